What follows belongs to an exercise in optimizing a design on an open flow for small area; a production flow would make more cautious choices. Function was checked by simulation only, so behaviour that the tests miss may differ from the original. Order is by start time. A run may have started before the one above it ended, and the first run may already hold edits. Not every run is shown, and edits may drop behaviour that the tests do not exercise. Power and IR drop assume default switching activity.

$ cat flow/config.mk
export PLATFORM = sky130hd
export DESIGN_NAME = sd_dac_top
export DESIGN_NICKNAME = sd_dac_top
export VERILOG_FILES = /design/flow/design.v
export SDC_FILE = /design/flow/constraint.sdc
export NUM_CORES = 8
export LEC_CHECK = 0
export CAP_MARGIN = 30
export CORE_MARGIN = 2
export CORE_UTILIZATION = 40
export SLEW_MARGIN = 30
$ cat flow/constraint.sdc
create_clock -name core_clock -period 15.0 [get_ports {clk}]
set_input_delay 3.0000 -clock core_clock [delete_from_list [all_inputs] [get_ports {clk}]]
set_output_delay 3.0000 -clock core_clock [all_outputs]
set_load 0.01 [all_outputs]
$ cat flow/design.v
module quarterwave_table #(
    parameter QLUT_DEPTH = 8,
    parameter DATA_WIDTH = 16
)(
    input  wire        [QLUT_DEPTH-3:0] address,  
    output reg signed [DATA_WIDTH-1:0] value     
);
    always @* begin
         case(address)
            6'd0: value = 16'h192;
            6'd1: value = 16'h4B6;
            6'd2: value = 16'h7D9;
            6'd3: value = 16'hAFB;
            6'd4: value = 16'hE1B;
            6'd5: value = 16'h1139;
            6'd6: value = 16'h1455;
            6'd7: value = 16'h176D;
            6'd8: value = 16'h1A82;
            6'd9: value = 16'h1D93;
            6'd10: value = 16'h209F;
            6'd11: value = 16'h23A6;
            6'd12: value = 16'h26A7;
            6'd13: value = 16'h29A3;
            6'd14: value = 16'h2C98;
            6'd15: value = 16'h2F86;
            6'd16: value = 16'h326D;
            6'd17: value = 16'h354D;
            6'd18: value = 16'h3824;
            6'd19: value = 16'h3AF2;
            6'd20: value = 16'h3DB7;
            6'd21: value = 16'h4073;
            6'd22: value = 16'h4325;
            6'd23: value = 16'h45CC;
            6'd24: value = 16'h4869;
            6'd25: value = 16'h4AFA;
            6'd26: value = 16'h4D80;
            6'd27: value = 16'h4FFA;
            6'd28: value = 16'h5268;
            6'd29: value = 16'h54C9;
            6'd30: value = 16'h571D;
            6'd31: value = 16'h5963;
            6'd32: value = 16'h5B9C;
            6'd33: value = 16'h5DC6;
            6'd34: value = 16'h5FE2;
            6'd35: value = 16'h61F0;
            6'd36: value = 16'h63EE;
            6'd37: value = 16'h65DD;
            6'd38: value = 16'h67BC;
            6'd39: value = 16'h698B;
            6'd40: value = 16'h6B4A;
            6'd41: value = 16'h6CF8;
            6'd42: value = 16'h6E95;
            6'd43: value = 16'h7022;
            6'd44: value = 16'h719D;
            6'd45: value = 16'h7306;
            6'd46: value = 16'h745E;
            6'd47: value = 16'h75A4;
            6'd48: value = 16'h76D8;
            6'd49: value = 16'h77F9;
            6'd50: value = 16'h7908;
            6'd51: value = 16'h7A04;
            6'd52: value = 16'h7AEE;
            6'd53: value = 16'h7BC4;
            6'd54: value = 16'h7C88;
            6'd55: value = 16'h7D38;
            6'd56: value = 16'h7DD5;
            6'd57: value = 16'h7E5E;
            6'd58: value = 16'h7ED4;
            6'd59: value = 16'h7F37;
            6'd60: value = 16'h7F86;
            6'd61: value = 16'h7FC1;
            6'd62: value = 16'h7FE8;
            6'd63: value = 16'h7FFC;
            default: value = 16'd0;
        endcase
    end
endmodule
module quarterwave_generator #(
    parameter DATA_WIDTH  = 16,
              QLUT_DEPTH  = 8,
              PHASE_WIDTH = 32
) (
    input  wire                            clk,
    input  wire                            arst,
    input  wire                            sample_clk_ce,
    input  wire        [PHASE_WIDTH-1:0]   phase_increment,
    output reg  signed [DATA_WIDTH -1:0]   sinewave,
    output reg  signed [DATA_WIDTH -1:0]   cosinewave
);
  reg         [           1:0] sine_negate;
  reg         [QLUT_DEPTH-3:0] sine_index;
  wire signed [DATA_WIDTH-1:0] sine_table_value;
  reg         [           1:0] cosine_negate;
  reg         [QLUT_DEPTH-3:0] cosine_index;
  wire signed [DATA_WIDTH-1:0] cosine_table_value;
  reg         [PHASE_WIDTH-1:0] phase_accumulator;
  quarterwave_table #( .QLUT_DEPTH(QLUT_DEPTH), .DATA_WIDTH(DATA_WIDTH) ) sinewave_inst (
      .address(sine_index),
      .value(sine_table_value)
  );
  quarterwave_table #( .QLUT_DEPTH(QLUT_DEPTH), .DATA_WIDTH(DATA_WIDTH) ) cosinewave_inst (
      .address(cosine_index),
      .value(cosine_table_value)
  );
  always @(posedge clk or negedge arst) begin
    if      (arst == 1'b0)          phase_accumulator <= '0;
    else if (sample_clk_ce == 1'b1) phase_accumulator <= PHASE_WIDTH'(phase_accumulator + phase_increment);
  end
  always @(posedge clk or negedge arst) begin
    if (arst == 1'b0) begin
      sine_negate        <= 2'b00;
      sine_index         <= '0;
      sinewave           <= '0;
      cosine_negate      <= 2'b00;
      cosine_index       <= '0;
      cosinewave         <= '0;
    end else if (sample_clk_ce == 1'b1) begin
      sine_negate[0]     <= phase_accumulator[PHASE_WIDTH-1];
      cosine_negate [0]  <= phase_accumulator[PHASE_WIDTH-1] ^ phase_accumulator[PHASE_WIDTH-2];
      if (phase_accumulator[(PHASE_WIDTH-2)]) begin
         sine_index      <= ~phase_accumulator[PHASE_WIDTH-3:(PHASE_WIDTH-QLUT_DEPTH)];
         cosine_index    <=  phase_accumulator[PHASE_WIDTH-3:(PHASE_WIDTH-QLUT_DEPTH)];
      end else begin
         sine_index      <=  phase_accumulator[PHASE_WIDTH-3:(PHASE_WIDTH-QLUT_DEPTH)];
         cosine_index    <= ~phase_accumulator[PHASE_WIDTH-3:(PHASE_WIDTH-QLUT_DEPTH)];
      end
      sine_negate  [1]   <= sine_negate  [0];
      cosine_negate[1]   <= cosine_negate[0];
      sinewave           <= sine_negate  [1] ? -sine_table_value   : sine_table_value;
      cosinewave         <= cosine_negate[1] ? -cosine_table_value : cosine_table_value;
    end
  end
endmodule
module halfBandFirst (
    input wire clk,
    input wire clk_enable,
    input wire reset,
    input wire signed [15:0] filter_in,
    output signed [20:0] filter_out,
    output ce_out
);
   reg signed [21:0] coeffs [0:32];  
	initial begin
		 coeffs[0]  = 22'b0000000000000000010110;  
		 coeffs[1]  = 22'b1111111111111111011010;  
		 coeffs[2]  = 22'b0000000000000001000101;  
		 coeffs[3]  = 22'b1111111111111110001101;  
		 coeffs[4]  = 22'b0000000000000010110111;  
		 coeffs[5]  = 22'b1111111111111011101010;  
		 coeffs[6]  = 22'b0000000000000110011000;  
		 coeffs[7]  = 22'b1111111111110110111011;  
		 coeffs[8]  = 22'b0000000000001100101000;  
		 coeffs[9]  = 22'b1111111111101110110100;  
		 coeffs[10] = 22'b0000000000010110111110;  
		 coeffs[11] = 22'b1111111111100001110010;  
		 coeffs[12] = 22'b0000000000100111001011;  
		 coeffs[13] = 22'b1111111111001101111000;  
		 coeffs[14] = 22'b0000000000111111011010;  
		 coeffs[15] = 22'b1111111110110000100111;  
		 coeffs[16] = 22'b0000000001100010100000;  
		 coeffs[17] = 22'b1111111110000110110010;  
		 coeffs[18] = 22'b0000000010010100001001;  
		 coeffs[19] = 22'b1111111101001100000011;  
		 coeffs[20] = 22'b0000000011011001100101;  
		 coeffs[21] = 22'b1111111011111001110111;  
		 coeffs[22] = 22'b0000000100111011001101;  
		 coeffs[23] = 22'b1111111010000101000011;  
		 coeffs[24] = 22'b0000000111001000100011;  
		 coeffs[25] = 22'b1111110111010111001001;  
		 coeffs[26] = 22'b0000001010100011101110;  
		 coeffs[27] = 22'b1111110010111001001111;  
		 coeffs[28] = 22'b0000010000101011110000;  
		 coeffs[29] = 22'b1111101001110101111001;  
		 coeffs[30] = 22'b0000011111110010001000;  
		 coeffs[31] = 22'b1111001010001010100111;  
		 coeffs[32] = 22'b0010100010110011111000;  
	end
    reg signed [15:0] delay_pipeline [0:65];  
    wire signed [16:0] tapsum [0:32];
    wire signed [15:0] add_signext;  
    wire signed [15:0] add_signext_1;  
    wire signed [15:0] add_signext_2;  
    wire signed [15:0] add_signext_3;  
    wire signed [15:0] add_signext_4;  
    wire signed [15:0] add_signext_5;  
    wire signed [15:0] add_signext_6;  
    wire signed [15:0] add_signext_7;  
    wire signed [15:0] add_signext_8;  
    wire signed [15:0] add_signext_9;  
    wire signed [15:0] add_signext_10;  
    wire signed [15:0] add_signext_11;  
    wire signed [15:0] add_signext_12;  
    wire signed [15:0] add_signext_13;  
    wire signed [15:0] add_signext_14;  
    wire signed [15:0] add_signext_15;  
    wire signed [15:0] add_signext_16;  
    wire signed [15:0] add_signext_17;  
    wire signed [15:0] add_signext_18;  
    wire signed [15:0] add_signext_19;  
    wire signed [15:0] add_signext_20;  
    wire signed [15:0] add_signext_21;  
    wire signed [15:0] add_signext_22;  
    wire signed [15:0] add_signext_23;  
    wire signed [15:0] add_signext_24;  
    wire signed [15:0] add_signext_25;  
    wire signed [15:0] add_signext_26;  
    wire signed [15:0] add_signext_27;  
    wire signed [15:0] add_signext_28;  
    wire signed [15:0] add_signext_29;  
    wire signed [15:0] add_signext_30;  
    wire signed [15:0] add_signext_31;  
    wire signed [15:0] add_signext_32;  
    wire signed [15:0] add_signext_33;  
    wire signed [15:0] add_signext_34;  
    wire signed [15:0] add_signext_35;  
    wire signed [15:0] add_signext_36;  
    wire signed [15:0] add_signext_37;  
    wire signed [15:0] add_signext_38;  
    wire signed [15:0] add_signext_39;  
    wire signed [15:0] add_signext_40;  
    wire signed [15:0] add_signext_41;  
    wire signed [15:0] add_signext_42;  
    wire signed [15:0] add_signext_43;  
    wire signed [15:0] add_signext_44;  
    wire signed [15:0] add_signext_45;  
    wire signed [15:0] add_signext_46;  
    wire signed [15:0] add_signext_47;  
    wire signed [15:0] add_signext_48;  
    wire signed [15:0] add_signext_49;  
    wire signed [15:0] add_signext_50;  
    wire signed [15:0] add_signext_51;  
    wire signed [15:0] add_signext_52;  
    wire signed [15:0] add_signext_53;  
    wire signed [15:0] add_signext_54;  
    wire signed [15:0] add_signext_55;  
    wire signed [15:0] add_signext_56;  
    wire signed [15:0] add_signext_57;  
    wire signed [15:0] add_signext_58;  
    wire signed [15:0] add_signext_59;  
    wire signed [15:0] add_signext_60;  
    wire signed [15:0] add_signext_61;  
    wire signed [15:0] add_signext_62;  
    wire signed [15:0] add_signext_63;  
    wire signed [15:0] add_signext_64;  
    wire signed [15:0] add_signext_65;  
    reg  [1:0] cur_count;  
    wire phase_1;  
    always @ (posedge clk or posedge reset)
    begin: ce_output
      if (reset == 1'b1) begin
        cur_count <= 2'b00;
      end
      else begin
        if (clk_enable == 1'b1) begin
          if (cur_count >= 2'b01) begin
            cur_count <= 2'b00;
          end
          else begin
            cur_count <= cur_count + 2'b01;
          end
        end
	  end
    end  
    assign  phase_1 = (cur_count == 2'b01 && clk_enable == 1'b1) ? 1'b1 : 1'b0;
    always @(posedge clk or posedge reset) begin
        if (reset) begin
            delay_pipeline[0] <= 0;
            delay_pipeline[1] <= 0;
            delay_pipeline[2] <= 0;
            delay_pipeline[3] <= 0;
            delay_pipeline[4] <= 0;
            delay_pipeline[5] <= 0;
            delay_pipeline[6] <= 0;
            delay_pipeline[7] <= 0;
            delay_pipeline[8] <= 0;
            delay_pipeline[9] <= 0;
            delay_pipeline[10] <= 0;
            delay_pipeline[11] <= 0;
            delay_pipeline[12] <= 0;
            delay_pipeline[13] <= 0;
            delay_pipeline[14] <= 0;
            delay_pipeline[15] <= 0;
            delay_pipeline[16] <= 0;
            delay_pipeline[17] <= 0;
            delay_pipeline[18] <= 0;
            delay_pipeline[19] <= 0;
            delay_pipeline[20] <= 0;
            delay_pipeline[21] <= 0;
            delay_pipeline[22] <= 0;
            delay_pipeline[23] <= 0;
            delay_pipeline[24] <= 0;
            delay_pipeline[25] <= 0;
            delay_pipeline[26] <= 0;
            delay_pipeline[27] <= 0;
            delay_pipeline[28] <= 0;
            delay_pipeline[29] <= 0;
            delay_pipeline[30] <= 0;
            delay_pipeline[31] <= 0;
            delay_pipeline[32] <= 0;
            delay_pipeline[33] <= 0;
            delay_pipeline[34] <= 0;
            delay_pipeline[35] <= 0;
            delay_pipeline[36] <= 0;
            delay_pipeline[37] <= 0;
            delay_pipeline[38] <= 0;
            delay_pipeline[39] <= 0;
            delay_pipeline[40] <= 0;
            delay_pipeline[41] <= 0;
            delay_pipeline[42] <= 0;
            delay_pipeline[43] <= 0;
            delay_pipeline[44] <= 0;
            delay_pipeline[45] <= 0;
            delay_pipeline[46] <= 0;
            delay_pipeline[47] <= 0;
            delay_pipeline[48] <= 0;
            delay_pipeline[49] <= 0;
            delay_pipeline[50] <= 0;
            delay_pipeline[51] <= 0;
            delay_pipeline[52] <= 0;
            delay_pipeline[53] <= 0;
            delay_pipeline[54] <= 0;
            delay_pipeline[55] <= 0;
            delay_pipeline[56] <= 0;
            delay_pipeline[57] <= 0;
            delay_pipeline[58] <= 0;
            delay_pipeline[59] <= 0;
            delay_pipeline[60] <= 0;
            delay_pipeline[61] <= 0;
            delay_pipeline[62] <= 0;
            delay_pipeline[63] <= 0;
            delay_pipeline[64] <= 0;
            delay_pipeline[65] <= 0;
        end else if (phase_1 == 1'b1) begin
            delay_pipeline[0] <= filter_in;
            delay_pipeline[1] <= delay_pipeline[0];
            delay_pipeline[2] <= delay_pipeline[1];
            delay_pipeline[3] <= delay_pipeline[2];
            delay_pipeline[4] <= delay_pipeline[3];
            delay_pipeline[5] <= delay_pipeline[4];
            delay_pipeline[6] <= delay_pipeline[5];
            delay_pipeline[7] <= delay_pipeline[6];
            delay_pipeline[8] <= delay_pipeline[7];
            delay_pipeline[9] <= delay_pipeline[8];
            delay_pipeline[10] <= delay_pipeline[9];
            delay_pipeline[11] <= delay_pipeline[10];
            delay_pipeline[12] <= delay_pipeline[11];
            delay_pipeline[13] <= delay_pipeline[12];
            delay_pipeline[14] <= delay_pipeline[13];
            delay_pipeline[15] <= delay_pipeline[14];
            delay_pipeline[16] <= delay_pipeline[15];
            delay_pipeline[17] <= delay_pipeline[16];
            delay_pipeline[18] <= delay_pipeline[17];
            delay_pipeline[19] <= delay_pipeline[18];
            delay_pipeline[20] <= delay_pipeline[19];
            delay_pipeline[21] <= delay_pipeline[20];
            delay_pipeline[22] <= delay_pipeline[21];
            delay_pipeline[23] <= delay_pipeline[22];
            delay_pipeline[24] <= delay_pipeline[23];
            delay_pipeline[25] <= delay_pipeline[24];
            delay_pipeline[26] <= delay_pipeline[25];
            delay_pipeline[27] <= delay_pipeline[26];
            delay_pipeline[28] <= delay_pipeline[27];
            delay_pipeline[29] <= delay_pipeline[28];
            delay_pipeline[30] <= delay_pipeline[29];
            delay_pipeline[31] <= delay_pipeline[30];
            delay_pipeline[32] <= delay_pipeline[31];
            delay_pipeline[33] <= delay_pipeline[32];
            delay_pipeline[34] <= delay_pipeline[33];
            delay_pipeline[35] <= delay_pipeline[34];
            delay_pipeline[36] <= delay_pipeline[35];
            delay_pipeline[37] <= delay_pipeline[36];
            delay_pipeline[38] <= delay_pipeline[37];
            delay_pipeline[39] <= delay_pipeline[38];
            delay_pipeline[40] <= delay_pipeline[39];
            delay_pipeline[41] <= delay_pipeline[40];
            delay_pipeline[42] <= delay_pipeline[41];
            delay_pipeline[43] <= delay_pipeline[42];
            delay_pipeline[44] <= delay_pipeline[43];
            delay_pipeline[45] <= delay_pipeline[44];
            delay_pipeline[46] <= delay_pipeline[45];
            delay_pipeline[47] <= delay_pipeline[46];
            delay_pipeline[48] <= delay_pipeline[47];
            delay_pipeline[49] <= delay_pipeline[48];
            delay_pipeline[50] <= delay_pipeline[49];
            delay_pipeline[51] <= delay_pipeline[50];
            delay_pipeline[52] <= delay_pipeline[51];
            delay_pipeline[53] <= delay_pipeline[52];
            delay_pipeline[54] <= delay_pipeline[53];
            delay_pipeline[55] <= delay_pipeline[54];
            delay_pipeline[56] <= delay_pipeline[55];
            delay_pipeline[57] <= delay_pipeline[56];
            delay_pipeline[58] <= delay_pipeline[57];
            delay_pipeline[59] <= delay_pipeline[58];
            delay_pipeline[60] <= delay_pipeline[59];
            delay_pipeline[61] <= delay_pipeline[60];
            delay_pipeline[62] <= delay_pipeline[61];
            delay_pipeline[63] <= delay_pipeline[62];
            delay_pipeline[64] <= delay_pipeline[63];
            delay_pipeline[65] <= delay_pipeline[64];
        end
    end
    assign add_signext = delay_pipeline[0];
    assign add_signext_1 = delay_pipeline[65];
    assign tapsum[0] = add_signext + add_signext_1;
    assign add_signext_2 = delay_pipeline[1];
    assign add_signext_3 = delay_pipeline[64];
    assign tapsum[1] = add_signext_2 + add_signext_3;
    assign add_signext_4 = delay_pipeline[2];
    assign add_signext_5 = delay_pipeline[63];
    assign tapsum[2] = add_signext_4 + add_signext_5;
    assign add_signext_6 = delay_pipeline[3];
    assign add_signext_7 = delay_pipeline[62];
    assign tapsum[3] = add_signext_6 + add_signext_7;
    assign add_signext_8 = delay_pipeline[4];
    assign add_signext_9 = delay_pipeline[61];
    assign tapsum[4] = add_signext_8 + add_signext_9;
    assign add_signext_10 = delay_pipeline[5];
    assign add_signext_11 = delay_pipeline[60];
    assign tapsum[5] = add_signext_10 + add_signext_11;
    assign add_signext_12 = delay_pipeline[6];
    assign add_signext_13 = delay_pipeline[59];
    assign tapsum[6] = add_signext_12 + add_signext_13;
    assign add_signext_14 = delay_pipeline[7];
    assign add_signext_15 = delay_pipeline[58];
    assign tapsum[7] = add_signext_14 + add_signext_15;
    assign add_signext_16 = delay_pipeline[8];
    assign add_signext_17 = delay_pipeline[57];
    assign tapsum[8] = add_signext_16 + add_signext_17;
    assign add_signext_18 = delay_pipeline[9];
    assign add_signext_19 = delay_pipeline[56];
    assign tapsum[9] = add_signext_18 + add_signext_19;
    assign add_signext_20 = delay_pipeline[10];
    assign add_signext_21 = delay_pipeline[55];
    assign tapsum[10] = add_signext_20 + add_signext_21;
    assign add_signext_22 = delay_pipeline[11];
    assign add_signext_23 = delay_pipeline[54];
    assign tapsum[11] = add_signext_22 + add_signext_23;
    assign add_signext_24 = delay_pipeline[12];
    assign add_signext_25 = delay_pipeline[53];
    assign tapsum[12] = add_signext_24 + add_signext_25;
    assign add_signext_26 = delay_pipeline[13];
    assign add_signext_27 = delay_pipeline[52];
    assign tapsum[13] = add_signext_26 + add_signext_27;
    assign add_signext_28 = delay_pipeline[14];
    assign add_signext_29 = delay_pipeline[51];
    assign tapsum[14] = add_signext_28 + add_signext_29;
    assign add_signext_30 = delay_pipeline[15];
    assign add_signext_31 = delay_pipeline[50];
    assign tapsum[15] = add_signext_30 + add_signext_31;
    assign add_signext_32 = delay_pipeline[16];
    assign add_signext_33 = delay_pipeline[49];
    assign tapsum[16] = add_signext_32 + add_signext_33;
    assign add_signext_34 = delay_pipeline[17];
    assign add_signext_35 = delay_pipeline[48];
    assign tapsum[17] = add_signext_34 + add_signext_35;
    assign add_signext_36 = delay_pipeline[18];
    assign add_signext_37 = delay_pipeline[47];
    assign tapsum[18] = add_signext_36 + add_signext_37;
    assign add_signext_38 = delay_pipeline[19];
    assign add_signext_39 = delay_pipeline[46];
    assign tapsum[19] = add_signext_38 + add_signext_39;
    assign add_signext_40 = delay_pipeline[20];
    assign add_signext_41 = delay_pipeline[45];
    assign tapsum[20] = add_signext_40 + add_signext_41;
    assign add_signext_42 = delay_pipeline[21];
    assign add_signext_43 = delay_pipeline[44];
    assign tapsum[21] = add_signext_42 + add_signext_43;
    assign add_signext_44 = delay_pipeline[22];
    assign add_signext_45 = delay_pipeline[43];
    assign tapsum[22] = add_signext_44 + add_signext_45;
    assign add_signext_46 = delay_pipeline[23];
    assign add_signext_47 = delay_pipeline[42];
    assign tapsum[23] = add_signext_46 + add_signext_47;
    assign add_signext_48 = delay_pipeline[24];
    assign add_signext_49 = delay_pipeline[41];
    assign tapsum[24] = add_signext_48 + add_signext_49;
    assign add_signext_50 = delay_pipeline[25];
    assign add_signext_51 = delay_pipeline[40];
    assign tapsum[25] = add_signext_50 + add_signext_51;
    assign add_signext_52 = delay_pipeline[26];
    assign add_signext_53 = delay_pipeline[39];
    assign tapsum[26] = add_signext_52 + add_signext_53;
    assign add_signext_54 = delay_pipeline[27];
    assign add_signext_55 = delay_pipeline[38];
    assign tapsum[27] = add_signext_54 + add_signext_55;
    assign add_signext_56 = delay_pipeline[28];
    assign add_signext_57 = delay_pipeline[37];
    assign tapsum[28] = add_signext_56 + add_signext_57;
    assign add_signext_58 = delay_pipeline[29];
    assign add_signext_59 = delay_pipeline[36];
    assign tapsum[29] = add_signext_58 + add_signext_59;
    assign add_signext_60 = delay_pipeline[30];
    assign add_signext_61 = delay_pipeline[35];
    assign tapsum[30] = add_signext_60 + add_signext_61;
    assign add_signext_62 = delay_pipeline[31];
    assign add_signext_63 = delay_pipeline[34];
    assign tapsum[31] = add_signext_62 + add_signext_63;
    assign add_signext_64 = delay_pipeline[32];
    assign add_signext_65 = delay_pipeline[33];
    assign tapsum[32] = add_signext_64 + add_signext_65;
	 localparam[1:0] INIT          = 2'd0,
					     MAC           = 2'd1,
					     OUTPUT_PHASE  = 2'd2;
	 reg[1:0] state_reg, state_nxt;
    reg signed [38:0] product_nxt;
	 reg signed [44:0] product_cast_nxt;
    reg signed [44:0] acc_reg , acc_nxt;
    reg  [6:0] counter_reg, counter_nxt;
    reg signed [20:0] output_typeconvert_reg, output_typeconvert_nxt;
	 always @(posedge clk or posedge reset) begin
			 if(reset) begin
				  state_reg <= INIT;
				  acc_reg <= 0;
				  counter_reg <= 0;
				  output_typeconvert_reg <= 0;
			 end
			 else begin
				  state_reg <= state_nxt;
				  acc_reg <= acc_nxt;
				  counter_reg <= counter_nxt;
				  output_typeconvert_reg <= output_typeconvert_nxt;
			 end
		end
		always @(*) begin
			 state_nxt = state_reg;
			 acc_nxt = acc_reg;
			 product_nxt = 0;
			 product_cast_nxt = 0;
			 counter_nxt = counter_reg;   
			 output_typeconvert_nxt = output_typeconvert_reg;
			 case(state_reg)
				  INIT: begin
						acc_nxt = 0;
						state_nxt = MAC;
						counter_nxt = 7'b0000_001;   
				  end
				  MAC: begin
						counter_nxt = counter_reg + 7'b0000_001;
						if (counter_reg == 7'd33) begin
							 state_nxt = OUTPUT_PHASE;
						end
						product_nxt = coeffs[counter_reg - 1] * tapsum[counter_reg - 1];
						product_cast_nxt = $signed({{6{product_nxt[38]}}, product_nxt});
						acc_nxt = acc_reg + product_cast_nxt;
				  end
				  OUTPUT_PHASE: begin
						if (counter_reg == 7'd127) begin
							 counter_nxt = 7'd0;
							 state_nxt = INIT;
							 output_typeconvert_nxt = $signed({{5{delay_pipeline[32][15]}}, delay_pipeline[32]});
						end
						else if (counter_reg > 7'd63) begin
							 output_typeconvert_nxt = (acc_reg[40:0] + {acc_reg[20], {19{~acc_reg[20]}}}) >>> 20;
							 counter_nxt = counter_reg + 7'b0000_001;
						end
						else begin
							 counter_nxt = counter_reg + 7'b0000_001;
						end
				  end
				  default: state_nxt = INIT;
			 endcase
		end
    assign filter_out = output_typeconvert_reg;
    assign ce_out = phase_1;
endmodule
module halfBandSecond (
    input wire clk,
    input wire clk_enable,
    input wire reset,
    input wire signed [20:0] filter_in,
    output signed [19:0] filter_out,
    output ce_out
);
	reg signed [19:0] coeffs [0:5];  
	initial begin
		 coeffs[0]  = 20'b11111111111101001001;  
		 coeffs[1]  = 20'b00000000010100101001;  
		 coeffs[2]  = 20'b11111110101100101010;  
		 coeffs[3]  = 20'b00000011111010011110;  
		 coeffs[4]  = 20'b11110101100000001111;  
		 coeffs[5]  = 20'b00100111100110110101;  
	end
    reg signed  [20:0] delay_pipeline [0:11];  
    wire signed [21:0] tapsum [0:5];
    wire signed [20:0] add_signext;  
    wire signed [20:0] add_signext_1;  
    wire signed [20:0] add_signext_2;  
    wire signed [20:0] add_signext_3;  
    wire signed [20:0] add_signext_4;  
    wire signed [20:0] add_signext_5;  
    wire signed [20:0] add_signext_6;  
    wire signed [20:0] add_signext_7;  
    wire signed [20:0] add_signext_8;  
    wire signed [20:0] add_signext_9;  
    wire signed [20:0] add_signext_10;  
    wire signed [20:0] add_signext_11;  
    reg  [1:0] cur_count;  
    wire phase_1;  
    always @ (posedge clk or posedge reset)
    begin: ce_output
      if (reset == 1'b1) begin
        cur_count <= 2'b00;
      end
      else begin
        if (clk_enable == 1'b1) begin
          if (cur_count >= 2'b01) begin
            cur_count <= 2'b00;
          end
          else begin
            cur_count <= cur_count + 2'b01;
          end
        end
	  end
    end  
    assign  phase_1 = (cur_count == 2'b01 && clk_enable == 1'b1) ? 1'b1 : 1'b0;
    always @(posedge clk or posedge reset) begin
        if (reset) begin
            delay_pipeline[0] <= 0;
            delay_pipeline[1] <= 0;
            delay_pipeline[2] <= 0;
            delay_pipeline[3] <= 0;
            delay_pipeline[4] <= 0;
            delay_pipeline[5] <= 0;
            delay_pipeline[6] <= 0;
            delay_pipeline[7] <= 0;
            delay_pipeline[8] <= 0;
            delay_pipeline[9] <= 0;
            delay_pipeline[10] <= 0;
            delay_pipeline[11] <= 0;
        end else if (phase_1 == 1'b1) begin
            delay_pipeline[0] <= filter_in;
            delay_pipeline[1] <= delay_pipeline[0];
            delay_pipeline[2] <= delay_pipeline[1];
            delay_pipeline[3] <= delay_pipeline[2];
            delay_pipeline[4] <= delay_pipeline[3];
            delay_pipeline[5] <= delay_pipeline[4];
            delay_pipeline[6] <= delay_pipeline[5];
            delay_pipeline[7] <= delay_pipeline[6];
            delay_pipeline[8] <= delay_pipeline[7];
            delay_pipeline[9] <= delay_pipeline[8];
            delay_pipeline[10] <= delay_pipeline[9];
            delay_pipeline[11] <= delay_pipeline[10];
        end
    end
    assign add_signext = delay_pipeline[0];
    assign add_signext_1 = delay_pipeline[11];
    assign tapsum[0] = add_signext + add_signext_1;
    assign add_signext_2 = delay_pipeline[1];
    assign add_signext_3 = delay_pipeline[10];
    assign tapsum[1] = add_signext_2 + add_signext_3;
    assign add_signext_4 = delay_pipeline[2];
    assign add_signext_5 = delay_pipeline[9];
    assign tapsum[2] = add_signext_4 + add_signext_5;
    assign add_signext_6 = delay_pipeline[3];
    assign add_signext_7 = delay_pipeline[8];
    assign tapsum[3] = add_signext_6 + add_signext_7;
    assign add_signext_8 = delay_pipeline[4];
    assign add_signext_9 = delay_pipeline[7];
    assign tapsum[4] = add_signext_8 + add_signext_9;
    assign add_signext_10 = delay_pipeline[5];
    assign add_signext_11 = delay_pipeline[6];
    assign tapsum[5] = add_signext_10 + add_signext_11;
	 localparam [1:0] INIT          = 2'd0,
					      MAC           = 2'd1,
					      OUTPUT_PHASE  = 2'd2;
	 reg[1:0] state_reg, state_nxt;
    reg signed [41:0] product_nxt ;
	 reg signed [44:0] product_cast_nxt;
    reg signed [44:0] acc_reg , acc_nxt;          
    reg  [5:0] counter_reg, counter_nxt;
    reg signed [19:0] output_typeconvert_reg, output_typeconvert_nxt;
	 always @(posedge clk or posedge reset) begin
			 if(reset) begin
				  state_reg <= INIT;
				  acc_reg <= 0;
				  counter_reg <= 0;
				  output_typeconvert_reg <= 0;
			 end
			 else begin
				  state_reg <= state_nxt;
				  acc_reg <= acc_nxt;
				  counter_reg <= counter_nxt;
				  output_typeconvert_reg <= output_typeconvert_nxt;
			 end
		end
		always @(*) begin
			 state_nxt = state_reg;
			 acc_nxt = acc_reg;
			 product_nxt = 0;
			 product_cast_nxt = 0;
			 counter_nxt = counter_reg;   
			 output_typeconvert_nxt = output_typeconvert_reg;
			 case(state_reg)
				  INIT: begin
						acc_nxt = 0;
						state_nxt = MAC;
						counter_nxt = 6'b000_001;   
				  end
				  MAC: begin
						counter_nxt = counter_reg + 6'b000_001;
						if (counter_reg == 6'd6) begin
							 state_nxt = OUTPUT_PHASE;
						end
						product_nxt = coeffs[counter_reg - 1] * tapsum[counter_reg - 1];
						product_cast_nxt = $signed({{3{product_nxt[41]}}, product_nxt});
						acc_nxt = acc_reg + product_cast_nxt;
				  end
				  OUTPUT_PHASE: begin
						if (counter_reg == 6'd63) begin
							 counter_nxt = 6'd0;
							 state_nxt = INIT;
							 output_typeconvert_nxt = delay_pipeline[5];
						end
						else if (counter_reg > 6'd31) begin
							 output_typeconvert_nxt = (acc_reg[37:0] + {acc_reg[18], {17{~acc_reg[18]}}}) >>> 18;
							 counter_nxt = counter_reg + 6'b000_001;
						end
						else begin
							 counter_nxt = counter_reg + 6'b000_001;
						end
				  end
				  default: state_nxt = INIT;
			 endcase
		end
    assign filter_out = output_typeconvert_reg;
    assign ce_out = phase_1;
endmodule
module inverseSinc (
    input wire clk,
    input wire clk_enable,
    input wire reset,
    input wire signed [19:0] filter_in,
    output signed [17:0] filter_out,
    output ce_out
);
	reg signed [15:0] coeffs [0:5];  
	initial begin
		 coeffs[0]  = 16'b0000000100011001;  
		 coeffs[1]  = 16'b1111100000000111;  
		 coeffs[2]  = 16'b0010001001000000;  
		 coeffs[3]  = 16'b0111000011011011;  
		 coeffs[4]  = 16'b1111000111101101;  
		 coeffs[5]  = 16'b0000000111011001;  
	end
    reg signed [19:0] delay_pipeline [0:5];  
    reg  [1:0] cur_count;  
    wire phase_1;  
    always @ (posedge clk or posedge reset)
    begin: ce_output
      if (reset == 1'b1) begin
        cur_count <= 2'b00;
      end
      else begin
        if (clk_enable == 1'b1) begin
          if (cur_count >= 2'b01) begin
            cur_count <= 2'b00;
          end
          else begin
            cur_count <= cur_count + 2'b01;
          end
        end
	  end
    end  
    assign  phase_1 = (cur_count == 2'b01 && clk_enable == 1'b1) ? 1'b1 : 1'b0;
    always @( posedge clk or posedge reset)
    begin: Delay_Pipeline_process
      if (reset == 1'b1) begin
        delay_pipeline[0] <= 0;
        delay_pipeline[1] <= 0;
        delay_pipeline[2] <= 0;
        delay_pipeline[3] <= 0;
        delay_pipeline[4] <= 0;
        delay_pipeline[5] <= 0;
      end
      else begin
        if (phase_1 == 1'b1) begin
          delay_pipeline[0] <= filter_in;
          delay_pipeline[1] <= delay_pipeline[0];
          delay_pipeline[2] <= delay_pipeline[1];
          delay_pipeline[3] <= delay_pipeline[2];
          delay_pipeline[4] <= delay_pipeline[3];
          delay_pipeline[5] <= delay_pipeline[4];
        end
      end
    end  
	 localparam [1:0] INIT          = 2'd0,
					      MAC   = 2'd1,
					      OUTPUT_PHASE  = 2'd2;
    reg[1:0] state_reg, state_nxt;
    reg signed [35:0] product_nxt ;
	 reg signed [38:0] product_cast_nxt;
    reg signed [38:0] acc_reg1 , acc_nxt1, acc_reg2 , acc_nxt2;
    reg  [5:0] counter_reg, counter_nxt;
    reg signed [19:0] output_typeconvert_reg, output_typeconvert_nxt;
	 always @(posedge clk or posedge reset) begin
			 if(reset) begin
				  state_reg <= INIT;
				  acc_reg1 <= 0;
				  acc_reg2 <= 0;
				  counter_reg <= 0;
				  output_typeconvert_reg <= 0;
   		 end
			 else begin
				  state_reg <= state_nxt;
				  acc_reg1 <= acc_nxt1;
				  acc_reg2 <= acc_nxt2;
				  counter_reg <= counter_nxt;
				  output_typeconvert_reg <= output_typeconvert_nxt;
			 end
		end
		always @(*) begin
			 state_nxt = state_reg;
			 acc_nxt1 = acc_reg1;
			 product_nxt = 0;
			 product_cast_nxt = 0;
			 acc_nxt2 = acc_reg2;
			 counter_nxt = counter_reg;   
			 output_typeconvert_nxt = output_typeconvert_reg;
			 case(state_reg)
				  INIT: begin
						acc_nxt1 = 39'd0;
						acc_nxt2 = 39'd0;
						state_nxt = MAC;
						counter_nxt = 6'b000_001;
				  end
				  MAC: begin
						counter_nxt = counter_reg + 6'b000_001;
						if (counter_reg > 0 && counter_reg < 6'd7) begin
							 product_nxt = coeffs[counter_reg - 1] * delay_pipeline[counter_reg - 1];
							 product_cast_nxt = $signed({{3{product_nxt[35]}}, product_nxt});
							 acc_nxt1 = acc_reg1 + product_cast_nxt;
						end
						else if (counter_reg == 6'd16) begin
							 output_typeconvert_nxt = (acc_reg1[32:0] + {acc_reg1[15], {14{~acc_reg1[15]}}}) >>> 15;
						end
						else if (counter_reg > 6'd16 && counter_reg < 6'd23) begin
							 product_nxt = coeffs[22 - counter_reg] * delay_pipeline[counter_reg - 17];
							 product_cast_nxt = $signed({{3{product_nxt[35]}}, product_nxt});
							 acc_nxt2 = acc_reg2 + product_cast_nxt;
						end
						else if (counter_reg > 6'd23) begin
							 state_nxt = OUTPUT_PHASE;
						end
				  end
				  OUTPUT_PHASE: begin
						if (counter_reg == 6'd31) begin
							 state_nxt = INIT;
							 output_typeconvert_nxt = (acc_reg2[32:0] + {acc_reg2[15], {14{~acc_reg2[15]}}}) >>> 15;
						end
						else begin
							 counter_nxt = counter_reg + 6'b000_001;
						end
				  end
				  default: state_nxt = INIT;
			 endcase
		end
		assign filter_out = output_typeconvert_reg;
		assign ce_out = phase_1;
endmodule
`timescale 1 ns / 1 ns
module cic1
               (
                clk,
                clk_enable,
                reset,
                filter_in,
                filter_out,
                ce_out
                );
  input   clk; 
  input   clk_enable; 
  input   reset; 
  input   signed [17:0] filter_in;  
  output  signed [18:0] filter_out;  
  output  ce_out; 
  parameter signed [17:0] zeroconst = 18'b000000000000000000;  
  reg  [1:0] cur_count;  
  wire phase_0;  
  reg  signed [17:0] input_register;  
  wire signed [17:0] section_in1;  
  wire signed [17:0] section_cast1;  
  reg  signed [17:0] diff1;  
  wire signed [17:0] section_out1;  
  wire signed [17:0] sub_cast;  
  wire signed [17:0] sub_cast_1;  
  wire signed [18:0] sub_temp;  
  reg  signed [17:0] cic_pipeline1;  
  wire signed [17:0] section_in2;  
  reg  signed [17:0] diff2;  
  wire signed [17:0] section_out2;  
  wire signed [17:0] sub_cast_2;  
  wire signed [17:0] sub_cast_3;  
  wire signed [18:0] sub_temp_1;  
  reg  signed [17:0] cic_pipeline2;  
  wire signed [17:0] section_in3;  
  reg  signed [17:0] diff3;  
  wire signed [17:0] section_out3;  
  wire signed [17:0] sub_cast_4;  
  wire signed [17:0] sub_cast_5;  
  wire signed [18:0] sub_temp_2;  
  reg  signed [17:0] cic_pipeline3;  
  wire signed [17:0] upsampling;  
  wire signed [17:0] section_in4;  
  wire signed [17:0] sum1;  
  reg  signed [17:0] section_out4;  
  wire signed [17:0] add_cast;  
  wire signed [17:0] add_cast_1;  
  wire signed [18:0] add_temp;  
  wire signed [17:0] section_in5;  
  wire signed [17:0] sum2;  
  reg  signed [17:0] section_out5;  
  wire signed [17:0] add_cast_2;  
  wire signed [17:0] add_cast_3;  
  wire signed [18:0] add_temp_1;  
  wire signed [17:0] section_in6;  
  wire signed [17:0] sum3;  
  reg  signed [17:0] section_out6;  
  wire signed [17:0] add_cast_4;  
  wire signed [17:0] add_cast_5;  
  wire signed [18:0] add_temp_2;  
  wire signed [18:0] output_typeconvert;  
  reg  signed [18:0] output_register;  
  always @ (posedge clk or posedge reset)
    begin: ce_output
      if (reset == 1'b1) begin
        cur_count <= 2'b00;
      end
      else begin
        if (clk_enable == 1'b1) begin
          if (cur_count >= 2'b01) begin
            cur_count <= 2'b00;
          end
          else begin
            cur_count <= cur_count + 2'b01;
          end
        end
      end
    end  
  assign  phase_0 = (cur_count == 2'b01 && clk_enable == 1'b1) ? 1'b1 : 1'b0;
  always @ (posedge clk or posedge reset)
    begin: input_reg_process
      if (reset == 1'b1) begin
        input_register <= 0;
      end
      else begin
        if (phase_0 == 1'b1) begin
          input_register <= filter_in;
        end
      end
    end  
  assign section_in1 = input_register;
  assign section_cast1 = $signed({{1{section_in1[17]}}, section_in1[17:1]});
  assign sub_cast = section_cast1;
  assign sub_cast_1 = diff1;
  assign sub_temp = sub_cast - sub_cast_1;
  assign section_out1 = sub_temp[17:0];
  always @ (posedge clk or posedge reset)
    begin: comb_delay_section1
      if (reset == 1'b1) begin
        diff1 <= 0;
      end
      else begin
        if (phase_0 == 1'b1) begin
          diff1 <= section_cast1;
        end
      end
    end  
  always @ (posedge clk or posedge reset)
    begin: cic_pipeline_process_section1
      if (reset == 1'b1) begin
        cic_pipeline1 <= 0;
      end
      else begin
        if (phase_0 == 1'b1) begin
          cic_pipeline1 <= section_out1;
        end
      end
    end  
  assign section_in2 = cic_pipeline1;
  assign sub_cast_2 = section_in2;
  assign sub_cast_3 = diff2;
  assign sub_temp_1 = sub_cast_2 - sub_cast_3;
  assign section_out2 = sub_temp_1[17:0];
  always @ (posedge clk or posedge reset)
    begin: comb_delay_section2
      if (reset == 1'b1) begin
        diff2 <= 0;
      end
      else begin
        if (phase_0 == 1'b1) begin
          diff2 <= section_in2;
        end
      end
    end  
  always @ (posedge clk or posedge reset)
    begin: cic_pipeline_process_section2
      if (reset == 1'b1) begin
        cic_pipeline2 <= 0;
      end
      else begin
        if (phase_0 == 1'b1) begin
          cic_pipeline2 <= section_out2;
        end
      end
    end  
  assign section_in3 = cic_pipeline2;
  assign sub_cast_4 = section_in3;
  assign sub_cast_5 = diff3;
  assign sub_temp_2 = sub_cast_4 - sub_cast_5;
  assign section_out3 = sub_temp_2[17:0];
  always @ (posedge clk or posedge reset)
    begin: comb_delay_section3
      if (reset == 1'b1) begin
        diff3 <= 0;
      end
      else begin
        if (phase_0 == 1'b1) begin
          diff3 <= section_in3;
        end
      end
    end  
  always @ (posedge clk or posedge reset)
    begin: cic_pipeline_process_section3
      if (reset == 1'b1) begin
        cic_pipeline3 <= 0;
      end
      else begin
        if (phase_0 == 1'b1) begin
          cic_pipeline3 <= section_out3;
        end
      end
    end  
  assign upsampling = (phase_0 == 1'b1) ? cic_pipeline3 :
                zeroconst;
  assign section_in4 = upsampling;
  assign add_cast = section_in4;
  assign add_cast_1 = section_out4;
  assign add_temp = add_cast + add_cast_1;
  assign sum1 = add_temp[17:0];
  always @ (posedge clk or posedge reset)
    begin: integrator_delay_section4
      if (reset == 1'b1) begin
        section_out4 <= 0;
      end
      else begin
        if (clk_enable == 1'b1) begin
          section_out4 <= sum1;
        end
      end
    end  
  assign section_in5 = section_out4;
  assign add_cast_2 = section_in5;
  assign add_cast_3 = section_out5;
  assign add_temp_1 = add_cast_2 + add_cast_3;
  assign sum2 = add_temp_1[17:0];
  always @ (posedge clk or posedge reset)
    begin: integrator_delay_section5
      if (reset == 1'b1) begin
        section_out5 <= 0;
      end
      else begin
        if (clk_enable == 1'b1) begin
          section_out5 <= sum2;
        end
      end
    end  
  assign section_in6 = section_out5;
  assign add_cast_4 = section_in6;
  assign add_cast_5 = section_out6;
  assign add_temp_2 = add_cast_4 + add_cast_5;
  assign sum3 = add_temp_2[17:0];
  always @ (posedge clk or posedge reset)
    begin: integrator_delay_section6
      if (reset == 1'b1) begin
        section_out6 <= 0;
      end
      else begin
        if (clk_enable == 1'b1) begin
          section_out6 <= sum3;
        end
      end
    end  
  assign output_typeconvert = $signed({section_out6[16:0], 2'b00});
  always @ (posedge clk or posedge reset)
    begin: output_reg_process
      if (reset == 1'b1) begin
        output_register <= 0;
      end
      else begin
        if (clk_enable == 1'b1) begin
          output_register <= output_typeconvert;
        end
      end
    end  
  assign ce_out = phase_0;
  assign filter_out = output_register;
endmodule   
`timescale 1 ns / 1 ns
module cic2
               (
                clk,
                clk_enable,
                reset,
                filter_in,
                filter_out,
                ce_out
                );
  input   clk; 
  input   clk_enable; 
  input   reset; 
  input   signed [18:0] filter_in;  
  output  signed [17:0] filter_out;  
  output  ce_out; 
  parameter signed [17:0] zeroconst = 18'b000000000000000000;  
  reg  [1:0] cur_count;  
  wire phase_0;  
  reg  signed [18:0] input_register;  
  wire signed [18:0] section_in1;  
  wire signed [17:0] section_cast1;  
  reg  signed [17:0] diff1;  
  wire signed [17:0] section_out1;  
  wire signed [17:0] sub_cast;  
  wire signed [17:0] sub_cast_1;  
  wire signed [18:0] sub_temp;  
  reg  signed [17:0] cic_pipeline1;  
  wire signed [17:0] section_in2;  
  reg  signed [17:0] diff2;  
  wire signed [17:0] section_out2;  
  wire signed [17:0] sub_cast_2;  
  wire signed [17:0] sub_cast_3;  
  wire signed [18:0] sub_temp_1;  
  reg  signed [17:0] cic_pipeline2;  
  wire signed [17:0] upsampling;  
  wire signed [17:0] section_in3;  
  wire signed [17:0] sum1;  
  reg  signed [17:0] section_out3;  
  wire signed [17:0] add_cast;  
  wire signed [17:0] add_cast_1;  
  wire signed [18:0] add_temp;  
  wire signed [17:0] section_in4;  
  wire signed [17:0] sum2;  
  reg  signed [17:0] section_out4;  
  wire signed [17:0] add_cast_2;  
  wire signed [17:0] add_cast_3;  
  wire signed [18:0] add_temp_1;  
  wire signed [17:0] output_typeconvert;  
  reg  signed [17:0] output_register;  
  always @ (posedge clk or posedge reset)
    begin: ce_output
      if (reset == 1'b1) begin
        cur_count <= 2'b00;
      end
      else begin
        if (clk_enable == 1'b1) begin
          if (cur_count >= 2'b01) begin
            cur_count <= 2'b00;
          end
          else begin
            cur_count <= cur_count + 2'b01;
          end
        end
      end
    end  
  assign  phase_0 = (cur_count == 2'b01 && clk_enable == 1'b1) ? 1'b1 : 1'b0;
  always @ (posedge clk or posedge reset)
    begin: input_reg_process
      if (reset == 1'b1) begin
        input_register <= 0;
      end
      else begin
        if (phase_0 == 1'b1) begin
          input_register <= filter_in;
        end
      end
    end  
  assign section_in1 = input_register;
  assign section_cast1 = $signed({{1{section_in1[18]}}, section_in1[18:2]});
  assign sub_cast = section_cast1;
  assign sub_cast_1 = diff1;
  assign sub_temp = sub_cast - sub_cast_1;
  assign section_out1 = sub_temp[17:0];
  always @ (posedge clk or posedge reset)
    begin: comb_delay_section1
      if (reset == 1'b1) begin
        diff1 <= 0;
      end
      else begin
        if (phase_0 == 1'b1) begin
          diff1 <= section_cast1;
        end
      end
    end  
  always @ (posedge clk or posedge reset)
    begin: cic_pipeline_process_section1
      if (reset == 1'b1) begin
        cic_pipeline1 <= 0;
      end
      else begin
        if (phase_0 == 1'b1) begin
          cic_pipeline1 <= section_out1;
        end
      end
    end  
  assign section_in2 = cic_pipeline1;
  assign sub_cast_2 = section_in2;
  assign sub_cast_3 = diff2;
  assign sub_temp_1 = sub_cast_2 - sub_cast_3;
  assign section_out2 = sub_temp_1[17:0];
  always @ (posedge clk or posedge reset)
    begin: comb_delay_section2
      if (reset == 1'b1) begin
        diff2 <= 0;
      end
      else begin
        if (phase_0 == 1'b1) begin
          diff2 <= section_in2;
        end
      end
    end  
  always @ (posedge clk or posedge reset)
    begin: cic_pipeline_process_section2
      if (reset == 1'b1) begin
        cic_pipeline2 <= 0;
      end
      else begin
        if (phase_0 == 1'b1) begin
          cic_pipeline2 <= section_out2;
        end
      end
    end  
  assign upsampling = (phase_0 == 1'b1) ? cic_pipeline2 :
                zeroconst;
  assign section_in3 = upsampling;
  assign add_cast = section_in3;
  assign add_cast_1 = section_out3;
  assign add_temp = add_cast + add_cast_1;
  assign sum1 = add_temp[17:0];
  always @ (posedge clk or posedge reset)
    begin: integrator_delay_section3
      if (reset == 1'b1) begin
        section_out3 <= 0;
      end
      else begin
        if (clk_enable == 1'b1) begin
          section_out3 <= sum1;
        end
      end
    end  
  assign section_in4 = section_out3;
  assign add_cast_2 = section_in4;
  assign add_cast_3 = section_out4;
  assign add_temp_1 = add_cast_2 + add_cast_3;
  assign sum2 = add_temp_1[17:0];
  always @ (posedge clk or posedge reset)
    begin: integrator_delay_section4
      if (reset == 1'b1) begin
        section_out4 <= 0;
      end
      else begin
        if (clk_enable == 1'b1) begin
          section_out4 <= sum2;
        end
      end
    end  
  assign output_typeconvert = $signed({section_out4[16:0], 1'b0});
  always @ (posedge clk or posedge reset)
    begin: output_reg_process
      if (reset == 1'b1) begin
        output_register <= 0;
      end
      else begin
        if (clk_enable == 1'b1) begin
          output_register <= output_typeconvert;
        end
      end
    end  
  assign ce_out = phase_0;
  assign filter_out = output_register;
endmodule   
`timescale 1 ns / 1 ns
module cic3
               (
                clk,
                clk_enable,
                reset,
                filter_in,
                filter_out,
                ce_out
                );
  input   clk; 
  input   clk_enable; 
  input   reset; 
  input   signed [17:0] filter_in;  
  output  signed [16:0] filter_out;  
  output  ce_out; 
  parameter signed [17:0] zeroconst = 18'b000000000000000000;  
  reg  [1:0] cur_count;  
  wire phase_0;  
  reg  signed [17:0] input_register;  
  wire signed [17:0] section_in1;  
  wire signed [17:0] section_cast1;  
  reg  signed [17:0] diff1;  
  wire signed [17:0] section_out1;  
  wire signed [17:0] sub_cast;  
  wire signed [17:0] sub_cast_1;  
  wire signed [18:0] sub_temp;  
  reg  signed [17:0] cic_pipeline1;  
  wire signed [17:0] upsampling;  
  wire signed [17:0] section_in2;  
  wire signed [17:0] sum1;  
  reg  signed [17:0] section_out2;  
  wire signed [17:0] add_cast;  
  wire signed [17:0] add_cast_1;  
  wire signed [18:0] add_temp;  
  wire signed [16:0] output_typeconvert;  
  reg  signed [16:0] output_register;  
  always @ (posedge clk or posedge reset)
    begin: ce_output
      if (reset == 1'b1) begin
        cur_count <= 2'b00;
      end
      else begin
        if (clk_enable == 1'b1) begin
          if (cur_count >= 2'b01) begin
            cur_count <= 2'b00;
          end
          else begin
            cur_count <= cur_count + 2'b01;
          end
        end
      end
    end  
  assign  phase_0 = (cur_count == 2'b01 && clk_enable == 1'b1) ? 1'b1 : 1'b0;
  always @ (posedge clk or posedge reset)
    begin: input_reg_process
      if (reset == 1'b1) begin
        input_register <= 0;
      end
      else begin
        if (phase_0 == 1'b1) begin
          input_register <= filter_in;
        end
      end
    end  
  assign section_in1 = input_register;
  assign section_cast1 = $signed({{1{section_in1[17]}}, section_in1[17:1]});
  assign sub_cast = section_cast1;
  assign sub_cast_1 = diff1;
  assign sub_temp = sub_cast - sub_cast_1;
  assign section_out1 = sub_temp[17:0];
  always @ (posedge clk or posedge reset)
    begin: comb_delay_section1
      if (reset == 1'b1) begin
        diff1 <= 0;
      end
      else begin
        if (phase_0 == 1'b1) begin
          diff1 <= section_cast1;
        end
      end
    end  
  always @ (posedge clk or posedge reset)
    begin: cic_pipeline_process_section1
      if (reset == 1'b1) begin
        cic_pipeline1 <= 0;
      end
      else begin
        if (phase_0 == 1'b1) begin
          cic_pipeline1 <= section_out1;
        end
      end
    end  
  assign upsampling = (phase_0 == 1'b1) ? cic_pipeline1 :
                zeroconst;
  assign section_in2 = upsampling;
  assign add_cast = section_in2;
  assign add_cast_1 = section_out2;
  assign add_temp = add_cast + add_cast_1;
  assign sum1 = add_temp[17:0];
  always @ (posedge clk or posedge reset)
    begin: integrator_delay_section2
      if (reset == 1'b1) begin
        section_out2 <= 0;
      end
      else begin
        if (clk_enable == 1'b1) begin
          section_out2 <= sum1;
        end
      end
    end  
  assign output_typeconvert = section_out2[16:0];
  always @ (posedge clk or posedge reset)
    begin: output_reg_process
      if (reset == 1'b1) begin
        output_register <= 0;
      end
      else begin
        if (clk_enable == 1'b1) begin
          output_register <= output_typeconvert;
        end
      end
    end  
  assign ce_out = phase_0;
  assign filter_out = output_register;
endmodule   
`timescale 1 ns / 1 ns
module cic4
               (
                clk,
                clk_enable,
                reset,
                filter_in,
                filter_out,
                ce_out
                );
  input   clk; 
  input   clk_enable; 
  input   reset; 
  input   signed [16:0] filter_in;  
  output  signed [15:0] filter_out;  
  output  ce_out; 
  parameter signed [17:0] zeroconst = 18'b000000000000000000;  
  reg  [1:0] cur_count;  
  wire phase_0;  
  reg  signed [16:0] input_register;  
  wire signed [16:0] section_in1;  
  wire signed [17:0] section_cast1;  
  reg  signed [17:0] diff1;  
  wire signed [17:0] section_out1;  
  wire signed [17:0] sub_cast;  
  wire signed [17:0] sub_cast_1;  
  wire signed [18:0] sub_temp;  
  reg  signed [17:0] cic_pipeline1;  
  wire signed [17:0] upsampling;  
  wire signed [17:0] section_in2;  
  wire signed [17:0] sum1;  
  reg  signed [17:0] section_out2;  
  wire signed [17:0] add_cast;  
  wire signed [17:0] add_cast_1;  
  wire signed [18:0] add_temp;  
  wire signed [15:0] output_typeconvert;  
  reg  signed [15:0] output_register;  
  always @ (posedge clk or posedge reset)
    begin: ce_output
      if (reset == 1'b1) begin
        cur_count <= 2'b00;
      end
      else begin
        if (clk_enable == 1'b1) begin
          if (cur_count >= 2'b01) begin
            cur_count <= 2'b00;
          end
          else begin
            cur_count <= cur_count + 2'b01;
          end
        end
      end
    end  
  assign  phase_0 = (cur_count == 2'b01 && clk_enable == 1'b1) ? 1'b1 : 1'b0;
  always @ (posedge clk or posedge reset)
    begin: input_reg_process
      if (reset == 1'b1) begin
        input_register <= 0;
      end
      else begin
        if (phase_0 == 1'b1) begin
          input_register <= filter_in;
        end
      end
    end  
  assign section_in1 = input_register;
  assign section_cast1 = $signed({{1{section_in1[16]}}, section_in1});
  assign sub_cast = section_cast1;
  assign sub_cast_1 = diff1;
  assign sub_temp = sub_cast - sub_cast_1;
  assign section_out1 = sub_temp[17:0];
  always @ (posedge clk or posedge reset)
    begin: comb_delay_section1
      if (reset == 1'b1) begin
        diff1 <= 0;
      end
      else begin
        if (phase_0 == 1'b1) begin
          diff1 <= section_cast1;
        end
      end
    end  
  always @ (posedge clk or posedge reset)
    begin: cic_pipeline_process_section1
      if (reset == 1'b1) begin
        cic_pipeline1 <= 0;
      end
      else begin
        if (phase_0 == 1'b1) begin
          cic_pipeline1 <= section_out1;
        end
      end
    end  
  assign upsampling = (phase_0 == 1'b1) ? cic_pipeline1 :
                zeroconst;
  assign section_in2 = upsampling;
  assign add_cast = section_in2;
  assign add_cast_1 = section_out2;
  assign add_temp = add_cast + add_cast_1;
  assign sum1 = add_temp[17:0];
  always @ (posedge clk or posedge reset)
    begin: integrator_delay_section2
      if (reset == 1'b1) begin
        section_out2 <= 0;
      end
      else begin
        if (clk_enable == 1'b1) begin
          section_out2 <= sum1;
        end
      end
    end  
  assign output_typeconvert = section_out2[15:0];
  always @ (posedge clk or posedge reset)
    begin: output_reg_process
      if (reset == 1'b1) begin
        output_register <= 0;
      end
      else begin
        if (clk_enable == 1'b1) begin
          output_register <= output_typeconvert;
        end
      end
    end  
  assign ce_out = phase_0;
  assign filter_out = output_register;
endmodule   
module interpolatingFilter (
    input         clk,
    input         clk_enable,
    input         reset,
    input  signed [15:0] input_data,
    output signed [15:0] output_data,
    output        ce_out
);
    wire signed [15:0] filter_in_stage1;
    wire signed [20:0] filter_out_stage1;
    wire ce_out_stage1, clk_enable_stage1;
    wire signed [20:0] filter_in_stage2;
    wire signed [19:0] filter_out_stage2;
    wire ce_out_stage2, clk_enable_stage2;
    wire signed [19:0] filter_in_stage3;
    wire signed [17:0] filter_out_stage3;
    wire ce_out_stage3, clk_enable_stage3;
    wire signed [17:0] filter_in_stage4;
    wire signed [18:0] filter_out_stage4;
    wire ce_out_stage4, clk_enable_stage4;
    wire signed [18:0] filter_in_stage5;
    wire signed [17:0] filter_out_stage5;
    wire ce_out_stage5, clk_enable_stage5;
    wire signed [17:0] filter_in_stage6;
    wire signed [16:0] filter_out_stage6;
    wire ce_out_stage6, clk_enable_stage6;
    wire signed [16:0] filter_in_stage7;
    wire signed [15:0] filter_out_stage7;
    wire ce_out_stage7, clk_enable_stage7;
    halfBandFirst stage1 (
        .clk(clk),
        .clk_enable(clk_enable_stage1),
        .reset(reset),
        .filter_in(filter_in_stage1),
        .filter_out(filter_out_stage1),
        .ce_out(ce_out_stage1)
    );
    halfBandSecond stage2 (
        .clk(clk),
        .clk_enable(clk_enable_stage2),
        .reset(reset),
        .filter_in(filter_in_stage2),
        .filter_out(filter_out_stage2),
        .ce_out(ce_out_stage2)
    );
    inverseSinc stage3 (
        .clk(clk),
        .clk_enable(clk_enable_stage3),
        .reset(reset),
        .filter_in(filter_in_stage3),
        .filter_out(filter_out_stage3),
        .ce_out(ce_out_stage3)
    );
    cic1 stage4 (
        .clk(clk),
        .clk_enable(clk_enable_stage4),
        .reset(reset),
        .filter_in(filter_in_stage4),
        .filter_out(filter_out_stage4),
        .ce_out(ce_out_stage4)
    );
    cic2 stage5 (
        .clk(clk),
        .clk_enable(clk_enable_stage5),
        .reset(reset),
        .filter_in(filter_in_stage5),
        .filter_out(filter_out_stage5),
        .ce_out(ce_out_stage5)
    );
    cic3 stage6 (
        .clk(clk),
        .clk_enable(clk_enable_stage6),
        .reset(reset),
        .filter_in(filter_in_stage6),
        .filter_out(filter_out_stage6),
        .ce_out(ce_out_stage6)
    );
    cic4 stage7 (
        .clk(clk),
        .clk_enable(clk_enable_stage7),
        .reset(reset),
        .filter_in(filter_in_stage7),
        .filter_out(filter_out_stage7),
        .ce_out(ce_out_stage7)
    );
    assign filter_in_stage1 = input_data;
    assign filter_in_stage2 = filter_out_stage1;
    assign filter_in_stage3 = filter_out_stage2;
    assign filter_in_stage4 = filter_out_stage3;
    assign filter_in_stage5 = filter_out_stage4;
    assign filter_in_stage6 = filter_out_stage5;
    assign filter_in_stage7 = filter_out_stage6;
    assign output_data = filter_out_stage7;
    assign clk_enable_stage7 = clk_enable;
    assign clk_enable_stage6 = ce_out_stage7;
    assign clk_enable_stage5 = ce_out_stage6;
    assign clk_enable_stage4 = ce_out_stage5;
    assign clk_enable_stage3 = ce_out_stage4;
    assign clk_enable_stage2 = ce_out_stage3;
    assign clk_enable_stage1 = ce_out_stage2;
    assign ce_out = ce_out_stage1;
endmodule
module sigma_delta_modulator (
    input wire clk,               
    input wire rst_n,             
    input wire signed [15:0] in,  
    output reg out                
);
    wire [20:0] sd_in;
    reg signed [20:0] s1, w1, y1;
    reg signed [20:0] r, s, v, w, y;
    localparam FULLSC = 19'd49152;  
    assign sd_in = {{5{in[15]}}, in};
    always @* begin
        r = sd_in - y1;
        s = r + s1;
        v = s - y1;
        w = v + w1;
        y = (w[20] == 1'b0) ? FULLSC : - FULLSC;
    end
    always @(posedge clk or negedge rst_n) begin
        if (rst_n == 1'b0) begin
            s1 <= 0;
            w1 <= 0;
            y1  <= 0;
            out <= 0;
        end else begin
            s1 <= s;
            w1 <= w;
            y1 <= y;
            out <= ~w[20];  
        end
    end
endmodule
module sd_dac_top(
    input clk,                        
    input rst_n,                      
    input tone_en,                    
    input [31:0] phase_increment,     
    input signed [15:0] sample_in,    
    output sample_strobe,             
    output output_pdm_p,
    output output_pdm_n
);
    wire ce_out;
    wire clk_enable = 1'b1;
    localparam PHASE_WIDTH=32;
  wire signed [15:0]               lo_cosinewave;
  wire signed [15:0]               lo_sinewave, lo_sinewave_int;
  wire signed [15:0]               filter_in;
    wire nco_ce;
    quarterwave_generator #(
      .DATA_WIDTH (16),
      .QLUT_DEPTH (8),
      .PHASE_WIDTH(PHASE_WIDTH)
  ) nco_inst (
      .clk            (clk),
      .arst           (rst_n),
      .sample_clk_ce  (nco_ce),
      .phase_increment(phase_increment),
      .sinewave         (lo_sinewave),
      .cosinewave     (lo_cosinewave)
  );
    assign filter_in = tone_en ? lo_sinewave : sample_in;
    interpolatingFilter u_interpolatingFilter (
        .clk(clk),           
        .clk_enable(clk_enable),
        .reset(!rst_n),
        .input_data(filter_in),
        .output_data(lo_sinewave_int),
        .ce_out(ce_out)
    );
     sigma_delta_modulator u_sigma_delta_modulator(
        .clk(clk),
        .rst_n(rst_n),
        .in(lo_sinewave_int),
        .out(output_pdm_p)
    );
	reg [6:0] counter44;
    reg clk44;
    always @(posedge clk or negedge rst_n) begin
        if (!rst_n) begin
            counter44 <= 7'd0;
            clk44 <= 1'b0;
        end else begin
            if (counter44 == 7'd63) begin
                counter44 <= 7'd0;
                clk44 <= ~clk44;
            end else begin
                counter44 <= counter44 + 7'd1;
            end
        end
    end
    assign nco_ce = (counter44 == 7'd63) && !clk44;
    assign output_pdm_n = ~ output_pdm_p;
    assign sample_strobe = ce_out;
endmodule
$ cat flow/run.sh
#!/bin/bash
# synth_recipe.tcl (not shown) runs the flow's synth.tcl, then flattens the netlist and writes it again
# the make line also repeats each setting of config.mk as NAME=value (left out here)
make -C /OpenROAD-flow-scripts/flow DESIGN_CONFIG=/design/flow/config.mk WORK_HOME=/design/flow/orfs CLKGATE_MAP_FILE= SYNTH_SCRIPT=/design/flow/synth_recipe.tcl finish
==> metrics.yaml, run 1 <==
run_status:
  status: "complete, no violations"
grt:
  grt_max_degree: 204
  grt_first_pass_wirelength_mm: 974
  track_usage: 0.271
  antenna_found_initial: 38
  overflow: 0
  grt_pass1_vias: 150000
die:
  ios: 54
  initial_core_util: 0.402
  rows: 251
  die_area_mm2: 0.476
  die_w_um: 690
  core_area_mm2: 0.468
  dieHeight_um: 690
layout:
  reg_top3: "u_interpolatingFilter.stage1.delay_pipeline: 1056 flops, u_interpolatingFilter.stage2.delay_pipeline: 252 flops, u_interpolatingFilter.stage3.delay_pipeline: 120 flops"
  largest_reg_flops: 1056
  regMostFlops: "u_interpolatingFilter.stage1.delay_pipeline"
  area_growth_pct: 9.63
  final_nets: 24300
  nFillCells: 45700
  multi_input_area_mm2: 0.120
  ff_latch_area_mm2: 0.0560
  layout-drive-gt1-share: 0.0665
synthesis:
  syn_inst: 21300
  synth-edff-count: 0
  yosysTopAreaCell: "dfrtp_1"
  synth_area_leaders: "dfrtp_1 30%, fa_1 16%, ha_1 10%"
  avgSynthCellArea_um2: 8.83
  yosys_warnings: 14
  synth_fp_nets: 24400
  synth-async-reset-ratio: 1.00
  synth-seq-area-share: 0.298
  ys.flop_type: "dfrtp_1"
  synth_top_area_share: 0.298
  synth_cell_types: 102
  netlist_top_cells_count: "5124 x nand2_1, 2529 x inv_1, 2239 x dfrtp_1"
  synthesis.area_mm2: 0.188
  synth-seq-cells: 2239
  yosysMostFrequentCell: "nand2_1"
sta:
  worst_slack_ns: 1.69
  worst_slew_pin_slew_ns: 1.29
  max_slew_margin: 0.131
  finalSetupTns_ns: 0
  fmax_mhz: 75.1
  finalCritPeriodShare: 0.887
  hold_viol: 0
  min_period_ns: 13.31
  slew_violations: 0
  finClkSkew_ns: 0.0469
  grt_setup_unrepaired: "false"
  setup_violations: 0
hold_path:
  min_path_cells: 0
  hold_path_end: "u_interpolatingFilter.stage7.output_register[9]$_DFF_PN0_"
  min_from: "u_interpolatingFilter.stage7.section_out2[9]$_DFF_PN0_"
  hp-class: "register to register"
placement:
  dp_slack_ns: 2.02
  gp_congestion: 1.03
  dp_hpwl_mm: 503
  portBuffers: 53
worst_setup_path:
  cp_data_required_time_ns: 15.86
  cp_slowest_cell: "a2111oi_1"
  end_kind: "register"
  worstReg2RegEnd: "u_interpolatingFilter.stage1.acc_reg[39]$_DFFE_PN0P_"
  crit_type: "register to register"
  start_kind: "register"
  crit_fanout: 21
  worst_path_most_repeated_cell: "fa_1"
  slowest_delay_ns: 0.96
  worstPathArrival_ns: 14.17
  r2r_slack_ns: 1.69
  reg2reg_depth: 42
  reg2reg_from: "u_interpolatingFilter.stage1.counter_reg[1]$_DFFE_PN0P_"
drt:
  drc_errors: 0
  wl_met2_mm: 284
  first_pass_iters: 8
  m1WireLength_mm: 289
  ant_nets: 0
  met3_length_mm: 43.4
  viasPerCell: 5.47
  dr_total_vias: 151000
  top_layer_used: "met5"
  wl_per_cell_um: 23.4
  wl_mm: 646
  drt-initial-drc-count: 13900
clock_network:
  cts_tree: "built"
  clock_sinks: 2239
  cts-buffers-inserted: 280
  insertion_delay_ns: 0.98
  cts_root_buf: "clkbuf_16"
  cts_buffer_depth: 4
  post_cts_buffers: 0
  cts_resized: 0
  clk_pin_slew_worst_paths_ns: 0.06
  cts_hold_buf: 0
  htreeDepth: 5
run:
  cap_violations: 0
power_and_ir_drop:
  powerDensity_mw_per_mm2: 69.6
  vdd_ir_drop_max_v: 0.000269
  p_leak_uw: 0.106
cells by family after synthesis:
kind of cell / Yosys count / synth area share
other cells: 1 / 0.0000199
xor+xnor: 866 / 0.0405
flops: 2239 / 0.298
mux: 541 / 0.0319
simple gates: 7719 / 0.176
fa+ha+maj: 3100 / 0.268
compound gates: 3488 / 0.119
buf+inv: 3341 / 0.0669
through the flow:
| stage | utilization | hold slack, ns | power [µW] | cells | cell area [µm²] |
|---|---|---|---|---|---|
| 4_1_cts | 0.440 | 0.353 | 14500 | 27500 | 206000 |
| 2_1_floorplan | - | 0.360 | 6910 | 21300 | 188000 |
| 3_3_place_gp | 0.419 | 0.368 | 7210 | 27000 | 196000 |
| 6_report | 0.441 | 0.380 | 14300 | 27600 | 206000 |
| 5_1_grt | 0.441 | 0.372 | 14900 | 27500 | 206000 |
| 3_5_place_dp | 0.420 | 0.373 | 7230 | 27000 | 196000 |
worst max path at each step:
| stage | slack (ns) | depth (start not counted) | from | end |
|---|---|---|---|---|
| 3_3_place_gp | 1.91 | 42 | u_interpolatingFilter.stage1.counter_reg[1]$_DFFE_PN0P_ | u_interpolatingFilter.stage1.acc_reg[39]$_DFFE_PN0P_ |
| 3_5_place_dp | 2.02 | 42 | u_interpolatingFilter.stage1.counter_reg[1]$_DFFE_PN0P_ | u_interpolatingFilter.stage1.acc_reg[39]$_DFFE_PN0P_ |
| 5_1_grt | 1.16 | 42 | u_interpolatingFilter.stage1.counter_reg[1]$_DFFE_PN0P_ | u_interpolatingFilter.stage1.acc_reg[39]$_DFFE_PN0P_ |
| 2_1_floorplan | 4.74 | 42 | u_interpolatingFilter.stage1.counter_reg[0]$_DFFE_PN0P_ | u_interpolatingFilter.stage1.acc_reg[39]$_DFFE_PN0P_ |
| 4_1_cts | 1.95 | 42 | u_interpolatingFilter.stage1.counter_reg[1]$_DFFE_PN0P_ | u_interpolatingFilter.stage1.acc_reg[39]$_DFFE_PN0P_ |
| 6_report | 1.69 | 42 | u_interpolatingFilter.stage1.counter_reg[1]$_DFFE_PN0P_ | u_interpolatingFilter.stage1.acc_reg[39]$_DFFE_PN0P_ |
power breakdown:
group          total, µW  leakage [µW]  switching (µW)  internal, µW
clock               7230       0.00470            2950          4280
combinational       1010        0.0703             583           430
sequential          6100        0.0307            14.1          6090
total              14300         0.106            3540         10800
cell type report:
cell class,count,area share
multi-input combinational,15700,0.582
sequential,2239,0.272
inverter,2536,0.0462
clock buffer,387,0.0388
tap,6198,0.0376
timing repair buffer,353,0.0152
clock inverter,110,0.00804
antenna,13,0.000158
cell usage in the layout, fill, tap and decap left out, types with 200 or more instances in the layout:
cell       instances
mux2_2           448
nor3_1           206
o21ai_0          989
inv_1           2529
fa_1            1540
nand2_1         5115
buf_4            268
xor2_1           318
nand3_1          248
a21o_1           251
dfrtp_1         2237
nor2_1           881
nor2b_1          200
clkbuf_16        285
ha_1            1557
nand2b_1         222
xnor2_1          540
a21oi_1          761
critical path, delay by kind of cell (launching register included):
family / cells / cell delay (ns)
AO/OA/AOI/OAI: 16 / 4.66
flip-flops: 1 / 0.57
XOR/XNOR: 1 / 0.11
AND/OR/NAND/NOR: 9 / 2.46
adder cells (fa/ha/maj): 8 / 3.85
buffers and inverters: 8 / 1.49
metal layers:
| metal | up-vias | track usage |
|---|---|---|
| met2 | 4836 | 0.420 |
| met1 | 75200 | 0.383 |
| li1 | 69400 | - |
| met3 | 1070 | 0.0393 |
| met4 | 22 | 0.105 |
| met5 | - | 0 |
==> run 2: changes to the inputs <==
==> flow/design.v (replaced) <==
module quarterwave_table #(
    parameter QLUT_DEPTH = 8,
    parameter DATA_WIDTH = 16
)(
    input  wire        [QLUT_DEPTH-3:0] address,  
    output reg signed [DATA_WIDTH-1:0] value     
);
    always @* begin
         case(address)
            6'd0: value = 16'h192;
            6'd1: value = 16'h4B6;
            6'd2: value = 16'h7D9;
            6'd3: value = 16'hAFB;
            6'd4: value = 16'hE1B;
            6'd5: value = 16'h1139;
            6'd6: value = 16'h1455;
            6'd7: value = 16'h176D;
            6'd8: value = 16'h1A82;
            6'd9: value = 16'h1D93;
            6'd10: value = 16'h209F;
            6'd11: value = 16'h23A6;
            6'd12: value = 16'h26A7;
            6'd13: value = 16'h29A3;
            6'd14: value = 16'h2C98;
            6'd15: value = 16'h2F86;
            6'd16: value = 16'h326D;
            6'd17: value = 16'h354D;
            6'd18: value = 16'h3824;
            6'd19: value = 16'h3AF2;
            6'd20: value = 16'h3DB7;
            6'd21: value = 16'h4073;
            6'd22: value = 16'h4325;
            6'd23: value = 16'h45CC;
            6'd24: value = 16'h4869;
            6'd25: value = 16'h4AFA;
            6'd26: value = 16'h4D80;
            6'd27: value = 16'h4FFA;
            6'd28: value = 16'h5268;
            6'd29: value = 16'h54C9;
            6'd30: value = 16'h571D;
            6'd31: value = 16'h5963;
            6'd32: value = 16'h5B9C;
            6'd33: value = 16'h5DC6;
            6'd34: value = 16'h5FE2;
            6'd35: value = 16'h61F0;
            6'd36: value = 16'h63EE;
            6'd37: value = 16'h65DD;
            6'd38: value = 16'h67BC;
            6'd39: value = 16'h698B;
            6'd40: value = 16'h6B4A;
            6'd41: value = 16'h6CF8;
            6'd42: value = 16'h6E95;
            6'd43: value = 16'h7022;
            6'd44: value = 16'h719D;
            6'd45: value = 16'h7306;
            6'd46: value = 16'h745E;
            6'd47: value = 16'h75A4;
            6'd48: value = 16'h76D8;
            6'd49: value = 16'h77F9;
            6'd50: value = 16'h7908;
            6'd51: value = 16'h7A04;
            6'd52: value = 16'h7AEE;
            6'd53: value = 16'h7BC4;
            6'd54: value = 16'h7C88;
            6'd55: value = 16'h7D38;
            6'd56: value = 16'h7DD5;
            6'd57: value = 16'h7E5E;
            6'd58: value = 16'h7ED4;
            6'd59: value = 16'h7F37;
            6'd60: value = 16'h7F86;
            6'd61: value = 16'h7FC1;
            6'd62: value = 16'h7FE8;
            6'd63: value = 16'h7FFC;
            default: value = 16'd0;
        endcase
    end
endmodule
module quarterwave_generator (
    input  wire        clk,
    input  wire        arst,
    input  wire        ce,
    input  wire [31:0] phase_increment,
    output wire [15:0] sinewave
);
  reg [31:0] phase_accumulator;
  reg [5:0]  sine_index;
  reg [1:0]  sine_negate;
  reg [5:0]  out_index;
  reg        out_negate;
  always @(posedge clk or negedge arst) begin
    if (!arst) begin
      phase_accumulator <= 32'd0;
      sine_index        <= 6'd0;
      sine_negate       <= 2'b00;
    end else if (ce) begin
      phase_accumulator <= phase_accumulator + phase_increment;
      sine_negate[0]    <= phase_accumulator[31];
      sine_negate[1]    <= sine_negate[0];
      sine_index        <= phase_accumulator[30] ? ~phase_accumulator[29:24] : phase_accumulator[29:24];
    end
  end
  always @(posedge clk) begin
    if (ce) begin
      out_index  <= sine_index;
      out_negate <= sine_negate[1];
    end
  end
  wire [15:0] table_value;
  quarterwave_table sine_table (.address(out_index), .value(table_value));
  assign sinewave = out_negate ? -table_value : table_value;
endmodule
module sigma_delta_modulator (
    input  wire        clk,
    input  wire        rst_n,
    input  wire [15:0] in,
    output wire        out
);
    reg [20:0] s1, w1;
    reg        fb_valid, fb_neg;
    wire [20:0] sd_in = {{5{in[15]}}, in};
    wire [20:0] y1 = fb_valid ? (fb_neg ? 21'h1F4000 : 21'h00C000) : 21'd0;
    wire [20:0] s = sd_in - y1 + s1;
    wire [20:0] w = s - y1 + w1;
    always @(posedge clk or negedge rst_n) begin
        if (!rst_n) begin
            s1 <= 21'd0; w1 <= 21'd0; fb_valid <= 1'b0; fb_neg <= 1'b0;
        end else begin
            s1 <= s; w1 <= w; fb_valid <= 1'b1; fb_neg <= w[20];
        end
    end
    assign out = fb_valid & ~fb_neg;
endmodule
module sd_dac_top(
    input clk, input rst_n, input tone_en, input [31:0] phase_increment,
    input signed [15:0] sample_in, output sample_strobe, output output_pdm_p, output output_pdm_n);
    reg [6:0] N;
    reg clr;    
    always @(posedge clk or negedge rst_n) begin
        if (!rst_n) begin N <= 7'd0; clr <= 1'b1; end
        else begin N <= N + 7'd1; if (N == 7'd127) clr <= 1'b0; end
    end
    assign sample_strobe = (N == 7'd127);
    wire [15:0] sine;
    quarterwave_generator nco (.clk(clk), .arst(rst_n), .ce(N == 7'd63), .phase_increment(phase_increment), .sinewave(sine));
    wire [15:0] xin = tone_en ? sine : sample_in;
    wire isH, isS, first, mf, mt, m2s;
    wire [20:0] coef;
    wire [7:0] xs;
    wire [1:0] ms;
    wire [127:0] onehot = 128'd1 << N;
    assign isH = |(onehot & 128'hab22844ecd6a1feccf6a00cd6d605feb);
    assign isS = |(onehot & 128'h54dd7bb13295e0133095ff32929ba010);
    assign first = |(onehot & 128'h00402020008020000080202000802001);
    assign mf = |(onehot & 128'h00001ba00000000000001f2000000000);
    assign mt = |(onehot & 128'h14084001009400100000800200020000);
    assign m2s = |(onehot & 128'h00d500102200e0031014201010918010);
    assign coef[0] = |(onehot & 128'h29028046c8081f0c400a000928404be0);
    assign coef[1] = |(onehot & 128'h0b028406cd20190ccd6800080460062a);
    assign coef[2] = |(onehot & 128'h8b0017c6c928100404000729040059c0);
    assign coef[3] = |(onehot & 128'h23000e6c046206e88e2a190169600383);
    assign coef[4] = |(onehot & 128'h820002aa852214e00b6a154c04201608);
    assign coef[5] = |(onehot & 128'h9ef9ff3bf8f6f4a7f5dbfbfe8399be5a);
    assign coef[6] = |(onehot & 128'h018064ae148a7eab8c22d447a0714cfa);
    assign coef[7] = |(onehot & 128'h9ab05cc0aca642c98ff84cede0f81383);
    assign coef[8] = |(onehot & 128'hb65b21593474af6a3bfba2122be9b330);
    assign coef[9] = |(onehot & 128'h8d4ba0ff1c50b122f821b4570321b9d2);
    assign coef[10] = |(onehot & 128'h331019c66426168488ba0e2168a80bc3);
    assign coef[11] = |(onehot & 128'hd17c2d677607b49e9cbf9ac752eb979b);
    assign coef[12] = |(onehot & 128'h907ab16b3404b722d0bb92a262899f5b);
    assign coef[13] = |(onehot & 128'hbd598fff6c169aa4f5f93f106a88bf6b);
    assign coef[14] = |(onehot & 128'hc00683e846010334c16c17017002178b);
    assign coef[15] = |(onehot & 128'h88020dea4c001d24856a1e004000172b);
    assign coef[16] = |(onehot & 128'h81824bce44805b2581684f44e010172b);
    assign coef[17] = |(onehot & 128'h9192694e74867fa781faca02a099173a);
    assign coef[18] = |(onehot & 128'hd9966b4e7e857f3781fecb02b09b173a);
    assign coef[19] = |(onehot & 128'h99926bce7c867fa781facf02a099173a);
    assign coef[20] = |(onehot & 128'h99924b4e6c845f2581fa4b00a098172a);
    assign xs[0] = |(onehot & 128'h00000800000000800000008428000000);
    assign xs[1] = |(onehot & 128'h20000640040210084000100001400080);
    assign xs[2] = |(onehot & 128'h00202088090000000901040040000421);
    assign xs[3] = |(onehot & 128'h01000020002001200400410000001800);
    assign xs[4] = |(onehot & 128'h000080020000064420c2080100000200);
    assign xs[5] = |(onehot & 128'h40021000004000008208020004004102);
    assign xs[6] = |(onehot & 128'h82000000000100000000000000082000);
    assign xs[7] = |(onehot & 128'h08000104d00808000020006882200048);
    assign ms[0] = |(onehot & 128'h14084aa10080000000000a2000020000);
    assign ms[1] = |(onehot & 128'h00001100001400100000950200000000);
    reg [67*16-1:0] r1;
    always @(posedge clk) r1 <= {r1[66*16-1:0], (N == 7'd127) ? xin : (clr ? 16'd0 : r1[67*16-1:66*16])};
    wire [20:0] rnd;
    reg [7*21-1:0] rm;
    always @(posedge clk) rm <= {rm[6*21-1:0], clr ? 21'd0 : (N == 7'd127) ? rnd : rm[7*21-1:6*21]};
    reg [3*20-1:0] rm2;
    always @(posedge clk) rm2 <= {rm2[2*20-1:0], clr ? 20'd0 : (N == 7'd44 || N == 7'd108) ? rnd[19:0] : rm2[3*20-1:2*20]};
    wire [15:0] xr = ({16{xs[0]}} & r1[7*16 +: 16]) | ({16{xs[1]}} & r1[11*16 +: 16]) | ({16{xs[2]}} & r1[15*16 +: 16]) | ({16{xs[3]}} & r1[19*16 +: 16]) | ({16{xs[4]}} & r1[28*16 +: 16]) | ({16{xs[5]}} & r1[32*16 +: 16]) | ({16{xs[6]}} & r1[53*16 +: 16]) | ({16{xs[7]}} & r1[65*16 +: 16]);
    wire [20:0] mr = ({21{ms[0]}} & rm[4*21 +: 21]) | ({21{ms[1]}} & rm[6*21 +: 21]);
    wire [19:0] m2r = rm2[0*20 +: 20];
    wire [21:0] opx = {{6{xr[15]}}, xr};
    wire [21:0] opy = mf ? {mr[20], mr} : mt ? {{2{mr[19]}}, mr[19:0]} : m2s ? {{2{m2r[19]}}, m2r} : 22'd0;
    wire [21:0] dat = opx + opy;
    reg [40:0] accH, accS;
    wire [40:0] acc_in = first ? 41'd0 : isH ? accH : accS;
    wire [21:0] cb = {coef[20], coef};   
    reg [40:0] pp [0:10];
    reg [40:0] negs, K;
    reg [23:0] m, q;
    reg one, two, neg;
    integer i;
    always @* begin
        negs = 0; K = 0;
        for (i = 0; i < 11; i = i + 1) begin
            neg = cb[2*i+1];
            if (i == 0) begin
                one = cb[0];
                two = cb[1] & ~cb[0];
            end else begin
                one = cb[2*i] ^ cb[2*i-1];
                two = (cb[2*i+1] & ~cb[2*i] & ~cb[2*i-1]) | (~cb[2*i+1] & cb[2*i] & cb[2*i-1]);
            end
            m = one ? {{2{dat[21]}}, dat} : two ? {dat[21], dat, 1'b0} : 24'd0;
            q = m ^ {24{neg}};
            q[23] = ~q[23];
            pp[i] = {17'd0, q} << (2*i);
            negs[2*i] = neg;
            K = K + (41'd1 << (23+2*i));
        end
    end
    wire [40:0] sum = acc_in + pp[0] + pp[1] + pp[2] + pp[3] + pp[4] + pp[5] + pp[6] + pp[7] + pp[8] + pp[9] + pp[10] + negs - K;
    always @(posedge clk) begin
        if (isH) accH <= sum;
        if (isS) accS <= sum;
    end
    wire [40:0] rsum = sum + {21'd0, sum[20], {19{~sum[20]}}};
    assign rnd = rsum[40:20];
    reg [15:0] v0, v1, v2;
    always @(posedge clk or negedge rst_n) begin
        if (!rst_n) begin v0 <= 0; v1 <= 0; v2 <= 0; end
        else if (N[3:0] == 4'd4) begin v0 <= clr ? 16'd0 : rnd[16:1]; v1 <= v0; v2 <= v1; end
    end
    wire [3:0] b = N[3:0] - 4'd5;
    reg [15:0] cic;
    always @* begin
        case (b[3:2])
            2'd0: cic = v0 + 6*v1 + v2;
            2'd1: cic = 2*v0 + 6*v1;
            2'd2: cic = 4*v0 + 4*v1;
            default: cic = 6*v0 + 2*v1;
        endcase
    end
    sigma_delta_modulator sdm (.clk(clk), .rst_n(rst_n), .in(cic), .out(output_pdm_p));
    assign output_pdm_n = ~output_pdm_p;
endmodule
==> metrics.yaml, run 2 <==
sta:
  fmax_mhz: 69.4  # was 75.1 MHz
  max_slew_margin: 0.292  # was 0.131
  setup_violations: 0  # unchanged
  finalCritPeriodShare: 0.961  # was 0.887
  finClkSkew_ns: 0.0505  # was 0.0469 ns
  slew_violations: 0  # unchanged
  finalSetupTns_ns: 0  # unchanged
  grt_setup_unrepaired: "false"  # unchanged
  worst_slew_pin_slew_ns: 1.05  # was 1.29 ns
  hold_viol: 0  # unchanged
  worst_slack_ns: 0.589  # was 1.69 ns
  min_period_ns: 14.41  # was 13.31 ns
synthesis:
  synth-seq-cells: 1522  # was 2239
  yosys_warnings: 5  # was 14
  ys.flop_type: "dfxtp_1"  # was dfrtp_1
  synthesis.area_mm2: 0.0686  # was 0.188 mm²
  synth_area_leaders: "dfxtp_1 38%, fa_1 7.7%, ha_1 6.2%"  # was dfrtp_1 30%, fa_1 16%, ha_1 10%
  yosysMostFrequentCell: "dfxtp_1"  # was nand2_1
  synth_top_area_share: 0.378  # was 0.298
  avgSynthCellArea_um2: 9.93  # was 8.83 µm²
  syn_inst: 6908  # was 21.3k
  synth-edff-count: 89  # was 0
  synth_fp_nets: 7563  # was 24.4k
  synth-async-reset-ratio: 0.0913  # was 1.00
  yosysTopAreaCell: "dfxtp_1"  # was dfrtp_1
  synth_cell_types: 112  # was 102
  synth-seq-area-share: 0.468  # was 0.298
  netlist_top_cells_count: "1294 x dfxtp_1, 533 x inv_1, 512 x o21ai_0"  # was 5124 x nand2_1, 2529 x inv_1, 2239 x dfrtp_1
drt:
  drc_errors: 0  # unchanged
  viasPerCell: 5.80  # was 5.47
  wl_per_cell_um: 25.1  # was 23.4 µm
  ant_nets: 0  # unchanged
  wl_mm: 233  # was 646 mm
  drt-initial-drc-count: 6023  # was 13.9k
  first_pass_iters: 8  # unchanged
  dr_total_vias: 53800  # was 151k
run_status:
  status: "complete, no violations"  # unchanged
clock_network:
  cts_hold_buf: 0  # unchanged
  cts_root_buf: "clkbuf_16"  # unchanged
  htreeDepth: 4  # was 5
  cts_tree: "built"  # unchanged
  cts_resized: 0  # unchanged
  cts_buffer_depth: 3  # was 4
  cts-buffers-inserted: 148  # was 280
  post_cts_buffers: 0  # unchanged
  insertion_delay_ns: 0.79  # was 0.98 ns
  clock_sinks: 1522  # was 2239
  clk_pin_slew_worst_paths_ns: 0.06  # about the same
power_and_ir_drop:
  power.net_switching_uw: 2030  # was 3540 µW
  switching_share: 0.232  # was 0.247
  p_seq_frac: 0.471  # was 0.425
  powerDensity_mw_per_mm2: 113  # was 69.6 mW/mm²
  internal_power_uw: 6740  # was 10800 µW
  clkPwrFrac: 0.438  # was 0.504
  vdd_ir_drop_max_v: 0.000405  # was 0.000269 V
  p_comb_frac: 0.091  # was 0.071
  p_leak_uw: 0.0327  # was 0.106 µW
  total_power_uw: 8770  # was 14300 µW
worst_setup_path:
  end_kind: "register"  # unchanged
  start_kind: "register"  # unchanged
  crit_fanout: 16  # was 21
  reg2reg_from: "N[0]$_DFF_PN0_"  # was u_interpolatingFilter.stage1.counter_reg[1]$_DFFE_PN0P_
  cp_slowest_cell: "nand3_1"  # was a2111oi_1
  crit_type: "register to register"  # unchanged
  critPathLaunch: "N[0]$_DFF_PN0_"  # was u_interpolatingFilter.stage1.counter_reg[1]$_DFFE_PN0P_
  slowest_delay_ns: 0.70  # was 0.96 ns
  cp_data_required_time_ns: 15.66  # was 15.86 ns
  worstPathArrival_ns: 15.07  # was 14.17 ns
placement:
  dp_slack_ns: 1.23  # was 2.02 ns
  portBuffers: 53  # unchanged
  dp.cells: 9001  # was 27.0k
  dp_hpwl_mm: 170  # was 503 mm
  gp_congestion: 1.04  # was 1.03
layout:
  nFillCells: 15800  # was 45.7k
  final_cells: 9274  # was 27.6k
  reg_top3: "r1: 1072 flops, rm: 147 flops, rm2: 60 flops"  # was u_interpolatingFilter.stage1.delay_pipeline: 1056 flops, u_interpolatingFilter.stage2.delay_pipeline: 252 flops, u_interpolatingFilter.stage3.delay_pipeline: 120 flops
  utilization: 0.458  # was 0.441
  final_nets: 7588  # was 24.3k
  layout-drive-gt1-share: 0.0966  # was 0.0665
  final_cell_mix: "1294 x dfxtp_1, 533 x inv_1, 512 x o21ai_0"  # was 5115 x nand2_1, 2529 x inv_1, 2237 x dfrtp_1
  area_growth_pct: 13.6  # was 9.63%
  regMostFlops: "r1"  # was u_interpolatingFilter.stage1.delay_pipeline
  largest_reg_flops: 1072  # was 1056
  final_common_cell: "dfxtp_1"  # was nand2_1
hold_path:
  hp-class: "register to register"  # unchanged
  min_from: "r1[497]$_DFF_P_"  # was u_interpolatingFilter.stage7.section_out2[9]$_DFF_PN0_
die:
  initial_core_util: 0.404  # was 0.402
  rows: 151  # was 251
  core_area_mm2: 0.170  # was 0.468 mm²
  die_area_mm2: 0.175  # was 0.476 mm²
  die_w_um: 418  # was 690 µm
  dieHeight_um: 418  # was 690 µm
  ios: 54  # unchanged
run:
  cap_violations: 0  # unchanged
grt:
  grt_max_degree: 75  # was 204
  overflow: 0  # unchanged
  grt_pass1_vias: 51900  # was 150k
  antenna_found_initial: 13  # was 38
  grt_first_pass_wirelength_mm: 345  # was 974 mm
  track_usage: 0.263  # was 0.271
[run 2: power groups by stage]
stage / Combinational [µW] / Sequential (µW) / Clock, µW
CTS: 806 / 4130 / 3930
global placement: 773 / 4220 / 0
detailed placement: 800 / 4220 / 0
finish: 800 / 4130 / 3840
floorplan: 634 / 4220 / 0
global route: 896 / 4130 / 4100
[run 2: per-stage QoR]
step / area [µm²] / hold WS [ns]
2_1_floorplan: 68600 / 0.310
3_3_place_gp: 72600 / 0.310
3_5_place_dp: 72600 / 0.312
4_1_cts: 77800 / 0.286
5_1_grt: 77900 / 0.297
6_report: 77900 / 0.294
[run 2: final timing paths]
kind | to | slack (ns) | cells after the start
min in group asynchronous | nco.phase_accumulator[23]$_DFFE_PN0P_ | 2.22 | 1
max in group asynchronous | v1[2]$_DFFE_PN0N_ | 11.54 | 2
worst min register to register | r1[513]$_DFF_P_ | 0.29 | 0
worst max register to register | rm2[19]$_SDFF_PP0_ | 0.59 | 44
worst min-delay path | r1[513]$_DFF_P_ | 0.29 | 0
worst max-delay path | rm2[19]$_SDFF_PP0_ | 0.59 | 44
[run 2: cell type report]
class | instances | area (µm²) | area share
sequential | 1522 | 32100 | 0.412
tap | 2218 | 2780 | 0.0356
multi-input combinational | 4392 | 33100 | 0.425
inverter | 542 | 2030 | 0.0261
clock inverter | 69 | 1070 | 0.0138
timing repair buffer | 327 | 2650 | 0.0341
clock buffer | 201 | 4140 | 0.0531
antenna | 3 | 7.51 | 0.0000964
[run 2: routing by layer]
layer,GRT usage,up-vias,wire length [µm]
met5,0,-,61
met4,0.122,10,12100
met3,0.0604,606,21000
met2,0.388,2648,98600
met1,0.364,26100,101000
li1,-,24400,-
[run 2: worst max-delay path, delay by kind of cell, from the launching register on]
kind,cells,cell delay (ns)
AOI/OAI and AO/OA,13,3.80
xor gates and xnor gates,2,0.69
adders and majority gates,8,3.93
buffers and inverters,9,1.66
DFF,1,0.40
and+or+nand+nor,12,3.78
[run 2: kinds of logic after synthesis]
| family | count (synthesis) | share of synthesized area |
|---|---|---|
| AOI/OAI and AO/OA | 1974 | 0.185 |
| DFF | 1522 | 0.468 |
| and+or+nand+nor | 1435 | 0.100 |
| buffers and inverters | 994 | 0.0561 |
| adders and majority gates | 617 | 0.141 |
| xor gates and xnor gates | 288 | 0.0372 |
| muxes | 77 | 0.0126 |
| other | 1 | 0.0000547 |
==> run 3: changes to the inputs <==
==> flow/design.v (replaced) <==
module quarterwave_table #(
    parameter QLUT_DEPTH = 8,
    parameter DATA_WIDTH = 16
)(
    input  wire        [QLUT_DEPTH-3:0] address,  
    output reg signed [DATA_WIDTH-1:0] value     
);
    always @* begin
         case(address)
            6'd0: value = 16'h192;
            6'd1: value = 16'h4B6;
            6'd2: value = 16'h7D9;
            6'd3: value = 16'hAFB;
            6'd4: value = 16'hE1B;
            6'd5: value = 16'h1139;
            6'd6: value = 16'h1455;
            6'd7: value = 16'h176D;
            6'd8: value = 16'h1A82;
            6'd9: value = 16'h1D93;
            6'd10: value = 16'h209F;
            6'd11: value = 16'h23A6;
            6'd12: value = 16'h26A7;
            6'd13: value = 16'h29A3;
            6'd14: value = 16'h2C98;
            6'd15: value = 16'h2F86;
            6'd16: value = 16'h326D;
            6'd17: value = 16'h354D;
            6'd18: value = 16'h3824;
            6'd19: value = 16'h3AF2;
            6'd20: value = 16'h3DB7;
            6'd21: value = 16'h4073;
            6'd22: value = 16'h4325;
            6'd23: value = 16'h45CC;
            6'd24: value = 16'h4869;
            6'd25: value = 16'h4AFA;
            6'd26: value = 16'h4D80;
            6'd27: value = 16'h4FFA;
            6'd28: value = 16'h5268;
            6'd29: value = 16'h54C9;
            6'd30: value = 16'h571D;
            6'd31: value = 16'h5963;
            6'd32: value = 16'h5B9C;
            6'd33: value = 16'h5DC6;
            6'd34: value = 16'h5FE2;
            6'd35: value = 16'h61F0;
            6'd36: value = 16'h63EE;
            6'd37: value = 16'h65DD;
            6'd38: value = 16'h67BC;
            6'd39: value = 16'h698B;
            6'd40: value = 16'h6B4A;
            6'd41: value = 16'h6CF8;
            6'd42: value = 16'h6E95;
            6'd43: value = 16'h7022;
            6'd44: value = 16'h719D;
            6'd45: value = 16'h7306;
            6'd46: value = 16'h745E;
            6'd47: value = 16'h75A4;
            6'd48: value = 16'h76D8;
            6'd49: value = 16'h77F9;
            6'd50: value = 16'h7908;
            6'd51: value = 16'h7A04;
            6'd52: value = 16'h7AEE;
            6'd53: value = 16'h7BC4;
            6'd54: value = 16'h7C88;
            6'd55: value = 16'h7D38;
            6'd56: value = 16'h7DD5;
            6'd57: value = 16'h7E5E;
            6'd58: value = 16'h7ED4;
            6'd59: value = 16'h7F37;
            6'd60: value = 16'h7F86;
            6'd61: value = 16'h7FC1;
            6'd62: value = 16'h7FE8;
            6'd63: value = 16'h7FFC;
            default: value = 16'd0;
        endcase
    end
endmodule
module quarterwave_generator (
    input  wire        clk,
    input  wire        arst,
    input  wire        ce,
    input  wire [31:0] phase_increment,
    output wire [15:0] sinewave
);
  reg [31:0] phase_accumulator;
  reg [5:0]  sine_index;
  reg [1:0]  sine_negate;
  reg [5:0]  out_index;
  reg        out_negate;
  wire [15:0] sum_lo, sum_hi0, sum_hi1;
  wire        c16, c_unused0, c_unused1;
  rca #(16) add_lo  (.a(phase_accumulator[15:0]),  .b(phase_increment[15:0]),  .ci(1'b0), .s(sum_lo),  .co(c16));
  rca #(16) add_hi0 (.a(phase_accumulator[31:16]), .b(phase_increment[31:16]), .ci(1'b0), .s(sum_hi0), .co(c_unused0));
  rca #(16) add_hi1 (.a(phase_accumulator[31:16]), .b(phase_increment[31:16]), .ci(1'b1), .s(sum_hi1), .co(c_unused1));
  wire [31:0] next_phase = {c16 ? sum_hi1 : sum_hi0, sum_lo};
  always @(posedge clk or negedge arst) begin
    if (!arst) begin
      phase_accumulator <= 32'd0;
      sine_index        <= 6'd0;
      sine_negate       <= 2'b00;
    end else if (ce) begin
      phase_accumulator <= next_phase;
      sine_negate[0]    <= phase_accumulator[31];
      sine_negate[1]    <= sine_negate[0];
      sine_index        <= phase_accumulator[29:24] ^ {6{phase_accumulator[30]}};
    end
  end
  always @(posedge clk) begin
    if (ce) begin
      out_index  <= sine_index;
      out_negate <= sine_negate[1];
    end
  end
  wire [15:0] table_value;
  quarterwave_table sine_table (.address(out_index), .value(table_value));
  wire [15:0] neg_value;
  wire        c_unused2;
  rca #(16) negate (.a(table_value ^ {16{out_negate}}), .b(16'd0), .ci(out_negate), .s(neg_value), .co(c_unused2));
  assign sinewave = neg_value;
endmodule
module rca #(parameter W = 16) (
    input  wire [W-1:0] a,
    input  wire [W-1:0] b,
    input  wire         ci,
    output wire [W-1:0] s,
    output wire         co
);
    wire [W:0] c;
    assign c[0] = ci;
    genvar i;
    generate
        for (i = 0; i < W; i = i + 1) begin : bit_
            assign s[i]   = a[i] ^ b[i] ^ c[i];
            assign c[i+1] = (a[i] & b[i]) | (c[i] & (a[i] ^ b[i]));
        end
    endgenerate
    assign co = c[W];
endmodule
module csa3 #(parameter W = 16) (
    input  wire [W-1:0] a,
    input  wire [W-1:0] b,
    input  wire [W-1:0] c,
    input  wire         ci,
    output wire [W-1:0] s
);
    wire [W-1:0] ps = a ^ b ^ c;
    wire [W-1:0] pc = (a & b) | (c & (a ^ b));
    wire co;
    rca #(W) add (.a(ps), .b({pc[W-2:0], 1'b0}), .ci(ci), .s(s), .co(co));
endmodule
module sigma_delta_modulator (
    input  wire        clk,
    input  wire        rst_n,
    input  wire [15:0] in,
    output wire        out
);
    reg [20:0] s1, w1;
    reg        fb_valid, fb_neg;
    wire [20:0] sd_in = {{5{in[15]}}, in};
    wire [20:0] my1  = fb_valid ? (fb_neg ? 21'h00C000 : 21'h1F4000) : 21'd0;
    wire [20:0] my2  = fb_valid ? (fb_neg ? 21'h018000 : 21'h1E8000) : 21'd0;
    wire [20:0] s, w, t;
    csa3 #(21) add_s (.a(s1), .b(sd_in), .c(my1), .ci(1'b0), .s(s));
    wire [20:0] ps1 = w1 ^ s1 ^ sd_in;
    wire [20:0] pc1 = (w1 & s1) | (sd_in & (w1 ^ s1));
    csa3 #(21) add_w (.a(ps1), .b({pc1[19:0], 1'b0}), .c(my2), .ci(1'b0), .s(w));
    always @(posedge clk or negedge rst_n) begin
        if (!rst_n) begin
            s1 <= 21'd0; w1 <= 21'd0; fb_valid <= 1'b0; fb_neg <= 1'b0;
        end else begin
            s1 <= s; w1 <= w; fb_valid <= 1'b1; fb_neg <= w[20];
        end
    end
    assign out = fb_valid & ~fb_neg;
endmodule
module sched_rom (
    input  wire [6:0]  N,
    output wire [7:0]  xs,      
    output wire        x8,      
    output wire [1:0]  ms,      
    output wire        mf,      
    output wire        mt,      
    output wire        m2s,     
    output wire        isH,     
    output wire        isS,     
    output wire        first,   
    output wire [18:0] coef     
);
    wire [127:0] onehot = 128'd1 << N;
    assign xs[0] = |(onehot & 128'h20020410c00001000200008308000000);
    assign xs[1] = |(onehot & 128'h0c180104000000000020002000000400);
    assign xs[2] = |(onehot & 128'h00000040208880610008080880000012);
    assign xs[3] = |(onehot & 128'h00008200006010880004000040000000);
    assign xs[4] = |(onehot & 128'h00000088000000000081060010000080);
    assign xs[5] = |(onehot & 128'h00c00020000002004500010000000000);
    assign xs[6] = |(onehot & 128'h10004000000004000040001000008000);
    assign xs[7] = |(onehot & 128'h80200000100040123002000005d22b68);
    assign x8 = |(onehot & 128'h00000002080000000000000000000000);
    assign ms[0] = |(onehot & 128'h42050540000000008000050000000000);
    assign ms[1] = |(onehot & 128'h000002a100102800000080b800081000);
    assign mf = |(onehot & 128'h000007e000000000000005b800000000);
    assign mt = |(onehot & 128'h42050001001028008000800000081000);
    assign m2s = |(onehot & 128'h01003800070700040810700420254005);
    assign isH = |(onehot & 128'h78f48035f1d12ff6e7541403aba14ff5);
    assign isS = |(onehot & 128'h870b7fca0e2ed00918abeb7c505eb00a);
    assign first = |(onehot & 128'h01001040002010000020201000101001);
    assign coef[0] = |(onehot & 128'hee2fdcfe5abf7c0efdffcd3450ded3fa);
    assign coef[1] = |(onehot & 128'h6ad983bf31c606c6f7270a4501b3c912);
    assign coef[2] = |(onehot & 128'h644815a758d53040a1f688546184ca26);
    assign coef[3] = |(onehot & 128'h96775bfd1b6b5d3a1b99cf61d97f16f9);
    assign coef[4] = |(onehot & 128'ha2d7450cb3ea46f8980d40513a5b1c5c);
    assign coef[5] = |(onehot & 128'h6cc49641a8d037b0a2849312e3a44054);
    assign coef[6] = |(onehot & 128'h07373839cdbbb2bb57cda029533f20e8);
    assign coef[7] = |(onehot & 128'h76f3151db96b140ab29990537b3f06bd);
    assign coef[8] = |(onehot & 128'h84f65e543b685d3e4c98c731f84d17dc);
    assign coef[9] = |(onehot & 128'h4910ab208591a13523142269a2212324);
    assign coef[10] = |(onehot & 128'h1074096411d12c000314056100a142f1);
    assign coef[11] = |(onehot & 128'h101c0fb38185068203361a7723a1c277);
    assign coef[12] = |(onehot & 128'h1e2d9d8a099636b412b79876603783d7);
    assign coef[13] = |(onehot & 128'h5fa9bf2b2d96beb177b7a67c61b7e297);
    assign coef[14] = |(onehot & 128'h1ea99e8e390716b412b38a3460b7c3b7);
    assign coef[15] = |(onehot & 128'h548c1a03298416b466b6822461a5c357);
    assign coef[16] = |(onehot & 128'h14a81aa6b98416b447b68a2462a5c397);
    assign coef[17] = |(onehot & 128'h04ac1ea2298416b447b68a3460a5c3d6);
    assign coef[18] = |(onehot & 128'h44ac1aa2298416b467b68a2460a5c3d6);
endmodule
module mac_unit (
    input  wire        clk,
    input  wire        isH,
    input  wire        isS,
    input  wire        first,
    input  wire [18:0] coef,
    input  wire [21:0] dat,
    output reg  [40:0] accH,
    output reg         cpH,
    output reg  [37:0] accS,
    output reg         cpS
);
    wire [40:0] acc_in = first ? 41'd0 : isH ? accH : {3'd0, accS};
    wire        cp_in  = first ? 1'b0 : isH ? cpH : cpS;
    wire [20:0] cb = {coef[18], coef, 1'b0};    
    wire [23:0] d  = {{2{dat[21]}}, dat};
    wire [9:0] neg, one, two;
    genvar i;
    generate
        for (i = 0; i < 10; i = i + 1) begin : digit
            assign neg[i] = cb[2*i+2] & ~(cb[2*i+1] & cb[2*i]);
            assign one[i] = cb[2*i+1] ^ cb[2*i];
            assign two[i] = (cb[2*i+2] & ~cb[2*i+1] & ~cb[2*i]) | (~cb[2*i+2] & cb[2*i+1] & cb[2*i]);
        end
    endgenerate
    wire pp0_0 = (((one[0] & d[0]) | (two[0] & 1'b0)) ^ neg[0]);
    wire pp0_1 = (((one[0] & d[1]) | (two[0] & d[0])) ^ neg[0]);
    wire pp0_2 = (((one[0] & d[2]) | (two[0] & d[1])) ^ neg[0]);
    wire pp0_3 = (((one[0] & d[3]) | (two[0] & d[2])) ^ neg[0]);
    wire pp0_4 = (((one[0] & d[4]) | (two[0] & d[3])) ^ neg[0]);
    wire pp0_5 = (((one[0] & d[5]) | (two[0] & d[4])) ^ neg[0]);
    wire pp0_6 = (((one[0] & d[6]) | (two[0] & d[5])) ^ neg[0]);
    wire pp0_7 = (((one[0] & d[7]) | (two[0] & d[6])) ^ neg[0]);
    wire pp0_8 = (((one[0] & d[8]) | (two[0] & d[7])) ^ neg[0]);
    wire pp0_9 = (((one[0] & d[9]) | (two[0] & d[8])) ^ neg[0]);
    wire pp0_10 = (((one[0] & d[10]) | (two[0] & d[9])) ^ neg[0]);
    wire pp0_11 = (((one[0] & d[11]) | (two[0] & d[10])) ^ neg[0]);
    wire pp0_12 = (((one[0] & d[12]) | (two[0] & d[11])) ^ neg[0]);
    wire pp0_13 = (((one[0] & d[13]) | (two[0] & d[12])) ^ neg[0]);
    wire pp0_14 = (((one[0] & d[14]) | (two[0] & d[13])) ^ neg[0]);
    wire pp0_15 = (((one[0] & d[15]) | (two[0] & d[14])) ^ neg[0]);
    wire pp0_16 = (((one[0] & d[16]) | (two[0] & d[15])) ^ neg[0]);
    wire pp0_17 = (((one[0] & d[17]) | (two[0] & d[16])) ^ neg[0]);
    wire pp0_18 = (((one[0] & d[18]) | (two[0] & d[17])) ^ neg[0]);
    wire pp0_19 = (((one[0] & d[19]) | (two[0] & d[18])) ^ neg[0]);
    wire pp0_20 = (((one[0] & d[20]) | (two[0] & d[19])) ^ neg[0]);
    wire pp0_21 = (((one[0] & d[21]) | (two[0] & d[20])) ^ neg[0]);
    wire pp0_22 = (((one[0] & d[22]) | (two[0] & d[21])) ^ neg[0]);
    wire pp0_23 = ~(((one[0] & d[23]) | (two[0] & d[22])) ^ neg[0]);
    wire pp1_0 = (((one[1] & d[0]) | (two[1] & 1'b0)) ^ neg[1]);
    wire pp1_1 = (((one[1] & d[1]) | (two[1] & d[0])) ^ neg[1]);
    wire pp1_2 = (((one[1] & d[2]) | (two[1] & d[1])) ^ neg[1]);
    wire pp1_3 = (((one[1] & d[3]) | (two[1] & d[2])) ^ neg[1]);
    wire pp1_4 = (((one[1] & d[4]) | (two[1] & d[3])) ^ neg[1]);
    wire pp1_5 = (((one[1] & d[5]) | (two[1] & d[4])) ^ neg[1]);
    wire pp1_6 = (((one[1] & d[6]) | (two[1] & d[5])) ^ neg[1]);
    wire pp1_7 = (((one[1] & d[7]) | (two[1] & d[6])) ^ neg[1]);
    wire pp1_8 = (((one[1] & d[8]) | (two[1] & d[7])) ^ neg[1]);
    wire pp1_9 = (((one[1] & d[9]) | (two[1] & d[8])) ^ neg[1]);
    wire pp1_10 = (((one[1] & d[10]) | (two[1] & d[9])) ^ neg[1]);
    wire pp1_11 = (((one[1] & d[11]) | (two[1] & d[10])) ^ neg[1]);
    wire pp1_12 = (((one[1] & d[12]) | (two[1] & d[11])) ^ neg[1]);
    wire pp1_13 = (((one[1] & d[13]) | (two[1] & d[12])) ^ neg[1]);
    wire pp1_14 = (((one[1] & d[14]) | (two[1] & d[13])) ^ neg[1]);
    wire pp1_15 = (((one[1] & d[15]) | (two[1] & d[14])) ^ neg[1]);
    wire pp1_16 = (((one[1] & d[16]) | (two[1] & d[15])) ^ neg[1]);
    wire pp1_17 = (((one[1] & d[17]) | (two[1] & d[16])) ^ neg[1]);
    wire pp1_18 = (((one[1] & d[18]) | (two[1] & d[17])) ^ neg[1]);
    wire pp1_19 = (((one[1] & d[19]) | (two[1] & d[18])) ^ neg[1]);
    wire pp1_20 = (((one[1] & d[20]) | (two[1] & d[19])) ^ neg[1]);
    wire pp1_21 = (((one[1] & d[21]) | (two[1] & d[20])) ^ neg[1]);
    wire pp1_22 = (((one[1] & d[22]) | (two[1] & d[21])) ^ neg[1]);
    wire pp1_23 = ~(((one[1] & d[23]) | (two[1] & d[22])) ^ neg[1]);
    wire pp2_0 = (((one[2] & d[0]) | (two[2] & 1'b0)) ^ neg[2]);
    wire pp2_1 = (((one[2] & d[1]) | (two[2] & d[0])) ^ neg[2]);
    wire pp2_2 = (((one[2] & d[2]) | (two[2] & d[1])) ^ neg[2]);
    wire pp2_3 = (((one[2] & d[3]) | (two[2] & d[2])) ^ neg[2]);
    wire pp2_4 = (((one[2] & d[4]) | (two[2] & d[3])) ^ neg[2]);
    wire pp2_5 = (((one[2] & d[5]) | (two[2] & d[4])) ^ neg[2]);
    wire pp2_6 = (((one[2] & d[6]) | (two[2] & d[5])) ^ neg[2]);
    wire pp2_7 = (((one[2] & d[7]) | (two[2] & d[6])) ^ neg[2]);
    wire pp2_8 = (((one[2] & d[8]) | (two[2] & d[7])) ^ neg[2]);
    wire pp2_9 = (((one[2] & d[9]) | (two[2] & d[8])) ^ neg[2]);
    wire pp2_10 = (((one[2] & d[10]) | (two[2] & d[9])) ^ neg[2]);
    wire pp2_11 = (((one[2] & d[11]) | (two[2] & d[10])) ^ neg[2]);
    wire pp2_12 = (((one[2] & d[12]) | (two[2] & d[11])) ^ neg[2]);
    wire pp2_13 = (((one[2] & d[13]) | (two[2] & d[12])) ^ neg[2]);
    wire pp2_14 = (((one[2] & d[14]) | (two[2] & d[13])) ^ neg[2]);
    wire pp2_15 = (((one[2] & d[15]) | (two[2] & d[14])) ^ neg[2]);
    wire pp2_16 = (((one[2] & d[16]) | (two[2] & d[15])) ^ neg[2]);
    wire pp2_17 = (((one[2] & d[17]) | (two[2] & d[16])) ^ neg[2]);
    wire pp2_18 = (((one[2] & d[18]) | (two[2] & d[17])) ^ neg[2]);
    wire pp2_19 = (((one[2] & d[19]) | (two[2] & d[18])) ^ neg[2]);
    wire pp2_20 = (((one[2] & d[20]) | (two[2] & d[19])) ^ neg[2]);
    wire pp2_21 = (((one[2] & d[21]) | (two[2] & d[20])) ^ neg[2]);
    wire pp2_22 = (((one[2] & d[22]) | (two[2] & d[21])) ^ neg[2]);
    wire pp2_23 = ~(((one[2] & d[23]) | (two[2] & d[22])) ^ neg[2]);
    wire pp3_0 = (((one[3] & d[0]) | (two[3] & 1'b0)) ^ neg[3]);
    wire pp3_1 = (((one[3] & d[1]) | (two[3] & d[0])) ^ neg[3]);
    wire pp3_2 = (((one[3] & d[2]) | (two[3] & d[1])) ^ neg[3]);
    wire pp3_3 = (((one[3] & d[3]) | (two[3] & d[2])) ^ neg[3]);
    wire pp3_4 = (((one[3] & d[4]) | (two[3] & d[3])) ^ neg[3]);
    wire pp3_5 = (((one[3] & d[5]) | (two[3] & d[4])) ^ neg[3]);
    wire pp3_6 = (((one[3] & d[6]) | (two[3] & d[5])) ^ neg[3]);
    wire pp3_7 = (((one[3] & d[7]) | (two[3] & d[6])) ^ neg[3]);
    wire pp3_8 = (((one[3] & d[8]) | (two[3] & d[7])) ^ neg[3]);
    wire pp3_9 = (((one[3] & d[9]) | (two[3] & d[8])) ^ neg[3]);
    wire pp3_10 = (((one[3] & d[10]) | (two[3] & d[9])) ^ neg[3]);
    wire pp3_11 = (((one[3] & d[11]) | (two[3] & d[10])) ^ neg[3]);
    wire pp3_12 = (((one[3] & d[12]) | (two[3] & d[11])) ^ neg[3]);
    wire pp3_13 = (((one[3] & d[13]) | (two[3] & d[12])) ^ neg[3]);
    wire pp3_14 = (((one[3] & d[14]) | (two[3] & d[13])) ^ neg[3]);
    wire pp3_15 = (((one[3] & d[15]) | (two[3] & d[14])) ^ neg[3]);
    wire pp3_16 = (((one[3] & d[16]) | (two[3] & d[15])) ^ neg[3]);
    wire pp3_17 = (((one[3] & d[17]) | (two[3] & d[16])) ^ neg[3]);
    wire pp3_18 = (((one[3] & d[18]) | (two[3] & d[17])) ^ neg[3]);
    wire pp3_19 = (((one[3] & d[19]) | (two[3] & d[18])) ^ neg[3]);
    wire pp3_20 = (((one[3] & d[20]) | (two[3] & d[19])) ^ neg[3]);
    wire pp3_21 = (((one[3] & d[21]) | (two[3] & d[20])) ^ neg[3]);
    wire pp3_22 = (((one[3] & d[22]) | (two[3] & d[21])) ^ neg[3]);
    wire pp3_23 = ~(((one[3] & d[23]) | (two[3] & d[22])) ^ neg[3]);
    wire pp4_0 = (((one[4] & d[0]) | (two[4] & 1'b0)) ^ neg[4]);
    wire pp4_1 = (((one[4] & d[1]) | (two[4] & d[0])) ^ neg[4]);
    wire pp4_2 = (((one[4] & d[2]) | (two[4] & d[1])) ^ neg[4]);
    wire pp4_3 = (((one[4] & d[3]) | (two[4] & d[2])) ^ neg[4]);
    wire pp4_4 = (((one[4] & d[4]) | (two[4] & d[3])) ^ neg[4]);
    wire pp4_5 = (((one[4] & d[5]) | (two[4] & d[4])) ^ neg[4]);
    wire pp4_6 = (((one[4] & d[6]) | (two[4] & d[5])) ^ neg[4]);
    wire pp4_7 = (((one[4] & d[7]) | (two[4] & d[6])) ^ neg[4]);
    wire pp4_8 = (((one[4] & d[8]) | (two[4] & d[7])) ^ neg[4]);
    wire pp4_9 = (((one[4] & d[9]) | (two[4] & d[8])) ^ neg[4]);
    wire pp4_10 = (((one[4] & d[10]) | (two[4] & d[9])) ^ neg[4]);
    wire pp4_11 = (((one[4] & d[11]) | (two[4] & d[10])) ^ neg[4]);
    wire pp4_12 = (((one[4] & d[12]) | (two[4] & d[11])) ^ neg[4]);
    wire pp4_13 = (((one[4] & d[13]) | (two[4] & d[12])) ^ neg[4]);
    wire pp4_14 = (((one[4] & d[14]) | (two[4] & d[13])) ^ neg[4]);
    wire pp4_15 = (((one[4] & d[15]) | (two[4] & d[14])) ^ neg[4]);
    wire pp4_16 = (((one[4] & d[16]) | (two[4] & d[15])) ^ neg[4]);
    wire pp4_17 = (((one[4] & d[17]) | (two[4] & d[16])) ^ neg[4]);
    wire pp4_18 = (((one[4] & d[18]) | (two[4] & d[17])) ^ neg[4]);
    wire pp4_19 = (((one[4] & d[19]) | (two[4] & d[18])) ^ neg[4]);
    wire pp4_20 = (((one[4] & d[20]) | (two[4] & d[19])) ^ neg[4]);
    wire pp4_21 = (((one[4] & d[21]) | (two[4] & d[20])) ^ neg[4]);
    wire pp4_22 = (((one[4] & d[22]) | (two[4] & d[21])) ^ neg[4]);
    wire pp4_23 = ~(((one[4] & d[23]) | (two[4] & d[22])) ^ neg[4]);
    wire pp5_0 = (((one[5] & d[0]) | (two[5] & 1'b0)) ^ neg[5]);
    wire pp5_1 = (((one[5] & d[1]) | (two[5] & d[0])) ^ neg[5]);
    wire pp5_2 = (((one[5] & d[2]) | (two[5] & d[1])) ^ neg[5]);
    wire pp5_3 = (((one[5] & d[3]) | (two[5] & d[2])) ^ neg[5]);
    wire pp5_4 = (((one[5] & d[4]) | (two[5] & d[3])) ^ neg[5]);
    wire pp5_5 = (((one[5] & d[5]) | (two[5] & d[4])) ^ neg[5]);
    wire pp5_6 = (((one[5] & d[6]) | (two[5] & d[5])) ^ neg[5]);
    wire pp5_7 = (((one[5] & d[7]) | (two[5] & d[6])) ^ neg[5]);
    wire pp5_8 = (((one[5] & d[8]) | (two[5] & d[7])) ^ neg[5]);
    wire pp5_9 = (((one[5] & d[9]) | (two[5] & d[8])) ^ neg[5]);
    wire pp5_10 = (((one[5] & d[10]) | (two[5] & d[9])) ^ neg[5]);
    wire pp5_11 = (((one[5] & d[11]) | (two[5] & d[10])) ^ neg[5]);
    wire pp5_12 = (((one[5] & d[12]) | (two[5] & d[11])) ^ neg[5]);
    wire pp5_13 = (((one[5] & d[13]) | (two[5] & d[12])) ^ neg[5]);
    wire pp5_14 = (((one[5] & d[14]) | (two[5] & d[13])) ^ neg[5]);
    wire pp5_15 = (((one[5] & d[15]) | (two[5] & d[14])) ^ neg[5]);
    wire pp5_16 = (((one[5] & d[16]) | (two[5] & d[15])) ^ neg[5]);
    wire pp5_17 = (((one[5] & d[17]) | (two[5] & d[16])) ^ neg[5]);
    wire pp5_18 = (((one[5] & d[18]) | (two[5] & d[17])) ^ neg[5]);
    wire pp5_19 = (((one[5] & d[19]) | (two[5] & d[18])) ^ neg[5]);
    wire pp5_20 = (((one[5] & d[20]) | (two[5] & d[19])) ^ neg[5]);
    wire pp5_21 = (((one[5] & d[21]) | (two[5] & d[20])) ^ neg[5]);
    wire pp5_22 = (((one[5] & d[22]) | (two[5] & d[21])) ^ neg[5]);
    wire pp5_23 = ~(((one[5] & d[23]) | (two[5] & d[22])) ^ neg[5]);
    wire pp6_0 = (((one[6] & d[0]) | (two[6] & 1'b0)) ^ neg[6]);
    wire pp6_1 = (((one[6] & d[1]) | (two[6] & d[0])) ^ neg[6]);
    wire pp6_2 = (((one[6] & d[2]) | (two[6] & d[1])) ^ neg[6]);
    wire pp6_3 = (((one[6] & d[3]) | (two[6] & d[2])) ^ neg[6]);
    wire pp6_4 = (((one[6] & d[4]) | (two[6] & d[3])) ^ neg[6]);
    wire pp6_5 = (((one[6] & d[5]) | (two[6] & d[4])) ^ neg[6]);
    wire pp6_6 = (((one[6] & d[6]) | (two[6] & d[5])) ^ neg[6]);
    wire pp6_7 = (((one[6] & d[7]) | (two[6] & d[6])) ^ neg[6]);
    wire pp6_8 = (((one[6] & d[8]) | (two[6] & d[7])) ^ neg[6]);
    wire pp6_9 = (((one[6] & d[9]) | (two[6] & d[8])) ^ neg[6]);
    wire pp6_10 = (((one[6] & d[10]) | (two[6] & d[9])) ^ neg[6]);
    wire pp6_11 = (((one[6] & d[11]) | (two[6] & d[10])) ^ neg[6]);
    wire pp6_12 = (((one[6] & d[12]) | (two[6] & d[11])) ^ neg[6]);
    wire pp6_13 = (((one[6] & d[13]) | (two[6] & d[12])) ^ neg[6]);
    wire pp6_14 = (((one[6] & d[14]) | (two[6] & d[13])) ^ neg[6]);
    wire pp6_15 = (((one[6] & d[15]) | (two[6] & d[14])) ^ neg[6]);
    wire pp6_16 = (((one[6] & d[16]) | (two[6] & d[15])) ^ neg[6]);
    wire pp6_17 = (((one[6] & d[17]) | (two[6] & d[16])) ^ neg[6]);
    wire pp6_18 = (((one[6] & d[18]) | (two[6] & d[17])) ^ neg[6]);
    wire pp6_19 = (((one[6] & d[19]) | (two[6] & d[18])) ^ neg[6]);
    wire pp6_20 = (((one[6] & d[20]) | (two[6] & d[19])) ^ neg[6]);
    wire pp6_21 = (((one[6] & d[21]) | (two[6] & d[20])) ^ neg[6]);
    wire pp6_22 = (((one[6] & d[22]) | (two[6] & d[21])) ^ neg[6]);
    wire pp6_23 = ~(((one[6] & d[23]) | (two[6] & d[22])) ^ neg[6]);
    wire pp7_0 = (((one[7] & d[0]) | (two[7] & 1'b0)) ^ neg[7]);
    wire pp7_1 = (((one[7] & d[1]) | (two[7] & d[0])) ^ neg[7]);
    wire pp7_2 = (((one[7] & d[2]) | (two[7] & d[1])) ^ neg[7]);
    wire pp7_3 = (((one[7] & d[3]) | (two[7] & d[2])) ^ neg[7]);
    wire pp7_4 = (((one[7] & d[4]) | (two[7] & d[3])) ^ neg[7]);
    wire pp7_5 = (((one[7] & d[5]) | (two[7] & d[4])) ^ neg[7]);
    wire pp7_6 = (((one[7] & d[6]) | (two[7] & d[5])) ^ neg[7]);
    wire pp7_7 = (((one[7] & d[7]) | (two[7] & d[6])) ^ neg[7]);
    wire pp7_8 = (((one[7] & d[8]) | (two[7] & d[7])) ^ neg[7]);
    wire pp7_9 = (((one[7] & d[9]) | (two[7] & d[8])) ^ neg[7]);
    wire pp7_10 = (((one[7] & d[10]) | (two[7] & d[9])) ^ neg[7]);
    wire pp7_11 = (((one[7] & d[11]) | (two[7] & d[10])) ^ neg[7]);
    wire pp7_12 = (((one[7] & d[12]) | (two[7] & d[11])) ^ neg[7]);
    wire pp7_13 = (((one[7] & d[13]) | (two[7] & d[12])) ^ neg[7]);
    wire pp7_14 = (((one[7] & d[14]) | (two[7] & d[13])) ^ neg[7]);
    wire pp7_15 = (((one[7] & d[15]) | (two[7] & d[14])) ^ neg[7]);
    wire pp7_16 = (((one[7] & d[16]) | (two[7] & d[15])) ^ neg[7]);
    wire pp7_17 = (((one[7] & d[17]) | (two[7] & d[16])) ^ neg[7]);
    wire pp7_18 = (((one[7] & d[18]) | (two[7] & d[17])) ^ neg[7]);
    wire pp7_19 = (((one[7] & d[19]) | (two[7] & d[18])) ^ neg[7]);
    wire pp7_20 = (((one[7] & d[20]) | (two[7] & d[19])) ^ neg[7]);
    wire pp7_21 = (((one[7] & d[21]) | (two[7] & d[20])) ^ neg[7]);
    wire pp7_22 = (((one[7] & d[22]) | (two[7] & d[21])) ^ neg[7]);
    wire pp7_23 = ~(((one[7] & d[23]) | (two[7] & d[22])) ^ neg[7]);
    wire pp8_0 = (((one[8] & d[0]) | (two[8] & 1'b0)) ^ neg[8]);
    wire pp8_1 = (((one[8] & d[1]) | (two[8] & d[0])) ^ neg[8]);
    wire pp8_2 = (((one[8] & d[2]) | (two[8] & d[1])) ^ neg[8]);
    wire pp8_3 = (((one[8] & d[3]) | (two[8] & d[2])) ^ neg[8]);
    wire pp8_4 = (((one[8] & d[4]) | (two[8] & d[3])) ^ neg[8]);
    wire pp8_5 = (((one[8] & d[5]) | (two[8] & d[4])) ^ neg[8]);
    wire pp8_6 = (((one[8] & d[6]) | (two[8] & d[5])) ^ neg[8]);
    wire pp8_7 = (((one[8] & d[7]) | (two[8] & d[6])) ^ neg[8]);
    wire pp8_8 = (((one[8] & d[8]) | (two[8] & d[7])) ^ neg[8]);
    wire pp8_9 = (((one[8] & d[9]) | (two[8] & d[8])) ^ neg[8]);
    wire pp8_10 = (((one[8] & d[10]) | (two[8] & d[9])) ^ neg[8]);
    wire pp8_11 = (((one[8] & d[11]) | (two[8] & d[10])) ^ neg[8]);
    wire pp8_12 = (((one[8] & d[12]) | (two[8] & d[11])) ^ neg[8]);
    wire pp8_13 = (((one[8] & d[13]) | (two[8] & d[12])) ^ neg[8]);
    wire pp8_14 = (((one[8] & d[14]) | (two[8] & d[13])) ^ neg[8]);
    wire pp8_15 = (((one[8] & d[15]) | (two[8] & d[14])) ^ neg[8]);
    wire pp8_16 = (((one[8] & d[16]) | (two[8] & d[15])) ^ neg[8]);
    wire pp8_17 = (((one[8] & d[17]) | (two[8] & d[16])) ^ neg[8]);
    wire pp8_18 = (((one[8] & d[18]) | (two[8] & d[17])) ^ neg[8]);
    wire pp8_19 = (((one[8] & d[19]) | (two[8] & d[18])) ^ neg[8]);
    wire pp8_20 = (((one[8] & d[20]) | (two[8] & d[19])) ^ neg[8]);
    wire pp8_21 = (((one[8] & d[21]) | (two[8] & d[20])) ^ neg[8]);
    wire pp8_22 = (((one[8] & d[22]) | (two[8] & d[21])) ^ neg[8]);
    wire pp8_23 = ~(((one[8] & d[23]) | (two[8] & d[22])) ^ neg[8]);
    wire pp9_0 = (((one[9] & d[0]) | (two[9] & 1'b0)) ^ neg[9]);
    wire pp9_1 = (((one[9] & d[1]) | (two[9] & d[0])) ^ neg[9]);
    wire pp9_2 = (((one[9] & d[2]) | (two[9] & d[1])) ^ neg[9]);
    wire pp9_3 = (((one[9] & d[3]) | (two[9] & d[2])) ^ neg[9]);
    wire pp9_4 = (((one[9] & d[4]) | (two[9] & d[3])) ^ neg[9]);
    wire pp9_5 = (((one[9] & d[5]) | (two[9] & d[4])) ^ neg[9]);
    wire pp9_6 = (((one[9] & d[6]) | (two[9] & d[5])) ^ neg[9]);
    wire pp9_7 = (((one[9] & d[7]) | (two[9] & d[6])) ^ neg[9]);
    wire pp9_8 = (((one[9] & d[8]) | (two[9] & d[7])) ^ neg[9]);
    wire pp9_9 = (((one[9] & d[9]) | (two[9] & d[8])) ^ neg[9]);
    wire pp9_10 = (((one[9] & d[10]) | (two[9] & d[9])) ^ neg[9]);
    wire pp9_11 = (((one[9] & d[11]) | (two[9] & d[10])) ^ neg[9]);
    wire pp9_12 = (((one[9] & d[12]) | (two[9] & d[11])) ^ neg[9]);
    wire pp9_13 = (((one[9] & d[13]) | (two[9] & d[12])) ^ neg[9]);
    wire pp9_14 = (((one[9] & d[14]) | (two[9] & d[13])) ^ neg[9]);
    wire pp9_15 = (((one[9] & d[15]) | (two[9] & d[14])) ^ neg[9]);
    wire pp9_16 = (((one[9] & d[16]) | (two[9] & d[15])) ^ neg[9]);
    wire pp9_17 = (((one[9] & d[17]) | (two[9] & d[16])) ^ neg[9]);
    wire pp9_18 = (((one[9] & d[18]) | (two[9] & d[17])) ^ neg[9]);
    wire pp9_19 = (((one[9] & d[19]) | (two[9] & d[18])) ^ neg[9]);
    wire pp9_20 = (((one[9] & d[20]) | (two[9] & d[19])) ^ neg[9]);
    wire pp9_21 = (((one[9] & d[21]) | (two[9] & d[20])) ^ neg[9]);
    wire pp9_22 = (((one[9] & d[22]) | (two[9] & d[21])) ^ neg[9]);
    wire t1, t2, t3, t4, t5, t6, t7, t8, t9, t10, t11, t12, t13, t14, t15, t16, t17, t18, t19, t20, t21, t22, t23, t24, t25, t26, t27, t28, t29, t30, t31, t32, t33, t34, t35, t36, t37, t38, t39, t40, t41, t42, t43, t44, t45, t46, t47, t48, t49, t50, t51, t52, t53, t54, t55, t56, t57, t58, t59, t60, t61, t62, t63, t64, t65, t66, t67, t68, t69, t70, t71, t72, t73, t74, t75, t76, t77, t78, t79, t80, t81, t82, t83, t84, t85, t86, t87, t88, t89, t90, t91, t92, t93, t94, t95, t96, t97, t98, t99, t100, t101, t102, t103, t104, t105, t106, t107, t108, t109, t110, t111, t112, t113, t114, t115, t116, t117, t118, t119, t120, t121, t122, t123, t124, t125, t126, t127, t128, t129, t130, t131, t132, t133, t134, t135, t136, t137, t138, t139, t140, t141, t142, t143, t144, t145, t146, t147, t148, t149, t150, t151, t152, t153, t154, t155, t156, t157, t158, t159, t160, t161, t162, t163, t164, t165, t166, t167, t168, t169, t170, t171, t172, t173, t174, t175, t176, t177, t178, t179, t180, t181, t182, t183, t184, t185, t186, t187, t188, t189, t190, t191, t192, t193, t194, t195, t196, t197, t198, t199, t200, t201, t202, t203, t204, t205, t206, t207, t208, t209, t210, t211, t212, t213, t214, t215, t216, t217, t218, t219, t220, t221, t222, t223, t224, t225, t226, t227, t228, t229, t230, t231, t232, t233, t234, t235, t236, t237, t238, t239, t240, t241, t242, t243, t244, t245, t246, t247, t248, t249, t250, t251, t252, t253, t254, t255, t256, t257, t258, t259, t260, t261, t262, t263, t264, t265, t266, t267, t268, t269, t270, t271, t272, t273, t274, t275, t276, t277, t278, t279, t280, t281, t282, t283, t284, t285, t286, t287, t288, t289, t290, t291, t292, t293, t294, t295, t296, t297, t298, t299, t300, t301, t302, t303, t304, t305, t306, t307, t308, t309, t310, t311, t312, t313, t314, t315, t316, t317, t318, t319, t320, t321, t322, t323, t324, t325, t326, t327, t328, t329, t330, t331, t332, t333, t334, t335, t336, t337, t338, t339, t340, t341, t342, t343, t344, t345, t346, t347, t348, t349, t350, t351, t352, t353, t354, t355, t356, t357, t358, t359, t360, t361, t362, t363, t364, t365, t366, t367, t368, t369, t370, t371, t372, t373, t374, t375, t376, t377, t378, t379, t380, t381, t382, t383, t384, t385, t386, t387, t388, t389, t390, t391, t392, t393, t394, t395, t396, t397, t398, t399, t400, t401, t402, t403, t404, t405, t406, t407, t408, t409, t410, t411, t412, t413, t414, t415, t416, t417, t418, t419, t420, t421, t422, t423, t424, t425, t426, t427, t428, t429, t430, t431, t432, t433, t434, t435, t436, t437, t438, t439, t440, t441, t442, t443, t444, t445, t446, t447, t448, t449, t450, t451, t452, t453, t454, t455, t456, t457, t458, t459, t460, t461, t462, t463, t464, t465, t466, t467, t468, t469, t470, t471, t472, t473, t474, t475, t476, t477, t478, t479, t480, t481, t482, t483, t484, t485, t486, t487, t488, t489, t490, t491, t492, t493, t494, t495, t496;
    assign t1 = acc_in[14] ^ pp0_14;
    assign t2 = acc_in[14] & pp0_14;
    assign t3 = acc_in[15] ^ pp0_15;
    assign t4 = acc_in[15] & pp0_15;
    assign t5 = acc_in[16] ^ pp0_16 ^ pp1_14;
    assign t6 = (acc_in[16] & pp0_16) | (pp1_14 & (acc_in[16] ^ pp0_16));
    assign t7 = pp2_12 ^ pp3_10;
    assign t8 = pp2_12 & pp3_10;
    assign t9 = acc_in[17] ^ pp0_17 ^ pp1_15;
    assign t10 = (acc_in[17] & pp0_17) | (pp1_15 & (acc_in[17] ^ pp0_17));
    assign t11 = pp2_13 ^ pp3_11;
    assign t12 = pp2_13 & pp3_11;
    assign t13 = acc_in[18] ^ pp0_18 ^ pp1_16;
    assign t14 = (acc_in[18] & pp0_18) | (pp1_16 & (acc_in[18] ^ pp0_18));
    assign t15 = pp2_14 ^ pp3_12 ^ pp4_10;
    assign t16 = (pp2_14 & pp3_12) | (pp4_10 & (pp2_14 ^ pp3_12));
    assign t17 = pp5_8 ^ pp6_6;
    assign t18 = pp5_8 & pp6_6;
    assign t19 = acc_in[19] ^ pp0_19 ^ pp1_17;
    assign t20 = (acc_in[19] & pp0_19) | (pp1_17 & (acc_in[19] ^ pp0_19));
    assign t21 = pp2_15 ^ pp3_13 ^ pp4_11;
    assign t22 = (pp2_15 & pp3_13) | (pp4_11 & (pp2_15 ^ pp3_13));
    assign t23 = pp5_9 ^ pp6_7;
    assign t24 = pp5_9 & pp6_7;
    assign t25 = acc_in[20] ^ pp0_20 ^ pp1_18;
    assign t26 = (acc_in[20] & pp0_20) | (pp1_18 & (acc_in[20] ^ pp0_20));
    assign t27 = pp2_16 ^ pp3_14 ^ pp4_12;
    assign t28 = (pp2_16 & pp3_14) | (pp4_12 & (pp2_16 ^ pp3_14));
    assign t29 = pp5_10 ^ pp6_8;
    assign t30 = pp5_10 & pp6_8;
    assign t31 = acc_in[21] ^ pp0_21 ^ pp1_19;
    assign t32 = (acc_in[21] & pp0_21) | (pp1_19 & (acc_in[21] ^ pp0_21));
    assign t33 = pp2_17 ^ pp3_15 ^ pp4_13;
    assign t34 = (pp2_17 & pp3_15) | (pp4_13 & (pp2_17 ^ pp3_15));
    assign t35 = pp5_11 ^ pp6_9;
    assign t36 = pp5_11 & pp6_9;
    assign t37 = acc_in[22] ^ pp0_22 ^ pp1_20;
    assign t38 = (acc_in[22] & pp0_22) | (pp1_20 & (acc_in[22] ^ pp0_22));
    assign t39 = pp2_18 ^ pp3_16 ^ pp4_14;
    assign t40 = (pp2_18 & pp3_16) | (pp4_14 & (pp2_18 ^ pp3_16));
    assign t41 = pp5_12 ^ pp6_10;
    assign t42 = pp5_12 & pp6_10;
    assign t43 = acc_in[23] ^ pp0_23 ^ pp1_21;
    assign t44 = (acc_in[23] & pp0_23) | (pp1_21 & (acc_in[23] ^ pp0_23));
    assign t45 = pp2_19 ^ pp3_17 ^ pp4_15;
    assign t46 = (pp2_19 & pp3_17) | (pp4_15 & (pp2_19 ^ pp3_17));
    assign t47 = pp5_13 ^ pp6_11 ^ pp7_9;
    assign t48 = (pp5_13 & pp6_11) | (pp7_9 & (pp5_13 ^ pp6_11));
    assign t49 = acc_in[24] ^ pp1_22 ^ pp2_20;
    assign t50 = (acc_in[24] & pp1_22) | (pp2_20 & (acc_in[24] ^ pp1_22));
    assign t51 = pp3_18 ^ pp4_16 ^ pp5_14;
    assign t52 = (pp3_18 & pp4_16) | (pp5_14 & (pp3_18 ^ pp4_16));
    assign t53 = pp6_12 ^ pp7_10;
    assign t54 = pp6_12 & pp7_10;
    assign t55 = acc_in[25] ^ pp1_23 ^ pp2_21;
    assign t56 = (acc_in[25] & pp1_23) | (pp2_21 & (acc_in[25] ^ pp1_23));
    assign t57 = pp3_19 ^ pp4_17 ^ pp5_15;
    assign t58 = (pp3_19 & pp4_17) | (pp5_15 & (pp3_19 ^ pp4_17));
    assign t59 = acc_in[26] ^ pp2_22 ^ pp3_20;
    assign t60 = (acc_in[26] & pp2_22) | (pp3_20 & (acc_in[26] ^ pp2_22));
    assign t61 = pp4_18 ^ pp5_16;
    assign t62 = pp4_18 & pp5_16;
    assign t63 = acc_in[27] ^ pp2_23 ^ pp3_21;
    assign t64 = (acc_in[27] & pp2_23) | (pp3_21 & (acc_in[27] ^ pp2_23));
    assign t65 = acc_in[28] ^ pp3_22;
    assign t66 = acc_in[28] & pp3_22;
    assign t67 = acc_in[8] ^ pp0_8;
    assign t68 = acc_in[8] & pp0_8;
    assign t69 = acc_in[9] ^ pp0_9;
    assign t70 = acc_in[9] & pp0_9;
    assign t71 = acc_in[10] ^ pp0_10 ^ pp1_8;
    assign t72 = (acc_in[10] & pp0_10) | (pp1_8 & (acc_in[10] ^ pp0_10));
    assign t73 = pp2_6 ^ pp3_4;
    assign t74 = pp2_6 & pp3_4;
    assign t75 = acc_in[11] ^ pp0_11 ^ pp1_9;
    assign t76 = (acc_in[11] & pp0_11) | (pp1_9 & (acc_in[11] ^ pp0_11));
    assign t77 = pp2_7 ^ pp3_5;
    assign t78 = pp2_7 & pp3_5;
    assign t79 = acc_in[12] ^ pp0_12 ^ pp1_10;
    assign t80 = (acc_in[12] & pp0_12) | (pp1_10 & (acc_in[12] ^ pp0_12));
    assign t81 = pp2_8 ^ pp3_6 ^ pp4_4;
    assign t82 = (pp2_8 & pp3_6) | (pp4_4 & (pp2_8 ^ pp3_6));
    assign t83 = pp5_2 ^ pp6_0;
    assign t84 = pp5_2 & pp6_0;
    assign t85 = acc_in[13] ^ pp0_13 ^ pp1_11;
    assign t86 = (acc_in[13] & pp0_13) | (pp1_11 & (acc_in[13] ^ pp0_13));
    assign t87 = pp2_9 ^ pp3_7 ^ pp4_5;
    assign t88 = (pp2_9 & pp3_7) | (pp4_5 & (pp2_9 ^ pp3_7));
    assign t89 = pp5_3 ^ pp6_1;
    assign t90 = pp5_3 & pp6_1;
    assign t91 = t1 ^ pp1_12 ^ pp2_10;
    assign t92 = (t1 & pp1_12) | (pp2_10 & (t1 ^ pp1_12));
    assign t93 = pp3_8 ^ pp4_6 ^ pp5_4;
    assign t94 = (pp3_8 & pp4_6) | (pp5_4 & (pp3_8 ^ pp4_6));
    assign t95 = pp6_2 ^ pp7_0 ^ neg[7];
    assign t96 = (pp6_2 & pp7_0) | (neg[7] & (pp6_2 ^ pp7_0));
    assign t97 = t3 ^ pp1_13 ^ pp2_11;
    assign t98 = (t3 & pp1_13) | (pp2_11 & (t3 ^ pp1_13));
    assign t99 = pp3_9 ^ pp4_7 ^ pp5_5;
    assign t100 = (pp3_9 & pp4_7) | (pp5_5 & (pp3_9 ^ pp4_7));
    assign t101 = pp6_3 ^ pp7_1 ^ t2;
    assign t102 = (pp6_3 & pp7_1) | (t2 & (pp6_3 ^ pp7_1));
    assign t103 = t5 ^ t7 ^ pp4_8;
    assign t104 = (t5 & t7) | (pp4_8 & (t5 ^ t7));
    assign t105 = pp5_6 ^ pp6_4 ^ pp7_2;
    assign t106 = (pp5_6 & pp6_4) | (pp7_2 & (pp5_6 ^ pp6_4));
    assign t107 = pp8_0 ^ neg[8] ^ t4;
    assign t108 = (pp8_0 & neg[8]) | (t4 & (pp8_0 ^ neg[8]));
    assign t109 = t9 ^ t11 ^ pp4_9;
    assign t110 = (t9 & t11) | (pp4_9 & (t9 ^ t11));
    assign t111 = pp5_7 ^ pp6_5 ^ pp7_3;
    assign t112 = (pp5_7 & pp6_5) | (pp7_3 & (pp5_7 ^ pp6_5));
    assign t113 = pp8_1 ^ t6 ^ t8;
    assign t114 = (pp8_1 & t6) | (t8 & (pp8_1 ^ t6));
    assign t115 = t13 ^ t15 ^ t17;
    assign t116 = (t13 & t15) | (t17 & (t13 ^ t15));
    assign t117 = pp7_4 ^ pp8_2 ^ pp9_0;
    assign t118 = (pp7_4 & pp8_2) | (pp9_0 & (pp7_4 ^ pp8_2));
    assign t119 = neg[9] ^ t10 ^ t12;
    assign t120 = (neg[9] & t10) | (t12 & (neg[9] ^ t10));
    assign t121 = t19 ^ t21 ^ t23;
    assign t122 = (t19 & t21) | (t23 & (t19 ^ t21));
    assign t123 = pp7_5 ^ pp8_3 ^ pp9_1;
    assign t124 = (pp7_5 & pp8_3) | (pp9_1 & (pp7_5 ^ pp8_3));
    assign t125 = t14 ^ t16 ^ t18;
    assign t126 = (t14 & t16) | (t18 & (t14 ^ t16));
    assign t127 = t25 ^ t27 ^ t29;
    assign t128 = (t25 & t27) | (t29 & (t25 ^ t27));
    assign t129 = pp7_6 ^ pp8_4 ^ pp9_2;
    assign t130 = (pp7_6 & pp8_4) | (pp9_2 & (pp7_6 ^ pp8_4));
    assign t131 = t20 ^ t22 ^ t24;
    assign t132 = (t20 & t22) | (t24 & (t20 ^ t22));
    assign t133 = t31 ^ t33 ^ t35;
    assign t134 = (t31 & t33) | (t35 & (t31 ^ t33));
    assign t135 = pp7_7 ^ pp8_5 ^ pp9_3;
    assign t136 = (pp7_7 & pp8_5) | (pp9_3 & (pp7_7 ^ pp8_5));
    assign t137 = t26 ^ t28 ^ t30;
    assign t138 = (t26 & t28) | (t30 & (t26 ^ t28));
    assign t139 = t37 ^ t39 ^ t41;
    assign t140 = (t37 & t39) | (t41 & (t37 ^ t39));
    assign t141 = pp7_8 ^ pp8_6 ^ pp9_4;
    assign t142 = (pp7_8 & pp8_6) | (pp9_4 & (pp7_8 ^ pp8_6));
    assign t143 = t32 ^ t34 ^ t36;
    assign t144 = (t32 & t34) | (t36 & (t32 ^ t34));
    assign t145 = t43 ^ t45 ^ t47;
    assign t146 = (t43 & t45) | (t47 & (t43 ^ t45));
    assign t147 = pp8_7 ^ pp9_5 ^ 1'b1;
    assign t148 = (pp8_7 & pp9_5) | (1'b1 & (pp8_7 ^ pp9_5));
    assign t149 = t38 ^ t40 ^ t42;
    assign t150 = (t38 & t40) | (t42 & (t38 ^ t40));
    assign t151 = t49 ^ t51 ^ t53;
    assign t152 = (t49 & t51) | (t53 & (t49 ^ t51));
    assign t153 = pp8_8 ^ pp9_6 ^ 1'b1;
    assign t154 = (pp8_8 & pp9_6) | (1'b1 & (pp8_8 ^ pp9_6));
    assign t155 = t44 ^ t46 ^ t48;
    assign t156 = (t44 & t46) | (t48 & (t44 ^ t46));
    assign t157 = t55 ^ t57 ^ pp6_13;
    assign t158 = (t55 & t57) | (pp6_13 & (t55 ^ t57));
    assign t159 = pp7_11 ^ pp8_9 ^ pp9_7;
    assign t160 = (pp7_11 & pp8_9) | (pp9_7 & (pp7_11 ^ pp8_9));
    assign t161 = t50 ^ t52 ^ t54;
    assign t162 = (t50 & t52) | (t54 & (t50 ^ t52));
    assign t163 = t59 ^ t61 ^ pp6_14;
    assign t164 = (t59 & t61) | (pp6_14 & (t59 ^ t61));
    assign t165 = pp7_12 ^ pp8_10 ^ pp9_8;
    assign t166 = (pp7_12 & pp8_10) | (pp9_8 & (pp7_12 ^ pp8_10));
    assign t167 = 1'b1 ^ t56 ^ t58;
    assign t168 = (1'b1 & t56) | (t58 & (1'b1 ^ t56));
    assign t169 = t63 ^ pp4_19 ^ pp5_17;
    assign t170 = (t63 & pp4_19) | (pp5_17 & (t63 ^ pp4_19));
    assign t171 = pp6_15 ^ pp7_13 ^ pp8_11;
    assign t172 = (pp6_15 & pp7_13) | (pp8_11 & (pp6_15 ^ pp7_13));
    assign t173 = pp9_9 ^ t60 ^ t62;
    assign t174 = (pp9_9 & t60) | (t62 & (pp9_9 ^ t60));
    assign t175 = t65 ^ pp4_20 ^ pp5_18;
    assign t176 = (t65 & pp4_20) | (pp5_18 & (t65 ^ pp4_20));
    assign t177 = pp6_16 ^ pp7_14 ^ pp8_12;
    assign t178 = (pp6_16 & pp7_14) | (pp8_12 & (pp6_16 ^ pp7_14));
    assign t179 = pp9_10 ^ 1'b1 ^ t64;
    assign t180 = (pp9_10 & 1'b1) | (t64 & (pp9_10 ^ 1'b1));
    assign t181 = acc_in[29] ^ pp3_23 ^ pp4_21;
    assign t182 = (acc_in[29] & pp3_23) | (pp4_21 & (acc_in[29] ^ pp3_23));
    assign t183 = pp5_19 ^ pp6_17 ^ pp7_15;
    assign t184 = (pp5_19 & pp6_17) | (pp7_15 & (pp5_19 ^ pp6_17));
    assign t185 = pp8_13 ^ pp9_11 ^ t66;
    assign t186 = (pp8_13 & pp9_11) | (t66 & (pp8_13 ^ pp9_11));
    assign t187 = acc_in[30] ^ pp4_22 ^ pp5_20;
    assign t188 = (acc_in[30] & pp4_22) | (pp5_20 & (acc_in[30] ^ pp4_22));
    assign t189 = pp6_18 ^ pp7_16 ^ pp8_14;
    assign t190 = (pp6_18 & pp7_16) | (pp8_14 & (pp6_18 ^ pp7_16));
    assign t191 = pp9_12 ^ 1'b1;
    assign t192 = pp9_12 & 1'b1;
    assign t193 = acc_in[31] ^ pp4_23 ^ pp5_21;
    assign t194 = (acc_in[31] & pp4_23) | (pp5_21 & (acc_in[31] ^ pp4_23));
    assign t195 = pp6_19 ^ pp7_17 ^ pp8_15;
    assign t196 = (pp6_19 & pp7_17) | (pp8_15 & (pp6_19 ^ pp7_17));
    assign t197 = acc_in[32] ^ pp5_22 ^ pp6_20;
    assign t198 = (acc_in[32] & pp5_22) | (pp6_20 & (acc_in[32] ^ pp5_22));
    assign t199 = pp7_18 ^ pp8_16;
    assign t200 = pp7_18 & pp8_16;
    assign t201 = acc_in[33] ^ pp5_23 ^ pp6_21;
    assign t202 = (acc_in[33] & pp5_23) | (pp6_21 & (acc_in[33] ^ pp5_23));
    assign t203 = acc_in[34] ^ pp6_22;
    assign t204 = acc_in[34] & pp6_22;
    assign t205 = acc_in[4] ^ pp0_4;
    assign t206 = acc_in[4] & pp0_4;
    assign t207 = acc_in[5] ^ pp0_5;
    assign t208 = acc_in[5] & pp0_5;
    assign t209 = acc_in[6] ^ pp0_6 ^ pp1_4;
    assign t210 = (acc_in[6] & pp0_6) | (pp1_4 & (acc_in[6] ^ pp0_6));
    assign t211 = pp2_2 ^ pp3_0;
    assign t212 = pp2_2 & pp3_0;
    assign t213 = acc_in[7] ^ pp0_7 ^ pp1_5;
    assign t214 = (acc_in[7] & pp0_7) | (pp1_5 & (acc_in[7] ^ pp0_7));
    assign t215 = pp2_3 ^ pp3_1;
    assign t216 = pp2_3 & pp3_1;
    assign t217 = t67 ^ pp1_6 ^ pp2_4;
    assign t218 = (t67 & pp1_6) | (pp2_4 & (t67 ^ pp1_6));
    assign t219 = pp3_2 ^ pp4_0 ^ neg[4];
    assign t220 = (pp3_2 & pp4_0) | (neg[4] & (pp3_2 ^ pp4_0));
    assign t221 = t69 ^ pp1_7 ^ pp2_5;
    assign t222 = (t69 & pp1_7) | (pp2_5 & (t69 ^ pp1_7));
    assign t223 = pp3_3 ^ pp4_1 ^ t68;
    assign t224 = (pp3_3 & pp4_1) | (t68 & (pp3_3 ^ pp4_1));
    assign t225 = t71 ^ t73 ^ pp4_2;
    assign t226 = (t71 & t73) | (pp4_2 & (t71 ^ t73));
    assign t227 = pp5_0 ^ neg[5] ^ t70;
    assign t228 = (pp5_0 & neg[5]) | (t70 & (pp5_0 ^ neg[5]));
    assign t229 = t75 ^ t77 ^ pp4_3;
    assign t230 = (t75 & t77) | (pp4_3 & (t75 ^ t77));
    assign t231 = pp5_1 ^ t72 ^ t74;
    assign t232 = (pp5_1 & t72) | (t74 & (pp5_1 ^ t72));
    assign t233 = t79 ^ t81 ^ t83;
    assign t234 = (t79 & t81) | (t83 & (t79 ^ t81));
    assign t235 = neg[6] ^ t76 ^ t78;
    assign t236 = (neg[6] & t76) | (t78 & (neg[6] ^ t76));
    assign t237 = t85 ^ t87 ^ t89;
    assign t238 = (t85 & t87) | (t89 & (t85 ^ t87));
    assign t239 = t80 ^ t82 ^ t84;
    assign t240 = (t80 & t82) | (t84 & (t80 ^ t82));
    assign t241 = t91 ^ t93 ^ t95;
    assign t242 = (t91 & t93) | (t95 & (t91 ^ t93));
    assign t243 = t86 ^ t88 ^ t90;
    assign t244 = (t86 & t88) | (t90 & (t86 ^ t88));
    assign t245 = t97 ^ t99 ^ t101;
    assign t246 = (t97 & t99) | (t101 & (t97 ^ t99));
    assign t247 = t92 ^ t94 ^ t96;
    assign t248 = (t92 & t94) | (t96 & (t92 ^ t94));
    assign t249 = t103 ^ t105 ^ t107;
    assign t250 = (t103 & t105) | (t107 & (t103 ^ t105));
    assign t251 = t98 ^ t100 ^ t102;
    assign t252 = (t98 & t100) | (t102 & (t98 ^ t100));
    assign t253 = t109 ^ t111 ^ t113;
    assign t254 = (t109 & t111) | (t113 & (t109 ^ t111));
    assign t255 = t104 ^ t106 ^ t108;
    assign t256 = (t104 & t106) | (t108 & (t104 ^ t106));
    assign t257 = t115 ^ t117 ^ t119;
    assign t258 = (t115 & t117) | (t119 & (t115 ^ t117));
    assign t259 = t110 ^ t112 ^ t114;
    assign t260 = (t110 & t112) | (t114 & (t110 ^ t112));
    assign t261 = t121 ^ t123 ^ t125;
    assign t262 = (t121 & t123) | (t125 & (t121 ^ t123));
    assign t263 = t116 ^ t118 ^ t120;
    assign t264 = (t116 & t118) | (t120 & (t116 ^ t118));
    assign t265 = t127 ^ t129 ^ t131;
    assign t266 = (t127 & t129) | (t131 & (t127 ^ t129));
    assign t267 = t122 ^ t124 ^ t126;
    assign t268 = (t122 & t124) | (t126 & (t122 ^ t124));
    assign t269 = t133 ^ t135 ^ t137;
    assign t270 = (t133 & t135) | (t137 & (t133 ^ t135));
    assign t271 = t128 ^ t130 ^ t132;
    assign t272 = (t128 & t130) | (t132 & (t128 ^ t130));
    assign t273 = t139 ^ t141 ^ t143;
    assign t274 = (t139 & t141) | (t143 & (t139 ^ t141));
    assign t275 = t134 ^ t136 ^ t138;
    assign t276 = (t134 & t136) | (t138 & (t134 ^ t136));
    assign t277 = t145 ^ t147 ^ t149;
    assign t278 = (t145 & t147) | (t149 & (t145 ^ t147));
    assign t279 = t140 ^ t142 ^ t144;
    assign t280 = (t140 & t142) | (t144 & (t140 ^ t142));
    assign t281 = t151 ^ t153 ^ t155;
    assign t282 = (t151 & t153) | (t155 & (t151 ^ t153));
    assign t283 = t146 ^ t148 ^ t150;
    assign t284 = (t146 & t148) | (t150 & (t146 ^ t148));
    assign t285 = t157 ^ t159 ^ t161;
    assign t286 = (t157 & t159) | (t161 & (t157 ^ t159));
    assign t287 = t152 ^ t154 ^ t156;
    assign t288 = (t152 & t154) | (t156 & (t152 ^ t154));
    assign t289 = t163 ^ t165 ^ t167;
    assign t290 = (t163 & t165) | (t167 & (t163 ^ t165));
    assign t291 = t158 ^ t160 ^ t162;
    assign t292 = (t158 & t160) | (t162 & (t158 ^ t160));
    assign t293 = t169 ^ t171 ^ t173;
    assign t294 = (t169 & t171) | (t173 & (t169 ^ t171));
    assign t295 = t164 ^ t166 ^ t168;
    assign t296 = (t164 & t166) | (t168 & (t164 ^ t166));
    assign t297 = t175 ^ t177 ^ t179;
    assign t298 = (t175 & t177) | (t179 & (t175 ^ t177));
    assign t299 = t170 ^ t172 ^ t174;
    assign t300 = (t170 & t172) | (t174 & (t170 ^ t172));
    assign t301 = t181 ^ t183 ^ t185;
    assign t302 = (t181 & t183) | (t185 & (t181 ^ t183));
    assign t303 = t176 ^ t178 ^ t180;
    assign t304 = (t176 & t178) | (t180 & (t176 ^ t178));
    assign t305 = t187 ^ t189 ^ t191;
    assign t306 = (t187 & t189) | (t191 & (t187 ^ t189));
    assign t307 = t182 ^ t184 ^ t186;
    assign t308 = (t182 & t184) | (t186 & (t182 ^ t184));
    assign t309 = t193 ^ t195 ^ pp9_13;
    assign t310 = (t193 & t195) | (pp9_13 & (t193 ^ t195));
    assign t311 = t188 ^ t190 ^ t192;
    assign t312 = (t188 & t190) | (t192 & (t188 ^ t190));
    assign t313 = t197 ^ t199 ^ pp9_14;
    assign t314 = (t197 & t199) | (pp9_14 & (t197 ^ t199));
    assign t315 = 1'b1 ^ t194 ^ t196;
    assign t316 = (1'b1 & t194) | (t196 & (1'b1 ^ t194));
    assign t317 = t201 ^ pp7_19 ^ pp8_17;
    assign t318 = (t201 & pp7_19) | (pp8_17 & (t201 ^ pp7_19));
    assign t319 = pp9_15 ^ t198 ^ t200;
    assign t320 = (pp9_15 & t198) | (t200 & (pp9_15 ^ t198));
    assign t321 = t203 ^ pp7_20 ^ pp8_18;
    assign t322 = (t203 & pp7_20) | (pp8_18 & (t203 ^ pp7_20));
    assign t323 = pp9_16 ^ 1'b1 ^ t202;
    assign t324 = (pp9_16 & 1'b1) | (t202 & (pp9_16 ^ 1'b1));
    assign t325 = acc_in[35] ^ pp6_23 ^ pp7_21;
    assign t326 = (acc_in[35] & pp6_23) | (pp7_21 & (acc_in[35] ^ pp6_23));
    assign t327 = pp8_19 ^ pp9_17 ^ t204;
    assign t328 = (pp8_19 & pp9_17) | (t204 & (pp8_19 ^ pp9_17));
    assign t329 = acc_in[36] ^ pp7_22 ^ pp8_20;
    assign t330 = (acc_in[36] & pp7_22) | (pp8_20 & (acc_in[36] ^ pp7_22));
    assign t331 = pp9_18 ^ 1'b1;
    assign t332 = pp9_18 & 1'b1;
    assign t333 = acc_in[37] ^ pp7_23 ^ pp8_21;
    assign t334 = (acc_in[37] & pp7_23) | (pp8_21 & (acc_in[37] ^ pp7_23));
    assign t335 = acc_in[38] ^ pp8_22;
    assign t336 = acc_in[38] & pp8_22;
    assign t337 = acc_in[2] ^ pp0_2;
    assign t338 = acc_in[2] & pp0_2;
    assign t339 = acc_in[3] ^ pp0_3;
    assign t340 = acc_in[3] & pp0_3;
    assign t341 = t205 ^ pp1_2 ^ pp2_0;
    assign t342 = (t205 & pp1_2) | (pp2_0 & (t205 ^ pp1_2));
    assign t343 = t207 ^ pp1_3 ^ pp2_1;
    assign t344 = (t207 & pp1_3) | (pp2_1 & (t207 ^ pp1_3));
    assign t345 = t209 ^ t211 ^ neg[3];
    assign t346 = (t209 & t211) | (neg[3] & (t209 ^ t211));
    assign t347 = t213 ^ t215 ^ t210;
    assign t348 = (t213 & t215) | (t210 & (t213 ^ t215));
    assign t349 = t217 ^ t219 ^ t214;
    assign t350 = (t217 & t219) | (t214 & (t217 ^ t219));
    assign t351 = t221 ^ t223 ^ t218;
    assign t352 = (t221 & t223) | (t218 & (t221 ^ t223));
    assign t353 = t225 ^ t227 ^ t222;
    assign t354 = (t225 & t227) | (t222 & (t225 ^ t227));
    assign t355 = t229 ^ t231 ^ t226;
    assign t356 = (t229 & t231) | (t226 & (t229 ^ t231));
    assign t357 = t233 ^ t235 ^ t230;
    assign t358 = (t233 & t235) | (t230 & (t233 ^ t235));
    assign t359 = t237 ^ t239 ^ t234;
    assign t360 = (t237 & t239) | (t234 & (t237 ^ t239));
    assign t361 = t241 ^ t243 ^ t238;
    assign t362 = (t241 & t243) | (t238 & (t241 ^ t243));
    assign t363 = t245 ^ t247 ^ t242;
    assign t364 = (t245 & t247) | (t242 & (t245 ^ t247));
    assign t365 = t249 ^ t251 ^ t246;
    assign t366 = (t249 & t251) | (t246 & (t249 ^ t251));
    assign t367 = t253 ^ t255 ^ t250;
    assign t368 = (t253 & t255) | (t250 & (t253 ^ t255));
    assign t369 = t257 ^ t259 ^ t254;
    assign t370 = (t257 & t259) | (t254 & (t257 ^ t259));
    assign t371 = t261 ^ t263 ^ t258;
    assign t372 = (t261 & t263) | (t258 & (t261 ^ t263));
    assign t373 = t265 ^ t267 ^ t262;
    assign t374 = (t265 & t267) | (t262 & (t265 ^ t267));
    assign t375 = t269 ^ t271 ^ t266;
    assign t376 = (t269 & t271) | (t266 & (t269 ^ t271));
    assign t377 = t273 ^ t275 ^ t270;
    assign t378 = (t273 & t275) | (t270 & (t273 ^ t275));
    assign t379 = t277 ^ t279 ^ t274;
    assign t380 = (t277 & t279) | (t274 & (t277 ^ t279));
    assign t381 = t281 ^ t283 ^ t278;
    assign t382 = (t281 & t283) | (t278 & (t281 ^ t283));
    assign t383 = t285 ^ t287 ^ t282;
    assign t384 = (t285 & t287) | (t282 & (t285 ^ t287));
    assign t385 = t289 ^ t291 ^ t286;
    assign t386 = (t289 & t291) | (t286 & (t289 ^ t291));
    assign t387 = t293 ^ t295 ^ t290;
    assign t388 = (t293 & t295) | (t290 & (t293 ^ t295));
    assign t389 = t297 ^ t299 ^ t294;
    assign t390 = (t297 & t299) | (t294 & (t297 ^ t299));
    assign t391 = t301 ^ t303 ^ t298;
    assign t392 = (t301 & t303) | (t298 & (t301 ^ t303));
    assign t393 = t305 ^ t307 ^ t302;
    assign t394 = (t305 & t307) | (t302 & (t305 ^ t307));
    assign t395 = t309 ^ t311 ^ t306;
    assign t396 = (t309 & t311) | (t306 & (t309 ^ t311));
    assign t397 = t313 ^ t315 ^ t310;
    assign t398 = (t313 & t315) | (t310 & (t313 ^ t315));
    assign t399 = t317 ^ t319 ^ t314;
    assign t400 = (t317 & t319) | (t314 & (t317 ^ t319));
    assign t401 = t321 ^ t323 ^ t318;
    assign t402 = (t321 & t323) | (t318 & (t321 ^ t323));
    assign t403 = t325 ^ t327 ^ t322;
    assign t404 = (t325 & t327) | (t322 & (t325 ^ t327));
    assign t405 = t329 ^ t331 ^ t326;
    assign t406 = (t329 & t331) | (t326 & (t329 ^ t331));
    assign t407 = t333 ^ pp9_19 ^ t330;
    assign t408 = (t333 & pp9_19) | (t330 & (t333 ^ pp9_19));
    assign t409 = t335 ^ pp9_20 ^ 1'b1;
    assign t410 = (t335 & pp9_20) | (1'b1 & (t335 ^ pp9_20));
    assign t411 = acc_in[39] ^ pp8_23 ^ pp9_21;
    assign t412 = (acc_in[39] & pp8_23) | (pp9_21 & (acc_in[39] ^ pp8_23));
    assign t413 = acc_in[40] ^ pp9_22;
    assign t414 = acc_in[40] & pp9_22;
    assign t415 = acc_in[0] ^ pp0_0;
    assign t416 = acc_in[0] & pp0_0;
    assign t417 = acc_in[1] ^ pp0_1;
    assign t418 = acc_in[1] & pp0_1;
    assign t419 = t337 ^ pp1_0 ^ neg[1];
    assign t420 = (t337 & pp1_0) | (neg[1] & (t337 ^ pp1_0));
    assign t421 = t339 ^ pp1_1 ^ t338;
    assign t422 = (t339 & pp1_1) | (t338 & (t339 ^ pp1_1));
    assign t423 = t341 ^ neg[2] ^ t340;
    assign t424 = (t341 & neg[2]) | (t340 & (t341 ^ neg[2]));
    assign t425 = t343 ^ t206 ^ t342;
    assign t426 = (t343 & t206) | (t342 & (t343 ^ t206));
    assign t427 = t345 ^ t208 ^ t344;
    assign t428 = (t345 & t208) | (t344 & (t345 ^ t208));
    assign t429 = t347 ^ t212 ^ t346;
    assign t430 = (t347 & t212) | (t346 & (t347 ^ t212));
    assign t431 = t349 ^ t216 ^ t348;
    assign t432 = (t349 & t216) | (t348 & (t349 ^ t216));
    assign t433 = t351 ^ t220 ^ t350;
    assign t434 = (t351 & t220) | (t350 & (t351 ^ t220));
    assign t435 = t353 ^ t224 ^ t352;
    assign t436 = (t353 & t224) | (t352 & (t353 ^ t224));
    assign t437 = t355 ^ t228 ^ t354;
    assign t438 = (t355 & t228) | (t354 & (t355 ^ t228));
    assign t439 = t357 ^ t232 ^ t356;
    assign t440 = (t357 & t232) | (t356 & (t357 ^ t232));
    assign t441 = t359 ^ t236 ^ t358;
    assign t442 = (t359 & t236) | (t358 & (t359 ^ t236));
    assign t443 = t361 ^ t240 ^ t360;
    assign t444 = (t361 & t240) | (t360 & (t361 ^ t240));
    assign t445 = t363 ^ t244 ^ t362;
    assign t446 = (t363 & t244) | (t362 & (t363 ^ t244));
    assign t447 = t365 ^ t248 ^ t364;
    assign t448 = (t365 & t248) | (t364 & (t365 ^ t248));
    assign t449 = t367 ^ t252 ^ t366;
    assign t450 = (t367 & t252) | (t366 & (t367 ^ t252));
    assign t451 = t369 ^ t256 ^ t368;
    assign t452 = (t369 & t256) | (t368 & (t369 ^ t256));
    assign t453 = t371 ^ t260 ^ t370;
    assign t454 = (t371 & t260) | (t370 & (t371 ^ t260));
    assign t455 = t373 ^ t264 ^ t372;
    assign t456 = (t373 & t264) | (t372 & (t373 ^ t264));
    assign t457 = t375 ^ t268 ^ t374;
    assign t458 = (t375 & t268) | (t374 & (t375 ^ t268));
    assign t459 = t377 ^ t272 ^ t376;
    assign t460 = (t377 & t272) | (t376 & (t377 ^ t272));
    assign t461 = t379 ^ t276 ^ t378;
    assign t462 = (t379 & t276) | (t378 & (t379 ^ t276));
    assign t463 = t381 ^ t280 ^ t380;
    assign t464 = (t381 & t280) | (t380 & (t381 ^ t280));
    assign t465 = t383 ^ t284 ^ t382;
    assign t466 = (t383 & t284) | (t382 & (t383 ^ t284));
    assign t467 = t385 ^ t288 ^ t384;
    assign t468 = (t385 & t288) | (t384 & (t385 ^ t288));
    assign t469 = t387 ^ t292 ^ t386;
    assign t470 = (t387 & t292) | (t386 & (t387 ^ t292));
    assign t471 = t389 ^ t296 ^ t388;
    assign t472 = (t389 & t296) | (t388 & (t389 ^ t296));
    assign t473 = t391 ^ t300 ^ t390;
    assign t474 = (t391 & t300) | (t390 & (t391 ^ t300));
    assign t475 = t393 ^ t304 ^ t392;
    assign t476 = (t393 & t304) | (t392 & (t393 ^ t304));
    assign t477 = t395 ^ t308 ^ t394;
    assign t478 = (t395 & t308) | (t394 & (t395 ^ t308));
    assign t479 = t397 ^ t312 ^ t396;
    assign t480 = (t397 & t312) | (t396 & (t397 ^ t312));
    assign t481 = t399 ^ t316 ^ t398;
    assign t482 = (t399 & t316) | (t398 & (t399 ^ t316));
    assign t483 = t401 ^ t320 ^ t400;
    assign t484 = (t401 & t320) | (t400 & (t401 ^ t320));
    assign t485 = t403 ^ t324 ^ t402;
    assign t486 = (t403 & t324) | (t402 & (t403 ^ t324));
    assign t487 = t405 ^ t328 ^ t404;
    assign t488 = (t405 & t328) | (t404 & (t405 ^ t328));
    assign t489 = t407 ^ t332 ^ t406;
    assign t490 = (t407 & t332) | (t406 & (t407 ^ t332));
    assign t491 = t409 ^ t334 ^ t408;
    assign t492 = (t409 & t334) | (t408 & (t409 ^ t334));
    assign t493 = t411 ^ t336 ^ t410;
    assign t494 = (t411 & t336) | (t410 & (t411 ^ t336));
    assign t495 = t413 ^ 1'b1 ^ t412;
    assign t496 = (t413 & 1'b1) | (t412 & (t413 ^ 1'b1));
    wire [40:0] ra = {t495, t493, t491, t489, t487, t485, t483, t481, t479, t477, t475, t473, t471, t469, t467, t465, t463, t461, t459, t457, t455, t453, t451, t449, t447, t445, t443, t441, t439, t437, t435, t433, t431, t429, t427, t425, t423, t421, t419, t417, t415};
    wire [40:0] rb = {t494, t492, t490, t488, t486, t484, t482, t480, t478, t476, t474, t472, t470, t468, t466, t464, t462, t460, t458, t456, t454, t452, t450, t448, t446, t444, t442, t440, t438, t436, t434, t432, t430, t428, t426, t424, t422, t420, t418, t416, neg[0]};
    wire [19:0] lo;
    wire [20:0] hi;
    wire        c20, c_unused;
    rca #(20) add_lo (.a(ra[19:0]),  .b(rb[19:0]),  .ci(1'b0),  .s(lo), .co(c20));
    rca #(21) add_hi (.a(ra[40:20]), .b(rb[40:20]), .ci(cp_in), .s(hi), .co(c_unused));
    always @(posedge clk) begin
        if (isH) begin accH <= {hi, lo}; cpH <= c20; end
        if (isS) begin accS <= {hi[17:0], lo}; cpS <= c20; end
    end
endmodule
module sd_dac_top (
    input               clk,
    input               rst_n,
    input               tone_en,
    input        [31:0] phase_increment,
    input signed [15:0] sample_in,
    output              sample_strobe,
    output              output_pdm_p,
    output              output_pdm_n
);
    reg [6:0] N;
    reg clr;    
    wire [6:0] N_next;
    wire c_unused0;
    rca #(7) count (.a(N), .b(7'd0), .ci(1'b1), .s(N_next), .co(c_unused0));
    always @(posedge clk or negedge rst_n) begin
        if (!rst_n) begin N <= 7'd0; clr <= 1'b1; end
        else begin N <= N_next; if (N == 7'd127) clr <= 1'b0; end
    end
    assign sample_strobe = (N == 7'd127);
    wire [15:0] sine;
    quarterwave_generator nco (.clk(clk), .arst(rst_n), .ce(N == 7'd63), .phase_increment(phase_increment), .sinewave(sine));
    wire [15:0] xin = tone_en ? sine : sample_in;
    wire [7:0] xs;
    wire [1:0] ms;
    wire x8, mf, mt, m2s, isH, isS, first;
    wire [18:0] coef;
    sched_rom ctl (.N(N), .xs(xs), .x8(x8), .ms(ms), .mf(mf), .mt(mt), .m2s(m2s),
                   .isH(isH), .isS(isS), .first(first), .coef(coef));
    wire [20:0] rndH;     
    wire [19:0] rndM2;    
    wire [15:0] rndV;     
    reg [67*16-1:0] r1;
    always @(posedge clk) r1 <= {r1[66*16-1:0], (N == 7'd127) ? xin : (clr ? 16'd0 : r1[67*16-1:66*16])};
    reg [7*21-1:0] rm;
    always @(posedge clk) rm <= {rm[6*21-1:0], clr ? 21'd0 : (N == 7'd127) ? rndH : rm[7*21-1:6*21]};
    reg [3*20-1:0] rm2;
    always @(posedge clk) rm2 <= {rm2[2*20-1:0], clr ? 20'd0 : (N == 7'd44 || N == 7'd108) ? rndM2 : rm2[3*20-1:2*20]};
    wire [15:0] xr = ({16{xs[0]}} & r1[0*16 +: 16]) | ({16{xs[1]}} & r1[4*16 +: 16]) | ({16{xs[2]}} & r1[8*16 +: 16]) | ({16{xs[3]}} & r1[17*16 +: 16]) | ({16{xs[4]}} & r1[21*16 +: 16]) | ({16{xs[5]}} & r1[25*16 +: 16]) | ({16{xs[6]}} & r1[27*16 +: 16]) | ({16{xs[7]}} & r1[51*16 +: 16]);
    wire [15:0] xr8 = {16{x8}} & r1[27*16 +: 16];
    wire [20:0] mr = ({21{ms[0]}} & rm[1*21 +: 21]) | ({21{ms[1]}} & rm[6*21 +: 21]);
    wire [19:0] m2r = rm2[0*20 +: 20];
    wire [21:0] opx = {{6{xr[15]}}, xr} | {{3{xr8[15]}}, xr8, 3'b000};
    wire [21:0] opy = ({22{mf}} & {mr[20], mr}) | ({22{mt}} & {{2{mr[19]}}, mr[19:0]}) | ({22{m2s}} & {{2{m2r[19]}}, m2r});
    wire [21:0] dsum;
    wire c_unused1;
    rca #(22) preadd (.a(opx), .b(opy), .ci(1'b0), .s(dsum), .co(c_unused1));
    reg [21:0] dat;
    always @(posedge clk) dat <= dsum;
    wire [40:0] accH;
    wire [37:0] accS;
    wire cpH, cpS;
    mac_unit mac (.clk(clk), .isH(isH), .isS(isS), .first(first), .coef(coef), .dat(dat),
                  .accH(accH), .cpH(cpH), .accS(accS), .cpS(cpS));
    wire rcH = accH[19] & ((accH[20] ^ cpH) | (|accH[18:0]));
    wire c_unused2, c_unused3, c_unused4;
    rca #(21) roundH (.a(accH[40:20]), .b({20'd0, cpH}), .ci(rcH), .s(rndH), .co(c_unused2));
    wire rcS2 = accS[17] & (accS[18] | (|accS[16:0]));
    rca #(20) roundM2 (.a(accS[37:18]), .b({17'd0, cpS, 2'b00}), .ci(rcS2), .s(rndM2), .co(c_unused3));
    wire rcS1 = accS[14] & (accS[15] | (|accS[13:0]));
    wire [16:0] rv;
    rca #(17) roundV (.a(accS[31:15]), .b({11'd0, cpS, 5'd0}), .ci(rcS1), .s(rv), .co(c_unused4));
    assign rndV = rv[16:1];
    reg [15:0] v0, v1, v2;
    always @(posedge clk or negedge rst_n) begin
        if (!rst_n) begin v0 <= 16'd0; v1 <= 16'd0; v2 <= 16'd0; end
        else if (N[3:0] == 4'd4) begin v0 <= clr ? 16'd0 : rndV; v1 <= v0; v2 <= v1; end
    end
    reg [15:0] cic;
    wire g_new = (N[3:0] == 4'd4);
    wire g_01  = (N[3:0] == 4'd8);
    wire g_dbl = (N[1:0] == 2'd0) & ~g_new & ~g_01;
    wire [15:0] dp = g_new ? (clr ? 16'd0 : rndV) : g_dbl ? {v0[14:0], 1'b0} : v0;
    wire [15:0] dq = g_new ? v1 : g_dbl ? {v1[14:0], 1'b0} : v2;
    wire [15:0] cic_next;
    csa3 #(16) cic_add (.a(cic), .b(dp), .c(~dq), .ci(1'b1), .s(cic_next));
    always @(posedge clk or negedge rst_n) begin
        if (!rst_n) cic <= 16'd0;
        else if (N[1:0] == 2'd0) cic <= cic_next;
    end
    sigma_delta_modulator sdm (.clk(clk), .rst_n(rst_n), .in(cic), .out(output_pdm_p));
    assign output_pdm_n = ~output_pdm_p;
endmodule
==> metrics.yaml, run 3 <==
layout:
  regMostFlops: "r1"  # unchanged
  final_cell_mix: "1316 x dfxtp_1, 615 x buf_4, 351 x fa_1"  # was 1294 x dfxtp_1, 533 x inv_1, 512 x o21ai_0
  fin_area_mm2: 0.0717  # was 0.0779 mm²
  utilization: 0.487  # was 0.458
  largest_reg_flops: 1072  # unchanged
  area_growth_pct: 21.1  # was 13.6%
  reg_top3: "r1: 1072 flops, rm: 147 flops, rm2: 60 flops"  # unchanged
  final_nets: 5947  # was 7588
  layout-drive-gt1-share: 0.206  # was 0.0966
  final_cells: 7396  # was 9274
  final_common_cell: "dfxtp_1"  # unchanged
sta:
  slew_violations: 0  # unchanged
  hold_viol: 0  # unchanged
  worst_slew_pin_slew_ns: 0.892  # was 1.05 ns
  worst_slack_ns: 0.446  # was 0.589 ns
  finalCritPeriodShare: 0.970  # was 0.961
  max_slew_margin: 0.404  # was 0.292
  fmax_mhz: 68.7  # was 69.4 MHz
  min_period_ns: 14.55  # was 14.41 ns
  finClkSkew_ns: 0.0737  # was 0.0505 ns
  grt_setup_unrepaired: "false"  # unchanged
  setup_violations: 0  # unchanged
clock_network:
  htreeDepth: 4  # unchanged
  insertion_delay_ns: 0.80  # was 0.79 ns
  cts_hold_buf: 0  # unchanged
  clk_pin_slew_worst_paths_ns: 0.08  # was 0.06 ns
  cts_buffer_depth: 3  # unchanged
  cts_tree: "built"  # unchanged
  cts-buffers-inserted: 150  # was 148
  clock_sinks: 1559  # was 1522
  cts_root_buf: "clkbuf_16"  # unchanged
synthesis:
  synth_fp_nets: 5402  # was 7563
  synth_cell_types: 101  # was 112
  synth-seq-area-share: 0.555  # was 0.468
  synth_compound_area_frac: 0.0956  # was 0.185
  yosys_warnings: 5  # unchanged
  ys.flop_type: "dfxtp_1"  # unchanged
  synth_area_leaders: "dfxtp_1 45%, fa_1 13%, dfrtp_1 6.5%"  # was dfxtp_1 38%, fa_1 7.7%, ha_1 6.2%
  synthSimpleGateAreaFrac: 0.0728  # was 0.100
  synth_mux_area_frac: 0.0274  # was 0.0126
  synth-seq-cells: 1559  # was 1522
  synth-adder-area-share: 0.168  # was 0.141
  yosysTopAreaCell: "dfxtp_1"  # unchanged
  avgSynthCellArea_um2: 12.4  # was 9.93 µm²
  netlist_top_cells_count: "1316 x dfxtp_1, 389 x fa_1, 343 x nand2_1"  # was 1294 x dfxtp_1, 533 x inv_1, 512 x o21ai_0
  yosysMostFrequentCell: "dfxtp_1"  # unchanged
  synthesis.area_mm2: 0.0592  # was 0.0686 mm²
  synth-edff-count: 88  # was 89
  syn_inst: 4791  # was 6908
  synth_top_family_by_area: "adder cells"  # was compound AO/OA/AOI/OAI gates
  synth_xor_area_frac: 0.0379  # was 0.0372
  synth_top_area_share: 0.445  # was 0.378
  synth-async-reset-ratio: 0.0994  # was 0.0913
drt:
  drt-initial-drc-count: 3391  # was 6023
  wl_mm: 176  # was 233 mm
  first_pass_iters: 9  # was 8
  ant_nets: 0  # unchanged
  wl_per_cell_um: 23.9  # was 25.1 µm
  dr_total_vias: 38100  # was 53.8k
  drc_errors: 0  # unchanged
  viasPerCell: 5.16  # was 5.80
worst_setup_path:
  r2r_slack_ns: 0.45  # was 0.59 ns
  start_kind: "register"  # unchanged
  critPathLaunch: "N[0]$_DFF_PN0_"  # unchanged
  reg2reg_from: "N[0]$_DFF_PN0_"  # unchanged
  crit_fanout: 5  # was 16
  worstPathArrival_ns: 15.12  # was 15.07 ns
  worst_path_most_repeated_cell: "fa_2"
  crit_end: "mac.accH[40]$_DFFE_PN_"  # was rm2[19]$_SDFF_PP0_
  worstReg2RegEnd: "mac.accH[40]$_DFFE_PN_"  # was rm2[19]$_SDFF_PP0_
  cp_data_required_time_ns: 15.56  # was 15.66 ns
  cp_slowest_cell: "fa_1"  # was nand3_1
  slowest_delay_ns: 0.56  # was 0.70 ns
  end_kind: "register"  # unchanged
  reg2reg_depth: 49  # was 44
  crit_type: "register to register"  # unchanged
grt:
  grt_first_pass_wirelength_mm: 263  # was 345 mm
  antenna_found_initial: 13  # unchanged
  grt_max_degree: 60  # was 75
  grt_pass1_vias: 39500  # was 51.9k
  overflow: 0  # unchanged
  use_met2: 0.365  # was 0.388
  grt_util_met3: 0.0340  # was 0.0604
  busiest_layer: "met2"  # unchanged
  track_usage: 0.235  # was 0.263
  grt_use_met1: 0.328  # was 0.364
power_and_ir_drop:
  p_leak_uw: 0.0299  # was 0.0327 µW
  vdd_ir_drop_max_v: 0.0000878  # was 0.000405 V
  total_power_uw: 8390  # was 8770 µW
  powerDensity_mw_per_mm2: 117  # was 113 mW/mm²
run_status:
  status: "complete, no violations"  # unchanged
placement:
  portBuffers: 53  # unchanged
  dpl-instance-area_mm2: 0.0660  # was 0.0726 mm²
  dp.cells: 7107  # was 9001
  dp_slack_ns: -0.819  # was 1.23 ns
  dp_hpwl_mm: 133  # was 170 mm
  gp_congestion: 1.02  # was 1.04
die:
  initial_core_util: 0.402  # was 0.404
  dieHeight_um: 389  # was 418 µm
  ios: 54  # unchanged
  core_area_mm2: 0.147  # was 0.170 mm²
  die_w_um: 389  # was 418 µm
  rows: 141  # was 151
  die_area_mm2: 0.151  # was 0.175 mm²
run:
  cap_violations: 0  # unchanged
hold_path:
  hp-class: "register to register"  # unchanged
==> run 3: cell types whose count changed after synthesis, moves of 126 or more <==
cell	delta
a21oi_1	-307
nor2_1	-222
clkbuf_1	-187
o21ai_0	-405
inv_1	-221
fa_1	+126
ha_1	-170
==> run 3: final cells by class <==
type	count	area, µm²
Sequential cell	1559	32900
Multi-Input combinational cell	2615	24200
Clock inverter	73	1040
Clock buffer	206	4330
Timing Repair Buffer	695	5670
Inverter	315	1180
Tap cell	1930	2410
Antenna cell	3	7.51
Fill cell	13100	75600
==> run 3: critical path: cells and delay by family, from the launching register on <==
| family | cells | cell delay (ns) |
|---|---|---|
| simple gates | 5 | 1.78 |
| compound gates | 2 | 0.16 |
| buf+inv | 6 | 0.48 |
| mux | 1 | 0.12 |
| fa+ha+maj | 30 | 10.63 |
| xor+xnor | 5 | 0.75 |
| flops | 1 | 0.39 |
==> run 3: layer usage <==
layer / vias to the layer above / wire length [µm]
li1: 17400 / -
met1: 19100 / 79600
met2: 1264 / 79100
met3: 330 / 9990
met4: 2 / 7780
met5: - / 13
==> run 3: power by group <==
| group | internal, µW | switching [µW] |
|---|---|---|
| registers | 4210 | 14.0 |
| clock network | 2260 | 1660 |
| logic | 126 | 128 |
==> run 3: cells by family (layout without fill, tap and decap cells) <==
logic type | after synthesis | after routing
AOI/OAI and AO/OA | 796 | 796
xor gates and xnor gates | 256 | 256
adders and majority gates | 560 | 560
buffers and inverters | 617 | 1289
DFF | 1559 | 1559
muxes | 149 | 149
other | 1 | 4
and+or+nand+nor | 853 | 853
==> run 3: worst min-delay path by stage <==
stage,start,end,cells after the start
after global placement,r1[423]$_DFF_P_,r1[439]$_DFF_P_,0
after detailed placement,r1[268]$_DFF_P_,r1[284]$_DFF_P_,0
final,r1[605]$_DFF_P_,r1[621]$_DFF_P_,0
after floorplan,r1[984]$_DFF_P_,r1[1000]$_DFF_P_,0
after global routing,r1[183]$_DFF_P_,r1[199]$_DFF_P_,0
after CTS,r1[670]$_DFF_P_,r1[686]$_DFF_P_,0
==> run 3: through the flow <==
stage                     TNS, ns  hold WS (ns)
after floorplan                 0         0.310
after global placement      -2.35         0.310
after detailed placement    -2.65         0.312
after CTS                       0         0.296
after global routing            0         0.309
final                           0         0.297
==> run 3: repair_timing <==
| action | in CTS | in global routing |
|---|---|---|
| hold endpoints to repair | 0 | 0 |
| pin swaps | 13 | 17 |
| setup endpoints to repair | 3 | 3 |
| setup buffers | 6 | 1 |
| resized for setup | 32 | 29 |
==> run 4: changes to the inputs <==
--- a/flow/config.mk
+++ b/flow/config.mk
@@ -9,3 +9,5 @@
 export CORE_MARGIN = 2
 export CORE_UTILIZATION = 40
+export CTS_BUF_LIST = sky130_fd_sc_hd__clkbuf_16
+export CTS_CLUSTER_SIZE = 20
 export SLEW_MARGIN = 30
==> metrics.yaml, run 4 <==
placement:
  dp_slack_ns: -0.819  # unchanged
  gp_congestion: 1.02  # unchanged
  dp_hpwl_mm: 133  # unchanged
  dp.cells: 7107  # unchanged
  portBuffers: 53  # unchanged
layout:
  ff_latch_area_mm2: 0.0329  # unchanged
  final_cell_mix: "1316 x dfxtp_1, 615 x buf_4, 351 x fa_1"  # unchanged
  final_common_cell: "dfxtp_1"  # unchanged
  area_growth_pct: 20.5  # was 21.1%
  largest_reg_flops: 1072  # unchanged
  utilization: 0.484  # was 0.487
  layout-drive-gt1-share: 0.200  # was 0.206
  final_cells: 7397  # was 7396
  final_nets: 5947  # unchanged
  nFillCells: 13100  # about the same
  multi_input_area_mm2: 0.0242  # unchanged
  reg_top3: "r1: 1072 flops, rm: 147 flops, rm2: 60 flops"  # unchanged
  regMostFlops: "r1"  # unchanged
synthesis:
  synth_top_area_share: 0.445  # unchanged
  avgSynthCellArea_um2: 12.4  # unchanged
  synth-async-reset-ratio: 0.0994  # unchanged
  synthesis.area_mm2: 0.0592  # unchanged
  ys.flop_type: "dfxtp_1"  # unchanged
  synth-edff-count: 88  # unchanged
  synth-seq-cells: 1559  # unchanged
  syn_inst: 4791  # unchanged
  synth_cell_types: 101  # unchanged
  yosys_warnings: 5  # unchanged
  netlist_top_cells_count: "1316 x dfxtp_1, 389 x fa_1, 343 x nand2_1"  # unchanged
  synth_area_leaders: "dfxtp_1 45%, fa_1 13%, dfrtp_1 6.5%"  # unchanged
  yosysTopAreaCell: "dfxtp_1"  # unchanged
  yosysMostFrequentCell: "dfxtp_1"  # unchanged
  synth_fp_nets: 5402  # unchanged
  synth-seq-area-share: 0.555  # unchanged
clock_network:
  clk_pin_slew_worst_paths_ns: 0.08  # about the same
  htreeDepth: 4  # unchanged
  cts_root_buf: "clkbuf_16"  # unchanged
  cts_buffer_depth: 3  # unchanged
  cts-buffers-inserted: 150  # unchanged
  cts_hold_buf: 0  # unchanged
  cts_tree: "built"  # unchanged
  clock_sinks: 1559  # unchanged
  insertion_delay_ns: 0.80  # about the same
grt:
  overflow: 0  # unchanged
  grt_first_pass_wirelength_mm: 263  # about the same
  grt_max_degree: 60  # unchanged
  antenna_found_initial: 13  # unchanged
  track_usage: 0.235  # about the same
  grt_pass1_vias: 39600  # was 39.5k
power_and_ir_drop:
  powerDensity_mw_per_mm2: 115  # was 117 mW/mm²
  total_power_uw: 8190  # was 8390 µW
  p_leak_uw: 0.0298  # was 0.0299 µW
  vdd_ir_drop_max_v: 0.0000876  # was 0.0000878 V
die:
  dieHeight_um: 389  # unchanged
  ios: 54  # unchanged
  die_w_um: 389  # unchanged
  rows: 141  # unchanged
  initial_core_util: 0.402  # unchanged
  die_area_mm2: 0.151  # unchanged
  core_area_mm2: 0.147  # unchanged
drt:
  drt-initial-drc-count: 3376  # was 3391
  dr_total_vias: 38300  # was 38.1k
  drc_errors: 0  # unchanged
  wl_mm: 176  # about the same
  viasPerCell: 5.18  # was 5.16
  ant_nets: 0  # unchanged
  first_pass_iters: 8  # was 9
  wl_per_cell_um: 23.8  # was 23.9 µm
run:
  cap_violations: 0  # unchanged
sta:
  setup_violations: 0  # unchanged
  grt_setup_unrepaired: "false"  # unchanged
  worst_slack_ns: 0.445  # was 0.446 ns
  finalCritPeriodShare: 0.970  # about the same
  finClkSkew_ns: 0.0781  # was 0.0737 ns
  max_slew_margin: 0.382  # was 0.404
  fmax_mhz: 68.7  # about the same
  slew_violations: 0  # unchanged
  min_period_ns: 14.55  # about the same
  hold_viol: 0  # unchanged
  worst_slew_pin_slew_ns: 0.918  # was 0.892 ns
worst_setup_path:
  reg2reg_depth: 49  # unchanged
  cp_data_required_time_ns: 15.56  # about the same
  cp_slowest_cell: "fa_1"  # unchanged
  r2r_slack_ns: 0.45  # about the same
  crit_type: "register to register"  # unchanged
  worst_path_most_repeated_cell: "fa_2"  # unchanged
  end_kind: "register"  # unchanged
  crit_fanout: 5  # unchanged
  worstPathArrival_ns: 15.12  # about the same
  start_kind: "register"  # unchanged
  slowest_delay_ns: 0.56  # about the same
run_status:
  status: "complete, no violations"  # unchanged
hold_path:
  min_path_cells: 0  # unchanged
  hp-class: "register to register"  # unchanged
## run 4: changes by cell type in the layout (fill, tap and decap cells not counted)
cell      change
clkbuf_1     -21
clkbuf_8     -34
clkinv_1     +34
diode_2       +1
inv_1        +21
## run 4: kinds of logic (layout without fill, tap and decap cells)
logic type                 after synthesis  in the layout  synth area share
DFF                                   1559           1559             0.555
and+or+nand+nor                        853            853            0.0728
AOI/OAI and AO/OA                      796            796            0.0956
buffers and inverters                  617           1289            0.0433
adders and majority gates              560            560             0.168
xor gates and xnor gates               256            256            0.0379
muxes                                  149            149            0.0274
other                                    1              5         0.0000634
## run 4: worst max-delay path, delay by kind of cell (launching register included)
family | cells | cell delay, ns
AO/OA/AOI/OAI | 2 | 0.16
XOR/XNOR | 5 | 0.75
adder cells (fa/ha/maj) | 30 | 10.63
buffers and inverters | 6 | 0.48
flip-flops | 1 | 0.39
multiplexers | 1 | 0.12
AND/OR/NAND/NOR | 5 | 1.78
## run 4: power breakdown
group	internal, µW	total, µW	switching [µW]
Sequential	4210	4220	14.0
Clock	2070	3720	1650
Combinational	126	254	128
Total	6410	8190	1790
## run 4: what timing repair did
item / 4_1_cts / 5_1_grt
resized for setup: 32 / 29
pin swaps: 13 / 17
setup buffers: 6 / 1
setup endpoints to repair: 3 / 3
## run 4: per-stage QoR
| stage | TNS (ns) | hold WS [ns] | area, µm² |
|---|---|---|---|
| final | 0 | 0.298 | 71300 |
| after detailed placement | -2.65 | 0.312 | 66000 |
| after global routing | 0 | 0.309 | 71300 |
| after floorplan | 0 | 0.310 | 59200 |
| after global placement | -2.35 | 0.310 | 66000 |
| after CTS | 0 | 0.297 | 71200 |
## run 4: routing by layer
layer  GRT usage  vias to the layer above  wire length, µm
met5           0                        -               29
met4       0.100                        4             7920
met3      0.0345                      345            10100
met2       0.365                     1344            78900
met1       0.327                    19200            79400
li1            -                    17400                -
## run 4: cell type report
class	count	area share
Clock inverter	128	0.0174
Inverter	315	0.0166
Antenna cell	4	0.000140
Timing Repair Buffer	695	0.0795
Sequential cell	1559	0.461
Tap cell	1930	0.0339
Clock buffer	151	0.0530
Multi-Input combinational cell	2615	0.339
## run 4: path summary, 6_finish.rpt
path                                           to       startpoint
setup / recovery           mac.accH[40]$_DFFE_PN_   N[0]$_DFF_PN0_
hold / removal                    r1[621]$_DFF_P_  r1[605]$_DFF_P_
hold reg to reg                   r1[621]$_DFF_P_  r1[605]$_DFF_P_
max in group asynchronous          N[6]$_DFF_PN0_            rst_n
min in group asynchronous    sdm.w1[20]$_DFF_PN0_            rst_n
setup reg to reg           mac.accH[40]$_DFFE_PN_   N[0]$_DFF_PN0_
==> run 5: changes to the inputs <==
--- a/flow/config.mk
+++ b/flow/config.mk
@@ -9,5 +9,4 @@
 export CORE_MARGIN = 2
 export CORE_UTILIZATION = 40
-export CTS_BUF_LIST = sky130_fd_sc_hd__clkbuf_16
-export CTS_CLUSTER_SIZE = 20
+export GPL_TIMING_DRIVEN = 0
 export SLEW_MARGIN = 30
==> metrics.yaml, run 5 <==
run_status:
  status: "complete, no violations"  # unchanged
layout:
  final_cell_mix: "1316 x dfxtp_1, 351 x fa_1, 338 x nand2_1"  # was 1316 x dfxtp_1, 615 x buf_4, 351 x fa_1
  fin_area_mm2: 0.0699  # was 0.0713 mm²
  layout-drive-gt1-share: 0.164  # was 0.200
  area_growth_pct: 18.1  # was 20.5%
  regMostFlops: "r1"  # unchanged
  final_cells: 7130  # was 7397
  largest_reg_flops: 1072  # unchanged
  reg_top3: "r1: 1072 flops, rm: 147 flops, rm2: 60 flops"  # unchanged
  final_nets: 5689  # was 5947
  final_common_cell: "dfxtp_1"  # unchanged
synthesis:
  synth-seq-area-share: 0.555  # unchanged
  synth_fp_nets: 5402  # unchanged
  syn_inst: 4791  # unchanged
  yosysMostFrequentCell: "dfxtp_1"  # unchanged
  synth_cell_types: 101  # unchanged
  synth_top_area_share: 0.445  # unchanged
  synth_area_leaders: "dfxtp_1 45%, fa_1 13%, dfrtp_1 6.5%"  # unchanged
  synth-edff-count: 88  # unchanged
  ys.flop_type: "dfxtp_1"  # unchanged
  avgSynthCellArea_um2: 12.4  # unchanged
  synth-seq-cells: 1559  # unchanged
  synthesis.area_mm2: 0.0592  # unchanged
  yosysTopAreaCell: "dfxtp_1"  # unchanged
  yosys_warnings: 5  # unchanged
  synth-async-reset-ratio: 0.0994  # unchanged
  netlist_top_cells_count: "1316 x dfxtp_1, 389 x fa_1, 343 x nand2_1"  # unchanged
power_and_ir_drop:
  internal_power_uw: 6530  # was 6410 µW
  powerDensity_mw_per_mm2: 118  # was 115 mW/mm²
  vdd_ir_drop_max_v: 0.000101  # was 0.0000876 V
  power.net_switching_uw: 1730  # was 1790 µW
  p_seq_frac: 0.511  # was 0.515
  p_leak_uw: 0.0282  # was 0.0298 µW
  p_comb_frac: 0.031  # about the same
  clkPwrFrac: 0.458  # was 0.454
  switching_share: 0.209  # was 0.218
run:
  cap_violations: 0  # unchanged
sta:
  slew_violations: 0  # unchanged
  worst_slew_pin_slew_ns: 1.15  # was 0.918 ns
  finClkSkew_ns: 0.0611  # was 0.0781 ns
  holdWs_ns: 0.289  # was 0.298 ns
  min_period_ns: 14.71  # was 14.55 ns
  finalSetupTns_ns: 0  # unchanged
  hold_viol: 0  # unchanged
  fmax_mhz: 68.0  # was 68.7 MHz
  setup_violations: 0  # unchanged
  finalCritPeriodShare: 0.981  # was 0.970
  grt_setup_unrepaired: "true"  # was false
  max_slew_margin: 0.232  # was 0.382
drt:
  wl_per_cell_um: 27.4  # was 23.8 µm
  wl_mm: 196  # was 176 mm
  viasPerCell: 5.43  # was 5.18
  drc_errors: 0  # unchanged
  dr_total_vias: 38700  # was 38.3k
  ant_nets: 0  # unchanged
  drt-initial-drc-count: 3705  # was 3376
  first_pass_iters: 8  # unchanged
worst_setup_path:
  slowest_delay_ns: 0.65  # was 0.56 ns
  start_kind: "register"  # unchanged
  reg2reg_depth: 42  # was 49
  cp_slowest_cell: "or4_1"  # was fa_1
  cp_data_required_time_ns: 15.52  # was 15.56 ns
  crit_type: "register to register"  # unchanged
  worstPathArrival_ns: 15.24  # was 15.12 ns
  worst_path_most_repeated_cell: "fa_2"  # unchanged
  r2r_slack_ns: 0.29  # was 0.45 ns
  worstReg2RegEnd: "mac.accH[40]$_DFFE_PN_"  # unchanged
  reg2reg_from: "N[3]$_DFF_PN0_"  # was N[0]$_DFF_PN0_
  crit_fanout: 10  # was 5
  end_kind: "register"  # unchanged
placement:
  portBuffers: 52  # was 53
  gp_congestion: 1.04  # was 1.02
  dp_hpwl_mm: 145  # was 133 mm
  dp.cells: 6788  # was 7107
  dpl-instance-area_mm2: 0.0626  # was 0.0660 mm²
clock_network:
  cts_root_buf: "clkbuf_16"  # unchanged
  insertion_delay_ns: 0.78  # was 0.80 ns
  htreeDepth: 4  # unchanged
  cts_buffer_depth: 3  # unchanged
  clk_pin_slew_worst_paths_ns: 0.06  # was 0.08 ns
  clock_sinks: 1559  # unchanged
  cts-buffers-inserted: 148  # was 150
  cts_tree: "built"  # unchanged
  cts_hold_buf: 0  # unchanged
die:
  core_area_mm2: 0.147  # unchanged
  die_area_mm2: 0.151  # unchanged
  ios: 54  # unchanged
  dieHeight_um: 389  # unchanged
  rows: 141  # unchanged
  die_w_um: 389  # unchanged
  initial_core_util: 0.402  # unchanged
grt:
  grt_pass1_vias: 39500  # was 39.6k
  track_usage: 0.259  # was 0.235
  grt_first_pass_wirelength_mm: 282  # was 263 mm
  antenna_found_initial: 10  # was 13
  overflow: 0  # unchanged
  grt_max_degree: 57  # was 60
hold_path:
  hp-class: "register to register"  # unchanged
  min_path_cells: 0  # unchanged
  hold_path_end: "rm[25]$_DFF_P_"  # was r1[621]$_DFF_P_
  min_from: "rm[4]$_SDFF_PP0_"  # was r1[605]$_DFF_P_
## run 5: cell counts after synthesis
No cell type changed its count.
## run 5: kinds of logic after synthesis
kind of cell / count (synthesis) / synth area share
AND/OR/NAND/NOR: 853 / 0.0728
AO/OA/AOI/OAI: 796 / 0.0956
adder cells (fa/ha/maj): 560 / 0.168
multiplexers: 149 / 0.0274
buffers and inverters: 617 / 0.0433
XOR/XNOR: 256 / 0.0379
other: 1 / 0.0000634
flip-flops: 1559 / 0.555
## run 5: how the worst max path moves through the flow
| stage | slack, ns | from | depth (start not counted) | to |
|---|---|---|---|---|
| after floorplan | 0.01 | phase_increment[0] | 37 | nco.phase_accumulator[31]$_DFFE_PN0P_ |
| after global placement | -3.70 | N[3]$_DFF_PN0_ | 46 | mac.accH[40]$_DFFE_PN_ |
| after detailed placement | -3.09 | N[2]$_DFF_PN0_ | 47 | mac.accH[40]$_DFFE_PN_ |
| after CTS | 0.0006 | N[3]$_DFF_PN0_ | 46 | mac.accH[40]$_DFFE_PN_ |
| after global routing | -0.11 | N[1]$_DFF_PN0_ | 49 | mac.accH[40]$_DFFE_PN_ |
| final | 0.29 | N[3]$_DFF_PN0_ | 42 | mac.accH[40]$_DFFE_PN_ |
## run 5: what timing repair did
item,CTS,global route
resized for setup,309,93
gates cloned,1,0
endpoints found under the setup margin,14,4
buffers inserted,65,15
pin swaps,42,36
## run 5: layout make-up
cell class	instances	area [µm²]
well taps	1930	2410
multi-input cells	2615	25100
clock inverters	61	821
plain buffers	290	1780
clock buffers	209	4280
inverters	315	1200
flip-flops and latches	1559	32900
fillers	13200	77400
repair buffers	149	1370
diodes	2	5.00
## run 5: layer usage
metal  share of wire  GRT usage  vias up
met5         0.00033          0        -
met4           0.058      0.134       10
met3           0.067     0.0465      513
met2            0.45      0.401     1684
met1            0.43      0.348    19600
li1                -          -    16900
## run 5: power groups by stage
stage | registers, µW | clock network (µW) | logic, µW
floorplan | 4310 | 0 | 184
global placement | 4310 | 0 | 245
detailed placement | 4310 | 0 | 264
CTS | 4220 | 3880 | 266
global route | 4220 | 4050 | 308
finish | 4220 | 3780 | 256
## run 5: per-stage QoR
step                power (µW)  worst slack [ns]  utilization
finish                    8260             0.288        0.474
detailed placement        4580             -3.09        0.425
global route              8580            -0.115        0.474
floorplan                 4490            0.0146            -
CTS                       8370          0.000599        0.472
global placement          4560             -3.70        0.422
## run 5: worst max-delay path: cells and delay by family, from the launching register on
family	cells	cell delay, ns
simple gates	3	1.69
flops	1	0.40
compound gates	3	0.87
xor+xnor	5	0.82
fa+ha+maj	26	9.94
buf+inv	5	0.72
==> run 6: changes to the inputs <==
--- a/flow/config.mk
+++ b/flow/config.mk
@@ -9,4 +9,6 @@
 export CORE_MARGIN = 2
 export CORE_UTILIZATION = 40
-export GPL_TIMING_DRIVEN = 0
+export CTS_BUF_LIST = sky130_fd_sc_hd__clkbuf_16
+export CTS_CLUSTER_DIAMETER = 100
+export CTS_CLUSTER_SIZE = 30
 export SLEW_MARGIN = 30
==> metrics.yaml, run 6 <==
run_status:
  status: "complete, no violations"  # unchanged
sta:
  setup_violations: 0  # unchanged
  grt_setup_unrepaired: "false"  # was true
  min_period_ns: 14.58  # was 14.71 ns
  hold_viol: 0  # unchanged
  worst_slack_ns: 0.418  # was 0.288 ns
  finClkSkew_ns: 0.0526  # was 0.0611 ns
  max_slew_margin: 0.415  # was 0.232
  fmax_mhz: 68.6  # was 68.0 MHz
  finalCritPeriodShare: 0.972  # was 0.981
  slew_violations: 0  # unchanged
  worst_slew_pin_slew_ns: 0.872  # was 1.15 ns
synthesis:
  synth_area_leaders: "dfxtp_1 45%, fa_1 13%, dfrtp_1 6.5%"  # unchanged
  yosys_warnings: 5  # unchanged
  syn_inst: 4791  # unchanged
  synth-seq-cells: 1559  # unchanged
  synth-async-reset-ratio: 0.0994  # unchanged
  synth-seq-area-share: 0.555  # unchanged
  yosysTopAreaCell: "dfxtp_1"  # unchanged
  synthesis.area_mm2: 0.0592  # unchanged
  netlist_top_cells_count: "1316 x dfxtp_1, 389 x fa_1, 343 x nand2_1"  # unchanged
  synth-edff-count: 88  # unchanged
  avgSynthCellArea_um2: 12.4  # unchanged
  synth_top_area_share: 0.445  # unchanged
  yosysMostFrequentCell: "dfxtp_1"  # unchanged
  synth_fp_nets: 5402  # unchanged
  ys.flop_type: "dfxtp_1"  # unchanged
  synth_cell_types: 101  # unchanged
layout:
  final_nets: 5863  # was 5689
  multi_input_area_mm2: 0.0242  # was 0.0251 mm²
  ff_latch_area_mm2: 0.0329  # about the same
  reg_top3: "r1: 1072 flops, rm: 147 flops, rm2: 60 flops"  # unchanged
  regMostFlops: "r1"  # unchanged
  layout-drive-gt1-share: 0.181  # was 0.164
  largest_reg_flops: 1072  # unchanged
  final_cell_mix: "1316 x dfxtp_1, 615 x buf_4, 349 x fa_1"  # was 1316 x dfxtp_1, 351 x fa_1, 338 x nand2_1
  area_growth_pct: 15.4  # was 18.1%
  nFillCells: 13400  # was 13.2k
  final_common_cell: "dfxtp_1"  # unchanged
drt:
  wl_mm: 173  # was 196 mm
  drc_errors: 0  # unchanged
  viasPerCell: 5.21  # was 5.43
  wl_per_cell_um: 24.0  # was 27.4 µm
  dr_total_vias: 37600  # was 38.7k
  first_pass_iters: 10  # was 8
  ant_nets: 0  # unchanged
  drt-initial-drc-count: 3517  # was 3705
worst_setup_path:
  reg2reg_depth: 49  # was 42
  r2r_slack_ns: 0.42  # was 0.29 ns
  crit_type: "register to register"  # unchanged
  critPathLaunch: "N[0]$_DFF_PN0_"  # was N[3]$_DFF_PN0_
  slowest_delay_ns: 0.57  # was 0.65 ns
  cp_data_required_time_ns: 15.41  # was 15.52 ns
  reg2reg_from: "N[0]$_DFF_PN0_"  # was N[3]$_DFF_PN0_
  cp_slowest_cell: "fa_1"  # was or4_1
  cpLargestDelayFamily: "adder cells"  # unchanged
  worstReg2RegEnd: "mac.accH[40]$_DFFE_PN_"  # unchanged
  start_kind: "register"  # unchanged
  end_kind: "register"  # unchanged
  crit_fanout: 5  # was 10
  cp_num_buf_inv: 6  # was 5
  worst_path_most_repeated_cell: "fa_2"  # unchanged
  worstPathArrival_ns: 14.99  # was 15.24 ns
run:
  cap_violations: 0  # unchanged
clock_network:
  clk_pin_slew_worst_paths_ns: 0.11  # was 0.06 ns
  cts-buffers-inserted: 66  # was 148
  cts_buffer_depth: 3  # unchanged
  insertion_delay_ns: 0.70  # was 0.78 ns
  htreeDepth: 3  # was 4
  clock_sinks: 1559  # unchanged
  cts_tree: "built"  # unchanged
  cts_root_buf: "clkbuf_16"  # unchanged
placement:
  gp_congestion: 1.02  # was 1.04
  portBuffers: 53  # was 52
  dp_hpwl_mm: 133  # was 145 mm
  dp_slack_ns: -0.819  # was -3.09 ns
power_and_ir_drop:
  powerDensity_mw_per_mm2: 96.6  # was 118 mW/mm²
  vdd_ir_drop_max_v: 0.0000976  # was 0.000101 V
  p_leak_uw: 0.0283  # was 0.0282 µW
  total_power_uw: 6600  # was 8260 µW
die:
  initial_core_util: 0.402  # unchanged
  core_area_mm2: 0.147  # unchanged
  ios: 54  # unchanged
  die_w_um: 389  # unchanged
  die_area_mm2: 0.151  # unchanged
  dieHeight_um: 389  # unchanged
  rows: 141  # unchanged
hold_path:
  hold_path_end: "rm[104]$_DFF_P_"  # was rm[25]$_DFF_P_
  min_path_cells: 0  # unchanged
  min_from: "rm[83]$_DFF_P_"  # was rm[4]$_SDFF_PP0_
  hp-class: "register to register"  # unchanged
grt:
  grt_max_degree: 60  # was 57
  grt_pass1_vias: 38400  # was 39.5k
  antenna_found_initial: 11  # was 10
  track_usage: 0.230  # was 0.259
  grt_first_pass_wirelength_mm: 258  # was 282 mm
  overflow: 0  # unchanged
run 6: report_power, final:
group	total (µW)	internal (µW)	switching (µW)	leakage (µW)
clock network	2130	871	1260	0.00101
logic	253	126	127	0.0137
registers	4220	4200	13.9	0.0135
total	6600	5200	1400	0.0283
run 6: how the worst max path moves through the flow:
| stage | slack (ns) | cells past startpoint | to |
|---|---|---|---|
| global placement | -0.83 | 38 | nco.phase_accumulator[31]$_DFFE_PN0P_ |
| floorplan | 0.01 | 37 | nco.phase_accumulator[31]$_DFFE_PN0P_ |
| global route | 0.03 | 49 | mac.accH[40]$_DFFE_PN_ |
| detailed placement | -0.82 | 38 | nco.phase_accumulator[31]$_DFFE_PN0P_ |
| finish | 0.42 | 49 | mac.accH[40]$_DFFE_PN_ |
| CTS | 0.02 | 48 | mac.accH[40]$_DFFE_PN_ |
run 6: cell type report:
type	instances	area share
inverters	315	0.0173
repair buffers	695	0.0830
clock inverters	24	0.00408
clock buffers	69	0.0253
diodes	4	0.000147
flip-flops and latches	1559	0.481
multi-input cells	2615	0.354
well taps	1930	0.0353
run 6: timing repair:
action	CTS	global route
hold endpoints to repair	0	0
hold buffers	0	0
pin swaps	14	17
endpoints found under the setup margin	4	3
setup buffers	6	1
resized for setup	34	29
run 6: per-layer routing:
metal  share of wire  GRT usage  up-vias
met4           0.042     0.0903        4
met5         0.00016          0        -
met1            0.46      0.326    18900
met2            0.45      0.358     1257
li1                -          -    17100
met3           0.055     0.0288      297
run 6: through the flow:
step | utilization | std cells | area [µm²] | setup TNS (ns) | hold slack, ns
detailed placement | 0.448 | 7107 | 66000 | -2.65 | 0.312
global route | 0.464 | 7207 | 68300 | 0 | 0.327
CTS | 0.463 | 7206 | 68200 | 0 | 0.326
global placement | 0.448 | 7107 | 66000 | -2.35 | 0.310
finish | 0.464 | 7211 | 68300 | 0 | 0.320
floorplan | - | 4791 | 59200 | 0 | 0.310
run 6: cell families after synthesis:
kind of cell             after synthesis  share of synthesized area
AO/OA/AOI/OAI                        796                     0.0956
XOR/XNOR                             256                     0.0379
adder cells (fa/ha/maj)              560                      0.168
buffers and inverters                617                     0.0433
flip-flops                          1559                      0.555
multiplexers                         149                     0.0274
other                                  1                  0.0000634
AND/OR/NAND/NOR                      853                     0.0728
==> run 7: changes to the inputs <==
--- a/flow/design.v
+++ b/flow/design.v
@@ -202,26 +202,26 @@
     assign mt = |(onehot & 128'h42050001001028008000800000081000);
     assign m2s = |(onehot & 128'h01003800070700040810700420254005);
-    assign isH = |(onehot & 128'h78f48035f1d12ff6e7541403aba14ff5);
-    assign isS = |(onehot & 128'h870b7fca0e2ed00918abeb7c505eb00a);
-    assign first = |(onehot & 128'h01001040002010000020201000101001);
-    assign coef[0] = |(onehot & 128'hee2fdcfe5abf7c0efdffcd3450ded3fa);
-    assign coef[1] = |(onehot & 128'h6ad983bf31c606c6f7270a4501b3c912);
-    assign coef[2] = |(onehot & 128'h644815a758d53040a1f688546184ca26);
-    assign coef[3] = |(onehot & 128'h96775bfd1b6b5d3a1b99cf61d97f16f9);
-    assign coef[4] = |(onehot & 128'ha2d7450cb3ea46f8980d40513a5b1c5c);
-    assign coef[5] = |(onehot & 128'h6cc49641a8d037b0a2849312e3a44054);
-    assign coef[6] = |(onehot & 128'h07373839cdbbb2bb57cda029533f20e8);
-    assign coef[7] = |(onehot & 128'h76f3151db96b140ab29990537b3f06bd);
-    assign coef[8] = |(onehot & 128'h84f65e543b685d3e4c98c731f84d17dc);
-    assign coef[9] = |(onehot & 128'h4910ab208591a13523142269a2212324);
-    assign coef[10] = |(onehot & 128'h1074096411d12c000314056100a142f1);
-    assign coef[11] = |(onehot & 128'h101c0fb38185068203361a7723a1c277);
-    assign coef[12] = |(onehot & 128'h1e2d9d8a099636b412b79876603783d7);
-    assign coef[13] = |(onehot & 128'h5fa9bf2b2d96beb177b7a67c61b7e297);
-    assign coef[14] = |(onehot & 128'h1ea99e8e390716b412b38a3460b7c3b7);
-    assign coef[15] = |(onehot & 128'h548c1a03298416b466b6822461a5c357);
-    assign coef[16] = |(onehot & 128'h14a81aa6b98416b447b68a2462a5c397);
-    assign coef[17] = |(onehot & 128'h04ac1ea2298416b447b68a3460a5c3d6);
-    assign coef[18] = |(onehot & 128'h44ac1aa2298416b467b68a2460a5c3d6);
+    assign isH = |(onehot & 128'hbc7a401af8e897fb73aa0a01d5d0a7fa);
+    assign isS = |(onehot & 128'h4385bfe5071768048c55f5be282f5805);
+    assign first = |(onehot & 128'h80800820001008000010100800080800);
+    assign coef[0] = |(onehot & 128'h7717ee7f2d5fbe077effe69a286f69fd);
+    assign coef[1] = |(onehot & 128'h356cc1df98e303637b93852280d9e489);
+    assign coef[2] = |(onehot & 128'h32240ad3ac6a982050fb442a30c26513);
+    assign coef[3] = |(onehot & 128'hcb3badfe8db5ae9d0dcce7b0ecbf8b7c);
+    assign coef[4] = |(onehot & 128'h516ba28659f5237c4c06a0289d2d8e2e);
+    assign coef[5] = |(onehot & 128'h36624b20d4681bd85142498971d2202a);
+    assign coef[6] = |(onehot & 128'h039b9c1ce6ddd95dabe6d014a99f9074);
+    assign coef[7] = |(onehot & 128'hbb798a8edcb58a05594cc829bd9f835e);
+    assign coef[8] = |(onehot & 128'h427b2f2a1db42e9f264c6398fc268bee);
+    assign coef[9] = |(onehot & 128'h2488559042c8d09a918a1134d1109192);
+    assign coef[10] = |(onehot & 128'h883a04b208e89600018a02b08050a178);
+    assign coef[11] = |(onehot & 128'h880e07d9c0c28341019b0d3b91d0e13b);
+    assign coef[12] = |(onehot & 128'h8f16cec504cb1b5a095bcc3b301bc1eb);
+    assign coef[13] = |(onehot & 128'hafd4df9596cb5f58bbdbd33e30dbf14b);
+    assign coef[14] = |(onehot & 128'h8f54cf471c838b5a0959c51a305be1db);
+    assign coef[15] = |(onehot & 128'haa460d0194c20b5a335b411230d2e1ab);
+    assign coef[16] = |(onehot & 128'h8a540d535cc20b5a23db45123152e1cb);
+    assign coef[17] = |(onehot & 128'h02560f5114c20b5a23db451a3052e1eb);
+    assign coef[18] = |(onehot & 128'h22560d5114c20b5a33db45123052e1eb);
 endmodule
 module mac_unit (
@@ -1025,6 +1025,12 @@
     wire x8, mf, mt, m2s, isH, isS, first;
     wire [18:0] coef;
+    wire isH_a, isS_a, first_a;
+    wire [18:0] coef_a;
     sched_rom ctl (.N(N), .xs(xs), .x8(x8), .ms(ms), .mf(mf), .mt(mt), .m2s(m2s),
-                   .isH(isH), .isS(isS), .first(first), .coef(coef));
+                   .isH(isH_a), .isS(isS_a), .first(first_a), .coef(coef_a));
+    reg isH_r, isS_r, first_r;
+    reg [18:0] coef_r;
+    always @(posedge clk) begin isH_r <= isH_a; isS_r <= isS_a; first_r <= first_a; coef_r <= coef_a; end
+    assign isH = isH_r; assign isS = isS_r; assign first = first_r; assign coef = coef_r;
     wire [20:0] rndH;     
     wire [19:0] rndM2;    
@@ -1062,7 +1068,6 @@
     assign rndV = rv[16:1];
     reg [15:0] v0, v1, v2;
-    always @(posedge clk or negedge rst_n) begin
-        if (!rst_n) begin v0 <= 16'd0; v1 <= 16'd0; v2 <= 16'd0; end
-        else if (N[3:0] == 4'd4) begin v0 <= clr ? 16'd0 : rndV; v1 <= v0; v2 <= v1; end
+    always @(posedge clk) begin
+        if (N[3:0] == 4'd4) begin v0 <= clr ? 16'd0 : rndV; v1 <= v0; v2 <= v1; end
     end
     reg [15:0] cic;
@@ -1070,5 +1075,5 @@
     wire g_01  = (N[3:0] == 4'd8);
     wire g_dbl = (N[1:0] == 2'd0) & ~g_new & ~g_01;
-    wire [15:0] dp = g_new ? (clr ? 16'd0 : rndV) : g_dbl ? {v0[14:0], 1'b0} : v0;
+    wire [15:0] dp = g_new ? rndV : g_dbl ? {v0[14:0], 1'b0} : v0;
     wire [15:0] dq = g_new ? v1 : g_dbl ? {v1[14:0], 1'b0} : v2;
     wire [15:0] cic_next;
@@ -1076,5 +1081,5 @@
     always @(posedge clk or negedge rst_n) begin
         if (!rst_n) cic <= 16'd0;
-        else if (N[1:0] == 2'd0) cic <= cic_next;
+        else if (N[1:0] == 2'd0 && !clr) cic <= cic_next;
     end
     sigma_delta_modulator sdm (.clk(clk), .rst_n(rst_n), .in(cic), .out(output_pdm_p));
--- a/flow/config.mk
+++ b/flow/config.mk
@@ -11,4 +11,5 @@
 export CTS_BUF_LIST = sky130_fd_sc_hd__clkbuf_16
 export CTS_CLUSTER_DIAMETER = 100
-export CTS_CLUSTER_SIZE = 30
+export CTS_CLUSTER_SIZE = 25
+export GPL_TIMING_DRIVEN = 0
 export SLEW_MARGIN = 30
==> metrics.yaml, run 7 <==
run_status:
  status: "complete, no violations"  # unchanged
synthesis:
  yosys_warnings: 5  # unchanged
  synth_area_leaders: "dfxtp_1 45%, fa_1 13%, edfxtp_1 6.8%"  # was dfxtp_1 45%, fa_1 13%, dfrtp_1 6.5%
  syn_inst: 4938  # was 4791
  synthesis.area_mm2: 0.0602  # was 0.0592 mm²
  netlist_top_cells_count: "1338 x dfxtp_1, 389 x fa_1, 379 x nand2_1"  # was 1316 x dfxtp_1, 389 x fa_1, 343 x nand2_1
  yosysMostFrequentCell: "dfxtp_1"  # unchanged
  synth_fp_nets: 5549  # was 5402
  yosysTopAreaCell: "dfxtp_1"  # unchanged
  synth_top_area_share: 0.445  # about the same
  synth-seq-cells: 1581  # was 1559
  synth-edff-count: 136  # was 88
  synth_cell_types: 93  # was 101
  synth-async-reset-ratio: 0.0677  # was 0.0994
  ys.flop_type: "dfxtp_1"  # unchanged
  avgSynthCellArea_um2: 12.2  # was 12.4 µm²
  synth-seq-area-share: 0.558  # was 0.555
clock_network:
  cts_tree: "built"  # unchanged
  cts_hold_buf: 0  # unchanged
  cts_root_buf: "clkbuf_16"  # unchanged
  post_cts_buffers: 0  # was 6
  clock_sinks: 1581  # was 1559
  clk_pin_slew_worst_paths_ns: 0.10  # was 0.11 ns
  htreeDepth: 3  # unchanged
  insertion_delay_ns: 0.73  # was 0.70 ns
  cts_buffer_depth: 3  # unchanged
  cts-buffers-inserted: 78  # was 66
die:
  core_area_mm2: 0.150  # was 0.147 mm²
  dieHeight_um: 392  # was 389 µm
  die_area_mm2: 0.154  # was 0.151 mm²
  die_w_um: 392  # was 389 µm
  rows: 142  # was 141
  ios: 54  # unchanged
  initial_core_util: 0.402  # about the same
sta:
  finalCritPeriodShare: 0.975  # was 0.972
  setup_violations: 0  # unchanged
  fmax_mhz: 68.4  # was 68.6 MHz
  finClkSkew_ns: 0.0322  # was 0.0526 ns
  hold_viol: 0  # unchanged
  finalSetupTns_ns: 0  # unchanged
  holdWs_ns: 0.313  # was 0.320 ns
  min_period_ns: 14.63  # was 14.58 ns
  slew_violations: 0  # unchanged
  worst_slew_pin_slew_ns: 1.09  # was 0.872 ns
  max_slew_margin: 0.271  # was 0.415
grt:
  grt_pass1_vias: 39400  # was 38.4k
  busiest_layer: "met2"  # unchanged
  grt_max_degree: 60  # unchanged
  antenna_found_initial: 7  # was 11
  overflow: 0  # unchanged
  grt_use_met1: 0.357  # was 0.326
  grt_first_pass_wirelength_mm: 284  # was 258 mm
  grt_util_met3: 0.0477  # was 0.0288
  track_usage: 0.257  # was 0.230
  use_met2: 0.392  # was 0.358
layout:
  largest_reg_flops: 1072  # unchanged
  ff_latch_area_mm2: 0.0336  # was 0.0329 mm²
  final_common_cell: "dfxtp_1"  # unchanged
  multi_input_area_mm2: 0.0243  # was 0.0242 mm²
  reg_top3: "r1: 1072 flops, rm: 147 flops, rm2: 60 flops"  # unchanged
  layout-drive-gt1-share: 0.0632  # was 0.181
  final_nets: 5693  # was 5863
  final_cell_mix: "1336 x dfxtp_1, 379 x nand2_1, 364 x fa_1"  # was 1316 x dfxtp_1, 615 x buf_4, 349 x fa_1
  area_growth_pct: 9.63  # was 15.4%
  fin_area_mm2: 0.0660  # was 0.0683 mm²
  regMostFlops: "r1"  # unchanged
  final_cells: 7129  # was 7211
  nFillCells: 14000  # was 13.4k
worst_setup_path:
  reg2reg_depth: 35  # was 49
  slowest_delay_ns: 0.45  # was 0.57 ns
  worstPathArrival_ns: 15.24  # was 14.99 ns
  cp_data_required_time_ns: 15.61  # was 15.41 ns
  crit_fanout: 3  # was 5
  end_kind: "register"  # unchanged
  worst_path_most_repeated_cell: "fa_2"  # unchanged
  start_kind: "primary input"  # was register
  cp_slowest_cell: "fa_2"  # was fa_1
  crit_type: "primary input to register"  # was register to register
power_and_ir_drop:
  total_power_uw: 6960  # was 6600 µW
  p_seq_frac: 0.617  # was 0.639
  clkPwrFrac: 0.340  # was 0.323
  internal_power_uw: 5450  # was 5200 µW
  p_leak_uw: 0.0258  # was 0.0283 µW
  switching_share: 0.216  # was 0.212
  p_comb_frac: 0.043  # was 0.038
  power.net_switching_uw: 1500  # was 1400 µW
  vdd_ir_drop_max_v: 0.000128  # was 0.0000976 V
  powerDensity_mw_per_mm2: 105  # was 96.6 mW/mm²
drt:
  dr_total_vias: 38700  # was 37.6k
  first_pass_iters: 6  # was 10
  wl_mm: 196  # was 173 mm
  wl_per_cell_um: 27.5  # was 24.0 µm
  viasPerCell: 5.43  # was 5.21
  drc_errors: 0  # unchanged
  ant_nets: 0  # unchanged
  drt-initial-drc-count: 3720  # was 3517
placement:
  portBuffers: 52  # was 53
  gp_congestion: 1.07  # was 1.02
  dp_hpwl_mm: 148  # was 133 mm
  dp.cells: 7017  # was 7107
  dpl-instance-area_mm2: 0.0635  # was 0.0660 mm²
run:
  cap_violations: 0  # unchanged
hold_path:
  min_path_cells: 0  # unchanged
  hp-class: "register to register"  # unchanged
[run 7: cell count changes in the layout (fill, tap and decap cells not counted), sizes merged, moves of 34 or more]
cell    before  now
nand2      343  381
clkbuf      69  263
edfxtp      88  136
mux2        72   21
a222oi      58    2
dfrtp      154  106
nand3       50   88
o21ai      119  153
buf        643  139
[run 7: kinds of logic after synthesis]
kind of cell,count (synthesis),synth area share
AOI/OAI and AO/OA,851,0.0973
xor gates and xnor gates,278,0.0406
adders and majority gates,560,0.165
buffers and inverters,593,0.0406
DFF,1581,0.558
muxes,111,0.0189
other,1,0.0000623
and+or+nand+nor,963,0.0800
[run 7: repair_timing]
action,in CTS,in global routing
resized for setup,4,7
endpoints found under the setup margin,2,2
pin swaps,1,2
[run 7: per-stage QoR]
stage | setup WS [ns] | utilization
3_3_place_gp | -0.925 | 0.423
5_1_grt | -0.0272 | 0.441
4_1_cts | 0.0265 | 0.441
2_1_floorplan | 0.00440 | -
6_report | 0.373 | 0.441
3_5_place_dp | -1.06 | 0.425
[run 7: routing by layer]
metal  up-vias  wire length [µm]
met5         -                18
met4         4             10400
met3       485             14700
met2      1706             84700
met1     19500             86200
li1      17000                 -
[run 7: power groups by stage]
stage                     logic, µW  clock network [µW]  registers (µW)
after global routing            356                2590            4300
after global placement          287                   0            4390
after detailed placement        309                   0            4390
final                           297                2370            4290
after CTS                       309                2450            4290
after floorplan                 225                   0            4390
[run 7: path summary, 6_finish.rpt]
kind	startpoint	end	slack (ns)
setup / recovery	phase_increment[0]	nco.phase_accumulator[31]$_DFFE_PN0P_	0.37
hold / removal	rm[90]$_DFF_P_	rm[111]$_DFF_P_	0.31
setup reg to reg	isH_r$_DFF_P_	mac.accH[40]$_DFFE_PP_	0.99
hold reg to reg	rm[90]$_DFF_P_	rm[111]$_DFF_P_	0.31
max in group asynchronous	rst_n	cic[0]$_DFFE_PN0P_	12.18
min in group asynchronous	rst_n	nco.phase_accumulator[3]$_DFFE_PN0P_	2.19
[run 7: cell type report]
cell class / count / share of cell area
multi-input cells: 2764 / 0.369
diodes: 2 / 0.0000759
well taps: 2016 / 0.0382
clock buffers: 80 / 0.0304
plain buffers: 309 / 0.0211
flip-flops and latches: 1581 / 0.509
inverters: 284 / 0.0162
clock inverters: 29 / 0.00615
repair buffers: 64 / 0.0102
[run 7: critical path, delay by kind of cell]
family / cells / cell delay [ns]
AOI/OAI and AO/OA: 1 / 0.10
xor gates and xnor gates: 2 / 0.28
adders and majority gates: 30 / 11.25
buffers and inverters: 2 / 0.48
and+or+nand+nor: 1 / 0.09
==> run 8: changes to the inputs <==
--- a/flow/config.mk
+++ b/flow/config.mk
@@ -11,5 +11,5 @@
 export CTS_BUF_LIST = sky130_fd_sc_hd__clkbuf_16
 export CTS_CLUSTER_DIAMETER = 100
-export CTS_CLUSTER_SIZE = 25
+export CTS_CLUSTER_SIZE = 35
 export GPL_TIMING_DRIVEN = 0
 export SLEW_MARGIN = 30
==> metrics.yaml, run 8 <==
synthesis:
  synth-edff-count: 136  # unchanged
  synthSimpleGateAreaFrac: 0.0800  # unchanged
  synth-seq-cells: 1581  # unchanged
  synthesis.area_mm2: 0.0602  # unchanged
  synth_mux_area_frac: 0.0189  # unchanged
  synth_top_family_by_area: "adder cells"  # unchanged
  synth-seq-area-share: 0.558  # unchanged
  yosysTopAreaCell: "dfxtp_1"  # unchanged
  synth_compound_area_frac: 0.0973  # unchanged
  ys.flop_type: "dfxtp_1"  # unchanged
  synth_area_leaders: "dfxtp_1 45%, fa_1 13%, edfxtp_1 6.8%"  # unchanged
  synth_fp_nets: 5549  # unchanged
  yosysMostFrequentCell: "dfxtp_1"  # unchanged
  syn_inst: 4938  # unchanged
  yosys_warnings: 5  # unchanged
  synth-adder-area-share: 0.165  # unchanged
  avgSynthCellArea_um2: 12.2  # unchanged
  synth_xor_area_frac: 0.0406  # unchanged
  netlist_top_cells_count: "1338 x dfxtp_1, 389 x fa_1, 379 x nand2_1"  # unchanged
  synth_top_area_share: 0.445  # unchanged
  synth-async-reset-ratio: 0.0677  # unchanged
  synth_cell_types: 93  # unchanged
power_and_ir_drop:
  clkPwrFrac: 0.311  # was 0.340
  power.net_switching_uw: 1460  # was 1500 µW
  vdd_ir_drop_max_v: 0.000124  # was 0.000128 V
  internal_power_uw: 5210  # was 5450 µW
  switching_share: 0.219  # was 0.216
  p_comb_frac: 0.045  # was 0.043
  p_leak_uw: 0.0256  # was 0.0258 µW
  powerDensity_mw_per_mm2: 102  # was 105 mW/mm²
  p_seq_frac: 0.644  # was 0.617
  total_power_uw: 6670  # was 6960 µW
hold_path:
  hp-class: "register to register"  # unchanged
worst_setup_path:
  start_kind: "primary input"  # unchanged
  cpLargestDelayFamily: "adder cells"  # unchanged
  cp_slowest_cell: "fa_2"  # unchanged
  worst_path_most_repeated_cell: "fa_2"  # unchanged
  cp_data_required_time_ns: 15.63  # was 15.61 ns
  crit_type: "primary input to register"  # unchanged
  end_kind: "register"  # unchanged
  slowest_delay_ns: 0.45  # about the same
  worstPathArrival_ns: 15.25  # was 15.24 ns
  cp_num_buf_inv: 2  # unchanged
  crit_fanout: 3  # unchanged
clock_network:
  clk_pin_slew_worst_paths_ns: 0.12  # was 0.10 ns
  cts_hold_buf: 0  # unchanged
  cts_root_buf: "clkbuf_16"  # unchanged
  insertion_delay_ns: 0.73  # about the same
  cts_tree: "built"  # unchanged
  clock_sinks: 1581  # unchanged
  cts_buffer_depth: 3  # unchanged
  cts-buffers-inserted: 58  # was 78
  htreeDepth: 2  # was 3
layout:
  layout-drive-gt1-share: 0.0597  # was 0.0632
  largest_reg_flops: 1072  # unchanged
  fin_area_mm2: 0.0655  # was 0.0660 mm²
  reg_top3: "r1: 1072 flops, rm: 147 flops, rm2: 60 flops"  # unchanged
  nFillCells: 14100  # was 14.0k
  final_cell_mix: "1336 x dfxtp_1, 379 x nand2_1, 364 x fa_1"  # unchanged
  final_common_cell: "dfxtp_1"  # unchanged
  final_nets: 5674  # was 5693
  regMostFlops: "r1"  # unchanged
  area_growth_pct: 8.80  # was 9.63%
die:
  ios: 54  # unchanged
  die_w_um: 392  # unchanged
  core_area_mm2: 0.150  # unchanged
  initial_core_util: 0.402  # unchanged
  rows: 142  # unchanged
  die_area_mm2: 0.154  # unchanged
  dieHeight_um: 392  # unchanged
grt:
  overflow: 0  # unchanged
  grt_first_pass_wirelength_mm: 282  # was 284 mm
  track_usage: 0.255  # was 0.257
  grt_max_degree: 60  # unchanged
  antenna_found_initial: 6  # was 7
  grt_pass1_vias: 39100  # was 39.4k
placement:
  dp_hpwl_mm: 148  # unchanged
  gp_congestion: 1.07  # unchanged
  portBuffers: 52  # unchanged
  dp_slack_ns: -1.06  # unchanged
  dpl-instance-area_mm2: 0.0635  # unchanged
drt:
  wl_per_cell_um: 27.5  # about the same
  drc_errors: 0  # unchanged
  drt-initial-drc-count: 3674  # was 3720
  ant_nets: 0  # unchanged
  wl_mm: 195  # was 196 mm
  dr_total_vias: 38600  # was 38.7k
  first_pass_iters: 10  # was 6
  viasPerCell: 5.42  # was 5.43
sta:
  min_period_ns: 14.62  # was 14.63 ns
  setup_violations: 0  # unchanged
  worst_slack_ns: 0.380  # was 0.373 ns
  max_slew_margin: 0.234  # was 0.271
  slew_violations: 0  # unchanged
  finClkSkew_ns: 0.0495  # was 0.0322 ns
  hold_viol: 0  # unchanged
  fmax_mhz: 68.4  # about the same
  finalCritPeriodShare: 0.975  # about the same
  worst_slew_pin_slew_ns: 1.15  # was 1.09 ns
run:
  cap_violations: 0  # unchanged
run_status:
  status: "complete, no violations"  # unchanged
==> run 8: worst register-to-register path: cells and delay by family, from the launching register on <==
family	cells	cell delay [ns]
xor+xnor	3	0.44
fa+ha+maj	24	10.71
buf+inv	6	1.79
flops	1	0.38
mux	1	0.29
simple gates	1	0.12
==> run 8: final timing paths <==
| check | endpoint | slack (ns) | cells after the start | startpoint |
|---|---|---|---|---|
| setup / recovery | nco.phase_accumulator[31]$_DFFE_PN0P_ | 0.38 | 36 | phase_increment[0] |
| hold / removal | rm[90]$_DFF_P_ | 0.28 | 0 | rm[69]$_DFF_P_ |
| setup reg to reg | mac.accH[40]$_DFFE_PP_ | 1.00 | 35 | isH_r$_DFF_P_ |
| hold reg to reg | rm[90]$_DFF_P_ | 0.28 | 0 | rm[69]$_DFF_P_ |
| max in group asynchronous | cic[0]$_DFFE_PN0P_ | 12.20 | 2 | rst_n |
| min in group asynchronous | nco.phase_accumulator[5]$_DFFE_PN0P_ | 2.18 | 1 | rst_n |
==> run 8: repair_timing <==
action | in CTS | in global routing
setup buffers | 0 | 1
pin swaps | 1 | 3
setup endpoints to repair | 2 | 2
gates resized for setup | 4 | 7
endpoints found under the hold margin | 0 | 0
==> run 8: power groups by stage <==
stage	clock network (µW)	logic [µW]	registers (µW)
global route	2290	356	4300
CTS	2140	309	4300
floorplan	0	225	4390
detailed placement	0	309	4390
global placement	0	287	4390
finish	2070	297	4300
==> run 8: routing by layer <==
layer | global-route usage | vias up | wire [µm]
met5 | 0 | - | 23
met4 | 0.104 | 4 | 9870
met3 | 0.0476 | 454 | 14600
met2 | 0.390 | 1671 | 84600
met1 | 0.356 | 19500 | 86300
li1 | - | 16900 | -
==> run 8: area by class of cell <==
cell class / instances / area (µm²) / share of cell area
Timing Repair Buffer: 65 / 682 / 0.0104
Clock buffer: 58 / 1450 / 0.0222
Inverter: 284 / 1070 / 0.0163
Clock inverter: 27 / 449 / 0.00686
Buffer: 309 / 1390 / 0.0212
Tap cell: 2016 / 2520 / 0.0385
Multi-Input combinational cell: 2764 / 24300 / 0.372
Antenna cell: 3 / 7.51 / 0.000115
Sequential cell: 1581 / 33600 / 0.513
==> run 8: metrics by stage <==
step           setup TNS [ns]  utilization  hold slack, ns  cells
3_5_place_dp            -2.50        0.425           0.312   7017
6_report                    0        0.438           0.279   7107
2_1_floorplan               0            -           0.310   4938
5_1_grt               -0.0284        0.438           0.281   7104
3_3_place_gp            -3.23        0.423           0.310   7006
4_1_cts                     0        0.437           0.284   7102
==> run 8: cell families (layout without fill, tap and decap cells) <==
| group | after synthesis | in the layout |
|---|---|---|
| other | 1 | 4 |
| AOI/OAI and AO/OA | 851 | 851 |
| DFF | 1581 | 1581 |
| xor gates and xnor gates | 278 | 278 |
| buffers and inverters | 593 | 743 |
| adders and majority gates | 560 | 560 |
| and+or+nand+nor | 963 | 963 |
| muxes | 111 | 111 |
==> run 9: changes to the inputs <==
--- a/flow/design.v
+++ b/flow/design.v
@@ -185,5 +185,5 @@
     output wire        isS,     
     output wire        first,   
-    output wire [18:0] coef     
+    output wire [5:0]  cidx     
 );
     wire [127:0] onehot = 128'd1 << N;
@@ -205,23 +205,62 @@
     assign isS = |(onehot & 128'h4385bfe5071768048c55f5be282f5805);
     assign first = |(onehot & 128'h80800820001008000010100800080800);
-    assign coef[0] = |(onehot & 128'h7717ee7f2d5fbe077effe69a286f69fd);
-    assign coef[1] = |(onehot & 128'h356cc1df98e303637b93852280d9e489);
-    assign coef[2] = |(onehot & 128'h32240ad3ac6a982050fb442a30c26513);
-    assign coef[3] = |(onehot & 128'hcb3badfe8db5ae9d0dcce7b0ecbf8b7c);
-    assign coef[4] = |(onehot & 128'h516ba28659f5237c4c06a0289d2d8e2e);
-    assign coef[5] = |(onehot & 128'h36624b20d4681bd85142498971d2202a);
-    assign coef[6] = |(onehot & 128'h039b9c1ce6ddd95dabe6d014a99f9074);
-    assign coef[7] = |(onehot & 128'hbb798a8edcb58a05594cc829bd9f835e);
-    assign coef[8] = |(onehot & 128'h427b2f2a1db42e9f264c6398fc268bee);
-    assign coef[9] = |(onehot & 128'h2488559042c8d09a918a1134d1109192);
-    assign coef[10] = |(onehot & 128'h883a04b208e89600018a02b08050a178);
-    assign coef[11] = |(onehot & 128'h880e07d9c0c28341019b0d3b91d0e13b);
-    assign coef[12] = |(onehot & 128'h8f16cec504cb1b5a095bcc3b301bc1eb);
-    assign coef[13] = |(onehot & 128'hafd4df9596cb5f58bbdbd33e30dbf14b);
-    assign coef[14] = |(onehot & 128'h8f54cf471c838b5a0959c51a305be1db);
-    assign coef[15] = |(onehot & 128'haa460d0194c20b5a335b411230d2e1ab);
-    assign coef[16] = |(onehot & 128'h8a540d535cc20b5a23db45123152e1cb);
-    assign coef[17] = |(onehot & 128'h02560f5114c20b5a23db451a3052e1eb);
-    assign coef[18] = |(onehot & 128'h22560d5114c20b5a33db45123052e1eb);
+    assign cidx[0] = |(onehot & 128'hac6c4553386a163833b307129410460b);
+    assign cidx[1] = |(onehot & 128'h9da3d1bca2f5461dc9a693a408ddb02c);
+    assign cidx[2] = |(onehot & 128'h32380ff08468188251ca45b8f0d221c2);
+    assign cidx[3] = |(onehot & 128'he8e332a25b7c768694063aad5d241aae);
+    assign cidx[4] = |(onehot & 128'h02cc1989164a5d5b80535b27a0427081);
+    assign cidx[5] = |(onehot & 128'had12c256c80180003a80840801890070);
+endmodule
+module coef_rom (input wire [5:0] cidx, output reg [18:0] coef);
+    always @* begin
+        case (cidx)
+            6'd1: coef = 19'sd22;
+            6'd2: coef = -19'sd38;
+            6'd3: coef = 19'sd69;
+            6'd4: coef = -19'sd115;
+            6'd5: coef = -19'sd183;
+            6'd6: coef = 19'sd183;
+            6'd7: coef = -19'sd278;
+            6'd8: coef = 19'sd281;
+            6'd9: coef = 19'sd408;
+            6'd10: coef = 19'sd473;
+            6'd11: coef = -19'sd581;
+            6'd12: coef = 19'sd808;
+            6'd13: coef = -19'sd1100;
+            6'd14: coef = 19'sd1321;
+            6'd15: coef = 19'sd1470;
+            6'd16: coef = -19'sd1934;
+            6'd17: coef = -19'sd2041;
+            6'd18: coef = 19'sd2507;
+            6'd19: coef = -19'sd3208;
+            6'd20: coef = -19'sd3603;
+            6'd21: coef = 19'sd4058;
+            6'd22: coef = -19'sd5081;
+            6'd23: coef = -19'sd5334;
+            6'd24: coef = 19'sd6304;
+            6'd25: coef = -19'sd7758;
+            6'd26: coef = 19'sd8768;
+            6'd27: coef = 19'sd9481;
+            6'd28: coef = -19'sd11517;
+            6'd29: coef = 19'sd13925;
+            6'd30: coef = 19'sd16030;
+            6'd31: coef = -19'sd16777;
+            6'd32: coef = 19'sd20173;
+            6'd33: coef = -19'sd24253;
+            6'd34: coef = 19'sd28891;
+            6'd35: coef = 19'sd29219;
+            6'd36: coef = -19'sd35383;
+            6'd37: coef = -19'sd42993;
+            6'd38: coef = 19'sd43246;
+            6'd39: coef = -19'sd53681;
+            6'd40: coef = 19'sd68336;
+            6'd41: coef = 19'sd83359;
+            6'd42: coef = -19'sd90759;
+            6'd43: coef = 19'sd130184;
+            6'd44: coef = 19'sd162229;
+            6'd45: coef = -19'sd220505;
+            default: coef = 19'd0;
+        endcase
+    end
 endmodule
 module mac_unit (
@@ -233,10 +272,10 @@
     input  wire [21:0] dat,
     output reg  [40:0] accH,
-    output reg         cpH,
+    output reg  [1:0]  cpH,
     output reg  [37:0] accS,
-    output reg         cpS
+    output reg  [1:0]  cpS
 );
     wire [40:0] acc_in = first ? 41'd0 : isH ? accH : {3'd0, accS};
-    wire        cp_in  = first ? 1'b0 : isH ? cpH : cpS;
+    wire [1:0]  cp_in  = first ? 2'd0 : isH ? cpH : cpS;
     wire [20:0] cb = {coef[18], coef, 1'b0};    
     wire [23:0] d  = {{2{dat[21]}}, dat};
@@ -989,11 +1028,13 @@
     wire [40:0] rb = {t494, t492, t490, t488, t486, t484, t482, t480, t478, t476, t474, t472, t470, t468, t466, t464, t462, t460, t458, t456, t454, t452, t450, t448, t446, t444, t442, t440, t438, t436, t434, t432, t430, t428, t426, t424, t422, t420, t418, t416, neg[0]};
     wire [19:0] lo;
-    wire [20:0] hi;
-    wire        c20, c_unused;
-    rca #(20) add_lo (.a(ra[19:0]),  .b(rb[19:0]),  .ci(1'b0),  .s(lo), .co(c20));
-    rca #(21) add_hi (.a(ra[40:20]), .b(rb[40:20]), .ci(cp_in), .s(hi), .co(c_unused));
+    wire [9:0]  mid;
+    wire [10:0] hi;
+    wire        c20, c30, c_unused;
+    rca #(20) add_lo  (.a(ra[19:0]),  .b(rb[19:0]),  .ci(1'b0),     .s(lo),  .co(c20));
+    rca #(10) add_mid (.a(ra[29:20]), .b(rb[29:20]), .ci(cp_in[0]), .s(mid), .co(c30));
+    rca #(11) add_hi  (.a(ra[40:30]), .b(rb[40:30]), .ci(cp_in[1]), .s(hi),  .co(c_unused));
     always @(posedge clk) begin
-        if (isH) begin accH <= {hi, lo}; cpH <= c20; end
-        if (isS) begin accS <= {hi[17:0], lo}; cpS <= c20; end
+        if (isH) begin accH <= {hi, mid, lo}; cpH <= {c30, c20}; end
+        if (isS) begin accS <= {hi[7:0], mid, lo}; cpS <= {c30, c20}; end
     end
 endmodule
@@ -1026,11 +1067,12 @@
     wire [18:0] coef;
     wire isH_a, isS_a, first_a;
-    wire [18:0] coef_a;
+    wire [5:0] cidx_a;
     sched_rom ctl (.N(N), .xs(xs), .x8(x8), .ms(ms), .mf(mf), .mt(mt), .m2s(m2s),
-                   .isH(isH_a), .isS(isS_a), .first(first_a), .coef(coef_a));
+                   .isH(isH_a), .isS(isS_a), .first(first_a), .cidx(cidx_a));
     reg isH_r, isS_r, first_r;
-    reg [18:0] coef_r;
-    always @(posedge clk) begin isH_r <= isH_a; isS_r <= isS_a; first_r <= first_a; coef_r <= coef_a; end
-    assign isH = isH_r; assign isS = isS_r; assign first = first_r; assign coef = coef_r;
+    reg [5:0] cidx_r;
+    always @(posedge clk) begin isH_r <= isH_a; isS_r <= isS_a; first_r <= first_a; cidx_r <= cidx_a; end
+    assign isH = isH_r; assign isS = isS_r; assign first = first_r;
+    coef_rom crom (.cidx(cidx_r), .coef(coef));
     wire [20:0] rndH;     
     wire [19:0] rndM2;    
@@ -1055,28 +1097,30 @@
     wire [40:0] accH;
     wire [37:0] accS;
-    wire cpH, cpS;
+    wire [1:0] cpH, cpS;
     mac_unit mac (.clk(clk), .isH(isH), .isS(isS), .first(first), .coef(coef), .dat(dat),
                   .accH(accH), .cpH(cpH), .accS(accS), .cpS(cpS));
-    wire rcH = accH[19] & ((accH[20] ^ cpH) | (|accH[18:0]));
+    wire rcH = accH[19] & ((accH[20] ^ cpH[0]) | (|accH[18:0]));
     wire c_unused2, c_unused3, c_unused4;
-    rca #(21) roundH (.a(accH[40:20]), .b({20'd0, cpH}), .ci(rcH), .s(rndH), .co(c_unused2));
+    rca #(21) roundH (.a(accH[40:20]), .b({10'd0, cpH[1], 9'd0, cpH[0]}), .ci(rcH), .s(rndH), .co(c_unused2));
     wire rcS2 = accS[17] & (accS[18] | (|accS[16:0]));
-    rca #(20) roundM2 (.a(accS[37:18]), .b({17'd0, cpS, 2'b00}), .ci(rcS2), .s(rndM2), .co(c_unused3));
+    rca #(20) roundM2 (.a(accS[37:18]), .b({7'd0, cpS[1], 9'd0, cpS[0], 2'b00}), .ci(rcS2), .s(rndM2), .co(c_unused3));
     wire rcS1 = accS[14] & (accS[15] | (|accS[13:0]));
     wire [16:0] rv;
-    rca #(17) roundV (.a(accS[31:15]), .b({11'd0, cpS, 5'd0}), .ci(rcS1), .s(rv), .co(c_unused4));
+    rca #(17) roundV (.a(accS[31:15]), .b({1'b0, cpS[1], 9'd0, cpS[0], 5'd0}), .ci(rcS1), .s(rv), .co(c_unused4));
     assign rndV = rv[16:1];
-    reg [15:0] v0, v1, v2;
+    reg [15:0] va, vb;
     always @(posedge clk) begin
-        if (N[3:0] == 4'd4) begin v0 <= clr ? 16'd0 : rndV; v1 <= v0; v2 <= v1; end
+        if (N[3:0] == 4'd4) begin va <= clr ? 16'd0 : rndV; vb <= va; end
     end
     reg [15:0] cic;
-    wire g_new = (N[3:0] == 4'd4);
-    wire g_01  = (N[3:0] == 4'd8);
-    wire g_dbl = (N[1:0] == 2'd0) & ~g_new & ~g_01;
-    wire [15:0] dp = g_new ? rndV : g_dbl ? {v0[14:0], 1'b0} : v0;
-    wire [15:0] dq = g_new ? v1 : g_dbl ? {v1[14:0], 1'b0} : v2;
+    wire g_new = (N[3:0] == 4'd4);      
+    wire g_abs = (N[3:0] == 4'd8);      
+    wire [15:0] va2 = {va[14:0], 1'b0};
+    wire [15:0] vb2 = {vb[14:0], 1'b0};
+    wire [15:0] opa = g_abs ? va2 : cic;
+    wire [15:0] opb = g_new ? rndV : g_abs ? {vb[13:0], 2'b00} : va2;
+    wire [15:0] opc = g_new ? ~vb : g_abs ? vb2 : ~vb2;
     wire [15:0] cic_next;
-    csa3 #(16) cic_add (.a(cic), .b(dp), .c(~dq), .ci(1'b1), .s(cic_next));
+    csa3 #(16) cic_add (.a(opa), .b(opb), .c(opc), .ci(~g_abs), .s(cic_next));
     always @(posedge clk or negedge rst_n) begin
         if (!rst_n) cic <= 16'd0;
--- a/flow/config.mk
+++ b/flow/config.mk
@@ -11,5 +11,5 @@
 export CTS_BUF_LIST = sky130_fd_sc_hd__clkbuf_16
 export CTS_CLUSTER_DIAMETER = 100
-export CTS_CLUSTER_SIZE = 35
+export CTS_CLUSTER_SIZE = 25
 export GPL_TIMING_DRIVEN = 0
 export SLEW_MARGIN = 30
==> metrics.yaml, run 9 <==
layout:
  final_cells: 6760  # was 7107
  final_cell_mix: "1336 x dfxtp_1, 367 x fa_1, 316 x inv_1"  # was 1336 x dfxtp_1, 379 x nand2_1, 364 x fa_1
  area_growth_pct: 9.59  # was 8.80%
  largest_reg_flops: 1072  # unchanged
  final_nets: 5438  # was 5674
  layout-drive-gt1-share: 0.0669  # was 0.0597
  nFillCells: 13400  # was 14.1k
  final_common_cell: "dfxtp_1"  # unchanged
  n_antenna_cell: 0  # was 3
  regMostFlops: "r1"  # unchanged
  reg_top3: "r1: 1072 flops, rm: 147 flops, rm2: 60 flops"  # unchanged
worst_setup_path:
  cp_data_required_time_ns: 15.63  # about the same
  worst_path_most_repeated_cell: "fa_2"  # unchanged
  worstPathArrival_ns: 15.13  # was 15.25 ns
  slowest_delay_ns: 0.43  # was 0.45 ns
  crit_fanout: 2  # was 3
  start_kind: "primary input"  # unchanged
  crit_type: "primary input to register"  # unchanged
  cp_slowest_cell: "fa_1"  # was fa_2
  end_kind: "register"  # unchanged
die:
  core_area_mm2: 0.146  # was 0.150 mm²
  initial_core_util: 0.403  # was 0.402
  rows: 140  # was 142
  die_area_mm2: 0.150  # was 0.154 mm²
  ios: 54  # unchanged
  die_w_um: 387  # was 392 µm
  dieHeight_um: 387  # was 392 µm
placement:
  dp_slack_ns: -0.876  # was -1.06 ns
  portBuffers: 52  # unchanged
  dp_hpwl_mm: 117  # was 148 mm
  dp.cells: 6646  # was 7017
  gp_congestion: 0.961  # was 1.07
grt:
  grt_max_degree: 61  # was 60
  grt_first_pass_wirelength_mm: 236  # was 282 mm
  overflow: 0  # unchanged
  grt_pass1_vias: 35600  # was 39.1k
  track_usage: 0.210  # was 0.255
  antenna_found_initial: 2  # was 6
clock_network:
  insertion_delay_ns: 0.74  # was 0.73 ns
  cts_root_buf: "clkbuf_16"  # unchanged
  cts_hold_buf: 0  # unchanged
  cts_tree: "built"  # unchanged
  post_cts_buffers: 0  # unchanged
  clock_sinks: 1567  # was 1581
  htreeDepth: 3  # was 2
  cts-buffers-inserted: 79  # was 58
  cts_buffer_depth: 3  # unchanged
  clk_pin_slew_worst_paths_ns: 0.10  # was 0.12 ns
drt:
  first_pass_iters: 9  # was 10
  viasPerCell: 5.20  # was 5.42
  drt-initial-drc-count: 3274  # was 3674
  ant_nets: 0  # unchanged
  wl_mm: 158  # was 195 mm
  wl_per_cell_um: 23.4  # was 27.5 µm
  dr_total_vias: 35200  # was 38.6k
  drc_errors: 0  # unchanged
run:
  cap_violations: 0  # unchanged
sta:
  min_period_ns: 14.50  # was 14.62 ns
  worst_slew_pin_slew_ns: 1.06  # was 1.15 ns
  slew_violations: 0  # unchanged
  max_slew_margin: 0.290  # was 0.234
  hold_viol: 0  # unchanged
  worst_slack_ns: 0.499  # was 0.380 ns
  setup_violations: 0  # unchanged
  finalCritPeriodShare: 0.967  # was 0.975
  fmax_mhz: 69.0  # was 68.4 MHz
  finClkSkew_ns: 0.0599  # was 0.0495 ns
  grt_setup_unrepaired: "false"
synthesis:
  synth-seq-area-share: 0.565  # was 0.558
  synth_top_area_share: 0.457  # was 0.445
  synth_area_leaders: "dfxtp_1 46%, fa_1 13%, edfxtp_1 6.2%"  # was dfxtp_1 45%, fa_1 13%, edfxtp_1 6.8%
  yosysTopAreaCell: "dfxtp_1"  # unchanged
  yosys_warnings: 6  # was 5
  yosysMostFrequentCell: "dfxtp_1"  # unchanged
  synth_fp_nets: 5295  # was 5549
  synth-edff-count: 122  # was 136
  syn_inst: 4669  # was 4938
  synth-seq-cells: 1567  # was 1581
  synth_cell_types: 95  # was 93
  ys.flop_type: "dfxtp_1"  # unchanged
  synthesis.area_mm2: 0.0586  # was 0.0602 mm²
  avgSynthCellArea_um2: 12.6  # was 12.2 µm²
  netlist_top_cells_count: "1338 x dfxtp_1, 392 x fa_1, 305 x inv_1"  # was 1338 x dfxtp_1, 389 x fa_1, 379 x nand2_1
  synth-async-reset-ratio: 0.0683  # was 0.0677
hold_path:
  hp-class: "register to register"  # unchanged
run_status:
  status: "complete, no violations"  # unchanged
power_and_ir_drop:
  powerDensity_mw_per_mm2: 108  # was 102 mW/mm²
  vdd_ir_drop_max_v: 0.000119  # was 0.000124 V
  p_leak_uw: 0.0252  # was 0.0256 µW
==> run 9: cell type report <==
cell class / instances / area [µm²] / area share
flip-flops and latches: 1567 / 33100 / 0.516
plain buffers: 283 / 1240 / 0.0193
clock buffers: 80 / 2000 / 0.0311
well taps: 1917 / 2400 / 0.0373
clock inverters: 32 / 429 / 0.00668
inverters: 315 / 1180 / 0.0184
repair buffers: 62 / 659 / 0.0103
multi-input cells: 2504 / 23200 / 0.361
==> run 9: critical path, delay by kind of cell <==
family | cells | cell delay (ns)
mux | 1 | 0.11
simple gates | 1 | 0.08
fa+ha+maj | 30 | 11.14
xor+xnor | 2 | 0.32
buf+inv | 2 | 0.50
==> run 9: per-layer routing <==
layer,vias to the layer above,part of all wire,track usage
li1,15900,-,-
met1,17700,0.44,0.290
met2,1335,0.45,0.328
met3,312,0.071,0.0409
met4,0,0.037,0.0738
met5,-,0,0
==> run 9: where the power goes <==
group / internal [µW] / switching, µW
Clock: 1020 / 1350
Combinational: 155 / 151
Sequential: 4240 / 14.7
Total: 5410 / 1520
==> run 9: cell families after synthesis <==
kind of cell | share of synthesized area
DFF | 0.565
xor gates and xnor gates | 0.0441
adders and majority gates | 0.173
muxes | 0.0281
AOI/OAI and AO/OA | 0.0886
buffers and inverters | 0.0412
other | 0.0000639
and+or+nand+nor | 0.0603
==> run 9: final timing paths <==
path | start | to | slack [ns] | cells past startpoint
max | phase_increment[0] | nco.phase_accumulator[31]$_DFFE_PN0P_ | 0.50 | 36
min | r1[855]$_DFF_P_ | r1[871]$_DFF_P_ | 0.30 | 0
max reg2reg | N[2]$_DFF_PN0_ | dat[20]$_DFF_P_ | 1.77 | 33
min reg2reg | r1[855]$_DFF_P_ | r1[871]$_DFF_P_ | 0.30 | 0
max in group asynchronous | rst_n | clr$_DFFE_PN1P_ | 12.15 | 2
min in group asynchronous | rst_n | sdm.s1[17]$_DFF_PN0_ | 2.17 | 1
==> run 9: metrics by stage <==
stage | total power [µW] | hold slack, ns | util | area, µm² | TNS [ns]
finish | 6920 | 0.295 | 0.442 | 64300 | 0
floorplan | 4570 | 0.310 | - | 58700 | 0
global placement | 4650 | 0.310 | 0.423 | 61600 | -1.82
detailed placement | 4670 | 0.312 | 0.425 | 61800 | -2.00
global route | 7220 | 0.305 | 0.442 | 64300 | 0
CTS | 7020 | 0.300 | 0.441 | 64200 | 0
==> run 9: repair_timing <==
action | in CTS | in global routing
resized for setup | 2 | 7
setup endpoints to repair | 2 | 2
pin swaps | 0 | 2
==> run 10: changes to the inputs <==
==> flow/flow/run.sh (new file) <==
#!/bin/bash
# The standard layout, with one change: synthesis maps the logic with an area-oriented ABC
# script (flow/abc_area.script, selected by ABC_AREA=1 in config.mk) instead of ORFS's.
set -euo pipefail
W=$(pwd)
rm -rf "$W/scripts"
cp -r "$FLOW_HOME/scripts" "$W/scripts"
cp "$W/flow/abc_area.script" "$W/scripts/abc_area.script"
bash "$W/standard.sh" SCRIPTS_DIR="$W/scripts" finish > "$W/standard_flow.log" 2>&1
==> flow/flow/abc_area.script (new file) <==
strash
dch -f
map -a
mfs2
strash
dch -f
map -a
topo
==> flow/standard.sh (new file) <==
#!/bin/bash
# synth_recipe.tcl (not shown) runs the flow's synth.tcl, then flattens the netlist and writes it again
# the make line also repeats each setting of config.mk as NAME=value (left out here)
make -C /OpenROAD-flow-scripts/flow DESIGN_CONFIG=/design/flow/config.mk WORK_HOME=/design/flow/orfs CLKGATE_MAP_FILE= SYNTH_SCRIPT=/design/flow/synth_recipe.tcl "${@:-finish}"
--- a/flow/config.mk
+++ b/flow/config.mk
@@ -6,4 +6,5 @@
 export NUM_CORES = 8
 export LEC_CHECK = 0
+export ABC_AREA = 1
 export CAP_MARGIN = 30
 export CORE_MARGIN = 2
removed: flow/run.sh
==> metrics.yaml, run 10 <==
grt:
  grt_pass1_vias: 34800  # was 35.6k
  grt_max_degree: 78  # was 61
  track_usage: 0.194  # was 0.210
  overflow: 0  # unchanged
  grt_first_pass_wirelength_mm: 213  # was 236 mm
  antenna_found_initial: 1  # was 2
clock_network:
  htreeDepth: 3  # unchanged
  cts_root_buf: "clkbuf_16"  # unchanged
  clock_sinks: 1567  # unchanged
  insertion_delay_ns: 0.72  # was 0.74 ns
  cts_tree: "built"  # unchanged
  cts_buffer_depth: 3  # unchanged
  cts-buffers-inserted: 78  # was 79
  clk_pin_slew_worst_paths_ns: 0.10  # about the same
sta:
  max_slew_margin: 0.342  # was 0.290
  finalCritPeriodShare: 0.973  # was 0.967
  worst_slack_ns: 0.398  # was 0.499 ns
  finalSetupTns_ns: 0  # unchanged
  setup_violations: 0  # unchanged
  fmax_mhz: 68.5  # was 69.0 MHz
  hold_viol: 0  # unchanged
  worst_slew_pin_slew_ns: 0.981  # was 1.06 ns
  finClkSkew_ns: 0.0570  # was 0.0599 ns
  min_period_ns: 14.60  # was 14.50 ns
  slew_violations: 0  # unchanged
synthesis:
  synth_cell_types: 42  # was 95
  avgSynthCellArea_um2: 11.9  # was 12.6 µm²
  synth_fp_nets: 5347  # was 5295
  synth_top_area_share: 0.476  # was 0.457
  synthesis.area_mm2: 0.0563  # was 0.0586 mm²
  synth-seq-cells: 1567  # unchanged
  synth-async-reset-ratio: 0.0683  # unchanged
  synth-edff-count: 122  # unchanged
  synth-seq-area-share: 0.588  # was 0.565
  synth_area_leaders: "dfxtp_1 48%, fa_1 14%, edfxtp_1 6.5%"  # was dfxtp_1 46%, fa_1 13%, edfxtp_1 6.2%
  ys.flop_type: "dfxtp_1"  # unchanged
  yosysTopAreaCell: "dfxtp_1"  # unchanged
  yosysMostFrequentCell: "dfxtp_1"  # unchanged
  yosys_warnings: 6  # unchanged
  netlist_top_cells_count: "1338 x dfxtp_1, 569 x clkinv_1, 410 x nand2_1"  # was 1338 x dfxtp_1, 392 x fa_1, 305 x inv_1
  syn_inst: 4721  # was 4669
layout:
  area_growth_pct: 11.5  # was 9.59%
  final_cells: 6809  # was 6760
  final_cell_mix: "1334 x dfxtp_1, 562 x clkinv_1, 409 x nand2_1"  # was 1336 x dfxtp_1, 367 x fa_1, 316 x inv_1
  final_nets: 5530  # was 5438
  reg_top3: "r1: 1072 flops, rm: 147 flops, rm2: 60 flops"  # unchanged
  regMostFlops: "r1"  # unchanged
  largest_reg_flops: 1072  # unchanged
  nFillCells: 13000  # was 13.4k
  layout-drive-gt1-share: 0.0487  # was 0.0669
  final_common_cell: "dfxtp_1"  # unchanged
  utilization: 0.450  # was 0.442
worst_setup_path:
  start_kind: "primary input"  # unchanged
  r2r_slack_ns: 2.01  # was 1.77 ns
  cp_slowest_cell: "fa_1"  # unchanged
  worstReg2RegEnd: "dat[20]$_DFF_P_"  # unchanged
  slowest_delay_ns: 0.43  # about the same
  worst_path_most_repeated_cell: "fa_2"  # unchanged
  cp_num_buf_inv: 2  # unchanged
  crit_type: "primary input to register"  # unchanged
  reg2reg_depth: 36  # was 33
  crit_end: "nco.phase_accumulator[31]$_DFFE_PN0P_"  # unchanged
  critPathLaunch: "phase_increment[0]"  # unchanged
  reg2reg_from: "N[0]$_DFF_PN0_"  # was N[2]$_DFF_PN0_
  end_kind: "register"  # unchanged
  cp_data_required_time_ns: 15.58  # was 15.63 ns
  worstPathArrival_ns: 15.18  # was 15.13 ns
  crit_fanout: 3  # was 2
  cpLargestDelayFamily: "adder cells"  # unchanged
  path_depth: 36  # unchanged
drt:
  first_pass_iters: 6  # was 9
  wl_per_cell_um: 20.2  # was 23.4 µm
  viasPerCell: 5.04  # was 5.20
  wl_mm: 137  # was 158 mm
  dr_total_vias: 34300  # was 35.2k
  drc_errors: 0  # unchanged
  ant_nets: 0  # unchanged
  drt-initial-drc-count: 2794  # was 3274
placement:
  portBuffers: 53  # was 52
  dp_slack_ns: -0.841  # was -0.876 ns
  dp_hpwl_mm: 99.2  # was 117 mm
  gp_congestion: 0.958  # was 0.961
  dp.cells: 6698  # was 6646
die:
  core_area_mm2: 0.140  # was 0.146 mm²
  rows: 137  # was 140
  ios: 54  # unchanged
  die_area_mm2: 0.144  # was 0.150 mm²
  die_w_um: 379  # was 387 µm
  initial_core_util: 0.403  # about the same
  dieHeight_um: 379  # was 387 µm
power_and_ir_drop:
  p_leak_uw: 0.0247  # was 0.0252 µW
  total_power_uw: 6840  # was 6920 µW
  powerDensity_mw_per_mm2: 109  # was 108 mW/mm²
  vdd_ir_drop_max_v: 0.000125  # was 0.000119 V
run_status:
  status: "complete, no violations"  # unchanged
run:
  cap_violations: 0  # unchanged
hold_path:
  hp-class: "register to register"  # unchanged
[run 10: changes by cell type after synthesis, moves of 53 or more]
cell,previous run,this run
a22oi_1,200,57
clkbuf_1,175,0
clkinv_1,3,569
inv_1,305,0
mux2_2,53,0
mux2i_1,105,1
nand2_1,259,410
nor2_1,153,370
o21ai_0,129,230
o22ai_1,14,232
xnor2_1,136,30
xor2_1,159,222
[run 10: layout make-up]
| type | instances | area (µm²) | area share |
|---|---|---|---|
| antenna | 2 | 5.00 | 0.0000797 |
| clock buffer | 80 | 2000 | 0.0319 |
| clock inverter | 27 | 363 | 0.00578 |
| inverter | 569 | 2140 | 0.0342 |
| multi-input combinational | 2585 | 21400 | 0.341 |
| sequential | 1567 | 33100 | 0.528 |
| tap | 1876 | 2350 | 0.0374 |
| timing repair buffer | 103 | 1390 | 0.0221 |
[run 10: power breakdown]
part	leakage [µW]	internal (µW)	switching, µW
clock network	0.00117	1000	1320
registers	0.0132	4240	16.9
logic	0.0104	131	134
total	0.0247	5370	1470
[run 10: per-stage QoR]
stage               hold slack, ns  area [µm²]
floorplan                    0.310       56300
global placement             0.310       59200
detailed placement           0.312       60400
CTS                          0.313       62700
global route                 0.311       62800
finish                       0.301       62800
[run 10: worst reg2reg max path: cells and delay by family (launching register included)]
family	cells	cell delay, ns
adder cells (fa/ha/maj)	21	8.51
AO/OA/AOI/OAI	3	1.07
flip-flops	1	0.40
buffers and inverters	5	1.69
AND/OR/NAND/NOR	7	1.16
[run 10: metal layers]
layer	global-route usage	vias up	wire, µm	share of wire
met2	0.305	1086	62100	0.45
met4	0.0681	0	4800	0.035
met1	0.272	17100	62500	0.46
met3	0.0318	279	7990	0.058
li1	-	15900	-	-
met5	0	-	0	0
[run 10: kinds of logic (layout without fill, tap and decap cells)]
group | after synthesis | after routing | synth area share
AO/OA/AOI/OAI | 818 | 818 | 0.0860
other | 1 | 3 | 0.0000666
multiplexers | 1 | 1 | 0.000178
adder cells (fa/ha/maj) | 575 | 575 | 0.180
buffers and inverters | 569 | 779 | 0.0379
flip-flops | 1567 | 1567 | 0.588
XOR/XNOR | 252 | 252 | 0.0392
AND/OR/NAND/NOR | 938 | 938 | 0.0681
[run 10: worst min path at each step]
stage                          startpoint          endpoint  slack [ns]  depth (start not counted)
after global routing       rm[90]$_DFF_P_   rm[111]$_DFF_P_        0.31                          0
final                     rm2[33]$_DFF_P_   rm2[53]$_DFF_P_        0.30                          0
after floorplan           r1[984]$_DFF_P_  r1[1000]$_DFF_P_        0.31                          0
after detailed placement  r1[269]$_DFF_P_   r1[285]$_DFF_P_        0.31                          0
after global placement    r1[769]$_DFF_P_   r1[785]$_DFF_P_        0.31                          0
after CTS                 rm2[32]$_DFF_P_   rm2[52]$_DFF_P_        0.31                          0
[run 10: what timing repair did]
item,4_1_cts,5_1_grt
hold buffers,0,0
setup endpoints to repair,1,2
setup buffers,0,2
gates resized for setup,3,5
hold endpoints to repair,0,0
pin swaps,1,1
==> run 11: changes to the inputs <==
--- a/flow/design.v
+++ b/flow/design.v
@@ -182,6 +182,5 @@
     output wire        mt,      
     output wire        m2s,     
-    output wire        isH,     
-    output wire        isS,     
+    output wire        swap,    
     output wire        first,   
     output wire [5:0]  cidx     
@@ -202,6 +201,5 @@
     assign mt = |(onehot & 128'h42050001001028008000800000081000);
     assign m2s = |(onehot & 128'h01003800070700040810700420254005);
-    assign isH = |(onehot & 128'hbc7a401af8e897fb73aa0a01d5d0a7fa);
-    assign isS = |(onehot & 128'h4385bfe5071768048c55f5be282f5805);
+    assign swap = |(onehot & 128'hc48ec02f0939b80d94fe1e027871e80f);
     assign first = |(onehot & 128'h80800820001008000010100800080800);
     assign cidx[0] = |(onehot & 128'hac6c4553386a163833b307129410460b);
@@ -266,16 +264,15 @@
 module mac_unit (
     input  wire        clk,
-    input  wire        isH,
-    input  wire        isS,
+    input  wire        swap,
     input  wire        first,
     input  wire [18:0] coef,
     input  wire [21:0] dat,
-    output reg  [40:0] accH,
-    output reg  [1:0]  cpH,
-    output reg  [37:0] accS,
-    output reg  [1:0]  cpS
+    output reg  [40:0] acc,
+    output reg  [1:0]  cp
 );
-    wire [40:0] acc_in = first ? 41'd0 : isH ? accH : {3'd0, accS};
-    wire [1:0]  cp_in  = first ? 2'd0 : isH ? cpH : cpS;
+    reg  [40:0] sh;
+    reg  [1:0]  shcp;
+    wire [40:0] acc_in = first ? 41'd0 : swap ? sh : acc;
+    wire [1:0]  cp_in  = first ? 2'd0 : swap ? shcp : cp;
     wire [20:0] cb = {coef[18], coef, 1'b0};    
     wire [23:0] d  = {{2{dat[21]}}, dat};
@@ -1035,6 +1032,7 @@
     rca #(11) add_hi  (.a(ra[40:30]), .b(rb[40:30]), .ci(cp_in[1]), .s(hi),  .co(c_unused));
     always @(posedge clk) begin
-        if (isH) begin accH <= {hi, mid, lo}; cpH <= {c30, c20}; end
-        if (isS) begin accS <= {hi[7:0], mid, lo}; cpS <= {c30, c20}; end
+        acc <= {hi, mid, lo};
+        cp  <= {c30, c20};
+        if (swap) begin sh <= acc; shcp <= cp; end
     end
 endmodule
@@ -1064,14 +1062,14 @@
     wire [7:0] xs;
     wire [1:0] ms;
-    wire x8, mf, mt, m2s, isH, isS, first;
+    wire x8, mf, mt, m2s, swap, first;
     wire [18:0] coef;
-    wire isH_a, isS_a, first_a;
+    wire swap_a, first_a;
     wire [5:0] cidx_a;
     sched_rom ctl (.N(N), .xs(xs), .x8(x8), .ms(ms), .mf(mf), .mt(mt), .m2s(m2s),
-                   .isH(isH_a), .isS(isS_a), .first(first_a), .cidx(cidx_a));
-    reg isH_r, isS_r, first_r;
+                   .swap(swap_a), .first(first_a), .cidx(cidx_a));
+    reg swap_r, first_r;
     reg [5:0] cidx_r;
-    always @(posedge clk) begin isH_r <= isH_a; isS_r <= isS_a; first_r <= first_a; cidx_r <= cidx_a; end
-    assign isH = isH_r; assign isS = isS_r; assign first = first_r;
+    always @(posedge clk) begin swap_r <= swap_a; first_r <= first_a; cidx_r <= cidx_a; end
+    assign swap = swap_r; assign first = first_r;
     coef_rom crom (.cidx(cidx_r), .coef(coef));
     wire [20:0] rndH;     
@@ -1095,9 +1093,9 @@
     reg [21:0] dat;
     always @(posedge clk) dat <= dsum;
-    wire [40:0] accH;
-    wire [37:0] accS;
-    wire [1:0] cpH, cpS;
-    mac_unit mac (.clk(clk), .isH(isH), .isS(isS), .first(first), .coef(coef), .dat(dat),
-                  .accH(accH), .cpH(cpH), .accS(accS), .cpS(cpS));
+    wire [40:0] acc;
+    wire [1:0] cp;
+    mac_unit mac (.clk(clk), .swap(swap), .first(first), .coef(coef), .dat(dat), .acc(acc), .cp(cp));
+    wire [40:0] accH = acc, accS = acc;
+    wire [1:0] cpH = cp, cpS = cp;
     wire rcH = accH[19] & ((accH[20] ^ cpH[0]) | (|accH[18:0]));
     wire c_unused2, c_unused3, c_unused4;
==> flow/run.sh (new file) <==
#!/bin/bash
# synth_recipe.tcl (not shown) runs the flow's synth.tcl, then flattens the netlist and writes it again
# the make line also repeats each setting of config.mk as NAME=value (left out here)
make -C /OpenROAD-flow-scripts/flow DESIGN_CONFIG=/design/flow/config.mk WORK_HOME=/design/flow/orfs CLKGATE_MAP_FILE= SYNTH_SCRIPT=/design/flow/synth_recipe.tcl finish
--- a/flow/config.mk
+++ b/flow/config.mk
@@ -6,11 +6,10 @@
 export NUM_CORES = 8
 export LEC_CHECK = 0
-export ABC_AREA = 1
 export CAP_MARGIN = 30
 export CORE_MARGIN = 2
 export CORE_UTILIZATION = 40
 export CTS_BUF_LIST = sky130_fd_sc_hd__clkbuf_16
-export CTS_CLUSTER_DIAMETER = 100
-export CTS_CLUSTER_SIZE = 25
+export CTS_CLUSTER_DIAMETER = 60
+export CTS_CLUSTER_SIZE = 30
 export GPL_TIMING_DRIVEN = 0
 export SLEW_MARGIN = 30
removed: flow/flow/run.sh
removed: flow/flow/abc_area.script
removed: flow/standard.sh
==> metrics.yaml, run 11 <==
worst_setup_path:
  cp_slowest_cell: "fa_1"  # unchanged
  worst_path_most_repeated_cell: "fa_2"  # unchanged
  slowest_delay_ns: 0.42  # was 0.43 ns
  cp_data_required_time_ns: 15.63  # was 15.58 ns
  end_kind: "register"  # unchanged
  crit_fanout: 2  # was 3
  crit_type: "primary input to register"  # unchanged
  worstPathArrival_ns: 15.17  # was 15.18 ns
  start_kind: "primary input"  # unchanged
  r2r_slack_ns: 1.79  # was 2.01 ns
drt:
  wl_mm: 157  # was 137 mm
  wl_per_cell_um: 23.1  # was 20.2 µm
  drt-initial-drc-count: 2944  # was 2794
  viasPerCell: 5.16  # was 5.04
  ant_nets: 0  # unchanged
  drc_errors: 0  # unchanged
  first_pass_iters: 6  # unchanged
  dr_total_vias: 35100  # was 34.3k
grt:
  overflow: 0  # unchanged
  grt_max_degree: 69  # was 78
  grt_pass1_vias: 35600  # was 34.8k
  track_usage: 0.211  # was 0.194
  antenna_found_initial: 7  # was 1
  grt_first_pass_wirelength_mm: 233  # was 213 mm
synthesis:
  syn_inst: 4668  # was 4721
  yosysMostFrequentCell: "dfxtp_1"  # unchanged
  synth-async-reset-ratio: 0.0682  # was 0.0683
  yosys_warnings: 6  # unchanged
  netlist_top_cells_count: "1380 x dfxtp_1, 391 x fa_1, 310 x inv_1"  # was 1338 x dfxtp_1, 569 x clkinv_1, 410 x nand2_1
  yosysTopAreaCell: "dfxtp_1"  # unchanged
  synth_fp_nets: 5293  # was 5347
  synth-seq-area-share: 0.562  # was 0.588
  avgSynthCellArea_um2: 12.5  # was 11.9 µm²
  synth_top_area_share: 0.474  # was 0.476
  synth_cell_types: 98  # was 42
  synthesis.area_mm2: 0.0583  # was 0.0563 mm²
  ys.flop_type: "dfxtp_1"  # unchanged
  synth-edff-count: 82  # was 122
  synth_area_leaders: "dfxtp_1 47%, fa_1 13%, dfrtp_1 4.5%"  # was dfxtp_1 48%, fa_1 14%, edfxtp_1 6.5%
  synth-seq-cells: 1569  # was 1567
layout:
  final_nets: 5442  # was 5530
  regMostFlops: "r1"  # unchanged
  area_growth_pct: 10.8  # was 11.5%
  final_common_cell: "dfxtp_1"  # unchanged
  layout-drive-gt1-share: 0.0693  # was 0.0487
  reg_top3: "r1: 1072 flops, rm: 147 flops, rm2: 60 flops"  # unchanged
  nFillCells: 13300  # was 13.0k
  fin_area_mm2: 0.0646  # was 0.0628 mm²
  final_cell_mix: "1379 x dfxtp_1, 366 x fa_1, 316 x inv_1"  # was 1334 x dfxtp_1, 562 x clkinv_1, 409 x nand2_1
  largest_reg_flops: 1072  # unchanged
sta:
  finalSetupTns_ns: 0  # unchanged
  fmax_mhz: 68.8  # was 68.5 MHz
  min_period_ns: 14.54  # was 14.60 ns
  slew_violations: 0  # unchanged
  hold_viol: 0  # unchanged
  finClkSkew_ns: 0.0662  # was 0.0570 ns
  grt_setup_unrepaired: "false"
  worst_slew_pin_slew_ns: 1.10  # was 0.981 ns
  holdWs_ns: 0.299  # was 0.301 ns
  worst_slack_ns: 0.459  # was 0.398 ns
  setup_violations: 0  # unchanged
  max_slew_margin: 0.264  # was 0.342
  finalCritPeriodShare: 0.969  # was 0.973
placement:
  portBuffers: 52  # was 53
  dp_hpwl_mm: 116  # was 99.2 mm
  gp_congestion: 0.967  # was 0.958
  dpl-instance-area_mm2: 0.0614  # was 0.0604 mm²
  dp_slack_ns: -0.971  # was -0.841 ns
clock_network:
  cts_buffer_depth: 3  # unchanged
  clk_pin_slew_worst_paths_ns: 0.10  # about the same
  cts_hold_buf: 0  # unchanged
  cts-buffers-inserted: 90  # was 78
  insertion_delay_ns: 0.74  # was 0.72 ns
  clock_sinks: 1569  # was 1567
  post_cts_buffers: 0  # unchanged
  htreeDepth: 3  # unchanged
  cts_tree: "built"  # unchanged
  cts_root_buf: "clkbuf_16"  # unchanged
power_and_ir_drop:
  switching_share: 0.227  # was 0.215
  powerDensity_mw_per_mm2: 112  # was 109 mW/mm²
  p_comb_frac: 0.038  # was 0.039
  clkPwrFrac: 0.376  # was 0.340
  internal_power_uw: 5590  # was 5370 µW
  vdd_ir_drop_max_v: 0.000115  # was 0.000125 V
  p_leak_uw: 0.0252  # was 0.0247 µW
  power.net_switching_uw: 1650  # was 1470 µW
  p_seq_frac: 0.586  # was 0.622
  total_power_uw: 7240  # was 6840 µW
run:
  cap_violations: 0  # unchanged
run_status:
  status: "complete, no violations"  # unchanged
die:
  ios: 54  # unchanged
  rows: 140  # was 137
  die_area_mm2: 0.149  # was 0.144 mm²
  initial_core_util: 0.402  # was 0.403
  dieHeight_um: 386  # was 379 µm
  die_w_um: 386  # was 379 µm
  core_area_mm2: 0.145  # was 0.140 mm²
hold_path:
  hp-class: "register to register"  # unchanged
## run 11: area by class of cell
| type | instances | area [µm²] | area share |
|---|---|---|---|
| Timing Repair Buffer | 57 | 626 | 0.00968 |
| Clock buffer | 91 | 2280 | 0.0352 |
| Clock inverter | 58 | 840 | 0.0130 |
| Tap cell | 1917 | 2400 | 0.0371 |
| Antenna cell | 2 | 5.00 | 0.0000775 |
| Buffer | 294 | 1300 | 0.0201 |
| Inverter | 316 | 1190 | 0.0184 |
| Multi-Input combinational cell | 2489 | 23200 | 0.359 |
| Sequential cell | 1569 | 32800 | 0.507 |
## run 11: cell families (layout without fill, tap and decap cells)
logic type | count (synthesis) | count (layout) | synth area share
buf+inv | 610 | 816 | 0.0425
simple gates | 713 | 713 | 0.0615
mux | 162 | 162 | 0.0290
flops | 1569 | 1569 | 0.562
fa+ha+maj | 574 | 574 | 0.173
compound gates | 747 | 747 | 0.0879
other cells | 1 | 3 | 0.0000643
xor+xnor | 292 | 292 | 0.0438
## run 11: power by group through the flow
stage	combinational, µW	sequential (µW)	clock, µW
after detailed placement	290	4340	0
after floorplan	204	4330	0
after global routing	324	4250	2960
after global placement	270	4340	0
after CTS	289	4240	2810
final	277	4240	2720
## run 11: timing repair
action,4_1_cts,5_1_grt
gates cloned,0,0
setup endpoints to repair,2,2
gates resized for setup,3,7
pin swaps,1,1
## run 11: path summary, 6_finish.rpt
check                      cells after the start                from                                    end
max in group asynchronous                      2               rst_n   nco.phase_accumulator[1]$_DFFE_PN0P_
min                                            0     r1[620]$_DFF_P_                        r1[636]$_DFF_P_
min in group asynchronous                      1               rst_n                   sdm.s1[20]$_DFF_PN0_
max                                           36  phase_increment[0]  nco.phase_accumulator[31]$_DFFE_PN0P_
max reg2reg                                   33      N[2]$_DFF_PN0_                        dat[20]$_DFF_P_
min reg2reg                                    0     r1[620]$_DFF_P_                        r1[636]$_DFF_P_
## run 11: critical path, delay by kind of cell
kind | cells | cell delay [ns]
mux | 1 | 0.13
buf+inv | 2 | 0.50
xor+xnor | 2 | 0.30
fa+ha+maj | 30 | 11.13
simple gates | 1 | 0.08
## run 11: stage by stage
step           cells  utilization
2_1_floorplan   4668            -
3_3_place_gp    6637        0.422
3_5_place_dp    6640        0.423
4_1_cts         6789        0.445
5_1_grt         6791        0.445
6_report        6793        0.445
## run 11: per-layer routing
layer,track usage,vias up,wire (µm)
met5,0,-,23
met4,0.0790,4,6260
met3,0.0335,296,9640
met2,0.328,1214,70500
met1,0.297,17600,70800
li1,-,15900,-
==> run 12: changes to the inputs <==
==> flow/flow/run.sh (new file) <==
#!/bin/bash
# The standard layout, with one change: synthesis maps the logic with an area-oriented ABC
# script (flow/abc_area.script, selected by ABC_AREA=1 in config.mk) instead of ORFS's.
set -euo pipefail
W=$(pwd)
rm -rf "$W/scripts"
cp -r "$FLOW_HOME/scripts" "$W/scripts"
cp "$W/flow/abc_area.script" "$W/scripts/abc_area.script"
bash "$W/standard.sh" SCRIPTS_DIR="$W/scripts" finish > "$W/standard_flow.log" 2>&1
==> flow/flow/abc_area.script (new file) <==
strash
dch -f
map -a
mfs2
strash
dch -f
map -a
topo
==> flow/standard.sh (new file) <==
#!/bin/bash
# synth_recipe.tcl (not shown) runs the flow's synth.tcl, then flattens the netlist and writes it again
# the make line also repeats each setting of config.mk as NAME=value (left out here)
make -C /OpenROAD-flow-scripts/flow DESIGN_CONFIG=/design/flow/config.mk WORK_HOME=/design/flow/orfs CLKGATE_MAP_FILE= SYNTH_SCRIPT=/design/flow/synth_recipe.tcl "${@:-finish}"
--- a/flow/config.mk
+++ b/flow/config.mk
@@ -6,10 +6,11 @@
 export NUM_CORES = 8
 export LEC_CHECK = 0
+export ABC_AREA = 1
 export CAP_MARGIN = 30
 export CORE_MARGIN = 2
 export CORE_UTILIZATION = 40
 export CTS_BUF_LIST = sky130_fd_sc_hd__clkbuf_16
-export CTS_CLUSTER_DIAMETER = 60
-export CTS_CLUSTER_SIZE = 30
+export CTS_CLUSTER_DIAMETER = 100
+export CTS_CLUSTER_SIZE = 25
 export GPL_TIMING_DRIVEN = 0
 export SLEW_MARGIN = 30
removed: flow/run.sh
==> metrics.yaml, run 12 <==
run_status:
  status: "complete, no violations"  # unchanged
layout:
  largest_reg_flops: 1072  # unchanged
  final_common_cell: "dfxtp_1"  # unchanged
  multi_input_area_mm2: 0.0211  # was 0.0232 mm²
  reg_top3: "r1: 1072 flops, rm: 147 flops, rm2: 60 flops"  # unchanged
  area_growth_pct: 11.1  # was 10.8%
  ff_latch_area_mm2: 0.0328  # about the same
  nFillCells: 12600  # was 13.3k
  final_cell_mix: "1377 x dfxtp_1, 519 x clkinv_1, 399 x nand2_1"  # was 1379 x dfxtp_1, 366 x fa_1, 316 x inv_1
  regMostFlops: "r1"  # unchanged
  utilization: 0.449  # was 0.445
  final_nets: 5411  # was 5442
  layout-drive-gt1-share: 0.0457  # was 0.0693
synthesis:
  synthesis.area_mm2: 0.0556  # was 0.0583 mm²
  synth_area_leaders: "dfxtp_1 50%, fa_1 14%, dfrtp_1 4.8%"  # was dfxtp_1 47%, fa_1 13%, dfrtp_1 4.5%
  synth_fp_nets: 5240  # was 5293
  avgSynthCellArea_um2: 12.0  # was 12.5 µm²
  yosysTopAreaCell: "dfxtp_1"  # unchanged
  yosys_warnings: 6  # unchanged
  syn_inst: 4615  # was 4668
  ys.flop_type: "dfxtp_1"  # unchanged
  synth-seq-area-share: 0.590  # was 0.562
  synth_cell_types: 46  # was 98
  synth-async-reset-ratio: 0.0682  # unchanged
  synth-edff-count: 82  # unchanged
  synth_top_area_share: 0.497  # was 0.474
  yosysMostFrequentCell: "dfxtp_1"  # unchanged
  synth-seq-cells: 1569  # unchanged
  netlist_top_cells_count: "1380 x dfxtp_1, 526 x clkinv_1, 400 x nand2_1"  # was 1380 x dfxtp_1, 391 x fa_1, 310 x inv_1
placement:
  portBuffers: 53  # was 52
  dp_slack_ns: -0.799  # was -0.971 ns
  gp_congestion: 0.944  # was 0.967
  dp_hpwl_mm: 93.1  # was 116 mm
worst_setup_path:
  end_kind: "register"  # unchanged
  start_kind: "primary input"  # unchanged
  worstPathArrival_ns: 15.19  # was 15.17 ns
  cp_slowest_cell: "clkdlybuf4s50_1"  # was fa_1
  worst_path_most_repeated_cell: "fa_2"  # unchanged
  slowest_delay_ns: 0.44  # was 0.42 ns
  crit_type: "primary input to register"  # unchanged
  cp_data_required_time_ns: 15.61  # was 15.63 ns
  crit_fanout: 3  # was 2
sta:
  grt_setup_unrepaired: "false"  # unchanged
  min_period_ns: 14.58  # was 14.54 ns
  finalSetupTns_ns: 0  # unchanged
  holdWs_ns: 0.298  # was 0.299 ns
  fmax_mhz: 68.6  # was 68.8 MHz
  worst_slack_ns: 0.419  # was 0.459 ns
  hold_viol: 0  # unchanged
  worst_slew_pin_slew_ns: 0.973  # was 1.10 ns
  setup_violations: 0  # unchanged
  finClkSkew_ns: 0.0514  # was 0.0662 ns
  finalCritPeriodShare: 0.972  # was 0.969
  slew_violations: 0  # unchanged
  max_slew_margin: 0.349  # was 0.264
clock_network:
  insertion_delay_ns: 0.72  # was 0.74 ns
  clk_pin_slew_worst_paths_ns: 0.10  # about the same
  clock_sinks: 1569  # unchanged
  cts-buffers-inserted: 79  # was 90
  cts_hold_buf: 0  # unchanged
  cts_root_buf: "clkbuf_16"  # unchanged
  cts_buffer_depth: 3  # unchanged
  cts_tree: "built"  # unchanged
  htreeDepth: 3  # unchanged
  post_cts_buffers: 0  # unchanged
drt:
  wl_mm: 130  # was 157 mm
  wl_per_cell_um: 19.7  # was 23.1 µm
  drc_errors: 0  # unchanged
  dr_total_vias: 33000  # was 35.1k
  drt-initial-drc-count: 2555  # was 2944
  viasPerCell: 5.00  # was 5.16
  first_pass_iters: 6  # unchanged
  ant_nets: 0  # unchanged
die:
  core_area_mm2: 0.138  # was 0.145 mm²
  dieHeight_um: 377  # was 386 µm
  initial_core_util: 0.404  # was 0.402
  die_w_um: 377  # was 386 µm
  ios: 54  # unchanged
  rows: 136  # was 140
  die_area_mm2: 0.142  # was 0.149 mm²
power_and_ir_drop:
  vdd_ir_drop_max_v: 0.000128  # was 0.000115 V
  powerDensity_mw_per_mm2: 111  # was 112 mW/mm²
  p_leak_uw: 0.0244  # was 0.0252 µW
hold_path:
  hp-class: "register to register"  # unchanged
run:
  cap_violations: 0  # unchanged
grt:
  antenna_found_initial: 2  # was 7
  track_usage: 0.186  # was 0.211
  overflow: 0  # unchanged
  grt_pass1_vias: 33900  # was 35.6k
  grt_max_degree: 71  # was 69
  grt_first_pass_wirelength_mm: 203  # was 233 mm
[run 12: changes by cell type after synthesis, moves of 48 or more]
cell	previous run	this run
nand2_1	251	400
xnor2_1	135	30
inv_1	310	0
nor2_1	141	322
a222oi_1	48	0
mux2_2	53	0
buf_1	52	0
o22ai_1	25	205
mux2i_1	107	1
clkinv_1	3	526
a22oi_1	189	67
o21ai_0	125	236
xor2_1	157	223
clkbuf_1	186	0
[run 12: stage by stage]
stage          std cells  instance area (µm²)  power, µW
2_1_floorplan       4615                55600       4550
3_3_place_gp        6462                58400       4610
3_5_place_dp        6498                59300       4640
4_1_cts             6604                61700       6970
5_1_grt             6605                61800       7160
6_report            6606                61800       6880
[run 12: cell families after synthesis]
family	count (synthesis)	share of synthesized area
DFF	1569	0.590
and+or+nand+nor	862	0.0632
AOI/OAI and AO/OA	829	0.0893
adders and majority gates	574	0.182
buffers and inverters	526	0.0355
xor gates and xnor gates	253	0.0399
other	1	0.0000675
muxes	1	0.000180
[run 12: worst paths after layout]
path / slack, ns / cells after the start / start / end
worst min register to register: 0.30 / 0 / rm[121]$_DFF_P_ / rm[142]$_DFF_P_
min in group asynchronous: 2.15 / 1 / rst_n / nco.phase_accumulator[8]$_DFFE_PN0P_
worst min-delay path: 0.30 / 0 / rm[121]$_DFF_P_ / rm[142]$_DFF_P_
max in group asynchronous: 12.18 / 2 / rst_n / cic[9]$_DFFE_PN0P_
worst max register to register: 1.47 / 33 / N[0]$_DFF_PN0_ / dat[20]$_DFF_P_
worst max-delay path: 0.42 / 36 / phase_increment[0] / nco.phase_accumulator[31]$_DFFE_PN0P_
[run 12: final cells by class]
cell class | count | share of cell area
sequential | 1569 | 0.531
multi-input combinational | 2520 | 0.342
antenna | 1 | 0.0000405
clock buffer | 81 | 0.0328
tap | 1794 | 0.0363
timing repair buffer | 90 | 0.0201
clock inverter | 25 | 0.00559
inverter | 526 | 0.0321
[run 12: timing repair]
| item | in CTS | in global routing |
|---|---|---|
| cloned | 0 | 0 |
| endpoints found under the setup margin | 1 | 2 |
| gates resized for setup | 1 | 6 |
[run 12: worst max-delay path: cells and delay by family]
family / cells / cell delay, ns
xor gates and xnor gates: 2 / 0.31
buffers and inverters: 2 / 0.52
adders and majority gates: 30 / 11.15
AOI/OAI and AO/OA: 1 / 0.10
and+or+nand+nor: 1 / 0.10
[run 12: layer usage]
metal,track usage,share of wire
met1,0.259,0.46
met2,0.294,0.45
met3,0.0291,0.053
met4,0.0618,0.035
met5,0,0
[run 12: power by group]
part	leakage, µW	switching, µW	internal (µW)
Sequential	0.0131	15.8	4230
Clock	0.00117	1330	1010
Combinational	0.0102	149	145
==> run 13: changes to the inputs <==
==> flow/flow/run.sh (replaced) <==
#!/bin/bash
# The standard layout, with a different synthesis of the same RTL:
#  - the standard synthesis is run first, for the names and cell types of its registers;
#  - then the whole flow runs with flow/synth.tcl as the synthesis script (Yosys's quick ABC pass
#    skipped, registers renamed to the standard names) and with flow/abc_area.script, an
#    area-oriented ABC script, in a copy of ORFS's scripts (ABC_AREA=1 in config.mk selects it).
set -euo pipefail
W=$(pwd)
RES="$W/orfs/results/$FLOW_PLATFORM/sd_dac_top/base"

bash "$W/standard.sh" synth > "$W/standard_synth.log" 2>&1
python3 "$W/flow/regs.py" "$RES/1_2_yosys.v" > "$W/standard_regs.txt"
cp "$RES/1_2_yosys.v" "$W/standard_synth.v"
rm -rf "$W/orfs"

rm -rf "$W/scripts"
cp -r "$FLOW_HOME/scripts" "$W/scripts"
cp "$W/flow/abc_area.script" "$W/scripts/abc_area.script"
REF_REGS="$W/standard_regs.txt" bash "$W/standard.sh" SCRIPTS_DIR="$W/scripts" \
  SYNTH_SCRIPT="$W/flow/synth.tcl" finish > "$W/flow.log" 2>&1
==> flow/flow/regs.py (new file) <==
# Lists the flip-flops of a mapped netlist: "base type name" per line (name without the leading
# backslash; base is the name without Yosys's cell-type suffix).
import re, sys
net = open(sys.argv[1]).read()
for typ, name in re.findall(r'^\s*(sky130_fd_sc_hd__\w*df\w*)\s+(\S+)\s*\(', net, re.M):
    if name.startswith('\\'):
        name = name[1:]
    base = re.sub(r'\$_[A-Z0-9_]+_$', '', name)
    print('{%s} %s {%s}' % (base, typ, name))
==> flow/flow/synth.tcl (new file) <==
# synth_recipe.tcl with two changes: Yosys's synth skips its quick ABC pass (-noabc), so that the
# adders are extracted from the logic as written, and the registers are then given the names the
# standard synthesis gives them (the enable polarity Yosys puts in a register's name can differ).
proc synth {args} { yosys synth -nofsm -noshare -noabc {*}$args }
source $::env(SCRIPTS_DIR)/synth.tcl
# left out here: clear keep_hierarchy, flatten, clean up, hide names made inside functions

# reference registers: lines "base type name" from the standard synthesis
set ref [dict create]
set f [open $::env(REF_REGS) r]
while {[gets $f line] >= 0} {
  if {[llength $line] != 3} { continue }
  lassign $line base type name
  dict set ref $base [list $type $name]
}
close $f
set top $::env(DESIGN_NAME)
set types [lsort -unique [lmap v [dict values $ref] {lindex $v 0}]]
set seen 0
set renames {}
foreach type $types {
  set l [yosys tee -q -s result.string select -list t:$type]
  foreach c [split [string trim $l] "\n"] {
    if {$c eq ""} { continue }
    set name [string range $c [expr {[string length $top] + 1}] end]
    regsub {\$_[A-Z0-9_]+_$} $name {} base
    if {![dict exists $ref $base]} { error "register $name has no counterpart in the standard synthesis" }
    lassign [dict get $ref $base] rtype rname
    if {$rtype ne $type} { error "register $name is a $type, the standard synthesis has a $rtype" }
    incr seen
    if {$name ne $rname} { lappend renames $name $rname }
  }
}
# every flip-flop cell must be one of the reference registers
set all [yosys tee -q -s result.string select -list t:sky130_fd_sc_hd__*df*]
set nall [llength [lsearch -all -inline -not [split [string trim $all] "\n"] ""]]
if {$seen != [dict size $ref] || $nall != $seen} { error "register count differs: $seen of [dict size $ref], $nall flip-flops" }
yosys cd $top
foreach {old new} $renames { yosys rename $old $new }
yosys cd
puts "registers renamed: [expr {[llength $renames] / 2}] of $seen"
# left out here: write 1_2_yosys.v
==> metrics.yaml, run 13 <==
run_status:
  status: "complete, no violations"  # unchanged
synthesis:
  synth_top_area_share: 0.507  # was 0.497
  synth-seq-cells: 1569  # unchanged
  yosysTopAreaCell: "dfxtp_1"  # unchanged
  synthesis.area_mm2: 0.0545  # was 0.0556 mm²
  yosysMostFrequentCell: "dfxtp_1"  # unchanged
  avgSynthCellArea_um2: 12.3  # was 12.0 µm²
  synth_fp_nets: 5023  # was 5240
  synth-async-reset-ratio: 0.0682  # unchanged
  synth-seq-area-share: 0.602  # was 0.590
  netlist_top_cells_count: "1380 x dfxtp_1, 491 x nand2_1, 402 x nor2_1"  # was 1380 x dfxtp_1, 526 x clkinv_1, 400 x nand2_1
  synth-edff-count: 82  # unchanged
  yosys_warnings: 6  # unchanged
  synth_cell_types: 47  # was 46
  ys.flop_type: "dfxtp_1"  # unchanged
  synth_area_leaders: "dfxtp_1 51%, fa_1 15%, dfrtp_1 4.9%"  # was dfxtp_1 50%, fa_1 14%, dfrtp_1 4.8%
  syn_inst: 4420  # was 4615
worst_setup_path:
  end_kind: "register"  # unchanged
  start_kind: "primary input"  # unchanged
  worstPathArrival_ns: 15.24  # was 15.19 ns
  crit_fanout: 4  # was 3
  cp_slowest_cell: "fa_2"  # was clkdlybuf4s50_1
  crit_type: "primary input to register"  # unchanged
  worst_path_most_repeated_cell: "fa_2"  # unchanged
  r2r_slack_ns: 2.22  # was 1.47 ns
  slowest_delay_ns: 0.41  # was 0.44 ns
  cp_data_required_time_ns: 15.59  # was 15.61 ns
clock_network:
  cts_buffer_depth: 3  # unchanged
  post_cts_buffers: 0  # unchanged
  cts-buffers-inserted: 77  # was 79
  cts_root_buf: "clkbuf_16"  # unchanged
  htreeDepth: 3  # unchanged
  cts_tree: "built"  # unchanged
  insertion_delay_ns: 0.72  # about the same
  clk_pin_slew_worst_paths_ns: 0.10  # about the same
  clock_sinks: 1569  # unchanged
sta:
  fmax_mhz: 68.3  # was 68.6 MHz
  setup_violations: 0  # unchanged
  slew_violations: 0  # unchanged
  hold_viol: 0  # unchanged
  max_slew_margin: 0.352  # was 0.349
  min_period_ns: 14.64  # was 14.58 ns
  finalCritPeriodShare: 0.976  # was 0.972
  grt_setup_unrepaired: "false"  # unchanged
  worst_slew_pin_slew_ns: 0.970  # was 0.973 ns
  finClkSkew_ns: 0.0469  # was 0.0514 ns
layout:
  area_growth_pct: 11.2  # was 11.1%
  final_common_cell: "dfxtp_1"  # unchanged
  largest_reg_flops: 1072  # unchanged
  regMostFlops: "r1"  # unchanged
  layout-drive-gt1-share: 0.0474  # was 0.0457
  final_cell_mix: "1377 x dfxtp_1, 491 x nand2_1, 383 x nor2_1"  # was 1377 x dfxtp_1, 519 x clkinv_1, 399 x nand2_1
  utilization: 0.448  # was 0.449
  reg_top3: "r1: 1072 flops, rm: 147 flops, rm2: 60 flops"  # unchanged
  final_nets: 5197  # was 5411
  final_cells: 6403  # was 6606
power_and_ir_drop:
  power.net_switching_uw: 1460  # was 1490 µW
  clkPwrFrac: 0.336  # was 0.340
  p_leak_uw: 0.0243  # was 0.0244 µW
  switching_share: 0.215  # was 0.217
  vdd_ir_drop_max_v: 0.000135  # was 0.000128 V
  p_comb_frac: 0.040  # was 0.043
  powerDensity_mw_per_mm2: 112  # was 111 mW/mm²
  p_seq_frac: 0.625  # was 0.617
  internal_power_uw: 5330  # was 5390 µW
run:
  cap_violations: 0  # unchanged
grt:
  grt_pass1_vias: 33100  # was 33.9k
  track_usage: 0.184  # was 0.186
  grt_max_degree: 74  # was 71
  overflow: 0  # unchanged
  antenna_found_initial: 1  # was 2
  grt_first_pass_wirelength_mm: 199  # was 203 mm
placement:
  dp.cells: 6295  # was 6498
  dp_hpwl_mm: 91.1  # was 93.1 mm
  portBuffers: 53  # unchanged
  gp_congestion: 0.928  # was 0.944
drt:
  ant_nets: 0  # unchanged
  dr_total_vias: 32100  # was 33.0k
  met3_length_mm: 5.75  # was 6.91 mm
  wl_per_cell_um: 19.7  # about the same
  m1WireLength_mm: 58.9  # was 59.8 mm
  wl_mm: 126  # was 130 mm
  wl_met2_mm: 58.1  # was 58.7 mm
  top_layer_used: "met5"  # was met4
  drt-initial-drc-count: 2763  # was 2555
  viasPerCell: 5.01  # was 5.00
  first_pass_iters: 8  # was 6
  drc_errors: 0  # unchanged
die:
  ios: 54  # unchanged
  core_area_mm2: 0.135  # was 0.138 mm²
  initial_core_util: 0.402  # was 0.404
  die_area_mm2: 0.139  # was 0.142 mm²
  die_w_um: 373  # was 377 µm
  dieHeight_um: 373  # was 377 µm
  rows: 135  # was 136
hold_path:
  hp-class: "register to register"  # unchanged
-- run 13: cell types whose count changed in the layout (fill, tap and decap cells not counted), sizes merged, moves of 7 or more --
cell,change
nor3,+27
clkinv,-221
nand2,+91
nor2,+80
nand4,+7
ha,-28
nand3,-10
o21a,-14
a31oi,+26
o21ai,-88
a22oi,-13
a21oi,-41
-- run 13: worst paths after layout --
path	startpoint	endpoint	cells past startpoint
max	phase_increment[0]	nco.phase_accumulator[31]$_DFFE_PN0P_	36
min	rm2[28]$_DFF_P_	rm2[48]$_DFF_P_	0
max reg2reg	N[3]$_DFF_PN0_	dat[20]$_DFF_P_	33
min reg2reg	rm2[28]$_DFF_P_	rm2[48]$_DFF_P_	0
max in group asynchronous	rst_n	cic[3]$_DFFE_PN0P_	2
min in group asynchronous	rst_n	nco.phase_accumulator[5]$_DFFE_PN0P_	1
-- run 13: logic make-up (layout without fill, tap and decap cells) --
| group | count (synthesis) | after routing | share of synthesized area |
|---|---|---|---|
| buf+inv | 301 | 500 | 0.0207 |
| compound gates | 699 | 699 | 0.0781 |
| other cells | 1 | 4 | 0.0000689 |
| fa+ha+maj | 552 | 552 | 0.182 |
| xor+xnor | 244 | 244 | 0.0392 |
| flops | 1569 | 1569 | 0.602 |
| simple gates | 1052 | 1052 | 0.0782 |
| mux | 2 | 2 | 0.000368 |
-- run 13: final cells by class --
cell class | count | area [µm²]
Multi-Input combinational cell | 2550 | 20900
Clock inverter | 27 | 343
Antenna cell | 3 | 7.51
Fill cell | 12400 | 74700
Inverter | 300 | 1130
Buffer | 1 | 3.75
Clock buffer | 77 | 1930
Sequential cell | 1569 | 32800
Timing Repair Buffer | 95 | 1270
Tap cell | 1781 | 2230
-- run 13: power by group through the flow --
stage / clock [µW] / combinational (µW) / sequential, µW
floorplan: 0 / 201 / 4340
global placement: 0 / 256 / 4340
detailed placement: 0 / 283 / 4340
CTS: 2360 / 282 / 4240
global route: 2510 / 332 / 4250
finish: 2280 / 270 / 4240
-- run 13: through the flow --
step | setup TNS (ns) | power [µW] | setup slack [ns] | hold slack [ns] | instance area, µm²
after floorplan | 0 | 4540 | 0.0315 | 0.310 | 54500
after global placement | -4.29 | 4600 | -0.871 | 0.309 | 57300
after detailed placement | -1.26 | 4620 | -0.731 | 0.312 | 58200
after CTS | 0 | 6890 | 0.0462 | 0.292 | 60500
after global routing | 0 | 7090 | 0.0237 | 0.298 | 60600
final | 0 | 6790 | 0.357 | 0.290 | 60600
-- run 13: repair_timing --
item,in CTS,in global routing
hold buffers,0,0
gates resized for setup,0,7
endpoints found under the setup margin,0,2
-- run 13: critical path: cells and delay by family --
family / cells / cell delay (ns)
adder cells (fa/ha/maj): 30 / 11.23
buffers and inverters: 1 / 0.40
XOR/XNOR: 2 / 0.31
AND/OR/NAND/NOR: 2 / 0.19
AO/OA/AOI/OAI: 1 / 0.06
-- run 13: metal layers --
| layer | up-vias | GRT usage |
|---|---|---|
| met5 | - | 0 |
| met4 | 2 | 0.0539 |
| met3 | 203 | 0.0223 |
| met2 | 851 | 0.294 |
| met1 | 15900 | 0.264 |
| li1 | 15100 | - |
==> run 14: changes to the inputs <==
--- a/flow/config.mk
+++ b/flow/config.mk
@@ -12,5 +12,5 @@
 export CTS_BUF_LIST = sky130_fd_sc_hd__clkbuf_16
 export CTS_CLUSTER_DIAMETER = 100
-export CTS_CLUSTER_SIZE = 25
+export CTS_CLUSTER_SIZE = 30
 export GPL_TIMING_DRIVEN = 0
 export SLEW_MARGIN = 30
==> metrics.yaml, run 14 <==
synthesis:
  synth-edff-count: 82  # unchanged
  synth_fp_nets: 5023  # unchanged
  synth_top_area_share: 0.507  # unchanged
  synthesis.area_mm2: 0.0545  # unchanged
  netlist_top_cells_count: "1380 x dfxtp_1, 491 x nand2_1, 402 x nor2_1"  # unchanged
  synth_area_leaders: "dfxtp_1 51%, fa_1 15%, dfrtp_1 4.9%"  # unchanged
  yosys_warnings: 6  # unchanged
  yosysTopAreaCell: "dfxtp_1"  # unchanged
  avgSynthCellArea_um2: 12.3  # unchanged
  syn_inst: 4420  # unchanged
  synth-seq-cells: 1569  # unchanged
  synth-async-reset-ratio: 0.0682  # unchanged
  synth_cell_types: 47  # unchanged
  yosysMostFrequentCell: "dfxtp_1"  # unchanged
  synth-seq-area-share: 0.602  # unchanged
  ys.flop_type: "dfxtp_1"  # unchanged
clock_network:
  insertion_delay_ns: 0.72  # about the same
  post_cts_buffers: 0  # unchanged
  clock_sinks: 1569  # unchanged
  cts-buffers-inserted: 68  # was 77
  cts_buffer_depth: 3  # unchanged
  htreeDepth: 3  # unchanged
  cts_root_buf: "clkbuf_16"  # unchanged
  clk_pin_slew_worst_paths_ns: 0.11  # was 0.10 ns
  cts_tree: "built"  # unchanged
die:
  initial_core_util: 0.402  # unchanged
  ios: 54  # unchanged
  core_area_mm2: 0.135  # unchanged
  dieHeight_um: 373  # unchanged
  rows: 135  # unchanged
  die_area_mm2: 0.139  # unchanged
  die_w_um: 373  # unchanged
drt:
  wl_mm: 126  # about the same
  first_pass_iters: 5  # was 8
  ant_nets: 0  # unchanged
  wl_per_cell_um: 19.7  # about the same
  dr_total_vias: 31800  # was 32.1k
  drt-initial-drc-count: 2669  # was 2763
  drc_errors: 0  # unchanged
  viasPerCell: 4.98  # was 5.01
layout:
  area_growth_pct: 10.9  # was 11.2%
  reg_top3: "r1: 1072 flops, rm: 147 flops, rm2: 60 flops"  # unchanged
  final_cells: 6393  # was 6403
  layout-drive-gt1-share: 0.0453  # was 0.0474
  final_common_cell: "dfxtp_1"  # unchanged
  regMostFlops: "r1"  # unchanged
  final_cell_mix: "1377 x dfxtp_1, 491 x nand2_1, 383 x nor2_1"  # unchanged
  final_nets: 5188  # was 5197
  largest_reg_flops: 1072  # unchanged
  nFillCells: 12400  # about the same
worst_setup_path:
  start_kind: "primary input"  # unchanged
  crit_type: "primary input to register"  # unchanged
  crit_fanout: 4  # unchanged
  r2r_slack_ns: 2.30  # was 2.22 ns
  cp_slowest_cell: "fa_2"  # unchanged
  cp_data_required_time_ns: 15.61  # was 15.59 ns
  end_kind: "register"  # unchanged
  cpLargestDelayFamily: "adder cells"  # unchanged
  cp_num_buf_inv: 1  # unchanged
  slowest_delay_ns: 0.41  # about the same
  worstPathArrival_ns: 15.25  # was 15.24 ns
  worst_path_most_repeated_cell: "fa_2"  # unchanged
run:
  cap_violations: 0  # unchanged
grt:
  overflow: 0  # unchanged
  grt_max_degree: 74  # unchanged
  track_usage: 0.184  # about the same
  grt_first_pass_wirelength_mm: 199  # about the same
  grt_pass1_vias: 32900  # was 33.1k
  antenna_found_initial: 2  # was 1
sta:
  holdWs_ns: 0.298  # was 0.290 ns
  min_period_ns: 14.64  # about the same
  worst_slack_ns: 0.355  # was 0.357 ns
  fmax_mhz: 68.3  # about the same
  max_slew_margin: 0.352  # about the same
  finalCritPeriodShare: 0.976  # about the same
  hold_viol: 0  # unchanged
  finClkSkew_ns: 0.0434  # was 0.0469 ns
  slew_violations: 0  # unchanged
  grt_setup_unrepaired: "false"  # unchanged
  finalSetupTns_ns: 0  # unchanged
  worst_slew_pin_slew_ns: 0.970  # about the same
  setup_violations: 0  # unchanged
power_and_ir_drop:
  powerDensity_mw_per_mm2: 111  # was 112 mW/mm²
  vdd_ir_drop_max_v: 0.000111  # was 0.000135 V
  p_leak_uw: 0.0242  # was 0.0243 µW
run_status:
  status: "complete, no violations"  # unchanged
hold_path:
  hp-class: "register to register"  # unchanged
placement:
  dp_hpwl_mm: 91.1  # unchanged
  dp.cells: 6295  # unchanged
  portBuffers: 53  # unchanged
  gp_congestion: 0.928  # unchanged
  dp_slack_ns: -0.731  # unchanged
## run 14: cell counts after synthesis
Identical to the previous run, type by type.
## run 14: through the flow
stage	instance area (µm²)	utilization	power [µW]
CTS	60300	0.446	6800
finish	60400	0.446	6710
detailed placement	58200	0.430	4620
global placement	57300	0.423	4600
floorplan	54500	-	4540
global route	60400	0.446	7000
## run 14: routing by layer
metal  share of wire  global-route usage
met1            0.47               0.263
met2            0.46               0.293
met3           0.043              0.0248
met4           0.026              0.0505
met5         0.00011                   0
## run 14: path summary, 6_finish.rpt
| path | start | endpoint | cells after the start |
|---|---|---|---|
| max reg2reg | N[3]$_DFF_PN0_ | dat[20]$_DFF_P_ | 33 |
| min | rm[15]$_SDFF_PP0_ | rm[36]$_DFF_P_ | 0 |
| min reg2reg | rm[15]$_SDFF_PP0_ | rm[36]$_DFF_P_ | 0 |
| max | phase_increment[0] | nco.phase_accumulator[31]$_DFFE_PN0P_ | 36 |
| min in group asynchronous | rst_n | nco.phase_accumulator[4]$_DFFE_PN0P_ | 1 |
| max in group asynchronous | rst_n | clr$_DFFE_PN1P_ | 2 |
## run 14: report_power, final
part / leakage [µW] / internal [µW] / switching (µW) / total (µW)
Clock: 0.00103 / 893 / 1300 / 2190
Combinational: 0.0101 / 137 / 132 / 269
Sequential: 0.0131 / 4230 / 16.1 / 4240
## run 14: cells by family (layout without fill, tap and decap cells)
family	Yosys count	in the layout	synth area share
AO/OA/AOI/OAI	699	699	0.0781
other	1	4	0.0000689
AND/OR/NAND/NOR	1052	1052	0.0782
XOR/XNOR	244	244	0.0392
multiplexers	2	2	0.000368
buffers and inverters	301	490	0.0207
adder cells (fa/ha/maj)	552	552	0.182
flip-flops	1569	1569	0.602
## run 14: worst register-to-register path: cells and delay by family, from the launching register on
family                     cells  cell delay, ns
adders and majority gates     21            8.48
and+or+nand+nor                6            1.69
buffers and inverters          4            1.03
DFF                            1            0.53
AOI/OAI and AO/OA              2            0.95
## run 14: what timing repair did
action	in CTS	in global routing
resized for setup	0	6
setup endpoints to repair	0	2
hold buffers	0	0
## run 14: cell type report
type / count / area [µm²] / area share
clock inverters: 24 / 347 / 0.00574
diodes: 3 / 7.51 / 0.000124
multi-input cells: 2550 / 20900 / 0.346
clock buffers: 70 / 1750 / 0.0290
inverters: 300 / 1130 / 0.0187
plain buffers: 1 / 3.75 / 0.0000622
well taps: 1781 / 2230 / 0.0369
repair buffers: 95 / 1270 / 0.0211
flip-flops and latches: 1569 / 32800 / 0.543
==> run 15: changes to the inputs <==
--- a/flow/config.mk
+++ b/flow/config.mk
@@ -10,7 +10,7 @@
 export CORE_MARGIN = 2
 export CORE_UTILIZATION = 40
-export CTS_BUF_LIST = sky130_fd_sc_hd__clkbuf_16
+export CTS_BUF_LIST = sky130_fd_sc_hd__clkbuf_8
 export CTS_CLUSTER_DIAMETER = 100
-export CTS_CLUSTER_SIZE = 30
+export CTS_CLUSTER_SIZE = 16
 export GPL_TIMING_DRIVEN = 0
 export SLEW_MARGIN = 30
==> metrics.yaml, run 15 <==
layout:
  area_growth_pct: 10.2  # was 10.9%
  largest_reg_flops: 1072  # unchanged
  reg_top3: "r1: 1072 flops, rm: 147 flops, rm2: 60 flops"  # unchanged
  ff_latch_area_mm2: 0.0328  # unchanged
  final_cell_mix: "1377 x dfxtp_1, 491 x nand2_1, 384 x nor2_1"  # was 1377 x dfxtp_1, 491 x nand2_1, 383 x nor2_1
  multi_input_area_mm2: 0.0209  # about the same
  utilization: 0.444  # was 0.446
  layout-drive-gt1-share: 0.0524  # was 0.0453
  regMostFlops: "r1"  # unchanged
  final_nets: 5230  # was 5188
  final_common_cell: "dfxtp_1"  # unchanged
  nFillCells: 12500  # was 12.4k
sta:
  worst_slew_pin_slew_ns: 1.01  # was 0.970 ns
  worst_slack_ns: 0.396  # was 0.355 ns
  finalCritPeriodShare: 0.974  # was 0.976
  slew_violations: 0  # unchanged
  max_slew_margin: 0.326  # was 0.352
  grt_setup_unrepaired: "false"  # unchanged
  holdWs_ns: 0.295  # was 0.298 ns
  finClkSkew_ns: 0.0623  # was 0.0434 ns
  hold_viol: 0  # unchanged
  min_period_ns: 14.60  # was 14.64 ns
  setup_violations: 0  # unchanged
  fmax_mhz: 68.5  # was 68.3 MHz
grt:
  grt_pass1_vias: 33400  # was 32.9k
  overflow: 0  # unchanged
  grt_first_pass_wirelength_mm: 200  # was 199 mm
  antenna_found_initial: 3  # was 2
  grt_max_degree: 74  # unchanged
  track_usage: 0.185  # was 0.184
hold_path:
  min_from: "rm[12]$_SDFF_PP0_"  # was rm[15]$_SDFF_PP0_
  hp-class: "register to register"  # unchanged
worst_setup_path:
  start_kind: "primary input"  # unchanged
  end_kind: "register"  # unchanged
  r2r_slack_ns: 2.26  # was 2.30 ns
  reg2reg_from: "N[3]$_DFF_PN0_"  # unchanged
  slowest_delay_ns: 0.41  # about the same
  worstPathArrival_ns: 15.34  # was 15.25 ns
  crit_type: "primary input to register"  # unchanged
  critPathLaunch: "phase_increment[0]"  # unchanged
  worst_path_most_repeated_cell: "fa_2"  # unchanged
  crit_fanout: 4  # unchanged
  cp_data_required_time_ns: 15.74  # was 15.61 ns
  cp_slowest_cell: "fa_2"  # unchanged
drt:
  ant_nets: 0  # unchanged
  dr_total_vias: 32100  # was 31.8k
  first_pass_iters: 5  # unchanged
  viasPerCell: 4.99  # was 4.98
  drc_errors: 0  # unchanged
  wl_mm: 126  # about the same
  drt-initial-drc-count: 2530  # was 2669
  wl_per_cell_um: 19.6  # was 19.7 µm
synthesis:
  netlist_top_cells_count: "1380 x dfxtp_1, 491 x nand2_1, 402 x nor2_1"  # unchanged
  yosysMostFrequentCell: "dfxtp_1"  # unchanged
  synth_fp_nets: 5023  # unchanged
  synth-seq-area-share: 0.602  # unchanged
  syn_inst: 4420  # unchanged
  yosys_warnings: 6  # unchanged
  synth_cell_types: 47  # unchanged
  avgSynthCellArea_um2: 12.3  # unchanged
  ys.flop_type: "dfxtp_1"  # unchanged
  synth-seq-cells: 1569  # unchanged
  synth_area_leaders: "dfxtp_1 51%, fa_1 15%, dfrtp_1 4.9%"  # unchanged
  yosysTopAreaCell: "dfxtp_1"  # unchanged
  synthesis.area_mm2: 0.0545  # unchanged
  synth_top_area_share: 0.507  # unchanged
  synth-edff-count: 82  # unchanged
  synth-async-reset-ratio: 0.0682  # unchanged
clock_network:
  htreeDepth: 3  # unchanged
  clock_sinks: 1569  # unchanged
  insertion_delay_ns: 0.86  # was 0.72 ns
  cts-buffers-inserted: 111  # was 68
  cts_resized: 0  # unchanged
  cts_root_buf: "clkbuf_8"  # was clkbuf_16
  cts_tree: "built"  # unchanged
  clk_pin_slew_worst_paths_ns: 0.11  # about the same
  cts_hold_buf: 0  # unchanged
  cts_buffer_depth: 3  # unchanged
  post_cts_buffers: 0  # unchanged
run_status:
  status: "complete, no violations"  # unchanged
power_and_ir_drop:
  vdd_ir_drop_max_v: 0.0000996  # was 0.000111 V
  power.net_switching_uw: 1400  # was 1450 µW
  p_seq_frac: 0.656  # was 0.633
  internal_power_uw: 5060  # was 5260 µW
  clkPwrFrac: 0.302  # was 0.327
  switching_share: 0.217  # was 0.216
  p_leak_uw: 0.0242  # about the same
  p_comb_frac: 0.042  # was 0.040
  powerDensity_mw_per_mm2: 108  # was 111 mW/mm²
  total_power_uw: 6460  # was 6710 µW
die:
  ios: 54  # unchanged
  core_area_mm2: 0.135  # unchanged
  dieHeight_um: 373  # unchanged
  initial_core_util: 0.402  # unchanged
  rows: 135  # unchanged
  die_w_um: 373  # unchanged
  die_area_mm2: 0.139  # unchanged
placement:
  dp_slack_ns: -0.731  # unchanged
  gp_congestion: 0.928  # unchanged
  portBuffers: 53  # unchanged
  dp_hpwl_mm: 91.1  # unchanged
run:
  cap_violations: 0  # unchanged
==> run 15: cell counts after synthesis <==
No cell type changed its count.
==> run 15: final timing paths <==
| path | endpoint | cells past startpoint |
|---|---|---|
| max | nco.phase_accumulator[31]$_DFFE_PN0P_ | 36 |
| min | rm[33]$_DFF_P_ | 0 |
| max reg2reg | dat[20]$_DFF_P_ | 33 |
| min reg2reg | rm[33]$_DFF_P_ | 0 |
| max in group asynchronous | sdm.w1[1]$_DFF_PN0_ | 2 |
| min in group asynchronous | nco.phase_accumulator[5]$_DFFE_PN0P_ | 1 |
==> run 15: critical path: cells and delay by family <==
family	cells	cell delay, ns
adder cells (fa/ha/maj)	30	11.32
buffers and inverters	1	0.40
XOR/XNOR	2	0.31
AND/OR/NAND/NOR	2	0.20
AO/OA/AOI/OAI	1	0.07
==> run 15: final cells by class <==
type                            instances  area share
Multi-Input combinational cell       2550       0.348
Antenna cell                            4    0.000167
Clock buffer                          113      0.0259
Tap cell                             1781      0.0371
Clock inverter                         32     0.00363
Sequential cell                      1569       0.546
Timing Repair Buffer                   94      0.0207
Buffer                                  1   0.0000625
Inverter                              300      0.0189
==> run 15: logic make-up after synthesis <==
family          synth area share
compound gates            0.0781
xor+xnor                  0.0392
fa+ha+maj                  0.182
buf+inv                   0.0207
flops                      0.602
mux                     0.000368
other cells            0.0000689
simple gates              0.0782
==> run 15: power groups by stage <==
stage | Clock, µW | Sequential [µW] | Combinational [µW]
after floorplan | 0 | 4340 | 201
after global placement | 0 | 4340 | 256
after detailed placement | 0 | 4340 | 283
after CTS | 2030 | 4240 | 282
after global routing | 2190 | 4250 | 332
final | 1950 | 4240 | 270
==> run 15: layer usage <==
| metal | global-route usage | up-vias | routed length, µm |
|---|---|---|---|
| met4 | 0.0552 | 2 | 3250 |
| met2 | 0.293 | 833 | 58200 |
| met3 | 0.0243 | 201 | 5370 |
| met1 | 0.263 | 15900 | 59400 |
| li1 | - | 15200 | - |
| met5 | 0 | - | 14 |
==> run 15: metrics by stage <==
step | TNS [ns] | cell area (µm²) | cells
global route | 0 | 60000 | 6442
global placement | -4.29 | 57300 | 6254
detailed placement | -1.26 | 58200 | 6295
finish | 0 | 60000 | 6444
floorplan | 0 | 54500 | 4420
CTS | 0 | 60000 | 6440
==> run 16: changes to the inputs <==
--- a/flow/config.mk
+++ b/flow/config.mk
@@ -7,10 +7,10 @@
 export LEC_CHECK = 0
 export ABC_AREA = 1
-export CAP_MARGIN = 30
+export CAP_MARGIN = 10
 export CORE_MARGIN = 2
 export CORE_UTILIZATION = 40
-export CTS_BUF_LIST = sky130_fd_sc_hd__clkbuf_8
+export CTS_BUF_LIST = sky130_fd_sc_hd__clkbuf_16
 export CTS_CLUSTER_DIAMETER = 100
-export CTS_CLUSTER_SIZE = 16
+export CTS_CLUSTER_SIZE = 25
 export GPL_TIMING_DRIVEN = 0
-export SLEW_MARGIN = 30
+export SLEW_MARGIN = 10
==> metrics.yaml, run 16 <==
run_status:
  status: "complete, no violations"  # unchanged
grt:
  grt_first_pass_wirelength_mm: 198  # was 200 mm
  antenna_found_initial: 4  # was 3
  grt_pass1_vias: 32800  # was 33.4k
  overflow: 0  # unchanged
  track_usage: 0.184  # was 0.185
  grt_max_degree: 74  # unchanged
die:
  rows: 135  # unchanged
  die_area_mm2: 0.139  # unchanged
  core_area_mm2: 0.135  # unchanged
  die_w_um: 373  # unchanged
  ios: 54  # unchanged
  initial_core_util: 0.402  # unchanged
  dieHeight_um: 373  # unchanged
sta:
  min_period_ns: 14.65  # was 14.60 ns
  finalCritPeriodShare: 0.977  # was 0.974
  worst_slew_pin_slew_ns: 1.24  # was 1.01 ns
  finalSetupTns_ns: 0  # unchanged
  hold_viol: 0  # unchanged
  slew_violations: 0  # unchanged
  grt_setup_unrepaired: "false"  # unchanged
  finClkSkew_ns: 0.0267  # was 0.0623 ns
  fmax_mhz: 68.3  # was 68.5 MHz
  max_slew_margin: 0.166  # was 0.326
  setup_violations: 0  # unchanged
layout:
  reg_top3: "r1: 1072 flops, rm: 147 flops, rm2: 60 flops"  # unchanged
  utilization: 0.447  # was 0.444
  nFillCells: 12400  # was 12.5k
  regMostFlops: "r1"  # unchanged
  final_cell_mix: "1377 x dfxtp_1, 491 x nand2_1, 385 x nor2_1"  # was 1377 x dfxtp_1, 491 x nand2_1, 384 x nor2_1
  fin_area_mm2: 0.0605  # was 0.0600 mm²
  area_growth_pct: 11.0  # was 10.2%
  layout-drive-gt1-share: 0.0453  # was 0.0524
  n_antenna_cell: 0  # was 4
  largest_reg_flops: 1072  # unchanged
  final_nets: 5194  # was 5230
  final_cells: 6397  # was 6444
  final_common_cell: "dfxtp_1"  # unchanged
worst_setup_path:
  cpLargestDelayFamily: "adder cells"  # unchanged
  worstReg2RegEnd: "dat[20]$_DFF_P_"  # unchanged
  r2r_slack_ns: 2.01  # was 2.26 ns
  critPathLaunch: "phase_increment[0]"  # unchanged
  worst_path_most_repeated_cell: "fa_2"  # unchanged
  end_kind: "register"  # unchanged
  cp_num_buf_inv: 1  # unchanged
  worstPathArrival_ns: 15.23  # was 15.34 ns
  cp_slowest_cell: "fa_1"  # was fa_2
  reg2reg_depth: 37  # was 33
  crit_type: "primary input to register"  # unchanged
  crit_fanout: 4  # unchanged
  reg2reg_from: "N[4]$_DFF_PN0_"  # was N[3]$_DFF_PN0_
  cp_data_required_time_ns: 15.58  # was 15.74 ns
  slowest_delay_ns: 0.43  # was 0.41 ns
  start_kind: "primary input"  # unchanged
placement:
  dp_hpwl_mm: 90.8  # was 91.1 mm
  portBuffers: 53  # unchanged
  gp_congestion: 0.928  # unchanged
  dp.cells: 6292  # was 6295
  dpl-instance-area_mm2: 0.0581  # was 0.0582 mm²
synthesis:
  synth-seq-area-share: 0.602  # unchanged
  netlist_top_cells_count: "1380 x dfxtp_1, 491 x nand2_1, 402 x nor2_1"  # unchanged
  synth-async-reset-ratio: 0.0682  # unchanged
  synth_cell_types: 47  # unchanged
  syn_inst: 4420  # unchanged
  synthesis.area_mm2: 0.0545  # unchanged
  synth_area_leaders: "dfxtp_1 51%, fa_1 15%, dfrtp_1 4.9%"  # unchanged
  synth-seq-cells: 1569  # unchanged
  synth-edff-count: 82  # unchanged
  yosysTopAreaCell: "dfxtp_1"  # unchanged
  ys.flop_type: "dfxtp_1"  # unchanged
  synth_fp_nets: 5023  # unchanged
  avgSynthCellArea_um2: 12.3  # unchanged
  yosysMostFrequentCell: "dfxtp_1"  # unchanged
  synth_top_area_share: 0.507  # unchanged
  yosys_warnings: 6  # unchanged
clock_network:
  cts-buffers-inserted: 77  # was 111
  cts_buffer_depth: 3  # unchanged
  cts_hold_buf: 0  # unchanged
  clk_pin_slew_worst_paths_ns: 0.10  # was 0.11 ns
  htreeDepth: 3  # unchanged
  clock_sinks: 1569  # unchanged
  cts_tree: "built"  # unchanged
  cts_root_buf: "clkbuf_16"  # was clkbuf_8
  insertion_delay_ns: 0.69  # was 0.86 ns
hold_path:
  min_path_cells: 0  # unchanged
  hold_path_end: "r1[823]$_DFF_P_"  # was rm[33]$_DFF_P_
  hp-class: "register to register"  # unchanged
  min_from: "r1[807]$_DFF_P_"  # was rm[12]$_SDFF_PP0_
drt:
  ant_nets: 0  # unchanged
  viasPerCell: 4.98  # was 4.99
  wl_per_cell_um: 19.7  # was 19.6 µm
  dr_total_vias: 31900  # was 32.1k
  first_pass_iters: 5  # unchanged
  drc_errors: 0  # unchanged
  wl_mm: 126  # about the same
  drt-initial-drc-count: 2631  # was 2530
power_and_ir_drop:
  powerDensity_mw_per_mm2: 113  # was 108 mW/mm²
  p_leak_uw: 0.0243  # was 0.0242 µW
  vdd_ir_drop_max_v: 0.000110  # was 0.0000996 V
run:
  cap_violations: 0  # unchanged
[run 16: area by class of cell]
| type | count | area [µm²] | area share |
|---|---|---|---|
| multi-input combinational | 2550 | 20800 | 0.344 |
| sequential | 1569 | 32800 | 0.542 |
| inverter | 300 | 1130 | 0.0187 |
| buffer | 1 | 3.75 | 0.0000621 |
| timing repair buffer | 92 | 1240 | 0.0206 |
| clock buffer | 80 | 2000 | 0.0331 |
| clock inverter | 24 | 283 | 0.00468 |
| tap | 1781 | 2230 | 0.0369 |
[run 16: cell families (layout without fill, tap and decap cells)]
kind of cell | after synthesis | in the layout | synth area share
fa+ha+maj | 552 | 552 | 0.182
compound gates | 699 | 699 | 0.0781
flops | 1569 | 1569 | 0.602
simple gates | 1052 | 1052 | 0.0782
xor+xnor | 244 | 244 | 0.0392
other cells | 1 | 1 | 0.0000689
mux | 2 | 2 | 0.000368
buf+inv | 301 | 497 | 0.0207
[run 16: per-layer routing]
| metal | share of wire | wire, µm | global-route usage |
|---|---|---|---|
| met1 | 0.47 | 58900 | 0.262 |
| met2 | 0.46 | 57500 | 0.290 |
| met3 | 0.047 | 5900 | 0.0260 |
| met4 | 0.029 | 3710 | 0.0538 |
| met5 | 0 | 0 | 0 |
[run 16: worst max-delay path by stage]
stage | cells past startpoint | endpoint | slack, ns
floorplan | 35 | nco.phase_accumulator[31]$_DFFE_PN0P_ | 0.03
global placement | 24 | mac.acc[19]$_DFF_P_ | -0.87
detailed placement | 36 | nco.phase_accumulator[31]$_DFFE_PN0P_ | -0.78
CTS | 36 | nco.phase_accumulator[31]$_DFFE_PN0P_ | 0.02
global route | 36 | nco.phase_accumulator[31]$_DFFE_PN0P_ | 0.02
finish | 36 | nco.phase_accumulator[31]$_DFFE_PN0P_ | 0.35
[run 16: worst register-to-register path, delay by kind of cell (launching register included)]
| kind | cells | cell delay (ns) |
|---|---|---|
| buffers and inverters | 7 | 1.69 |
| adder cells (fa/ha/maj) | 21 | 8.47 |
| flip-flops | 1 | 0.44 |
| AND/OR/NAND/NOR | 9 | 2.34 |
[run 16: report_power, final]
part           internal, µW  switching, µW
logic                   137            133
registers              4230           16.0
clock network           995           1310
[run 16: repair_timing]
| item | CTS | global route |
|---|---|---|
| buffers inserted | 0 | 0 |
| gates resized for setup | 1 | 4 |
| setup endpoints to repair | 1 | 2 |
| pin swaps | 1 | 6 |
| hold endpoints to repair | 0 | 0 |
[run 16: through the flow]
| stage | hold WS (ns) | worst slack, ns | total power, µW |
|---|---|---|---|
| 3_3_place_gp | 0.309 | -0.871 | 4600 |
| 2_1_floorplan | 0.310 | 0.0315 | 4540 |
| 6_report | 0.312 | 0.349 | 6820 |
| 4_1_cts | 0.311 | 0.0172 | 6910 |
| 3_5_place_dp | 0.312 | -0.777 | 4620 |
| 5_1_grt | 0.317 | 0.0191 | 7110 |
==> run 17: changes to the inputs <==
--- a/flow/config.mk
+++ b/flow/config.mk
@@ -10,7 +10,7 @@
 export CORE_MARGIN = 2
 export CORE_UTILIZATION = 40
-export CTS_BUF_LIST = sky130_fd_sc_hd__clkbuf_16
+export CTS_BUF_LIST = sky130_fd_sc_hd__clkbuf_8
 export CTS_CLUSTER_DIAMETER = 100
-export CTS_CLUSTER_SIZE = 25
+export CTS_CLUSTER_SIZE = 16
 export GPL_TIMING_DRIVEN = 0
 export SLEW_MARGIN = 10
==> metrics.yaml, run 17 <==
drt:
  wl_mm: 127  # was 126 mm
  first_pass_iters: 7  # was 5
  dr_total_vias: 32100  # was 31.9k
  viasPerCell: 4.99  # was 4.98
  wl_per_cell_um: 19.7  # about the same
  drt-initial-drc-count: 2430  # was 2631
  drc_errors: 0  # unchanged
  ant_nets: 0  # unchanged
worst_setup_path:
  crit_type: "primary input to register"  # unchanged
  worstPathArrival_ns: 15.41  # was 15.23 ns
  worst_path_most_repeated_cell: "fa_2"  # unchanged
  reg2reg_depth: 37  # unchanged
  crit_end: "nco.phase_accumulator[31]$_DFFE_PN0P_"  # unchanged
  start_kind: "primary input"  # unchanged
  worstReg2RegEnd: "dat[20]$_DFF_P_"  # unchanged
  slowest_delay_ns: 0.43  # about the same
  cp_data_required_time_ns: 15.75  # was 15.58 ns
  reg2reg_from: "N[4]$_DFF_PN0_"  # unchanged
  critPathLaunch: "phase_increment[0]"  # unchanged
  cp_slowest_cell: "fa_1"  # unchanged
  r2r_slack_ns: 1.87  # was 2.01 ns
  crit_fanout: 4  # unchanged
  end_kind: "register"  # unchanged
grt:
  grt_max_degree: 74  # unchanged
  grt_first_pass_wirelength_mm: 199  # was 198 mm
  track_usage: 0.185  # was 0.184
  antenna_found_initial: 7  # was 4
  overflow: 0  # unchanged
  grt_pass1_vias: 33000  # was 32.8k
sta:
  finalCritPeriodShare: 0.977  # about the same
  slew_violations: 0  # unchanged
  setup_violations: 0  # unchanged
  max_slew_margin: 0.204  # was 0.166
  holdWs_ns: 0.290  # was 0.312 ns
  finClkSkew_ns: 0.0723  # was 0.0267 ns
  worst_slew_pin_slew_ns: 1.18  # was 1.24 ns
  hold_viol: 0  # unchanged
  fmax_mhz: 68.2  # was 68.3 MHz
  finalSetupTns_ns: 0  # unchanged
  min_period_ns: 14.66  # was 14.65 ns
  worst_slack_ns: 0.339  # was 0.349 ns
  grt_setup_unrepaired: "false"  # unchanged
layout:
  layout-drive-gt1-share: 0.0511  # was 0.0453
  nFillCells: 12500  # was 12.4k
  area_growth_pct: 10.1  # was 11.0%
  final_nets: 5228  # was 5194
  ff_latch_area_mm2: 0.0328  # unchanged
  final_cells: 6443  # was 6397
  largest_reg_flops: 1072  # unchanged
  final_common_cell: "dfxtp_1"  # unchanged
  fin_area_mm2: 0.0600  # was 0.0605 mm²
  final_cell_mix: "1377 x dfxtp_1, 491 x nand2_1, 386 x nor2_1"  # was 1377 x dfxtp_1, 491 x nand2_1, 385 x nor2_1
  reg_top3: "r1: 1072 flops, rm: 147 flops, rm2: 60 flops"  # unchanged
  regMostFlops: "r1"  # unchanged
  multi_input_area_mm2: 0.0208  # about the same
die:
  ios: 54  # unchanged
  die_area_mm2: 0.139  # unchanged
  initial_core_util: 0.402  # unchanged
  die_w_um: 373  # unchanged
  dieHeight_um: 373  # unchanged
  core_area_mm2: 0.135  # unchanged
  rows: 135  # unchanged
hold_path:
  hp-class: "register to register"  # unchanged
  min_from: "r1[307]$_DFF_P_"  # was r1[807]$_DFF_P_
clock_network:
  post_cts_buffers: 0  # unchanged
  cts_buffer_depth: 3  # unchanged
  clk_pin_slew_worst_paths_ns: 0.11  # was 0.10 ns
  cts_tree: "built"  # unchanged
  cts-buffers-inserted: 111  # was 77
  cts_root_buf: "clkbuf_8"  # was clkbuf_16
  clock_sinks: 1569  # unchanged
  htreeDepth: 3  # unchanged
  insertion_delay_ns: 0.86  # was 0.69 ns
  cts_hold_buf: 0  # unchanged
synthesis:
  syn_inst: 4420  # unchanged
  synth-edff-count: 82  # unchanged
  yosysMostFrequentCell: "dfxtp_1"  # unchanged
  synth-async-reset-ratio: 0.0682  # unchanged
  yosys_warnings: 6  # unchanged
  yosysTopAreaCell: "dfxtp_1"  # unchanged
  synth_fp_nets: 5023  # unchanged
  synth_top_area_share: 0.507  # unchanged
  synthesis.area_mm2: 0.0545  # unchanged
  synth-seq-area-share: 0.602  # unchanged
  ys.flop_type: "dfxtp_1"  # unchanged
  netlist_top_cells_count: "1380 x dfxtp_1, 491 x nand2_1, 402 x nor2_1"  # unchanged
  synth_cell_types: 47  # unchanged
  synth_area_leaders: "dfxtp_1 51%, fa_1 15%, dfrtp_1 4.9%"  # unchanged
  synth-seq-cells: 1569  # unchanged
  avgSynthCellArea_um2: 12.3  # unchanged
placement:
  dp_hpwl_mm: 90.8  # unchanged
  portBuffers: 53  # unchanged
  dp_slack_ns: -0.777  # unchanged
  dp.cells: 6292  # unchanged
  dpl-instance-area_mm2: 0.0581  # unchanged
  gp_congestion: 0.928  # unchanged
power_and_ir_drop:
  powerDensity_mw_per_mm2: 108  # was 113 mW/mm²
  p_leak_uw: 0.0242  # was 0.0243 µW
  vdd_ir_drop_max_v: 0.000126  # was 0.000110 V
run:
  cap_violations: 0  # unchanged
run_status:
  status: "complete, no violations"  # unchanged
[run 17: changes by cell type in the layout (fill, tap and decap cells not counted), moves of 2 or more]
| cell | before | now |
|---|---|---|
| inv_1 | 8 | 20 |
| fa_1 | 371 | 373 |
| inv_6 | 2 | 4 |
| diode_2 | 0 | 2 |
| clkinv_8 | 2 | 0 |
| clkinv_16 | 3 | 0 |
| inv_4 | 3 | 0 |
| fa_2 | 26 | 24 |
| clkbuf_16 | 80 | 0 |
| clkbuf_8 | 0 | 113 |
| clkinvlp_4 | 0 | 2 |
| inv_8 | 0 | 2 |
[run 17: cells by family after synthesis]
kind of cell | Yosys count | synth area share
simple gates | 1052 | 0.0782
mux | 2 | 0.000368
flops | 1569 | 0.602
fa+ha+maj | 552 | 0.182
compound gates | 699 | 0.0781
xor+xnor | 244 | 0.0392
other cells | 1 | 0.0000689
buf+inv | 301 | 0.0207
[run 17: routing by layer]
layer  part of all wire  GRT usage
met4              0.029     0.0598
met5            0.00010          0
met2               0.46      0.291
met1               0.47      0.263
met3              0.044     0.0248
[run 17: area by class of cell]
class / count / area share
clock buffer: 113 / 0.0259
sequential: 1569 / 0.547
antenna: 2 / 0.0000835
multi-input combinational: 2550 / 0.347
timing repair buffer: 92 / 0.0208
inverter: 300 / 0.0188
buffer: 1 / 0.0000626
tap: 1781 / 0.0372
clock inverter: 35 / 0.00399
[run 17: worst min-delay path by stage]
stage | to | slack (ns) | cells after the start
floorplan | r1[1000]$_DFF_P_ | 0.31 | 0
global placement | r1[1064]$_DFF_P_ | 0.31 | 0
detailed placement | r1[1014]$_DFF_P_ | 0.31 | 0
CTS | r1[383]$_DFF_P_ | 0.29 | 0
global route | r1[979]$_DFF_P_ | 0.30 | 0
finish | r1[323]$_DFF_P_ | 0.29 | 0
[run 17: repair_timing]
| item | 4_1_cts | 5_1_grt |
|---|---|---|
| hold endpoints to repair | 0 | 0 |
| setup endpoints to repair | 0 | 1 |
| gates resized for setup | 0 | 2 |
[run 17: critical path, delay by kind of cell]
| kind | cells | cell delay (ns) |
|---|---|---|
| AO/OA/AOI/OAI | 1 | 0.07 |
| XOR/XNOR | 2 | 0.37 |
| adder cells (fa/ha/maj) | 30 | 11.34 |
| buffers and inverters | 1 | 0.40 |
| AND/OR/NAND/NOR | 2 | 0.21 |
[run 17: metrics by stage]
stage | utilization | power, µW
3_5_place_dp | 0.430 | 4620
6_report | 0.443 | 6490
3_3_place_gp | 0.423 | 4600
4_1_cts | 0.443 | 6590
5_1_grt | 0.443 | 6790
2_1_floorplan | - | 4540
[run 17: report_power, final]
part | leakage, µW | switching [µW] | internal (µW)
Combinational | 0.0101 | 133 | 138
Clock | 0.000996 | 1270 | 704
Sequential | 0.0131 | 16.1 | 4230
Total | 0.0242 | 1420 | 5070
==> run 18: changes to the inputs <==
--- a/flow/flow/run.sh
+++ b/flow/flow/run.sh
@@ -18,3 +18,3 @@
 cp "$W/flow/abc_area.script" "$W/scripts/abc_area.script"
 REF_REGS="$W/standard_regs.txt" bash "$W/standard.sh" SCRIPTS_DIR="$W/scripts" \
-  SYNTH_SCRIPT="$W/flow/synth.tcl" finish > "$W/flow.log" 2>&1
+  SYNTH_SCRIPT="$W/flow/synth.tcl" BUFFER_PORTS_ARGS="-buffer_cell sky130_fd_sc_hd__buf_1" finish > "$W/flow.log" 2>&1
==> metrics.yaml, run 18 <==
clock_network:
  post_cts_buffers: 0  # unchanged
  clk_pin_slew_worst_paths_ns: 0.11  # about the same
  cts_tree: "built"  # unchanged
  cts_root_buf: "clkbuf_8"  # unchanged
  cts_resized: 0  # unchanged
  insertion_delay_ns: 0.86  # about the same
  htreeDepth: 3  # unchanged
  cts_hold_buf: 0  # unchanged
  cts-buffers-inserted: 111  # unchanged
  clock_sinks: 1569  # unchanged
  cts_buffer_depth: 3  # unchanged
layout:
  ff_latch_area_mm2: 0.0328  # unchanged
  utilization: 0.441  # was 0.443
  largest_reg_flops: 1072  # unchanged
  multi_input_area_mm2: 0.0208  # about the same
  final_cell_mix: "1377 x dfxtp_1, 491 x nand2_1, 387 x nor2_1"  # was 1377 x dfxtp_1, 491 x nand2_1, 386 x nor2_1
  nFillCells: 12500  # unchanged
  regMostFlops: "r1"  # unchanged
  reg_top3: "r1: 1072 flops, rm: 147 flops, rm2: 60 flops"  # unchanged
  layout-drive-gt1-share: 0.0504  # was 0.0511
  final_common_cell: "dfxtp_1"  # unchanged
  final_nets: 5231  # was 5228
  area_growth_pct: 9.56  # was 10.1%
  fin_area_mm2: 0.0597  # was 0.0600 mm²
power_and_ir_drop:
  powerDensity_mw_per_mm2: 109  # was 108 mW/mm²
  clkPwrFrac: 0.307  # was 0.305
  p_comb_frac: 0.041  # was 0.042
  power.net_switching_uw: 1420  # about the same
  p_leak_uw: 0.0240  # was 0.0242 µW
  vdd_ir_drop_max_v: 0.000120  # was 0.000126 V
  p_seq_frac: 0.652  # was 0.654
  internal_power_uw: 5090  # was 5070 µW
  total_power_uw: 6510  # was 6490 µW
  switching_share: 0.218  # was 0.219
placement:
  dpl-instance-area_mm2: 0.0578  # was 0.0581 mm²
  gp_congestion: 0.937  # was 0.928
  portBuffers: 53  # unchanged
  dp_slack_ns: -0.486  # was -0.777 ns
  dp_hpwl_mm: 90.6  # was 90.8 mm
worst_setup_path:
  cp_slowest_cell: "fa_1"  # unchanged
  worstPathArrival_ns: 15.27  # was 15.41 ns
  worstReg2RegEnd: "dat[20]$_DFF_P_"  # unchanged
  slowest_delay_ns: 0.44  # was 0.43 ns
  crit_fanout: 4  # unchanged
  reg2reg_from: "N[6]$_DFF_PN0_"  # was N[4]$_DFF_PN0_
  worst_path_most_repeated_cell: "fa_2"  # unchanged
  crit_type: "primary input to register"  # unchanged
  cp_data_required_time_ns: 15.76  # was 15.75 ns
  start_kind: "primary input"  # unchanged
  end_kind: "register"  # unchanged
  r2r_slack_ns: 2.34  # was 1.87 ns
  reg2reg_depth: 34  # was 37
drt:
  wl_per_cell_um: 19.4  # was 19.7 µm
  wl_met2_mm: 57.6  # was 57.9 mm
  first_pass_iters: 6  # was 7
  top_layer_used: "met4"  # was met5
  drt-initial-drc-count: 2554  # was 2430
  wl_mm: 125  # was 127 mm
  met3_length_mm: 5.39  # was 5.61 mm
  m1WireLength_mm: 58.4  # was 59.5 mm
  ant_nets: 0  # unchanged
  dr_total_vias: 32100  # about the same
  viasPerCell: 4.98  # was 4.99
  drc_errors: 0  # unchanged
sta:
  slew_violations: 0  # unchanged
  finalSetupTns_ns: 0  # unchanged
  fmax_mhz: 68.9  # was 68.2 MHz
  grt_setup_unrepaired: "false"  # unchanged
  worst_slack_ns: 0.487  # was 0.339 ns
  finalCritPeriodShare: 0.968  # was 0.977
  worst_slew_pin_slew_ns: 1.20  # was 1.18 ns
  finClkSkew_ns: 0.0555  # was 0.0723 ns
  max_slew_margin: 0.191  # was 0.204
  min_period_ns: 14.51  # was 14.66 ns
  hold_viol: 0  # unchanged
  setup_violations: 0  # unchanged
die:
  die_w_um: 373  # unchanged
  initial_core_util: 0.402  # unchanged
  ios: 54  # unchanged
  dieHeight_um: 373  # unchanged
  rows: 135  # unchanged
  die_area_mm2: 0.139  # unchanged
  core_area_mm2: 0.135  # unchanged
synthesis:
  yosys_warnings: 6  # unchanged
  synth_cell_types: 47  # unchanged
  synth-edff-count: 82  # unchanged
  netlist_top_cells_count: "1380 x dfxtp_1, 491 x nand2_1, 402 x nor2_1"  # unchanged
  yosysMostFrequentCell: "dfxtp_1"  # unchanged
  synth_area_leaders: "dfxtp_1 51%, fa_1 15%, dfrtp_1 4.9%"  # unchanged
  avgSynthCellArea_um2: 12.3  # unchanged
  synthesis.area_mm2: 0.0545  # unchanged
  synth_fp_nets: 5023  # unchanged
  synth_top_area_share: 0.507  # unchanged
  synth-seq-area-share: 0.602  # unchanged
  syn_inst: 4420  # unchanged
  ys.flop_type: "dfxtp_1"  # unchanged
  yosysTopAreaCell: "dfxtp_1"  # unchanged
  synth-async-reset-ratio: 0.0682  # unchanged
  synth-seq-cells: 1569  # unchanged
grt:
  overflow: 0  # unchanged
  grt_pass1_vias: 33400  # was 33.0k
  grt_first_pass_wirelength_mm: 198  # was 199 mm
  antenna_found_initial: 4  # was 7
  track_usage: 0.183  # was 0.185
  grt_max_degree: 47  # was 74
hold_path:
  hp-class: "register to register"  # unchanged
  hold_path_end: "r1[276]$_DFF_P_"  # was r1[323]$_DFF_P_
  min_path_cells: 0  # unchanged
  min_from: "r1[260]$_DFF_P_"  # was r1[307]$_DFF_P_
run_status:
  status: "complete, no violations"  # unchanged
run:
  cap_violations: 0  # unchanged
[run 18: cell counts after synthesis]
No cell type changed its count.
[run 18: stage by stage]
stage | hold WS (ns) | instances
final | 0.290 | 6447
after CTS | 0.280 | 6439
after global placement | 0.309 | 6254
after detailed placement | 0.312 | 6294
after floorplan | 0.310 | 4420
after global routing | 0.281 | 6443
[run 18: cell families (layout without fill, tap and decap cells)]
kind of cell	after synthesis	in the layout	synth area share
other cells	1	7	0.0000689
flops	1569	1569	0.602
compound gates	699	699	0.0781
fa+ha+maj	552	552	0.182
xor+xnor	244	244	0.0392
mux	2	2	0.000368
buf+inv	301	541	0.0207
simple gates	1052	1052	0.0782
[run 18: worst max path at each step]
| stage | startpoint | end |
|---|---|---|
| 2_1_floorplan | phase_increment[0] | nco.phase_accumulator[31]$_DFFE_PN0P_ |
| 3_3_place_gp | swap_r$_DFF_P_ | mac.acc[19]$_DFF_P_ |
| 3_5_place_dp | phase_increment[0] | nco.phase_accumulator[31]$_DFFE_PN0P_ |
| 4_1_cts | phase_increment[0] | nco.phase_accumulator[31]$_DFFE_PN0P_ |
| 5_1_grt | phase_increment[0] | nco.phase_accumulator[31]$_DFFE_PN0P_ |
| 6_report | phase_increment[0] | nco.phase_accumulator[31]$_DFFE_PN0P_ |
[run 18: power groups by stage]
stage / clock, µW / sequential, µW / combinational, µW
2_1_floorplan: 0 / 4340 / 201
3_3_place_gp: 0 / 4340 / 244
3_5_place_dp: 0 / 4340 / 275
4_1_cts: 2080 / 4240 / 281
5_1_grt: 2240 / 4250 / 326
6_report: 2000 / 4240 / 268
[run 18: per-layer routing]
layer	GRT usage	vias to the layer above
met1	0.256	15900
met4	0.0583	0
li1	-	15200
met2	0.292	787
met3	0.0268	234
met5	0	-
[run 18: worst max-delay path, delay by kind of cell]
kind                     cells  cell delay (ns)
adder cells (fa/ha/maj)     30            11.53
XOR/XNOR                     2             0.35
AND/OR/NAND/NOR              2             0.22
buffers and inverters        1             0.08
AO/OA/AOI/OAI                1             0.07
[run 18: final cells by class]
| class | count | share of cell area |
|---|---|---|
| timing repair buffer | 95 | 0.0155 |
| multi-input combinational | 2550 | 0.348 |
| buffer | 1 | 0.0000629 |
| sequential | 1569 | 0.549 |
| clock inverter | 33 | 0.00480 |
| antenna | 6 | 0.000252 |
| inverter | 300 | 0.0189 |
| tap | 1781 | 0.0373 |
| clock buffer | 112 | 0.0258 |
==> run 19: changes to the inputs <==
--- a/flow/config.mk
+++ b/flow/config.mk
@@ -12,5 +12,5 @@
 export CTS_BUF_LIST = sky130_fd_sc_hd__clkbuf_8
 export CTS_CLUSTER_DIAMETER = 100
-export CTS_CLUSTER_SIZE = 16
+export CTS_CLUSTER_SIZE = 14
 export GPL_TIMING_DRIVEN = 0
 export SLEW_MARGIN = 10
==> metrics.yaml, run 19 <==
clock_network:
  cts_hold_buf: 0  # unchanged
  clk_pin_slew_worst_paths_ns: 0.10  # was 0.11 ns
  htreeDepth: 4  # was 3
  cts_resized: 0  # unchanged
  cts_root_buf: "clkbuf_8"  # unchanged
  insertion_delay_ns: 0.85  # was 0.86 ns
  clock_sinks: 1569  # unchanged
  post_cts_buffers: 0  # unchanged
  cts_buffer_depth: 3  # unchanged
  cts_tree: "built"  # unchanged
  cts-buffers-inserted: 134  # was 111
sta:
  fmax_mhz: 68.7  # was 68.9 MHz
  worst_slew_pin_slew_ns: 1.17  # was 1.20 ns
  max_slew_margin: 0.213  # was 0.191
  grt_setup_unrepaired: "false"  # unchanged
  finalCritPeriodShare: 0.970  # was 0.968
  hold_viol: 0  # unchanged
  min_period_ns: 14.55  # was 14.51 ns
  slew_violations: 0  # unchanged
  setup_violations: 0  # unchanged
  finClkSkew_ns: 0.0652  # was 0.0555 ns
  holdWs_ns: 0.295  # was 0.290 ns
run:
  cap_violations: 0  # unchanged
synthesis:
  synth-seq-area-share: 0.602  # unchanged
  synth_area_leaders: "dfxtp_1 51%, fa_1 15%, dfrtp_1 4.9%"  # unchanged
  yosysMostFrequentCell: "dfxtp_1"  # unchanged
  yosys_warnings: 6  # unchanged
  netlist_top_cells_count: "1380 x dfxtp_1, 491 x nand2_1, 402 x nor2_1"  # unchanged
  synth_cell_types: 47  # unchanged
  synth-async-reset-ratio: 0.0682  # unchanged
  ys.flop_type: "dfxtp_1"  # unchanged
  yosysTopAreaCell: "dfxtp_1"  # unchanged
  avgSynthCellArea_um2: 12.3  # unchanged
  synthesis.area_mm2: 0.0545  # unchanged
  synth_fp_nets: 5023  # unchanged
  syn_inst: 4420  # unchanged
  synth_top_area_share: 0.507  # unchanged
  synth-edff-count: 82  # unchanged
  synth-seq-cells: 1569  # unchanged
worst_setup_path:
  cpLargestDelayFamily: "adder cells"  # unchanged
  crit_type: "primary input to register"  # unchanged
  end_kind: "register"  # unchanged
  worst_path_most_repeated_cell: "fa_2"  # unchanged
  worstPathArrival_ns: 15.26  # was 15.27 ns
  crit_fanout: 4  # unchanged
  cp_num_buf_inv: 1  # unchanged
  slowest_delay_ns: 0.44  # about the same
  cp_slowest_cell: "fa_1"  # unchanged
  cp_data_required_time_ns: 15.71  # was 15.76 ns
  start_kind: "primary input"  # unchanged
  reg2reg_from: "N[6]$_DFF_PN0_"  # unchanged
  critPathLaunch: "phase_increment[0]"  # unchanged
die:
  ios: 54  # unchanged
  die_area_mm2: 0.139  # unchanged
  core_area_mm2: 0.135  # unchanged
  rows: 135  # unchanged
  initial_core_util: 0.402  # unchanged
  die_w_um: 373  # unchanged
  dieHeight_um: 373  # unchanged
grt:
  grt_max_degree: 47  # unchanged
  antenna_found_initial: 4  # unchanged
  overflow: 0  # unchanged
  track_usage: 0.184  # was 0.183
  grt_first_pass_wirelength_mm: 199  # was 198 mm
  grt_pass1_vias: 33600  # was 33.4k
power_and_ir_drop:
  clkPwrFrac: 0.328  # was 0.307
  p_leak_uw: 0.0242  # was 0.0240 µW
  powerDensity_mw_per_mm2: 112  # was 109 mW/mm²
  p_seq_frac: 0.632  # was 0.652
  switching_share: 0.219  # was 0.218
  power.net_switching_uw: 1470  # was 1420 µW
  total_power_uw: 6710  # was 6510 µW
  p_comb_frac: 0.040  # was 0.041
  internal_power_uw: 5230  # was 5090 µW
  vdd_ir_drop_max_v: 0.000106  # was 0.000120 V
layout:
  multi_input_area_mm2: 0.0208  # unchanged
  reg_top3: "r1: 1072 flops, rm: 147 flops, rm2: 60 flops"  # unchanged
  layout-drive-gt1-share: 0.0569  # was 0.0504
  final_common_cell: "dfxtp_1"  # unchanged
  nFillCells: 12400  # was 12.5k
  final_nets: 5254  # was 5231
  largest_reg_flops: 1072  # unchanged
  regMostFlops: "r1"  # unchanged
  final_cell_mix: "1377 x dfxtp_1, 491 x nand2_1, 387 x nor2_1"  # unchanged
  area_growth_pct: 10.3  # was 9.56%
  ff_latch_area_mm2: 0.0328  # unchanged
drt:
  ant_nets: 0  # unchanged
  wl_mm: 126  # was 125 mm
  viasPerCell: 4.97  # was 4.98
  drt-initial-drc-count: 2497  # was 2554
  first_pass_iters: 6  # unchanged
  drc_errors: 0  # unchanged
  wl_per_cell_um: 19.4  # about the same
  dr_total_vias: 32200  # was 32.1k
run_status:
  status: "complete, no violations"  # unchanged
placement:
  dp_hpwl_mm: 90.6  # unchanged
  gp_congestion: 0.937  # unchanged
  portBuffers: 53  # unchanged
hold_path:
  hp-class: "register to register"  # unchanged
  min_from: "r1[271]$_DFF_P_"  # was r1[260]$_DFF_P_
[run 19: path summary, 6_finish.rpt]
path / end / slack [ns] / cells after the start
max in group asynchronous: sdm.w1[0]$_DFF_PN0_ / 12.19 / 2
worst min-delay path: r1[287]$_DFF_P_ / 0.29 / 0
worst max register to register: dat[20]$_DFF_P_ / 2.30 / 34
worst max-delay path: nco.phase_accumulator[31]$_DFFE_PN0P_ / 0.45 / 36
worst min register to register: r1[287]$_DFF_P_ / 0.29 / 0
min in group asynchronous: sdm.w1[19]$_DFF_PN0_ / 2.18 / 1
[run 19: cell type report]
type	instances	share of cell area
Sequential cell	1569	0.546
Multi-Input combinational cell	2550	0.346
Tap cell	1781	0.0371
Clock buffer	137	0.0314
Inverter	300	0.0188
Timing Repair Buffer	95	0.0154
Clock inverter	40	0.00565
Antenna cell	5	0.000208
Buffer	1	0.0000625
[run 19: through the flow]
step                 util  cell area [µm²]  TNS, ns  worst slack, ns  cells
finish              0.444            60100        0            0.445   6478
global route        0.444            60100        0            0.122   6475
CTS                 0.444            60000        0            0.447   6471
detailed placement  0.427            57800   -0.717           -0.486   6294
global placement    0.421            56900    -2.54           -0.727   6254
floorplan               -            54500        0           0.0315   4420
[run 19: power groups by stage]
stage	Sequential [µW]	Combinational, µW	Clock (µW)
finish	4240	268	2200
global route	4250	326	2460
CTS	4240	281	2290
detailed placement	4340	275	0
global placement	4340	244	0
floorplan	4340	201	0
[run 19: cell families after synthesis]
| logic type | synth area share |
|---|---|
| other | 0.0000689 |
| flip-flops | 0.602 |
| multiplexers | 0.000368 |
| buffers and inverters | 0.0207 |
| adder cells (fa/ha/maj) | 0.182 |
| AO/OA/AOI/OAI | 0.0781 |
| AND/OR/NAND/NOR | 0.0782 |
| XOR/XNOR | 0.0392 |
[run 19: metal layers]
| metal | track usage | vias up | wire [µm] | share of wire |
|---|---|---|---|---|
| li1 | - | 15200 | - | - |
| met1 | 0.257 | 15900 | 58700 | 0.47 |
| met2 | 0.291 | 869 | 58000 | 0.46 |
| met3 | 0.0268 | 188 | 5430 | 0.043 |
| met4 | 0.0665 | 0 | 3430 | 0.027 |
| met5 | 0 | - | 0 | 0 |
==> run 20: changes to the inputs <==
--- a/flow/config.mk
+++ b/flow/config.mk
@@ -12,5 +12,5 @@
 export CTS_BUF_LIST = sky130_fd_sc_hd__clkbuf_8
 export CTS_CLUSTER_DIAMETER = 100
-export CTS_CLUSTER_SIZE = 14
+export CTS_CLUSTER_SIZE = 15
 export GPL_TIMING_DRIVEN = 0
 export SLEW_MARGIN = 10
==> metrics.yaml, run 20 <==
layout:
  area_growth_pct: 9.69  # was 10.3%
  regMostFlops: "r1"  # unchanged
  final_cell_mix: "1377 x dfxtp_1, 491 x nand2_1, 387 x nor2_1"  # unchanged
  fin_area_mm2: 0.0597  # was 0.0601 mm²
  reg_top3: "r1: 1072 flops, rm: 147 flops, rm2: 60 flops"  # unchanged
  final_nets: 5237  # was 5254
  final_common_cell: "dfxtp_1"  # unchanged
  layout-drive-gt1-share: 0.0514  # was 0.0569
  largest_reg_flops: 1072  # unchanged
worst_setup_path:
  cp_slowest_cell: "fa_1"  # unchanged
  r2r_slack_ns: 2.33  # was 2.30 ns
  reg2reg_depth: 35  # was 34
  reg2reg_from: "nco.phase_accumulator[0]$_DFFE_PN0P_"  # was N[6]$_DFF_PN0_
  crit_type: "primary input to register"  # unchanged
  cp_data_required_time_ns: 15.74  # was 15.71 ns
  start_kind: "primary input"  # unchanged
  crit_fanout: 4  # unchanged
  end_kind: "register"  # unchanged
  slowest_delay_ns: 0.44  # about the same
  worst_path_most_repeated_cell: "fa_2"  # unchanged
  worstReg2RegEnd: "nco.phase_accumulator[31]$_DFFE_PN0P_"  # was dat[20]$_DFF_P_
  worstPathArrival_ns: 15.28  # was 15.26 ns
synthesis:
  yosys_warnings: 6  # unchanged
  yosysMostFrequentCell: "dfxtp_1"  # unchanged
  synthesis.area_mm2: 0.0545  # unchanged
  synth_cell_types: 47  # unchanged
  syn_inst: 4420  # unchanged
  avgSynthCellArea_um2: 12.3  # unchanged
  synth-async-reset-ratio: 0.0682  # unchanged
  yosysTopAreaCell: "dfxtp_1"  # unchanged
  synth-edff-count: 82  # unchanged
  synth-seq-area-share: 0.602  # unchanged
  ys.flop_type: "dfxtp_1"  # unchanged
  netlist_top_cells_count: "1380 x dfxtp_1, 491 x nand2_1, 402 x nor2_1"  # unchanged
  synth-seq-cells: 1569  # unchanged
  synth_area_leaders: "dfxtp_1 51%, fa_1 15%, dfrtp_1 4.9%"  # unchanged
  synth_top_area_share: 0.507  # unchanged
  synth_fp_nets: 5023  # unchanged
clock_network:
  cts_root_buf: "clkbuf_8"  # unchanged
  cts_hold_buf: 0  # unchanged
  cts-buffers-inserted: 117  # was 134
  post_cts_buffers: 0  # unchanged
  htreeDepth: 3  # was 4
  clock_sinks: 1569  # unchanged
  cts_tree: "built"  # unchanged
  cts_resized: 0  # unchanged
  clk_pin_slew_worst_paths_ns: 0.11  # was 0.10 ns
  cts_buffer_depth: 3  # unchanged
  insertion_delay_ns: 0.87  # was 0.85 ns
sta:
  max_slew_margin: 0.191  # was 0.213
  hold_viol: 0  # unchanged
  slew_violations: 0  # unchanged
  finalCritPeriodShare: 0.969  # was 0.970
  worst_slack_ns: 0.463  # was 0.445 ns
  grt_setup_unrepaired: "false"  # unchanged
  min_period_ns: 14.54  # was 14.55 ns
  finClkSkew_ns: 0.0674  # was 0.0652 ns
  worst_slew_pin_slew_ns: 1.20  # was 1.17 ns
  fmax_mhz: 68.8  # was 68.7 MHz
  setup_violations: 0  # unchanged
die:
  die_area_mm2: 0.139  # unchanged
  initial_core_util: 0.402  # unchanged
  ios: 54  # unchanged
  die_w_um: 373  # unchanged
  rows: 135  # unchanged
  dieHeight_um: 373  # unchanged
  core_area_mm2: 0.135  # unchanged
drt:
  viasPerCell: 4.97  # about the same
  wl_mm: 125  # was 126 mm
  dr_total_vias: 32100  # was 32.2k
  drc_errors: 0  # unchanged
  ant_nets: 0  # unchanged
  first_pass_iters: 5  # was 6
  drt-initial-drc-count: 2501  # was 2497
  wl_per_cell_um: 19.4  # about the same
placement:
  portBuffers: 53  # unchanged
  dp_hpwl_mm: 90.6  # unchanged
  dp_slack_ns: -0.486  # unchanged
  gp_congestion: 0.937  # unchanged
  dpl-instance-area_mm2: 0.0578  # unchanged
grt:
  grt_first_pass_wirelength_mm: 198  # was 199 mm
  track_usage: 0.183  # was 0.184
  grt_max_degree: 47  # unchanged
  overflow: 0  # unchanged
  antenna_found_initial: 3  # was 4
  grt_pass1_vias: 33400  # was 33.6k
power_and_ir_drop:
  vdd_ir_drop_max_v: 0.000108  # was 0.000106 V
  total_power_uw: 6530  # was 6710 µW
  p_leak_uw: 0.0241  # was 0.0242 µW
  powerDensity_mw_per_mm2: 109  # was 112 mW/mm²
run:
  cap_violations: 0  # unchanged
hold_path:
  hold_path_end: "r1[286]$_DFF_P_"  # was r1[287]$_DFF_P_
  min_path_cells: 0  # unchanged
  hp-class: "register to register"  # unchanged
  min_from: "r1[270]$_DFF_P_"  # was r1[271]$_DFF_P_
run_status:
  status: "complete, no violations"  # unchanged
run 20: cell counts after synthesis:
No cell type changed its count.
run 20: how the worst max path moves through the flow:
stage / start / end / slack (ns) / depth (start not counted)
floorplan: phase_increment[0] / nco.phase_accumulator[31]$_DFFE_PN0P_ / 0.03 / 35
global placement: swap_r$_DFF_P_ / mac.acc[19]$_DFF_P_ / -0.73 / 24
detailed placement: phase_increment[0] / nco.phase_accumulator[31]$_DFFE_PN0P_ / -0.49 / 36
CTS: phase_increment[0] / nco.phase_accumulator[31]$_DFFE_PN0P_ / 0.45 / 36
global route: phase_increment[0] / nco.phase_accumulator[31]$_DFFE_PN0P_ / 0.15 / 36
finish: phase_increment[0] / nco.phase_accumulator[31]$_DFFE_PN0P_ / 0.46 / 36
run 20: logic make-up after synthesis:
logic type	count (synthesis)	share of synthesized area
AO/OA/AOI/OAI	699	0.0781
XOR/XNOR	244	0.0392
adder cells (fa/ha/maj)	552	0.182
buffers and inverters	301	0.0207
flip-flops	1569	0.602
multiplexers	2	0.000368
other	1	0.0000689
AND/OR/NAND/NOR	1052	0.0782
run 20: worst max-delay path, delay by kind of cell:
family | cells | cell delay (ns)
AO/OA/AOI/OAI | 1 | 0.07
XOR/XNOR | 2 | 0.35
adder cells (fa/ha/maj) | 30 | 11.54
buffers and inverters | 1 | 0.08
AND/OR/NAND/NOR | 2 | 0.22
run 20: routing by layer:
layer  part of all wire  GRT usage  routed length (µm)  up-vias
met5                  0          0                   0        -
li1                   -          -                   -    15200
met1               0.47      0.256               58300    15900
met2               0.46      0.291               57400      825
met4              0.032     0.0595                3960        0
met3              0.045     0.0277                5620      214
run 20: final cells by class:
| class | instances | area (µm²) |
|---|---|---|
| inverter | 300 | 1130 |
| fill | 12500 | 75600 |
| clock inverter | 33 | 234 |
| clock buffer | 121 | 1670 |
| multi-input combinational | 2550 | 20800 |
| tap | 1781 | 2230 |
| sequential | 1569 | 32800 |
| timing repair buffer | 95 | 926 |
| buffer | 1 | 3.75 |
| antenna | 6 | 15.0 |
run 20: report_power, final:
part	internal (µW)	switching (µW)	total, µW
clock	760	1260	2020
combinational	132	137	269
sequential	4230	16.0	4240
total	5120	1410	6530
run 20: per-stage QoR:
| stage | cells | hold WS, ns | setup TNS, ns | util |
|---|---|---|---|---|
| 3_5_place_dp | 6294 | 0.312 | -0.717 | 0.427 |
| 6_report | 6456 | 0.299 | 0 | 0.442 |
| 5_1_grt | 6452 | 0.286 | 0 | 0.441 |
| 3_3_place_gp | 6254 | 0.309 | -2.54 | 0.421 |
| 4_1_cts | 6448 | 0.281 | 0 | 0.441 |
| 2_1_floorplan | 4420 | 0.310 | 0 | - |
==> run 21: changes to the inputs <==
==> flow/flow/abc_area.script (replaced) <==
strash
dch -f
map -a
mfs2
strash
dch -f
map -a
topo
stime -c
buffer -c
upsize -c
dnsize -c
--- a/flow/config.mk
+++ b/flow/config.mk
@@ -12,5 +12,5 @@
 export CTS_BUF_LIST = sky130_fd_sc_hd__clkbuf_8
 export CTS_CLUSTER_DIAMETER = 100
-export CTS_CLUSTER_SIZE = 15
+export CTS_CLUSTER_SIZE = 16
 export GPL_TIMING_DRIVEN = 0
 export SLEW_MARGIN = 10
==> metrics.yaml, run 21 <==
worst_setup_path:
  crit_type: "primary input to register"  # unchanged
  crit_fanout: 4  # unchanged
  end_kind: "register"  # unchanged
  worst_path_most_repeated_cell: "fa_2"  # unchanged
  worstPathArrival_ns: 15.34  # was 15.28 ns
  cp_data_required_time_ns: 15.75  # was 15.74 ns
  r2r_slack_ns: 2.25  # was 2.33 ns
  start_kind: "primary input"  # unchanged
  cp_slowest_cell: "fa_1"  # unchanged
  slowest_delay_ns: 0.44  # about the same
synthesis:
  synth-edff-count: 82  # unchanged
  yosys_warnings: 6  # unchanged
  avgSynthCellArea_um2: 12.0  # was 12.3 µm²
  synth_top_area_share: 0.500  # was 0.507
  netlist_top_cells_count: "1380 x dfxtp_1, 487 x nand2_1, 397 x fa_1"  # was 1380 x dfxtp_1, 491 x nand2_1, 402 x nor2_1
  synth_fp_nets: 5205  # was 5023
  synth_cell_types: 66  # was 47
  synth-async-reset-ratio: 0.0682  # unchanged
  synth_area_leaders: "dfxtp_1 50%, fa_1 14%, dfrtp_1 4.8%"  # was dfxtp_1 51%, fa_1 15%, dfrtp_1 4.9%
  ys.flop_type: "dfxtp_1"  # unchanged
  yosysMostFrequentCell: "dfxtp_1"  # unchanged
  synth-seq-cells: 1569  # unchanged
  synthesis.area_mm2: 0.0553  # was 0.0545 mm²
  syn_inst: 4602  # was 4420
  synth-seq-area-share: 0.593  # was 0.602
  yosysTopAreaCell: "dfxtp_1"  # unchanged
placement:
  dp.cells: 6455  # was 6294
  dp_hpwl_mm: 107  # was 90.6 mm
  portBuffers: 52  # was 53
  dp_slack_ns: -0.514  # was -0.486 ns
  gp_congestion: 0.969  # was 0.937
layout:
  nFillCells: 12800  # was 12.5k
  final_cell_mix: "1379 x dfxtp_1, 487 x nand2_1, 380 x nor2_1"  # was 1377 x dfxtp_1, 491 x nand2_1, 387 x nor2_1
  ff_latch_area_mm2: 0.0328  # about the same
  reg_top3: "r1: 1072 flops, rm: 147 flops, rm2: 60 flops"  # unchanged
  final_cells: 6608  # was 6456
  final_nets: 5377  # was 5237
  final_common_cell: "dfxtp_1"  # unchanged
  regMostFlops: "r1"  # unchanged
  area_growth_pct: 8.07  # was 9.69%
  largest_reg_flops: 1072  # unchanged
  multi_input_area_mm2: 0.0208  # about the same
  layout-drive-gt1-share: 0.0509  # was 0.0514
clock_network:
  cts_root_buf: "clkbuf_8"  # unchanged
  cts_buffer_depth: 3  # unchanged
  insertion_delay_ns: 0.91  # was 0.87 ns
  clock_sinks: 1569  # unchanged
  htreeDepth: 3  # unchanged
  clk_pin_slew_worst_paths_ns: 0.11  # about the same
  cts_hold_buf: 0  # unchanged
  cts-buffers-inserted: 111  # was 117
  cts_tree: "built"  # unchanged
drt:
  viasPerCell: 5.03  # was 4.97
  drc_errors: 0  # unchanged
  first_pass_iters: 8  # was 5
  dr_total_vias: 33200  # was 32.1k
  wl_per_cell_um: 21.5  # was 19.4 µm
  wl_mm: 142  # was 125 mm
  drt-initial-drc-count: 2743  # was 2501
  ant_nets: 0  # unchanged
power_and_ir_drop:
  vdd_ir_drop_max_v: 0.000113  # was 0.000108 V
  powerDensity_mw_per_mm2: 109  # about the same
  p_leak_uw: 0.0246  # was 0.0241 µW
sta:
  fmax_mhz: 68.5  # was 68.8 MHz
  max_slew_margin: 0.206  # was 0.191
  finalCritPeriodShare: 0.973  # was 0.969
  worst_slack_ns: 0.412  # was 0.463 ns
  min_period_ns: 14.59  # was 14.54 ns
  grt_setup_unrepaired: "false"  # unchanged
  slew_violations: 0  # unchanged
  finClkSkew_ns: 0.0979  # was 0.0674 ns
  setup_violations: 0  # unchanged
  worst_slew_pin_slew_ns: 1.19  # was 1.20 ns
  hold_viol: 0  # unchanged
grt:
  grt_pass1_vias: 33900  # was 33.4k
  grt_max_degree: 34  # was 47
  grt_first_pass_wirelength_mm: 217  # was 198 mm
  overflow: 0  # unchanged
  track_usage: 0.203  # was 0.183
  antenna_found_initial: 5  # was 3
die:
  ios: 54  # unchanged
  initial_core_util: 0.403  # was 0.402
  rows: 136  # was 135
  die_w_um: 376  # was 373 µm
  core_area_mm2: 0.137  # was 0.135 mm²
  die_area_mm2: 0.141  # was 0.139 mm²
  dieHeight_um: 376  # was 373 µm
run:
  cap_violations: 0  # unchanged
hold_path:
  hp-class: "register to register"  # unchanged
run_status:
  status: "complete, no violations"  # unchanged
-- run 21: layout make-up --
cell class | instances | area share
Timing Repair Buffer | 59 | 0.00523
Buffer | 183 | 0.0118
Sequential cell | 1569 | 0.548
Inverter | 300 | 0.0189
Antenna cell | 5 | 0.000209
Clock buffer | 113 | 0.0260
Clock inverter | 35 | 0.00448
Tap cell | 1794 | 0.0376
Multi-Input combinational cell | 2550 | 0.347
-- run 21: worst max-delay path, delay by kind of cell --
kind,cells,cell delay [ns]
AND/OR/NAND/NOR,2,0.19
adder cells (fa/ha/maj),30,11.64
XOR/XNOR,2,0.33
buffers and inverters,1,0.09
AO/OA/AOI/OAI,1,0.07
-- run 21: kinds of logic after synthesis --
group                      synth area share
xor gates and xnor gates             0.0386
other                             0.0000678
AOI/OAI and AO/OA                    0.0771
muxes                              0.000362
buffers and inverters                0.0332
and+or+nand+nor                      0.0793
adders and majority gates             0.179
DFF                                   0.593
-- run 21: per-stage QoR --
step	hold WS [ns]	TNS (ns)	utilization	power [µW]	instance area (µm²)
after detailed placement	0.312	-0.835	0.422	4610	57900
final	0.249	0	0.435	6500	59800
after global routing	0.270	0	0.435	6780	59700
after global placement	0.310	-0.692	0.421	4580	57800
after CTS	0.254	0	0.435	6600	59700
after floorplan	0.310	0	-	4540	55300
-- run 21: what timing repair did --
action | in CTS | in global routing
buffers inserted | 0 | 0
gates resized for setup | 0 | 1
endpoints found under the setup margin | 0 | 1
-- run 21: final timing paths --
| kind | depth (start not counted) | to | startpoint |
|---|---|---|---|
| max | 36 | nco.phase_accumulator[31]$_DFFE_PN0P_ | phase_increment[0] |
| min | 0 | rm2[50]$_DFF_P_ | rm2[30]$_DFF_P_ |
| max reg2reg | 35 | nco.phase_accumulator[31]$_DFFE_PN0P_ | nco.phase_accumulator[0]$_DFFE_PN0P_ |
| min reg2reg | 0 | rm2[50]$_DFF_P_ | rm2[30]$_DFF_P_ |
| max in group asynchronous | 4 | clr$_DFFE_PN1P_ | rst_n |
| min in group asynchronous | 1 | sdm.s1[8]$_DFF_PN0_ | rst_n |
-- run 21: per-layer routing --
metal | vias up | share of wire | GRT usage
met2 | 1034 | 0.45 | 0.317
met1 | 16500 | 0.46 | 0.290
met3 | 236 | 0.053 | 0.0286
met5 | - | 0 | 0
met4 | 0 | 0.035 | 0.0699
li1 | 15400 | - | -
-- run 21: power by group --
group	internal (µW)	total, µW	leakage [µW]	switching [µW]
Sequential	4230	4240	0.0131	16.2
Combinational	126	257	0.0106	131
Clock	706	2000	0.00100	1290
Total	5060	6500	0.0246	1440
==> run 22: changes to the inputs <==
==> flow/flow/abc_area.script (replaced) <==
strash
dch -f
map -a
mfs2
strash
dch -f
map -a
topo
--- a/flow/config.mk
+++ b/flow/config.mk
@@ -9,8 +9,8 @@
 export CAP_MARGIN = 10
 export CORE_MARGIN = 2
-export CORE_UTILIZATION = 40
+export CORE_UTILIZATION = 45
 export CTS_BUF_LIST = sky130_fd_sc_hd__clkbuf_8
 export CTS_CLUSTER_DIAMETER = 100
-export CTS_CLUSTER_SIZE = 16
+export CTS_CLUSTER_SIZE = 15
 export GPL_TIMING_DRIVEN = 0
 export SLEW_MARGIN = 10
==> metrics.yaml, run 22 <==
layout:
  reg_top3: "r1: 1072 flops, rm: 147 flops, rm2: 60 flops"  # unchanged
  largest_reg_flops: 1072  # unchanged
  area_growth_pct: 9.25  # was 8.07%
  final_cell_mix: "1377 x dfxtp_1, 491 x nand2_1, 387 x nor2_1"  # was 1379 x dfxtp_1, 487 x nand2_1, 380 x nor2_1
  layout-drive-gt1-share: 0.0506  # was 0.0509
  final_common_cell: "dfxtp_1"  # unchanged
  regMostFlops: "r1"  # unchanged
  final_nets: 5233  # was 5377
grt:
  grt_util_met3: 0.0295  # was 0.0286
  antenna_found_initial: 4  # was 5
  grt_use_met1: 0.295  # was 0.290
  overflow: 0  # unchanged
  busiest_layer: "met2"  # unchanged
  grt_pass1_vias: 33300  # was 33.9k
  use_met2: 0.333  # was 0.317
  grt_first_pass_wirelength_mm: 198  # was 217 mm
  grt_max_degree: 47  # was 34
  track_usage: 0.208  # was 0.203
synthesis:
  yosys_warnings: 6  # unchanged
  ys.flop_type: "dfxtp_1"  # unchanged
  synth_area_leaders: "dfxtp_1 51%, fa_1 15%, dfrtp_1 4.9%"  # was dfxtp_1 50%, fa_1 14%, dfrtp_1 4.8%
  yosysTopAreaCell: "dfxtp_1"  # unchanged
  yosysMostFrequentCell: "dfxtp_1"  # unchanged
  synth-seq-cells: 1569  # unchanged
  netlist_top_cells_count: "1380 x dfxtp_1, 491 x nand2_1, 402 x nor2_1"  # was 1380 x dfxtp_1, 487 x nand2_1, 397 x fa_1
  syn_inst: 4420  # was 4602
  synth_cell_types: 47  # was 66
  synth-edff-count: 82  # unchanged
  synth-async-reset-ratio: 0.0682  # unchanged
  avgSynthCellArea_um2: 12.3  # was 12.0 µm²
  synth_top_area_share: 0.507  # was 0.500
  synth-seq-area-share: 0.602  # was 0.593
  synth_fp_nets: 5023  # was 5205
  synthesis.area_mm2: 0.0545  # was 0.0553 mm²
placement:
  portBuffers: 53  # was 52
  dp_slack_ns: -0.407  # was -0.514 ns
  dp_hpwl_mm: 90.5  # was 107 mm
  gp_congestion: 0.932  # was 0.969
worst_setup_path:
  crit_fanout: 4  # unchanged
  cp_data_required_time_ns: 15.72  # was 15.75 ns
  end_kind: "register"  # unchanged
  slowest_delay_ns: 0.43  # was 0.44 ns
  reg2reg_depth: 34  # was 35
  worstPathArrival_ns: 15.21  # was 15.34 ns
  cp_slowest_cell: "fa_1"  # unchanged
  start_kind: "primary input"  # unchanged
  crit_type: "primary input to register"  # unchanged
  worst_path_most_repeated_cell: "fa_2"  # unchanged
power_and_ir_drop:
  p_leak_uw: 0.0241  # was 0.0246 µW
  vdd_ir_drop_max_v: 0.0000928  # was 0.000113 V
  powerDensity_mw_per_mm2: 110  # was 109 mW/mm²
sta:
  setup_violations: 0  # unchanged
  min_period_ns: 14.48  # was 14.59 ns
  grt_setup_unrepaired: "false"  # unchanged
  holdWs_ns: 0.295  # was 0.249 ns
  fmax_mhz: 69.0  # was 68.5 MHz
  hold_viol: 0  # unchanged
  worst_slew_pin_slew_ns: 1.21  # was 1.19 ns
  finClkSkew_ns: 0.0848  # was 0.0979 ns
  max_slew_margin: 0.190  # was 0.206
  worst_slack_ns: 0.518  # was 0.412 ns
  slew_violations: 0  # unchanged
  finalCritPeriodShare: 0.965  # was 0.973
clock_network:
  cts_root_buf: "clkbuf_8"  # unchanged
  cts_hold_buf: 0  # unchanged
  htreeDepth: 3  # unchanged
  insertion_delay_ns: 0.84  # was 0.91 ns
  cts_resized: 0  # unchanged
  cts-buffers-inserted: 116  # was 111
  clock_sinks: 1569  # unchanged
  clk_pin_slew_worst_paths_ns: 0.10  # was 0.11 ns
  cts_tree: "built"  # unchanged
  post_cts_buffers: 0  # unchanged
  cts_buffer_depth: 3  # unchanged
drt:
  first_pass_iters: 5  # was 8
  wl_mm: 125  # was 142 mm
  dr_total_vias: 32100  # was 33.2k
  ant_nets: 0  # unchanged
  viasPerCell: 5.12  # was 5.03
  wl_per_cell_um: 19.9  # was 21.5 µm
  drc_errors: 0  # unchanged
  drt-initial-drc-count: 2421  # was 2743
die:
  die_w_um: 352  # was 376 µm
  core_area_mm2: 0.120  # was 0.137 mm²
  initial_core_util: 0.454  # was 0.403
  die_area_mm2: 0.124  # was 0.141 mm²
  ios: 54  # unchanged
  rows: 127  # was 136
  dieHeight_um: 352  # was 376 µm
hold_path:
  min_path_cells: 0  # unchanged
  hp-class: "register to register"  # unchanged
run:
  cap_violations: 0  # unchanged
run_status:
  status: "complete, no violations"  # unchanged
[run 22: cell types whose count changed in the layout (fill, tap and decap cells not counted), moves of 10 or more]
| cell | previous run | this run |
|---|---|---|
| buf_2 | 14 | 1 |
| buf_8 | 0 | 10 |
| clkbuf_1 | 164 | 0 |
| clkinv_1 | 26 | 298 |
| inv_1 | 257 | 18 |
| inv_2 | 36 | 0 |
| nor2_2 | 16 | 4 |
[run 22: critical path: cells and delay by family]
kind / cells / cell delay (ns)
compound gates: 1 / 0.07
xor+xnor: 2 / 0.34
fa+ha+maj: 30 / 11.52
buf+inv: 1 / 0.08
simple gates: 2 / 0.20
[run 22: per-stage QoR]
stage                     total power, µW  std cells   util  TNS, ns  area [µm²]
after floorplan                      4540       4420      -        0       54500
after global placement               4590       6085  0.473    -3.27       56700
after detailed placement             4620       6122  0.479   -0.594       57500
after CTS                            6650       6271  0.495        0       59400
after global routing                 6860       6274  0.496        0       59500
final                                6550       6279  0.496        0       59500
[run 22: per-layer routing]
metal,part of all wire,up-vias
li1,-,15200
met1,0.47,15900
met2,0.46,870
met3,0.049,220
met4,0.027,2
met5,0.00010,-
[run 22: logic make-up after synthesis]
group,after synthesis,synth area share
other,1,0.0000689
flip-flops,1569,0.602
multiplexers,2,0.000368
AND/OR/NAND/NOR,1052,0.0782
buffers and inverters,301,0.0207
AO/OA/AOI/OAI,699,0.0781
XOR/XNOR,244,0.0392
adder cells (fa/ha/maj),552,0.182
[run 22: final timing paths]
path                       slack (ns)                                     to               start
setup / recovery                 0.52  nco.phase_accumulator[31]$_DFFE_PN0P_  phase_increment[0]
hold / removal                   0.30                         rm[22]$_DFF_P_    rm[1]$_SDFF_PP0_
setup reg to reg                 2.28                        dat[20]$_DFF_P_      N[6]$_DFF_PN0_
hold reg to reg                  0.30                         rm[22]$_DFF_P_    rm[1]$_SDFF_PP0_
max in group asynchronous       12.11                        clr$_DFFE_PN1P_               rst_n
min in group asynchronous        2.18                     cic[7]$_DFFE_PN0P_               rst_n
[run 22: report_power, final]
part	switching, µW	internal (µW)	total [µW]
clock network	1260	779	2040
logic	137	129	266
registers	15.4	4230	4240
total	1420	5130	6550
[run 22: area by class of cell]
class                   instances  area, µm²
inverters                     300       1130
multi-input cells            2550      20800
plain buffers                   1       3.75
repair buffers                 92        867
fillers                     10700      60500
clock inverters                31        303
clock buffers                 118       1620
well taps                    1612       2020
diodes                          6       15.0
flip-flops and latches       1569      32800
==> run 23: changes to the inputs <==
--- a/flow/config.mk
+++ b/flow/config.mk
@@ -9,5 +9,5 @@
 export CAP_MARGIN = 10
 export CORE_MARGIN = 2
-export CORE_UTILIZATION = 45
+export CORE_UTILIZATION = 50
 export CTS_BUF_LIST = sky130_fd_sc_hd__clkbuf_8
 export CTS_CLUSTER_DIAMETER = 100
==> metrics.yaml, run 23 <==
die:
  core_area_mm2: 0.108  # was 0.120 mm²
  die_area_mm2: 0.112  # was 0.124 mm²
  dieHeight_um: 334  # was 352 µm
  rows: 121  # was 127
  ios: 54  # unchanged
  initial_core_util: 0.502  # was 0.454
  die_w_um: 334  # was 352 µm
worst_setup_path:
  slowest_delay_ns: 0.43  # about the same
  crit_fanout: 4  # unchanged
  reg2reg_depth: 35  # was 34
  cp_slowest_cell: "fa_1"  # unchanged
  worst_path_most_repeated_cell: "fa_2"  # unchanged
  start_kind: "primary input"  # unchanged
  worstPathArrival_ns: 15.28  # was 15.21 ns
  cp_data_required_time_ns: 15.70  # was 15.72 ns
  crit_type: "primary input to register"  # unchanged
  end_kind: "register"  # unchanged
layout:
  regMostFlops: "r1"  # unchanged
  largest_reg_flops: 1072  # unchanged
  area_growth_pct: 8.59  # was 9.25%
  final_nets: 5232  # was 5233
  utilization: 0.546  # was 0.496
  layout-drive-gt1-share: 0.0500  # was 0.0506
  nFillCells: 9380  # was 10.7k
  reg_top3: "r1: 1072 flops, rm: 147 flops, rm2: 60 flops"  # unchanged
  final_common_cell: "dfxtp_1"  # unchanged
  final_cell_mix: "1377 x dfxtp_1, 491 x nand2_1, 387 x nor2_1"  # unchanged
drt:
  wl_per_cell_um: 20.3  # was 19.9 µm
  drt-initial-drc-count: 2304  # was 2421
  viasPerCell: 5.29  # was 5.12
  wl_mm: 124  # was 125 mm
  dr_total_vias: 32200  # was 32.1k
  drc_errors: 0  # unchanged
  first_pass_iters: 5  # unchanged
  ant_nets: 0  # unchanged
synthesis:
  avgSynthCellArea_um2: 12.3  # unchanged
  synth_area_leaders: "dfxtp_1 51%, fa_1 15%, dfrtp_1 4.9%"  # unchanged
  yosysMostFrequentCell: "dfxtp_1"  # unchanged
  ys.flop_type: "dfxtp_1"  # unchanged
  synthesis.area_mm2: 0.0545  # unchanged
  synth_fp_nets: 5023  # unchanged
  synth_cell_types: 47  # unchanged
  synth_top_area_share: 0.507  # unchanged
  synth-seq-cells: 1569  # unchanged
  synth-seq-area-share: 0.602  # unchanged
  synth-edff-count: 82  # unchanged
  synth-async-reset-ratio: 0.0682  # unchanged
  netlist_top_cells_count: "1380 x dfxtp_1, 491 x nand2_1, 402 x nor2_1"  # unchanged
  syn_inst: 4420  # unchanged
  yosysTopAreaCell: "dfxtp_1"  # unchanged
  yosys_warnings: 6  # unchanged
clock_network:
  cts_resized: 0  # unchanged
  cts_tree: "built"  # unchanged
  cts_buffer_depth: 3  # unchanged
  cts-buffers-inserted: 117  # was 116
  post_cts_buffers: 0  # unchanged
  cts_hold_buf: 0  # unchanged
  htreeDepth: 3  # unchanged
  cts_root_buf: "clkbuf_8"  # unchanged
  insertion_delay_ns: 0.82  # was 0.84 ns
  clk_pin_slew_worst_paths_ns: 0.10  # about the same
  clock_sinks: 1569  # unchanged
run_status:
  status: "complete, no violations"  # unchanged
sta:
  worst_slew_pin_slew_ns: 1.19  # was 1.21 ns
  setup_violations: 0  # unchanged
  grt_setup_unrepaired: "false"  # unchanged
  finClkSkew_ns: 0.0572  # was 0.0848 ns
  min_period_ns: 14.58  # was 14.48 ns
  hold_viol: 0  # unchanged
  fmax_mhz: 68.6  # was 69.0 MHz
  worst_slack_ns: 0.415  # was 0.518 ns
  max_slew_margin: 0.206  # was 0.190
  finalSetupTns_ns: 0  # unchanged
  slew_violations: 0  # unchanged
  finalCritPeriodShare: 0.972  # was 0.965
power_and_ir_drop:
  p_leak_uw: 0.0240  # was 0.0241 µW
  powerDensity_mw_per_mm2: 110  # about the same
  vdd_ir_drop_max_v: 0.000118  # was 0.0000928 V
placement:
  portBuffers: 53  # unchanged
  dp_hpwl_mm: 89.0  # was 90.5 mm
  dp_slack_ns: -0.486  # was -0.407 ns
  gp_congestion: 0.980  # was 0.932
hold_path:
  min_path_cells: 0  # unchanged
  hp-class: "register to register"  # unchanged
grt:
  track_usage: 0.226  # was 0.208
  grt_max_degree: 50  # was 47
  antenna_found_initial: 4  # unchanged
  overflow: 0  # unchanged
  grt_pass1_vias: 32800  # was 33.3k
  grt_first_pass_wirelength_mm: 194  # was 198 mm
run:
  cap_violations: 0  # unchanged
==> run 23: cell counts after synthesis <==
Identical to the previous run, type by type.
==> run 23: worst max-delay path, delay by kind of cell <==
family / cells / cell delay (ns)
AO/OA/AOI/OAI: 1 / 0.07
XOR/XNOR: 2 / 0.35
adder cells (fa/ha/maj): 30 / 11.57
buffers and inverters: 1 / 0.08
AND/OR/NAND/NOR: 2 / 0.21
==> run 23: cell families (layout without fill, tap and decap cells) <==
family,Yosys count,in the layout,synth area share
mux,2,2,0.000368
fa+ha+maj,552,552,0.182
buf+inv,301,544,0.0207
other cells,1,4,0.0000689
simple gates,1052,1052,0.0782
compound gates,699,699,0.0781
flops,1569,1569,0.602
xor+xnor,244,244,0.0392
==> run 23: power by group <==
group	total, µW	internal (µW)	switching, µW
combinational	262	127	135
sequential	4240	4230	15.9
clock	2000	733	1260
total	6500	5090	1410
==> run 23: cell type report <==
class / count / area, µm² / share of cell area
diodes: 3 / 7.51 / 0.000127
plain buffers: 1 / 3.75 / 0.0000635
clock buffers: 119 / 1640 / 0.0277
clock inverters: 34 / 215 / 0.00364
inverters: 300 / 1130 / 0.0191
multi-input cells: 2550 / 20800 / 0.351
flip-flops and latches: 1569 / 32800 / 0.554
well taps: 1414 / 1770 / 0.0299
repair buffers: 90 / 828 / 0.0140
==> run 23: metrics by stage <==
step	total power (µW)	instance area, µm²	cells	hold slack [ns]
finish	6500	59100	6080	0.294
CTS	6600	59100	6076	0.286
detailed placement	4610	57200	5923	0.312
global placement	4590	56500	5887	0.310
global route	6790	59100	6079	0.297
floorplan	4540	54500	4420	0.310
==> run 23: per-layer routing <==
layer  track usage  vias to the layer above  wire [µm]
met5             0                        -          0
met4        0.0732                        0       3830
met3        0.0326                      250       6140
met2         0.354                      916      55800
met1         0.324                    15900      57800
li1              -                    15200          -
==> run 23: final timing paths <==
check                                                          start                               endpoint  slack, ns
worst min register to register                       r1[399]$_DFF_P_                        r1[415]$_DFF_P_       0.29
worst max register to register  nco.phase_accumulator[0]$_DFFE_PN0P_  nco.phase_accumulator[31]$_DFFE_PN0P_       2.30
worst min-delay path                                 r1[399]$_DFF_P_                        r1[415]$_DFF_P_       0.29
min in group asynchronous                                      rst_n                         N[6]$_DFF_PN0_       2.12
worst max-delay path                              phase_increment[0]  nco.phase_accumulator[31]$_DFFE_PN0P_       0.42
max in group asynchronous                                      rst_n                    sdm.w1[1]$_DFF_PN0_      12.12
==> run 24: changes to the inputs <==
--- a/flow/design.v
+++ b/flow/design.v
@@ -3,76 +3,8 @@
     parameter DATA_WIDTH = 16
 )(
-    input  wire        [QLUT_DEPTH-3:0] address,  
-    output reg signed [DATA_WIDTH-1:0] value     
+    input  wire [QLUT_DEPTH-3:0] address,
+    output wire [DATA_WIDTH-1:0] value
 );
-    always @* begin
-         case(address)
-            6'd0: value = 16'h192;
-            6'd1: value = 16'h4B6;
-            6'd2: value = 16'h7D9;
-            6'd3: value = 16'hAFB;
-            6'd4: value = 16'hE1B;
-            6'd5: value = 16'h1139;
-            6'd6: value = 16'h1455;
-            6'd7: value = 16'h176D;
-            6'd8: value = 16'h1A82;
-            6'd9: value = 16'h1D93;
-            6'd10: value = 16'h209F;
-            6'd11: value = 16'h23A6;
-            6'd12: value = 16'h26A7;
-            6'd13: value = 16'h29A3;
-            6'd14: value = 16'h2C98;
-            6'd15: value = 16'h2F86;
-            6'd16: value = 16'h326D;
-            6'd17: value = 16'h354D;
-            6'd18: value = 16'h3824;
-            6'd19: value = 16'h3AF2;
-            6'd20: value = 16'h3DB7;
-            6'd21: value = 16'h4073;
-            6'd22: value = 16'h4325;
-            6'd23: value = 16'h45CC;
-            6'd24: value = 16'h4869;
-            6'd25: value = 16'h4AFA;
-            6'd26: value = 16'h4D80;
-            6'd27: value = 16'h4FFA;
-            6'd28: value = 16'h5268;
-            6'd29: value = 16'h54C9;
-            6'd30: value = 16'h571D;
-            6'd31: value = 16'h5963;
-            6'd32: value = 16'h5B9C;
-            6'd33: value = 16'h5DC6;
-            6'd34: value = 16'h5FE2;
-            6'd35: value = 16'h61F0;
-            6'd36: value = 16'h63EE;
-            6'd37: value = 16'h65DD;
-            6'd38: value = 16'h67BC;
-            6'd39: value = 16'h698B;
-            6'd40: value = 16'h6B4A;
-            6'd41: value = 16'h6CF8;
-            6'd42: value = 16'h6E95;
-            6'd43: value = 16'h7022;
-            6'd44: value = 16'h719D;
-            6'd45: value = 16'h7306;
-            6'd46: value = 16'h745E;
-            6'd47: value = 16'h75A4;
-            6'd48: value = 16'h76D8;
-            6'd49: value = 16'h77F9;
-            6'd50: value = 16'h7908;
-            6'd51: value = 16'h7A04;
-            6'd52: value = 16'h7AEE;
-            6'd53: value = 16'h7BC4;
-            6'd54: value = 16'h7C88;
-            6'd55: value = 16'h7D38;
-            6'd56: value = 16'h7DD5;
-            6'd57: value = 16'h7E5E;
-            6'd58: value = 16'h7ED4;
-            6'd59: value = 16'h7F37;
-            6'd60: value = 16'h7F86;
-            6'd61: value = 16'h7FC1;
-            6'd62: value = 16'h7FE8;
-            6'd63: value = 16'h7FFC;
-            default: value = 16'd0;
-        endcase
-    end
+    assign value = (address[5] ? (address[4] ? (address[3] ? (address[2] ? (address[1] ? (address[0] ? 16'h7ffc : 16'h7fe8) : (address[0] ? 16'h7fc1 : 16'h7f86)) : (address[1] ? (address[0] ? 16'h7f37 : 16'h7ed4) : (address[0] ? 16'h7e5e : 16'h7dd5))) : (address[2] ? (address[1] ? (address[0] ? 16'h7d38 : 16'h7c88) : (address[0] ? 16'h7bc4 : 16'h7aee)) : (address[1] ? (address[0] ? 16'h7a04 : 16'h7908) : (address[0] ? 16'h77f9 : 16'h76d8)))) : (address[3] ? (address[2] ? (address[1] ? (address[0] ? 16'h75a4 : 16'h745e) : (address[0] ? 16'h7306 : 16'h719d)) : (address[1] ? (address[0] ? 16'h7022 : 16'h6e95) : (address[0] ? 16'h6cf8 : 16'h6b4a))) : (address[2] ? (address[1] ? (address[0] ? 16'h698b : 16'h67bc) : (address[0] ? 16'h65dd : 16'h63ee)) : (address[1] ? (address[0] ? 16'h61f0 : 16'h5fe2) : (address[0] ? 16'h5dc6 : 16'h5b9c))))) : (address[4] ? (address[3] ? (address[2] ? (address[1] ? (address[0] ? 16'h5963 : 16'h571d) : (address[0] ? 16'h54c9 : 16'h5268)) : (address[1] ? (address[0] ? 16'h4ffa : 16'h4d80) : (address[0] ? 16'h4afa : 16'h4869))) : (address[2] ? (address[1] ? (address[0] ? 16'h45cc : 16'h4325) : (address[0] ? 16'h4073 : 16'h3db7)) : (address[1] ? (address[0] ? 16'h3af2 : 16'h3824) : (address[0] ? 16'h354d : 16'h326d)))) : (address[3] ? (address[2] ? (address[1] ? (address[0] ? 16'h2f86 : 16'h2c98) : (address[0] ? 16'h29a3 : 16'h26a7)) : (address[1] ? (address[0] ? 16'h23a6 : 16'h209f) : (address[0] ? 16'h1d93 : 16'h1a82))) : (address[2] ? (address[1] ? (address[0] ? 16'h176d : 16'h1455) : (address[0] ? 16'h1139 : 16'he1b)) : (address[1] ? (address[0] ? 16'hafb : 16'h7d9) : (address[0] ? 16'h4b6 : 16'h192))))));
 endmodule
 module quarterwave_generator (
@@ -186,79 +118,10 @@
     output wire [5:0]  cidx     
 );
-    wire [127:0] onehot = 128'd1 << N;
-    assign xs[0] = |(onehot & 128'h20020410c00001000200008308000000);
-    assign xs[1] = |(onehot & 128'h0c180104000000000020002000000400);
-    assign xs[2] = |(onehot & 128'h00000040208880610008080880000012);
-    assign xs[3] = |(onehot & 128'h00008200006010880004000040000000);
-    assign xs[4] = |(onehot & 128'h00000088000000000081060010000080);
-    assign xs[5] = |(onehot & 128'h00c00020000002004500010000000000);
-    assign xs[6] = |(onehot & 128'h10004000000004000040001000008000);
-    assign xs[7] = |(onehot & 128'h80200000100040123002000005d22b68);
-    assign x8 = |(onehot & 128'h00000002080000000000000000000000);
-    assign ms[0] = |(onehot & 128'h42050540000000008000050000000000);
-    assign ms[1] = |(onehot & 128'h000002a100102800000080b800081000);
-    assign mf = |(onehot & 128'h000007e000000000000005b800000000);
-    assign mt = |(onehot & 128'h42050001001028008000800000081000);
-    assign m2s = |(onehot & 128'h01003800070700040810700420254005);
-    assign swap = |(onehot & 128'hc48ec02f0939b80d94fe1e027871e80f);
-    assign first = |(onehot & 128'h80800820001008000010100800080800);
-    assign cidx[0] = |(onehot & 128'hac6c4553386a163833b307129410460b);
-    assign cidx[1] = |(onehot & 128'h9da3d1bca2f5461dc9a693a408ddb02c);
-    assign cidx[2] = |(onehot & 128'h32380ff08468188251ca45b8f0d221c2);
-    assign cidx[3] = |(onehot & 128'he8e332a25b7c768694063aad5d241aae);
-    assign cidx[4] = |(onehot & 128'h02cc1989164a5d5b80535b27a0427081);
-    assign cidx[5] = |(onehot & 128'had12c256c80180003a80840801890070);
+    wire [21:0] ctl;
+    assign ctl = (N[6] ? (N[5] ? (N[4] ? (N[3] ? (N[2] ? (N[1] ? (N[0] ? 22'h2bc080 : 22'h85200) : (N[0] ? 22'h2d0001 : 22'h60040)) : (N[1] ? (N[0] ? 22'h2b0002 : 22'h234002) : (N[0] ? 22'h141200 : 22'h222000))) : (N[2] ? (N[1] ? (N[0] ? 22'h1ac020 : 22'h190020) : (N[0] ? 22'hf0080 : 22'h240002)) : (N[1] ? (N[0] ? 22'h154002 : 22'h115200) : (N[0] ? 22'h2a4001 : 22'ha1200)))) : (N[3] ? (N[2] ? (N[1] ? (N[0] ? 22'h224008 : 22'h234040) : (N[0] ? 22'h82000 : 22'h1a2000)) : (N[1] ? (N[0] ? 22'h14a000 : 22'h50a01) : (N[0] ? 22'h2c0c08 : 22'h170a02))) : (N[2] ? (N[1] ? (N[0] ? 22'h1e0c10 : 22'h250a04) : (N[0] ? 22'hecc20 : 22'h270001)) : (N[1] ? (N[0] ? 22'h124010 : 22'h224002) : (N[0] ? 22'h294100 : 22'h115400))))) : (N[4] ? (N[3] ? (N[2] ? (N[1] ? (N[0] ? 22'h260001 : 22'h280001) : (N[0] ? 22'h30004 : 22'h190080)) : (N[1] ? (N[0] ? 22'h294100 : 22'h142000) : (N[0] ? 22'h1a2000 : 22'h86000))) : (N[2] ? (N[1] ? (N[0] ? 22'h20004 : 22'h1f0008) : (N[0] ? 22'hf4008 : 22'had400)) : (N[1] ? (N[0] ? 22'h1d4004 : 22'ha2000) : (N[0] ? 22'h112000 : 22'h226000)))) : (N[3] ? (N[2] ? (N[1] ? (N[0] ? 22'h204004 : 22'h1a0080) : (N[0] ? 22'h85400 : 22'h1d4008)) : (N[1] ? (N[0] ? 22'h14d400 : 22'h1b0040) : (N[0] ? 22'hb0020 : 22'h100001))) : (N[2] ? (N[1] ? (N[0] ? 22'hc0008 : 22'h100004) : (N[0] ? 22'h10004 : 22'h130080)) : (N[1] ? (N[0] ? 22'h134008 : 22'ha6000) : (N[0] ? 22'h1c0080 : 22'h124004)))))) : (N[5] ? (N[4] ? (N[3] ? (N[2] ? (N[1] ? (N[0] ? 22'h1a5200 : 22'h60020) : (N[0] ? 22'h210080 : 22'h2d4080)) : (N[1] ? (N[0] ? 22'h222000 : 22'h84020) : (N[0] ? 22'h210001 : 22'h70020))) : (N[2] ? (N[1] ? (N[0] ? 22'h274010 : 22'h144040) : (N[0] ? 22'h34002 : 22'h11e000)) : (N[1] ? (N[0] ? 22'h44004 : 22'ha4008) : (N[0] ? 22'h1f4080 : 22'h110010)))) : (N[3] ? (N[2] ? (N[1] ? (N[0] ? 22'h221400 : 22'h142000) : (N[0] ? 22'h82000 : 22'h1ae000)) : (N[1] ? (N[0] ? 22'h184004 : 22'h254a10) : (N[0] ? 22'h1b4010 : 22'h170a20))) : (N[2] ? (N[1] ? (N[0] ? 22'he0c01 : 22'h0) : (N[0] ? 22'h1e0c02 : 22'h50c40)) : (N[1] ? (N[0] ? 22'h2c8c04 : 22'h1a2000) : (N[0] ? 22'h114001 : 22'h180001))))) : (N[4] ? (N[3] ? (N[2] ? (N[1] ? (N[0] ? 22'h150004 : 22'hc4008) : (N[0] ? 22'h146000 : 22'hd4010)) : (N[1] ? (N[0] ? 22'ha4001 : 22'h90080) : (N[0] ? 22'h0 : 22'h280080))) : (N[2] ? (N[1] ? (N[0] ? 22'h260080 : 22'h164080) : (N[0] ? 22'h86000 : 22'h74080)) : (N[1] ? (N[0] ? 22'h229400 : 22'ha2000) : (N[0] ? 22'h140080 : 22'h226000)))) : (N[3] ? (N[2] ? (N[1] ? (N[0] ? 22'h24040 : 22'h116000) : (N[0] ? 22'h164080 : 22'h1a1400)) : (N[1] ? (N[0] ? 22'h8c080 : 22'h10002) : (N[0] ? 22'h90080 : 22'h40080))) : (N[2] ? (N[1] ? (N[0] ? 22'h1c0010 : 22'h240080) : (N[0] ? 22'h2a0080 : 22'h200004)) : (N[1] ? (N[0] ? 22'hb4080 : 22'ha6000) : (N[0] ? 22'hd4004 : 22'h116000)))))));
+    assign {cidx[5], cidx[4], cidx[3], cidx[2], cidx[1], cidx[0], first, swap, m2s, mt, mf, ms[1], ms[0], x8, xs[7], xs[6], xs[5], xs[4], xs[3], xs[2], xs[1], xs[0]} = ctl;
 endmodule
-module coef_rom (input wire [5:0] cidx, output reg [18:0] coef);
-    always @* begin
-        case (cidx)
-            6'd1: coef = 19'sd22;
-            6'd2: coef = -19'sd38;
-            6'd3: coef = 19'sd69;
-            6'd4: coef = -19'sd115;
-            6'd5: coef = -19'sd183;
-            6'd6: coef = 19'sd183;
-            6'd7: coef = -19'sd278;
-            6'd8: coef = 19'sd281;
-            6'd9: coef = 19'sd408;
-            6'd10: coef = 19'sd473;
-            6'd11: coef = -19'sd581;
-            6'd12: coef = 19'sd808;
-            6'd13: coef = -19'sd1100;
-            6'd14: coef = 19'sd1321;
-            6'd15: coef = 19'sd1470;
-            6'd16: coef = -19'sd1934;
-            6'd17: coef = -19'sd2041;
-            6'd18: coef = 19'sd2507;
-            6'd19: coef = -19'sd3208;
-            6'd20: coef = -19'sd3603;
-            6'd21: coef = 19'sd4058;
-            6'd22: coef = -19'sd5081;
-            6'd23: coef = -19'sd5334;
-            6'd24: coef = 19'sd6304;
-            6'd25: coef = -19'sd7758;
-            6'd26: coef = 19'sd8768;
-            6'd27: coef = 19'sd9481;
-            6'd28: coef = -19'sd11517;
-            6'd29: coef = 19'sd13925;
-            6'd30: coef = 19'sd16030;
-            6'd31: coef = -19'sd16777;
-            6'd32: coef = 19'sd20173;
-            6'd33: coef = -19'sd24253;
-            6'd34: coef = 19'sd28891;
-            6'd35: coef = 19'sd29219;
-            6'd36: coef = -19'sd35383;
-            6'd37: coef = -19'sd42993;
-            6'd38: coef = 19'sd43246;
-            6'd39: coef = -19'sd53681;
-            6'd40: coef = 19'sd68336;
-            6'd41: coef = 19'sd83359;
-            6'd42: coef = -19'sd90759;
-            6'd43: coef = 19'sd130184;
-            6'd44: coef = 19'sd162229;
-            6'd45: coef = -19'sd220505;
-            default: coef = 19'd0;
-        endcase
-    end
+module coef_rom (input wire [5:0] cidx, output wire [18:0] coef);
+    assign coef = (cidx[5] ? (cidx[4] ? 19'h0 : (cidx[3] ? (cidx[2] ? (cidx[1] ? 19'h0 : (cidx[0] ? 19'h4a2a7 : 19'h279b5)) : (cidx[1] ? (cidx[0] ? 19'h1fc88 : 19'h69d79) : (cidx[0] ? 19'h1459f : 19'h10af0))) : (cidx[2] ? (cidx[1] ? (cidx[0] ? 19'h72e4f : 19'ha8ee) : (cidx[0] ? 19'h7580f : 19'h775c9)) : (cidx[1] ? (cidx[0] ? 19'h7223 : 19'h70db) : (cidx[0] ? 19'h7a143 : 19'h4ecd))))) : (cidx[4] ? (cidx[3] ? (cidx[2] ? (cidx[1] ? (cidx[0] ? 19'h7be77 : 19'h3e9e) : (cidx[0] ? 19'h3665 : 19'h7d303)) : (cidx[1] ? (cidx[0] ? 19'h2509 : 19'h2240) : (cidx[0] ? 19'h7e1b2 : 19'h18a0))) : (cidx[2] ? (cidx[1] ? (cidx[0] ? 19'h7eb2a : 19'h7ec27) : (cidx[0] ? 19'hfda : 19'h7f1ed)) : (cidx[1] ? (cidx[0] ? 19'h7f378 : 19'h9cb) : (cidx[0] ? 19'h7f807 : 19'h7f872)))) : (cidx[3] ? (cidx[2] ? (cidx[1] ? (cidx[0] ? 19'h5be : 19'h529) : (cidx[0] ? 19'h7fbb4 : 19'h328)) : (cidx[1] ? (cidx[0] ? 19'h7fdbb : 19'h1d9) : (cidx[0] ? 19'h198 : 19'h119))) : (cidx[2] ? (cidx[1] ? (cidx[0] ? 19'h7feea : 19'hb7) : (cidx[0] ? 19'h7ff49 : 19'h7ff8d)) : (cidx[1] ? (cidx[0] ? 19'h45 : 19'h7ffda) : (cidx[0] ? 19'h16 : 19'h0))))));
 endmodule
 module mac_unit (
--- a/flow/config.mk
+++ b/flow/config.mk
@@ -9,5 +9,5 @@
 export CAP_MARGIN = 10
 export CORE_MARGIN = 2
-export CORE_UTILIZATION = 50
+export CORE_UTILIZATION = 40
 export CTS_BUF_LIST = sky130_fd_sc_hd__clkbuf_8
 export CTS_CLUSTER_DIAMETER = 100
==> metrics.yaml, run 24 <==
run_status:
  status: "complete, no violations"  # unchanged
run:
  cap_violations: 0  # unchanged
grt:
  grt_first_pass_wirelength_mm: 188  # was 194 mm
  track_usage: 0.175  # was 0.226
  grt_pass1_vias: 32400  # was 32.8k
  overflow: 0  # unchanged
  grt_max_degree: 51  # was 50
  antenna_found_initial: 3  # was 4
drt:
  ant_nets: 0  # unchanged
  dr_total_vias: 31200  # was 32.2k
  first_pass_iters: 6  # was 5
  drt-initial-drc-count: 2437  # was 2304
  drc_errors: 0  # unchanged
  viasPerCell: 5.01  # was 5.29
  wl_per_cell_um: 18.8  # was 20.3 µm
  wl_mm: 117  # was 124 mm
die:
  dieHeight_um: 370  # was 334 µm
  die_area_mm2: 0.137  # was 0.112 mm²
  ios: 54  # unchanged
  core_area_mm2: 0.133  # was 0.108 mm²
  rows: 134  # was 121
  initial_core_util: 0.403  # was 0.502
  die_w_um: 370  # was 334 µm
power_and_ir_drop:
  p_leak_uw: 0.0239  # was 0.0240 µW
  total_power_uw: 6400  # was 6500 µW
  vdd_ir_drop_max_v: 0.000116  # was 0.000118 V
  powerDensity_mw_per_mm2: 109  # was 110 mW/mm²
placement:
  dp_hpwl_mm: 82.9  # was 89.0 mm
  dp.cells: 6085  # was 5923
  portBuffers: 53  # unchanged
  dpl-instance-area_mm2: 0.0570  # was 0.0572 mm²
  gp_congestion: 0.903  # was 0.980
  dp_slack_ns: -0.470  # was -0.486 ns
synthesis:
  synth_mux_area_frac: 0.00687  # was 0.000368
  synth_top_family_by_area: "adder cells"  # unchanged
  syn_inst: 4225  # was 4420
  synth-adder-area-share: 0.184  # was 0.182
  synth-seq-area-share: 0.600  # was 0.602
  synthesis.area_mm2: 0.0537  # was 0.0545 mm²
  synthSimpleGateAreaFrac: 0.0520  # was 0.0782
  synth_cell_types: 45  # was 47
  synth-edff-count: 82  # unchanged
  yosysMostFrequentCell: "dfxtp_1"  # unchanged
  yosys_warnings: 4  # was 6
  avgSynthCellArea_um2: 12.7  # was 12.3 µm²
  synth_top_area_share: 0.504  # was 0.507
  yosysTopAreaCell: "dfxtp_1"  # unchanged
  ys.flop_type: "dfxtp_1"  # unchanged
  synth-seq-cells: 1541  # was 1569
  synth_compound_area_frac: 0.0913  # was 0.0781
  synth_area_leaders: "dfxtp_1 50%, fa_1 15%, dfrtp_1 4.9%"  # was dfxtp_1 51%, fa_1 15%, dfrtp_1 4.9%
  synth_xor_area_frac: 0.0436  # was 0.0392
  synth_fp_nets: 4828  # was 5023
  netlist_top_cells_count: "1352 x dfxtp_1, 397 x fa_1, 342 x nor2_1"  # was 1380 x dfxtp_1, 491 x nand2_1, 402 x nor2_1
  synth-async-reset-ratio: 0.0694  # was 0.0682
sta:
  finalSetupTns_ns: 0  # unchanged
  fmax_mhz: 68.8  # was 68.6 MHz
  worst_slew_pin_slew_ns: 1.31  # was 1.19 ns
  setup_violations: 0  # unchanged
  max_slew_margin: 0.126  # was 0.206
  grt_setup_unrepaired: "false"  # unchanged
  worst_slack_ns: 0.465  # was 0.415 ns
  slew_violations: 0  # unchanged
  hold_viol: 0  # unchanged
  min_period_ns: 14.54  # was 14.58 ns
  finalCritPeriodShare: 0.969  # was 0.972
  finClkSkew_ns: 0.0543  # was 0.0572 ns
worst_setup_path:
  crit_fanout: 4  # unchanged
  start_kind: "primary input"  # unchanged
  cp_slowest_cell: "fa_1"  # unchanged
  worst_path_most_repeated_cell: "fa_2"  # unchanged
  slowest_delay_ns: 0.43  # about the same
  worstPathArrival_ns: 15.30  # was 15.28 ns
  crit_type: "primary input to register"  # unchanged
  end_kind: "register"  # unchanged
  cp_data_required_time_ns: 15.76  # was 15.70 ns
layout:
  nFillCells: 12400  # was 9380
  layout-drive-gt1-share: 0.0590  # was 0.0500
  largest_reg_flops: 1072  # unchanged
  final_nets: 5036  # was 5232
  final_common_cell: "dfxtp_1"  # unchanged
  reg_top3: "r1: 1072 flops, rm: 147 flops, rm2: 60 flops"  # unchanged
  final_cells: 6232  # was 6080
  regMostFlops: "r1"  # unchanged
  area_growth_pct: 9.64  # was 8.59%
  final_cell_mix: "1350 x dfxtp_1, 375 x fa_1, 328 x nor2_1"  # was 1377 x dfxtp_1, 491 x nand2_1, 387 x nor2_1
  fin_area_mm2: 0.0589  # was 0.0591 mm²
clock_network:
  cts_root_buf: "clkbuf_8"  # unchanged
  cts_tree: "built"  # unchanged
  clock_sinks: 1541  # was 1569
  cts_hold_buf: 0  # unchanged
  cts-buffers-inserted: 114  # was 117
  insertion_delay_ns: 0.83  # was 0.82 ns
  cts_buffer_depth: 3  # unchanged
  post_cts_buffers: 0  # unchanged
  htreeDepth: 3  # unchanged
  clk_pin_slew_worst_paths_ns: 0.10  # about the same
  cts_resized: 0  # unchanged
hold_path:
  hp-class: "register to register"  # unchanged
-- run 24: cell families after synthesis --
group / count (synthesis)
multiplexers: 33
AO/OA/AOI/OAI: 813
flip-flops: 1541
XOR/XNOR: 267
buffers and inverters: 316
adder cells (fa/ha/maj): 552
AND/OR/NAND/NOR: 702
other: 1
-- run 24: final cells by class --
type	count	area, µm²	area share
flip-flops and latches	1541	32200	0.547
multi-input cells	2368	20500	0.348
well taps	1768	2210	0.0376
clock buffers	115	1580	0.0269
inverters	315	1190	0.0202
repair buffers	92	922	0.0157
clock inverters	29	230	0.00391
diodes	3	7.51	0.000128
plain buffers	1	3.75	0.0000638
-- run 24: worst paths after layout --
check | slack, ns | cells past startpoint | startpoint | endpoint
min | 0.29 | 0 | r1[308]$_DFF_P_ | r1[324]$_DFF_P_
max in group asynchronous | 12.13 | 3 | rst_n | cic[9]$_DFFE_PN0P_
min reg2reg | 0.29 | 0 | r1[308]$_DFF_P_ | r1[324]$_DFF_P_
max reg2reg | 1.43 | 35 | N[1]$_DFF_PN0_ | dat[20]$_DFF_P_
min in group asynchronous | 2.06 | 1 | rst_n | nco.phase_accumulator[5]$_DFFE_PN0N_
max | 0.46 | 36 | phase_increment[0] | nco.phase_accumulator[31]$_DFFE_PN0N_
-- run 24: metal layers --
layer	vias to the layer above	share of wire	GRT usage	wire, µm
met5	-	0.00011	0	13
met4	2	0.030	0.0561	3460
met3	209	0.050	0.0273	5890
met2	876	0.46	0.276	53600
met1	15500	0.46	0.246	54200
li1	14600	-	-	-
-- run 24: report_power, final --
| part | total [µW] | internal, µW | switching (µW) |
|---|---|---|---|
| sequential | 4170 | 4150 | 16.6 |
| clock | 1970 | 726 | 1240 |
| combinational | 259 | 127 | 132 |
-- run 24: critical path, delay by kind of cell --
family                     cells  cell delay [ns]
adders and majority gates     30            11.45
and+or+nand+nor                3             0.51
xor gates and xnor gates       1             0.16
buffers and inverters          1             0.08
AOI/OAI and AO/OA              1             0.08
-- run 24: per-stage QoR --
stage                      util  hold slack, ns
after floorplan               -           0.310
after global placement    0.421           0.309
after detailed placement  0.428           0.312
after CTS                 0.442           0.294
after global routing      0.442           0.287
final                     0.442           0.289
==> run 25: changes to the inputs <==
--- a/flow/config.mk
+++ b/flow/config.mk
@@ -9,5 +9,5 @@
 export CAP_MARGIN = 10
 export CORE_MARGIN = 2
-export CORE_UTILIZATION = 40
+export CORE_UTILIZATION = 50
 export CTS_BUF_LIST = sky130_fd_sc_hd__clkbuf_8
 export CTS_CLUSTER_DIAMETER = 100
==> metrics.yaml, run 25 <==
sta:
  setup_violations: 0  # unchanged
  holdWs_ns: 0.290  # was 0.289 ns
  slew_violations: 0  # unchanged
  min_period_ns: 14.53  # was 14.54 ns
  finalSetupTns_ns: 0  # unchanged
  finalCritPeriodShare: 0.969  # about the same
  finClkSkew_ns: 0.0601  # was 0.0543 ns
  grt_setup_unrepaired: "false"  # unchanged
  hold_viol: 0  # unchanged
  worst_slew_pin_slew_ns: 1.27  # was 1.31 ns
  fmax_mhz: 68.8  # about the same
  max_slew_margin: 0.150  # was 0.126
placement:
  dp_hpwl_mm: 84.4  # was 82.9 mm
  dp.cells: 5720  # was 6085
  gp_congestion: 0.930  # was 0.903
  portBuffers: 53  # unchanged
power_and_ir_drop:
  vdd_ir_drop_max_v: 0.000105  # was 0.000116 V
  powerDensity_mw_per_mm2: 110  # was 109 mW/mm²
  total_power_uw: 6400  # about the same
  p_leak_uw: 0.0239  # about the same
layout:
  reg_top3: "r1: 1072 flops, rm: 147 flops, rm2: 60 flops"  # unchanged
  final_common_cell: "dfxtp_1"  # unchanged
  regMostFlops: "r1"  # unchanged
  largest_reg_flops: 1072  # unchanged
  final_cells: 5874  # was 6232
  final_nets: 5037  # was 5036
  final_cell_mix: "1350 x dfxtp_1, 375 x fa_1, 328 x nor2_1"  # unchanged
  layout-drive-gt1-share: 0.0589  # was 0.0590
  area_growth_pct: 8.83  # was 9.64%
synthesis:
  netlist_top_cells_count: "1352 x dfxtp_1, 397 x fa_1, 342 x nor2_1"  # unchanged
  yosys_warnings: 4  # unchanged
  avgSynthCellArea_um2: 12.7  # unchanged
  synth_area_leaders: "dfxtp_1 50%, fa_1 15%, dfrtp_1 4.9%"  # unchanged
  synth_top_area_share: 0.504  # unchanged
  synth_mux_area_frac: 0.00687  # unchanged
  ys.flop_type: "dfxtp_1"  # unchanged
  synth_xor_area_frac: 0.0436  # unchanged
  synth-adder-area-share: 0.184  # unchanged
  synth-edff-count: 82  # unchanged
  syn_inst: 4225  # unchanged
  synth_fp_nets: 4828  # unchanged
  synth-seq-cells: 1541  # unchanged
  synth_compound_area_frac: 0.0913  # unchanged
  synth-async-reset-ratio: 0.0694  # unchanged
  synthesis.area_mm2: 0.0537  # unchanged
  synth_top_family_by_area: "adder cells"  # unchanged
  yosysTopAreaCell: "dfxtp_1"  # unchanged
  yosysMostFrequentCell: "dfxtp_1"  # unchanged
  synthSimpleGateAreaFrac: 0.0520  # unchanged
  synth_cell_types: 45  # unchanged
  synth-seq-area-share: 0.600  # unchanged
run_status:
  status: "complete, no violations"  # unchanged
clock_network:
  cts_tree: "built"  # unchanged
  cts-buffers-inserted: 114  # unchanged
  post_cts_buffers: 0  # unchanged
  clk_pin_slew_worst_paths_ns: 0.10  # about the same
  cts_hold_buf: 0  # unchanged
  clock_sinks: 1541  # unchanged
  cts_buffer_depth: 3  # unchanged
  htreeDepth: 3  # unchanged
  cts_resized: 0  # unchanged
  insertion_delay_ns: 0.80  # was 0.83 ns
  cts_root_buf: "clkbuf_8"  # unchanged
worst_setup_path:
  end_kind: "register"  # unchanged
  crit_type: "primary input to register"  # unchanged
  cp_slowest_cell: "fa_1"  # unchanged
  start_kind: "primary input"  # unchanged
  cp_data_required_time_ns: 15.73  # was 15.76 ns
  worst_path_most_repeated_cell: "fa_2"  # unchanged
  slowest_delay_ns: 0.43  # about the same
  worstPathArrival_ns: 15.26  # was 15.30 ns
  crit_fanout: 4  # unchanged
drt:
  dr_total_vias: 31200  # about the same
  drt-initial-drc-count: 2520  # was 2437
  drc_errors: 0  # unchanged
  wl_mm: 120  # was 117 mm
  viasPerCell: 5.31  # was 5.01
  first_pass_iters: 6  # unchanged
  wl_per_cell_um: 20.4  # was 18.8 µm
  ant_nets: 0  # unchanged
grt:
  overflow: 0  # unchanged
  track_usage: 0.221  # was 0.175
  antenna_found_initial: 5  # was 3
  grt_max_degree: 51  # unchanged
  grt_first_pass_wirelength_mm: 190  # was 188 mm
  grt_pass1_vias: 32300  # was 32.4k
die:
  die_area_mm2: 0.110  # was 0.137 mm²
  ios: 54  # unchanged
  core_area_mm2: 0.107  # was 0.133 mm²
  dieHeight_um: 332  # was 370 µm
  die_w_um: 332  # was 370 µm
  initial_core_util: 0.503  # was 0.403
  rows: 120  # was 134
run:
  cap_violations: 0  # unchanged
hold_path:
  hp-class: "register to register"  # unchanged
-- run 25: worst paths after layout --
path	from	depth (start not counted)	end	slack [ns]
max	phase_increment[0]	36	nco.phase_accumulator[31]$_DFFE_PN0N_	0.47
min	rm[91]$_DFF_P_	0	rm[112]$_DFF_P_	0.29
max reg2reg	cidx_r[3]$_DFF_P_	29	mac.acc[19]$_DFF_P_	1.10
min reg2reg	rm[91]$_DFF_P_	0	rm[112]$_DFF_P_	0.29
max in group asynchronous	rst_n	3	clr$_DFFE_PN1P_	12.10
min in group asynchronous	rst_n	1	nco.phase_accumulator[8]$_DFFE_PN0N_	2.13
-- run 25: cell families (layout without fill, tap and decap cells) --
logic type      after synthesis  count (layout)
simple gates                702             702
fa+ha+maj                   552             552
mux                          33              33
buf+inv                     316             557
other cells                   1               6
flops                      1541            1541
compound gates              813             813
xor+xnor                    267             267
-- run 25: final cells by class --
cell class / count / area [µm²]
plain buffers: 1 / 3.75
clock buffers: 116 / 1600
multi-input cells: 2368 / 20500
well taps: 1403 / 1760
fillers: 9113 / 48300
diodes: 5 / 12.5
inverters: 315 / 1190
repair buffers: 93 / 935
clock inverters: 32 / 201
flip-flops and latches: 1541 / 32200
-- run 25: power by group --
group / internal [µW] / switching (µW)
clock network: 714 / 1250
logic: 133 / 139
registers: 4150 / 16.4
total: 5000 / 1400
-- run 25: worst max-delay path, delay by kind of cell --
kind                     cells  cell delay (ns)
adder cells (fa/ha/maj)     30            11.45
AND/OR/NAND/NOR              3             0.48
XOR/XNOR                     1             0.15
buffers and inverters        1             0.07
AO/OA/AOI/OAI                1             0.07
-- run 25: metrics by stage --
step / area [µm²] / utilization / worst slack [ns]
6_report: 58400 / 0.547 / 0.469
5_1_grt: 58400 / 0.547 / 0.109
4_1_cts: 58400 / 0.547 / 0.469
3_5_place_dp: 56600 / 0.530 / -0.391
3_3_place_gp: 55700 / 0.522 / -0.527
2_1_floorplan: 53700 / - / 0.0382
-- run 25: metal layers --
metal  share of wire  vias up  track usage
met5               0        -            0
met4           0.030        0       0.0741
met3           0.048      226       0.0301
met2            0.45      900        0.347
met1            0.47    15500        0.318
li1                -    14600            -
==> run 26: changes to the inputs <==
--- a/flow/config.mk
+++ b/flow/config.mk
@@ -10,7 +10,7 @@
 export CORE_MARGIN = 2
 export CORE_UTILIZATION = 50
-export CTS_BUF_LIST = sky130_fd_sc_hd__clkbuf_8
+export CTS_BUF_LIST = sky130_fd_sc_hd__clkbuf_8 sky130_fd_sc_hd__clkbuf_16
 export CTS_CLUSTER_DIAMETER = 100
-export CTS_CLUSTER_SIZE = 15
+export CTS_CLUSTER_SIZE = 20
 export GPL_TIMING_DRIVEN = 0
 export SLEW_MARGIN = 10
==> metrics.yaml, run 26 <==
run_status:
  status: "complete, no violations"  # unchanged
drt:
  wl_met2_mm: 54.0  # was 54.2 mm
  drc_errors: 0  # unchanged
  drt-initial-drc-count: 2536  # was 2520
  wl_mm: 119  # was 120 mm
  ant_nets: 0  # unchanged
  dr_total_vias: 31100  # was 31.2k
  m1WireLength_mm: 55.9  # was 56.1 mm
  top_layer_used: "met4"  # unchanged
  viasPerCell: 5.32  # was 5.31
  wl_per_cell_um: 20.5  # was 20.4 µm
  first_pass_iters: 8  # was 6
  met3_length_mm: 5.83  # was 5.76 mm
grt:
  grt_first_pass_wirelength_mm: 190  # about the same
  grt_pass1_vias: 32200  # was 32.3k
  grt_max_degree: 51  # unchanged
  overflow: 0  # unchanged
  track_usage: 0.221  # about the same
  antenna_found_initial: 7  # was 5
layout:
  layout-drive-gt1-share: 0.0552  # was 0.0589
  largest_reg_flops: 1072  # unchanged
  area_growth_pct: 10.4  # was 8.83%
  final_common_cell: "dfxtp_1"  # unchanged
  final_cell_mix: "1350 x dfxtp_1, 375 x fa_1, 328 x nor2_1"  # unchanged
  final_nets: 5013  # was 5037
  regMostFlops: "r1"  # unchanged
  reg_top3: "r1: 1072 flops, rm: 147 flops, rm2: 60 flops"  # unchanged
  utilization: 0.555  # was 0.547
worst_setup_path:
  cp_slowest_cell: "fa_1"  # unchanged
  worstPathArrival_ns: 15.25  # was 15.26 ns
  end_kind: "register"  # unchanged
  worst_path_most_repeated_cell: "fa_2"  # unchanged
  reg2reg_from: "cidx_r[3]$_DFF_P_"  # unchanged
  crit_fanout: 4  # unchanged
  crit_type: "primary input to register"  # unchanged
  start_kind: "primary input"  # unchanged
  cp_data_required_time_ns: 15.62  # was 15.73 ns
  r2r_slack_ns: 1.08  # was 1.10 ns
  worstReg2RegEnd: "mac.acc[19]$_DFF_P_"  # unchanged
  reg2reg_depth: 29  # unchanged
  slowest_delay_ns: 0.44  # was 0.43 ns
placement:
  dp_slack_ns: -0.391  # unchanged
  gp_congestion: 0.930  # unchanged
  portBuffers: 53  # unchanged
  dp_hpwl_mm: 84.4  # unchanged
sta:
  slew_violations: 0  # unchanged
  setup_violations: 0  # unchanged
  grt_setup_unrepaired: "false"  # unchanged
  finalSetupTns_ns: 0  # unchanged
  min_period_ns: 14.62  # was 14.53 ns
  finalCritPeriodShare: 0.975  # was 0.969
  worst_slew_pin_slew_ns: 1.30  # was 1.27 ns
  worst_slack_ns: 0.376  # was 0.469 ns
  finClkSkew_ns: 0.0581  # was 0.0601 ns
  fmax_mhz: 68.4  # was 68.8 MHz
  hold_viol: 0  # unchanged
  max_slew_margin: 0.132  # was 0.150
power_and_ir_drop:
  vdd_ir_drop_max_v: 0.000111  # was 0.000105 V
  powerDensity_mw_per_mm2: 116  # was 110 mW/mm²
  p_leak_uw: 0.0242  # was 0.0239 µW
  total_power_uw: 6890  # was 6400 µW
clock_network:
  cts_hold_buf: 0  # unchanged
  clock_sinks: 1541  # unchanged
  post_cts_buffers: 0  # unchanged
  cts_resized: 0  # unchanged
  cts-buffers-inserted: 90  # was 114
  clk_pin_slew_worst_paths_ns: 0.09  # was 0.10 ns
  cts_buffer_depth: 3  # unchanged
  insertion_delay_ns: 0.70  # was 0.80 ns
  cts_tree: "built"  # unchanged
  cts_root_buf: "clkbuf_16"  # was clkbuf_8
  htreeDepth: 3  # unchanged
synthesis:
  synth_top_area_share: 0.504  # unchanged
  synth_fp_nets: 4828  # unchanged
  yosysTopAreaCell: "dfxtp_1"  # unchanged
  avgSynthCellArea_um2: 12.7  # unchanged
  syn_inst: 4225  # unchanged
  synth-async-reset-ratio: 0.0694  # unchanged
  yosys_warnings: 4  # unchanged
  synthSimpleGateAreaFrac: 0.0520  # unchanged
  synth_compound_area_frac: 0.0913  # unchanged
  ys.flop_type: "dfxtp_1"  # unchanged
  synth-adder-area-share: 0.184  # unchanged
  synth_area_leaders: "dfxtp_1 50%, fa_1 15%, dfrtp_1 4.9%"  # unchanged
  yosysMostFrequentCell: "dfxtp_1"  # unchanged
  synthesis.area_mm2: 0.0537  # unchanged
  synth_xor_area_frac: 0.0436  # unchanged
  synth-seq-cells: 1541  # unchanged
  netlist_top_cells_count: "1352 x dfxtp_1, 397 x fa_1, 342 x nor2_1"  # unchanged
  synth_cell_types: 45  # unchanged
  synth-edff-count: 82  # unchanged
  synth-seq-area-share: 0.600  # unchanged
  synth_mux_area_frac: 0.00687  # unchanged
  synth_top_family_by_area: "adder cells"  # unchanged
die:
  core_area_mm2: 0.107  # unchanged
  die_w_um: 332  # unchanged
  initial_core_util: 0.503  # unchanged
  ios: 54  # unchanged
  dieHeight_um: 332  # unchanged
  die_area_mm2: 0.110  # unchanged
  rows: 120  # unchanged
hold_path:
  hp-class: "register to register"  # unchanged
  min_from: "rm[91]$_DFF_P_"  # unchanged
  hold_path_end: "rm[112]$_DFF_P_"  # unchanged
  min_path_cells: 0  # unchanged
run:
  cap_violations: 0  # unchanged
## run 26: cell counts after synthesis
Identical to the previous run, type by type.
## run 26: cell type report
class / count / area, µm²
Clock buffer: 93 / 2320
Tap cell: 1403 / 1760
Clock inverter: 25 / 315
Buffer: 1 / 3.75
Antenna cell: 1 / 2.50
Multi-Input combinational cell: 2368 / 20500
Timing Repair Buffer: 93 / 935
Sequential cell: 1541 / 32200
Fill cell: 8975 / 47500
Inverter: 315 / 1190
## run 26: metal layers
layer  global-route usage  vias up
met5                    0        -
met4               0.0688        0
met3               0.0303      221
met2                0.348      867
met1                0.319    15500
li1                     -    14500
## run 26: power breakdown
group / total (µW) / leakage (µW) / internal [µW] / switching, µW
sequential: 4170 / 0.0130 / 4150 / 16.2
clock: 2450 / 0.00131 / 1130 / 1320
combinational: 273 / 0.00991 / 133 / 140
total: 6890 / 0.0242 / 5420 / 1470
## run 26: how the worst max path moves through the flow
| stage | startpoint | endpoint | slack, ns | cells past startpoint |
|---|---|---|---|---|
| floorplan | phase_increment[0] | nco.phase_accumulator[31]$_DFFE_PN0N_ | 0.04 | 35 |
| global placement | swap_r$_DFF_P_ | mac.acc[19]$_DFF_P_ | -0.53 | 24 |
| detailed placement | phase_increment[0] | nco.phase_accumulator[31]$_DFFE_PN0N_ | -0.39 | 36 |
| CTS | phase_increment[0] | nco.phase_accumulator[31]$_DFFE_PN0N_ | 0.34 | 36 |
| global route | phase_increment[0] | nco.phase_accumulator[31]$_DFFE_PN0N_ | 0.01 | 36 |
| finish | phase_increment[0] | nco.phase_accumulator[31]$_DFFE_PN0N_ | 0.38 | 36 |
## run 26: stage by stage
step | instances | hold slack, ns | instance area [µm²]
2_1_floorplan | 4225 | 0.310 | 53700
3_3_place_gp | 5681 | 0.310 | 55700
3_5_place_dp | 5720 | 0.312 | 56600
4_1_cts | 5838 | 0.280 | 59200
5_1_grt | 5839 | 0.275 | 59300
6_report | 5840 | 0.283 | 59300
## run 26: kinds of logic after synthesis
family	after synthesis
DFF	1541
AOI/OAI and AO/OA	813
and+or+nand+nor	702
adders and majority gates	552
buffers and inverters	316
xor gates and xnor gates	267
muxes	33
other	1
## run 26: worst max-delay path: cells and delay by family
kind	cells	cell delay (ns)
buf+inv	1	0.07
fa+ha+maj	30	11.43
compound gates	1	0.07
simple gates	3	0.48
xor+xnor	1	0.15
==> run 27: changes to the inputs <==
--- a/flow/flow/run.sh
+++ b/flow/flow/run.sh
@@ -4,5 +4,7 @@
 #  - then the whole flow runs with flow/synth.tcl as the synthesis script (Yosys's quick ABC pass
 #    skipped, registers renamed to the standard names) and with flow/abc_area.script, an
-#    area-oriented ABC script, in a copy of ORFS's scripts (ABC_AREA=1 in config.mk selects it).
+#    area-oriented ABC script, in a copy of ORFS's scripts (ABC_AREA=1 in config.mk selects it);
+#  - the input and output ports are buffered with sky130_fd_sc_hd__buf_1.
+# Each step's full output: standard_synth.log, flow.log, and ORFS's logs under orfs/logs.
 set -euo pipefail
 W=$(pwd)
--- a/flow/config.mk
+++ b/flow/config.mk
@@ -9,8 +9,8 @@
 export CAP_MARGIN = 10
 export CORE_MARGIN = 2
-export CORE_UTILIZATION = 50
-export CTS_BUF_LIST = sky130_fd_sc_hd__clkbuf_8 sky130_fd_sc_hd__clkbuf_16
+export CORE_UTILIZATION = 40
+export CTS_BUF_LIST = sky130_fd_sc_hd__clkbuf_8
 export CTS_CLUSTER_DIAMETER = 100
-export CTS_CLUSTER_SIZE = 20
+export CTS_CLUSTER_SIZE = 15
 export GPL_TIMING_DRIVEN = 0
 export SLEW_MARGIN = 10
==> metrics.yaml, run 27 <==
die:
  die_area_mm2: 0.137  # was 0.110 mm²
  ios: 54  # unchanged
  die_w_um: 370  # was 332 µm
  dieHeight_um: 370  # was 332 µm
  initial_core_util: 0.403  # was 0.503
  rows: 134  # was 120
  core_area_mm2: 0.133  # was 0.107 mm²
sta:
  max_slew_margin: 0.126  # was 0.132
  grt_setup_unrepaired: "false"  # unchanged
  finalCritPeriodShare: 0.969  # was 0.975
  min_period_ns: 14.54  # was 14.62 ns
  hold_viol: 0  # unchanged
  worst_slack_ns: 0.465  # was 0.376 ns
  slew_violations: 0  # unchanged
  finClkSkew_ns: 0.0543  # was 0.0581 ns
  fmax_mhz: 68.8  # was 68.4 MHz
  setup_violations: 0  # unchanged
  worst_slew_pin_slew_ns: 1.31  # was 1.30 ns
layout:
  largest_reg_flops: 1072  # unchanged
  utilization: 0.442  # was 0.555
  reg_top3: "r1: 1072 flops, rm: 147 flops, rm2: 60 flops"  # unchanged
  final_nets: 5036  # was 5013
  regMostFlops: "r1"  # unchanged
  final_common_cell: "dfxtp_1"  # unchanged
  layout-drive-gt1-share: 0.0590  # was 0.0552
  final_cell_mix: "1350 x dfxtp_1, 375 x fa_1, 328 x nor2_1"  # unchanged
  fin_area_mm2: 0.0589  # was 0.0593 mm²
  area_growth_pct: 9.64  # was 10.4%
worst_setup_path:
  worst_path_most_repeated_cell: "fa_2"  # unchanged
  crit_type: "primary input to register"  # unchanged
  critPathLaunch: "phase_increment[0]"  # unchanged
  cp_slowest_cell: "fa_1"  # unchanged
  cp_data_required_time_ns: 15.76  # was 15.62 ns
  worstReg2RegEnd: "dat[20]$_DFF_P_"  # was mac.acc[19]$_DFF_P_
  reg2reg_from: "N[1]$_DFF_PN0_"  # was cidx_r[3]$_DFF_P_
  slowest_delay_ns: 0.43  # was 0.44 ns
  crit_end: "nco.phase_accumulator[31]$_DFFE_PN0N_"  # unchanged
  worstPathArrival_ns: 15.30  # was 15.25 ns
  end_kind: "register"  # unchanged
  crit_fanout: 4  # unchanged
  r2r_slack_ns: 1.43  # was 1.08 ns
  reg2reg_depth: 35  # was 29
  start_kind: "primary input"  # unchanged
synthesis:
  yosys_warnings: 4  # unchanged
  synth-edff-count: 82  # unchanged
  synth-seq-cells: 1541  # unchanged
  avgSynthCellArea_um2: 12.7  # unchanged
  synth_fp_nets: 4828  # unchanged
  synthesis.area_mm2: 0.0537  # unchanged
  synth_area_leaders: "dfxtp_1 50%, fa_1 15%, dfrtp_1 4.9%"  # unchanged
  synth-async-reset-ratio: 0.0694  # unchanged
  synth_top_area_share: 0.504  # unchanged
  netlist_top_cells_count: "1352 x dfxtp_1, 397 x fa_1, 342 x nor2_1"  # unchanged
  syn_inst: 4225  # unchanged
  ys.flop_type: "dfxtp_1"  # unchanged
  yosysTopAreaCell: "dfxtp_1"  # unchanged
  synth-seq-area-share: 0.600  # unchanged
  yosysMostFrequentCell: "dfxtp_1"  # unchanged
  synth_cell_types: 45  # unchanged
grt:
  track_usage: 0.175  # was 0.221
  antenna_found_initial: 3  # was 7
  overflow: 0  # unchanged
  grt_first_pass_wirelength_mm: 188  # was 190 mm
  grt_pass1_vias: 32400  # was 32.2k
  grt_max_degree: 51  # unchanged
clock_network:
  cts_resized: 0  # unchanged
  insertion_delay_ns: 0.83  # was 0.70 ns
  cts_hold_buf: 0  # unchanged
  cts_root_buf: "clkbuf_8"  # was clkbuf_16
  clock_sinks: 1541  # unchanged
  cts_buffer_depth: 3  # unchanged
  clk_pin_slew_worst_paths_ns: 0.10  # was 0.09 ns
  htreeDepth: 3  # unchanged
  post_cts_buffers: 0  # unchanged
  cts_tree: "built"  # unchanged
  cts-buffers-inserted: 114  # was 90
placement:
  dpl-instance-area_mm2: 0.0570  # was 0.0566 mm²
  dp_slack_ns: -0.470  # was -0.391 ns
  gp_congestion: 0.903  # was 0.930
  portBuffers: 53  # unchanged
  dp_hpwl_mm: 82.9  # was 84.4 mm
power_and_ir_drop:
  p_comb_frac: 0.040  # about the same
  switching_share: 0.218  # was 0.214
  p_leak_uw: 0.0239  # was 0.0242 µW
  vdd_ir_drop_max_v: 0.000116  # was 0.000111 V
  p_seq_frac: 0.651  # was 0.605
  powerDensity_mw_per_mm2: 109  # was 116 mW/mm²
  clkPwrFrac: 0.308  # was 0.355
  internal_power_uw: 5000  # was 5420 µW
  power.net_switching_uw: 1390  # was 1470 µW
hold_path:
  hp-class: "register to register"  # unchanged
drt:
  viasPerCell: 5.01  # was 5.32
  drc_errors: 0  # unchanged
  wl_per_cell_um: 18.8  # was 20.5 µm
  drt-initial-drc-count: 2437  # was 2536
  first_pass_iters: 6  # was 8
  wl_mm: 117  # was 119 mm
  dr_total_vias: 31200  # was 31.1k
  ant_nets: 0  # unchanged
run:
  cap_violations: 0  # unchanged
run_status:
  status: "complete, no violations"  # unchanged
## run 27: cell counts after synthesis
Identical to the previous run, type by type.
## run 27: cell families (layout without fill, tap and decap cells)
family                   count (synthesis)  count (layout)  synth area share
XOR/XNOR                               267             267            0.0436
AND/OR/NAND/NOR                        702             702            0.0520
flip-flops                            1541            1541             0.600
other                                    1               4         0.0000698
buffers and inverters                  316             552            0.0221
multiplexers                            33              33           0.00687
AO/OA/AOI/OAI                          813             813            0.0913
adder cells (fa/ha/maj)                552             552             0.184
## run 27: how the worst min path moves through the flow
stage                    start                to  slack, ns  cells past startpoint
3_5_place_dp   r1[264]$_DFF_P_   r1[280]$_DFF_P_       0.31                      0
4_1_cts        r1[308]$_DFF_P_   r1[324]$_DFF_P_       0.29                      0
5_1_grt        r1[743]$_DFF_P_   r1[759]$_DFF_P_       0.29                      0
6_report       r1[308]$_DFF_P_   r1[324]$_DFF_P_       0.29                      0
2_1_floorplan  r1[984]$_DFF_P_  r1[1000]$_DFF_P_       0.31                      0
3_3_place_gp   rm[113]$_DFF_P_   rm[134]$_DFF_P_       0.31                      0
## run 27: per-stage QoR
| stage | hold WS (ns) | power [µW] | TNS, ns | std cells |
|---|---|---|---|---|
| final | 0.289 | 6400 | 0 | 6232 |
| after global routing | 0.287 | 6710 | 0 | 6230 |
| after CTS | 0.294 | 6500 | 0 | 6229 |
| after detailed placement | 0.312 | 4540 | -0.703 | 6085 |
| after global placement | 0.309 | 4520 | -2.13 | 6046 |
| after floorplan | 0.310 | 4470 | 0 | 4225 |
## run 27: power groups by stage
stage	clock [µW]	sequential [µW]	combinational [µW]
2_1_floorplan	0	4260	207
3_3_place_gp	0	4260	252
3_5_place_dp	0	4260	277
4_1_cts	2060	4170	270
5_1_grt	2210	4170	321
6_report	1970	4170	259
## run 27: cell type report
cell class / count / area [µm²]
fillers: 12400 / 74400
flip-flops and latches: 1541 / 32200
multi-input cells: 2368 / 20500
well taps: 1768 / 2210
clock buffers: 115 / 1580
inverters: 315 / 1190
repair buffers: 92 / 922
clock inverters: 29 / 230
diodes: 3 / 7.51
plain buffers: 1 / 3.75
## run 27: per-layer routing
| layer | wire (µm) | share of wire | vias up | track usage |
|---|---|---|---|---|
| met5 | 13 | 0.00011 | - | 0 |
| met4 | 3460 | 0.030 | 2 | 0.0561 |
| met3 | 5890 | 0.050 | 209 | 0.0273 |
| met2 | 53600 | 0.46 | 876 | 0.276 |
| met1 | 54200 | 0.46 | 15500 | 0.246 |
| li1 | - | - | 14600 | - |
## run 27: critical path, delay by kind of cell
kind            cells  cell delay (ns)
xor+xnor            1             0.16
simple gates        3             0.51
buf+inv             1             0.08
compound gates      1             0.08
fa+ha+maj          30            11.45
==> run 28: changes to the inputs <==
--- a/flow/config.mk
+++ b/flow/config.mk
@@ -11,5 +11,5 @@
 export CORE_UTILIZATION = 40
 export CTS_BUF_LIST = sky130_fd_sc_hd__clkbuf_8
-export CTS_CLUSTER_DIAMETER = 100
+export CTS_CLUSTER_DIAMETER = 60
 export CTS_CLUSTER_SIZE = 15
 export GPL_TIMING_DRIVEN = 0
==> metrics.yaml, run 28 <==
drt:
  drc_errors: 0  # unchanged
  drt-initial-drc-count: 2379  # was 2437
  dr_total_vias: 31300  # was 31.2k
  first_pass_iters: 6  # unchanged
  ant_nets: 0  # unchanged
  wl_per_cell_um: 18.7  # was 18.8 µm
  wl_mm: 117  # about the same
  viasPerCell: 5.00  # was 5.01
sta:
  finalCritPeriodShare: 0.967  # was 0.969
  min_period_ns: 14.51  # was 14.54 ns
  setup_violations: 0  # unchanged
  max_slew_margin: 0.172  # was 0.126
  holdWs_ns: 0.306  # was 0.289 ns
  worst_slew_pin_slew_ns: 1.24  # was 1.31 ns
  slew_violations: 0  # unchanged
  grt_setup_unrepaired: "false"  # unchanged
  finalSetupTns_ns: 0  # unchanged
  fmax_mhz: 68.9  # was 68.8 MHz
  hold_viol: 0  # unchanged
  finClkSkew_ns: 0.0591  # was 0.0543 ns
layout:
  largest_reg_flops: 1072  # unchanged
  final_cells: 6267  # was 6232
  regMostFlops: "r1"  # unchanged
  final_common_cell: "dfxtp_1"  # unchanged
  nFillCells: 12400  # about the same
  final_cell_mix: "1350 x dfxtp_1, 375 x fa_1, 329 x nor2_1"  # was 1350 x dfxtp_1, 375 x fa_1, 328 x nor2_1
  reg_top3: "r1: 1072 flops, rm: 147 flops, rm2: 60 flops"  # unchanged
  area_growth_pct: 10.6  # was 9.64%
  layout-drive-gt1-share: 0.0683  # was 0.0590
  final_nets: 5055  # was 5036
  utilization: 0.445  # was 0.442
synthesis:
  synth-async-reset-ratio: 0.0694  # unchanged
  synth_top_area_share: 0.504  # unchanged
  synth-edff-count: 82  # unchanged
  yosysMostFrequentCell: "dfxtp_1"  # unchanged
  avgSynthCellArea_um2: 12.7  # unchanged
  synthesis.area_mm2: 0.0537  # unchanged
  netlist_top_cells_count: "1352 x dfxtp_1, 397 x fa_1, 342 x nor2_1"  # unchanged
  synth-seq-cells: 1541  # unchanged
  synth-seq-area-share: 0.600  # unchanged
  yosys_warnings: 4  # unchanged
  synth_area_leaders: "dfxtp_1 50%, fa_1 15%, dfrtp_1 4.9%"  # unchanged
  syn_inst: 4225  # unchanged
  synth_cell_types: 45  # unchanged
  ys.flop_type: "dfxtp_1"  # unchanged
  yosysTopAreaCell: "dfxtp_1"  # unchanged
  synth_fp_nets: 4828  # unchanged
die:
  core_area_mm2: 0.133  # unchanged
  die_area_mm2: 0.137  # unchanged
  rows: 134  # unchanged
  dieHeight_um: 370  # unchanged
  die_w_um: 370  # unchanged
  initial_core_util: 0.403  # unchanged
  ios: 54  # unchanged
worst_setup_path:
  cp_data_required_time_ns: 15.78  # was 15.76 ns
  worst_path_most_repeated_cell: "fa_2"  # unchanged
  cp_slowest_cell: "fa_1"  # unchanged
  end_kind: "register"  # unchanged
  crit_fanout: 4  # unchanged
  r2r_slack_ns: 1.53  # was 1.43 ns
  crit_type: "primary input to register"  # unchanged
  start_kind: "primary input"  # unchanged
  worstPathArrival_ns: 15.30  # about the same
  slowest_delay_ns: 0.43  # about the same
clock_network:
  cts_buffer_depth: 3  # unchanged
  cts-buffers-inserted: 131  # was 114
  insertion_delay_ns: 0.87  # was 0.83 ns
  post_cts_buffers: 0  # unchanged
  clock_sinks: 1541  # unchanged
  cts_hold_buf: 0  # unchanged
  cts_resized: 0  # unchanged
  htreeDepth: 4  # was 3
  cts_root_buf: "clkbuf_8"  # unchanged
  clk_pin_slew_worst_paths_ns: 0.09  # was 0.10 ns
  cts_tree: "built"  # unchanged
placement:
  dp.cells: 6085  # unchanged
  gp_congestion: 0.903  # unchanged
  dp_hpwl_mm: 82.9  # unchanged
  portBuffers: 53  # unchanged
grt:
  grt_first_pass_wirelength_mm: 188  # about the same
  grt_pass1_vias: 32500  # was 32.4k
  grt_max_degree: 51  # unchanged
  antenna_found_initial: 3  # unchanged
  track_usage: 0.176  # was 0.175
  overflow: 0  # unchanged
run:
  cap_violations: 0  # unchanged
power_and_ir_drop:
  vdd_ir_drop_max_v: 0.000104  # was 0.000116 V
  p_leak_uw: 0.0241  # was 0.0239 µW
  powerDensity_mw_per_mm2: 112  # was 109 mW/mm²
  total_power_uw: 6640  # was 6400 µW
run_status:
  status: "complete, no violations"  # unchanged
hold_path:
  hp-class: "register to register"  # unchanged
-- run 28: power by group --
group | total, µW | leakage [µW] | switching, µW | internal [µW]
combinational | 259 | 0.00991 | 132 | 127
clock | 2210 | 0.00120 | 1330 | 877
sequential | 4170 | 0.0130 | 16.5 | 4150
total | 6640 | 0.0241 | 1480 | 5160
-- run 28: worst paths after layout --
check | endpoint | startpoint | cells after the start
worst min register to register | r1[1032]$_DFF_P_ | r1[1016]$_DFF_P_ | 0
max in group asynchronous | sdm.s1[12]$_DFF_PN0_ | rst_n | 3
worst max-delay path | nco.phase_accumulator[31]$_DFFE_PN0N_ | phase_increment[0] | 36
worst max register to register | mac.acc[19]$_DFF_P_ | cidx_r[0]$_DFF_P_ | 31
min in group asynchronous | nco.phase_accumulator[5]$_DFFE_PN0N_ | rst_n | 1
worst min-delay path | r1[1032]$_DFF_P_ | r1[1016]$_DFF_P_ | 0
-- run 28: cells by family after synthesis --
logic type / after synthesis / share of synthesized area
other: 1 / 0.0000698
and+or+nand+nor: 702 / 0.0520
adders and majority gates: 552 / 0.184
buffers and inverters: 316 / 0.0221
DFF: 1541 / 0.600
xor gates and xnor gates: 267 / 0.0436
AOI/OAI and AO/OA: 813 / 0.0913
muxes: 33 / 0.00687
-- run 28: final cells by class --
cell class | instances | area, µm² | area share
clock inverters | 44 | 444 | 0.00748
inverters | 315 | 1190 | 0.0200
repair buffers | 94 | 945 | 0.0159
flip-flops and latches | 1541 | 32200 | 0.543
clock buffers | 134 | 1840 | 0.0311
multi-input cells | 2368 | 20500 | 0.345
well taps | 1768 | 2210 | 0.0373
plain buffers | 1 | 3.75 | 0.0000632
diodes | 2 | 5.00 | 0.0000843
-- run 28: critical path, delay by kind of cell --
kind	cells	cell delay, ns
AO/OA/AOI/OAI	1	0.08
XOR/XNOR	1	0.16
adder cells (fa/ha/maj)	30	11.45
buffers and inverters	1	0.08
AND/OR/NAND/NOR	3	0.51
-- run 28: per-stage QoR --
step	setup WS, ns	instance area (µm²)
2_1_floorplan	0.0382	53700
3_3_place_gp	-0.705	56200
3_5_place_dp	-0.470	57000
4_1_cts	0.502	59300
5_1_grt	0.160	59400
6_report	0.489	59400
-- run 28: routing by layer --
layer	track usage	part of all wire
met5	0	0.00011
met4	0.0681	0.035
met3	0.0292	0.050
met2	0.274	0.45
met1	0.245	0.46
==> run 29: changes to the inputs <==
--- a/flow/config.mk
+++ b/flow/config.mk
@@ -11,5 +11,5 @@
 export CORE_UTILIZATION = 40
 export CTS_BUF_LIST = sky130_fd_sc_hd__clkbuf_8
-export CTS_CLUSTER_DIAMETER = 60
+export CTS_CLUSTER_DIAMETER = 150
 export CTS_CLUSTER_SIZE = 15
 export GPL_TIMING_DRIVEN = 0
==> metrics.yaml, run 29 <==
layout:
  largest_reg_flops: 1072  # unchanged
  final_cell_mix: "1350 x dfxtp_1, 375 x fa_1, 328 x nor2_1"  # was 1350 x dfxtp_1, 375 x fa_1, 329 x nor2_1
  reg_top3: "r1: 1072 flops, rm: 147 flops, rm2: 60 flops"  # unchanged
  area_growth_pct: 9.47  # was 10.6%
  final_common_cell: "dfxtp_1"  # unchanged
  layout-drive-gt1-share: 0.0576  # was 0.0683
  nFillCells: 12400  # about the same
  regMostFlops: "r1"  # unchanged
  final_cells: 6230  # was 6267
  final_nets: 5034  # was 5055
sta:
  setup_violations: 0  # unchanged
  grt_setup_unrepaired: "false"  # unchanged
  slew_violations: 0  # unchanged
  fmax_mhz: 68.8  # was 68.9 MHz
  worst_slew_pin_slew_ns: 1.35  # was 1.24 ns
  max_slew_margin: 0.0968  # was 0.172
  finClkSkew_ns: 0.0706  # was 0.0591 ns
  min_period_ns: 14.54  # was 14.51 ns
  holdWs_ns: 0.273  # was 0.306 ns
  finalCritPeriodShare: 0.970  # was 0.967
  finalSetupTns_ns: 0  # unchanged
  hold_viol: 0  # unchanged
drt:
  drt-initial-drc-count: 2525  # was 2379
  drc_errors: 0  # unchanged
  wl_mm: 117  # about the same
  ant_nets: 0  # unchanged
  viasPerCell: 5.02  # was 5.00
  dr_total_vias: 31300  # about the same
  wl_per_cell_um: 18.8  # was 18.7 µm
  first_pass_iters: 6  # unchanged
worst_setup_path:
  crit_fanout: 4  # unchanged
  end_kind: "register"  # unchanged
  crit_type: "primary input to register"  # unchanged
  cpLargestDelayFamily: "adder cells"  # unchanged
  worstPathArrival_ns: 15.30  # about the same
  cp_num_buf_inv: 1  # unchanged
  start_kind: "primary input"  # unchanged
  worst_path_most_repeated_cell: "fa_2"  # unchanged
  path_depth: 36  # unchanged
  slowest_delay_ns: 0.43  # about the same
  cp_data_required_time_ns: 15.76  # was 15.78 ns
  reg2reg_depth: 35  # was 31
  cp_slowest_cell: "fa_1"  # unchanged
power_and_ir_drop:
  powerDensity_mw_per_mm2: 108  # was 112 mW/mm²
  vdd_ir_drop_max_v: 0.0000985  # was 0.000104 V
  p_leak_uw: 0.0238  # was 0.0241 µW
grt:
  grt_first_pass_wirelength_mm: 188  # about the same
  antenna_found_initial: 4  # was 3
  grt_max_degree: 51  # unchanged
  grt_pass1_vias: 32400  # was 32.5k
  overflow: 0  # unchanged
  track_usage: 0.174  # was 0.176
placement:
  portBuffers: 53  # unchanged
  dp.cells: 6085  # unchanged
  gp_congestion: 0.903  # unchanged
  dp_hpwl_mm: 82.9  # unchanged
synthesis:
  synth-seq-cells: 1541  # unchanged
  yosys_warnings: 4  # unchanged
  synth-seq-area-share: 0.600  # unchanged
  synth-edff-count: 82  # unchanged
  avgSynthCellArea_um2: 12.7  # unchanged
  syn_inst: 4225  # unchanged
  synth_top_area_share: 0.504  # unchanged
  synth-async-reset-ratio: 0.0694  # unchanged
  ys.flop_type: "dfxtp_1"  # unchanged
  synth_area_leaders: "dfxtp_1 50%, fa_1 15%, dfrtp_1 4.9%"  # unchanged
  netlist_top_cells_count: "1352 x dfxtp_1, 397 x fa_1, 342 x nor2_1"  # unchanged
  synth_cell_types: 45  # unchanged
  yosysMostFrequentCell: "dfxtp_1"  # unchanged
  synthesis.area_mm2: 0.0537  # unchanged
  synth_fp_nets: 4828  # unchanged
  yosysTopAreaCell: "dfxtp_1"  # unchanged
hold_path:
  min_path_cells: 0  # unchanged
  hp-class: "register to register"  # unchanged
clock_network:
  cts_hold_buf: 0  # unchanged
  clock_sinks: 1541  # unchanged
  insertion_delay_ns: 0.82  # was 0.87 ns
  htreeDepth: 3  # was 4
  cts_resized: 0  # unchanged
  cts_root_buf: "clkbuf_8"  # unchanged
  cts_buffer_depth: 3  # unchanged
  post_cts_buffers: 0  # unchanged
  cts-buffers-inserted: 112  # was 131
  clk_pin_slew_worst_paths_ns: 0.12  # was 0.09 ns
  cts_tree: "built"  # unchanged
run_status:
  status: "complete, no violations"  # unchanged
run:
  cap_violations: 0  # unchanged
die:
  die_w_um: 370  # unchanged
  rows: 134  # unchanged
  ios: 54  # unchanged
  initial_core_util: 0.403  # unchanged
  die_area_mm2: 0.137  # unchanged
  dieHeight_um: 370  # unchanged
  core_area_mm2: 0.133  # unchanged
run 29: cell counts after synthesis:
Identical to the previous run, type by type.
run 29: area by class of cell:
class	count	area, µm²	share of cell area
flip-flops and latches	1541	32200	0.548
multi-input cells	2368	20500	0.349
clock buffers	113	1560	0.0265
well taps	1768	2210	0.0376
clock inverters	28	165	0.00281
inverters	315	1190	0.0202
repair buffers	92	922	0.0157
diodes	4	10.0	0.000170
plain buffers	1	3.75	0.0000639
run 29: cells by family (layout without fill, tap and decap cells):
group | count (synthesis) | after routing | share of synthesized area
muxes | 33 | 33 | 0.00687
xor gates and xnor gates | 267 | 267 | 0.0436
other | 1 | 5 | 0.0000698
and+or+nand+nor | 702 | 702 | 0.0520
AOI/OAI and AO/OA | 813 | 813 | 0.0913
adders and majority gates | 552 | 552 | 0.184
buffers and inverters | 316 | 549 | 0.0221
DFF | 1541 | 1541 | 0.600
run 29: path summary, 6_finish.rpt:
kind / start / endpoint / slack, ns
min: r1[709]$_DFF_P_ / r1[725]$_DFF_P_ / 0.27
max: phase_increment[0] / nco.phase_accumulator[31]$_DFFE_PN0N_ / 0.46
min reg2reg: r1[709]$_DFF_P_ / r1[725]$_DFF_P_ / 0.27
max reg2reg: N[1]$_DFF_PN0_ / dat[20]$_DFF_P_ / 1.47
max in group asynchronous: rst_n / cic[2]$_DFFE_PN0P_ / 12.13
min in group asynchronous: rst_n / nco.phase_accumulator[5]$_DFFE_PN0N_ / 2.09
run 29: power breakdown:
group / leakage, µW / internal [µW] / total [µW] / switching, µW
registers: 0.0130 / 4150 / 4170 / 16.5
logic: 0.00990 / 126 / 258 / 132
clock network: 0.000964 / 692 / 1910 / 1220
run 29: stage by stage:
stage / area (µm²) / utilization / worst slack, ns / power, µW
final: 58800 / 0.441 / 0.457 / 6340
after global routing: 58800 / 0.441 / 0.129 / 6650
after CTS: 58800 / 0.441 / 0.449 / 6440
after detailed placement: 57000 / 0.428 / -0.470 / 4540
after global placement: 56200 / 0.421 / -0.705 / 4520
after floorplan: 53700 / - / 0.0382 / 4470
run 29: layer usage:
| metal | track usage | vias to the layer above | share of wire |
|---|---|---|---|
| li1 | - | 14600 | - |
| met1 | 0.246 | 15600 | 0.46 |
| met2 | 0.275 | 870 | 0.46 |
| met3 | 0.0247 | 210 | 0.048 |
| met4 | 0.0561 | 2 | 0.030 |
| met5 | 0 | - | 0.000094 |
==> run 30: changes to the inputs <==
--- a/flow/design.v
+++ b/flow/design.v
@@ -92,5 +92,5 @@
     wire [20:0] my1  = fb_valid ? (fb_neg ? 21'h00C000 : 21'h1F4000) : 21'd0;
     wire [20:0] my2  = fb_valid ? (fb_neg ? 21'h018000 : 21'h1E8000) : 21'd0;
-    wire [20:0] s, w, t;
+    wire [20:0] s, w;
     csa3 #(21) add_s (.a(s1), .b(sd_in), .c(my1), .ci(1'b0), .s(s));
     wire [20:0] ps1 = w1 ^ s1 ^ sd_in;
@@ -118,7 +118,7 @@
     output wire [5:0]  cidx     
 );
-    wire [21:0] ctl;
-    assign ctl = (N[6] ? (N[5] ? (N[4] ? (N[3] ? (N[2] ? (N[1] ? (N[0] ? 22'h2bc080 : 22'h85200) : (N[0] ? 22'h2d0001 : 22'h60040)) : (N[1] ? (N[0] ? 22'h2b0002 : 22'h234002) : (N[0] ? 22'h141200 : 22'h222000))) : (N[2] ? (N[1] ? (N[0] ? 22'h1ac020 : 22'h190020) : (N[0] ? 22'hf0080 : 22'h240002)) : (N[1] ? (N[0] ? 22'h154002 : 22'h115200) : (N[0] ? 22'h2a4001 : 22'ha1200)))) : (N[3] ? (N[2] ? (N[1] ? (N[0] ? 22'h224008 : 22'h234040) : (N[0] ? 22'h82000 : 22'h1a2000)) : (N[1] ? (N[0] ? 22'h14a000 : 22'h50a01) : (N[0] ? 22'h2c0c08 : 22'h170a02))) : (N[2] ? (N[1] ? (N[0] ? 22'h1e0c10 : 22'h250a04) : (N[0] ? 22'hecc20 : 22'h270001)) : (N[1] ? (N[0] ? 22'h124010 : 22'h224002) : (N[0] ? 22'h294100 : 22'h115400))))) : (N[4] ? (N[3] ? (N[2] ? (N[1] ? (N[0] ? 22'h260001 : 22'h280001) : (N[0] ? 22'h30004 : 22'h190080)) : (N[1] ? (N[0] ? 22'h294100 : 22'h142000) : (N[0] ? 22'h1a2000 : 22'h86000))) : (N[2] ? (N[1] ? (N[0] ? 22'h20004 : 22'h1f0008) : (N[0] ? 22'hf4008 : 22'had400)) : (N[1] ? (N[0] ? 22'h1d4004 : 22'ha2000) : (N[0] ? 22'h112000 : 22'h226000)))) : (N[3] ? (N[2] ? (N[1] ? (N[0] ? 22'h204004 : 22'h1a0080) : (N[0] ? 22'h85400 : 22'h1d4008)) : (N[1] ? (N[0] ? 22'h14d400 : 22'h1b0040) : (N[0] ? 22'hb0020 : 22'h100001))) : (N[2] ? (N[1] ? (N[0] ? 22'hc0008 : 22'h100004) : (N[0] ? 22'h10004 : 22'h130080)) : (N[1] ? (N[0] ? 22'h134008 : 22'ha6000) : (N[0] ? 22'h1c0080 : 22'h124004)))))) : (N[5] ? (N[4] ? (N[3] ? (N[2] ? (N[1] ? (N[0] ? 22'h1a5200 : 22'h60020) : (N[0] ? 22'h210080 : 22'h2d4080)) : (N[1] ? (N[0] ? 22'h222000 : 22'h84020) : (N[0] ? 22'h210001 : 22'h70020))) : (N[2] ? (N[1] ? (N[0] ? 22'h274010 : 22'h144040) : (N[0] ? 22'h34002 : 22'h11e000)) : (N[1] ? (N[0] ? 22'h44004 : 22'ha4008) : (N[0] ? 22'h1f4080 : 22'h110010)))) : (N[3] ? (N[2] ? (N[1] ? (N[0] ? 22'h221400 : 22'h142000) : (N[0] ? 22'h82000 : 22'h1ae000)) : (N[1] ? (N[0] ? 22'h184004 : 22'h254a10) : (N[0] ? 22'h1b4010 : 22'h170a20))) : (N[2] ? (N[1] ? (N[0] ? 22'he0c01 : 22'h0) : (N[0] ? 22'h1e0c02 : 22'h50c40)) : (N[1] ? (N[0] ? 22'h2c8c04 : 22'h1a2000) : (N[0] ? 22'h114001 : 22'h180001))))) : (N[4] ? (N[3] ? (N[2] ? (N[1] ? (N[0] ? 22'h150004 : 22'hc4008) : (N[0] ? 22'h146000 : 22'hd4010)) : (N[1] ? (N[0] ? 22'ha4001 : 22'h90080) : (N[0] ? 22'h0 : 22'h280080))) : (N[2] ? (N[1] ? (N[0] ? 22'h260080 : 22'h164080) : (N[0] ? 22'h86000 : 22'h74080)) : (N[1] ? (N[0] ? 22'h229400 : 22'ha2000) : (N[0] ? 22'h140080 : 22'h226000)))) : (N[3] ? (N[2] ? (N[1] ? (N[0] ? 22'h24040 : 22'h116000) : (N[0] ? 22'h164080 : 22'h1a1400)) : (N[1] ? (N[0] ? 22'h8c080 : 22'h10002) : (N[0] ? 22'h90080 : 22'h40080))) : (N[2] ? (N[1] ? (N[0] ? 22'h1c0010 : 22'h240080) : (N[0] ? 22'h2a0080 : 22'h200004)) : (N[1] ? (N[0] ? 22'hb4080 : 22'ha6000) : (N[0] ? 22'hd4004 : 22'h116000)))))));
-    assign {cidx[5], cidx[4], cidx[3], cidx[2], cidx[1], cidx[0], first, swap, m2s, mt, mf, ms[1], ms[0], x8, xs[7], xs[6], xs[5], xs[4], xs[3], xs[2], xs[1], xs[0]} = ctl;
+    wire [21:0] word;
+    assign word = (N[6] ? (N[5] ? (N[4] ? (N[3] ? (N[2] ? (N[1] ? (N[0] ? 22'h2bc080 : 22'h85200) : (N[0] ? 22'h2d0001 : 22'h60040)) : (N[1] ? (N[0] ? 22'h2b0002 : 22'h234002) : (N[0] ? 22'h141200 : 22'h222000))) : (N[2] ? (N[1] ? (N[0] ? 22'h1ac020 : 22'h190020) : (N[0] ? 22'hf0080 : 22'h240002)) : (N[1] ? (N[0] ? 22'h154002 : 22'h115200) : (N[0] ? 22'h2a4001 : 22'ha1200)))) : (N[3] ? (N[2] ? (N[1] ? (N[0] ? 22'h224008 : 22'h234040) : (N[0] ? 22'h82000 : 22'h1a2000)) : (N[1] ? (N[0] ? 22'h14a000 : 22'h50a01) : (N[0] ? 22'h2c0c08 : 22'h170a02))) : (N[2] ? (N[1] ? (N[0] ? 22'h1e0c10 : 22'h250a04) : (N[0] ? 22'hecc20 : 22'h270001)) : (N[1] ? (N[0] ? 22'h124010 : 22'h224002) : (N[0] ? 22'h294100 : 22'h115400))))) : (N[4] ? (N[3] ? (N[2] ? (N[1] ? (N[0] ? 22'h260001 : 22'h280001) : (N[0] ? 22'h30004 : 22'h190080)) : (N[1] ? (N[0] ? 22'h294100 : 22'h142000) : (N[0] ? 22'h1a2000 : 22'h86000))) : (N[2] ? (N[1] ? (N[0] ? 22'h20004 : 22'h1f0008) : (N[0] ? 22'hf4008 : 22'had400)) : (N[1] ? (N[0] ? 22'h1d4004 : 22'ha2000) : (N[0] ? 22'h112000 : 22'h226000)))) : (N[3] ? (N[2] ? (N[1] ? (N[0] ? 22'h204004 : 22'h1a0080) : (N[0] ? 22'h85400 : 22'h1d4008)) : (N[1] ? (N[0] ? 22'h14d400 : 22'h1b0040) : (N[0] ? 22'hb0020 : 22'h100001))) : (N[2] ? (N[1] ? (N[0] ? 22'hc0008 : 22'h100004) : (N[0] ? 22'h10004 : 22'h130080)) : (N[1] ? (N[0] ? 22'h134008 : 22'ha6000) : (N[0] ? 22'h1c0080 : 22'h124004)))))) : (N[5] ? (N[4] ? (N[3] ? (N[2] ? (N[1] ? (N[0] ? 22'h1a5200 : 22'h60020) : (N[0] ? 22'h210080 : 22'h2d4080)) : (N[1] ? (N[0] ? 22'h222000 : 22'h84020) : (N[0] ? 22'h210001 : 22'h70020))) : (N[2] ? (N[1] ? (N[0] ? 22'h274010 : 22'h144040) : (N[0] ? 22'h34002 : 22'h11e000)) : (N[1] ? (N[0] ? 22'h44004 : 22'ha4008) : (N[0] ? 22'h1f4080 : 22'h110010)))) : (N[3] ? (N[2] ? (N[1] ? (N[0] ? 22'h221400 : 22'h142000) : (N[0] ? 22'h82000 : 22'h1ae000)) : (N[1] ? (N[0] ? 22'h184004 : 22'h254a10) : (N[0] ? 22'h1b4010 : 22'h170a20))) : (N[2] ? (N[1] ? (N[0] ? 22'he0c01 : 22'h0) : (N[0] ? 22'h1e0c02 : 22'h50c40)) : (N[1] ? (N[0] ? 22'h2c8c04 : 22'h1a2000) : (N[0] ? 22'h114001 : 22'h180001))))) : (N[4] ? (N[3] ? (N[2] ? (N[1] ? (N[0] ? 22'h150004 : 22'hc4008) : (N[0] ? 22'h146000 : 22'hd4010)) : (N[1] ? (N[0] ? 22'ha4001 : 22'h90080) : (N[0] ? 22'h0 : 22'h280080))) : (N[2] ? (N[1] ? (N[0] ? 22'h260080 : 22'h164080) : (N[0] ? 22'h86000 : 22'h74080)) : (N[1] ? (N[0] ? 22'h229400 : 22'ha2000) : (N[0] ? 22'h140080 : 22'h226000)))) : (N[3] ? (N[2] ? (N[1] ? (N[0] ? 22'h24040 : 22'h116000) : (N[0] ? 22'h164080 : 22'h1a1400)) : (N[1] ? (N[0] ? 22'h8c080 : 22'h10002) : (N[0] ? 22'h90080 : 22'h40080))) : (N[2] ? (N[1] ? (N[0] ? 22'h1c0010 : 22'h240080) : (N[0] ? 22'h2a0080 : 22'h200004)) : (N[1] ? (N[0] ? 22'hb4080 : 22'ha6000) : (N[0] ? 22'hd4004 : 22'h116000)))))));
+    assign {cidx[5], cidx[4], cidx[3], cidx[2], cidx[1], cidx[0], first, swap, m2s, mt, mf, ms[1], ms[0], x8, xs[7], xs[6], xs[5], xs[4], xs[3], xs[2], xs[1], xs[0]} = word;
 endmodule
 module coef_rom (input wire [5:0] cidx, output wire [18:0] coef);
--- a/flow/config.mk
+++ b/flow/config.mk
@@ -11,5 +11,5 @@
 export CORE_UTILIZATION = 40
 export CTS_BUF_LIST = sky130_fd_sc_hd__clkbuf_8
-export CTS_CLUSTER_DIAMETER = 150
+export CTS_CLUSTER_DIAMETER = 100
 export CTS_CLUSTER_SIZE = 15
 export GPL_TIMING_DRIVEN = 0
==> metrics.yaml, run 30 <==
worst_setup_path:
  cp_data_required_time_ns: 15.78  # was 15.76 ns
  slowest_delay_ns: 0.43  # about the same
  start_kind: "primary input"  # unchanged
  cp_slowest_cell: "fa_2"  # was fa_1
  reg2reg_depth: 31  # was 35
  crit_type: "primary input to register"  # unchanged
  cpLargestDelayFamily: "adder cells"  # unchanged
  worstPathArrival_ns: 15.26  # was 15.30 ns
  worstReg2RegEnd: "mac.acc[19]$_DFF_P_"  # was dat[20]$_DFF_P_
  worst_path_most_repeated_cell: "fa_2"  # unchanged
  reg2reg_from: "cidx_r[1]$_DFF_P_"  # was N[1]$_DFF_PN0_
  crit_fanout: 4  # unchanged
  r2r_slack_ns: 1.10  # was 1.47 ns
  cp_num_buf_inv: 1  # unchanged
  end_kind: "register"  # unchanged
grt:
  overflow: 0  # unchanged
  grt_max_degree: 43  # was 51
  antenna_found_initial: 7  # was 4
  track_usage: 0.177  # was 0.174
  grt_first_pass_wirelength_mm: 190  # was 188 mm
  grt_pass1_vias: 32900  # was 32.4k
synthesis:
  synth-edff-count: 82  # unchanged
  yosys_warnings: 4  # unchanged
  netlist_top_cells_count: "1352 x dfxtp_1, 397 x fa_1, 394 x nor2_1"  # was 1352 x dfxtp_1, 397 x fa_1, 342 x nor2_1
  ys.flop_type: "dfxtp_1"  # unchanged
  avgSynthCellArea_um2: 12.6  # was 12.7 µm²
  synth-seq-cells: 1541  # unchanged
  synth_top_area_share: 0.503  # was 0.504
  yosysTopAreaCell: "dfxtp_1"  # unchanged
  synth_fp_nets: 4890  # was 4828
  synth_area_leaders: "dfxtp_1 50%, fa_1 15%, dfrtp_1 4.9%"  # unchanged
  synthesis.area_mm2: 0.0538  # was 0.0537 mm²
  yosysMostFrequentCell: "dfxtp_1"  # unchanged
  synth-seq-area-share: 0.598  # was 0.600
  synth-async-reset-ratio: 0.0694  # unchanged
  syn_inst: 4287  # was 4225
  synth_cell_types: 46  # was 45
drt:
  ant_nets: 0  # unchanged
  viasPerCell: 5.00  # was 5.02
  first_pass_iters: 6  # unchanged
  drc_errors: 0  # unchanged
  drt-initial-drc-count: 2521  # was 2525
  dr_total_vias: 31500  # was 31.3k
  wl_per_cell_um: 18.9  # was 18.8 µm
  wl_mm: 119  # was 117 mm
placement:
  portBuffers: 53  # unchanged
  dp.cells: 6149  # was 6085
  gp_congestion: 0.906  # was 0.903
  dpl-instance-area_mm2: 0.0572  # was 0.0570 mm²
  dp_hpwl_mm: 84.2  # was 82.9 mm
  dp_slack_ns: -0.411  # was -0.470 ns
layout:
  nFillCells: 12400  # about the same
  multi_input_area_mm2: 0.0206  # was 0.0205 mm²
  final_common_cell: "dfxtp_1"  # unchanged
  reg_top3: "r1: 1072 flops, rm: 147 flops, rm2: 60 flops"  # unchanged
  ff_latch_area_mm2: 0.0322  # unchanged
  final_nets: 5101  # was 5034
  final_cell_mix: "1350 x dfxtp_1, 382 x nor2_1, 375 x fa_1"  # was 1350 x dfxtp_1, 375 x fa_1, 328 x nor2_1
  largest_reg_flops: 1072  # unchanged
  final_cells: 6304  # was 6230
  area_growth_pct: 9.66  # was 9.47%
  fin_area_mm2: 0.0591  # was 0.0588 mm²
  layout-drive-gt1-share: 0.0581  # was 0.0576
  regMostFlops: "r1"  # unchanged
sta:
  fmax_mhz: 69.0  # was 68.8 MHz
  min_period_ns: 14.49  # was 14.54 ns
  worst_slew_pin_slew_ns: 1.23  # was 1.35 ns
  setup_violations: 0  # unchanged
  max_slew_margin: 0.179  # was 0.0968
  grt_setup_unrepaired: "false"  # unchanged
  slew_violations: 0  # unchanged
  hold_viol: 0  # unchanged
  finalCritPeriodShare: 0.966  # was 0.970
  worst_slack_ns: 0.515  # was 0.457 ns
  finClkSkew_ns: 0.0569  # was 0.0706 ns
power_and_ir_drop:
  p_leak_uw: 0.0238  # about the same
  powerDensity_mw_per_mm2: 108  # about the same
  vdd_ir_drop_max_v: 0.0000987  # was 0.0000985 V
clock_network:
  post_cts_buffers: 0  # unchanged
  cts_tree: "built"  # unchanged
  clock_sinks: 1541  # unchanged
  cts_root_buf: "clkbuf_8"  # unchanged
  insertion_delay_ns: 0.85  # was 0.82 ns
  cts_hold_buf: 0  # unchanged
  clk_pin_slew_worst_paths_ns: 0.09  # was 0.12 ns
  cts_buffer_depth: 3  # unchanged
  htreeDepth: 3  # unchanged
  cts_resized: 0  # unchanged
  cts-buffers-inserted: 114  # was 112
die:
  die_w_um: 371  # was 370 µm
  initial_core_util: 0.403  # about the same
  dieHeight_um: 371  # was 370 µm
  ios: 54  # unchanged
  die_area_mm2: 0.138  # was 0.137 mm²
  core_area_mm2: 0.133  # about the same
  rows: 134  # unchanged
hold_path:
  min_from: "r1[225]$_DFF_P_"  # was r1[709]$_DFF_P_
  hold_path_end: "r1[241]$_DFF_P_"  # was r1[725]$_DFF_P_
  min_path_cells: 0  # unchanged
  hp-class: "register to register"  # unchanged
run:
  cap_violations: 0  # unchanged
run_status:
  status: "complete, no violations"  # unchanged
==> run 30: worst register-to-register path, delay by kind of cell (launching register included) <==
| kind | cells | cell delay [ns] |
|---|---|---|
| simple gates | 7 | 2.85 |
| flops | 1 | 0.51 |
| compound gates | 2 | 0.58 |
| buf+inv | 1 | 0.36 |
| xor+xnor | 1 | 0.23 |
| fa+ha+maj | 20 | 9.27 |
==> run 30: area by class of cell <==
class,count,area share
Antenna cell,7,0.000297
Clock inverter,31,0.00381
Inverter,343,0.0219
Multi-Input combinational cell,2402,0.348
Timing Repair Buffer,95,0.0157
Clock buffer,116,0.0270
Tap cell,1768,0.0375
Sequential cell,1541,0.545
Buffer,1,0.0000636
==> run 30: per-layer routing <==
metal  track usage  wire [µm]  vias to the layer above
li1              -          -                    14800
met1         0.247      55000                    15700
met2         0.280      53900                      880
met3        0.0297       6210                      229
met4        0.0597       3840                        0
met5             0          0                        -
==> run 30: where the power goes <==
group          internal (µW)  total [µW]  switching (µW)  leakage [µW]
Clock                    716        1970            1250       0.00102
Combinational            126         259             133       0.00979
Sequential              4150        4170            15.8        0.0130
==> run 30: how the worst max path moves through the flow <==
stage	start	to	slack (ns)	depth (start not counted)
CTS	phase_increment[0]	nco.phase_accumulator[31]$_DFFE_PN0N_	0.51	36
floorplan	phase_increment[0]	nco.phase_accumulator[31]$_DFFE_PN0N_	0.04	35
global route	phase_increment[0]	nco.phase_accumulator[31]$_DFFE_PN0N_	0.17	36
detailed placement	phase_increment[0]	nco.phase_accumulator[31]$_DFFE_PN0N_	-0.41	36
finish	phase_increment[0]	nco.phase_accumulator[31]$_DFFE_PN0N_	0.51	36
global placement	swap_r$_DFF_P_	mac.acc[19]$_DFF_P_	-0.70	24
==> run 30: stage by stage <==
stage	setup TNS [ns]	util	hold slack, ns	total power [µW]
after floorplan	0	-	0.310	4460
after CTS	0	0.442	0.292	6490
final	0	0.442	0.290	6400
after global routing	0	0.442	0.302	6680
after detailed placement	-0.613	0.429	0.312	4540
after global placement	-2.03	0.422	0.310	4510
==> run 30: cell families after synthesis <==
| family | synth area share |
|---|---|
| other cells | 0.0000696 |
| buf+inv | 0.0240 |
| fa+ha+maj | 0.184 |
| xor+xnor | 0.0434 |
| simple gates | 0.0568 |
| mux | 0.00667 |
| compound gates | 0.0874 |
| flops | 0.598 |
==> run 31: changes to the inputs <==
==> flow/design.v: back to that of run 24 <==
--- a/flow/config.mk
+++ b/flow/config.mk
@@ -14,3 +14,4 @@
 export CTS_CLUSTER_SIZE = 15
 export GPL_TIMING_DRIVEN = 0
+export PLACE_DENSITY = 0.9
 export SLEW_MARGIN = 10
==> metrics.yaml, run 31 <==
layout:
  area_growth_pct: 9.39  # was 9.66%
  utilization: 0.441  # was 0.442
  layout-drive-gt1-share: 0.0572  # was 0.0581
  nFillCells: 11400  # was 12.4k
  final_nets: 5033  # was 5101
  largest_reg_flops: 1072  # unchanged
  final_common_cell: "dfxtp_1"  # unchanged
  regMostFlops: "r1"  # unchanged
  reg_top3: "r1: 1072 flops, rm: 147 flops, rm2: 60 flops"  # unchanged
  final_cell_mix: "1350 x dfxtp_1, 375 x fa_1, 329 x nor2_1"  # was 1350 x dfxtp_1, 382 x nor2_1, 375 x fa_1
clock_network:
  clk_pin_slew_worst_paths_ns: 0.10  # was 0.09 ns
  cts_root_buf: "clkbuf_8"  # unchanged
  cts_tree: "built"  # unchanged
  insertion_delay_ns: 0.81  # was 0.85 ns
  cts_hold_buf: 0  # unchanged
  clock_sinks: 1541  # unchanged
  cts_buffer_depth: 3  # unchanged
  cts-buffers-inserted: 113  # was 114
  post_cts_buffers: 0  # unchanged
  cts_resized: 0  # unchanged
  htreeDepth: 3  # unchanged
die:
  rows: 134  # unchanged
  core_area_mm2: 0.133  # about the same
  dieHeight_um: 370  # was 371 µm
  ios: 54  # unchanged
  die_area_mm2: 0.137  # was 0.138 mm²
  initial_core_util: 0.403  # about the same
  die_w_um: 370  # was 371 µm
worst_setup_path:
  crit_type: "primary input to register"  # unchanged
  worstPathArrival_ns: 15.37  # was 15.26 ns
  cpLargestDelayFamily: "adder cells"  # unchanged
  start_kind: "primary input"  # unchanged
  reg2reg_depth: 35  # was 31
  critPathLaunch: "phase_increment[0]"  # unchanged
  crit_fanout: 4  # unchanged
  slowest_delay_ns: 0.44  # was 0.43 ns
  worstReg2RegEnd: "dat[20]$_DFF_P_"  # was mac.acc[19]$_DFF_P_
  cp_slowest_cell: "fa_1"  # was fa_2
  end_kind: "register"  # unchanged
  cp_num_buf_inv: 1  # unchanged
  cp_data_required_time_ns: 15.72  # was 15.78 ns
  reg2reg_from: "N[1]$_DFF_PN0_"  # was cidx_r[1]$_DFF_P_
  r2r_slack_ns: 1.21  # was 1.10 ns
  worst_path_most_repeated_cell: "fa_2"  # unchanged
hold_path:
  hold_path_end: "rm[21]$_DFF_P_"  # was r1[241]$_DFF_P_
  hp-class: "register to register"  # unchanged
  min_path_cells: 0  # unchanged
  min_from: "rm[0]$_SDFF_PP0_"  # was r1[225]$_DFF_P_
grt:
  grt_pass1_vias: 35500  # was 32.9k
  antenna_found_initial: 6  # was 7
  track_usage: 0.185  # was 0.177
  grt_max_degree: 65  # was 43
  overflow: 0  # unchanged
  grt_first_pass_wirelength_mm: 200  # was 190 mm
synthesis:
  avgSynthCellArea_um2: 12.7  # was 12.6 µm²
  synth-seq-cells: 1541  # unchanged
  synthesis.area_mm2: 0.0537  # was 0.0538 mm²
  yosysMostFrequentCell: "dfxtp_1"  # unchanged
  synth_area_leaders: "dfxtp_1 50%, fa_1 15%, dfrtp_1 4.9%"  # unchanged
  synth_cell_types: 45  # was 46
  yosysTopAreaCell: "dfxtp_1"  # unchanged
  synth-seq-area-share: 0.600  # was 0.598
  yosys_warnings: 4  # unchanged
  synth_fp_nets: 4828  # was 4890
  ys.flop_type: "dfxtp_1"  # unchanged
  syn_inst: 4225  # was 4287
  netlist_top_cells_count: "1352 x dfxtp_1, 397 x fa_1, 342 x nor2_1"  # was 1352 x dfxtp_1, 397 x fa_1, 394 x nor2_1
  synth-edff-count: 82  # unchanged
  synth-async-reset-ratio: 0.0694  # unchanged
  synth_top_area_share: 0.504  # was 0.503
drt:
  viasPerCell: 5.33  # was 5.00
  wl_mm: 127  # was 119 mm
  ant_nets: 0  # unchanged
  first_pass_iters: 8  # was 6
  wl_per_cell_um: 20.3  # was 18.9 µm
  dr_total_vias: 33200  # was 31.5k
  drt-initial-drc-count: 3571  # was 2521
  drc_errors: 0  # unchanged
sta:
  setup_violations: 0  # unchanged
  finalCritPeriodShare: 0.977  # was 0.966
  finClkSkew_ns: 0.0791  # was 0.0569 ns
  max_slew_margin: 0.182  # was 0.179
  grt_setup_unrepaired: "false"  # unchanged
  holdWs_ns: 0.274  # was 0.290 ns
  slew_violations: 0  # unchanged
  fmax_mhz: 68.3  # was 69.0 MHz
  min_period_ns: 14.65  # was 14.49 ns
  hold_viol: 0  # unchanged
  worst_slew_pin_slew_ns: 1.22  # was 1.23 ns
power_and_ir_drop:
  vdd_ir_drop_max_v: 0.000117  # was 0.0000987 V
  p_leak_uw: 0.0238  # about the same
  powerDensity_mw_per_mm2: 109  # was 108 mW/mm²
placement:
  gp_congestion: 0.920  # was 0.906
  portBuffers: 53  # unchanged
  dp_hpwl_mm: 87.6  # was 84.2 mm
run_status:
  status: "complete, no violations"  # unchanged
run:
  cap_violations: 0  # unchanged
-- run 31: kinds of logic after synthesis --
family	count (synthesis)	share of synthesized area
buf+inv	316	0.0221
simple gates	702	0.0520
flops	1541	0.600
mux	33	0.00687
compound gates	813	0.0913
xor+xnor	267	0.0436
other cells	1	0.0000698
fa+ha+maj	552	0.184
-- run 31: area by class of cell --
type / instances / area [µm²] / area share
flip-flops and latches: 1541 / 32200 / 0.548
multi-input cells: 2368 / 20500 / 0.349
well taps: 1768 / 2210 / 0.0377
clock buffers: 116 / 1600 / 0.0272
inverters: 315 / 1190 / 0.0202
repair buffers: 90 / 842 / 0.0143
clock inverters: 28 / 164 / 0.00279
diodes: 4 / 10.0 / 0.000170
plain buffers: 1 / 3.75 / 0.0000639
-- run 31: metrics by stage --
step                      power (µW)  area (µm²)  setup slack (ns)  setup TNS [ns]  cells
after floorplan                 4470       53700            0.0382               0   4225
after global placement          4510       56200            -0.305          -0.582   6046
after detailed placement        4560       57000            -0.537          -0.851   6083
after CTS                       6450       58700             0.303               0   6227
after global routing            6640       58700            0.0179               0   6229
final                           6400       58700             0.352               0   6231
-- run 31: where the power goes --
| group | leakage (µW) | internal (µW) | switching (µW) |
|---|---|---|---|
| Clock | 0.000992 | 708 | 1250 |
| Combinational | 0.00987 | 135 | 145 |
| Sequential | 0.0130 | 4150 | 16.5 |
| Total | 0.0238 | 5000 | 1410 |
-- run 31: worst max path at each step --
stage,to,cells past startpoint
2_1_floorplan,nco.phase_accumulator[31]$_DFFE_PN0N_,35
3_3_place_gp,nco.phase_accumulator[31]$_DFFE_PN0N_,36
3_5_place_dp,nco.phase_accumulator[31]$_DFFE_PN0N_,36
4_1_cts,nco.phase_accumulator[31]$_DFFE_PN0N_,36
5_1_grt,nco.phase_accumulator[31]$_DFFE_PN0N_,36
6_report,nco.phase_accumulator[31]$_DFFE_PN0N_,36
-- run 31: layer usage --
metal  global-route usage  wire [µm]
met1                0.231      49500
met2                0.307      61100
met3               0.0350       9610
met4               0.0919       6650
met5                    0          0
==> run 32: changes to the inputs <==
--- a/flow/config.mk
+++ b/flow/config.mk
@@ -14,4 +14,4 @@
 export CTS_CLUSTER_SIZE = 15
 export GPL_TIMING_DRIVEN = 0
-export PLACE_DENSITY = 0.9
+export PLACE_DENSITY = 0.75
 export SLEW_MARGIN = 10
==> metrics.yaml, run 32 <==
clock_network:
  cts_resized: 0  # unchanged
  htreeDepth: 3  # unchanged
  cts_buffer_depth: 3  # unchanged
  cts-buffers-inserted: 114  # was 113
  clock_sinks: 1541  # unchanged
  insertion_delay_ns: 0.80  # was 0.81 ns
  cts_hold_buf: 0  # unchanged
  cts_tree: "built"  # unchanged
  cts_root_buf: "clkbuf_8"  # unchanged
  post_cts_buffers: 0  # unchanged
  clk_pin_slew_worst_paths_ns: 0.10  # about the same
sta:
  worst_slew_pin_slew_ns: 1.35  # was 1.22 ns
  finalCritPeriodShare: 0.971  # was 0.977
  max_slew_margin: 0.0943  # was 0.182
  min_period_ns: 14.57  # was 14.65 ns
  finClkSkew_ns: 0.0646  # was 0.0791 ns
  fmax_mhz: 68.6  # was 68.3 MHz
  setup_violations: 0  # unchanged
  worst_slack_ns: 0.431  # was 0.352 ns
  slew_violations: 0  # unchanged
  hold_viol: 0  # unchanged
  grt_setup_unrepaired: "false"  # unchanged
worst_setup_path:
  crit_fanout: 4  # unchanged
  crit_type: "primary input to register"  # unchanged
  cp_slowest_cell: "fa_1"  # unchanged
  cp_num_buf_inv: 1  # unchanged
  slowest_delay_ns: 0.44  # about the same
  worstPathArrival_ns: 15.29  # was 15.37 ns
  r2r_slack_ns: 1.48  # was 1.21 ns
  start_kind: "primary input"  # unchanged
  worst_path_most_repeated_cell: "fa_2"  # unchanged
  cpLargestDelayFamily: "adder cells"  # unchanged
  cp_data_required_time_ns: 15.72  # about the same
  end_kind: "register"  # unchanged
drt:
  drc_errors: 0  # unchanged
  ant_nets: 0  # unchanged
  wl_mm: 117  # was 127 mm
  drt-initial-drc-count: 2646  # was 3571
  wl_per_cell_um: 18.7  # was 20.3 µm
  viasPerCell: 5.10  # was 5.33
  dr_total_vias: 31800  # was 33.2k
  first_pass_iters: 6  # was 8
grt:
  grt_first_pass_wirelength_mm: 186  # was 200 mm
  track_usage: 0.172  # was 0.185
  overflow: 0  # unchanged
  grt_max_degree: 57  # was 65
  grt_pass1_vias: 33400  # was 35.5k
  antenna_found_initial: 10  # was 6
synthesis:
  avgSynthCellArea_um2: 12.7  # unchanged
  synth-edff-count: 82  # unchanged
  netlist_top_cells_count: "1352 x dfxtp_1, 397 x fa_1, 342 x nor2_1"  # unchanged
  synth-seq-area-share: 0.600  # unchanged
  syn_inst: 4225  # unchanged
  synth_top_area_share: 0.504  # unchanged
  synthesis.area_mm2: 0.0537  # unchanged
  synth_fp_nets: 4828  # unchanged
  synth-seq-cells: 1541  # unchanged
  ys.flop_type: "dfxtp_1"  # unchanged
  synth-async-reset-ratio: 0.0694  # unchanged
  yosysTopAreaCell: "dfxtp_1"  # unchanged
  yosys_warnings: 4  # unchanged
  synth_area_leaders: "dfxtp_1 50%, fa_1 15%, dfrtp_1 4.9%"  # unchanged
  synth_cell_types: 45  # unchanged
  yosysMostFrequentCell: "dfxtp_1"  # unchanged
power_and_ir_drop:
  vdd_ir_drop_max_v: 0.000122  # was 0.000117 V
  internal_power_uw: 5010  # was 5000 µW
  powerDensity_mw_per_mm2: 109  # about the same
  switching_share: 0.217  # was 0.220
  total_power_uw: 6400  # about the same
  p_leak_uw: 0.0238  # about the same
  clkPwrFrac: 0.306  # was 0.305
  p_comb_frac: 0.043  # was 0.044
  power.net_switching_uw: 1390  # was 1410 µW
  p_seq_frac: 0.651  # about the same
layout:
  layout-drive-gt1-share: 0.0576  # was 0.0572
  final_nets: 5032  # was 5033
  regMostFlops: "r1"  # unchanged
  reg_top3: "r1: 1072 flops, rm: 147 flops, rm2: 60 flops"  # unchanged
  area_growth_pct: 9.45  # was 9.39%
  final_common_cell: "dfxtp_1"  # unchanged
  largest_reg_flops: 1072  # unchanged
  final_cell_mix: "1350 x dfxtp_1, 375 x fa_1, 329 x nor2_1"  # unchanged
  nFillCells: 11800  # was 11.4k
  utilization: 0.441  # about the same
die:
  die_area_mm2: 0.137  # unchanged
  dieHeight_um: 370  # unchanged
  ios: 54  # unchanged
  initial_core_util: 0.403  # unchanged
  core_area_mm2: 0.133  # unchanged
  rows: 134  # unchanged
  die_w_um: 370  # unchanged
hold_path:
  hp-class: "register to register"  # unchanged
placement:
  portBuffers: 53  # unchanged
  dp_hpwl_mm: 81.8  # was 87.6 mm
  gp_congestion: 0.914  # was 0.920
  dp_slack_ns: -0.460  # was -0.537 ns
run:
  cap_violations: 0  # unchanged
run_status:
  status: "complete, no violations"  # unchanged
[run 32: metal layers]
layer | GRT usage | wire length [µm] | vias to the layer above
li1 | - | - | 14600
met1 | 0.234 | 51100 | 15700
met2 | 0.276 | 54200 | 1192
met3 | 0.0283 | 7330 | 271
met4 | 0.0632 | 3980 | 0
met5 | 0 | 0 | -
[run 32: power groups by stage]
stage	combinational (µW)	sequential, µW	clock (µW)
floorplan	207	4260	0
global placement	245	4260	0
detailed placement	289	4260	0
CTS	287	4170	2020
global route	327	4170	2160
finish	274	4170	1960
[run 32: through the flow]
stage               cell area (µm²)  std cells  hold slack, ns  TNS, ns
floorplan                     53700       4225           0.310        0
global placement              56200       6046           0.310    -1.23
detailed placement            56900       6081           0.312   -0.730
CTS                           58700       6228           0.278        0
global route                  58800       6230           0.288        0
finish                        58800       6233           0.291        0
[run 32: path summary, 6_finish.rpt]
kind / endpoint / cells past startpoint / start
min in group asynchronous: nco.phase_accumulator[7]$_DFFE_PN0N_ / 1 / rst_n
hold reg to reg: rm2[53]$_DFF_P_ / 0 / rm2[33]$_DFF_P_
hold / removal: rm2[53]$_DFF_P_ / 0 / rm2[33]$_DFF_P_
max in group asynchronous: clr$_DFFE_PN1P_ / 3 / rst_n
setup reg to reg: mac.acc[19]$_DFF_P_ / 31 / cidx_r[0]$_DFF_P_
setup / recovery: nco.phase_accumulator[31]$_DFFE_PN0N_ / 36 / phase_increment[0]
[run 32: kinds of logic (layout without fill, tap and decap cells)]
| logic type | count (synthesis) | count (layout) | share of synthesized area |
|---|---|---|---|
| buffers and inverters | 316 | 551 | 0.0221 |
| muxes | 33 | 33 | 0.00687 |
| xor gates and xnor gates | 267 | 267 | 0.0436 |
| adders and majority gates | 552 | 552 | 0.184 |
| AOI/OAI and AO/OA | 813 | 813 | 0.0913 |
| and+or+nand+nor | 702 | 702 | 0.0520 |
| other | 1 | 6 | 0.0000698 |
| DFF | 1541 | 1541 | 0.600 |
[run 32: final cells by class]
class / count / area (µm²) / share of cell area
Buffer: 1 / 3.75 / 0.0000639
Multi-Input combinational cell: 2368 / 20500 / 0.349
Clock buffer: 115 / 1580 / 0.0269
Clock inverter: 32 / 249 / 0.00424
Tap cell: 1768 / 2210 / 0.0376
Inverter: 315 / 1190 / 0.0202
Sequential cell: 1541 / 32200 / 0.548
Antenna cell: 5 / 12.5 / 0.000213
Timing Repair Buffer: 88 / 801 / 0.0136

==> afterwards: timing with drivers on the ports <==
How much do the figures lean on ideal ports? The routed layouts below were timed once more, with nothing changed but the port constraints. Step 1, drivers: a clkbuf_16 drives clk and a buf_2 each remaining input, both assumed. Step 2, shift: input delay + t, output delay - t, t = (earliest + latest rising clock arrival at the registers) / 2. This alone moves slack from input paths to output paths. a / b / c = ideal ports / drivers / drivers and shift; a / b = the first two.
run	t, ns	setup slack, ns	hold slack, ns	latest minus earliest clock arrival (ns)
run 1	1.082	1.690 / 1.690 / 1.690	0.380 / 0.380 / 0.380	0.048 / 0.048
run 2	0.845	0.589 / 0.589 / 0.589	0.294 / 0.294 / 0.294	0.052 / 0.052
run 3	0.844	0.446 / 0.446 / -0.302	0.297 / 0.297 / 0.297	0.074 / 0.074
run 4	0.843	0.445 / 0.445 / -0.301	0.298 / 0.298 / 0.298	0.078 / 0.078
run 5	0.837	0.288 / 0.288 / -0.279	0.289 / 0.289 / 0.289	0.072 / 0.072
run 6	0.757	0.418 / 0.418 / -0.228	0.320 / 0.320 / 0.320	0.054 / 0.054
run 7	0.787	0.373 / 0.421 / -0.366	0.313 / 0.313 / 0.313	0.036 / 0.036
run 8	0.786	0.380 / 0.428 / -0.357	0.279 / 0.279 / 0.279	0.051 / 0.051
run 9	0.772	0.499 / 0.533 / -0.239	0.295 / 0.295 / 0.295	0.070 / 0.070
run 10	0.762	0.398 / 0.438 / -0.324	0.301 / 0.301 / 0.301	0.060 / 0.060
run 11	0.780	0.459 / 0.507 / -0.274	0.299 / 0.299 / 0.299	0.068 / 0.069
run 12	0.763	0.419 / 0.460 / -0.303	0.298 / 0.298 / 0.298	0.051 / 0.052
run 13	0.762	0.357 / 0.392 / -0.370	0.290 / 0.290 / 0.290	0.048 / 0.048
run 14	0.764	0.355 / 0.389 / -0.375	0.298 / 0.298 / 0.298	0.044 / 0.043
run 15	0.893	0.396 / 0.423 / -0.471	0.295 / 0.295 / 0.295	0.063 / 0.063
run 16	0.746	0.349 / 0.382 / -0.364	0.312 / 0.312 / 0.312	0.032 / 0.032
run 17	0.897	0.339 / 0.370 / -0.526	0.290 / 0.290 / 0.290	0.076 / 0.077
run 18	0.903	0.487 / 0.531 / -0.372	0.290 / 0.290 / 0.290	0.056 / 0.057
run 19	0.887	0.445 / 0.490 / -0.398	0.295 / 0.295 / 0.295	0.068 / 0.069
run 20	0.902	0.463 / 0.507 / -0.395	0.299 / 0.299 / 0.299	0.068 / 0.068
run 21	0.922	0.412 / 0.455 / -0.467	0.249 / 0.249 / 0.249	0.104 / 0.104
run 22	0.860	0.518 / 0.552 / -0.308	0.295 / 0.295 / 0.295	0.088 / 0.088
run 23	0.854	0.415 / 0.443 / -0.411	0.294 / 0.294 / 0.294	0.060 / 0.060
run 24	0.871	0.465 / 0.506 / -0.366	0.289 / 0.289 / 0.289	0.062 / 0.063
run 25	0.838	0.469 / 0.512 / -0.326	0.290 / 0.290 / 0.290	0.061 / 0.060
run 26	0.740	0.376 / 0.425 / -0.315	0.283 / 0.283 / 0.283	0.060 / 0.060
run 27	0.871	0.465 / 0.506 / -0.366	0.289 / 0.289 / 0.289	0.062 / 0.063
run 28	0.903	0.489 / 0.532 / -0.371	0.306 / 0.306 / 0.306	0.060 / 0.060
run 29	0.853	0.457 / 0.498 / -0.355	0.273 / 0.273 / 0.273	0.071 / 0.071
run 30	0.887	0.515 / 0.556 / -0.331	0.290 / 0.290 / 0.290	0.061 / 0.061
run 31	0.836	0.352 / 0.397 / -0.439	0.274 / 0.274 / 0.274	0.081 / 0.081
run 32	0.837	0.431 / 0.475 / -0.362	0.291 / 0.291 / 0.291	0.066 / 0.066
Met with ideal ports but missed after step 2: setup timing in 30 of these runs. For run 21, which loses most, drivers alone change the setup slack by +0.043 ns; drivers and shift together by -0.879 ns.
